Context: an optimization exercise on an open-source flow, tuned for small area, a short achievable clock period and few clock cycles. The choices shown serve that exercise and are no tape-out recipe.
RTL that was checked went through simulation tests only; none was proved equivalent to the original.
Order is by start time. A run may have started before the one above it ended, and the first run may already hold edits.
The series may have gaps, and a smaller design here may also do less where the tests do not look.
The RTL of runs 1, 2, 6, 7, 9 to 12, 24 and 25 was laid out without a check of its function.
The clock cells of runs 19 to 25 come from the design's own scripts or RTL, not from TritonCTS.
The flow treats the clock pin as an ideal source. Dropping or thinning the clock tree relies on that and would not hold on a real chip.
Power and IR drop assume default switching activity.

**design/flow/config.mk**
```make
export PLATFORM = sky130hd
export DESIGN_NAME = MyDesign
export DESIGN_NICKNAME = MyDesign
export VERILOG_FILES = /design/flow/design.v
export SDC_FILE = /design/flow/constraint.sdc
export NUM_CORES = 4
export LEC_CHECK = 0
export CAP_MARGIN = 20
export CORE_MARGIN = 2
export CORE_UTILIZATION = 40
export SLEW_MARGIN = 20
```
**design/flow/constraint.sdc**
```tcl
create_clock -name core_clock -period 16.0 [get_ports {clk}]
set_input_delay 3.2000 -clock core_clock [delete_from_list [all_inputs] [get_ports {clk}]]
set_output_delay 3.2000 -clock core_clock [all_outputs]
set_load 0.01 [all_outputs]
```
**design/flow/design.v**
```verilog
module MyDesign(
  input wire reset_n                      ,  
  input wire clk                          ,
  input wire dut_valid                    , 
  output wire dut_ready                   ,
  output wire                           dut__tb__sram_input_write_enable  ,
  output wire [16-1 : 0     ]   dut__tb__sram_input_write_address ,
  output wire [32-1 : 0     ]   dut__tb__sram_input_write_data    ,
  output wire [16-1 : 0     ]   dut__tb__sram_input_read_address  , 
  input  wire signed [32-1 : 0     ]   tb__dut__sram_input_read_data     ,     
  output wire                           dut__tb__sram_weight_write_enable  ,
  output wire [16-1 : 0     ]   dut__tb__sram_weight_write_address ,
  output wire [32-1 : 0     ]   dut__tb__sram_weight_write_data    ,
  output wire [16-1 : 0     ]   dut__tb__sram_weight_read_address  , 
  input  wire signed [32-1 : 0     ]   tb__dut__sram_weight_read_data     ,     
  output wire                           dut__tb__sram_result_write_enable  ,
  output wire [16-1 : 0     ]   dut__tb__sram_result_write_address ,
  output wire signed [32-1 : 0     ]   dut__tb__sram_result_write_data    ,
  output wire [16-1 : 0     ]   dut__tb__sram_result_read_address  , 
  input  wire signed [32-1 : 0     ]   tb__dut__sram_result_read_data     ,     
  output wire                           dut__tb__sram_scratchpad_write_enable  ,
  output wire [16-1 : 0     ]   dut__tb__sram_scratchpad_write_address ,
  output wire signed [32-1 : 0     ]   dut__tb__sram_scratchpad_write_data    ,
  output wire [16-1 : 0     ]   dut__tb__sram_scratchpad_read_address  , 
  input  wire signed [32-1 : 0     ]   tb__dut__sram_scratchpad_read_data  
);
typedef enum bit[2:0] {
  IDLE              = 3'd0, 
  INITIAL           = 3'd1,   
  READ_ADDRESS      = 3'd2,
  MATRIX_COMPLETED  = 3'd3} states;
states current_state, next_state; 
logic signed [32-1 : 0     ]   A_matrix_read_data;
logic signed [32-1 : 0     ]   B_matrix_read_data;
logic [16-1 : 0     ]   A_matrix_read_addr;
logic [16-1 : 0     ]   B_matrix_read_addr;
logic [16-1 : 0     ]   C_matrix_write_addr;
logic [16-1 : 0] dut__tb__sram_scratchpad_write_address_r ;
logic dut_ready_r;
logic write_flag;
logic reset_transpose;
logic matrix_change_flag;
logic [1:0] initial_flag;
logic [15:0] rows_A; 
logic [15:0] columns_A; 
logic [15:0] rows_B; 
logic [15:0] columns_B; 
logic [15:0] A_row_counter; 
logic [15:0] A_column_counter; 
logic [3:0] matrix_mult_count;
logic [3:0] delayed_matrix_change;
logic [15:0] result_counter; 
logic [15:0] write_counter;  
logic [15:0] QKV_matrix_size;
logic signed [32-1 : 0     ] accum_result_r;
logic signed [32-1 : 0     ] mult_res;
always_ff @(posedge clk) begin
  if (!reset_n)
    current_state <= IDLE;
  else
    current_state <= next_state;
end
always_comb begin
  case (current_state)
    IDLE: begin
      dut_ready_r <= 1; 
      if (dut_valid==1) begin
        next_state <= INITIAL;
      end
      else begin
        next_state <= IDLE;
      end
    end
    INITIAL: begin
      dut_ready_r <= 0; 
      next_state <= READ_ADDRESS;
    end
    READ_ADDRESS: begin
      dut_ready_r <= 0;
      if ((write_counter == ((rows_A*columns_B)-1)) && (A_column_counter == columns_A)) begin
        next_state <= MATRIX_COMPLETED;
      end
      else begin
        next_state <= READ_ADDRESS;
      end
    end
    MATRIX_COMPLETED: begin
      dut_ready_r <= 0; 
      if (matrix_mult_count == 4) begin  
        next_state <= IDLE;
      end
      else if (matrix_mult_count > 1) begin   
        next_state <= INITIAL;
      end
      else begin
        next_state <= READ_ADDRESS;
      end
    end
    default: begin
      dut_ready_r <= 0; 
      next_state <= IDLE;
    end
  endcase
end
assign dut_ready = dut_ready_r;
always_ff @(posedge clk) begin
  if(current_state == IDLE) begin
    rows_A <= 16'b0;
    columns_A <= 16'b0;
    rows_B <= 16'b0;
    columns_B <= 16'b0; 
  end 
  else if (current_state == INITIAL) begin
    if (matrix_mult_count == 3) begin
      rows_A <= rows_A;  
      columns_A <= columns_B;  
      rows_B <= columns_B;  
      columns_B <= rows_A;  
    end
    else if (matrix_mult_count == 4) begin
      rows_A <= rows_A;  
      columns_A <= columns_B;  
      rows_B <= rows_A;  
      columns_B <= columns_A;  
    end
    else begin
      rows_A <= A_matrix_read_data[31:16];  
      columns_A <= A_matrix_read_data[15:0];  
      rows_B <= B_matrix_read_data[31:16];  
      columns_B <= B_matrix_read_data[15:0];  
    end
  end
end
always_ff @(posedge clk) begin
  if(current_state == IDLE) begin
    A_matrix_read_addr <= 16'b0;
    B_matrix_read_addr <= 16'b0;
    matrix_mult_count <= 0;
    A_row_counter <= 0;
    A_column_counter <= 0;
    result_counter <= 0;
    matrix_change_flag <= 0;
  end
  else if(current_state == READ_ADDRESS && next_state != MATRIX_COMPLETED) begin
  matrix_change_flag <= 0;
    if (matrix_change_flag == 1) begin
      case (matrix_mult_count)
        1:  
        begin 
          A_matrix_read_addr <= 16'b1;
          B_matrix_read_addr <= (rows_B*columns_B) + 16'b1;
          QKV_matrix_size <= (rows_A*columns_B);   
        end     
        2:  
        begin
          A_matrix_read_addr <= 16'b1;
          B_matrix_read_addr <= (rows_B*columns_B) + (rows_B*columns_B) + 16'b1; 
        end
        3:  
        begin
          A_matrix_read_addr <= 16'b0;
          B_matrix_read_addr <= 16'b0;
        end
        4:  
        begin
          A_matrix_read_addr <= QKV_matrix_size + QKV_matrix_size + QKV_matrix_size;
          B_matrix_read_addr <= QKV_matrix_size; 
        end
        default:  
        begin
          A_matrix_read_addr <= 16'b0;
          B_matrix_read_addr <= 16'b0;
        end
      endcase
      A_column_counter <= A_column_counter + 1;
    end
    else begin
      if((A_column_counter == columns_A) && (result_counter == (columns_B-1))) begin 
        A_matrix_read_addr <= A_matrix_read_addr + 16'b1;
        B_matrix_read_addr <= (B_matrix_read_addr - (rows_B*columns_B)) + 16'b1;
        result_counter <= 0;
        A_column_counter <= 1;
        A_row_counter <= A_row_counter + 1;
      end
      else if ((A_column_counter == columns_A)) begin
        A_matrix_read_addr <= A_matrix_read_addr - columns_A + 16'b1;
        B_matrix_read_addr <= B_matrix_read_addr + 16'b1;
        A_column_counter <= 1;
        result_counter <= result_counter + 1;   
      end
      else begin
        A_matrix_read_addr <= A_matrix_read_addr + 16'b1;
        B_matrix_read_addr <= B_matrix_read_addr + 16'b1;
        A_column_counter <= A_column_counter + 1;
      end
    end
  end
  else if(current_state == MATRIX_COMPLETED) begin
      A_column_counter <= 0;
      result_counter <= 0;
      A_row_counter <= 0;    
      matrix_change_flag <= 1;
      matrix_mult_count <= matrix_mult_count+1;
  end
end
always_ff @(posedge clk) begin
  if(current_state == IDLE) begin
    C_matrix_write_addr <= 16'b0;
    dut__tb__sram_scratchpad_write_address_r <= 16'b0;
    write_flag <= 0;
    reset_transpose <= 0;
    write_counter <= 0;
  end
  if(current_state == INITIAL) begin
    write_flag <= 0;
    write_counter <= 0;
  end
  else if(current_state == READ_ADDRESS) begin
    if (matrix_change_flag == 1) begin
      write_flag <= 1'b0;
      reset_transpose <= 1;
    end
    else begin
      if((A_column_counter == columns_A) && (result_counter == (columns_B-1))) begin 
        write_flag <= 1'b1;
        write_counter <= write_counter + 1'b1;
        C_matrix_write_addr <= C_matrix_write_addr + 1;
        reset_transpose <= 1;
        if(matrix_mult_count == 1) 
        begin
          dut__tb__sram_scratchpad_write_address_r <= dut__tb__sram_scratchpad_write_address_r + 16'b1;
        end
        else if (matrix_mult_count == 2)
        begin
          dut__tb__sram_scratchpad_write_address_r <= dut__tb__sram_scratchpad_write_address_r + rows_A;
        end
      end
      else if ((A_column_counter == columns_A)) begin      
        write_flag <= 1'b1;
        write_counter <= write_counter + 1'b1;
        C_matrix_write_addr <= C_matrix_write_addr + 1;
        if(matrix_mult_count == 1) 
        begin
          dut__tb__sram_scratchpad_write_address_r <= dut__tb__sram_scratchpad_write_address_r + 16'b1;
        end
        else if (matrix_mult_count == 2)
        begin
          if(reset_transpose == 1) 
          begin 
            dut__tb__sram_scratchpad_write_address_r <= (rows_A*columns_B) + A_row_counter + 1;
            reset_transpose <= 0;
          end
          else
          begin
            dut__tb__sram_scratchpad_write_address_r <= dut__tb__sram_scratchpad_write_address_r + rows_A;
          end
        end
      end
      else begin
        write_flag <= 1'b0;
      end
    end
  end
  else if(current_state == MATRIX_COMPLETED) begin
    write_flag <= 1'b0;
    write_counter <= 0;
  end
end
always_ff @(posedge clk) begin
  if(current_state == IDLE || current_state == INITIAL) begin
    accum_result_r <= 32'b0;  
    initial_flag <= 2;
  end
  else if(initial_flag > 0) begin
    initial_flag <= initial_flag - 1;
    accum_result_r <= 32'b0; 
  end
  else if(write_flag == 1'b1) begin
    accum_result_r <= 32'b0; 
  end
  else if(matrix_change_flag == 1'b1) begin
    accum_result_r <= 32'b0; 
    initial_flag <= 1;
  end  
  else begin
    accum_result_r <= accum_result_r + mult_res;    
  end
end
always_ff @(posedge clk) begin
  if(current_state == IDLE) begin
    delayed_matrix_change <= 0;
  end
  else if(matrix_mult_count > 0) begin
    delayed_matrix_change <= matrix_mult_count;  
  end
  else begin
    delayed_matrix_change <= 0;  
  end
end
assign mult_res = A_matrix_read_data*B_matrix_read_data;
assign dut__tb__sram_input_write_enable = 1'b0;
assign dut__tb__sram_input_write_address = 16'b0;
assign dut__tb__sram_input_write_data = 32'b0;
assign dut__tb__sram_input_read_address = (delayed_matrix_change < 3) ? A_matrix_read_addr : 32'b0;
assign dut__tb__sram_weight_write_enable = 1'b0;
assign dut__tb__sram_weight_write_address = 16'b0;
assign dut__tb__sram_weight_write_data = 32'b0;
assign dut__tb__sram_weight_read_address = (delayed_matrix_change < 3) ? B_matrix_read_addr : 32'b0;
assign dut__tb__sram_result_read_address = (delayed_matrix_change < 3) ? 32'b0 : A_matrix_read_addr;
assign dut__tb__sram_result_write_enable = write_flag;
assign dut__tb__sram_result_write_address = C_matrix_write_addr - 1;
assign dut__tb__sram_result_write_data = accum_result_r + mult_res;
assign dut__tb__sram_scratchpad_read_address = (delayed_matrix_change < 3) ? 32'b0 : B_matrix_read_addr;
assign dut__tb__sram_scratchpad_write_enable = ((delayed_matrix_change < 1) || (delayed_matrix_change > 2)) ? 32'b0 : write_flag;
assign dut__tb__sram_scratchpad_write_address = dut__tb__sram_scratchpad_write_address_r - 1;
assign dut__tb__sram_scratchpad_write_data = ((delayed_matrix_change < 1) || (delayed_matrix_change > 2)) ? 32'b0 : accum_result_r + mult_res;
assign A_matrix_read_data = (delayed_matrix_change < 3) ? tb__dut__sram_input_read_data : tb__dut__sram_result_read_data;
assign B_matrix_read_data = (delayed_matrix_change < 3) ? tb__dut__sram_weight_read_data : tb__dut__sram_scratchpad_read_data;
endmodule
```
**design/flow/run.sh**
```bash
#!/bin/bash
# synth_recipe.tcl (not shown) runs the flow's synth.tcl, then flattens the netlist and writes it again
# the make line also repeats each setting of config.mk as NAME=value (left out here)
make -C /OpenROAD-flow-scripts/flow DESIGN_CONFIG=/design/flow/config.mk WORK_HOME=/design/flow/orfs CLKGATE_MAP_FILE= SYNTH_SCRIPT=/design/flow/synth_recipe.tcl finish
```
==> results of run 1 <==
## layer usage
metal,share of wire,wire [um]
met3,0.078,12500
met4,0.036,5820
met5,0.00017,27
met2,0.46,74100
met1,0.42,68000
## worst min-delay path by stage
stage / startpoint / slack [ns] / to / depth (start not counted)
final: initial_flag[0] / 0.44 / initial_flag[1] / 2
after global routing: initial_flag[0] / 0.47 / initial_flag[1] / 2
after CTS: initial_flag[0] / 0.45 / initial_flag[1] / 2
after detailed placement: initial_flag[0] / 0.44 / initial_flag[1] / 2
after global placement: initial_flag[0] / 0.42 / initial_flag[1] / 2
after floorplan: initial_flag[0] / 0.41 / initial_flag[1] / 2
## worst register-to-register path, delay by kind of cell (launching register included)
kind            cells  cell delay, ns
fa+ha+maj          10            3.98
mux                 1            0.63
buf+inv             5            0.74
xor+xnor            2            0.45
compound gates     12            2.99
flops               1            0.36
simple gates        4            0.55
## cells by family after synthesis
group,after synthesis,share of synthesized area
and+or+nand+nor,2040,0.187
buffers and inverters,1424,0.114
adders and majority gates,1142,0.386
AOI/OAI and AO/OA,869,0.111
xor gates and xnor gates,393,0.0692
DFF,255,0.105
muxes,128,0.0268
other,1,0.0000745
## layout by cell type, fill, tap and decap left out, drive strengths merged, types with 17 or more instances in the layout
master         instances
o211ai                22
nor3                  73
conb                  98
a21oi                225
dfxtp                239
and3                  68
a31oi                 26
nand2b                31
o21ai                220
nor2                 474
nor4                  42
nand4                 27
buf                  132
o22ai                 36
ha                   454
mux2i                 73
clkbuf                45
inv                 1014
a21o                  55
or2                   17
nor2b                 61
mux2                  55
fa                   688
xor2                 154
o21bai                17
and2                 236
nand2                839
xnor2                236
a211oi                82
o21a                  31
clkdlybuf4s50        293
nand3                110
## through the flow
stage                     hold slack (ns)  setup slack (ns)  std cells  instance area, um^2   util
after CTS                           0.445             0.350       8072                56000  0.447
after global placement              0.424             0.509       8006                54800  0.437
after detailed placement            0.436             0.395       8007                54800  0.437
final                               0.441             0.442       8077                56100  0.448
after global routing                0.467          0.000594       8077                56100  0.448
after floorplan                     0.415              1.69       6349                50700      -
## what timing repair did
item	in CTS	in global routing
setup buffers	0	4
endpoints found under the setup margin	0	8
resized for setup	0	18
## final cells by class
class                      instances  area [um^2]  area share
sequential                       255         5270      0.0938
clock buffer                      45          995      0.0177
clock inverter                    20          255     0.00455
tap                             1650         2060      0.0368
multi-input combinational       4670        39800       0.709
timing repair buffer             425         3940      0.0702
inverter                        1012         3800      0.0677
==> impl_metrics.tcl, run 1 <==
set metrics [dict create \
    start_util 0.402 \
    busiest_layer "met2" \
    min_period_ns 15.56 \
    core.rowCount 130 \
    fin_crit_sh 0.972 \
    rrSetupSlack_ns 6.16 \
    maxSlewHeadroom 0.191 \
    status "finished clean" \
    clockBufferDepth 3 \
    grt_start_max_net_pins 67 \
    fillerInstances 12500 \
    via_count 43100 \
    grt.overflow.total 0 \
    route.detailed.drc 0 \
    r2r_start "delayed_matrix_change[0]" \
    drv_cap 0 \
    vias_per_cell 5.33 \
    ys_ff_latch 255 \
    async_reset_ff_frac 0 \
    clk_pin_slew_worst_paths_ns 0.06 \
    synth_most_common_cell "inv_1" \
    grt_usage 0.250 \
    fp.dieW_um 359 \
    cts_buffers 36 \
    tightestPinTransition_ns 1.20 \
    diodes 0 \
    setup_tns_ns 0 \
    ios 392 \
    grtUsageMet2 0.416 \
    crit_required_ns 12.80 \
    synth-edff-count 16 \
    fmax_ghz 0.0643 \
    largest_register_ffs 32 \
    drtIter0Drc 3536 \
    finalHoldViolations 0 \
    crit_fanout 15 \
    syn_inst 6252 \
    use_met1 0.330 \
    ys_seq_area_frac 0.105 \
    grt_pass1_wl_um 251000 \
    numPortBuffers 293 \
    yosysWarnings 1 \
    rr_endpoint "accum_result_r[29]" \
    ant_nets 0 \
    htreeDepth 2 \
    syn_area_per_cell_um2 8.05 \
    cts_sinks 255 \
    crit_top_cell "fa_1" \
    reg2reg_depth 34 \
    synth_ff_type "dfxtp_1" \
    core-area_mm2 0.125 \
    die_h_um 359 \
    regMostFlops "accum_result_r" \
    hpwl_um 128000 \
    crit_buf_inv 5 \
    synth_top_area_frac 0.274 \
    dieArea_mm2 0.129 \
    cts_tree "done" \
    dr.pass1.iters 5 \
    rsz0062_at_grt "false" \
    critPathLaunchType "input pin" \
    cpLargestDelayFamily "adder cells" \
    insertion_delay_ns 0.59 \
    wl_per_cell_um 19.9 \
    slowest_stage "fa_1" \
    setup_viol 0 \
    cts_hold_buf 0 \
    syn_area_mm2 0.0503 \
    finalWeightedCongestion 0.967 \
    globalRouteMet3Util 0.0430 \
    yosysTopAreaCell "fa_1" \
    synthTopCellsByArea "fa_1 (27%), ha_1 (11%), dfxtp_1 (9.5%)" \
    fin_worst_skew_ns 0.0366 \
    drive_above_1_share 0.0482 \
    synthDistinctLibCells 95 \
    crit_start "tb__dut__sram_result_read_data[4]" \
    path_class "input pin to output pin" \
    drv_slew 0 \
    fin_nets 7673 \
    cp.depth 33 \
    synthToLayoutAreaGrowth_pct 11.5 \
    ys_top_cells_by_count "inv_1 (1009), nand2_1 (839), fa_1 (688), nor2_1 (473), ha_1 (454)" \
    worstPathArrival_ns 12.36 \
    first_global_vias 43300 \
    end_kind "output pin" \
    postRouteWirelength_um 160000 \
    min_path_type "flop to flop" \
    clock-root-buffer "clkbuf_16" \
    endpoint "dut__tb__sram_scratchpad_write_data[29]" \
    antenna_found_initial 3 \
    cp_slowest_stage_delay_ns 0.53 \
]
Power of run 1 is left out: the tool's default activity adds up to more than one toggle a clock period on the data nets, which glitch-free logic cannot reach.
==> run 2: changes to the inputs <==
==> design/flow/design.v (replaced) <==
module MyDesign(
  input wire reset_n                      ,  
  input wire clk                          ,
  input wire dut_valid                    , 
  output wire dut_ready                   ,
  output wire                           dut__tb__sram_input_write_enable  ,
  output wire [16-1 : 0     ]   dut__tb__sram_input_write_address ,
  output wire [32-1 : 0     ]   dut__tb__sram_input_write_data    ,
  output wire [16-1 : 0     ]   dut__tb__sram_input_read_address  , 
  input  wire signed [32-1 : 0     ]   tb__dut__sram_input_read_data     ,     
  output wire                           dut__tb__sram_weight_write_enable  ,
  output wire [16-1 : 0     ]   dut__tb__sram_weight_write_address ,
  output wire [32-1 : 0     ]   dut__tb__sram_weight_write_data    ,
  output wire [16-1 : 0     ]   dut__tb__sram_weight_read_address  , 
  input  wire signed [32-1 : 0     ]   tb__dut__sram_weight_read_data     ,     
  output wire                           dut__tb__sram_result_write_enable  ,
  output wire [16-1 : 0     ]   dut__tb__sram_result_write_address ,
  output wire signed [32-1 : 0     ]   dut__tb__sram_result_write_data    ,
  output wire [16-1 : 0     ]   dut__tb__sram_result_read_address  , 
  input  wire signed [32-1 : 0     ]   tb__dut__sram_result_read_data     ,     
  output wire                           dut__tb__sram_scratchpad_write_enable  ,
  output wire [16-1 : 0     ]   dut__tb__sram_scratchpad_write_address ,
  output wire signed [32-1 : 0     ]   dut__tb__sram_scratchpad_write_data    ,
  output wire [16-1 : 0     ]   dut__tb__sram_scratchpad_read_address  , 
  input  wire signed [32-1 : 0     ]   tb__dut__sram_scratchpad_read_data  
);
localparam AW = 12;    
localparam [2:0] ST_IDLE = 3'd0, ST_HDR = 3'd1, ST_RUN = 3'd2, ST_WAIT = 3'd3, ST_FIN = 3'd4;
localparam [2:0] PH_Q = 3'd0, PH_K = 3'd1, PH_V = 3'd2, PH_S = 3'd3, PH_Z = 3'd4;
logic [2:0]    st;
logic          ready_r;
logic [2:0]    ph;
logic [1:0]    wcnt;
logic [3:0]    n1;         
logic [4:0]    d1;         
logic [4:0]    p1;         
logic [4:0]    k_cnt;      
logic [4:0]    j_cnt;      
logic [3:0]    i_cnt;      
logic          kfirst;
logic [9:0]    np;         
logic [AW-1:0] a_addr, a_row, b_addr, b_base, b_col;
logic f0, l0, sel0, f1, l1, f2, l2;
logic [31:0] opa, opb, s_r, c_r, acc;
logic        we_r;
logic [AW-1:0] waddr;
wire kl = (k_cnt == 5'd0);
wire jl = (j_cnt == 5'd0);
wire il = (i_cnt == 4'd0);
function automatic [4:0] klen(input [2:0] p, input [3:0] n1_, input [4:0] d1_, input [4:0] p1_);
  klen = (p == PH_S) ? p1_ : (p == PH_Z) ? {1'b0, n1_} : d1_;
endfunction
function automatic [4:0] jlen(input [2:0] p, input [3:0] n1_, input [4:0] p1_);
  jlen = (p == PH_S) ? {1'b0, n1_} : p1_;
endfunction
wire [AW-1:0] np2 = {1'b0, np, 1'b0};
wire [AW-1:0] np3 = {2'b0, np} + np2;
wire [AW-1:0] a_inc = a_addr + 1'b1;
wire [AW-1:0] b_inc = b_addr + 1'b1;
wire [AW-1:0] b_step = b_addr + ((ph == PH_Z) ? {{(AW-5){1'b0}}, p1} + 1'b1 : {{(AW-1){1'b0}}, 1'b1});
wire          n_is1 = (n1 == 4'd0);
always_ff @(posedge clk) begin
  if (!reset_n) begin
    st      <= ST_IDLE;
    ready_r <= 1'b1;
    a_addr  <= '0;
    b_addr  <= '0;
    f0 <= 1'b0; l0 <= 1'b0; sel0 <= 1'b0;
    kfirst  <= 1'b1;
  end else begin
    f0 <= 1'b0; l0 <= 1'b0;
    case (st)
      ST_IDLE: begin
        a_addr <= '0;
        b_addr <= '0;
        if (dut_valid) begin
          st      <= ST_HDR;
          ready_r <= 1'b0;
        end
      end
      ST_HDR: begin
        n1     <= tb__dut__sram_input_read_data[19:16] - 4'd1;
        d1     <= tb__dut__sram_input_read_data[4:0] - 5'd1;
        p1     <= tb__dut__sram_weight_read_data[4:0] - 5'd1;
        k_cnt  <= tb__dut__sram_input_read_data[4:0] - 5'd1;
        j_cnt  <= tb__dut__sram_weight_read_data[4:0] - 5'd1;
        i_cnt  <= tb__dut__sram_input_read_data[19:16] - 4'd1;
        ph     <= PH_Q;
        np     <= '0;
        a_addr <= 1; a_row <= 1;
        b_addr <= 1; b_base <= 1;
        kfirst <= 1'b1;
        st     <= ST_RUN;
      end
      ST_WAIT: begin
        wcnt <= wcnt + 2'd1;
        if (wcnt == 2'd3) st <= ST_RUN;
      end
      ST_FIN: begin
        wcnt <= wcnt + 2'd1;
        if (wcnt == 2'd3) begin
          st      <= ST_IDLE;
          ready_r <= 1'b1;
        end
      end
      ST_RUN: begin
        f0     <= kfirst;
        l0     <= kl;
        sel0   <= (ph == PH_S) || (ph == PH_Z);
        kfirst <= kl;
        if (ph == PH_Q && kl) np <= np + 1'b1;
        if (!kl) begin
          k_cnt  <= k_cnt - 1'b1;
          a_addr <= a_inc;
          b_addr <= b_step;
        end else begin
          k_cnt <= klen(ph, n1, d1, p1);
          if (!jl) begin
            j_cnt  <= j_cnt - 1'b1;
            a_addr <= a_row;
            if (ph == PH_Z) begin
              b_addr <= b_col + 1'b1;
              b_col  <= b_col + 1'b1;
            end else begin
              b_addr <= b_inc;
            end
          end else begin
            j_cnt <= jlen(ph, n1, p1);
            if (!il) begin
              i_cnt  <= i_cnt - 1'b1;
              a_addr <= a_inc;
              a_row  <= a_inc;
              b_addr <= b_base;
              b_col  <= b_base;
            end else begin
              i_cnt <= n1;
              ph    <= ph + 3'd1;
              k_cnt <= klen(ph + 3'd1, n1, d1, p1);
              j_cnt <= jlen(ph + 3'd1, n1, p1);
              wcnt  <= 2'd0;
              case (ph)
                PH_Q, PH_K: begin
                  a_addr <= 1; a_row <= 1;
                  b_addr <= b_inc; b_base <= b_inc;
                end
                PH_V: begin
                  a_addr <= '0; a_row <= '0;
                  b_addr <= {2'b0, np}; b_base <= {2'b0, np};
                  if (n_is1) st <= ST_WAIT;
                end
                PH_S: begin
                  a_addr <= np3; a_row <= np3;
                  b_addr <= np2; b_base <= np2; b_col <= np2;
                  if (n_is1) st <= ST_WAIT;
                end
                default: begin
                  a_addr <= '0;
                  b_addr <= '0;
                  st <= ST_FIN;
                end
              endcase
            end
          end
        end
      end
      default: st <= ST_IDLE;
    endcase
  end
end
wire [31:0] mt_s, mt_c;
mul_tree u_mul (.a(opa), .b(opb), .s(mt_s), .c(mt_c));
always_ff @(posedge clk) begin
  if (!reset_n) begin
    f1 <= 1'b0; l1 <= 1'b0; f2 <= 1'b0; l2 <= 1'b0;
    we_r <= 1'b0;
  end else begin
    f1 <= f0; l1 <= l0;
    f2 <= f1; l2 <= l1;
    we_r <= l2;
  end
end
always_ff @(posedge clk) begin
  opa <= sel0 ? tb__dut__sram_result_read_data : tb__dut__sram_input_read_data;
  opb <= sel0 ? tb__dut__sram_scratchpad_read_data : tb__dut__sram_weight_read_data;
  s_r <= mt_s;
  c_r <= mt_c;
  acc <= (f2 ? 32'd0 : acc) + s_r + c_r;
end
always_ff @(posedge clk) begin
  if (st == ST_HDR) waddr <= '0;
  else if (we_r)    waddr <= waddr + 1'b1;
end
assign dut_ready = ready_r;
assign dut__tb__sram_input_write_enable  = 1'b0;
assign dut__tb__sram_input_write_address = 16'b0;
assign dut__tb__sram_input_write_data    = 32'b0;
assign dut__tb__sram_input_read_address  = {{(16-AW){1'b0}}, a_addr};
assign dut__tb__sram_weight_write_enable  = 1'b0;
assign dut__tb__sram_weight_write_address = 16'b0;
assign dut__tb__sram_weight_write_data    = 32'b0;
assign dut__tb__sram_weight_read_address  = {{(16-AW){1'b0}}, b_addr};
assign dut__tb__sram_result_write_enable  = we_r;
assign dut__tb__sram_result_write_address = {{(16-AW){1'b0}}, waddr};
assign dut__tb__sram_result_write_data    = acc;
assign dut__tb__sram_result_read_address  = {{(16-AW){1'b0}}, a_addr};
assign dut__tb__sram_scratchpad_write_enable  = we_r;
assign dut__tb__sram_scratchpad_write_address = {{(16-AW){1'b0}}, waddr};
assign dut__tb__sram_scratchpad_write_data    = acc;
assign dut__tb__sram_scratchpad_read_address  = {{(16-AW){1'b0}}, b_addr};
endmodule
module mul_tree(input wire [31:0] a, input wire [31:0] b, output wire [31:0] s, output wire [31:0] c);
  wire neg0 = a[1];
  wire one0 = a[0] ^ 1'b0;
  wire two0 = (a[1] & ~a[0] & ~1'b0) | (~a[1] & a[0] & 1'b0);
  wire pp0_0 = (one0 & b[0]) ^ neg0;
  wire pp0_1 = ((one0 & b[1]) | (two0 & b[0])) ^ neg0;
  wire pp0_2 = ((one0 & b[2]) | (two0 & b[1])) ^ neg0;
  wire pp0_3 = ((one0 & b[3]) | (two0 & b[2])) ^ neg0;
  wire pp0_4 = ((one0 & b[4]) | (two0 & b[3])) ^ neg0;
  wire pp0_5 = ((one0 & b[5]) | (two0 & b[4])) ^ neg0;
  wire pp0_6 = ((one0 & b[6]) | (two0 & b[5])) ^ neg0;
  wire pp0_7 = ((one0 & b[7]) | (two0 & b[6])) ^ neg0;
  wire pp0_8 = ((one0 & b[8]) | (two0 & b[7])) ^ neg0;
  wire pp0_9 = ((one0 & b[9]) | (two0 & b[8])) ^ neg0;
  wire pp0_10 = ((one0 & b[10]) | (two0 & b[9])) ^ neg0;
  wire pp0_11 = ((one0 & b[11]) | (two0 & b[10])) ^ neg0;
  wire pp0_12 = ((one0 & b[12]) | (two0 & b[11])) ^ neg0;
  wire pp0_13 = ((one0 & b[13]) | (two0 & b[12])) ^ neg0;
  wire pp0_14 = ((one0 & b[14]) | (two0 & b[13])) ^ neg0;
  wire pp0_15 = ((one0 & b[15]) | (two0 & b[14])) ^ neg0;
  wire pp0_16 = ((one0 & b[16]) | (two0 & b[15])) ^ neg0;
  wire pp0_17 = ((one0 & b[17]) | (two0 & b[16])) ^ neg0;
  wire pp0_18 = ((one0 & b[18]) | (two0 & b[17])) ^ neg0;
  wire pp0_19 = ((one0 & b[19]) | (two0 & b[18])) ^ neg0;
  wire pp0_20 = ((one0 & b[20]) | (two0 & b[19])) ^ neg0;
  wire pp0_21 = ((one0 & b[21]) | (two0 & b[20])) ^ neg0;
  wire pp0_22 = ((one0 & b[22]) | (two0 & b[21])) ^ neg0;
  wire pp0_23 = ((one0 & b[23]) | (two0 & b[22])) ^ neg0;
  wire pp0_24 = ((one0 & b[24]) | (two0 & b[23])) ^ neg0;
  wire pp0_25 = ((one0 & b[25]) | (two0 & b[24])) ^ neg0;
  wire pp0_26 = ((one0 & b[26]) | (two0 & b[25])) ^ neg0;
  wire pp0_27 = ((one0 & b[27]) | (two0 & b[26])) ^ neg0;
  wire pp0_28 = ((one0 & b[28]) | (two0 & b[27])) ^ neg0;
  wire pp0_29 = ((one0 & b[29]) | (two0 & b[28])) ^ neg0;
  wire pp0_30 = ((one0 & b[30]) | (two0 & b[29])) ^ neg0;
  wire pp0_31 = ((one0 & b[31]) | (two0 & b[30])) ^ neg0;
  wire neg1 = a[3];
  wire one1 = a[2] ^ a[1];
  wire two1 = (a[3] & ~a[2] & ~a[1]) | (~a[3] & a[2] & a[1]);
  wire pp1_0 = (one1 & b[0]) ^ neg1;
  wire pp1_1 = ((one1 & b[1]) | (two1 & b[0])) ^ neg1;
  wire pp1_2 = ((one1 & b[2]) | (two1 & b[1])) ^ neg1;
  wire pp1_3 = ((one1 & b[3]) | (two1 & b[2])) ^ neg1;
  wire pp1_4 = ((one1 & b[4]) | (two1 & b[3])) ^ neg1;
  wire pp1_5 = ((one1 & b[5]) | (two1 & b[4])) ^ neg1;
  wire pp1_6 = ((one1 & b[6]) | (two1 & b[5])) ^ neg1;
  wire pp1_7 = ((one1 & b[7]) | (two1 & b[6])) ^ neg1;
  wire pp1_8 = ((one1 & b[8]) | (two1 & b[7])) ^ neg1;
  wire pp1_9 = ((one1 & b[9]) | (two1 & b[8])) ^ neg1;
  wire pp1_10 = ((one1 & b[10]) | (two1 & b[9])) ^ neg1;
  wire pp1_11 = ((one1 & b[11]) | (two1 & b[10])) ^ neg1;
  wire pp1_12 = ((one1 & b[12]) | (two1 & b[11])) ^ neg1;
  wire pp1_13 = ((one1 & b[13]) | (two1 & b[12])) ^ neg1;
  wire pp1_14 = ((one1 & b[14]) | (two1 & b[13])) ^ neg1;
  wire pp1_15 = ((one1 & b[15]) | (two1 & b[14])) ^ neg1;
  wire pp1_16 = ((one1 & b[16]) | (two1 & b[15])) ^ neg1;
  wire pp1_17 = ((one1 & b[17]) | (two1 & b[16])) ^ neg1;
  wire pp1_18 = ((one1 & b[18]) | (two1 & b[17])) ^ neg1;
  wire pp1_19 = ((one1 & b[19]) | (two1 & b[18])) ^ neg1;
  wire pp1_20 = ((one1 & b[20]) | (two1 & b[19])) ^ neg1;
  wire pp1_21 = ((one1 & b[21]) | (two1 & b[20])) ^ neg1;
  wire pp1_22 = ((one1 & b[22]) | (two1 & b[21])) ^ neg1;
  wire pp1_23 = ((one1 & b[23]) | (two1 & b[22])) ^ neg1;
  wire pp1_24 = ((one1 & b[24]) | (two1 & b[23])) ^ neg1;
  wire pp1_25 = ((one1 & b[25]) | (two1 & b[24])) ^ neg1;
  wire pp1_26 = ((one1 & b[26]) | (two1 & b[25])) ^ neg1;
  wire pp1_27 = ((one1 & b[27]) | (two1 & b[26])) ^ neg1;
  wire pp1_28 = ((one1 & b[28]) | (two1 & b[27])) ^ neg1;
  wire pp1_29 = ((one1 & b[29]) | (two1 & b[28])) ^ neg1;
  wire neg2 = a[5];
  wire one2 = a[4] ^ a[3];
  wire two2 = (a[5] & ~a[4] & ~a[3]) | (~a[5] & a[4] & a[3]);
  wire pp2_0 = (one2 & b[0]) ^ neg2;
  wire pp2_1 = ((one2 & b[1]) | (two2 & b[0])) ^ neg2;
  wire pp2_2 = ((one2 & b[2]) | (two2 & b[1])) ^ neg2;
  wire pp2_3 = ((one2 & b[3]) | (two2 & b[2])) ^ neg2;
  wire pp2_4 = ((one2 & b[4]) | (two2 & b[3])) ^ neg2;
  wire pp2_5 = ((one2 & b[5]) | (two2 & b[4])) ^ neg2;
  wire pp2_6 = ((one2 & b[6]) | (two2 & b[5])) ^ neg2;
  wire pp2_7 = ((one2 & b[7]) | (two2 & b[6])) ^ neg2;
  wire pp2_8 = ((one2 & b[8]) | (two2 & b[7])) ^ neg2;
  wire pp2_9 = ((one2 & b[9]) | (two2 & b[8])) ^ neg2;
  wire pp2_10 = ((one2 & b[10]) | (two2 & b[9])) ^ neg2;
  wire pp2_11 = ((one2 & b[11]) | (two2 & b[10])) ^ neg2;
  wire pp2_12 = ((one2 & b[12]) | (two2 & b[11])) ^ neg2;
  wire pp2_13 = ((one2 & b[13]) | (two2 & b[12])) ^ neg2;
  wire pp2_14 = ((one2 & b[14]) | (two2 & b[13])) ^ neg2;
  wire pp2_15 = ((one2 & b[15]) | (two2 & b[14])) ^ neg2;
  wire pp2_16 = ((one2 & b[16]) | (two2 & b[15])) ^ neg2;
  wire pp2_17 = ((one2 & b[17]) | (two2 & b[16])) ^ neg2;
  wire pp2_18 = ((one2 & b[18]) | (two2 & b[17])) ^ neg2;
  wire pp2_19 = ((one2 & b[19]) | (two2 & b[18])) ^ neg2;
  wire pp2_20 = ((one2 & b[20]) | (two2 & b[19])) ^ neg2;
  wire pp2_21 = ((one2 & b[21]) | (two2 & b[20])) ^ neg2;
  wire pp2_22 = ((one2 & b[22]) | (two2 & b[21])) ^ neg2;
  wire pp2_23 = ((one2 & b[23]) | (two2 & b[22])) ^ neg2;
  wire pp2_24 = ((one2 & b[24]) | (two2 & b[23])) ^ neg2;
  wire pp2_25 = ((one2 & b[25]) | (two2 & b[24])) ^ neg2;
  wire pp2_26 = ((one2 & b[26]) | (two2 & b[25])) ^ neg2;
  wire pp2_27 = ((one2 & b[27]) | (two2 & b[26])) ^ neg2;
  wire neg3 = a[7];
  wire one3 = a[6] ^ a[5];
  wire two3 = (a[7] & ~a[6] & ~a[5]) | (~a[7] & a[6] & a[5]);
  wire pp3_0 = (one3 & b[0]) ^ neg3;
  wire pp3_1 = ((one3 & b[1]) | (two3 & b[0])) ^ neg3;
  wire pp3_2 = ((one3 & b[2]) | (two3 & b[1])) ^ neg3;
  wire pp3_3 = ((one3 & b[3]) | (two3 & b[2])) ^ neg3;
  wire pp3_4 = ((one3 & b[4]) | (two3 & b[3])) ^ neg3;
  wire pp3_5 = ((one3 & b[5]) | (two3 & b[4])) ^ neg3;
  wire pp3_6 = ((one3 & b[6]) | (two3 & b[5])) ^ neg3;
  wire pp3_7 = ((one3 & b[7]) | (two3 & b[6])) ^ neg3;
  wire pp3_8 = ((one3 & b[8]) | (two3 & b[7])) ^ neg3;
  wire pp3_9 = ((one3 & b[9]) | (two3 & b[8])) ^ neg3;
  wire pp3_10 = ((one3 & b[10]) | (two3 & b[9])) ^ neg3;
  wire pp3_11 = ((one3 & b[11]) | (two3 & b[10])) ^ neg3;
  wire pp3_12 = ((one3 & b[12]) | (two3 & b[11])) ^ neg3;
  wire pp3_13 = ((one3 & b[13]) | (two3 & b[12])) ^ neg3;
  wire pp3_14 = ((one3 & b[14]) | (two3 & b[13])) ^ neg3;
  wire pp3_15 = ((one3 & b[15]) | (two3 & b[14])) ^ neg3;
  wire pp3_16 = ((one3 & b[16]) | (two3 & b[15])) ^ neg3;
  wire pp3_17 = ((one3 & b[17]) | (two3 & b[16])) ^ neg3;
  wire pp3_18 = ((one3 & b[18]) | (two3 & b[17])) ^ neg3;
  wire pp3_19 = ((one3 & b[19]) | (two3 & b[18])) ^ neg3;
  wire pp3_20 = ((one3 & b[20]) | (two3 & b[19])) ^ neg3;
  wire pp3_21 = ((one3 & b[21]) | (two3 & b[20])) ^ neg3;
  wire pp3_22 = ((one3 & b[22]) | (two3 & b[21])) ^ neg3;
  wire pp3_23 = ((one3 & b[23]) | (two3 & b[22])) ^ neg3;
  wire pp3_24 = ((one3 & b[24]) | (two3 & b[23])) ^ neg3;
  wire pp3_25 = ((one3 & b[25]) | (two3 & b[24])) ^ neg3;
  wire neg4 = a[9];
  wire one4 = a[8] ^ a[7];
  wire two4 = (a[9] & ~a[8] & ~a[7]) | (~a[9] & a[8] & a[7]);
  wire pp4_0 = (one4 & b[0]) ^ neg4;
  wire pp4_1 = ((one4 & b[1]) | (two4 & b[0])) ^ neg4;
  wire pp4_2 = ((one4 & b[2]) | (two4 & b[1])) ^ neg4;
  wire pp4_3 = ((one4 & b[3]) | (two4 & b[2])) ^ neg4;
  wire pp4_4 = ((one4 & b[4]) | (two4 & b[3])) ^ neg4;
  wire pp4_5 = ((one4 & b[5]) | (two4 & b[4])) ^ neg4;
  wire pp4_6 = ((one4 & b[6]) | (two4 & b[5])) ^ neg4;
  wire pp4_7 = ((one4 & b[7]) | (two4 & b[6])) ^ neg4;
  wire pp4_8 = ((one4 & b[8]) | (two4 & b[7])) ^ neg4;
  wire pp4_9 = ((one4 & b[9]) | (two4 & b[8])) ^ neg4;
  wire pp4_10 = ((one4 & b[10]) | (two4 & b[9])) ^ neg4;
  wire pp4_11 = ((one4 & b[11]) | (two4 & b[10])) ^ neg4;
  wire pp4_12 = ((one4 & b[12]) | (two4 & b[11])) ^ neg4;
  wire pp4_13 = ((one4 & b[13]) | (two4 & b[12])) ^ neg4;
  wire pp4_14 = ((one4 & b[14]) | (two4 & b[13])) ^ neg4;
  wire pp4_15 = ((one4 & b[15]) | (two4 & b[14])) ^ neg4;
  wire pp4_16 = ((one4 & b[16]) | (two4 & b[15])) ^ neg4;
  wire pp4_17 = ((one4 & b[17]) | (two4 & b[16])) ^ neg4;
  wire pp4_18 = ((one4 & b[18]) | (two4 & b[17])) ^ neg4;
  wire pp4_19 = ((one4 & b[19]) | (two4 & b[18])) ^ neg4;
  wire pp4_20 = ((one4 & b[20]) | (two4 & b[19])) ^ neg4;
  wire pp4_21 = ((one4 & b[21]) | (two4 & b[20])) ^ neg4;
  wire pp4_22 = ((one4 & b[22]) | (two4 & b[21])) ^ neg4;
  wire pp4_23 = ((one4 & b[23]) | (two4 & b[22])) ^ neg4;
  wire neg5 = a[11];
  wire one5 = a[10] ^ a[9];
  wire two5 = (a[11] & ~a[10] & ~a[9]) | (~a[11] & a[10] & a[9]);
  wire pp5_0 = (one5 & b[0]) ^ neg5;
  wire pp5_1 = ((one5 & b[1]) | (two5 & b[0])) ^ neg5;
  wire pp5_2 = ((one5 & b[2]) | (two5 & b[1])) ^ neg5;
  wire pp5_3 = ((one5 & b[3]) | (two5 & b[2])) ^ neg5;
  wire pp5_4 = ((one5 & b[4]) | (two5 & b[3])) ^ neg5;
  wire pp5_5 = ((one5 & b[5]) | (two5 & b[4])) ^ neg5;
  wire pp5_6 = ((one5 & b[6]) | (two5 & b[5])) ^ neg5;
  wire pp5_7 = ((one5 & b[7]) | (two5 & b[6])) ^ neg5;
  wire pp5_8 = ((one5 & b[8]) | (two5 & b[7])) ^ neg5;
  wire pp5_9 = ((one5 & b[9]) | (two5 & b[8])) ^ neg5;
  wire pp5_10 = ((one5 & b[10]) | (two5 & b[9])) ^ neg5;
  wire pp5_11 = ((one5 & b[11]) | (two5 & b[10])) ^ neg5;
  wire pp5_12 = ((one5 & b[12]) | (two5 & b[11])) ^ neg5;
  wire pp5_13 = ((one5 & b[13]) | (two5 & b[12])) ^ neg5;
  wire pp5_14 = ((one5 & b[14]) | (two5 & b[13])) ^ neg5;
  wire pp5_15 = ((one5 & b[15]) | (two5 & b[14])) ^ neg5;
  wire pp5_16 = ((one5 & b[16]) | (two5 & b[15])) ^ neg5;
  wire pp5_17 = ((one5 & b[17]) | (two5 & b[16])) ^ neg5;
  wire pp5_18 = ((one5 & b[18]) | (two5 & b[17])) ^ neg5;
  wire pp5_19 = ((one5 & b[19]) | (two5 & b[18])) ^ neg5;
  wire pp5_20 = ((one5 & b[20]) | (two5 & b[19])) ^ neg5;
  wire pp5_21 = ((one5 & b[21]) | (two5 & b[20])) ^ neg5;
  wire neg6 = a[13];
  wire one6 = a[12] ^ a[11];
  wire two6 = (a[13] & ~a[12] & ~a[11]) | (~a[13] & a[12] & a[11]);
  wire pp6_0 = (one6 & b[0]) ^ neg6;
  wire pp6_1 = ((one6 & b[1]) | (two6 & b[0])) ^ neg6;
  wire pp6_2 = ((one6 & b[2]) | (two6 & b[1])) ^ neg6;
  wire pp6_3 = ((one6 & b[3]) | (two6 & b[2])) ^ neg6;
  wire pp6_4 = ((one6 & b[4]) | (two6 & b[3])) ^ neg6;
  wire pp6_5 = ((one6 & b[5]) | (two6 & b[4])) ^ neg6;
  wire pp6_6 = ((one6 & b[6]) | (two6 & b[5])) ^ neg6;
  wire pp6_7 = ((one6 & b[7]) | (two6 & b[6])) ^ neg6;
  wire pp6_8 = ((one6 & b[8]) | (two6 & b[7])) ^ neg6;
  wire pp6_9 = ((one6 & b[9]) | (two6 & b[8])) ^ neg6;
  wire pp6_10 = ((one6 & b[10]) | (two6 & b[9])) ^ neg6;
  wire pp6_11 = ((one6 & b[11]) | (two6 & b[10])) ^ neg6;
  wire pp6_12 = ((one6 & b[12]) | (two6 & b[11])) ^ neg6;
  wire pp6_13 = ((one6 & b[13]) | (two6 & b[12])) ^ neg6;
  wire pp6_14 = ((one6 & b[14]) | (two6 & b[13])) ^ neg6;
  wire pp6_15 = ((one6 & b[15]) | (two6 & b[14])) ^ neg6;
  wire pp6_16 = ((one6 & b[16]) | (two6 & b[15])) ^ neg6;
  wire pp6_17 = ((one6 & b[17]) | (two6 & b[16])) ^ neg6;
  wire pp6_18 = ((one6 & b[18]) | (two6 & b[17])) ^ neg6;
  wire pp6_19 = ((one6 & b[19]) | (two6 & b[18])) ^ neg6;
  wire neg7 = a[15];
  wire one7 = a[14] ^ a[13];
  wire two7 = (a[15] & ~a[14] & ~a[13]) | (~a[15] & a[14] & a[13]);
  wire pp7_0 = (one7 & b[0]) ^ neg7;
  wire pp7_1 = ((one7 & b[1]) | (two7 & b[0])) ^ neg7;
  wire pp7_2 = ((one7 & b[2]) | (two7 & b[1])) ^ neg7;
  wire pp7_3 = ((one7 & b[3]) | (two7 & b[2])) ^ neg7;
  wire pp7_4 = ((one7 & b[4]) | (two7 & b[3])) ^ neg7;
  wire pp7_5 = ((one7 & b[5]) | (two7 & b[4])) ^ neg7;
  wire pp7_6 = ((one7 & b[6]) | (two7 & b[5])) ^ neg7;
  wire pp7_7 = ((one7 & b[7]) | (two7 & b[6])) ^ neg7;
  wire pp7_8 = ((one7 & b[8]) | (two7 & b[7])) ^ neg7;
  wire pp7_9 = ((one7 & b[9]) | (two7 & b[8])) ^ neg7;
  wire pp7_10 = ((one7 & b[10]) | (two7 & b[9])) ^ neg7;
  wire pp7_11 = ((one7 & b[11]) | (two7 & b[10])) ^ neg7;
  wire pp7_12 = ((one7 & b[12]) | (two7 & b[11])) ^ neg7;
  wire pp7_13 = ((one7 & b[13]) | (two7 & b[12])) ^ neg7;
  wire pp7_14 = ((one7 & b[14]) | (two7 & b[13])) ^ neg7;
  wire pp7_15 = ((one7 & b[15]) | (two7 & b[14])) ^ neg7;
  wire pp7_16 = ((one7 & b[16]) | (two7 & b[15])) ^ neg7;
  wire pp7_17 = ((one7 & b[17]) | (two7 & b[16])) ^ neg7;
  wire neg8 = a[17];
  wire one8 = a[16] ^ a[15];
  wire two8 = (a[17] & ~a[16] & ~a[15]) | (~a[17] & a[16] & a[15]);
  wire pp8_0 = (one8 & b[0]) ^ neg8;
  wire pp8_1 = ((one8 & b[1]) | (two8 & b[0])) ^ neg8;
  wire pp8_2 = ((one8 & b[2]) | (two8 & b[1])) ^ neg8;
  wire pp8_3 = ((one8 & b[3]) | (two8 & b[2])) ^ neg8;
  wire pp8_4 = ((one8 & b[4]) | (two8 & b[3])) ^ neg8;
  wire pp8_5 = ((one8 & b[5]) | (two8 & b[4])) ^ neg8;
  wire pp8_6 = ((one8 & b[6]) | (two8 & b[5])) ^ neg8;
  wire pp8_7 = ((one8 & b[7]) | (two8 & b[6])) ^ neg8;
  wire pp8_8 = ((one8 & b[8]) | (two8 & b[7])) ^ neg8;
  wire pp8_9 = ((one8 & b[9]) | (two8 & b[8])) ^ neg8;
  wire pp8_10 = ((one8 & b[10]) | (two8 & b[9])) ^ neg8;
  wire pp8_11 = ((one8 & b[11]) | (two8 & b[10])) ^ neg8;
  wire pp8_12 = ((one8 & b[12]) | (two8 & b[11])) ^ neg8;
  wire pp8_13 = ((one8 & b[13]) | (two8 & b[12])) ^ neg8;
  wire pp8_14 = ((one8 & b[14]) | (two8 & b[13])) ^ neg8;
  wire pp8_15 = ((one8 & b[15]) | (two8 & b[14])) ^ neg8;
  wire neg9 = a[19];
  wire one9 = a[18] ^ a[17];
  wire two9 = (a[19] & ~a[18] & ~a[17]) | (~a[19] & a[18] & a[17]);
  wire pp9_0 = (one9 & b[0]) ^ neg9;
  wire pp9_1 = ((one9 & b[1]) | (two9 & b[0])) ^ neg9;
  wire pp9_2 = ((one9 & b[2]) | (two9 & b[1])) ^ neg9;
  wire pp9_3 = ((one9 & b[3]) | (two9 & b[2])) ^ neg9;
  wire pp9_4 = ((one9 & b[4]) | (two9 & b[3])) ^ neg9;
  wire pp9_5 = ((one9 & b[5]) | (two9 & b[4])) ^ neg9;
  wire pp9_6 = ((one9 & b[6]) | (two9 & b[5])) ^ neg9;
  wire pp9_7 = ((one9 & b[7]) | (two9 & b[6])) ^ neg9;
  wire pp9_8 = ((one9 & b[8]) | (two9 & b[7])) ^ neg9;
  wire pp9_9 = ((one9 & b[9]) | (two9 & b[8])) ^ neg9;
  wire pp9_10 = ((one9 & b[10]) | (two9 & b[9])) ^ neg9;
  wire pp9_11 = ((one9 & b[11]) | (two9 & b[10])) ^ neg9;
  wire pp9_12 = ((one9 & b[12]) | (two9 & b[11])) ^ neg9;
  wire pp9_13 = ((one9 & b[13]) | (two9 & b[12])) ^ neg9;
  wire neg10 = a[21];
  wire one10 = a[20] ^ a[19];
  wire two10 = (a[21] & ~a[20] & ~a[19]) | (~a[21] & a[20] & a[19]);
  wire pp10_0 = (one10 & b[0]) ^ neg10;
  wire pp10_1 = ((one10 & b[1]) | (two10 & b[0])) ^ neg10;
  wire pp10_2 = ((one10 & b[2]) | (two10 & b[1])) ^ neg10;
  wire pp10_3 = ((one10 & b[3]) | (two10 & b[2])) ^ neg10;
  wire pp10_4 = ((one10 & b[4]) | (two10 & b[3])) ^ neg10;
  wire pp10_5 = ((one10 & b[5]) | (two10 & b[4])) ^ neg10;
  wire pp10_6 = ((one10 & b[6]) | (two10 & b[5])) ^ neg10;
  wire pp10_7 = ((one10 & b[7]) | (two10 & b[6])) ^ neg10;
  wire pp10_8 = ((one10 & b[8]) | (two10 & b[7])) ^ neg10;
  wire pp10_9 = ((one10 & b[9]) | (two10 & b[8])) ^ neg10;
  wire pp10_10 = ((one10 & b[10]) | (two10 & b[9])) ^ neg10;
  wire pp10_11 = ((one10 & b[11]) | (two10 & b[10])) ^ neg10;
  wire neg11 = a[23];
  wire one11 = a[22] ^ a[21];
  wire two11 = (a[23] & ~a[22] & ~a[21]) | (~a[23] & a[22] & a[21]);
  wire pp11_0 = (one11 & b[0]) ^ neg11;
  wire pp11_1 = ((one11 & b[1]) | (two11 & b[0])) ^ neg11;
  wire pp11_2 = ((one11 & b[2]) | (two11 & b[1])) ^ neg11;
  wire pp11_3 = ((one11 & b[3]) | (two11 & b[2])) ^ neg11;
  wire pp11_4 = ((one11 & b[4]) | (two11 & b[3])) ^ neg11;
  wire pp11_5 = ((one11 & b[5]) | (two11 & b[4])) ^ neg11;
  wire pp11_6 = ((one11 & b[6]) | (two11 & b[5])) ^ neg11;
  wire pp11_7 = ((one11 & b[7]) | (two11 & b[6])) ^ neg11;
  wire pp11_8 = ((one11 & b[8]) | (two11 & b[7])) ^ neg11;
  wire pp11_9 = ((one11 & b[9]) | (two11 & b[8])) ^ neg11;
  wire neg12 = a[25];
  wire one12 = a[24] ^ a[23];
  wire two12 = (a[25] & ~a[24] & ~a[23]) | (~a[25] & a[24] & a[23]);
  wire pp12_0 = (one12 & b[0]) ^ neg12;
  wire pp12_1 = ((one12 & b[1]) | (two12 & b[0])) ^ neg12;
  wire pp12_2 = ((one12 & b[2]) | (two12 & b[1])) ^ neg12;
  wire pp12_3 = ((one12 & b[3]) | (two12 & b[2])) ^ neg12;
  wire pp12_4 = ((one12 & b[4]) | (two12 & b[3])) ^ neg12;
  wire pp12_5 = ((one12 & b[5]) | (two12 & b[4])) ^ neg12;
  wire pp12_6 = ((one12 & b[6]) | (two12 & b[5])) ^ neg12;
  wire pp12_7 = ((one12 & b[7]) | (two12 & b[6])) ^ neg12;
  wire neg13 = a[27];
  wire one13 = a[26] ^ a[25];
  wire two13 = (a[27] & ~a[26] & ~a[25]) | (~a[27] & a[26] & a[25]);
  wire pp13_0 = (one13 & b[0]) ^ neg13;
  wire pp13_1 = ((one13 & b[1]) | (two13 & b[0])) ^ neg13;
  wire pp13_2 = ((one13 & b[2]) | (two13 & b[1])) ^ neg13;
  wire pp13_3 = ((one13 & b[3]) | (two13 & b[2])) ^ neg13;
  wire pp13_4 = ((one13 & b[4]) | (two13 & b[3])) ^ neg13;
  wire pp13_5 = ((one13 & b[5]) | (two13 & b[4])) ^ neg13;
  wire neg14 = a[29];
  wire one14 = a[28] ^ a[27];
  wire two14 = (a[29] & ~a[28] & ~a[27]) | (~a[29] & a[28] & a[27]);
  wire pp14_0 = (one14 & b[0]) ^ neg14;
  wire pp14_1 = ((one14 & b[1]) | (two14 & b[0])) ^ neg14;
  wire pp14_2 = ((one14 & b[2]) | (two14 & b[1])) ^ neg14;
  wire pp14_3 = ((one14 & b[3]) | (two14 & b[2])) ^ neg14;
  wire neg15 = a[31];
  wire one15 = a[30] ^ a[29];
  wire two15 = (a[31] & ~a[30] & ~a[29]) | (~a[31] & a[30] & a[29]);
  wire pp15_0 = (one15 & b[0]) ^ neg15;
  wire pp15_1 = ((one15 & b[1]) | (two15 & b[0])) ^ neg15;
  wire hs1 = neg12 ^ pp0_24;
  wire hc2 = neg12 & pp0_24;
  wire hs3 = pp0_25 ^ pp1_23;
  wire hc4 = pp0_25 & pp1_23;
  wire fs5 = neg13 ^ pp0_26 ^ pp1_24;
  wire fc6 = (neg13 & pp0_26) | (neg13 & pp1_24) | (pp0_26 & pp1_24);
  wire hs7 = pp2_22 ^ pp3_20;
  wire hc8 = pp2_22 & pp3_20;
  wire fs9 = pp0_27 ^ pp1_25 ^ pp2_23;
  wire fc10 = (pp0_27 & pp1_25) | (pp0_27 & pp2_23) | (pp1_25 & pp2_23);
  wire hs11 = pp3_21 ^ pp4_19;
  wire hc12 = pp3_21 & pp4_19;
  wire fs13 = neg14 ^ pp0_28 ^ pp1_26;
  wire fc14 = (neg14 & pp0_28) | (neg14 & pp1_26) | (pp0_28 & pp1_26);
  wire fs15 = pp2_24 ^ pp3_22 ^ pp4_20;
  wire fc16 = (pp2_24 & pp3_22) | (pp2_24 & pp4_20) | (pp3_22 & pp4_20);
  wire hs17 = pp5_18 ^ pp6_16;
  wire hc18 = pp5_18 & pp6_16;
  wire fs19 = pp0_29 ^ pp1_27 ^ pp2_25;
  wire fc20 = (pp0_29 & pp1_27) | (pp0_29 & pp2_25) | (pp1_27 & pp2_25);
  wire fs21 = pp3_23 ^ pp4_21 ^ pp5_19;
  wire fc22 = (pp3_23 & pp4_21) | (pp3_23 & pp5_19) | (pp4_21 & pp5_19);
  wire hs23 = pp6_17 ^ pp7_15;
  wire hc24 = pp6_17 & pp7_15;
  wire fs25 = neg15 ^ pp0_30 ^ pp1_28;
  wire fc26 = (neg15 & pp0_30) | (neg15 & pp1_28) | (pp0_30 & pp1_28);
  wire fs27 = pp2_26 ^ pp3_24 ^ pp4_22;
  wire fc28 = (pp2_26 & pp3_24) | (pp2_26 & pp4_22) | (pp3_24 & pp4_22);
  wire fs29 = pp5_20 ^ pp6_18 ^ pp7_16;
  wire fc30 = (pp5_20 & pp6_18) | (pp5_20 & pp7_16) | (pp6_18 & pp7_16);
  wire hs31 = pp8_14 ^ pp9_12;
  wire hc32 = pp8_14 & pp9_12;
  wire fs33 = pp0_31 ^ pp1_29 ^ pp2_27;
  wire fc34 = (pp0_31 & pp1_29) | (pp0_31 & pp2_27) | (pp1_29 & pp2_27);
  wire fs35 = pp3_25 ^ pp4_23 ^ pp5_21;
  wire fc36 = (pp3_25 & pp4_23) | (pp3_25 & pp5_21) | (pp4_23 & pp5_21);
  wire fs37 = pp6_19 ^ pp7_17 ^ pp8_15;
  wire fc38 = (pp6_19 & pp7_17) | (pp6_19 & pp8_15) | (pp7_17 & pp8_15);
  wire hs39 = pp9_13 ^ pp10_11;
  wire hc40 = pp9_13 & pp10_11;
  wire hs41 = neg8 ^ pp0_16;
  wire hc42 = neg8 & pp0_16;
  wire hs43 = pp0_17 ^ pp1_15;
  wire hc44 = pp0_17 & pp1_15;
  wire fs45 = neg9 ^ pp0_18 ^ pp1_16;
  wire fc46 = (neg9 & pp0_18) | (neg9 & pp1_16) | (pp0_18 & pp1_16);
  wire hs47 = pp2_14 ^ pp3_12;
  wire hc48 = pp2_14 & pp3_12;
  wire fs49 = pp0_19 ^ pp1_17 ^ pp2_15;
  wire fc50 = (pp0_19 & pp1_17) | (pp0_19 & pp2_15) | (pp1_17 & pp2_15);
  wire hs51 = pp3_13 ^ pp4_11;
  wire hc52 = pp3_13 & pp4_11;
  wire fs53 = neg10 ^ pp0_20 ^ pp1_18;
  wire fc54 = (neg10 & pp0_20) | (neg10 & pp1_18) | (pp0_20 & pp1_18);
  wire fs55 = pp2_16 ^ pp3_14 ^ pp4_12;
  wire fc56 = (pp2_16 & pp3_14) | (pp2_16 & pp4_12) | (pp3_14 & pp4_12);
  wire hs57 = pp5_10 ^ pp6_8;
  wire hc58 = pp5_10 & pp6_8;
  wire fs59 = pp0_21 ^ pp1_19 ^ pp2_17;
  wire fc60 = (pp0_21 & pp1_19) | (pp0_21 & pp2_17) | (pp1_19 & pp2_17);
  wire fs61 = pp3_15 ^ pp4_13 ^ pp5_11;
  wire fc62 = (pp3_15 & pp4_13) | (pp3_15 & pp5_11) | (pp4_13 & pp5_11);
  wire hs63 = pp6_9 ^ pp7_7;
  wire hc64 = pp6_9 & pp7_7;
  wire fs65 = neg11 ^ pp0_22 ^ pp1_20;
  wire fc66 = (neg11 & pp0_22) | (neg11 & pp1_20) | (pp0_22 & pp1_20);
  wire fs67 = pp2_18 ^ pp3_16 ^ pp4_14;
  wire fc68 = (pp2_18 & pp3_16) | (pp2_18 & pp4_14) | (pp3_16 & pp4_14);
  wire fs69 = pp5_12 ^ pp6_10 ^ pp7_8;
  wire fc70 = (pp5_12 & pp6_10) | (pp5_12 & pp7_8) | (pp6_10 & pp7_8);
  wire hs71 = pp8_6 ^ pp9_4;
  wire hc72 = pp8_6 & pp9_4;
  wire fs73 = pp0_23 ^ pp1_21 ^ pp2_19;
  wire fc74 = (pp0_23 & pp1_21) | (pp0_23 & pp2_19) | (pp1_21 & pp2_19);
  wire fs75 = pp3_17 ^ pp4_15 ^ pp5_13;
  wire fc76 = (pp3_17 & pp4_15) | (pp3_17 & pp5_13) | (pp4_15 & pp5_13);
  wire fs77 = pp6_11 ^ pp7_9 ^ pp8_7;
  wire fc78 = (pp6_11 & pp7_9) | (pp6_11 & pp8_7) | (pp7_9 & pp8_7);
  wire hs79 = pp9_5 ^ pp10_3;
  wire hc80 = pp9_5 & pp10_3;
  wire fs81 = pp1_22 ^ pp2_20 ^ pp3_18;
  wire fc82 = (pp1_22 & pp2_20) | (pp1_22 & pp3_18) | (pp2_20 & pp3_18);
  wire fs83 = pp4_16 ^ pp5_14 ^ pp6_12;
  wire fc84 = (pp4_16 & pp5_14) | (pp4_16 & pp6_12) | (pp5_14 & pp6_12);
  wire fs85 = pp7_10 ^ pp8_8 ^ pp9_6;
  wire fc86 = (pp7_10 & pp8_8) | (pp7_10 & pp9_6) | (pp8_8 & pp9_6);
  wire fs87 = pp10_4 ^ pp11_2 ^ pp12_0;
  wire fc88 = (pp10_4 & pp11_2) | (pp10_4 & pp12_0) | (pp11_2 & pp12_0);
  wire fs89 = pp2_21 ^ pp3_19 ^ pp4_17;
  wire fc90 = (pp2_21 & pp3_19) | (pp2_21 & pp4_17) | (pp3_19 & pp4_17);
  wire fs91 = pp5_15 ^ pp6_13 ^ pp7_11;
  wire fc92 = (pp5_15 & pp6_13) | (pp5_15 & pp7_11) | (pp6_13 & pp7_11);
  wire fs93 = pp8_9 ^ pp9_7 ^ pp10_5;
  wire fc94 = (pp8_9 & pp9_7) | (pp8_9 & pp10_5) | (pp9_7 & pp10_5);
  wire fs95 = pp11_3 ^ pp12_1 ^ hc2;
  wire fc96 = (pp11_3 & pp12_1) | (pp11_3 & hc2) | (pp12_1 & hc2);
  wire fs97 = pp4_18 ^ pp5_16 ^ pp6_14;
  wire fc98 = (pp4_18 & pp5_16) | (pp4_18 & pp6_14) | (pp5_16 & pp6_14);
  wire fs99 = pp7_12 ^ pp8_10 ^ pp9_8;
  wire fc100 = (pp7_12 & pp8_10) | (pp7_12 & pp9_8) | (pp8_10 & pp9_8);
  wire fs101 = pp10_6 ^ pp11_4 ^ pp12_2;
  wire fc102 = (pp10_6 & pp11_4) | (pp10_6 & pp12_2) | (pp11_4 & pp12_2);
  wire fs103 = pp13_0 ^ hc4 ^ hs7;
  wire fc104 = (pp13_0 & hc4) | (pp13_0 & hs7) | (hc4 & hs7);
  wire fs105 = pp5_17 ^ pp6_15 ^ pp7_13;
  wire fc106 = (pp5_17 & pp6_15) | (pp5_17 & pp7_13) | (pp6_15 & pp7_13);
  wire fs107 = pp8_11 ^ pp9_9 ^ pp10_7;
  wire fc108 = (pp8_11 & pp9_9) | (pp8_11 & pp10_7) | (pp9_9 & pp10_7);
  wire fs109 = pp11_5 ^ pp12_3 ^ pp13_1;
  wire fc110 = (pp11_5 & pp12_3) | (pp11_5 & pp13_1) | (pp12_3 & pp13_1);
  wire fs111 = hc8 ^ hs11 ^ fc6;
  wire fc112 = (hc8 & hs11) | (hc8 & fc6) | (hs11 & fc6);
  wire fs113 = pp7_14 ^ pp8_12 ^ pp9_10;
  wire fc114 = (pp7_14 & pp8_12) | (pp7_14 & pp9_10) | (pp8_12 & pp9_10);
  wire fs115 = pp10_8 ^ pp11_6 ^ pp12_4;
  wire fc116 = (pp10_8 & pp11_6) | (pp10_8 & pp12_4) | (pp11_6 & pp12_4);
  wire fs117 = pp13_2 ^ pp14_0 ^ hc12;
  wire fc118 = (pp13_2 & pp14_0) | (pp13_2 & hc12) | (pp14_0 & hc12);
  wire fs119 = hs17 ^ fc10 ^ fs13;
  wire fc120 = (hs17 & fc10) | (hs17 & fs13) | (fc10 & fs13);
  wire fs121 = pp8_13 ^ pp9_11 ^ pp10_9;
  wire fc122 = (pp8_13 & pp9_11) | (pp8_13 & pp10_9) | (pp9_11 & pp10_9);
  wire fs123 = pp11_7 ^ pp12_5 ^ pp13_3;
  wire fc124 = (pp11_7 & pp12_5) | (pp11_7 & pp13_3) | (pp12_5 & pp13_3);
  wire fs125 = pp14_1 ^ hc18 ^ hs23;
  wire fc126 = (pp14_1 & hc18) | (pp14_1 & hs23) | (hc18 & hs23);
  wire fs127 = fc14 ^ fc16 ^ fs19;
  wire fc128 = (fc14 & fc16) | (fc14 & fs19) | (fc16 & fs19);
  wire fs129 = pp10_10 ^ pp11_8 ^ pp12_6;
  wire fc130 = (pp10_10 & pp11_8) | (pp10_10 & pp12_6) | (pp11_8 & pp12_6);
  wire fs131 = pp13_4 ^ pp14_2 ^ pp15_0;
  wire fc132 = (pp13_4 & pp14_2) | (pp13_4 & pp15_0) | (pp14_2 & pp15_0);
  wire fs133 = hc24 ^ hs31 ^ fc20;
  wire fc134 = (hc24 & hs31) | (hc24 & fc20) | (hs31 & fc20);
  wire fs135 = fc22 ^ fs25 ^ fs27;
  wire fc136 = (fc22 & fs25) | (fc22 & fs27) | (fs25 & fs27);
  wire fs137 = pp11_9 ^ pp12_7 ^ pp13_5;
  wire fc138 = (pp11_9 & pp12_7) | (pp11_9 & pp13_5) | (pp12_7 & pp13_5);
  wire fs139 = pp14_3 ^ pp15_1 ^ hc32;
  wire fc140 = (pp14_3 & pp15_1) | (pp14_3 & hc32) | (pp15_1 & hc32);
  wire fs141 = hs39 ^ fc26 ^ fc28;
  wire fc142 = (hs39 & fc26) | (hs39 & fc28) | (fc26 & fc28);
  wire fs143 = fc30 ^ fs33 ^ fs35;
  wire fc144 = (fc30 & fs33) | (fc30 & fs35) | (fs33 & fs35);
  wire hs145 = neg5 ^ pp0_10;
  wire hc146 = neg5 & pp0_10;
  wire hs147 = pp0_11 ^ pp1_9;
  wire hc148 = pp0_11 & pp1_9;
  wire fs149 = neg6 ^ pp0_12 ^ pp1_10;
  wire fc150 = (neg6 & pp0_12) | (neg6 & pp1_10) | (pp0_12 & pp1_10);
  wire hs151 = pp2_8 ^ pp3_6;
  wire hc152 = pp2_8 & pp3_6;
  wire fs153 = pp0_13 ^ pp1_11 ^ pp2_9;
  wire fc154 = (pp0_13 & pp1_11) | (pp0_13 & pp2_9) | (pp1_11 & pp2_9);
  wire hs155 = pp3_7 ^ pp4_5;
  wire hc156 = pp3_7 & pp4_5;
  wire fs157 = neg7 ^ pp0_14 ^ pp1_12;
  wire fc158 = (neg7 & pp0_14) | (neg7 & pp1_12) | (pp0_14 & pp1_12);
  wire fs159 = pp2_10 ^ pp3_8 ^ pp4_6;
  wire fc160 = (pp2_10 & pp3_8) | (pp2_10 & pp4_6) | (pp3_8 & pp4_6);
  wire hs161 = pp5_4 ^ pp6_2;
  wire hc162 = pp5_4 & pp6_2;
  wire fs163 = pp0_15 ^ pp1_13 ^ pp2_11;
  wire fc164 = (pp0_15 & pp1_13) | (pp0_15 & pp2_11) | (pp1_13 & pp2_11);
  wire fs165 = pp3_9 ^ pp4_7 ^ pp5_5;
  wire fc166 = (pp3_9 & pp4_7) | (pp3_9 & pp5_5) | (pp4_7 & pp5_5);
  wire hs167 = pp6_3 ^ pp7_1;
  wire hc168 = pp6_3 & pp7_1;
  wire fs169 = pp1_14 ^ pp2_12 ^ pp3_10;
  wire fc170 = (pp1_14 & pp2_12) | (pp1_14 & pp3_10) | (pp2_12 & pp3_10);
  wire fs171 = pp4_8 ^ pp5_6 ^ pp6_4;
  wire fc172 = (pp4_8 & pp5_6) | (pp4_8 & pp6_4) | (pp5_6 & pp6_4);
  wire fs173 = pp7_2 ^ pp8_0 ^ hs41;
  wire fc174 = (pp7_2 & pp8_0) | (pp7_2 & hs41) | (pp8_0 & hs41);
  wire fs175 = pp2_13 ^ pp3_11 ^ pp4_9;
  wire fc176 = (pp2_13 & pp3_11) | (pp2_13 & pp4_9) | (pp3_11 & pp4_9);
  wire fs177 = pp5_7 ^ pp6_5 ^ pp7_3;
  wire fc178 = (pp5_7 & pp6_5) | (pp5_7 & pp7_3) | (pp6_5 & pp7_3);
  wire fs179 = pp8_1 ^ hc42 ^ hs43;
  wire fc180 = (pp8_1 & hc42) | (pp8_1 & hs43) | (hc42 & hs43);
  wire fs181 = pp4_10 ^ pp5_8 ^ pp6_6;
  wire fc182 = (pp4_10 & pp5_8) | (pp4_10 & pp6_6) | (pp5_8 & pp6_6);
  wire fs183 = pp7_4 ^ pp8_2 ^ pp9_0;
  wire fc184 = (pp7_4 & pp8_2) | (pp7_4 & pp9_0) | (pp8_2 & pp9_0);
  wire fs185 = hc44 ^ hs47 ^ fs45;
  wire fc186 = (hc44 & hs47) | (hc44 & fs45) | (hs47 & fs45);
  wire fs187 = pp5_9 ^ pp6_7 ^ pp7_5;
  wire fc188 = (pp5_9 & pp6_7) | (pp5_9 & pp7_5) | (pp6_7 & pp7_5);
  wire fs189 = pp8_3 ^ pp9_1 ^ hc48;
  wire fc190 = (pp8_3 & pp9_1) | (pp8_3 & hc48) | (pp9_1 & hc48);
  wire fs191 = hs51 ^ fc46 ^ fs49;
  wire fc192 = (hs51 & fc46) | (hs51 & fs49) | (fc46 & fs49);
  wire fs193 = pp7_6 ^ pp8_4 ^ pp9_2;
  wire fc194 = (pp7_6 & pp8_4) | (pp7_6 & pp9_2) | (pp8_4 & pp9_2);
  wire fs195 = pp10_0 ^ hc52 ^ hs57;
  wire fc196 = (pp10_0 & hc52) | (pp10_0 & hs57) | (hc52 & hs57);
  wire fs197 = fc50 ^ fs53 ^ fs55;
  wire fc198 = (fc50 & fs53) | (fc50 & fs55) | (fs53 & fs55);
  wire fs199 = pp8_5 ^ pp9_3 ^ pp10_1;
  wire fc200 = (pp8_5 & pp9_3) | (pp8_5 & pp10_1) | (pp9_3 & pp10_1);
  wire fs201 = hc58 ^ hs63 ^ fc54;
  wire fc202 = (hc58 & hs63) | (hc58 & fc54) | (hs63 & fc54);
  wire fs203 = fc56 ^ fs59 ^ fs61;
  wire fc204 = (fc56 & fs59) | (fc56 & fs61) | (fs59 & fs61);
  wire fs205 = pp10_2 ^ pp11_0 ^ hc64;
  wire fc206 = (pp10_2 & pp11_0) | (pp10_2 & hc64) | (pp11_0 & hc64);
  wire fs207 = hs71 ^ fc60 ^ fc62;
  wire fc208 = (hs71 & fc60) | (hs71 & fc62) | (fc60 & fc62);
  wire fs209 = fs65 ^ fs67 ^ fs69;
  wire fc210 = (fs65 & fs67) | (fs65 & fs69) | (fs67 & fs69);
  wire fs211 = pp11_1 ^ hc72 ^ hs79;
  wire fc212 = (pp11_1 & hc72) | (pp11_1 & hs79) | (hc72 & hs79);
  wire fs213 = fc66 ^ fc68 ^ fc70;
  wire fc214 = (fc66 & fc68) | (fc66 & fc70) | (fc68 & fc70);
  wire fs215 = fs73 ^ fs75 ^ fs77;
  wire fc216 = (fs73 & fs75) | (fs73 & fs77) | (fs75 & fs77);
  wire fs217 = hc80 ^ hs1 ^ fc74;
  wire fc218 = (hc80 & hs1) | (hc80 & fc74) | (hs1 & fc74);
  wire fs219 = fc76 ^ fc78 ^ fs81;
  wire fc220 = (fc76 & fc78) | (fc76 & fs81) | (fc78 & fs81);
  wire fs221 = fs83 ^ fs85 ^ fs87;
  wire fc222 = (fs83 & fs85) | (fs83 & fs87) | (fs85 & fs87);
  wire fs223 = hs3 ^ fc82 ^ fc84;
  wire fc224 = (hs3 & fc82) | (hs3 & fc84) | (fc82 & fc84);
  wire fs225 = fc86 ^ fc88 ^ fs89;
  wire fc226 = (fc86 & fc88) | (fc86 & fs89) | (fc88 & fs89);
  wire fs227 = fs91 ^ fs93 ^ fs95;
  wire fc228 = (fs91 & fs93) | (fs91 & fs95) | (fs93 & fs95);
  wire fs229 = fc90 ^ fc92 ^ fc94;
  wire fc230 = (fc90 & fc92) | (fc90 & fc94) | (fc92 & fc94);
  wire fs231 = fs97 ^ fs99 ^ fs101;
  wire fc232 = (fs97 & fs99) | (fs97 & fs101) | (fs99 & fs101);
  wire fs233 = fs5 ^ fc96 ^ fs103;
  wire fc234 = (fs5 & fc96) | (fs5 & fs103) | (fc96 & fs103);
  wire fs235 = fc98 ^ fc100 ^ fc102;
  wire fc236 = (fc98 & fc100) | (fc98 & fc102) | (fc100 & fc102);
  wire fs237 = fs105 ^ fs107 ^ fs109;
  wire fc238 = (fs105 & fs107) | (fs105 & fs109) | (fs107 & fs109);
  wire fs239 = fs9 ^ fc104 ^ fs111;
  wire fc240 = (fs9 & fc104) | (fs9 & fs111) | (fc104 & fs111);
  wire fs241 = fc106 ^ fc108 ^ fc110;
  wire fc242 = (fc106 & fc108) | (fc106 & fc110) | (fc108 & fc110);
  wire fs243 = fs113 ^ fs115 ^ fs15;
  wire fc244 = (fs113 & fs115) | (fs113 & fs15) | (fs115 & fs15);
  wire fs245 = fs117 ^ fc112 ^ fs119;
  wire fc246 = (fs117 & fc112) | (fs117 & fs119) | (fc112 & fs119);
  wire fs247 = fc114 ^ fc116 ^ fs121;
  wire fc248 = (fc114 & fc116) | (fc114 & fs121) | (fc116 & fs121);
  wire fs249 = fs123 ^ fs21 ^ fc118;
  wire fc250 = (fs123 & fs21) | (fs123 & fc118) | (fs21 & fc118);
  wire fs251 = fs125 ^ fc120 ^ fs127;
  wire fc252 = (fs125 & fc120) | (fs125 & fs127) | (fc120 & fs127);
  wire fs253 = fc122 ^ fc124 ^ fs129;
  wire fc254 = (fc122 & fc124) | (fc122 & fs129) | (fc124 & fs129);
  wire fs255 = fs131 ^ fs29 ^ fc126;
  wire fc256 = (fs131 & fs29) | (fs131 & fc126) | (fs29 & fc126);
  wire fs257 = fc128 ^ fs133 ^ fs135;
  wire fc258 = (fc128 & fs133) | (fc128 & fs135) | (fs133 & fs135);
  wire fs259 = fc130 ^ fc132 ^ fs137;
  wire fc260 = (fc130 & fc132) | (fc130 & fs137) | (fc132 & fs137);
  wire fs261 = fs37 ^ fs139 ^ fc134;
  wire fc262 = (fs37 & fs139) | (fs37 & fc134) | (fs139 & fc134);
  wire fs263 = fc136 ^ fs141 ^ fs143;
  wire fc264 = (fc136 & fs141) | (fc136 & fs143) | (fs141 & fs143);
  wire hs265 = neg3 ^ pp0_6;
  wire hc266 = neg3 & pp0_6;
  wire hs267 = pp0_7 ^ pp1_5;
  wire hc268 = pp0_7 & pp1_5;
  wire fs269 = neg4 ^ pp0_8 ^ pp1_6;
  wire fc270 = (neg4 & pp0_8) | (neg4 & pp1_6) | (pp0_8 & pp1_6);
  wire hs271 = pp2_4 ^ pp3_2;
  wire hc272 = pp2_4 & pp3_2;
  wire fs273 = pp0_9 ^ pp1_7 ^ pp2_5;
  wire fc274 = (pp0_9 & pp1_7) | (pp0_9 & pp2_5) | (pp1_7 & pp2_5);
  wire hs275 = pp3_3 ^ pp4_1;
  wire hc276 = pp3_3 & pp4_1;
  wire fs277 = pp1_8 ^ pp2_6 ^ pp3_4;
  wire fc278 = (pp1_8 & pp2_6) | (pp1_8 & pp3_4) | (pp2_6 & pp3_4);
  wire fs279 = pp4_2 ^ pp5_0 ^ hs145;
  wire fc280 = (pp4_2 & pp5_0) | (pp4_2 & hs145) | (pp5_0 & hs145);
  wire fs281 = pp2_7 ^ pp3_5 ^ pp4_3;
  wire fc282 = (pp2_7 & pp3_5) | (pp2_7 & pp4_3) | (pp3_5 & pp4_3);
  wire fs283 = pp5_1 ^ hc146 ^ hs147;
  wire fc284 = (pp5_1 & hc146) | (pp5_1 & hs147) | (hc146 & hs147);
  wire fs285 = pp4_4 ^ pp5_2 ^ pp6_0;
  wire fc286 = (pp4_4 & pp5_2) | (pp4_4 & pp6_0) | (pp5_2 & pp6_0);
  wire fs287 = hc148 ^ hs151 ^ fs149;
  wire fc288 = (hc148 & hs151) | (hc148 & fs149) | (hs151 & fs149);
  wire fs289 = pp5_3 ^ pp6_1 ^ hc152;
  wire fc290 = (pp5_3 & pp6_1) | (pp5_3 & hc152) | (pp6_1 & hc152);
  wire fs291 = hs155 ^ fc150 ^ fs153;
  wire fc292 = (hs155 & fc150) | (hs155 & fs153) | (fc150 & fs153);
  wire fs293 = pp7_0 ^ hc156 ^ hs161;
  wire fc294 = (pp7_0 & hc156) | (pp7_0 & hs161) | (hc156 & hs161);
  wire fs295 = fc154 ^ fs157 ^ fs159;
  wire fc296 = (fc154 & fs157) | (fc154 & fs159) | (fs157 & fs159);
  wire fs297 = hc162 ^ hs167 ^ fc158;
  wire fc298 = (hc162 & hs167) | (hc162 & fc158) | (hs167 & fc158);
  wire fs299 = fc160 ^ fs163 ^ fs165;
  wire fc300 = (fc160 & fs163) | (fc160 & fs165) | (fs163 & fs165);
  wire fs301 = hc168 ^ fc164 ^ fc166;
  wire fc302 = (hc168 & fc164) | (hc168 & fc166) | (fc164 & fc166);
  wire fs303 = fs169 ^ fs171 ^ fs173;
  wire fc304 = (fs169 & fs171) | (fs169 & fs173) | (fs171 & fs173);
  wire fs305 = fc170 ^ fc172 ^ fs175;
  wire fc306 = (fc170 & fc172) | (fc170 & fs175) | (fc172 & fs175);
  wire fs307 = fs177 ^ fc174 ^ fs179;
  wire fc308 = (fs177 & fc174) | (fs177 & fs179) | (fc174 & fs179);
  wire fs309 = fc176 ^ fc178 ^ fs181;
  wire fc310 = (fc176 & fc178) | (fc176 & fs181) | (fc178 & fs181);
  wire fs311 = fs183 ^ fc180 ^ fs185;
  wire fc312 = (fs183 & fc180) | (fs183 & fs185) | (fc180 & fs185);
  wire fs313 = fc182 ^ fc184 ^ fs187;
  wire fc314 = (fc182 & fc184) | (fc182 & fs187) | (fc184 & fs187);
  wire fs315 = fs189 ^ fc186 ^ fs191;
  wire fc316 = (fs189 & fc186) | (fs189 & fs191) | (fc186 & fs191);
  wire fs317 = fc188 ^ fs193 ^ fc190;
  wire fc318 = (fc188 & fs193) | (fc188 & fc190) | (fs193 & fc190);
  wire fs319 = fs195 ^ fc192 ^ fs197;
  wire fc320 = (fs195 & fc192) | (fs195 & fs197) | (fc192 & fs197);
  wire fs321 = fc194 ^ fs199 ^ fc196;
  wire fc322 = (fc194 & fs199) | (fc194 & fc196) | (fs199 & fc196);
  wire fs323 = fc198 ^ fs201 ^ fs203;
  wire fc324 = (fc198 & fs201) | (fc198 & fs203) | (fs201 & fs203);
  wire fs325 = fc200 ^ fs205 ^ fc202;
  wire fc326 = (fc200 & fs205) | (fc200 & fc202) | (fs205 & fc202);
  wire fs327 = fc204 ^ fs207 ^ fs209;
  wire fc328 = (fc204 & fs207) | (fc204 & fs209) | (fs207 & fs209);
  wire fs329 = fc206 ^ fs211 ^ fc208;
  wire fc330 = (fc206 & fs211) | (fc206 & fc208) | (fs211 & fc208);
  wire fs331 = fc210 ^ fs213 ^ fs215;
  wire fc332 = (fc210 & fs213) | (fc210 & fs215) | (fs213 & fs215);
  wire fs333 = fc212 ^ fc214 ^ fc216;
  wire fc334 = (fc212 & fc214) | (fc212 & fc216) | (fc214 & fc216);
  wire fs335 = fs217 ^ fs219 ^ fs221;
  wire fc336 = (fs217 & fs219) | (fs217 & fs221) | (fs219 & fs221);
  wire fs337 = fc218 ^ fc220 ^ fc222;
  wire fc338 = (fc218 & fc220) | (fc218 & fc222) | (fc220 & fc222);
  wire fs339 = fs223 ^ fs225 ^ fs227;
  wire fc340 = (fs223 & fs225) | (fs223 & fs227) | (fs225 & fs227);
  wire fs341 = fc224 ^ fc226 ^ fs229;
  wire fc342 = (fc224 & fc226) | (fc224 & fs229) | (fc226 & fs229);
  wire fs343 = fs231 ^ fc228 ^ fs233;
  wire fc344 = (fs231 & fc228) | (fs231 & fs233) | (fc228 & fs233);
  wire fs345 = fc230 ^ fc232 ^ fs235;
  wire fc346 = (fc230 & fc232) | (fc230 & fs235) | (fc232 & fs235);
  wire fs347 = fs237 ^ fc234 ^ fs239;
  wire fc348 = (fs237 & fc234) | (fs237 & fs239) | (fc234 & fs239);
  wire fs349 = fc236 ^ fc238 ^ fs241;
  wire fc350 = (fc236 & fc238) | (fc236 & fs241) | (fc238 & fs241);
  wire fs351 = fs243 ^ fc240 ^ fs245;
  wire fc352 = (fs243 & fc240) | (fs243 & fs245) | (fc240 & fs245);
  wire fs353 = fc242 ^ fc244 ^ fs247;
  wire fc354 = (fc242 & fc244) | (fc242 & fs247) | (fc244 & fs247);
  wire fs355 = fs249 ^ fc246 ^ fs251;
  wire fc356 = (fs249 & fc246) | (fs249 & fs251) | (fc246 & fs251);
  wire fs357 = fc248 ^ fs253 ^ fc250;
  wire fc358 = (fc248 & fs253) | (fc248 & fc250) | (fs253 & fc250);
  wire fs359 = fs255 ^ fc252 ^ fs257;
  wire fc360 = (fs255 & fc252) | (fs255 & fs257) | (fc252 & fs257);
  wire fs361 = fc254 ^ fs259 ^ fc256;
  wire fc362 = (fc254 & fs259) | (fc254 & fc256) | (fs259 & fc256);
  wire fs363 = fc258 ^ fs261 ^ fs263;
  wire fc364 = (fc258 & fs261) | (fc258 & fs263) | (fs261 & fs263);
  wire hs365 = neg2 ^ pp0_4;
  wire hc366 = neg2 & pp0_4;
  wire hs367 = pp0_5 ^ pp1_3;
  wire hc368 = pp0_5 & pp1_3;
  wire fs369 = pp1_4 ^ pp2_2 ^ pp3_0;
  wire fc370 = (pp1_4 & pp2_2) | (pp1_4 & pp3_0) | (pp2_2 & pp3_0);
  wire fs371 = pp2_3 ^ pp3_1 ^ hc266;
  wire fc372 = (pp2_3 & pp3_1) | (pp2_3 & hc266) | (pp3_1 & hc266);
  wire fs373 = pp4_0 ^ hc268 ^ hs271;
  wire fc374 = (pp4_0 & hc268) | (pp4_0 & hs271) | (hc268 & hs271);
  wire fs375 = hc272 ^ hs275 ^ fc270;
  wire fc376 = (hc272 & hs275) | (hc272 & fc270) | (hs275 & fc270);
  wire fs377 = hc276 ^ fc274 ^ fs277;
  wire fc378 = (hc276 & fc274) | (hc276 & fs277) | (fc274 & fs277);
  wire fs379 = fc278 ^ fs281 ^ fc280;
  wire fc380 = (fc278 & fs281) | (fc278 & fc280) | (fs281 & fc280);
  wire fs381 = fc282 ^ fs285 ^ fc284;
  wire fc382 = (fc282 & fs285) | (fc282 & fc284) | (fs285 & fc284);
  wire fs383 = fc286 ^ fs289 ^ fc288;
  wire fc384 = (fc286 & fs289) | (fc286 & fc288) | (fs289 & fc288);
  wire fs385 = fc290 ^ fs293 ^ fc292;
  wire fc386 = (fc290 & fs293) | (fc290 & fc292) | (fs293 & fc292);
  wire fs387 = fc294 ^ fc296 ^ fs297;
  wire fc388 = (fc294 & fc296) | (fc294 & fs297) | (fc296 & fs297);
  wire fs389 = fc298 ^ fc300 ^ fs301;
  wire fc390 = (fc298 & fc300) | (fc298 & fs301) | (fc300 & fs301);
  wire fs391 = fc302 ^ fs305 ^ fc304;
  wire fc392 = (fc302 & fs305) | (fc302 & fc304) | (fs305 & fc304);
  wire fs393 = fc306 ^ fs309 ^ fc308;
  wire fc394 = (fc306 & fs309) | (fc306 & fc308) | (fs309 & fc308);
  wire fs395 = fc310 ^ fs313 ^ fc312;
  wire fc396 = (fc310 & fs313) | (fc310 & fc312) | (fs313 & fc312);
  wire fs397 = fc314 ^ fs317 ^ fc316;
  wire fc398 = (fc314 & fs317) | (fc314 & fc316) | (fs317 & fc316);
  wire fs399 = fc318 ^ fs321 ^ fc320;
  wire fc400 = (fc318 & fs321) | (fc318 & fc320) | (fs321 & fc320);
  wire fs401 = fc322 ^ fc324 ^ fs325;
  wire fc402 = (fc322 & fc324) | (fc322 & fs325) | (fc324 & fs325);
  wire fs403 = fc326 ^ fc328 ^ fs329;
  wire fc404 = (fc326 & fc328) | (fc326 & fs329) | (fc328 & fs329);
  wire fs405 = fc330 ^ fc332 ^ fs333;
  wire fc406 = (fc330 & fc332) | (fc330 & fs333) | (fc332 & fs333);
  wire fs407 = fc334 ^ fc336 ^ fs337;
  wire fc408 = (fc334 & fc336) | (fc334 & fs337) | (fc336 & fs337);
  wire fs409 = fc338 ^ fs341 ^ fc340;
  wire fc410 = (fc338 & fs341) | (fc338 & fc340) | (fs341 & fc340);
  wire fs411 = fc342 ^ fs345 ^ fc344;
  wire fc412 = (fc342 & fs345) | (fc342 & fc344) | (fs345 & fc344);
  wire fs413 = fc346 ^ fs349 ^ fc348;
  wire fc414 = (fc346 & fs349) | (fc346 & fc348) | (fs349 & fc348);
  wire fs415 = fc350 ^ fs353 ^ fc352;
  wire fc416 = (fc350 & fs353) | (fc350 & fc352) | (fs353 & fc352);
  wire fs417 = fc354 ^ fs357 ^ fc356;
  wire fc418 = (fc354 & fs357) | (fc354 & fc356) | (fs357 & fc356);
  wire fs419 = fc358 ^ fs361 ^ fc360;
  wire fc420 = (fc358 & fs361) | (fc358 & fc360) | (fs361 & fc360);
  wire hs421 = neg1 ^ pp0_2;
  wire hc422 = neg1 & pp0_2;
  wire hs423 = pp0_3 ^ pp1_1;
  wire hc424 = pp0_3 & pp1_1;
  wire fs425 = pp1_2 ^ pp2_0 ^ hs365;
  wire fc426 = (pp1_2 & pp2_0) | (pp1_2 & hs365) | (pp2_0 & hs365);
  wire fs427 = pp2_1 ^ hc366 ^ hs367;
  wire fc428 = (pp2_1 & hc366) | (pp2_1 & hs367) | (hc366 & hs367);
  wire fs429 = hc368 ^ hs265 ^ fs369;
  wire fc430 = (hc368 & hs265) | (hc368 & fs369) | (hs265 & fs369);
  wire fs431 = hs267 ^ fc370 ^ fs371;
  wire fc432 = (hs267 & fc370) | (hs267 & fs371) | (fc370 & fs371);
  wire fs433 = fs269 ^ fc372 ^ fs373;
  wire fc434 = (fs269 & fc372) | (fs269 & fs373) | (fc372 & fs373);
  wire fs435 = fs273 ^ fc374 ^ fs375;
  wire fc436 = (fs273 & fc374) | (fs273 & fs375) | (fc374 & fs375);
  wire fs437 = fs279 ^ fc376 ^ fs377;
  wire fc438 = (fs279 & fc376) | (fs279 & fs377) | (fc376 & fs377);
  wire fs439 = fs283 ^ fc378 ^ fs379;
  wire fc440 = (fs283 & fc378) | (fs283 & fs379) | (fc378 & fs379);
  wire fs441 = fs287 ^ fc380 ^ fs381;
  wire fc442 = (fs287 & fc380) | (fs287 & fs381) | (fc380 & fs381);
  wire fs443 = fs291 ^ fc382 ^ fs383;
  wire fc444 = (fs291 & fc382) | (fs291 & fs383) | (fc382 & fs383);
  wire fs445 = fs295 ^ fc384 ^ fs385;
  wire fc446 = (fs295 & fc384) | (fs295 & fs385) | (fc384 & fs385);
  wire fs447 = fs299 ^ fc386 ^ fs387;
  wire fc448 = (fs299 & fc386) | (fs299 & fs387) | (fc386 & fs387);
  wire fs449 = fs303 ^ fc388 ^ fs389;
  wire fc450 = (fs303 & fc388) | (fs303 & fs389) | (fc388 & fs389);
  wire fs451 = fs307 ^ fc390 ^ fs391;
  wire fc452 = (fs307 & fc390) | (fs307 & fs391) | (fc390 & fs391);
  wire fs453 = fs311 ^ fc392 ^ fs393;
  wire fc454 = (fs311 & fc392) | (fs311 & fs393) | (fc392 & fs393);
  wire fs455 = fs315 ^ fc394 ^ fs395;
  wire fc456 = (fs315 & fc394) | (fs315 & fs395) | (fc394 & fs395);
  wire fs457 = fs319 ^ fc396 ^ fs397;
  wire fc458 = (fs319 & fc396) | (fs319 & fs397) | (fc396 & fs397);
  wire fs459 = fs323 ^ fc398 ^ fs399;
  wire fc460 = (fs323 & fc398) | (fs323 & fs399) | (fc398 & fs399);
  wire fs461 = fs327 ^ fc400 ^ fs401;
  wire fc462 = (fs327 & fc400) | (fs327 & fs401) | (fc400 & fs401);
  wire fs463 = fs331 ^ fc402 ^ fs403;
  wire fc464 = (fs331 & fc402) | (fs331 & fs403) | (fc402 & fs403);
  wire fs465 = fs335 ^ fc404 ^ fs405;
  wire fc466 = (fs335 & fc404) | (fs335 & fs405) | (fc404 & fs405);
  wire fs467 = fs339 ^ fc406 ^ fs407;
  wire fc468 = (fs339 & fc406) | (fs339 & fs407) | (fc406 & fs407);
  wire fs469 = fs343 ^ fc408 ^ fs409;
  wire fc470 = (fs343 & fc408) | (fs343 & fs409) | (fc408 & fs409);
  wire fs471 = fs347 ^ fc410 ^ fs411;
  wire fc472 = (fs347 & fc410) | (fs347 & fs411) | (fc410 & fs411);
  wire fs473 = fs351 ^ fc412 ^ fs413;
  wire fc474 = (fs351 & fc412) | (fs351 & fs413) | (fc412 & fs413);
  wire fs475 = fs355 ^ fc414 ^ fs415;
  wire fc476 = (fs355 & fc414) | (fs355 & fs415) | (fc414 & fs415);
  wire fs477 = fs359 ^ fc416 ^ fs417;
  wire fc478 = (fs359 & fc416) | (fs359 & fs417) | (fc416 & fs417);
  wire fs479 = fs363 ^ fc418 ^ fs419;
  wire fc480 = (fs363 & fc418) | (fs363 & fs419) | (fc418 & fs419);
  assign s[0] = neg0;
  assign c[0] = pp0_0;
  assign s[1] = pp0_1;
  assign c[1] = 1'b0;
  assign s[2] = hs421;
  assign c[2] = pp1_0;
  assign s[3] = hc422;
  assign c[3] = hs423;
  assign s[4] = hc424;
  assign c[4] = fs425;
  assign s[5] = fc426;
  assign c[5] = fs427;
  assign s[6] = fc428;
  assign c[6] = fs429;
  assign s[7] = fc430;
  assign c[7] = fs431;
  assign s[8] = fc432;
  assign c[8] = fs433;
  assign s[9] = fc434;
  assign c[9] = fs435;
  assign s[10] = fc436;
  assign c[10] = fs437;
  assign s[11] = fc438;
  assign c[11] = fs439;
  assign s[12] = fc440;
  assign c[12] = fs441;
  assign s[13] = fc442;
  assign c[13] = fs443;
  assign s[14] = fc444;
  assign c[14] = fs445;
  assign s[15] = fc446;
  assign c[15] = fs447;
  assign s[16] = fc448;
  assign c[16] = fs449;
  assign s[17] = fc450;
  assign c[17] = fs451;
  assign s[18] = fc452;
  assign c[18] = fs453;
  assign s[19] = fc454;
  assign c[19] = fs455;
  assign s[20] = fc456;
  assign c[20] = fs457;
  assign s[21] = fc458;
  assign c[21] = fs459;
  assign s[22] = fc460;
  assign c[22] = fs461;
  assign s[23] = fc462;
  assign c[23] = fs463;
  assign s[24] = fc464;
  assign c[24] = fs465;
  assign s[25] = fc466;
  assign c[25] = fs467;
  assign s[26] = fc468;
  assign c[26] = fs469;
  assign s[27] = fc470;
  assign c[27] = fs471;
  assign s[28] = fc472;
  assign c[28] = fs473;
  assign s[29] = fc474;
  assign c[29] = fs475;
  assign s[30] = fc476;
  assign c[30] = fs477;
  assign s[31] = fc478;
  assign c[31] = fs479;
endmodule
==> run 2 against run 1 <==
  * Still clean on timing, DRC and antenna
  * Register-to-register slack better by 4.0 ns
  * Global-route usage shrank 1.1 points
  * Wire length fell by 37%
  * Largest cell class unchanged
==> impl_metrics.tcl, run 2 <==
set metrics [dict create \
    wl_per_cell_um 19.6 \
    dr.pass1.iters 9 \
    drv_cap 0 \
    yosysWarnings 1 \
    core-area_mm2 0.0787 \
    cts_tree "done" \
    synth_top_area_frac 0.144 \
    fin_util 0.446 \
    crit_start "opa[9]" \
    core.rowCount 103 \
    ctsResizeCount 0 \
    mostFrequentLayoutCells "nand2_1 (435), a21oi_1 (346), nor2_1 (335), o21ai_0 (332), inv_1 (271)" \
    diodes 0 \
    fin_worst_skew_ns 0.0271 \
    end_kind "flop" \
    async_reset_ff_frac 0 \
    synthDistinctLibCells 80 \
    dpl_cell_area_mm2 0.0338 \
    tightestPinTransition_ns 1.13 \
    start_util 0.403 \
    crit_buf_inv 4 \
    syn_area_per_cell_um2 7.71 \
    final_common_cell "nand2_1" \
    fp.dieW_um 286 \
    drive_above_1_share 0.0527 \
    status "finished clean" \
    cp_slowest_stage_delay_ns 0.94 \
    finalHoldViolations 0 \
    ant_nets 0 \
    clk_pin_slew_worst_paths_ns 0.06 \
    critPathLaunchType "flop" \
    crit_required_ns 16.49 \
    cts_buffers 37 \
    grt_pass1_wl_um 153000 \
    slowest_stage "dfxtp_2" \
    ys_top_cells_by_count "nand2_1 (435), a21oi_1 (347), nor2_1 (337), o21ai_0 (332), clkbuf_1 (303)" \
    synthTopCellsByArea "fa_1 (14%), dfxtp_1 (13%), edfxtp_1 (7.5%)" \
    maxSlewHeadroom 0.245 \
    antenna_found_initial 0 \
    path_class "flop to flop" \
    insertion_delay_ns 0.58 \
    grt.overflow.total 0 \
    ys_seq_area_frac 0.206 \
    drtIter0Drc 3520 \
    fmax_ghz 0.170 \
    cts_setup_buffers 0 \
    die_h_um 286 \
    fin_crit_sh 0.368 \
    yosysTopAreaCell "fa_1" \
    worstPathArrival_ns 6.38 \
    ys_ff_latch 287 \
    clockBufferDepth 3 \
    via_count 28400 \
    cpLargestDelayFamily "adder cells" \
    syn_area_mm2 0.0318 \
    numPortBuffers 269 \
    syn_inst 4120 \
    dpl.cell_count 5048 \
    route.detailed.drc 0 \
    min_path_type "flop to flop" \
    rsz0062_at_grt "false" \
    crit_chain "buf_4, nand2_1, a211oi_1, nor2_1, a221oi_1, ha_1, inv_1, fa_1, fa_1, inv_1, fa_1, inv_1, fa_1, xor2_1, xnor2_1, xnor2_1, xnor2_1, xnor2_1, xnor2_1, xnor2_1" \
    finalNonFillerCells 5114 \
    synth-edff-count 79 \
    crit_top_cell "xnor2_1" \
    grt_usage 0.239 \
    synthToLayoutAreaGrowth_pct 10.4 \
    setup_viol 0 \
    setup_tns_ns 0 \
    cts_hold_buf 0 \
    vias_per_cell 5.55 \
    hold_start "l1" \
    postRouteWirelength_um 100000 \
    crit_fanout 52 \
    drv_slew 0 \
    ios 392 \
    grt_start_max_net_pins 104 \
    final_area_mm2 0.0351 \
    hpwl_um 72300 \
    dieArea_mm2 0.0817 \
    r2r_start "opa[9]" \
    synth_ff_type "dfxtp_1" \
    finalWeightedCongestion 0.901 \
    min_period_ns 5.88 \
    clock-root-buffer "clkbuf_16" \
    fin_nets 4490 \
    htreeDepth 2 \
    first_global_vias 25200 \
    cts_sinks 287 \
    synth_most_common_cell "nand2_1" \
]
run 2: changes by cell type in the layout (fill, tap and decap cells not counted), sizes merged, moves of 135 or more:
cell and delta:
inv -737, o21ai +135, nor2 -136, and2 -194, nand2 -403, ha -361, fa -459
run 2: cell type report:
cell class,instances,area [um^2]
multi-input combinational,3100,21700
clock buffer,46,1020
clock inverter,20,234
inverter,282,1060
tap,1050,1310
sequential,287,6570
timing repair buffer,329,3140
fill,7843,43700
run 2: cell families (layout without fill, tap and decap cells):
logic type	Yosys count	in the layout	synth area share
flip-flops	287	287	0.206
AND/OR/NAND/NOR	1101	1101	0.151
other	1	122	0.000118
multiplexers	83	83	0.0285
adder cells (fa/ha/maj)	413	413	0.210
XOR/XNOR	204	204	0.0567
AO/OA/AOI/OAI	1177	1177	0.223
buffers and inverters	854	677	0.125
run 2: per-stage QoR:
stage | hold WS [ns] | setup WS, ns
CTS | 0.437 | 10.21
finish | 0.435 | 10.12
global route | 0.453 | 9.81
floorplan | 0.329 | 11.04
global placement | 0.414 | 10.02
detailed placement | 0.427 | 9.96
run 2: path summary, 6_finish.rpt:
path	to	slack, ns	cells after the start
setup / recovery	c_r[31]	10.12	20
hold / removal	l2	0.43	1
setup reg to reg	c_r[31]	10.12	20
hold reg to reg	l2	0.43	1
run 2: per-layer routing:
metal / up-vias / routed length (um) / share of wire / track usage
met4: 0 / 3530 / 0.035 / 0.0809
met5: - / 0 / 0 / 0
met1: 13300 / 45500 / 0.45 / 0.354
met3: 160 / 8840 / 0.088 / 0.0382
met2: 1309 / 42600 / 0.42 / 0.351
li1: 13600 / - / - / -
Power of run 2 is not shown: the default activity estimate is doubtful for this run.
==> run 3: changes to the inputs <==
==> design/flow/design.v (replaced) <==
module MyDesign(
  input wire reset_n                      ,  
  input wire clk                          ,
  input wire dut_valid                    , 
  output wire dut_ready                   ,
  output wire                           dut__tb__sram_input_write_enable  ,
  output wire [16-1 : 0     ]   dut__tb__sram_input_write_address ,
  output wire [32-1 : 0     ]   dut__tb__sram_input_write_data    ,
  output wire [16-1 : 0     ]   dut__tb__sram_input_read_address  , 
  input  wire signed [32-1 : 0     ]   tb__dut__sram_input_read_data     ,     
  output wire                           dut__tb__sram_weight_write_enable  ,
  output wire [16-1 : 0     ]   dut__tb__sram_weight_write_address ,
  output wire [32-1 : 0     ]   dut__tb__sram_weight_write_data    ,
  output wire [16-1 : 0     ]   dut__tb__sram_weight_read_address  , 
  input  wire signed [32-1 : 0     ]   tb__dut__sram_weight_read_data     ,     
  output wire                           dut__tb__sram_result_write_enable  ,
  output wire [16-1 : 0     ]   dut__tb__sram_result_write_address ,
  output wire signed [32-1 : 0     ]   dut__tb__sram_result_write_data    ,
  output wire [16-1 : 0     ]   dut__tb__sram_result_read_address  , 
  input  wire signed [32-1 : 0     ]   tb__dut__sram_result_read_data     ,     
  output wire                           dut__tb__sram_scratchpad_write_enable  ,
  output wire [16-1 : 0     ]   dut__tb__sram_scratchpad_write_address ,
  output wire signed [32-1 : 0     ]   dut__tb__sram_scratchpad_write_data    ,
  output wire [16-1 : 0     ]   dut__tb__sram_scratchpad_read_address  , 
  input  wire signed [32-1 : 0     ]   tb__dut__sram_scratchpad_read_data  
);
localparam AW = 12;    
localparam [2:0] ST_IDLE = 3'd0, ST_HDR = 3'd1, ST_RUN = 3'd2, ST_WAIT = 3'd3, ST_FIN = 3'd4;
localparam [2:0] PH_Q = 3'd0, PH_K = 3'd1, PH_V = 3'd2, PH_S = 3'd3, PH_Z = 3'd4;
logic [2:0]    st;
logic          ready_r;
logic [2:0]    ph;
logic [1:0]    wcnt;
logic [4:0]    n1;         
logic [5:0]    d1;         
logic [5:0]    p1;         
logic [5:0]    k_cnt;      
logic [5:0]    j_cnt;      
logic [4:0]    i_cnt;      
logic          kfirst;
logic [9:0]    np;         
logic [AW-1:0] a_addr, a_row, b_addr, b_base, b_col;
logic f0, l0, sel0, f1, l1, f2, l2;
logic [31:0] opa, opb, s_r, c_r, acc;
logic        we_r;
logic [AW-1:0] waddr;
wire kl = (k_cnt == 6'd1);
wire jl = (j_cnt == 6'd1);
wire il = (i_cnt == 5'd1);
function automatic [5:0] klen(input [2:0] p, input [4:0] n1_, input [5:0] d1_, input [5:0] p1_);
  klen = (p == PH_S) ? p1_ : (p == PH_Z) ? {1'b0, n1_} : d1_;
endfunction
function automatic [5:0] jlen(input [2:0] p, input [4:0] n1_, input [5:0] p1_);
  jlen = (p == PH_S) ? {1'b0, n1_} : p1_;
endfunction
wire [AW-1:0] np2 = {1'b0, np, 1'b0};
wire [AW-1:0] np3 = {2'b0, np} + np2;
wire [AW-1:0] a_inc = a_addr + 1'b1;
wire [AW-1:0] b_inc = b_addr + 1'b1;
wire [AW-1:0] b_step = b_addr + ((ph == PH_Z) ? {{(AW-6){1'b0}}, p1} : {{(AW-1){1'b0}}, 1'b1});
wire          n_is1 = (n1 == 5'd1);
wire issue     = (st == ST_RUN);
wire phase_end = issue && kl && jl && il;
always_ff @(posedge clk) begin
  if (!reset_n) begin
    st      <= ST_IDLE;
    ready_r <= 1'b1;
    f0      <= 1'b0;
    l0      <= 1'b0;
  end else begin
    f0 <= issue && kfirst;
    l0 <= issue && kl;
    case (st)
      ST_IDLE: if (dut_valid) begin
        st      <= ST_HDR;
        ready_r <= 1'b0;
      end
      ST_HDR: st <= ST_RUN;
      ST_RUN: if (phase_end) begin
        if (ph == PH_Z)                            st <= ST_FIN;
        else if ((ph == PH_V || ph == PH_S) && n_is1) st <= ST_WAIT;
      end
      ST_WAIT: if (wcnt == 2'd3) st <= ST_RUN;
      ST_FIN: if (wcnt == 2'd3) begin
        st      <= ST_IDLE;
        ready_r <= 1'b1;
      end
      default: st <= ST_IDLE;
    endcase
  end
end
always_ff @(posedge clk) begin
  wcnt <= issue ? 2'd0 : wcnt + 2'd1;
  case (st)
    ST_IDLE: begin
      a_addr <= '0;
      b_addr <= '0;
    end
    ST_HDR: begin
      n1     <= tb__dut__sram_input_read_data[20:16];
      d1     <= tb__dut__sram_input_read_data[5:0];
      p1     <= tb__dut__sram_weight_read_data[5:0];
      k_cnt  <= tb__dut__sram_input_read_data[5:0];
      j_cnt  <= tb__dut__sram_weight_read_data[5:0];
      i_cnt  <= tb__dut__sram_input_read_data[20:16];
      ph     <= PH_Q;
      np     <= '0;
      a_addr <= 1; a_row <= 1;
      b_addr <= 1; b_base <= 1;
      kfirst <= 1'b1;
    end
    ST_RUN: begin
      sel0   <= (ph == PH_S) || (ph == PH_Z);
      kfirst <= kl;
      if (ph == PH_Q && kl) np <= np + 1'b1;
      if (!kl) begin
        k_cnt  <= k_cnt - 1'b1;
        a_addr <= a_inc;
        b_addr <= b_step;
      end else begin
        k_cnt <= klen(ph, n1, d1, p1);
        if (!jl) begin
          j_cnt  <= j_cnt - 1'b1;
          a_addr <= a_row;
          if (ph == PH_Z) begin
            b_addr <= b_col + 1'b1;
            b_col  <= b_col + 1'b1;
          end else begin
            b_addr <= b_inc;
          end
        end else begin
          j_cnt <= jlen(ph, n1, p1);
          if (!il) begin
            i_cnt  <= i_cnt - 1'b1;
            a_addr <= a_inc;
            a_row  <= a_inc;
            b_addr <= b_base;
            b_col  <= b_base;
          end else begin
            i_cnt <= n1;
            ph    <= ph + 3'd1;
            k_cnt <= klen(ph + 3'd1, n1, d1, p1);
            j_cnt <= jlen(ph + 3'd1, n1, p1);
            case (ph)
              PH_Q, PH_K: begin
                a_addr <= 1; a_row <= 1;
                b_addr <= b_inc; b_base <= b_inc;
              end
              PH_V: begin
                a_addr <= '0; a_row <= '0;
                b_addr <= {2'b0, np}; b_base <= {2'b0, np};
              end
              PH_S: begin
                a_addr <= np3; a_row <= np3;
                b_addr <= np2; b_base <= np2; b_col <= np2;
              end
              default: begin
                a_addr <= '0;
                b_addr <= '0;
              end
            endcase
          end
        end
      end
    end
    default: ;
  endcase
end
wire [31:0] mt_s, mt_c;
mul_tree u_mul (.a(opa), .b(opb), .s(mt_s), .c(mt_c));
always_ff @(posedge clk) begin
  if (!reset_n) begin
    f1 <= 1'b0; l1 <= 1'b0; f2 <= 1'b0; l2 <= 1'b0;
    we_r <= 1'b0;
  end else begin
    f1 <= f0; l1 <= l0;
    f2 <= f1; l2 <= l1;
    we_r <= l2;
  end
end
always_ff @(posedge clk) begin
  opa <= sel0 ? tb__dut__sram_result_read_data : tb__dut__sram_input_read_data;
  opb <= sel0 ? tb__dut__sram_scratchpad_read_data : tb__dut__sram_weight_read_data;
  s_r <= mt_s;
  c_r <= mt_c;
  acc <= (f2 ? 32'd0 : acc) + s_r + c_r;
end
always_ff @(posedge clk) begin
  if (st == ST_HDR) waddr <= '0;
  else if (we_r)    waddr <= waddr + 1'b1;
end
assign dut_ready = ready_r;
assign dut__tb__sram_input_write_enable  = 1'b0;
assign dut__tb__sram_input_write_address = 16'b0;
assign dut__tb__sram_input_write_data    = 32'b0;
assign dut__tb__sram_input_read_address  = {{(16-AW){1'b0}}, a_addr};
assign dut__tb__sram_weight_write_enable  = 1'b0;
assign dut__tb__sram_weight_write_address = 16'b0;
assign dut__tb__sram_weight_write_data    = 32'b0;
assign dut__tb__sram_weight_read_address  = {{(16-AW){1'b0}}, b_addr};
assign dut__tb__sram_result_write_enable  = we_r;
assign dut__tb__sram_result_write_address = {{(16-AW){1'b0}}, waddr};
assign dut__tb__sram_result_write_data    = acc;
assign dut__tb__sram_result_read_address  = {{(16-AW){1'b0}}, a_addr};
assign dut__tb__sram_scratchpad_write_enable  = we_r;
assign dut__tb__sram_scratchpad_write_address = {{(16-AW){1'b0}}, waddr};
assign dut__tb__sram_scratchpad_write_data    = acc;
assign dut__tb__sram_scratchpad_read_address  = {{(16-AW){1'b0}}, b_addr};
endmodule
module mul_tree(input wire [31:0] a, input wire [31:0] b, output wire [31:0] s, output wire [31:0] c);
  wire neg0 = a[1] & ~(a[0] & 1'b0);
  wire one0 = a[0] ^ 1'b0;
  wire two0 = (a[1] & ~a[0] & ~1'b0) | (~a[1] & a[0] & 1'b0);
  wire [31:0] xb0 = b[31:0] ^ {32{neg0}};
  wire pp0_0 = (one0 & xb0[0]) | (two0 & neg0);
  wire pp0_1 = (one0 & xb0[1]) | (two0 & xb0[0]);
  wire pp0_2 = (one0 & xb0[2]) | (two0 & xb0[1]);
  wire pp0_3 = (one0 & xb0[3]) | (two0 & xb0[2]);
  wire pp0_4 = (one0 & xb0[4]) | (two0 & xb0[3]);
  wire pp0_5 = (one0 & xb0[5]) | (two0 & xb0[4]);
  wire pp0_6 = (one0 & xb0[6]) | (two0 & xb0[5]);
  wire pp0_7 = (one0 & xb0[7]) | (two0 & xb0[6]);
  wire pp0_8 = (one0 & xb0[8]) | (two0 & xb0[7]);
  wire pp0_9 = (one0 & xb0[9]) | (two0 & xb0[8]);
  wire pp0_10 = (one0 & xb0[10]) | (two0 & xb0[9]);
  wire pp0_11 = (one0 & xb0[11]) | (two0 & xb0[10]);
  wire pp0_12 = (one0 & xb0[12]) | (two0 & xb0[11]);
  wire pp0_13 = (one0 & xb0[13]) | (two0 & xb0[12]);
  wire pp0_14 = (one0 & xb0[14]) | (two0 & xb0[13]);
  wire pp0_15 = (one0 & xb0[15]) | (two0 & xb0[14]);
  wire pp0_16 = (one0 & xb0[16]) | (two0 & xb0[15]);
  wire pp0_17 = (one0 & xb0[17]) | (two0 & xb0[16]);
  wire pp0_18 = (one0 & xb0[18]) | (two0 & xb0[17]);
  wire pp0_19 = (one0 & xb0[19]) | (two0 & xb0[18]);
  wire pp0_20 = (one0 & xb0[20]) | (two0 & xb0[19]);
  wire pp0_21 = (one0 & xb0[21]) | (two0 & xb0[20]);
  wire pp0_22 = (one0 & xb0[22]) | (two0 & xb0[21]);
  wire pp0_23 = (one0 & xb0[23]) | (two0 & xb0[22]);
  wire pp0_24 = (one0 & xb0[24]) | (two0 & xb0[23]);
  wire pp0_25 = (one0 & xb0[25]) | (two0 & xb0[24]);
  wire pp0_26 = (one0 & xb0[26]) | (two0 & xb0[25]);
  wire pp0_27 = (one0 & xb0[27]) | (two0 & xb0[26]);
  wire pp0_28 = (one0 & xb0[28]) | (two0 & xb0[27]);
  wire pp0_29 = (one0 & xb0[29]) | (two0 & xb0[28]);
  wire pp0_30 = (one0 & xb0[30]) | (two0 & xb0[29]);
  wire pp0_31 = (one0 & xb0[31]) | (two0 & xb0[30]);
  wire neg1 = a[3] & ~(a[2] & a[1]);
  wire one1 = a[2] ^ a[1];
  wire two1 = (a[3] & ~a[2] & ~a[1]) | (~a[3] & a[2] & a[1]);
  wire [29:0] xb1 = b[29:0] ^ {30{neg1}};
  wire pp1_0 = (one1 & xb1[0]) | (two1 & neg1);
  wire pp1_1 = (one1 & xb1[1]) | (two1 & xb1[0]);
  wire pp1_2 = (one1 & xb1[2]) | (two1 & xb1[1]);
  wire pp1_3 = (one1 & xb1[3]) | (two1 & xb1[2]);
  wire pp1_4 = (one1 & xb1[4]) | (two1 & xb1[3]);
  wire pp1_5 = (one1 & xb1[5]) | (two1 & xb1[4]);
  wire pp1_6 = (one1 & xb1[6]) | (two1 & xb1[5]);
  wire pp1_7 = (one1 & xb1[7]) | (two1 & xb1[6]);
  wire pp1_8 = (one1 & xb1[8]) | (two1 & xb1[7]);
  wire pp1_9 = (one1 & xb1[9]) | (two1 & xb1[8]);
  wire pp1_10 = (one1 & xb1[10]) | (two1 & xb1[9]);
  wire pp1_11 = (one1 & xb1[11]) | (two1 & xb1[10]);
  wire pp1_12 = (one1 & xb1[12]) | (two1 & xb1[11]);
  wire pp1_13 = (one1 & xb1[13]) | (two1 & xb1[12]);
  wire pp1_14 = (one1 & xb1[14]) | (two1 & xb1[13]);
  wire pp1_15 = (one1 & xb1[15]) | (two1 & xb1[14]);
  wire pp1_16 = (one1 & xb1[16]) | (two1 & xb1[15]);
  wire pp1_17 = (one1 & xb1[17]) | (two1 & xb1[16]);
  wire pp1_18 = (one1 & xb1[18]) | (two1 & xb1[17]);
  wire pp1_19 = (one1 & xb1[19]) | (two1 & xb1[18]);
  wire pp1_20 = (one1 & xb1[20]) | (two1 & xb1[19]);
  wire pp1_21 = (one1 & xb1[21]) | (two1 & xb1[20]);
  wire pp1_22 = (one1 & xb1[22]) | (two1 & xb1[21]);
  wire pp1_23 = (one1 & xb1[23]) | (two1 & xb1[22]);
  wire pp1_24 = (one1 & xb1[24]) | (two1 & xb1[23]);
  wire pp1_25 = (one1 & xb1[25]) | (two1 & xb1[24]);
  wire pp1_26 = (one1 & xb1[26]) | (two1 & xb1[25]);
  wire pp1_27 = (one1 & xb1[27]) | (two1 & xb1[26]);
  wire pp1_28 = (one1 & xb1[28]) | (two1 & xb1[27]);
  wire pp1_29 = (one1 & xb1[29]) | (two1 & xb1[28]);
  wire neg2 = a[5] & ~(a[4] & a[3]);
  wire one2 = a[4] ^ a[3];
  wire two2 = (a[5] & ~a[4] & ~a[3]) | (~a[5] & a[4] & a[3]);
  wire [27:0] xb2 = b[27:0] ^ {28{neg2}};
  wire pp2_0 = (one2 & xb2[0]) | (two2 & neg2);
  wire pp2_1 = (one2 & xb2[1]) | (two2 & xb2[0]);
  wire pp2_2 = (one2 & xb2[2]) | (two2 & xb2[1]);
  wire pp2_3 = (one2 & xb2[3]) | (two2 & xb2[2]);
  wire pp2_4 = (one2 & xb2[4]) | (two2 & xb2[3]);
  wire pp2_5 = (one2 & xb2[5]) | (two2 & xb2[4]);
  wire pp2_6 = (one2 & xb2[6]) | (two2 & xb2[5]);
  wire pp2_7 = (one2 & xb2[7]) | (two2 & xb2[6]);
  wire pp2_8 = (one2 & xb2[8]) | (two2 & xb2[7]);
  wire pp2_9 = (one2 & xb2[9]) | (two2 & xb2[8]);
  wire pp2_10 = (one2 & xb2[10]) | (two2 & xb2[9]);
  wire pp2_11 = (one2 & xb2[11]) | (two2 & xb2[10]);
  wire pp2_12 = (one2 & xb2[12]) | (two2 & xb2[11]);
  wire pp2_13 = (one2 & xb2[13]) | (two2 & xb2[12]);
  wire pp2_14 = (one2 & xb2[14]) | (two2 & xb2[13]);
  wire pp2_15 = (one2 & xb2[15]) | (two2 & xb2[14]);
  wire pp2_16 = (one2 & xb2[16]) | (two2 & xb2[15]);
  wire pp2_17 = (one2 & xb2[17]) | (two2 & xb2[16]);
  wire pp2_18 = (one2 & xb2[18]) | (two2 & xb2[17]);
  wire pp2_19 = (one2 & xb2[19]) | (two2 & xb2[18]);
  wire pp2_20 = (one2 & xb2[20]) | (two2 & xb2[19]);
  wire pp2_21 = (one2 & xb2[21]) | (two2 & xb2[20]);
  wire pp2_22 = (one2 & xb2[22]) | (two2 & xb2[21]);
  wire pp2_23 = (one2 & xb2[23]) | (two2 & xb2[22]);
  wire pp2_24 = (one2 & xb2[24]) | (two2 & xb2[23]);
  wire pp2_25 = (one2 & xb2[25]) | (two2 & xb2[24]);
  wire pp2_26 = (one2 & xb2[26]) | (two2 & xb2[25]);
  wire pp2_27 = (one2 & xb2[27]) | (two2 & xb2[26]);
  wire neg3 = a[7] & ~(a[6] & a[5]);
  wire one3 = a[6] ^ a[5];
  wire two3 = (a[7] & ~a[6] & ~a[5]) | (~a[7] & a[6] & a[5]);
  wire [25:0] xb3 = b[25:0] ^ {26{neg3}};
  wire pp3_0 = (one3 & xb3[0]) | (two3 & neg3);
  wire pp3_1 = (one3 & xb3[1]) | (two3 & xb3[0]);
  wire pp3_2 = (one3 & xb3[2]) | (two3 & xb3[1]);
  wire pp3_3 = (one3 & xb3[3]) | (two3 & xb3[2]);
  wire pp3_4 = (one3 & xb3[4]) | (two3 & xb3[3]);
  wire pp3_5 = (one3 & xb3[5]) | (two3 & xb3[4]);
  wire pp3_6 = (one3 & xb3[6]) | (two3 & xb3[5]);
  wire pp3_7 = (one3 & xb3[7]) | (two3 & xb3[6]);
  wire pp3_8 = (one3 & xb3[8]) | (two3 & xb3[7]);
  wire pp3_9 = (one3 & xb3[9]) | (two3 & xb3[8]);
  wire pp3_10 = (one3 & xb3[10]) | (two3 & xb3[9]);
  wire pp3_11 = (one3 & xb3[11]) | (two3 & xb3[10]);
  wire pp3_12 = (one3 & xb3[12]) | (two3 & xb3[11]);
  wire pp3_13 = (one3 & xb3[13]) | (two3 & xb3[12]);
  wire pp3_14 = (one3 & xb3[14]) | (two3 & xb3[13]);
  wire pp3_15 = (one3 & xb3[15]) | (two3 & xb3[14]);
  wire pp3_16 = (one3 & xb3[16]) | (two3 & xb3[15]);
  wire pp3_17 = (one3 & xb3[17]) | (two3 & xb3[16]);
  wire pp3_18 = (one3 & xb3[18]) | (two3 & xb3[17]);
  wire pp3_19 = (one3 & xb3[19]) | (two3 & xb3[18]);
  wire pp3_20 = (one3 & xb3[20]) | (two3 & xb3[19]);
  wire pp3_21 = (one3 & xb3[21]) | (two3 & xb3[20]);
  wire pp3_22 = (one3 & xb3[22]) | (two3 & xb3[21]);
  wire pp3_23 = (one3 & xb3[23]) | (two3 & xb3[22]);
  wire pp3_24 = (one3 & xb3[24]) | (two3 & xb3[23]);
  wire pp3_25 = (one3 & xb3[25]) | (two3 & xb3[24]);
  wire neg4 = a[9] & ~(a[8] & a[7]);
  wire one4 = a[8] ^ a[7];
  wire two4 = (a[9] & ~a[8] & ~a[7]) | (~a[9] & a[8] & a[7]);
  wire [23:0] xb4 = b[23:0] ^ {24{neg4}};
  wire pp4_0 = (one4 & xb4[0]) | (two4 & neg4);
  wire pp4_1 = (one4 & xb4[1]) | (two4 & xb4[0]);
  wire pp4_2 = (one4 & xb4[2]) | (two4 & xb4[1]);
  wire pp4_3 = (one4 & xb4[3]) | (two4 & xb4[2]);
  wire pp4_4 = (one4 & xb4[4]) | (two4 & xb4[3]);
  wire pp4_5 = (one4 & xb4[5]) | (two4 & xb4[4]);
  wire pp4_6 = (one4 & xb4[6]) | (two4 & xb4[5]);
  wire pp4_7 = (one4 & xb4[7]) | (two4 & xb4[6]);
  wire pp4_8 = (one4 & xb4[8]) | (two4 & xb4[7]);
  wire pp4_9 = (one4 & xb4[9]) | (two4 & xb4[8]);
  wire pp4_10 = (one4 & xb4[10]) | (two4 & xb4[9]);
  wire pp4_11 = (one4 & xb4[11]) | (two4 & xb4[10]);
  wire pp4_12 = (one4 & xb4[12]) | (two4 & xb4[11]);
  wire pp4_13 = (one4 & xb4[13]) | (two4 & xb4[12]);
  wire pp4_14 = (one4 & xb4[14]) | (two4 & xb4[13]);
  wire pp4_15 = (one4 & xb4[15]) | (two4 & xb4[14]);
  wire pp4_16 = (one4 & xb4[16]) | (two4 & xb4[15]);
  wire pp4_17 = (one4 & xb4[17]) | (two4 & xb4[16]);
  wire pp4_18 = (one4 & xb4[18]) | (two4 & xb4[17]);
  wire pp4_19 = (one4 & xb4[19]) | (two4 & xb4[18]);
  wire pp4_20 = (one4 & xb4[20]) | (two4 & xb4[19]);
  wire pp4_21 = (one4 & xb4[21]) | (two4 & xb4[20]);
  wire pp4_22 = (one4 & xb4[22]) | (two4 & xb4[21]);
  wire pp4_23 = (one4 & xb4[23]) | (two4 & xb4[22]);
  wire neg5 = a[11] & ~(a[10] & a[9]);
  wire one5 = a[10] ^ a[9];
  wire two5 = (a[11] & ~a[10] & ~a[9]) | (~a[11] & a[10] & a[9]);
  wire [21:0] xb5 = b[21:0] ^ {22{neg5}};
  wire pp5_0 = (one5 & xb5[0]) | (two5 & neg5);
  wire pp5_1 = (one5 & xb5[1]) | (two5 & xb5[0]);
  wire pp5_2 = (one5 & xb5[2]) | (two5 & xb5[1]);
  wire pp5_3 = (one5 & xb5[3]) | (two5 & xb5[2]);
  wire pp5_4 = (one5 & xb5[4]) | (two5 & xb5[3]);
  wire pp5_5 = (one5 & xb5[5]) | (two5 & xb5[4]);
  wire pp5_6 = (one5 & xb5[6]) | (two5 & xb5[5]);
  wire pp5_7 = (one5 & xb5[7]) | (two5 & xb5[6]);
  wire pp5_8 = (one5 & xb5[8]) | (two5 & xb5[7]);
  wire pp5_9 = (one5 & xb5[9]) | (two5 & xb5[8]);
  wire pp5_10 = (one5 & xb5[10]) | (two5 & xb5[9]);
  wire pp5_11 = (one5 & xb5[11]) | (two5 & xb5[10]);
  wire pp5_12 = (one5 & xb5[12]) | (two5 & xb5[11]);
  wire pp5_13 = (one5 & xb5[13]) | (two5 & xb5[12]);
  wire pp5_14 = (one5 & xb5[14]) | (two5 & xb5[13]);
  wire pp5_15 = (one5 & xb5[15]) | (two5 & xb5[14]);
  wire pp5_16 = (one5 & xb5[16]) | (two5 & xb5[15]);
  wire pp5_17 = (one5 & xb5[17]) | (two5 & xb5[16]);
  wire pp5_18 = (one5 & xb5[18]) | (two5 & xb5[17]);
  wire pp5_19 = (one5 & xb5[19]) | (two5 & xb5[18]);
  wire pp5_20 = (one5 & xb5[20]) | (two5 & xb5[19]);
  wire pp5_21 = (one5 & xb5[21]) | (two5 & xb5[20]);
  wire neg6 = a[13] & ~(a[12] & a[11]);
  wire one6 = a[12] ^ a[11];
  wire two6 = (a[13] & ~a[12] & ~a[11]) | (~a[13] & a[12] & a[11]);
  wire [19:0] xb6 = b[19:0] ^ {20{neg6}};
  wire pp6_0 = (one6 & xb6[0]) | (two6 & neg6);
  wire pp6_1 = (one6 & xb6[1]) | (two6 & xb6[0]);
  wire pp6_2 = (one6 & xb6[2]) | (two6 & xb6[1]);
  wire pp6_3 = (one6 & xb6[3]) | (two6 & xb6[2]);
  wire pp6_4 = (one6 & xb6[4]) | (two6 & xb6[3]);
  wire pp6_5 = (one6 & xb6[5]) | (two6 & xb6[4]);
  wire pp6_6 = (one6 & xb6[6]) | (two6 & xb6[5]);
  wire pp6_7 = (one6 & xb6[7]) | (two6 & xb6[6]);
  wire pp6_8 = (one6 & xb6[8]) | (two6 & xb6[7]);
  wire pp6_9 = (one6 & xb6[9]) | (two6 & xb6[8]);
  wire pp6_10 = (one6 & xb6[10]) | (two6 & xb6[9]);
  wire pp6_11 = (one6 & xb6[11]) | (two6 & xb6[10]);
  wire pp6_12 = (one6 & xb6[12]) | (two6 & xb6[11]);
  wire pp6_13 = (one6 & xb6[13]) | (two6 & xb6[12]);
  wire pp6_14 = (one6 & xb6[14]) | (two6 & xb6[13]);
  wire pp6_15 = (one6 & xb6[15]) | (two6 & xb6[14]);
  wire pp6_16 = (one6 & xb6[16]) | (two6 & xb6[15]);
  wire pp6_17 = (one6 & xb6[17]) | (two6 & xb6[16]);
  wire pp6_18 = (one6 & xb6[18]) | (two6 & xb6[17]);
  wire pp6_19 = (one6 & xb6[19]) | (two6 & xb6[18]);
  wire neg7 = a[15] & ~(a[14] & a[13]);
  wire one7 = a[14] ^ a[13];
  wire two7 = (a[15] & ~a[14] & ~a[13]) | (~a[15] & a[14] & a[13]);
  wire [17:0] xb7 = b[17:0] ^ {18{neg7}};
  wire pp7_0 = (one7 & xb7[0]) | (two7 & neg7);
  wire pp7_1 = (one7 & xb7[1]) | (two7 & xb7[0]);
  wire pp7_2 = (one7 & xb7[2]) | (two7 & xb7[1]);
  wire pp7_3 = (one7 & xb7[3]) | (two7 & xb7[2]);
  wire pp7_4 = (one7 & xb7[4]) | (two7 & xb7[3]);
  wire pp7_5 = (one7 & xb7[5]) | (two7 & xb7[4]);
  wire pp7_6 = (one7 & xb7[6]) | (two7 & xb7[5]);
  wire pp7_7 = (one7 & xb7[7]) | (two7 & xb7[6]);
  wire pp7_8 = (one7 & xb7[8]) | (two7 & xb7[7]);
  wire pp7_9 = (one7 & xb7[9]) | (two7 & xb7[8]);
  wire pp7_10 = (one7 & xb7[10]) | (two7 & xb7[9]);
  wire pp7_11 = (one7 & xb7[11]) | (two7 & xb7[10]);
  wire pp7_12 = (one7 & xb7[12]) | (two7 & xb7[11]);
  wire pp7_13 = (one7 & xb7[13]) | (two7 & xb7[12]);
  wire pp7_14 = (one7 & xb7[14]) | (two7 & xb7[13]);
  wire pp7_15 = (one7 & xb7[15]) | (two7 & xb7[14]);
  wire pp7_16 = (one7 & xb7[16]) | (two7 & xb7[15]);
  wire pp7_17 = (one7 & xb7[17]) | (two7 & xb7[16]);
  wire neg8 = a[17] & ~(a[16] & a[15]);
  wire one8 = a[16] ^ a[15];
  wire two8 = (a[17] & ~a[16] & ~a[15]) | (~a[17] & a[16] & a[15]);
  wire [15:0] xb8 = b[15:0] ^ {16{neg8}};
  wire pp8_0 = (one8 & xb8[0]) | (two8 & neg8);
  wire pp8_1 = (one8 & xb8[1]) | (two8 & xb8[0]);
  wire pp8_2 = (one8 & xb8[2]) | (two8 & xb8[1]);
  wire pp8_3 = (one8 & xb8[3]) | (two8 & xb8[2]);
  wire pp8_4 = (one8 & xb8[4]) | (two8 & xb8[3]);
  wire pp8_5 = (one8 & xb8[5]) | (two8 & xb8[4]);
  wire pp8_6 = (one8 & xb8[6]) | (two8 & xb8[5]);
  wire pp8_7 = (one8 & xb8[7]) | (two8 & xb8[6]);
  wire pp8_8 = (one8 & xb8[8]) | (two8 & xb8[7]);
  wire pp8_9 = (one8 & xb8[9]) | (two8 & xb8[8]);
  wire pp8_10 = (one8 & xb8[10]) | (two8 & xb8[9]);
  wire pp8_11 = (one8 & xb8[11]) | (two8 & xb8[10]);
  wire pp8_12 = (one8 & xb8[12]) | (two8 & xb8[11]);
  wire pp8_13 = (one8 & xb8[13]) | (two8 & xb8[12]);
  wire pp8_14 = (one8 & xb8[14]) | (two8 & xb8[13]);
  wire pp8_15 = (one8 & xb8[15]) | (two8 & xb8[14]);
  wire neg9 = a[19] & ~(a[18] & a[17]);
  wire one9 = a[18] ^ a[17];
  wire two9 = (a[19] & ~a[18] & ~a[17]) | (~a[19] & a[18] & a[17]);
  wire [13:0] xb9 = b[13:0] ^ {14{neg9}};
  wire pp9_0 = (one9 & xb9[0]) | (two9 & neg9);
  wire pp9_1 = (one9 & xb9[1]) | (two9 & xb9[0]);
  wire pp9_2 = (one9 & xb9[2]) | (two9 & xb9[1]);
  wire pp9_3 = (one9 & xb9[3]) | (two9 & xb9[2]);
  wire pp9_4 = (one9 & xb9[4]) | (two9 & xb9[3]);
  wire pp9_5 = (one9 & xb9[5]) | (two9 & xb9[4]);
  wire pp9_6 = (one9 & xb9[6]) | (two9 & xb9[5]);
  wire pp9_7 = (one9 & xb9[7]) | (two9 & xb9[6]);
  wire pp9_8 = (one9 & xb9[8]) | (two9 & xb9[7]);
  wire pp9_9 = (one9 & xb9[9]) | (two9 & xb9[8]);
  wire pp9_10 = (one9 & xb9[10]) | (two9 & xb9[9]);
  wire pp9_11 = (one9 & xb9[11]) | (two9 & xb9[10]);
  wire pp9_12 = (one9 & xb9[12]) | (two9 & xb9[11]);
  wire pp9_13 = (one9 & xb9[13]) | (two9 & xb9[12]);
  wire neg10 = a[21] & ~(a[20] & a[19]);
  wire one10 = a[20] ^ a[19];
  wire two10 = (a[21] & ~a[20] & ~a[19]) | (~a[21] & a[20] & a[19]);
  wire [11:0] xb10 = b[11:0] ^ {12{neg10}};
  wire pp10_0 = (one10 & xb10[0]) | (two10 & neg10);
  wire pp10_1 = (one10 & xb10[1]) | (two10 & xb10[0]);
  wire pp10_2 = (one10 & xb10[2]) | (two10 & xb10[1]);
  wire pp10_3 = (one10 & xb10[3]) | (two10 & xb10[2]);
  wire pp10_4 = (one10 & xb10[4]) | (two10 & xb10[3]);
  wire pp10_5 = (one10 & xb10[5]) | (two10 & xb10[4]);
  wire pp10_6 = (one10 & xb10[6]) | (two10 & xb10[5]);
  wire pp10_7 = (one10 & xb10[7]) | (two10 & xb10[6]);
  wire pp10_8 = (one10 & xb10[8]) | (two10 & xb10[7]);
  wire pp10_9 = (one10 & xb10[9]) | (two10 & xb10[8]);
  wire pp10_10 = (one10 & xb10[10]) | (two10 & xb10[9]);
  wire pp10_11 = (one10 & xb10[11]) | (two10 & xb10[10]);
  wire neg11 = a[23] & ~(a[22] & a[21]);
  wire one11 = a[22] ^ a[21];
  wire two11 = (a[23] & ~a[22] & ~a[21]) | (~a[23] & a[22] & a[21]);
  wire [9:0] xb11 = b[9:0] ^ {10{neg11}};
  wire pp11_0 = (one11 & xb11[0]) | (two11 & neg11);
  wire pp11_1 = (one11 & xb11[1]) | (two11 & xb11[0]);
  wire pp11_2 = (one11 & xb11[2]) | (two11 & xb11[1]);
  wire pp11_3 = (one11 & xb11[3]) | (two11 & xb11[2]);
  wire pp11_4 = (one11 & xb11[4]) | (two11 & xb11[3]);
  wire pp11_5 = (one11 & xb11[5]) | (two11 & xb11[4]);
  wire pp11_6 = (one11 & xb11[6]) | (two11 & xb11[5]);
  wire pp11_7 = (one11 & xb11[7]) | (two11 & xb11[6]);
  wire pp11_8 = (one11 & xb11[8]) | (two11 & xb11[7]);
  wire pp11_9 = (one11 & xb11[9]) | (two11 & xb11[8]);
  wire neg12 = a[25] & ~(a[24] & a[23]);
  wire one12 = a[24] ^ a[23];
  wire two12 = (a[25] & ~a[24] & ~a[23]) | (~a[25] & a[24] & a[23]);
  wire [7:0] xb12 = b[7:0] ^ {8{neg12}};
  wire pp12_0 = (one12 & xb12[0]) | (two12 & neg12);
  wire pp12_1 = (one12 & xb12[1]) | (two12 & xb12[0]);
  wire pp12_2 = (one12 & xb12[2]) | (two12 & xb12[1]);
  wire pp12_3 = (one12 & xb12[3]) | (two12 & xb12[2]);
  wire pp12_4 = (one12 & xb12[4]) | (two12 & xb12[3]);
  wire pp12_5 = (one12 & xb12[5]) | (two12 & xb12[4]);
  wire pp12_6 = (one12 & xb12[6]) | (two12 & xb12[5]);
  wire pp12_7 = (one12 & xb12[7]) | (two12 & xb12[6]);
  wire neg13 = a[27] & ~(a[26] & a[25]);
  wire one13 = a[26] ^ a[25];
  wire two13 = (a[27] & ~a[26] & ~a[25]) | (~a[27] & a[26] & a[25]);
  wire [5:0] xb13 = b[5:0] ^ {6{neg13}};
  wire pp13_0 = (one13 & xb13[0]) | (two13 & neg13);
  wire pp13_1 = (one13 & xb13[1]) | (two13 & xb13[0]);
  wire pp13_2 = (one13 & xb13[2]) | (two13 & xb13[1]);
  wire pp13_3 = (one13 & xb13[3]) | (two13 & xb13[2]);
  wire pp13_4 = (one13 & xb13[4]) | (two13 & xb13[3]);
  wire pp13_5 = (one13 & xb13[5]) | (two13 & xb13[4]);
  wire neg14 = a[29] & ~(a[28] & a[27]);
  wire one14 = a[28] ^ a[27];
  wire two14 = (a[29] & ~a[28] & ~a[27]) | (~a[29] & a[28] & a[27]);
  wire [3:0] xb14 = b[3:0] ^ {4{neg14}};
  wire pp14_0 = (one14 & xb14[0]) | (two14 & neg14);
  wire pp14_1 = (one14 & xb14[1]) | (two14 & xb14[0]);
  wire pp14_2 = (one14 & xb14[2]) | (two14 & xb14[1]);
  wire pp14_3 = (one14 & xb14[3]) | (two14 & xb14[2]);
  wire neg15 = a[31] & ~(a[30] & a[29]);
  wire one15 = a[30] ^ a[29];
  wire two15 = (a[31] & ~a[30] & ~a[29]) | (~a[31] & a[30] & a[29]);
  wire [1:0] xb15 = b[1:0] ^ {2{neg15}};
  wire pp15_0 = (one15 & xb15[0]) | (two15 & neg15);
  wire pp15_1 = (one15 & xb15[1]) | (two15 & xb15[0]);
  wire hs1, hc2;
  ha_cell u_hs1 (.a(neg12), .b(pp0_24), .s(hs1), .co(hc2));
  wire hs3, hc4;
  ha_cell u_hs3 (.a(pp0_25), .b(pp1_23), .s(hs3), .co(hc4));
  wire fs5, fc6;
  fa_cell u_fs5 (.a(neg13), .b(pp0_26), .c(pp1_24), .s(fs5), .co(fc6));
  wire hs7, hc8;
  ha_cell u_hs7 (.a(pp2_22), .b(pp3_20), .s(hs7), .co(hc8));
  wire fs9, fc10;
  fa_cell u_fs9 (.a(pp0_27), .b(pp1_25), .c(pp2_23), .s(fs9), .co(fc10));
  wire hs11, hc12;
  ha_cell u_hs11 (.a(pp3_21), .b(pp4_19), .s(hs11), .co(hc12));
  wire fs13, fc14;
  fa_cell u_fs13 (.a(neg14), .b(pp0_28), .c(pp1_26), .s(fs13), .co(fc14));
  wire fs15, fc16;
  fa_cell u_fs15 (.a(pp2_24), .b(pp3_22), .c(pp4_20), .s(fs15), .co(fc16));
  wire hs17, hc18;
  ha_cell u_hs17 (.a(pp5_18), .b(pp6_16), .s(hs17), .co(hc18));
  wire fs19, fc20;
  fa_cell u_fs19 (.a(pp0_29), .b(pp1_27), .c(pp2_25), .s(fs19), .co(fc20));
  wire fs21, fc22;
  fa_cell u_fs21 (.a(pp3_23), .b(pp4_21), .c(pp5_19), .s(fs21), .co(fc22));
  wire hs23, hc24;
  ha_cell u_hs23 (.a(pp6_17), .b(pp7_15), .s(hs23), .co(hc24));
  wire fs25, fc26;
  fa_cell u_fs25 (.a(neg15), .b(pp0_30), .c(pp1_28), .s(fs25), .co(fc26));
  wire fs27, fc28;
  fa_cell u_fs27 (.a(pp2_26), .b(pp3_24), .c(pp4_22), .s(fs27), .co(fc28));
  wire fs29, fc30;
  fa_cell u_fs29 (.a(pp5_20), .b(pp6_18), .c(pp7_16), .s(fs29), .co(fc30));
  wire hs31, hc32;
  ha_cell u_hs31 (.a(pp8_14), .b(pp9_12), .s(hs31), .co(hc32));
  wire fs33, fc34;
  fa_cell u_fs33 (.a(pp0_31), .b(pp1_29), .c(pp2_27), .s(fs33), .co(fc34));
  wire fs35, fc36;
  fa_cell u_fs35 (.a(pp3_25), .b(pp4_23), .c(pp5_21), .s(fs35), .co(fc36));
  wire fs37, fc38;
  fa_cell u_fs37 (.a(pp6_19), .b(pp7_17), .c(pp8_15), .s(fs37), .co(fc38));
  wire hs39, hc40;
  ha_cell u_hs39 (.a(pp9_13), .b(pp10_11), .s(hs39), .co(hc40));
  wire hs41, hc42;
  ha_cell u_hs41 (.a(neg8), .b(pp0_16), .s(hs41), .co(hc42));
  wire hs43, hc44;
  ha_cell u_hs43 (.a(pp0_17), .b(pp1_15), .s(hs43), .co(hc44));
  wire fs45, fc46;
  fa_cell u_fs45 (.a(neg9), .b(pp0_18), .c(pp1_16), .s(fs45), .co(fc46));
  wire hs47, hc48;
  ha_cell u_hs47 (.a(pp2_14), .b(pp3_12), .s(hs47), .co(hc48));
  wire fs49, fc50;
  fa_cell u_fs49 (.a(pp0_19), .b(pp1_17), .c(pp2_15), .s(fs49), .co(fc50));
  wire hs51, hc52;
  ha_cell u_hs51 (.a(pp3_13), .b(pp4_11), .s(hs51), .co(hc52));
  wire fs53, fc54;
  fa_cell u_fs53 (.a(neg10), .b(pp0_20), .c(pp1_18), .s(fs53), .co(fc54));
  wire fs55, fc56;
  fa_cell u_fs55 (.a(pp2_16), .b(pp3_14), .c(pp4_12), .s(fs55), .co(fc56));
  wire hs57, hc58;
  ha_cell u_hs57 (.a(pp5_10), .b(pp6_8), .s(hs57), .co(hc58));
  wire fs59, fc60;
  fa_cell u_fs59 (.a(pp0_21), .b(pp1_19), .c(pp2_17), .s(fs59), .co(fc60));
  wire fs61, fc62;
  fa_cell u_fs61 (.a(pp3_15), .b(pp4_13), .c(pp5_11), .s(fs61), .co(fc62));
  wire hs63, hc64;
  ha_cell u_hs63 (.a(pp6_9), .b(pp7_7), .s(hs63), .co(hc64));
  wire fs65, fc66;
  fa_cell u_fs65 (.a(neg11), .b(pp0_22), .c(pp1_20), .s(fs65), .co(fc66));
  wire fs67, fc68;
  fa_cell u_fs67 (.a(pp2_18), .b(pp3_16), .c(pp4_14), .s(fs67), .co(fc68));
  wire fs69, fc70;
  fa_cell u_fs69 (.a(pp5_12), .b(pp6_10), .c(pp7_8), .s(fs69), .co(fc70));
  wire hs71, hc72;
  ha_cell u_hs71 (.a(pp8_6), .b(pp9_4), .s(hs71), .co(hc72));
  wire fs73, fc74;
  fa_cell u_fs73 (.a(pp0_23), .b(pp1_21), .c(pp2_19), .s(fs73), .co(fc74));
  wire fs75, fc76;
  fa_cell u_fs75 (.a(pp3_17), .b(pp4_15), .c(pp5_13), .s(fs75), .co(fc76));
  wire fs77, fc78;
  fa_cell u_fs77 (.a(pp6_11), .b(pp7_9), .c(pp8_7), .s(fs77), .co(fc78));
  wire hs79, hc80;
  ha_cell u_hs79 (.a(pp9_5), .b(pp10_3), .s(hs79), .co(hc80));
  wire fs81, fc82;
  fa_cell u_fs81 (.a(pp1_22), .b(pp2_20), .c(pp3_18), .s(fs81), .co(fc82));
  wire fs83, fc84;
  fa_cell u_fs83 (.a(pp4_16), .b(pp5_14), .c(pp6_12), .s(fs83), .co(fc84));
  wire fs85, fc86;
  fa_cell u_fs85 (.a(pp7_10), .b(pp8_8), .c(pp9_6), .s(fs85), .co(fc86));
  wire fs87, fc88;
  fa_cell u_fs87 (.a(pp10_4), .b(pp11_2), .c(pp12_0), .s(fs87), .co(fc88));
  wire fs89, fc90;
  fa_cell u_fs89 (.a(pp2_21), .b(pp3_19), .c(pp4_17), .s(fs89), .co(fc90));
  wire fs91, fc92;
  fa_cell u_fs91 (.a(pp5_15), .b(pp6_13), .c(pp7_11), .s(fs91), .co(fc92));
  wire fs93, fc94;
  fa_cell u_fs93 (.a(pp8_9), .b(pp9_7), .c(pp10_5), .s(fs93), .co(fc94));
  wire fs95, fc96;
  fa_cell u_fs95 (.a(pp11_3), .b(pp12_1), .c(hc2), .s(fs95), .co(fc96));
  wire fs97, fc98;
  fa_cell u_fs97 (.a(pp4_18), .b(pp5_16), .c(pp6_14), .s(fs97), .co(fc98));
  wire fs99, fc100;
  fa_cell u_fs99 (.a(pp7_12), .b(pp8_10), .c(pp9_8), .s(fs99), .co(fc100));
  wire fs101, fc102;
  fa_cell u_fs101 (.a(pp10_6), .b(pp11_4), .c(pp12_2), .s(fs101), .co(fc102));
  wire fs103, fc104;
  fa_cell u_fs103 (.a(pp13_0), .b(hc4), .c(hs7), .s(fs103), .co(fc104));
  wire fs105, fc106;
  fa_cell u_fs105 (.a(pp5_17), .b(pp6_15), .c(pp7_13), .s(fs105), .co(fc106));
  wire fs107, fc108;
  fa_cell u_fs107 (.a(pp8_11), .b(pp9_9), .c(pp10_7), .s(fs107), .co(fc108));
  wire fs109, fc110;
  fa_cell u_fs109 (.a(pp11_5), .b(pp12_3), .c(pp13_1), .s(fs109), .co(fc110));
  wire fs111, fc112;
  fa_cell u_fs111 (.a(hc8), .b(hs11), .c(fc6), .s(fs111), .co(fc112));
  wire fs113, fc114;
  fa_cell u_fs113 (.a(pp7_14), .b(pp8_12), .c(pp9_10), .s(fs113), .co(fc114));
  wire fs115, fc116;
  fa_cell u_fs115 (.a(pp10_8), .b(pp11_6), .c(pp12_4), .s(fs115), .co(fc116));
  wire fs117, fc118;
  fa_cell u_fs117 (.a(pp13_2), .b(pp14_0), .c(hc12), .s(fs117), .co(fc118));
  wire fs119, fc120;
  fa_cell u_fs119 (.a(hs17), .b(fc10), .c(fs13), .s(fs119), .co(fc120));
  wire fs121, fc122;
  fa_cell u_fs121 (.a(pp8_13), .b(pp9_11), .c(pp10_9), .s(fs121), .co(fc122));
  wire fs123, fc124;
  fa_cell u_fs123 (.a(pp11_7), .b(pp12_5), .c(pp13_3), .s(fs123), .co(fc124));
  wire fs125, fc126;
  fa_cell u_fs125 (.a(pp14_1), .b(hc18), .c(hs23), .s(fs125), .co(fc126));
  wire fs127, fc128;
  fa_cell u_fs127 (.a(fc14), .b(fc16), .c(fs19), .s(fs127), .co(fc128));
  wire fs129, fc130;
  fa_cell u_fs129 (.a(pp10_10), .b(pp11_8), .c(pp12_6), .s(fs129), .co(fc130));
  wire fs131, fc132;
  fa_cell u_fs131 (.a(pp13_4), .b(pp14_2), .c(pp15_0), .s(fs131), .co(fc132));
  wire fs133, fc134;
  fa_cell u_fs133 (.a(hc24), .b(hs31), .c(fc20), .s(fs133), .co(fc134));
  wire fs135, fc136;
  fa_cell u_fs135 (.a(fc22), .b(fs25), .c(fs27), .s(fs135), .co(fc136));
  wire fs137, fc138;
  fa_cell u_fs137 (.a(pp11_9), .b(pp12_7), .c(pp13_5), .s(fs137), .co(fc138));
  wire fs139, fc140;
  fa_cell u_fs139 (.a(pp14_3), .b(pp15_1), .c(hc32), .s(fs139), .co(fc140));
  wire fs141, fc142;
  fa_cell u_fs141 (.a(hs39), .b(fc26), .c(fc28), .s(fs141), .co(fc142));
  wire fs143, fc144;
  fa_cell u_fs143 (.a(fc30), .b(fs33), .c(fs35), .s(fs143), .co(fc144));
  wire hs145, hc146;
  ha_cell u_hs145 (.a(neg5), .b(pp0_10), .s(hs145), .co(hc146));
  wire hs147, hc148;
  ha_cell u_hs147 (.a(pp0_11), .b(pp1_9), .s(hs147), .co(hc148));
  wire fs149, fc150;
  fa_cell u_fs149 (.a(neg6), .b(pp0_12), .c(pp1_10), .s(fs149), .co(fc150));
  wire hs151, hc152;
  ha_cell u_hs151 (.a(pp2_8), .b(pp3_6), .s(hs151), .co(hc152));
  wire fs153, fc154;
  fa_cell u_fs153 (.a(pp0_13), .b(pp1_11), .c(pp2_9), .s(fs153), .co(fc154));
  wire hs155, hc156;
  ha_cell u_hs155 (.a(pp3_7), .b(pp4_5), .s(hs155), .co(hc156));
  wire fs157, fc158;
  fa_cell u_fs157 (.a(neg7), .b(pp0_14), .c(pp1_12), .s(fs157), .co(fc158));
  wire fs159, fc160;
  fa_cell u_fs159 (.a(pp2_10), .b(pp3_8), .c(pp4_6), .s(fs159), .co(fc160));
  wire hs161, hc162;
  ha_cell u_hs161 (.a(pp5_4), .b(pp6_2), .s(hs161), .co(hc162));
  wire fs163, fc164;
  fa_cell u_fs163 (.a(pp0_15), .b(pp1_13), .c(pp2_11), .s(fs163), .co(fc164));
  wire fs165, fc166;
  fa_cell u_fs165 (.a(pp3_9), .b(pp4_7), .c(pp5_5), .s(fs165), .co(fc166));
  wire hs167, hc168;
  ha_cell u_hs167 (.a(pp6_3), .b(pp7_1), .s(hs167), .co(hc168));
  wire fs169, fc170;
  fa_cell u_fs169 (.a(pp1_14), .b(pp2_12), .c(pp3_10), .s(fs169), .co(fc170));
  wire fs171, fc172;
  fa_cell u_fs171 (.a(pp4_8), .b(pp5_6), .c(pp6_4), .s(fs171), .co(fc172));
  wire fs173, fc174;
  fa_cell u_fs173 (.a(pp7_2), .b(pp8_0), .c(hs41), .s(fs173), .co(fc174));
  wire fs175, fc176;
  fa_cell u_fs175 (.a(pp2_13), .b(pp3_11), .c(pp4_9), .s(fs175), .co(fc176));
  wire fs177, fc178;
  fa_cell u_fs177 (.a(pp5_7), .b(pp6_5), .c(pp7_3), .s(fs177), .co(fc178));
  wire fs179, fc180;
  fa_cell u_fs179 (.a(pp8_1), .b(hc42), .c(hs43), .s(fs179), .co(fc180));
  wire fs181, fc182;
  fa_cell u_fs181 (.a(pp4_10), .b(pp5_8), .c(pp6_6), .s(fs181), .co(fc182));
  wire fs183, fc184;
  fa_cell u_fs183 (.a(pp7_4), .b(pp8_2), .c(pp9_0), .s(fs183), .co(fc184));
  wire fs185, fc186;
  fa_cell u_fs185 (.a(hc44), .b(hs47), .c(fs45), .s(fs185), .co(fc186));
  wire fs187, fc188;
  fa_cell u_fs187 (.a(pp5_9), .b(pp6_7), .c(pp7_5), .s(fs187), .co(fc188));
  wire fs189, fc190;
  fa_cell u_fs189 (.a(pp8_3), .b(pp9_1), .c(hc48), .s(fs189), .co(fc190));
  wire fs191, fc192;
  fa_cell u_fs191 (.a(hs51), .b(fc46), .c(fs49), .s(fs191), .co(fc192));
  wire fs193, fc194;
  fa_cell u_fs193 (.a(pp7_6), .b(pp8_4), .c(pp9_2), .s(fs193), .co(fc194));
  wire fs195, fc196;
  fa_cell u_fs195 (.a(pp10_0), .b(hc52), .c(hs57), .s(fs195), .co(fc196));
  wire fs197, fc198;
  fa_cell u_fs197 (.a(fc50), .b(fs53), .c(fs55), .s(fs197), .co(fc198));
  wire fs199, fc200;
  fa_cell u_fs199 (.a(pp8_5), .b(pp9_3), .c(pp10_1), .s(fs199), .co(fc200));
  wire fs201, fc202;
  fa_cell u_fs201 (.a(hc58), .b(hs63), .c(fc54), .s(fs201), .co(fc202));
  wire fs203, fc204;
  fa_cell u_fs203 (.a(fc56), .b(fs59), .c(fs61), .s(fs203), .co(fc204));
  wire fs205, fc206;
  fa_cell u_fs205 (.a(pp10_2), .b(pp11_0), .c(hc64), .s(fs205), .co(fc206));
  wire fs207, fc208;
  fa_cell u_fs207 (.a(hs71), .b(fc60), .c(fc62), .s(fs207), .co(fc208));
  wire fs209, fc210;
  fa_cell u_fs209 (.a(fs65), .b(fs67), .c(fs69), .s(fs209), .co(fc210));
  wire fs211, fc212;
  fa_cell u_fs211 (.a(pp11_1), .b(hc72), .c(hs79), .s(fs211), .co(fc212));
  wire fs213, fc214;
  fa_cell u_fs213 (.a(fc66), .b(fc68), .c(fc70), .s(fs213), .co(fc214));
  wire fs215, fc216;
  fa_cell u_fs215 (.a(fs73), .b(fs75), .c(fs77), .s(fs215), .co(fc216));
  wire fs217, fc218;
  fa_cell u_fs217 (.a(hc80), .b(hs1), .c(fc74), .s(fs217), .co(fc218));
  wire fs219, fc220;
  fa_cell u_fs219 (.a(fc76), .b(fc78), .c(fs81), .s(fs219), .co(fc220));
  wire fs221, fc222;
  fa_cell u_fs221 (.a(fs83), .b(fs85), .c(fs87), .s(fs221), .co(fc222));
  wire fs223, fc224;
  fa_cell u_fs223 (.a(hs3), .b(fc82), .c(fc84), .s(fs223), .co(fc224));
  wire fs225, fc226;
  fa_cell u_fs225 (.a(fc86), .b(fc88), .c(fs89), .s(fs225), .co(fc226));
  wire fs227, fc228;
  fa_cell u_fs227 (.a(fs91), .b(fs93), .c(fs95), .s(fs227), .co(fc228));
  wire fs229, fc230;
  fa_cell u_fs229 (.a(fc90), .b(fc92), .c(fc94), .s(fs229), .co(fc230));
  wire fs231, fc232;
  fa_cell u_fs231 (.a(fs97), .b(fs99), .c(fs101), .s(fs231), .co(fc232));
  wire fs233, fc234;
  fa_cell u_fs233 (.a(fs5), .b(fc96), .c(fs103), .s(fs233), .co(fc234));
  wire fs235, fc236;
  fa_cell u_fs235 (.a(fc98), .b(fc100), .c(fc102), .s(fs235), .co(fc236));
  wire fs237, fc238;
  fa_cell u_fs237 (.a(fs105), .b(fs107), .c(fs109), .s(fs237), .co(fc238));
  wire fs239, fc240;
  fa_cell u_fs239 (.a(fs9), .b(fc104), .c(fs111), .s(fs239), .co(fc240));
  wire fs241, fc242;
  fa_cell u_fs241 (.a(fc106), .b(fc108), .c(fc110), .s(fs241), .co(fc242));
  wire fs243, fc244;
  fa_cell u_fs243 (.a(fs113), .b(fs115), .c(fs15), .s(fs243), .co(fc244));
  wire fs245, fc246;
  fa_cell u_fs245 (.a(fs117), .b(fc112), .c(fs119), .s(fs245), .co(fc246));
  wire fs247, fc248;
  fa_cell u_fs247 (.a(fc114), .b(fc116), .c(fs121), .s(fs247), .co(fc248));
  wire fs249, fc250;
  fa_cell u_fs249 (.a(fs123), .b(fs21), .c(fc118), .s(fs249), .co(fc250));
  wire fs251, fc252;
  fa_cell u_fs251 (.a(fs125), .b(fc120), .c(fs127), .s(fs251), .co(fc252));
  wire fs253, fc254;
  fa_cell u_fs253 (.a(fc122), .b(fc124), .c(fs129), .s(fs253), .co(fc254));
  wire fs255, fc256;
  fa_cell u_fs255 (.a(fs131), .b(fs29), .c(fc126), .s(fs255), .co(fc256));
  wire fs257, fc258;
  fa_cell u_fs257 (.a(fc128), .b(fs133), .c(fs135), .s(fs257), .co(fc258));
  wire fs259, fc260;
  fa_cell u_fs259 (.a(fc130), .b(fc132), .c(fs137), .s(fs259), .co(fc260));
  wire fs261, fc262;
  fa_cell u_fs261 (.a(fs37), .b(fs139), .c(fc134), .s(fs261), .co(fc262));
  wire fs263, fc264;
  fa_cell u_fs263 (.a(fc136), .b(fs141), .c(fs143), .s(fs263), .co(fc264));
  wire hs265, hc266;
  ha_cell u_hs265 (.a(neg3), .b(pp0_6), .s(hs265), .co(hc266));
  wire hs267, hc268;
  ha_cell u_hs267 (.a(pp0_7), .b(pp1_5), .s(hs267), .co(hc268));
  wire fs269, fc270;
  fa_cell u_fs269 (.a(neg4), .b(pp0_8), .c(pp1_6), .s(fs269), .co(fc270));
  wire hs271, hc272;
  ha_cell u_hs271 (.a(pp2_4), .b(pp3_2), .s(hs271), .co(hc272));
  wire fs273, fc274;
  fa_cell u_fs273 (.a(pp0_9), .b(pp1_7), .c(pp2_5), .s(fs273), .co(fc274));
  wire hs275, hc276;
  ha_cell u_hs275 (.a(pp3_3), .b(pp4_1), .s(hs275), .co(hc276));
  wire fs277, fc278;
  fa_cell u_fs277 (.a(pp1_8), .b(pp2_6), .c(pp3_4), .s(fs277), .co(fc278));
  wire fs279, fc280;
  fa_cell u_fs279 (.a(pp4_2), .b(pp5_0), .c(hs145), .s(fs279), .co(fc280));
  wire fs281, fc282;
  fa_cell u_fs281 (.a(pp2_7), .b(pp3_5), .c(pp4_3), .s(fs281), .co(fc282));
  wire fs283, fc284;
  fa_cell u_fs283 (.a(pp5_1), .b(hc146), .c(hs147), .s(fs283), .co(fc284));
  wire fs285, fc286;
  fa_cell u_fs285 (.a(pp4_4), .b(pp5_2), .c(pp6_0), .s(fs285), .co(fc286));
  wire fs287, fc288;
  fa_cell u_fs287 (.a(hc148), .b(hs151), .c(fs149), .s(fs287), .co(fc288));
  wire fs289, fc290;
  fa_cell u_fs289 (.a(pp5_3), .b(pp6_1), .c(hc152), .s(fs289), .co(fc290));
  wire fs291, fc292;
  fa_cell u_fs291 (.a(hs155), .b(fc150), .c(fs153), .s(fs291), .co(fc292));
  wire fs293, fc294;
  fa_cell u_fs293 (.a(pp7_0), .b(hc156), .c(hs161), .s(fs293), .co(fc294));
  wire fs295, fc296;
  fa_cell u_fs295 (.a(fc154), .b(fs157), .c(fs159), .s(fs295), .co(fc296));
  wire fs297, fc298;
  fa_cell u_fs297 (.a(hc162), .b(hs167), .c(fc158), .s(fs297), .co(fc298));
  wire fs299, fc300;
  fa_cell u_fs299 (.a(fc160), .b(fs163), .c(fs165), .s(fs299), .co(fc300));
  wire fs301, fc302;
  fa_cell u_fs301 (.a(hc168), .b(fc164), .c(fc166), .s(fs301), .co(fc302));
  wire fs303, fc304;
  fa_cell u_fs303 (.a(fs169), .b(fs171), .c(fs173), .s(fs303), .co(fc304));
  wire fs305, fc306;
  fa_cell u_fs305 (.a(fc170), .b(fc172), .c(fs175), .s(fs305), .co(fc306));
  wire fs307, fc308;
  fa_cell u_fs307 (.a(fs177), .b(fc174), .c(fs179), .s(fs307), .co(fc308));
  wire fs309, fc310;
  fa_cell u_fs309 (.a(fc176), .b(fc178), .c(fs181), .s(fs309), .co(fc310));
  wire fs311, fc312;
  fa_cell u_fs311 (.a(fs183), .b(fc180), .c(fs185), .s(fs311), .co(fc312));
  wire fs313, fc314;
  fa_cell u_fs313 (.a(fc182), .b(fc184), .c(fs187), .s(fs313), .co(fc314));
  wire fs315, fc316;
  fa_cell u_fs315 (.a(fs189), .b(fc186), .c(fs191), .s(fs315), .co(fc316));
  wire fs317, fc318;
  fa_cell u_fs317 (.a(fc188), .b(fs193), .c(fc190), .s(fs317), .co(fc318));
  wire fs319, fc320;
  fa_cell u_fs319 (.a(fs195), .b(fc192), .c(fs197), .s(fs319), .co(fc320));
  wire fs321, fc322;
  fa_cell u_fs321 (.a(fc194), .b(fs199), .c(fc196), .s(fs321), .co(fc322));
  wire fs323, fc324;
  fa_cell u_fs323 (.a(fc198), .b(fs201), .c(fs203), .s(fs323), .co(fc324));
  wire fs325, fc326;
  fa_cell u_fs325 (.a(fc200), .b(fs205), .c(fc202), .s(fs325), .co(fc326));
  wire fs327, fc328;
  fa_cell u_fs327 (.a(fc204), .b(fs207), .c(fs209), .s(fs327), .co(fc328));
  wire fs329, fc330;
  fa_cell u_fs329 (.a(fc206), .b(fs211), .c(fc208), .s(fs329), .co(fc330));
  wire fs331, fc332;
  fa_cell u_fs331 (.a(fc210), .b(fs213), .c(fs215), .s(fs331), .co(fc332));
  wire fs333, fc334;
  fa_cell u_fs333 (.a(fc212), .b(fc214), .c(fc216), .s(fs333), .co(fc334));
  wire fs335, fc336;
  fa_cell u_fs335 (.a(fs217), .b(fs219), .c(fs221), .s(fs335), .co(fc336));
  wire fs337, fc338;
  fa_cell u_fs337 (.a(fc218), .b(fc220), .c(fc222), .s(fs337), .co(fc338));
  wire fs339, fc340;
  fa_cell u_fs339 (.a(fs223), .b(fs225), .c(fs227), .s(fs339), .co(fc340));
  wire fs341, fc342;
  fa_cell u_fs341 (.a(fc224), .b(fc226), .c(fs229), .s(fs341), .co(fc342));
  wire fs343, fc344;
  fa_cell u_fs343 (.a(fs231), .b(fc228), .c(fs233), .s(fs343), .co(fc344));
  wire fs345, fc346;
  fa_cell u_fs345 (.a(fc230), .b(fc232), .c(fs235), .s(fs345), .co(fc346));
  wire fs347, fc348;
  fa_cell u_fs347 (.a(fs237), .b(fc234), .c(fs239), .s(fs347), .co(fc348));
  wire fs349, fc350;
  fa_cell u_fs349 (.a(fc236), .b(fc238), .c(fs241), .s(fs349), .co(fc350));
  wire fs351, fc352;
  fa_cell u_fs351 (.a(fs243), .b(fc240), .c(fs245), .s(fs351), .co(fc352));
  wire fs353, fc354;
  fa_cell u_fs353 (.a(fc242), .b(fc244), .c(fs247), .s(fs353), .co(fc354));
  wire fs355, fc356;
  fa_cell u_fs355 (.a(fs249), .b(fc246), .c(fs251), .s(fs355), .co(fc356));
  wire fs357, fc358;
  fa_cell u_fs357 (.a(fc248), .b(fs253), .c(fc250), .s(fs357), .co(fc358));
  wire fs359, fc360;
  fa_cell u_fs359 (.a(fs255), .b(fc252), .c(fs257), .s(fs359), .co(fc360));
  wire fs361, fc362;
  fa_cell u_fs361 (.a(fc254), .b(fs259), .c(fc256), .s(fs361), .co(fc362));
  wire fs363, fc364;
  fa_cell u_fs363 (.a(fc258), .b(fs261), .c(fs263), .s(fs363), .co(fc364));
  wire hs365, hc366;
  ha_cell u_hs365 (.a(neg2), .b(pp0_4), .s(hs365), .co(hc366));
  wire hs367, hc368;
  ha_cell u_hs367 (.a(pp0_5), .b(pp1_3), .s(hs367), .co(hc368));
  wire fs369, fc370;
  fa_cell u_fs369 (.a(pp1_4), .b(pp2_2), .c(pp3_0), .s(fs369), .co(fc370));
  wire fs371, fc372;
  fa_cell u_fs371 (.a(pp2_3), .b(pp3_1), .c(hc266), .s(fs371), .co(fc372));
  wire fs373, fc374;
  fa_cell u_fs373 (.a(pp4_0), .b(hc268), .c(hs271), .s(fs373), .co(fc374));
  wire fs375, fc376;
  fa_cell u_fs375 (.a(hc272), .b(hs275), .c(fc270), .s(fs375), .co(fc376));
  wire fs377, fc378;
  fa_cell u_fs377 (.a(hc276), .b(fc274), .c(fs277), .s(fs377), .co(fc378));
  wire fs379, fc380;
  fa_cell u_fs379 (.a(fc278), .b(fs281), .c(fc280), .s(fs379), .co(fc380));
  wire fs381, fc382;
  fa_cell u_fs381 (.a(fc282), .b(fs285), .c(fc284), .s(fs381), .co(fc382));
  wire fs383, fc384;
  fa_cell u_fs383 (.a(fc286), .b(fs289), .c(fc288), .s(fs383), .co(fc384));
  wire fs385, fc386;
  fa_cell u_fs385 (.a(fc290), .b(fs293), .c(fc292), .s(fs385), .co(fc386));
  wire fs387, fc388;
  fa_cell u_fs387 (.a(fc294), .b(fc296), .c(fs297), .s(fs387), .co(fc388));
  wire fs389, fc390;
  fa_cell u_fs389 (.a(fc298), .b(fc300), .c(fs301), .s(fs389), .co(fc390));
  wire fs391, fc392;
  fa_cell u_fs391 (.a(fc302), .b(fs305), .c(fc304), .s(fs391), .co(fc392));
  wire fs393, fc394;
  fa_cell u_fs393 (.a(fc306), .b(fs309), .c(fc308), .s(fs393), .co(fc394));
  wire fs395, fc396;
  fa_cell u_fs395 (.a(fc310), .b(fs313), .c(fc312), .s(fs395), .co(fc396));
  wire fs397, fc398;
  fa_cell u_fs397 (.a(fc314), .b(fs317), .c(fc316), .s(fs397), .co(fc398));
  wire fs399, fc400;
  fa_cell u_fs399 (.a(fc318), .b(fs321), .c(fc320), .s(fs399), .co(fc400));
  wire fs401, fc402;
  fa_cell u_fs401 (.a(fc322), .b(fc324), .c(fs325), .s(fs401), .co(fc402));
  wire fs403, fc404;
  fa_cell u_fs403 (.a(fc326), .b(fc328), .c(fs329), .s(fs403), .co(fc404));
  wire fs405, fc406;
  fa_cell u_fs405 (.a(fc330), .b(fc332), .c(fs333), .s(fs405), .co(fc406));
  wire fs407, fc408;
  fa_cell u_fs407 (.a(fc334), .b(fc336), .c(fs337), .s(fs407), .co(fc408));
  wire fs409, fc410;
  fa_cell u_fs409 (.a(fc338), .b(fs341), .c(fc340), .s(fs409), .co(fc410));
  wire fs411, fc412;
  fa_cell u_fs411 (.a(fc342), .b(fs345), .c(fc344), .s(fs411), .co(fc412));
  wire fs413, fc414;
  fa_cell u_fs413 (.a(fc346), .b(fs349), .c(fc348), .s(fs413), .co(fc414));
  wire fs415, fc416;
  fa_cell u_fs415 (.a(fc350), .b(fs353), .c(fc352), .s(fs415), .co(fc416));
  wire fs417, fc418;
  fa_cell u_fs417 (.a(fc354), .b(fs357), .c(fc356), .s(fs417), .co(fc418));
  wire fs419, fc420;
  fa_cell u_fs419 (.a(fc358), .b(fs361), .c(fc360), .s(fs419), .co(fc420));
  wire hs421, hc422;
  ha_cell u_hs421 (.a(neg1), .b(pp0_2), .s(hs421), .co(hc422));
  wire hs423, hc424;
  ha_cell u_hs423 (.a(pp0_3), .b(pp1_1), .s(hs423), .co(hc424));
  wire fs425, fc426;
  fa_cell u_fs425 (.a(pp1_2), .b(pp2_0), .c(hs365), .s(fs425), .co(fc426));
  wire fs427, fc428;
  fa_cell u_fs427 (.a(pp2_1), .b(hc366), .c(hs367), .s(fs427), .co(fc428));
  wire fs429, fc430;
  fa_cell u_fs429 (.a(hc368), .b(hs265), .c(fs369), .s(fs429), .co(fc430));
  wire fs431, fc432;
  fa_cell u_fs431 (.a(hs267), .b(fc370), .c(fs371), .s(fs431), .co(fc432));
  wire fs433, fc434;
  fa_cell u_fs433 (.a(fs269), .b(fc372), .c(fs373), .s(fs433), .co(fc434));
  wire fs435, fc436;
  fa_cell u_fs435 (.a(fs273), .b(fc374), .c(fs375), .s(fs435), .co(fc436));
  wire fs437, fc438;
  fa_cell u_fs437 (.a(fs279), .b(fc376), .c(fs377), .s(fs437), .co(fc438));
  wire fs439, fc440;
  fa_cell u_fs439 (.a(fs283), .b(fc378), .c(fs379), .s(fs439), .co(fc440));
  wire fs441, fc442;
  fa_cell u_fs441 (.a(fs287), .b(fc380), .c(fs381), .s(fs441), .co(fc442));
  wire fs443, fc444;
  fa_cell u_fs443 (.a(fs291), .b(fc382), .c(fs383), .s(fs443), .co(fc444));
  wire fs445, fc446;
  fa_cell u_fs445 (.a(fs295), .b(fc384), .c(fs385), .s(fs445), .co(fc446));
  wire fs447, fc448;
  fa_cell u_fs447 (.a(fs299), .b(fc386), .c(fs387), .s(fs447), .co(fc448));
  wire fs449, fc450;
  fa_cell u_fs449 (.a(fs303), .b(fc388), .c(fs389), .s(fs449), .co(fc450));
  wire fs451, fc452;
  fa_cell u_fs451 (.a(fs307), .b(fc390), .c(fs391), .s(fs451), .co(fc452));
  wire fs453, fc454;
  fa_cell u_fs453 (.a(fs311), .b(fc392), .c(fs393), .s(fs453), .co(fc454));
  wire fs455, fc456;
  fa_cell u_fs455 (.a(fs315), .b(fc394), .c(fs395), .s(fs455), .co(fc456));
  wire fs457, fc458;
  fa_cell u_fs457 (.a(fs319), .b(fc396), .c(fs397), .s(fs457), .co(fc458));
  wire fs459, fc460;
  fa_cell u_fs459 (.a(fs323), .b(fc398), .c(fs399), .s(fs459), .co(fc460));
  wire fs461, fc462;
  fa_cell u_fs461 (.a(fs327), .b(fc400), .c(fs401), .s(fs461), .co(fc462));
  wire fs463, fc464;
  fa_cell u_fs463 (.a(fs331), .b(fc402), .c(fs403), .s(fs463), .co(fc464));
  wire fs465, fc466;
  fa_cell u_fs465 (.a(fs335), .b(fc404), .c(fs405), .s(fs465), .co(fc466));
  wire fs467, fc468;
  fa_cell u_fs467 (.a(fs339), .b(fc406), .c(fs407), .s(fs467), .co(fc468));
  wire fs469, fc470;
  fa_cell u_fs469 (.a(fs343), .b(fc408), .c(fs409), .s(fs469), .co(fc470));
  wire fs471, fc472;
  fa_cell u_fs471 (.a(fs347), .b(fc410), .c(fs411), .s(fs471), .co(fc472));
  wire fs473, fc474;
  fa_cell u_fs473 (.a(fs351), .b(fc412), .c(fs413), .s(fs473), .co(fc474));
  wire fs475, fc476;
  fa_cell u_fs475 (.a(fs355), .b(fc414), .c(fs415), .s(fs475), .co(fc476));
  wire fs477, fc478;
  fa_cell u_fs477 (.a(fs359), .b(fc416), .c(fs417), .s(fs477), .co(fc478));
  wire fs479, fc480;
  fa_cell u_fs479 (.a(fs363), .b(fc418), .c(fs419), .s(fs479), .co(fc480));
  assign s[0] = neg0;
  assign c[0] = pp0_0;
  assign s[1] = pp0_1;
  assign c[1] = 1'b0;
  assign s[2] = hs421;
  assign c[2] = pp1_0;
  assign s[3] = hc422;
  assign c[3] = hs423;
  assign s[4] = hc424;
  assign c[4] = fs425;
  assign s[5] = fc426;
  assign c[5] = fs427;
  assign s[6] = fc428;
  assign c[6] = fs429;
  assign s[7] = fc430;
  assign c[7] = fs431;
  assign s[8] = fc432;
  assign c[8] = fs433;
  assign s[9] = fc434;
  assign c[9] = fs435;
  assign s[10] = fc436;
  assign c[10] = fs437;
  assign s[11] = fc438;
  assign c[11] = fs439;
  assign s[12] = fc440;
  assign c[12] = fs441;
  assign s[13] = fc442;
  assign c[13] = fs443;
  assign s[14] = fc444;
  assign c[14] = fs445;
  assign s[15] = fc446;
  assign c[15] = fs447;
  assign s[16] = fc448;
  assign c[16] = fs449;
  assign s[17] = fc450;
  assign c[17] = fs451;
  assign s[18] = fc452;
  assign c[18] = fs453;
  assign s[19] = fc454;
  assign c[19] = fs455;
  assign s[20] = fc456;
  assign c[20] = fs457;
  assign s[21] = fc458;
  assign c[21] = fs459;
  assign s[22] = fc460;
  assign c[22] = fs461;
  assign s[23] = fc462;
  assign c[23] = fs463;
  assign s[24] = fc464;
  assign c[24] = fs465;
  assign s[25] = fc466;
  assign c[25] = fs467;
  assign s[26] = fc468;
  assign c[26] = fs469;
  assign s[27] = fc470;
  assign c[27] = fs471;
  assign s[28] = fc472;
  assign c[28] = fs473;
  assign s[29] = fc474;
  assign c[29] = fs475;
  assign s[30] = fc476;
  assign c[30] = fs477;
  assign s[31] = fc478;
  assign c[31] = fs479;
endmodule
module fa_cell(input wire a, input wire b, input wire c, output wire s, output wire co);
  assign s = a ^ b ^ c;
  assign co = (a & b) | (a & c) | (b & c);
endmodule
module bsel_cell(input wire one, input wire two, input wire neg, input wire b0, input wire b1, output wire p);
  assign p = ((one & b0) | (two & b1)) ^ neg;
endmodule
module ha_cell(input wire a, input wire b, output wire s, output wire co);
  assign s = a ^ b;
  assign co = a & b;
endmodule
--- a/design/flow/config.mk
+++ b/design/flow/config.mk
@@ -11 +11,3 @@
 export SLEW_MARGIN = 20
+export SYNTH_HIERARCHICAL = 1
+export SYNTH_MINIMUM_KEEP_SIZE = 0
==> run 3 against run 2 <==
  * Worst hold slack got worse by 0.0099 ns
  * Register-to-register slack improved by 0.65 ns
  * Cell count fell by 28%
  * Fmax rose by 12%
  * Area after synthesis fell by 15%
  * Global-route usage fell by 2.6 points
  * Via count fell by 29%
  * Wire length fell by 25%
  * First-iteration DRC count fell by 54%
  * Non-clock buffer count fell by 24
  * Clock skew rose by 0.0051 ns
  * Die area fell by 15%
==> impl_metrics.tcl, run 3 <==
set metrics [dict create \
    grtUsageMet2 0.344 \
    use_met1 0.288 \
    antenna_found_initial 0 \
    ys_ff_latch 294 \
    drive_above_1_share 0.0684 \
    maxSlewHeadroom 0.284 \
    synth_ff_type "dfxtp_1" \
    via_count 20200 \
    cp_slowest_stage_delay_ns 0.84 \
    reg2reg_depth 10 \
    synthDistinctLibCells 81 \
    vias_per_cell 5.47 \
    die_h_um 263 \
    cts_tree "done" \
    synth-edff-count 109 \
    end_kind "flop" \
    fin_worst_skew_ns 0.0322 \
    critPathLaunchType "flop" \
    ant_nets 0 \
    rsz0062_at_grt "false" \
    drv_cap 0 \
    finalHoldViolations 0 \
    start_util 0.402 \
    core.rowCount 95 \
    ctsResizeCount 0 \
    drv_slew 0 \
    cts_hold_buf 0 \
    min_path_type "flop to flop" \
    final_common_cell "xnor2_1" \
    globalRouteMet3Util 0.0386 \
    crit_required_ns 16.45 \
    hpwl_um 58300 \
    crit_top_cell "fa_1" \
    synthToLayoutAreaGrowth_pct 11.1 \
    path_class "flop to flop" \
    fin_nets 3277 \
    setup_tns_ns 0 \
    dr.pass1.iters 7 \
    cpLargestDelayFamily "adder cells" \
    crit_chain "ha_1, nor2b_4, xnor2_1, o22ai_1, fa_1, fa_1, fa_1, fa_1, fa_1, fa_1" \
    cts_sinks 294 \
    yosysWarnings 7 \
    async_reset_ff_frac 0 \
    synth_top_area_frac 0.182 \
    synthTopCellsByArea "fa_1 (18%), dfxtp_1 (14%), edfxtp_1 (12%)" \
    first_global_vias 20300 \
    syn_area_per_cell_um2 9.73 \
    route.detailed.drc 0 \
    rr_endpoint "c_r[31]" \
    crit_buf_inv 0 \
    grt.overflow.total 0 \
    clk_pin_slew_worst_paths_ns 0.06 \
    core-area_mm2 0.0669 \
    dieArea_mm2 0.0694 \
    busiest_layer "met2" \
    postRouteWirelength_um 75200 \
    clock-root-buffer "clkbuf_16" \
    clockBufferDepth 3 \
    min_period_ns 5.23 \
    slowest_stage "nor2b_4" \
    cts_setup_buffers 0 \
    yosysTopAreaCell "fa_1" \
    wl_per_cell_um 20.4 \
    crit_fanout 67 \
    worstPathArrival_ns 5.68 \
    finalWeightedCongestion 0.905 \
    fmax_ghz 0.191 \
    grt_start_max_net_pins 80 \
    ys_top_cells_by_count "xnor2_1 (292), buf_4 (268), o22ai_1 (245), fa_1 (244), dfxtp_1 (185)" \
    syn_inst 2764 \
    grt_usage 0.212 \
    cp.depth 10 \
    grt_pass1_wl_um 117000 \
    rrSetupSlack_ns 10.77 \
    fin_crit_sh 0.327 \
    ys_seq_area_frac 0.259 \
    fp.dieW_um 263 \
    htreeDepth 2 \
    r2r_start "opa[1]" \
    insertion_delay_ns 0.58 \
    cts_buffers 37 \
    numPortBuffers 269 \
    status "finished clean" \
    tightestPinTransition_ns 1.07 \
    diodes 0 \
    drtIter0Drc 1606 \
    synth_most_common_cell "xnor2_1" \
    ios 392 \
    endpoint "c_r[31]" \
    setup_viol 0 \
    crit_start "opa[1]" \
    mostFrequentLayoutCells "xnor2_1 (292), clkdlybuf4s50_1 (269), o22ai_1 (245), fa_1 (244), dfxtp_1 (184)" \
    syn_area_mm2 0.0269 \
]
-- run 3: changes by cell type in the layout (fill, tap and decap cells not counted), sizes merged, moves of 42 or more --
cell    change
nand2     -262
o21ai     -241
a21oi     -233
nor2      -216
inv       -205
xnor2     +176
o22ai     +148
maj3       -91
a22oi      -76
a211oi     -52
nand3      -42
-- run 3: per-layer routing --
| metal | share of wire | wire (um) |
|---|---|---|
| met5 | 0 | 0 |
| met4 | 0.027 | 2060 |
| met3 | 0.074 | 5540 |
| met2 | 0.46 | 34700 |
| met1 | 0.44 | 33000 |
-- run 3: cell families after synthesis --
group | synth area share
muxes | 0.0340
xor gates and xnor gates | 0.111
other | 0.000279
and+or+nand+nor | 0.104
DFF | 0.259
AOI/OAI and AO/OA | 0.144
adders and majority gates | 0.231
buffers and inverters | 0.116
-- run 3: worst min path at each step --
| stage | to | cells past startpoint | from |
|---|---|---|---|
| floorplan | wcnt[0] | 1 | wcnt[0] |
| global placement | wcnt[0] | 1 | wcnt[0] |
| finish | wcnt[0] | 1 | wcnt[0] |
| CTS | wcnt[0] | 1 | wcnt[0] |
| detailed placement | wcnt[0] | 1 | wcnt[0] |
| global route | f1 | 1 | f0 |
-- run 3: area by class of cell --
type                       instances  area, um^2
tap                              873        1090
clock inverter                    18         231
multi-input combinational       2085       17300
clock buffer                      49        1010
sequential                       294        6980
timing repair buffer             305        2960
fill                            6353       37000
inverter                          72         270
-- run 3: through the flow --
stage / setup WS [ns] / hold WS, ns / std cells / utilization / area (um^2)
CTS: 10.78 / 0.430 / 3696 / 0.446 / 29900
finish: 10.77 / 0.425 / 3696 / 0.447 / 29900
detailed placement: 10.79 / 0.421 / 3629 / 0.428 / 28600
global route: 10.41 / 0.453 / 3696 / 0.447 / 29900
global placement: 10.77 / 0.409 / 3629 / 0.428 / 28600
floorplan: 11.89 / 0.399 / 2885 / - / 27400
-- run 3: Yosys stat by module, one instance, submodules excluded --
module	cells	area (um^2)	flops+latches
MyDesign	1638	16200	294
ha_cell	1	12.5	0
fa_cell	1	20.0	0
mul_tree	886	6080	0
Testbench counts for the RTL of run 3, summed over its fixed seeds: cycles 88,723.
Power of run 3 is not shown: the default activity estimate is doubtful for this run.
==> run 4: changes to the inputs <==
==> design/flow/flow/run.sh (new file) <==
#!/bin/bash
# Layout flow: the standard flow (standard.sh) with two changes to how the
# layout is made: port buffers use the small sky130_fd_sc_hd__buf_1 cell, and
# timing repair aims for extra setup slack so that the achieved period shrinks.
# The clock period and constraints are the standard flow's own (constraint.sdc).
set -euo pipefail
bash standard.sh finish \
  "BUFFER_PORTS_ARGS=-buffer_cell sky130_fd_sc_hd__buf_1" \
  "SETUP_SLACK_MARGIN=12" \
  > standard.log 2>&1
==> design/flow/standard.sh (new file) <==
#!/bin/bash
# synth_recipe.tcl (not shown) runs the flow's synth.tcl, then flattens the netlist and writes it again
# the make line also repeats each setting of config.mk as NAME=value (left out here)
make -C /OpenROAD-flow-scripts/flow DESIGN_CONFIG=/design/flow/config.mk WORK_HOME=/design/flow/orfs CLKGATE_MAP_FILE= SYNTH_SCRIPT=/design/flow/synth_recipe.tcl "${@:-finish}"
--- a/design/flow/config.mk
+++ b/design/flow/config.mk
@@ -10,2 +10,3 @@
 export CORE_UTILIZATION = 40
+export CTS_BUF_LIST = sky130_fd_sc_hd__clkbuf_4 sky130_fd_sc_hd__clkbuf_8
 export SLEW_MARGIN = 20
removed: design/flow/run.sh
==> run 4 against run 3 <==
  * Clock skew is 0.031 ns higher
  * Largest cell class unchanged
  * Non-clock buffer count is 116 higher
  * Global-route usage is 0.92 points higher
  * Worst setup slack better by 0.63 ns
  * Synthesized cell count stayed put
  * Still clean on timing, DRC and antenna
  * Sequential cell count stayed put
  * Die area stayed put
==> impl_metrics.tcl, run 4 <==
set metrics [dict create \
    status "finished clean" \
    hold_start "wcnt[0]" \
    ys_ff_latch 294 \
    min_to "wcnt[0]" \
    synthToLayoutAreaGrowth_pct 15.1 \
    hpwl_um 58300 \
    fin_nets 3415 \
    drv_slew 0 \
    cp_slowest_stage_delay_ns 0.42 \
    final_common_cell "xnor2_1" \
    grt_start_max_net_pins 65 \
    cts_buffers 53 \
    antenna_found_initial 3 \
    syn_area_mm2 0.0269 \
    fin_worst_skew_ns 0.0635 \
    fp.dieW_um 263 \
    cts_hold_buf 0 \
    grt_pass1_wl_um 121000 \
    synth_top_area_frac 0.182 \
    clk_pin_slew_worst_paths_ns 0.06 \
    fin_crit_sh 0.288 \
    cpLargestDelayFamily "flip-flops" \
    drv_cap 0 \
    numPortBuffers 269 \
    critPathLaunchType "flop" \
    postRouteWirelength_um 79400 \
    route.detailed.drc 0 \
    crit_buf_inv 2 \
    synthTopCellsByArea "fa_1 (18%), dfxtp_1 (14%), edfxtp_1 (12%)" \
    grt.overflow.total 0 \
    clockBufferDepth 3 \
    min_period_ns 4.60 \
    yosysWarnings 7 \
    grt_usage 0.222 \
    crit_chain "buf_6, buf_6" \
    via_count 20900 \
    ys_seq_area_frac 0.259 \
    rrSetupSlack_ns 11.93 \
    tightestPinTransition_ns 0.926 \
    synth_most_common_cell "xnor2_1" \
    crit_required_ns 12.80 \
    fmax_ghz 0.217 \
    die_h_um 263 \
    reg2reg_depth 11 \
    drive_above_1_share 0.213 \
    synthDistinctLibCells 81 \
    ys_top_cells_by_count "xnor2_1 (292), buf_4 (268), o22ai_1 (245), fa_1 (244), dfxtp_1 (185)" \
    holdWs_ns 0.423 \
    hold_depth 1 \
    mostFrequentLayoutCells "xnor2_1 (264), o22ai_1 (227), fa_1 (222), nand2_1 (174), buf_1 (152)" \
    core-area_mm2 0.0669 \
    end_kind "output pin" \
    r2r_start "opa[7]" \
    crit_fanout 2 \
    crit_top_cell "buf_6" \
    finalWeightedCongestion 0.864 \
    async_reset_ff_frac 0 \
    worstPathArrival_ns 1.40 \
    clock-root-buffer "clkbuf_8" \
    cp.depth 2 \
    core.rowCount 95 \
    ios 392 \
    syn_area_per_cell_um2 9.73 \
    htreeDepth 2 \
    maxSlewHeadroom 0.383 \
    setup_tns_ns 0 \
    dieArea_mm2 0.0694 \
    min_path_type "flop to flop" \
    cts_sinks 294 \
    start_util 0.402 \
    ant_nets 0 \
    slowest_stage "edfxtp_1" \
    vias_per_cell 5.43 \
    insertion_delay_ns 0.70 \
    drtIter0Drc 1607 \
    synth_ff_type "dfxtp_1" \
    rsz0062_at_grt "true" \
    finalHoldViolations 0 \
    wl_per_cell_um 20.6 \
    setup_viol 0 \
    yosysTopAreaCell "fa_1" \
    dr.pass1.iters 5 \
    syn_inst 2764 \
    first_global_vias 21100 \
    path_class "flop to output pin" \
    cts_tree "done" \
    synth-edff-count 109 \
    rr_endpoint "c_r[31]" \
]
## run 4: changes by cell type in the layout (fill, tap and decap cells not counted), sizes merged, moves of 3 or more
cell	before	now
bufbuf	0	3
inv	72	67
clkdlybuf4s50	269	0
clkbuf	49	106
buf	36	392
clkinvlp	2	9
## run 4: what timing repair did
action,CTS,global route
endpoints found under the setup margin,181,165
gates resized for setup,318,143
pin swaps,8,24
setup buffers,78,31
cloned,9,2
## run 4: worst max path at each step
stage	slack, ns	from	to
after floorplan	11.98	opa[5]	c_r[31]
after global placement	10.86	opa[1]	c_r[31]
after detailed placement	10.79	opa[1]	c_r[30]
after CTS	11.37	b_addr[0]	dut__tb__sram_weight_read_address[0]
after global routing	11.36	b_addr[0]	dut__tb__sram_scratchpad_read_address[0]
final	11.40	b_addr[0]	dut__tb__sram_weight_read_address[0]
## run 4: cell type report
cell class	instances	area, um^2
antenna	2	5.00
clock buffer	80	1030
clock inverter	20	259
fill	6259	35900
inverter	72	298
multi-input combinational	2087	17900
sequential	294	7160
tap	873	1090
timing repair buffer	421	3240
timing repair inverter	4	22.5
## run 4: Yosys stat by module (local to each module, per instance)
module | times used | area, um^2 | flops+latches | cells inside
fa_cell | 210 | 20.0 | 0 | 1
ha_cell | 30 | 12.5 | 0 | 1
MyDesign | 1 | 16200 | 294 | 1638
mul_tree | 1 | 6080 | 0 | 886
## run 4: routing by layer
| layer | part of all wire | global-route usage | wire length [um] |
|---|---|---|---|
| met4 | 0.034 | 0.0755 | 2720 |
| met5 | 0.00016 | 0 | 13 |
| met3 | 0.071 | 0.0355 | 5660 |
| met1 | 0.44 | 0.303 | 34800 |
| met2 | 0.46 | 0.357 | 36200 |
## run 4: worst reg2reg max path: cells and delay by family, from the launching register on
| family | cells | cell delay, ns |
|---|---|---|
| AO/OA/AOI/OAI | 1 | 0.13 |
| XOR/XNOR | 1 | 0.15 |
| buffers and inverters | 1 | 0.15 |
| adder cells (fa/ha/maj) | 7 | 2.89 |
| flip-flops | 1 | 0.37 |
| AND/OR/NAND/NOR | 1 | 0.25 |
## run 4: cells by family (layout without fill, tap and decap cells)
| family | Yosys count | after routing | share of synthesized area |
|---|---|---|---|
| compound gates | 620 | 620 | 0.144 |
| flops | 294 | 294 | 0.259 |
| other cells | 2 | 125 | 0.000279 |
| xor+xnor | 340 | 340 | 0.111 |
| buf+inv | 506 | 597 | 0.116 |
| fa+ha+maj | 351 | 351 | 0.231 |
| simple gates | 568 | 570 | 0.104 |
| mux | 83 | 83 | 0.0340 |
## run 4: through the flow
stage	utilization	setup WS [ns]	instance area, um^2	instances
5_1_grt	0.463	11.36	31000	3853
2_1_floorplan	-	11.98	27400	2885
3_3_place_gp	0.403	10.86	27000	3630
4_1_cts	0.451	11.37	30200	3818
3_5_place_dp	0.403	10.79	27000	3631
6_report	0.463	11.40	31000	3853
Power of run 4 is not shown: the default activity estimate is doubtful for this run.
==> run 5: changes to the inputs <==
--- a/design/flow/config.mk
+++ b/design/flow/config.mk
@@ -10,3 +10,2 @@
 export CORE_UTILIZATION = 40
-export CTS_BUF_LIST = sky130_fd_sc_hd__clkbuf_4 sky130_fd_sc_hd__clkbuf_8
 export SLEW_MARGIN = 20
==> run 5 against run 4 <==
  * Still clean on timing, DRC and antenna
  * Via count is 0.25% lower
  * Critical path depth unchanged
  * First-iteration DRC count down 0.62%
  * Cell count decreased by 0.65%
  * Core utilization rose by 0.12 points
  * Sequential cell count is the same
  * Clock skew fell by 0.0060 ns
  * Fmax increased by 2.5%
  * Largest cell class unchanged
==> impl_metrics.tcl, run 5 <==
set metrics [dict create \
    finalHoldViolations 0 \
    crit_start "b_addr[0]" \
    drv_cap 0 \
    ant_nets 0 \
    yosysWarnings 7 \
    antenna_found_initial 2 \
    pre_cts_ws_ns 10.79 \
    cpLargestDelayFamily "flip-flops" \
    core-area_mm2 0.0669 \
    rr_endpoint "c_r[31]" \
    dpl.cell_count 3631 \
    finalWeightedCongestion 0.864 \
    clk_pin_slew_worst_paths_ns 0.06 \
    numPortBuffers 269 \
    clock-root-buffer "clkbuf_16" \
    fp.dieW_um 263 \
    fmax_ghz 0.223 \
    min_period_ns 4.49 \
    syn_area_mm2 0.0269 \
    clockBufferDepth 3 \
    rsz0062_at_grt "true" \
    drive_above_1_share 0.205 \
    cts_tree "done" \
    synth_top_area_frac 0.182 \
    crit_top_cell "buf_6" \
    fin_nets 3411 \
    grt_pass1_wl_um 121000 \
    endpoint "dut__tb__sram_weight_read_address[0]" \
    ys_ff_latch 294 \
    synthToLayoutAreaGrowth_pct 15.4 \
    cp.depth 2 \
    critPathLaunchType "flop" \
    ios 392 \
    dieArea_mm2 0.0694 \
    dr.pass1.iters 7 \
    mostFrequentLayoutCells "xnor2_1 (267), o22ai_1 (227), fa_1 (215), nand2_1 (174), buf_1 (151)" \
    synth_ff_type "dfxtp_1" \
    postRouteWirelength_um 79300 \
    synth_most_common_cell "xnor2_1" \
    diodes 0 \
    holdWs_ns 0.426 \
    r2r_start "opa[19]" \
    reg2reg_depth 9 \
    final_common_cell "xnor2_1" \
    insertion_delay_ns 0.60 \
    fin_worst_skew_ns 0.0575 \
    route.detailed.drc 0 \
    crit_buf_inv 2 \
    hpwl_um 58300 \
    ys_top_cells_by_count "xnor2_1 (292), buf_4 (268), o22ai_1 (245), fa_1 (244), dfxtp_1 (185)" \
    cp_slowest_stage_delay_ns 0.42 \
    crit_required_ns 12.80 \
    async_reset_ff_frac 0 \
    grt_start_max_net_pins 65 \
    synthDistinctLibCells 81 \
    crit_fanout 2 \
    status "finished clean" \
    drtIter0Drc 1597 \
    rrSetupSlack_ns 11.93 \
    syn_inst 2764 \
    end_kind "output pin" \
    yosysTopAreaCell "fa_1" \
    core.rowCount 95 \
    syn_area_per_cell_um2 9.73 \
    maxSlewHeadroom 0.378 \
    vias_per_cell 5.46 \
    tightestPinTransition_ns 0.930 \
    wl_per_cell_um 20.7 \
    crit_chain "buf_6, buf_6" \
    grt_usage 0.221 \
    fillerInstances 6240 \
    first_global_vias 21000 \
    cts_buffers 36 \
    setup_slack_ns 11.51 \
    start_util 0.402 \
    finalNonFillerCells 3828 \
    setup_tns_ns 0 \
    synthTopCellsByArea "fa_1 (18%), dfxtp_1 (14%), edfxtp_1 (12%)" \
    drv_slew 0 \
    ys_seq_area_frac 0.259 \
    worstPathArrival_ns 1.29 \
    synth-edff-count 109 \
    min_path_type "flop to flop" \
    via_count 20900 \
    htreeDepth 2 \
    cts_sinks 294 \
    fin_crit_sh 0.281 \
    setup_viol 0 \
    path_class "flop to output pin" \
    die_h_um 263 \
    grt.overflow.total 0 \
    slowest_stage "edfxtp_1" \
]
-- run 5: timing repair --
item / 4_1_cts / 5_1_grt
setup endpoints to repair: 182 / 162
setup buffers: 82 / 40
pin swaps: 14 / 25
cloned: 9 / 2
hold buffers: 0 / 0
resized for setup: 322 / 138
-- run 5: worst min-delay path by stage --
| stage | start | to | slack [ns] | depth (start not counted) |
|---|---|---|---|---|
| 2_1_floorplan | wcnt[0] | wcnt[0] | 0.40 | 1 |
| 3_3_place_gp | wcnt[0] | wcnt[0] | 0.41 | 1 |
| 3_5_place_dp | wcnt[0] | wcnt[0] | 0.41 | 1 |
| 4_1_cts | wcnt[0] | wcnt[0] | 0.42 | 1 |
| 5_1_grt | wcnt[0] | wcnt[0] | 0.45 | 1 |
| 6_report | wcnt[0] | wcnt[0] | 0.43 | 1 |
-- run 5: stage by stage --
step,utilization,cell area [um^2]
global route,0.464,31100
CTS,0.451,30200
detailed placement,0.403,27000
finish,0.464,31100
global placement,0.403,27000
floorplan,-,27400
-- run 5: layer usage --
layer  GRT usage  vias to the layer above  share of wire
met1       0.304                    10100           0.43
met5           0                        -        0.00028
met2       0.358                      975           0.46
met3      0.0315                      170          0.072
met4      0.0741                        4          0.034
li1            -                     9609              -
-- run 5: logic make-up (layout without fill, tap and decap cells) --
group,after synthesis,count (layout),synth area share
multiplexers,83,83,0.0340
buffers and inverters,506,574,0.116
other,2,123,0.000279
AND/OR/NAND/NOR,568,570,0.104
adder cells (fa/ha/maj),351,351,0.231
XOR/XNOR,340,340,0.111
flip-flops,294,294,0.259
AO/OA/AOI/OAI,620,620,0.144
-- run 5: area by class of cell --
cell class	count	area [um^2]	area share
Clock buffer	48	1040	0.0335
Clock inverter	16	235	0.00757
Inverter	72	298	0.00959
Multi-Input combinational cell	2087	17900	0.576
Sequential cell	294	7160	0.230
Tap cell	873	1090	0.0352
Timing Repair Buffer	434	3340	0.107
Timing Repair inverter	4	20.0	0.000645
-- run 5: Yosys stat by module, one instance, submodules excluded --
module    flops+latches  times used  cell area, um^2  cells
fa_cell               0         210             20.0      1
ha_cell               0          30             12.5      1
MyDesign            294           1            16200   1638
mul_tree              0           1             6080    886
Power of run 5 is not shown: the default activity estimate is doubtful for this run.
==> run 6: changes to the inputs <==
--- a/design/flow/design.v
+++ b/design/flow/design.v
@@ -43,3 +43,4 @@
 logic f0, l0, sel0, f1, l1, f2, l2;
-logic [31:0] opa, opb, s_r, c_r, acc;
+logic [15:0] bone, btwo, bneg;    
+logic [31:0] opb, s_r, c_r, acc;
 logic        we_r;
@@ -168,4 +169,7 @@
 end
+wire [31:0] a_in = sel0 ? tb__dut__sram_result_read_data : tb__dut__sram_input_read_data;
+wire [15:0] enc_one, enc_two, enc_neg;
+booth_enc u_enc (.a(a_in), .one(enc_one), .two(enc_two), .neg(enc_neg));
 wire [31:0] mt_s, mt_c;
-mul_tree u_mul (.a(opa), .b(opb), .s(mt_s), .c(mt_c));
+mul_tree u_mul (.one(bone), .two(btwo), .neg(bneg), .b(opb), .s(mt_s), .c(mt_c));
 always_ff @(posedge clk) begin
@@ -181,3 +185,5 @@
 always_ff @(posedge clk) begin
-  opa <= sel0 ? tb__dut__sram_result_read_data : tb__dut__sram_input_read_data;
+  bone <= enc_one;
+  btwo <= enc_two;
+  bneg <= enc_neg;
   opb <= sel0 ? tb__dut__sram_scratchpad_read_data : tb__dut__sram_weight_read_data;
@@ -209,341 +215,302 @@
 endmodule
-module mul_tree(input wire [31:0] a, input wire [31:0] b, output wire [31:0] s, output wire [31:0] c);
-  wire neg0 = a[1] & ~(a[0] & 1'b0);
-  wire one0 = a[0] ^ 1'b0;
-  wire two0 = (a[1] & ~a[0] & ~1'b0) | (~a[1] & a[0] & 1'b0);
-  wire [31:0] xb0 = b[31:0] ^ {32{neg0}};
-  wire pp0_0 = (one0 & xb0[0]) | (two0 & neg0);
-  wire pp0_1 = (one0 & xb0[1]) | (two0 & xb0[0]);
-  wire pp0_2 = (one0 & xb0[2]) | (two0 & xb0[1]);
-  wire pp0_3 = (one0 & xb0[3]) | (two0 & xb0[2]);
-  wire pp0_4 = (one0 & xb0[4]) | (two0 & xb0[3]);
-  wire pp0_5 = (one0 & xb0[5]) | (two0 & xb0[4]);
-  wire pp0_6 = (one0 & xb0[6]) | (two0 & xb0[5]);
-  wire pp0_7 = (one0 & xb0[7]) | (two0 & xb0[6]);
-  wire pp0_8 = (one0 & xb0[8]) | (two0 & xb0[7]);
-  wire pp0_9 = (one0 & xb0[9]) | (two0 & xb0[8]);
-  wire pp0_10 = (one0 & xb0[10]) | (two0 & xb0[9]);
-  wire pp0_11 = (one0 & xb0[11]) | (two0 & xb0[10]);
-  wire pp0_12 = (one0 & xb0[12]) | (two0 & xb0[11]);
-  wire pp0_13 = (one0 & xb0[13]) | (two0 & xb0[12]);
-  wire pp0_14 = (one0 & xb0[14]) | (two0 & xb0[13]);
-  wire pp0_15 = (one0 & xb0[15]) | (two0 & xb0[14]);
-  wire pp0_16 = (one0 & xb0[16]) | (two0 & xb0[15]);
-  wire pp0_17 = (one0 & xb0[17]) | (two0 & xb0[16]);
-  wire pp0_18 = (one0 & xb0[18]) | (two0 & xb0[17]);
-  wire pp0_19 = (one0 & xb0[19]) | (two0 & xb0[18]);
-  wire pp0_20 = (one0 & xb0[20]) | (two0 & xb0[19]);
-  wire pp0_21 = (one0 & xb0[21]) | (two0 & xb0[20]);
-  wire pp0_22 = (one0 & xb0[22]) | (two0 & xb0[21]);
-  wire pp0_23 = (one0 & xb0[23]) | (two0 & xb0[22]);
-  wire pp0_24 = (one0 & xb0[24]) | (two0 & xb0[23]);
-  wire pp0_25 = (one0 & xb0[25]) | (two0 & xb0[24]);
-  wire pp0_26 = (one0 & xb0[26]) | (two0 & xb0[25]);
-  wire pp0_27 = (one0 & xb0[27]) | (two0 & xb0[26]);
-  wire pp0_28 = (one0 & xb0[28]) | (two0 & xb0[27]);
-  wire pp0_29 = (one0 & xb0[29]) | (two0 & xb0[28]);
-  wire pp0_30 = (one0 & xb0[30]) | (two0 & xb0[29]);
-  wire pp0_31 = (one0 & xb0[31]) | (two0 & xb0[30]);
-  wire neg1 = a[3] & ~(a[2] & a[1]);
-  wire one1 = a[2] ^ a[1];
-  wire two1 = (a[3] & ~a[2] & ~a[1]) | (~a[3] & a[2] & a[1]);
-  wire [29:0] xb1 = b[29:0] ^ {30{neg1}};
-  wire pp1_0 = (one1 & xb1[0]) | (two1 & neg1);
-  wire pp1_1 = (one1 & xb1[1]) | (two1 & xb1[0]);
-  wire pp1_2 = (one1 & xb1[2]) | (two1 & xb1[1]);
-  wire pp1_3 = (one1 & xb1[3]) | (two1 & xb1[2]);
-  wire pp1_4 = (one1 & xb1[4]) | (two1 & xb1[3]);
-  wire pp1_5 = (one1 & xb1[5]) | (two1 & xb1[4]);
-  wire pp1_6 = (one1 & xb1[6]) | (two1 & xb1[5]);
-  wire pp1_7 = (one1 & xb1[7]) | (two1 & xb1[6]);
-  wire pp1_8 = (one1 & xb1[8]) | (two1 & xb1[7]);
-  wire pp1_9 = (one1 & xb1[9]) | (two1 & xb1[8]);
-  wire pp1_10 = (one1 & xb1[10]) | (two1 & xb1[9]);
-  wire pp1_11 = (one1 & xb1[11]) | (two1 & xb1[10]);
-  wire pp1_12 = (one1 & xb1[12]) | (two1 & xb1[11]);
-  wire pp1_13 = (one1 & xb1[13]) | (two1 & xb1[12]);
-  wire pp1_14 = (one1 & xb1[14]) | (two1 & xb1[13]);
-  wire pp1_15 = (one1 & xb1[15]) | (two1 & xb1[14]);
-  wire pp1_16 = (one1 & xb1[16]) | (two1 & xb1[15]);
-  wire pp1_17 = (one1 & xb1[17]) | (two1 & xb1[16]);
-  wire pp1_18 = (one1 & xb1[18]) | (two1 & xb1[17]);
-  wire pp1_19 = (one1 & xb1[19]) | (two1 & xb1[18]);
-  wire pp1_20 = (one1 & xb1[20]) | (two1 & xb1[19]);
-  wire pp1_21 = (one1 & xb1[21]) | (two1 & xb1[20]);
-  wire pp1_22 = (one1 & xb1[22]) | (two1 & xb1[21]);
-  wire pp1_23 = (one1 & xb1[23]) | (two1 & xb1[22]);
-  wire pp1_24 = (one1 & xb1[24]) | (two1 & xb1[23]);
-  wire pp1_25 = (one1 & xb1[25]) | (two1 & xb1[24]);
-  wire pp1_26 = (one1 & xb1[26]) | (two1 & xb1[25]);
-  wire pp1_27 = (one1 & xb1[27]) | (two1 & xb1[26]);
-  wire pp1_28 = (one1 & xb1[28]) | (two1 & xb1[27]);
-  wire pp1_29 = (one1 & xb1[29]) | (two1 & xb1[28]);
-  wire neg2 = a[5] & ~(a[4] & a[3]);
-  wire one2 = a[4] ^ a[3];
-  wire two2 = (a[5] & ~a[4] & ~a[3]) | (~a[5] & a[4] & a[3]);
-  wire [27:0] xb2 = b[27:0] ^ {28{neg2}};
-  wire pp2_0 = (one2 & xb2[0]) | (two2 & neg2);
-  wire pp2_1 = (one2 & xb2[1]) | (two2 & xb2[0]);
-  wire pp2_2 = (one2 & xb2[2]) | (two2 & xb2[1]);
-  wire pp2_3 = (one2 & xb2[3]) | (two2 & xb2[2]);
-  wire pp2_4 = (one2 & xb2[4]) | (two2 & xb2[3]);
-  wire pp2_5 = (one2 & xb2[5]) | (two2 & xb2[4]);
-  wire pp2_6 = (one2 & xb2[6]) | (two2 & xb2[5]);
-  wire pp2_7 = (one2 & xb2[7]) | (two2 & xb2[6]);
-  wire pp2_8 = (one2 & xb2[8]) | (two2 & xb2[7]);
-  wire pp2_9 = (one2 & xb2[9]) | (two2 & xb2[8]);
-  wire pp2_10 = (one2 & xb2[10]) | (two2 & xb2[9]);
-  wire pp2_11 = (one2 & xb2[11]) | (two2 & xb2[10]);
-  wire pp2_12 = (one2 & xb2[12]) | (two2 & xb2[11]);
-  wire pp2_13 = (one2 & xb2[13]) | (two2 & xb2[12]);
-  wire pp2_14 = (one2 & xb2[14]) | (two2 & xb2[13]);
-  wire pp2_15 = (one2 & xb2[15]) | (two2 & xb2[14]);
-  wire pp2_16 = (one2 & xb2[16]) | (two2 & xb2[15]);
-  wire pp2_17 = (one2 & xb2[17]) | (two2 & xb2[16]);
-  wire pp2_18 = (one2 & xb2[18]) | (two2 & xb2[17]);
-  wire pp2_19 = (one2 & xb2[19]) | (two2 & xb2[18]);
-  wire pp2_20 = (one2 & xb2[20]) | (two2 & xb2[19]);
-  wire pp2_21 = (one2 & xb2[21]) | (two2 & xb2[20]);
-  wire pp2_22 = (one2 & xb2[22]) | (two2 & xb2[21]);
-  wire pp2_23 = (one2 & xb2[23]) | (two2 & xb2[22]);
-  wire pp2_24 = (one2 & xb2[24]) | (two2 & xb2[23]);
-  wire pp2_25 = (one2 & xb2[25]) | (two2 & xb2[24]);
-  wire pp2_26 = (one2 & xb2[26]) | (two2 & xb2[25]);
-  wire pp2_27 = (one2 & xb2[27]) | (two2 & xb2[26]);
-  wire neg3 = a[7] & ~(a[6] & a[5]);
-  wire one3 = a[6] ^ a[5];
-  wire two3 = (a[7] & ~a[6] & ~a[5]) | (~a[7] & a[6] & a[5]);
-  wire [25:0] xb3 = b[25:0] ^ {26{neg3}};
-  wire pp3_0 = (one3 & xb3[0]) | (two3 & neg3);
-  wire pp3_1 = (one3 & xb3[1]) | (two3 & xb3[0]);
-  wire pp3_2 = (one3 & xb3[2]) | (two3 & xb3[1]);
-  wire pp3_3 = (one3 & xb3[3]) | (two3 & xb3[2]);
-  wire pp3_4 = (one3 & xb3[4]) | (two3 & xb3[3]);
-  wire pp3_5 = (one3 & xb3[5]) | (two3 & xb3[4]);
-  wire pp3_6 = (one3 & xb3[6]) | (two3 & xb3[5]);
-  wire pp3_7 = (one3 & xb3[7]) | (two3 & xb3[6]);
-  wire pp3_8 = (one3 & xb3[8]) | (two3 & xb3[7]);
-  wire pp3_9 = (one3 & xb3[9]) | (two3 & xb3[8]);
-  wire pp3_10 = (one3 & xb3[10]) | (two3 & xb3[9]);
-  wire pp3_11 = (one3 & xb3[11]) | (two3 & xb3[10]);
-  wire pp3_12 = (one3 & xb3[12]) | (two3 & xb3[11]);
-  wire pp3_13 = (one3 & xb3[13]) | (two3 & xb3[12]);
-  wire pp3_14 = (one3 & xb3[14]) | (two3 & xb3[13]);
-  wire pp3_15 = (one3 & xb3[15]) | (two3 & xb3[14]);
-  wire pp3_16 = (one3 & xb3[16]) | (two3 & xb3[15]);
-  wire pp3_17 = (one3 & xb3[17]) | (two3 & xb3[16]);
-  wire pp3_18 = (one3 & xb3[18]) | (two3 & xb3[17]);
-  wire pp3_19 = (one3 & xb3[19]) | (two3 & xb3[18]);
-  wire pp3_20 = (one3 & xb3[20]) | (two3 & xb3[19]);
-  wire pp3_21 = (one3 & xb3[21]) | (two3 & xb3[20]);
-  wire pp3_22 = (one3 & xb3[22]) | (two3 & xb3[21]);
-  wire pp3_23 = (one3 & xb3[23]) | (two3 & xb3[22]);
-  wire pp3_24 = (one3 & xb3[24]) | (two3 & xb3[23]);
-  wire pp3_25 = (one3 & xb3[25]) | (two3 & xb3[24]);
-  wire neg4 = a[9] & ~(a[8] & a[7]);
-  wire one4 = a[8] ^ a[7];
-  wire two4 = (a[9] & ~a[8] & ~a[7]) | (~a[9] & a[8] & a[7]);
-  wire [23:0] xb4 = b[23:0] ^ {24{neg4}};
-  wire pp4_0 = (one4 & xb4[0]) | (two4 & neg4);
-  wire pp4_1 = (one4 & xb4[1]) | (two4 & xb4[0]);
-  wire pp4_2 = (one4 & xb4[2]) | (two4 & xb4[1]);
-  wire pp4_3 = (one4 & xb4[3]) | (two4 & xb4[2]);
-  wire pp4_4 = (one4 & xb4[4]) | (two4 & xb4[3]);
-  wire pp4_5 = (one4 & xb4[5]) | (two4 & xb4[4]);
-  wire pp4_6 = (one4 & xb4[6]) | (two4 & xb4[5]);
-  wire pp4_7 = (one4 & xb4[7]) | (two4 & xb4[6]);
-  wire pp4_8 = (one4 & xb4[8]) | (two4 & xb4[7]);
-  wire pp4_9 = (one4 & xb4[9]) | (two4 & xb4[8]);
-  wire pp4_10 = (one4 & xb4[10]) | (two4 & xb4[9]);
-  wire pp4_11 = (one4 & xb4[11]) | (two4 & xb4[10]);
-  wire pp4_12 = (one4 & xb4[12]) | (two4 & xb4[11]);
-  wire pp4_13 = (one4 & xb4[13]) | (two4 & xb4[12]);
-  wire pp4_14 = (one4 & xb4[14]) | (two4 & xb4[13]);
-  wire pp4_15 = (one4 & xb4[15]) | (two4 & xb4[14]);
-  wire pp4_16 = (one4 & xb4[16]) | (two4 & xb4[15]);
-  wire pp4_17 = (one4 & xb4[17]) | (two4 & xb4[16]);
-  wire pp4_18 = (one4 & xb4[18]) | (two4 & xb4[17]);
-  wire pp4_19 = (one4 & xb4[19]) | (two4 & xb4[18]);
-  wire pp4_20 = (one4 & xb4[20]) | (two4 & xb4[19]);
-  wire pp4_21 = (one4 & xb4[21]) | (two4 & xb4[20]);
-  wire pp4_22 = (one4 & xb4[22]) | (two4 & xb4[21]);
-  wire pp4_23 = (one4 & xb4[23]) | (two4 & xb4[22]);
-  wire neg5 = a[11] & ~(a[10] & a[9]);
-  wire one5 = a[10] ^ a[9];
-  wire two5 = (a[11] & ~a[10] & ~a[9]) | (~a[11] & a[10] & a[9]);
-  wire [21:0] xb5 = b[21:0] ^ {22{neg5}};
-  wire pp5_0 = (one5 & xb5[0]) | (two5 & neg5);
-  wire pp5_1 = (one5 & xb5[1]) | (two5 & xb5[0]);
-  wire pp5_2 = (one5 & xb5[2]) | (two5 & xb5[1]);
-  wire pp5_3 = (one5 & xb5[3]) | (two5 & xb5[2]);
-  wire pp5_4 = (one5 & xb5[4]) | (two5 & xb5[3]);
-  wire pp5_5 = (one5 & xb5[5]) | (two5 & xb5[4]);
-  wire pp5_6 = (one5 & xb5[6]) | (two5 & xb5[5]);
-  wire pp5_7 = (one5 & xb5[7]) | (two5 & xb5[6]);
-  wire pp5_8 = (one5 & xb5[8]) | (two5 & xb5[7]);
-  wire pp5_9 = (one5 & xb5[9]) | (two5 & xb5[8]);
-  wire pp5_10 = (one5 & xb5[10]) | (two5 & xb5[9]);
-  wire pp5_11 = (one5 & xb5[11]) | (two5 & xb5[10]);
-  wire pp5_12 = (one5 & xb5[12]) | (two5 & xb5[11]);
-  wire pp5_13 = (one5 & xb5[13]) | (two5 & xb5[12]);
-  wire pp5_14 = (one5 & xb5[14]) | (two5 & xb5[13]);
-  wire pp5_15 = (one5 & xb5[15]) | (two5 & xb5[14]);
-  wire pp5_16 = (one5 & xb5[16]) | (two5 & xb5[15]);
-  wire pp5_17 = (one5 & xb5[17]) | (two5 & xb5[16]);
-  wire pp5_18 = (one5 & xb5[18]) | (two5 & xb5[17]);
-  wire pp5_19 = (one5 & xb5[19]) | (two5 & xb5[18]);
-  wire pp5_20 = (one5 & xb5[20]) | (two5 & xb5[19]);
-  wire pp5_21 = (one5 & xb5[21]) | (two5 & xb5[20]);
-  wire neg6 = a[13] & ~(a[12] & a[11]);
-  wire one6 = a[12] ^ a[11];
-  wire two6 = (a[13] & ~a[12] & ~a[11]) | (~a[13] & a[12] & a[11]);
-  wire [19:0] xb6 = b[19:0] ^ {20{neg6}};
-  wire pp6_0 = (one6 & xb6[0]) | (two6 & neg6);
-  wire pp6_1 = (one6 & xb6[1]) | (two6 & xb6[0]);
-  wire pp6_2 = (one6 & xb6[2]) | (two6 & xb6[1]);
-  wire pp6_3 = (one6 & xb6[3]) | (two6 & xb6[2]);
-  wire pp6_4 = (one6 & xb6[4]) | (two6 & xb6[3]);
-  wire pp6_5 = (one6 & xb6[5]) | (two6 & xb6[4]);
-  wire pp6_6 = (one6 & xb6[6]) | (two6 & xb6[5]);
-  wire pp6_7 = (one6 & xb6[7]) | (two6 & xb6[6]);
-  wire pp6_8 = (one6 & xb6[8]) | (two6 & xb6[7]);
-  wire pp6_9 = (one6 & xb6[9]) | (two6 & xb6[8]);
-  wire pp6_10 = (one6 & xb6[10]) | (two6 & xb6[9]);
-  wire pp6_11 = (one6 & xb6[11]) | (two6 & xb6[10]);
-  wire pp6_12 = (one6 & xb6[12]) | (two6 & xb6[11]);
-  wire pp6_13 = (one6 & xb6[13]) | (two6 & xb6[12]);
-  wire pp6_14 = (one6 & xb6[14]) | (two6 & xb6[13]);
-  wire pp6_15 = (one6 & xb6[15]) | (two6 & xb6[14]);
-  wire pp6_16 = (one6 & xb6[16]) | (two6 & xb6[15]);
-  wire pp6_17 = (one6 & xb6[17]) | (two6 & xb6[16]);
-  wire pp6_18 = (one6 & xb6[18]) | (two6 & xb6[17]);
-  wire pp6_19 = (one6 & xb6[19]) | (two6 & xb6[18]);
-  wire neg7 = a[15] & ~(a[14] & a[13]);
-  wire one7 = a[14] ^ a[13];
-  wire two7 = (a[15] & ~a[14] & ~a[13]) | (~a[15] & a[14] & a[13]);
-  wire [17:0] xb7 = b[17:0] ^ {18{neg7}};
-  wire pp7_0 = (one7 & xb7[0]) | (two7 & neg7);
-  wire pp7_1 = (one7 & xb7[1]) | (two7 & xb7[0]);
-  wire pp7_2 = (one7 & xb7[2]) | (two7 & xb7[1]);
-  wire pp7_3 = (one7 & xb7[3]) | (two7 & xb7[2]);
-  wire pp7_4 = (one7 & xb7[4]) | (two7 & xb7[3]);
-  wire pp7_5 = (one7 & xb7[5]) | (two7 & xb7[4]);
-  wire pp7_6 = (one7 & xb7[6]) | (two7 & xb7[5]);
-  wire pp7_7 = (one7 & xb7[7]) | (two7 & xb7[6]);
-  wire pp7_8 = (one7 & xb7[8]) | (two7 & xb7[7]);
-  wire pp7_9 = (one7 & xb7[9]) | (two7 & xb7[8]);
-  wire pp7_10 = (one7 & xb7[10]) | (two7 & xb7[9]);
-  wire pp7_11 = (one7 & xb7[11]) | (two7 & xb7[10]);
-  wire pp7_12 = (one7 & xb7[12]) | (two7 & xb7[11]);
-  wire pp7_13 = (one7 & xb7[13]) | (two7 & xb7[12]);
-  wire pp7_14 = (one7 & xb7[14]) | (two7 & xb7[13]);
-  wire pp7_15 = (one7 & xb7[15]) | (two7 & xb7[14]);
-  wire pp7_16 = (one7 & xb7[16]) | (two7 & xb7[15]);
-  wire pp7_17 = (one7 & xb7[17]) | (two7 & xb7[16]);
-  wire neg8 = a[17] & ~(a[16] & a[15]);
-  wire one8 = a[16] ^ a[15];
-  wire two8 = (a[17] & ~a[16] & ~a[15]) | (~a[17] & a[16] & a[15]);
-  wire [15:0] xb8 = b[15:0] ^ {16{neg8}};
-  wire pp8_0 = (one8 & xb8[0]) | (two8 & neg8);
-  wire pp8_1 = (one8 & xb8[1]) | (two8 & xb8[0]);
-  wire pp8_2 = (one8 & xb8[2]) | (two8 & xb8[1]);
-  wire pp8_3 = (one8 & xb8[3]) | (two8 & xb8[2]);
-  wire pp8_4 = (one8 & xb8[4]) | (two8 & xb8[3]);
-  wire pp8_5 = (one8 & xb8[5]) | (two8 & xb8[4]);
-  wire pp8_6 = (one8 & xb8[6]) | (two8 & xb8[5]);
-  wire pp8_7 = (one8 & xb8[7]) | (two8 & xb8[6]);
-  wire pp8_8 = (one8 & xb8[8]) | (two8 & xb8[7]);
-  wire pp8_9 = (one8 & xb8[9]) | (two8 & xb8[8]);
-  wire pp8_10 = (one8 & xb8[10]) | (two8 & xb8[9]);
-  wire pp8_11 = (one8 & xb8[11]) | (two8 & xb8[10]);
-  wire pp8_12 = (one8 & xb8[12]) | (two8 & xb8[11]);
-  wire pp8_13 = (one8 & xb8[13]) | (two8 & xb8[12]);
-  wire pp8_14 = (one8 & xb8[14]) | (two8 & xb8[13]);
-  wire pp8_15 = (one8 & xb8[15]) | (two8 & xb8[14]);
-  wire neg9 = a[19] & ~(a[18] & a[17]);
-  wire one9 = a[18] ^ a[17];
-  wire two9 = (a[19] & ~a[18] & ~a[17]) | (~a[19] & a[18] & a[17]);
-  wire [13:0] xb9 = b[13:0] ^ {14{neg9}};
-  wire pp9_0 = (one9 & xb9[0]) | (two9 & neg9);
-  wire pp9_1 = (one9 & xb9[1]) | (two9 & xb9[0]);
-  wire pp9_2 = (one9 & xb9[2]) | (two9 & xb9[1]);
-  wire pp9_3 = (one9 & xb9[3]) | (two9 & xb9[2]);
-  wire pp9_4 = (one9 & xb9[4]) | (two9 & xb9[3]);
-  wire pp9_5 = (one9 & xb9[5]) | (two9 & xb9[4]);
-  wire pp9_6 = (one9 & xb9[6]) | (two9 & xb9[5]);
-  wire pp9_7 = (one9 & xb9[7]) | (two9 & xb9[6]);
-  wire pp9_8 = (one9 & xb9[8]) | (two9 & xb9[7]);
-  wire pp9_9 = (one9 & xb9[9]) | (two9 & xb9[8]);
-  wire pp9_10 = (one9 & xb9[10]) | (two9 & xb9[9]);
-  wire pp9_11 = (one9 & xb9[11]) | (two9 & xb9[10]);
-  wire pp9_12 = (one9 & xb9[12]) | (two9 & xb9[11]);
-  wire pp9_13 = (one9 & xb9[13]) | (two9 & xb9[12]);
-  wire neg10 = a[21] & ~(a[20] & a[19]);
-  wire one10 = a[20] ^ a[19];
-  wire two10 = (a[21] & ~a[20] & ~a[19]) | (~a[21] & a[20] & a[19]);
-  wire [11:0] xb10 = b[11:0] ^ {12{neg10}};
-  wire pp10_0 = (one10 & xb10[0]) | (two10 & neg10);
-  wire pp10_1 = (one10 & xb10[1]) | (two10 & xb10[0]);
-  wire pp10_2 = (one10 & xb10[2]) | (two10 & xb10[1]);
-  wire pp10_3 = (one10 & xb10[3]) | (two10 & xb10[2]);
-  wire pp10_4 = (one10 & xb10[4]) | (two10 & xb10[3]);
-  wire pp10_5 = (one10 & xb10[5]) | (two10 & xb10[4]);
-  wire pp10_6 = (one10 & xb10[6]) | (two10 & xb10[5]);
-  wire pp10_7 = (one10 & xb10[7]) | (two10 & xb10[6]);
-  wire pp10_8 = (one10 & xb10[8]) | (two10 & xb10[7]);
-  wire pp10_9 = (one10 & xb10[9]) | (two10 & xb10[8]);
-  wire pp10_10 = (one10 & xb10[10]) | (two10 & xb10[9]);
-  wire pp10_11 = (one10 & xb10[11]) | (two10 & xb10[10]);
-  wire neg11 = a[23] & ~(a[22] & a[21]);
-  wire one11 = a[22] ^ a[21];
-  wire two11 = (a[23] & ~a[22] & ~a[21]) | (~a[23] & a[22] & a[21]);
-  wire [9:0] xb11 = b[9:0] ^ {10{neg11}};
-  wire pp11_0 = (one11 & xb11[0]) | (two11 & neg11);
-  wire pp11_1 = (one11 & xb11[1]) | (two11 & xb11[0]);
-  wire pp11_2 = (one11 & xb11[2]) | (two11 & xb11[1]);
-  wire pp11_3 = (one11 & xb11[3]) | (two11 & xb11[2]);
-  wire pp11_4 = (one11 & xb11[4]) | (two11 & xb11[3]);
-  wire pp11_5 = (one11 & xb11[5]) | (two11 & xb11[4]);
-  wire pp11_6 = (one11 & xb11[6]) | (two11 & xb11[5]);
-  wire pp11_7 = (one11 & xb11[7]) | (two11 & xb11[6]);
-  wire pp11_8 = (one11 & xb11[8]) | (two11 & xb11[7]);
-  wire pp11_9 = (one11 & xb11[9]) | (two11 & xb11[8]);
-  wire neg12 = a[25] & ~(a[24] & a[23]);
-  wire one12 = a[24] ^ a[23];
-  wire two12 = (a[25] & ~a[24] & ~a[23]) | (~a[25] & a[24] & a[23]);
-  wire [7:0] xb12 = b[7:0] ^ {8{neg12}};
-  wire pp12_0 = (one12 & xb12[0]) | (two12 & neg12);
-  wire pp12_1 = (one12 & xb12[1]) | (two12 & xb12[0]);
-  wire pp12_2 = (one12 & xb12[2]) | (two12 & xb12[1]);
-  wire pp12_3 = (one12 & xb12[3]) | (two12 & xb12[2]);
-  wire pp12_4 = (one12 & xb12[4]) | (two12 & xb12[3]);
-  wire pp12_5 = (one12 & xb12[5]) | (two12 & xb12[4]);
-  wire pp12_6 = (one12 & xb12[6]) | (two12 & xb12[5]);
-  wire pp12_7 = (one12 & xb12[7]) | (two12 & xb12[6]);
-  wire neg13 = a[27] & ~(a[26] & a[25]);
-  wire one13 = a[26] ^ a[25];
-  wire two13 = (a[27] & ~a[26] & ~a[25]) | (~a[27] & a[26] & a[25]);
-  wire [5:0] xb13 = b[5:0] ^ {6{neg13}};
-  wire pp13_0 = (one13 & xb13[0]) | (two13 & neg13);
-  wire pp13_1 = (one13 & xb13[1]) | (two13 & xb13[0]);
-  wire pp13_2 = (one13 & xb13[2]) | (two13 & xb13[1]);
-  wire pp13_3 = (one13 & xb13[3]) | (two13 & xb13[2]);
-  wire pp13_4 = (one13 & xb13[4]) | (two13 & xb13[3]);
-  wire pp13_5 = (one13 & xb13[5]) | (two13 & xb13[4]);
-  wire neg14 = a[29] & ~(a[28] & a[27]);
-  wire one14 = a[28] ^ a[27];
-  wire two14 = (a[29] & ~a[28] & ~a[27]) | (~a[29] & a[28] & a[27]);
-  wire [3:0] xb14 = b[3:0] ^ {4{neg14}};
-  wire pp14_0 = (one14 & xb14[0]) | (two14 & neg14);
-  wire pp14_1 = (one14 & xb14[1]) | (two14 & xb14[0]);
-  wire pp14_2 = (one14 & xb14[2]) | (two14 & xb14[1]);
-  wire pp14_3 = (one14 & xb14[3]) | (two14 & xb14[2]);
-  wire neg15 = a[31] & ~(a[30] & a[29]);
-  wire one15 = a[30] ^ a[29];
-  wire two15 = (a[31] & ~a[30] & ~a[29]) | (~a[31] & a[30] & a[29]);
-  wire [1:0] xb15 = b[1:0] ^ {2{neg15}};
-  wire pp15_0 = (one15 & xb15[0]) | (two15 & neg15);
-  wire pp15_1 = (one15 & xb15[1]) | (two15 & xb15[0]);
+module booth_enc(input wire [31:0] a, output wire [15:0] one, output wire [15:0] two, output wire [15:0] neg);
+  wire [32:0] ax = {a, 1'b0};
+  genvar i;
+  for (i = 0; i < 16; i = i + 1) begin : g_enc
+    assign neg[i] = ax[2*i+2] & ~(ax[2*i+1] & ax[2*i]);
+    assign one[i] = ax[2*i+1] ^ ax[2*i];
+    assign two[i] = (ax[2*i+2] & ~ax[2*i+1] & ~ax[2*i]) | (~ax[2*i+2] & ax[2*i+1] & ax[2*i]);
+  end
+endmodule
+module mul_tree(input wire [15:0] one, input wire [15:0] two, input wire [15:0] neg, input wire [31:0] b, output wire [31:0] s, output wire [31:0] c);
+  wire [31:0] xb0 = b[31:0] ^ {32{neg[0]}};
+  wire pp0_0 = (one[0] & xb0[0]) | (two[0] & neg[0]);
+  wire pp0_1 = (one[0] & xb0[1]) | (two[0] & xb0[0]);
+  wire pp0_2 = (one[0] & xb0[2]) | (two[0] & xb0[1]);
+  wire pp0_3 = (one[0] & xb0[3]) | (two[0] & xb0[2]);
+  wire pp0_4 = (one[0] & xb0[4]) | (two[0] & xb0[3]);
+  wire pp0_5 = (one[0] & xb0[5]) | (two[0] & xb0[4]);
+  wire pp0_6 = (one[0] & xb0[6]) | (two[0] & xb0[5]);
+  wire pp0_7 = (one[0] & xb0[7]) | (two[0] & xb0[6]);
+  wire pp0_8 = (one[0] & xb0[8]) | (two[0] & xb0[7]);
+  wire pp0_9 = (one[0] & xb0[9]) | (two[0] & xb0[8]);
+  wire pp0_10 = (one[0] & xb0[10]) | (two[0] & xb0[9]);
+  wire pp0_11 = (one[0] & xb0[11]) | (two[0] & xb0[10]);
+  wire pp0_12 = (one[0] & xb0[12]) | (two[0] & xb0[11]);
+  wire pp0_13 = (one[0] & xb0[13]) | (two[0] & xb0[12]);
+  wire pp0_14 = (one[0] & xb0[14]) | (two[0] & xb0[13]);
+  wire pp0_15 = (one[0] & xb0[15]) | (two[0] & xb0[14]);
+  wire pp0_16 = (one[0] & xb0[16]) | (two[0] & xb0[15]);
+  wire pp0_17 = (one[0] & xb0[17]) | (two[0] & xb0[16]);
+  wire pp0_18 = (one[0] & xb0[18]) | (two[0] & xb0[17]);
+  wire pp0_19 = (one[0] & xb0[19]) | (two[0] & xb0[18]);
+  wire pp0_20 = (one[0] & xb0[20]) | (two[0] & xb0[19]);
+  wire pp0_21 = (one[0] & xb0[21]) | (two[0] & xb0[20]);
+  wire pp0_22 = (one[0] & xb0[22]) | (two[0] & xb0[21]);
+  wire pp0_23 = (one[0] & xb0[23]) | (two[0] & xb0[22]);
+  wire pp0_24 = (one[0] & xb0[24]) | (two[0] & xb0[23]);
+  wire pp0_25 = (one[0] & xb0[25]) | (two[0] & xb0[24]);
+  wire pp0_26 = (one[0] & xb0[26]) | (two[0] & xb0[25]);
+  wire pp0_27 = (one[0] & xb0[27]) | (two[0] & xb0[26]);
+  wire pp0_28 = (one[0] & xb0[28]) | (two[0] & xb0[27]);
+  wire pp0_29 = (one[0] & xb0[29]) | (two[0] & xb0[28]);
+  wire pp0_30 = (one[0] & xb0[30]) | (two[0] & xb0[29]);
+  wire pp0_31 = (one[0] & xb0[31]) | (two[0] & xb0[30]);
+  wire [29:0] xb1 = b[29:0] ^ {30{neg[1]}};
+  wire pp1_0 = (one[1] & xb1[0]) | (two[1] & neg[1]);
+  wire pp1_1 = (one[1] & xb1[1]) | (two[1] & xb1[0]);
+  wire pp1_2 = (one[1] & xb1[2]) | (two[1] & xb1[1]);
+  wire pp1_3 = (one[1] & xb1[3]) | (two[1] & xb1[2]);
+  wire pp1_4 = (one[1] & xb1[4]) | (two[1] & xb1[3]);
+  wire pp1_5 = (one[1] & xb1[5]) | (two[1] & xb1[4]);
+  wire pp1_6 = (one[1] & xb1[6]) | (two[1] & xb1[5]);
+  wire pp1_7 = (one[1] & xb1[7]) | (two[1] & xb1[6]);
+  wire pp1_8 = (one[1] & xb1[8]) | (two[1] & xb1[7]);
+  wire pp1_9 = (one[1] & xb1[9]) | (two[1] & xb1[8]);
+  wire pp1_10 = (one[1] & xb1[10]) | (two[1] & xb1[9]);
+  wire pp1_11 = (one[1] & xb1[11]) | (two[1] & xb1[10]);
+  wire pp1_12 = (one[1] & xb1[12]) | (two[1] & xb1[11]);
+  wire pp1_13 = (one[1] & xb1[13]) | (two[1] & xb1[12]);
+  wire pp1_14 = (one[1] & xb1[14]) | (two[1] & xb1[13]);
+  wire pp1_15 = (one[1] & xb1[15]) | (two[1] & xb1[14]);
+  wire pp1_16 = (one[1] & xb1[16]) | (two[1] & xb1[15]);
+  wire pp1_17 = (one[1] & xb1[17]) | (two[1] & xb1[16]);
+  wire pp1_18 = (one[1] & xb1[18]) | (two[1] & xb1[17]);
+  wire pp1_19 = (one[1] & xb1[19]) | (two[1] & xb1[18]);
+  wire pp1_20 = (one[1] & xb1[20]) | (two[1] & xb1[19]);
+  wire pp1_21 = (one[1] & xb1[21]) | (two[1] & xb1[20]);
+  wire pp1_22 = (one[1] & xb1[22]) | (two[1] & xb1[21]);
+  wire pp1_23 = (one[1] & xb1[23]) | (two[1] & xb1[22]);
+  wire pp1_24 = (one[1] & xb1[24]) | (two[1] & xb1[23]);
+  wire pp1_25 = (one[1] & xb1[25]) | (two[1] & xb1[24]);
+  wire pp1_26 = (one[1] & xb1[26]) | (two[1] & xb1[25]);
+  wire pp1_27 = (one[1] & xb1[27]) | (two[1] & xb1[26]);
+  wire pp1_28 = (one[1] & xb1[28]) | (two[1] & xb1[27]);
+  wire pp1_29 = (one[1] & xb1[29]) | (two[1] & xb1[28]);
+  wire [27:0] xb2 = b[27:0] ^ {28{neg[2]}};
+  wire pp2_0 = (one[2] & xb2[0]) | (two[2] & neg[2]);
+  wire pp2_1 = (one[2] & xb2[1]) | (two[2] & xb2[0]);
+  wire pp2_2 = (one[2] & xb2[2]) | (two[2] & xb2[1]);
+  wire pp2_3 = (one[2] & xb2[3]) | (two[2] & xb2[2]);
+  wire pp2_4 = (one[2] & xb2[4]) | (two[2] & xb2[3]);
+  wire pp2_5 = (one[2] & xb2[5]) | (two[2] & xb2[4]);
+  wire pp2_6 = (one[2] & xb2[6]) | (two[2] & xb2[5]);
+  wire pp2_7 = (one[2] & xb2[7]) | (two[2] & xb2[6]);
+  wire pp2_8 = (one[2] & xb2[8]) | (two[2] & xb2[7]);
+  wire pp2_9 = (one[2] & xb2[9]) | (two[2] & xb2[8]);
+  wire pp2_10 = (one[2] & xb2[10]) | (two[2] & xb2[9]);
+  wire pp2_11 = (one[2] & xb2[11]) | (two[2] & xb2[10]);
+  wire pp2_12 = (one[2] & xb2[12]) | (two[2] & xb2[11]);
+  wire pp2_13 = (one[2] & xb2[13]) | (two[2] & xb2[12]);
+  wire pp2_14 = (one[2] & xb2[14]) | (two[2] & xb2[13]);
+  wire pp2_15 = (one[2] & xb2[15]) | (two[2] & xb2[14]);
+  wire pp2_16 = (one[2] & xb2[16]) | (two[2] & xb2[15]);
+  wire pp2_17 = (one[2] & xb2[17]) | (two[2] & xb2[16]);
+  wire pp2_18 = (one[2] & xb2[18]) | (two[2] & xb2[17]);
+  wire pp2_19 = (one[2] & xb2[19]) | (two[2] & xb2[18]);
+  wire pp2_20 = (one[2] & xb2[20]) | (two[2] & xb2[19]);
+  wire pp2_21 = (one[2] & xb2[21]) | (two[2] & xb2[20]);
+  wire pp2_22 = (one[2] & xb2[22]) | (two[2] & xb2[21]);
+  wire pp2_23 = (one[2] & xb2[23]) | (two[2] & xb2[22]);
+  wire pp2_24 = (one[2] & xb2[24]) | (two[2] & xb2[23]);
+  wire pp2_25 = (one[2] & xb2[25]) | (two[2] & xb2[24]);
+  wire pp2_26 = (one[2] & xb2[26]) | (two[2] & xb2[25]);
+  wire pp2_27 = (one[2] & xb2[27]) | (two[2] & xb2[26]);
+  wire [25:0] xb3 = b[25:0] ^ {26{neg[3]}};
+  wire pp3_0 = (one[3] & xb3[0]) | (two[3] & neg[3]);
+  wire pp3_1 = (one[3] & xb3[1]) | (two[3] & xb3[0]);
+  wire pp3_2 = (one[3] & xb3[2]) | (two[3] & xb3[1]);
+  wire pp3_3 = (one[3] & xb3[3]) | (two[3] & xb3[2]);
+  wire pp3_4 = (one[3] & xb3[4]) | (two[3] & xb3[3]);
+  wire pp3_5 = (one[3] & xb3[5]) | (two[3] & xb3[4]);
+  wire pp3_6 = (one[3] & xb3[6]) | (two[3] & xb3[5]);
+  wire pp3_7 = (one[3] & xb3[7]) | (two[3] & xb3[6]);
+  wire pp3_8 = (one[3] & xb3[8]) | (two[3] & xb3[7]);
+  wire pp3_9 = (one[3] & xb3[9]) | (two[3] & xb3[8]);
+  wire pp3_10 = (one[3] & xb3[10]) | (two[3] & xb3[9]);
+  wire pp3_11 = (one[3] & xb3[11]) | (two[3] & xb3[10]);
+  wire pp3_12 = (one[3] & xb3[12]) | (two[3] & xb3[11]);
+  wire pp3_13 = (one[3] & xb3[13]) | (two[3] & xb3[12]);
+  wire pp3_14 = (one[3] & xb3[14]) | (two[3] & xb3[13]);
+  wire pp3_15 = (one[3] & xb3[15]) | (two[3] & xb3[14]);
+  wire pp3_16 = (one[3] & xb3[16]) | (two[3] & xb3[15]);
+  wire pp3_17 = (one[3] & xb3[17]) | (two[3] & xb3[16]);
+  wire pp3_18 = (one[3] & xb3[18]) | (two[3] & xb3[17]);
+  wire pp3_19 = (one[3] & xb3[19]) | (two[3] & xb3[18]);
+  wire pp3_20 = (one[3] & xb3[20]) | (two[3] & xb3[19]);
+  wire pp3_21 = (one[3] & xb3[21]) | (two[3] & xb3[20]);
+  wire pp3_22 = (one[3] & xb3[22]) | (two[3] & xb3[21]);
+  wire pp3_23 = (one[3] & xb3[23]) | (two[3] & xb3[22]);
+  wire pp3_24 = (one[3] & xb3[24]) | (two[3] & xb3[23]);
+  wire pp3_25 = (one[3] & xb3[25]) | (two[3] & xb3[24]);
+  wire [23:0] xb4 = b[23:0] ^ {24{neg[4]}};
+  wire pp4_0 = (one[4] & xb4[0]) | (two[4] & neg[4]);
+  wire pp4_1 = (one[4] & xb4[1]) | (two[4] & xb4[0]);
+  wire pp4_2 = (one[4] & xb4[2]) | (two[4] & xb4[1]);
+  wire pp4_3 = (one[4] & xb4[3]) | (two[4] & xb4[2]);
+  wire pp4_4 = (one[4] & xb4[4]) | (two[4] & xb4[3]);
+  wire pp4_5 = (one[4] & xb4[5]) | (two[4] & xb4[4]);
+  wire pp4_6 = (one[4] & xb4[6]) | (two[4] & xb4[5]);
+  wire pp4_7 = (one[4] & xb4[7]) | (two[4] & xb4[6]);
+  wire pp4_8 = (one[4] & xb4[8]) | (two[4] & xb4[7]);
+  wire pp4_9 = (one[4] & xb4[9]) | (two[4] & xb4[8]);
+  wire pp4_10 = (one[4] & xb4[10]) | (two[4] & xb4[9]);
+  wire pp4_11 = (one[4] & xb4[11]) | (two[4] & xb4[10]);
+  wire pp4_12 = (one[4] & xb4[12]) | (two[4] & xb4[11]);
+  wire pp4_13 = (one[4] & xb4[13]) | (two[4] & xb4[12]);
+  wire pp4_14 = (one[4] & xb4[14]) | (two[4] & xb4[13]);
+  wire pp4_15 = (one[4] & xb4[15]) | (two[4] & xb4[14]);
+  wire pp4_16 = (one[4] & xb4[16]) | (two[4] & xb4[15]);
+  wire pp4_17 = (one[4] & xb4[17]) | (two[4] & xb4[16]);
+  wire pp4_18 = (one[4] & xb4[18]) | (two[4] & xb4[17]);
+  wire pp4_19 = (one[4] & xb4[19]) | (two[4] & xb4[18]);
+  wire pp4_20 = (one[4] & xb4[20]) | (two[4] & xb4[19]);
+  wire pp4_21 = (one[4] & xb4[21]) | (two[4] & xb4[20]);
+  wire pp4_22 = (one[4] & xb4[22]) | (two[4] & xb4[21]);
+  wire pp4_23 = (one[4] & xb4[23]) | (two[4] & xb4[22]);
+  wire [21:0] xb5 = b[21:0] ^ {22{neg[5]}};
+  wire pp5_0 = (one[5] & xb5[0]) | (two[5] & neg[5]);
+  wire pp5_1 = (one[5] & xb5[1]) | (two[5] & xb5[0]);
+  wire pp5_2 = (one[5] & xb5[2]) | (two[5] & xb5[1]);
+  wire pp5_3 = (one[5] & xb5[3]) | (two[5] & xb5[2]);
+  wire pp5_4 = (one[5] & xb5[4]) | (two[5] & xb5[3]);
+  wire pp5_5 = (one[5] & xb5[5]) | (two[5] & xb5[4]);
+  wire pp5_6 = (one[5] & xb5[6]) | (two[5] & xb5[5]);
+  wire pp5_7 = (one[5] & xb5[7]) | (two[5] & xb5[6]);
+  wire pp5_8 = (one[5] & xb5[8]) | (two[5] & xb5[7]);
+  wire pp5_9 = (one[5] & xb5[9]) | (two[5] & xb5[8]);
+  wire pp5_10 = (one[5] & xb5[10]) | (two[5] & xb5[9]);
+  wire pp5_11 = (one[5] & xb5[11]) | (two[5] & xb5[10]);
+  wire pp5_12 = (one[5] & xb5[12]) | (two[5] & xb5[11]);
+  wire pp5_13 = (one[5] & xb5[13]) | (two[5] & xb5[12]);
+  wire pp5_14 = (one[5] & xb5[14]) | (two[5] & xb5[13]);
+  wire pp5_15 = (one[5] & xb5[15]) | (two[5] & xb5[14]);
+  wire pp5_16 = (one[5] & xb5[16]) | (two[5] & xb5[15]);
+  wire pp5_17 = (one[5] & xb5[17]) | (two[5] & xb5[16]);
+  wire pp5_18 = (one[5] & xb5[18]) | (two[5] & xb5[17]);
+  wire pp5_19 = (one[5] & xb5[19]) | (two[5] & xb5[18]);
+  wire pp5_20 = (one[5] & xb5[20]) | (two[5] & xb5[19]);
+  wire pp5_21 = (one[5] & xb5[21]) | (two[5] & xb5[20]);
+  wire [19:0] xb6 = b[19:0] ^ {20{neg[6]}};
+  wire pp6_0 = (one[6] & xb6[0]) | (two[6] & neg[6]);
+  wire pp6_1 = (one[6] & xb6[1]) | (two[6] & xb6[0]);
+  wire pp6_2 = (one[6] & xb6[2]) | (two[6] & xb6[1]);
+  wire pp6_3 = (one[6] & xb6[3]) | (two[6] & xb6[2]);
+  wire pp6_4 = (one[6] & xb6[4]) | (two[6] & xb6[3]);
+  wire pp6_5 = (one[6] & xb6[5]) | (two[6] & xb6[4]);
+  wire pp6_6 = (one[6] & xb6[6]) | (two[6] & xb6[5]);
+  wire pp6_7 = (one[6] & xb6[7]) | (two[6] & xb6[6]);
+  wire pp6_8 = (one[6] & xb6[8]) | (two[6] & xb6[7]);
+  wire pp6_9 = (one[6] & xb6[9]) | (two[6] & xb6[8]);
+  wire pp6_10 = (one[6] & xb6[10]) | (two[6] & xb6[9]);
+  wire pp6_11 = (one[6] & xb6[11]) | (two[6] & xb6[10]);
+  wire pp6_12 = (one[6] & xb6[12]) | (two[6] & xb6[11]);
+  wire pp6_13 = (one[6] & xb6[13]) | (two[6] & xb6[12]);
+  wire pp6_14 = (one[6] & xb6[14]) | (two[6] & xb6[13]);
+  wire pp6_15 = (one[6] & xb6[15]) | (two[6] & xb6[14]);
+  wire pp6_16 = (one[6] & xb6[16]) | (two[6] & xb6[15]);
+  wire pp6_17 = (one[6] & xb6[17]) | (two[6] & xb6[16]);
+  wire pp6_18 = (one[6] & xb6[18]) | (two[6] & xb6[17]);
+  wire pp6_19 = (one[6] & xb6[19]) | (two[6] & xb6[18]);
+  wire [17:0] xb7 = b[17:0] ^ {18{neg[7]}};
+  wire pp7_0 = (one[7] & xb7[0]) | (two[7] & neg[7]);
+  wire pp7_1 = (one[7] & xb7[1]) | (two[7] & xb7[0]);
+  wire pp7_2 = (one[7] & xb7[2]) | (two[7] & xb7[1]);
+  wire pp7_3 = (one[7] & xb7[3]) | (two[7] & xb7[2]);
+  wire pp7_4 = (one[7] & xb7[4]) | (two[7] & xb7[3]);
+  wire pp7_5 = (one[7] & xb7[5]) | (two[7] & xb7[4]);
+  wire pp7_6 = (one[7] & xb7[6]) | (two[7] & xb7[5]);
+  wire pp7_7 = (one[7] & xb7[7]) | (two[7] & xb7[6]);
+  wire pp7_8 = (one[7] & xb7[8]) | (two[7] & xb7[7]);
+  wire pp7_9 = (one[7] & xb7[9]) | (two[7] & xb7[8]);
+  wire pp7_10 = (one[7] & xb7[10]) | (two[7] & xb7[9]);
+  wire pp7_11 = (one[7] & xb7[11]) | (two[7] & xb7[10]);
+  wire pp7_12 = (one[7] & xb7[12]) | (two[7] & xb7[11]);
+  wire pp7_13 = (one[7] & xb7[13]) | (two[7] & xb7[12]);
+  wire pp7_14 = (one[7] & xb7[14]) | (two[7] & xb7[13]);
+  wire pp7_15 = (one[7] & xb7[15]) | (two[7] & xb7[14]);
+  wire pp7_16 = (one[7] & xb7[16]) | (two[7] & xb7[15]);
+  wire pp7_17 = (one[7] & xb7[17]) | (two[7] & xb7[16]);
+  wire [15:0] xb8 = b[15:0] ^ {16{neg[8]}};
+  wire pp8_0 = (one[8] & xb8[0]) | (two[8] & neg[8]);
+  wire pp8_1 = (one[8] & xb8[1]) | (two[8] & xb8[0]);
+  wire pp8_2 = (one[8] & xb8[2]) | (two[8] & xb8[1]);
+  wire pp8_3 = (one[8] & xb8[3]) | (two[8] & xb8[2]);
+  wire pp8_4 = (one[8] & xb8[4]) | (two[8] & xb8[3]);
+  wire pp8_5 = (one[8] & xb8[5]) | (two[8] & xb8[4]);
+  wire pp8_6 = (one[8] & xb8[6]) | (two[8] & xb8[5]);
+  wire pp8_7 = (one[8] & xb8[7]) | (two[8] & xb8[6]);
+  wire pp8_8 = (one[8] & xb8[8]) | (two[8] & xb8[7]);
+  wire pp8_9 = (one[8] & xb8[9]) | (two[8] & xb8[8]);
+  wire pp8_10 = (one[8] & xb8[10]) | (two[8] & xb8[9]);
+  wire pp8_11 = (one[8] & xb8[11]) | (two[8] & xb8[10]);
+  wire pp8_12 = (one[8] & xb8[12]) | (two[8] & xb8[11]);
+  wire pp8_13 = (one[8] & xb8[13]) | (two[8] & xb8[12]);
+  wire pp8_14 = (one[8] & xb8[14]) | (two[8] & xb8[13]);
+  wire pp8_15 = (one[8] & xb8[15]) | (two[8] & xb8[14]);
+  wire [13:0] xb9 = b[13:0] ^ {14{neg[9]}};
+  wire pp9_0 = (one[9] & xb9[0]) | (two[9] & neg[9]);
+  wire pp9_1 = (one[9] & xb9[1]) | (two[9] & xb9[0]);
+  wire pp9_2 = (one[9] & xb9[2]) | (two[9] & xb9[1]);
+  wire pp9_3 = (one[9] & xb9[3]) | (two[9] & xb9[2]);
+  wire pp9_4 = (one[9] & xb9[4]) | (two[9] & xb9[3]);
+  wire pp9_5 = (one[9] & xb9[5]) | (two[9] & xb9[4]);
+  wire pp9_6 = (one[9] & xb9[6]) | (two[9] & xb9[5]);
+  wire pp9_7 = (one[9] & xb9[7]) | (two[9] & xb9[6]);
+  wire pp9_8 = (one[9] & xb9[8]) | (two[9] & xb9[7]);
+  wire pp9_9 = (one[9] & xb9[9]) | (two[9] & xb9[8]);
+  wire pp9_10 = (one[9] & xb9[10]) | (two[9] & xb9[9]);
+  wire pp9_11 = (one[9] & xb9[11]) | (two[9] & xb9[10]);
+  wire pp9_12 = (one[9] & xb9[12]) | (two[9] & xb9[11]);
+  wire pp9_13 = (one[9] & xb9[13]) | (two[9] & xb9[12]);
+  wire [11:0] xb10 = b[11:0] ^ {12{neg[10]}};
+  wire pp10_0 = (one[10] & xb10[0]) | (two[10] & neg[10]);
+  wire pp10_1 = (one[10] & xb10[1]) | (two[10] & xb10[0]);
+  wire pp10_2 = (one[10] & xb10[2]) | (two[10] & xb10[1]);
+  wire pp10_3 = (one[10] & xb10[3]) | (two[10] & xb10[2]);
+  wire pp10_4 = (one[10] & xb10[4]) | (two[10] & xb10[3]);
+  wire pp10_5 = (one[10] & xb10[5]) | (two[10] & xb10[4]);
+  wire pp10_6 = (one[10] & xb10[6]) | (two[10] & xb10[5]);
+  wire pp10_7 = (one[10] & xb10[7]) | (two[10] & xb10[6]);
+  wire pp10_8 = (one[10] & xb10[8]) | (two[10] & xb10[7]);
+  wire pp10_9 = (one[10] & xb10[9]) | (two[10] & xb10[8]);
+  wire pp10_10 = (one[10] & xb10[10]) | (two[10] & xb10[9]);
+  wire pp10_11 = (one[10] & xb10[11]) | (two[10] & xb10[10]);
+  wire [9:0] xb11 = b[9:0] ^ {10{neg[11]}};
+  wire pp11_0 = (one[11] & xb11[0]) | (two[11] & neg[11]);
+  wire pp11_1 = (one[11] & xb11[1]) | (two[11] & xb11[0]);
+  wire pp11_2 = (one[11] & xb11[2]) | (two[11] & xb11[1]);
+  wire pp11_3 = (one[11] & xb11[3]) | (two[11] & xb11[2]);
+  wire pp11_4 = (one[11] & xb11[4]) | (two[11] & xb11[3]);
+  wire pp11_5 = (one[11] & xb11[5]) | (two[11] & xb11[4]);
+  wire pp11_6 = (one[11] & xb11[6]) | (two[11] & xb11[5]);
+  wire pp11_7 = (one[11] & xb11[7]) | (two[11] & xb11[6]);
+  wire pp11_8 = (one[11] & xb11[8]) | (two[11] & xb11[7]);
+  wire pp11_9 = (one[11] & xb11[9]) | (two[11] & xb11[8]);
+  wire [7:0] xb12 = b[7:0] ^ {8{neg[12]}};
+  wire pp12_0 = (one[12] & xb12[0]) | (two[12] & neg[12]);
+  wire pp12_1 = (one[12] & xb12[1]) | (two[12] & xb12[0]);
+  wire pp12_2 = (one[12] & xb12[2]) | (two[12] & xb12[1]);
+  wire pp12_3 = (one[12] & xb12[3]) | (two[12] & xb12[2]);
+  wire pp12_4 = (one[12] & xb12[4]) | (two[12] & xb12[3]);
+  wire pp12_5 = (one[12] & xb12[5]) | (two[12] & xb12[4]);
+  wire pp12_6 = (one[12] & xb12[6]) | (two[12] & xb12[5]);
+  wire pp12_7 = (one[12] & xb12[7]) | (two[12] & xb12[6]);
+  wire [5:0] xb13 = b[5:0] ^ {6{neg[13]}};
+  wire pp13_0 = (one[13] & xb13[0]) | (two[13] & neg[13]);
+  wire pp13_1 = (one[13] & xb13[1]) | (two[13] & xb13[0]);
+  wire pp13_2 = (one[13] & xb13[2]) | (two[13] & xb13[1]);
+  wire pp13_3 = (one[13] & xb13[3]) | (two[13] & xb13[2]);
+  wire pp13_4 = (one[13] & xb13[4]) | (two[13] & xb13[3]);
+  wire pp13_5 = (one[13] & xb13[5]) | (two[13] & xb13[4]);
+  wire [3:0] xb14 = b[3:0] ^ {4{neg[14]}};
+  wire pp14_0 = (one[14] & xb14[0]) | (two[14] & neg[14]);
+  wire pp14_1 = (one[14] & xb14[1]) | (two[14] & xb14[0]);
+  wire pp14_2 = (one[14] & xb14[2]) | (two[14] & xb14[1]);
+  wire pp14_3 = (one[14] & xb14[3]) | (two[14] & xb14[2]);
+  wire [1:0] xb15 = b[1:0] ^ {2{neg[15]}};
+  wire pp15_0 = (one[15] & xb15[0]) | (two[15] & neg[15]);
+  wire pp15_1 = (one[15] & xb15[1]) | (two[15] & xb15[0]);
   wire hs1, hc2;
-  ha_cell u_hs1 (.a(neg12), .b(pp0_24), .s(hs1), .co(hc2));
+  ha_cell u_hs1 (.a(neg[12]), .b(pp0_24), .s(hs1), .co(hc2));
   wire hs3, hc4;
@@ -551,3 +518,3 @@
   wire fs5, fc6;
-  fa_cell u_fs5 (.a(neg13), .b(pp0_26), .c(pp1_24), .s(fs5), .co(fc6));
+  fa_cell u_fs5 (.a(neg[13]), .b(pp0_26), .c(pp1_24), .s(fs5), .co(fc6));
   wire hs7, hc8;
@@ -559,3 +526,3 @@
   wire fs13, fc14;
-  fa_cell u_fs13 (.a(neg14), .b(pp0_28), .c(pp1_26), .s(fs13), .co(fc14));
+  fa_cell u_fs13 (.a(neg[14]), .b(pp0_28), .c(pp1_26), .s(fs13), .co(fc14));
   wire fs15, fc16;
@@ -571,3 +538,3 @@
   wire fs25, fc26;
-  fa_cell u_fs25 (.a(neg15), .b(pp0_30), .c(pp1_28), .s(fs25), .co(fc26));
+  fa_cell u_fs25 (.a(neg[15]), .b(pp0_30), .c(pp1_28), .s(fs25), .co(fc26));
   wire fs27, fc28;
@@ -587,3 +554,3 @@
   wire hs41, hc42;
-  ha_cell u_hs41 (.a(neg8), .b(pp0_16), .s(hs41), .co(hc42));
+  ha_cell u_hs41 (.a(neg[8]), .b(pp0_16), .s(hs41), .co(hc42));
   wire hs43, hc44;
@@ -591,3 +558,3 @@
   wire fs45, fc46;
-  fa_cell u_fs45 (.a(neg9), .b(pp0_18), .c(pp1_16), .s(fs45), .co(fc46));
+  fa_cell u_fs45 (.a(neg[9]), .b(pp0_18), .c(pp1_16), .s(fs45), .co(fc46));
   wire hs47, hc48;
@@ -599,3 +566,3 @@
   wire fs53, fc54;
-  fa_cell u_fs53 (.a(neg10), .b(pp0_20), .c(pp1_18), .s(fs53), .co(fc54));
+  fa_cell u_fs53 (.a(neg[10]), .b(pp0_20), .c(pp1_18), .s(fs53), .co(fc54));
   wire fs55, fc56;
@@ -611,3 +578,3 @@
   wire fs65, fc66;
-  fa_cell u_fs65 (.a(neg11), .b(pp0_22), .c(pp1_20), .s(fs65), .co(fc66));
+  fa_cell u_fs65 (.a(neg[11]), .b(pp0_22), .c(pp1_20), .s(fs65), .co(fc66));
   wire fs67, fc68;
@@ -691,3 +658,3 @@
   wire hs145, hc146;
-  ha_cell u_hs145 (.a(neg5), .b(pp0_10), .s(hs145), .co(hc146));
+  ha_cell u_hs145 (.a(neg[5]), .b(pp0_10), .s(hs145), .co(hc146));
   wire hs147, hc148;
@@ -695,3 +662,3 @@
   wire fs149, fc150;
-  fa_cell u_fs149 (.a(neg6), .b(pp0_12), .c(pp1_10), .s(fs149), .co(fc150));
+  fa_cell u_fs149 (.a(neg[6]), .b(pp0_12), .c(pp1_10), .s(fs149), .co(fc150));
   wire hs151, hc152;
@@ -703,3 +670,3 @@
   wire fs157, fc158;
-  fa_cell u_fs157 (.a(neg7), .b(pp0_14), .c(pp1_12), .s(fs157), .co(fc158));
+  fa_cell u_fs157 (.a(neg[7]), .b(pp0_14), .c(pp1_12), .s(fs157), .co(fc158));
   wire fs159, fc160;
@@ -811,3 +778,3 @@
   wire hs265, hc266;
-  ha_cell u_hs265 (.a(neg3), .b(pp0_6), .s(hs265), .co(hc266));
+  ha_cell u_hs265 (.a(neg[3]), .b(pp0_6), .s(hs265), .co(hc266));
   wire hs267, hc268;
@@ -815,3 +782,3 @@
   wire fs269, fc270;
-  fa_cell u_fs269 (.a(neg4), .b(pp0_8), .c(pp1_6), .s(fs269), .co(fc270));
+  fa_cell u_fs269 (.a(neg[4]), .b(pp0_8), .c(pp1_6), .s(fs269), .co(fc270));
   wire hs271, hc272;
@@ -911,3 +878,3 @@
   wire hs365, hc366;
-  ha_cell u_hs365 (.a(neg2), .b(pp0_4), .s(hs365), .co(hc366));
+  ha_cell u_hs365 (.a(neg[2]), .b(pp0_4), .s(hs365), .co(hc366));
   wire hs367, hc368;
@@ -967,3 +934,3 @@
   wire hs421, hc422;
-  ha_cell u_hs421 (.a(neg1), .b(pp0_2), .s(hs421), .co(hc422));
+  ha_cell u_hs421 (.a(neg[1]), .b(pp0_2), .s(hs421), .co(hc422));
   wire hs423, hc424;
@@ -1026,3 +993,3 @@
   fa_cell u_fs479 (.a(fs363), .b(fc418), .c(fs419), .s(fs479), .co(fc480));
-  assign s[0] = neg0;
+  assign s[0] = neg[0];
   assign c[0] = pp0_0;
@@ -1095,5 +1062,2 @@
 endmodule
-module bsel_cell(input wire one, input wire two, input wire neg, input wire b0, input wire b1, output wire p);
-  assign p = ((one & b0) | (two & b1)) ^ neg;
-endmodule
 module ha_cell(input wire a, input wire b, output wire s, output wire co);
--- a/design/flow/flow/run.sh
+++ b/design/flow/flow/run.sh
@@ -8,3 +8,3 @@
   "BUFFER_PORTS_ARGS=-buffer_cell sky130_fd_sc_hd__buf_1" \
-  "SETUP_SLACK_MARGIN=12" \
+  "SETUP_SLACK_MARGIN=11.5" \
   > standard.log 2>&1
==> run 6 against run 5 <==
  * Worst hold slack worse by 0.0049 ns
  * First-iteration DRC count rose by 52%
  * Via count rose by 20%
  * Final area grew 3.6%
  * Core utilization decreased by 4.7 points
  * Largest cell class unchanged
  * Critical endpoint is now dut__tb__sram_weight_read_address[5]
  * Critical path depth shrank 1
  * Die area up 15%
  * Sequential cell count rose by 16
  * Area after synthesis increased by 16%
  * Worst setup slack improved by 0.018 ns
  * Still clean on timing, DRC and antenna
  * Clock skew down 0.016 ns
  * Cell count grew 15%
==> impl_metrics.tcl, run 6 <==
set metrics [dict create \
    grt_start_max_net_pins 78 \
    clock-root-buffer "clkbuf_16" \
    p_leak_nw 11.7 \
    rsz0062_at_grt "true" \
    synth_most_common_cell "nand2b_1" \
    yosysTopAreaCell "fa_1" \
    fin_util 0.417 \
    fin_crit_sh 0.280 \
    hpwl_um 61000 \
    mostFrequentLayoutCells "nand2b_1 (535), buf_1 (266), a221oi_1 (264), a31oi_1 (264), fa_1 (244)" \
    min_path_type "flop to flop" \
    fp.dieW_um 283 \
    ant_nets 0 \
    final_common_cell "nand2b_1" \
    dpl.cell_count 4315 \
    synth_xor_area_frac 0.0285 \
    fin_worst_skew_ns 0.0415 \
    core.rowCount 102 \
    final_area_mm2 0.0322 \
    cp_slowest_stage_delay_ns 0.51 \
    grt_usage 0.218 \
    drive_above_1_share 0.0718 \
    insertion_delay_ns 0.59 \
    synthTopCellsByArea "fa_1 (16%), dfxtp_1 (13%), nand2b_1 (11%)" \
    vias_per_cell 5.71 \
    start_util 0.403 \
    drtIter0Drc 2435 \
    cts_buffers 38 \
    grt.overflow.total 0 \
    cts_sinks 310 \
    finalWeightedCongestion 0.868 \
    clockBufferDepth 3 \
    synthToLayoutAreaGrowth_pct 3.58 \
    synth-edff-count 109 \
    fmax_ghz 0.224 \
    yosysWarnings 7 \
    dpl_cell_area_mm2 0.0308 \
    holdWs_ns 0.421 \
    crit_fanout 5 \
    path_class "flop to output pin" \
    pre_cts_ws_ns 11.78 \
    synth_compound_area_frac 0.200 \
    setup_tns_ns 0 \
    ios 392 \
    core-area_mm2 0.0772 \
    setup_slack_ns 11.53 \
    synth_ff_type "dfxtp_1" \
    clk_pin_slew_worst_paths_ns 0.06 \
    tightestPinTransition_ns 0.998 \
    numPortBuffers 269 \
    ir_drop_mv 0.212 \
    rrSetupSlack_ns 11.71 \
    min_period_ns 4.47 \
    dieArea_mm2 0.0799 \
    status "finished clean" \
    rr_endpoint "c_r[29]" \
    maxSlewHeadroom 0.334 \
    hold_depth 1 \
    slowest_stage "edfxtp_1" \
    synth-adder-area-share 0.200 \
    postRouteWirelength_um 88900 \
    setup_viol 0 \
    antenna_found_initial 0 \
    first_global_vias 22700 \
    syn_area_per_cell_um2 9.10 \
    r2r_start "btwo[0]" \
    worstPathArrival_ns 1.27 \
    finalNonFillerCells 4395 \
    diodes 0 \
    ys_ff_latch 310 \
    hold_start "wcnt[0]" \
    synth_top_area_frac 0.157 \
    syn_inst 3417 \
    synth_top_family_by_area "adder cells" \
    min_to "wcnt[0]" \
    via_count 25100 \
    syn_area_mm2 0.0311 \
    cts_tree "done" \
    p_per_area_mw_per_mm2 215 \
    ys_seq_area_frac 0.235 \
    drv_cap 0 \
    dr.pass1.iters 6 \
    synthDistinctLibCells 73 \
    cpLargestDelayFamily "flip-flops" \
    grt_pass1_wl_um 137000 \
    critPathLaunchType "flop" \
    crit_required_ns 12.80 \
    wl_per_cell_um 20.2 \
    fin_nets 3809 \
    die_h_um 283 \
    power_mw 6.91 \
    finalHoldViolations 0 \
    ys_top_cells_by_count "nand2b_1 (535), buf_4 (270), a31oi_1 (265), a221oi_1 (264), fa_1 (244)" \
    synthMuxAreaShare 0.0291 \
    fillerInstances 7656 \
    drv_slew 0 \
    synthSimpleGateAreaFrac 0.187 \
    route.detailed.drc 0 \
    crit_buf_inv 1 \
    crit_chain "buf_1" \
    async_reset_ff_frac 0 \
    end_kind "output pin" \
    htreeDepth 2 \
    reg2reg_depth 9 \
]
## run 6: cell count changes in the layout (fill, tap and decap cells not counted), moves of 40 or more
cell / change
a31oi_1: +254
buf_1: +115
buf_6: -104
dfxtp_4: -40
buf_4: -58
dfxtp_1: +66
a221oi_1: +256
xnor2_1: -214
nand2b_1: +494
o22ai_1: -220
## run 6: repair_timing
item                       in CTS  in global routing
pin swaps                       0                  0
buffers inserted               11                  1
setup endpoints to repair      18                  8
hold buffers                    0                  0
cloned                          0                  0
resized for setup               0                  5
## run 6: worst max path at each step
stage,startpoint,endpoint,slack [ns],cells after the start
CTS,b_addr[0],dut__tb__sram_scratchpad_read_address[0],11.50,1
global route,a_addr[4],dut__tb__sram_input_read_address[4],11.50,1
floorplan,dut_valid,st[0],12.09,4
global placement,btwo[0],c_r[31],11.81,9
detailed placement,btwo[0],c_r[31],11.78,9
finish,b_addr[5],dut__tb__sram_weight_read_address[5],11.53,1
## run 6: power breakdown
part           switching, mW  internal (mW)  leakage (nW)
clock network          0.363          0.517         0.637
registers              0.186           1.13          2.77
logic                   2.65           2.05          8.30
total                   3.20           3.70          11.7
## run 6: area by class of cell
type | instances | area (um^2) | area share
well taps | 1040 | 1300 | 0.0404
repair buffers | 343 | 1570 | 0.0487
clock inverters | 15 | 198 | 0.00614
inverters | 47 | 176 | 0.00548
multi-input cells | 2587 | 20500 | 0.638
flip-flops and latches | 310 | 7310 | 0.227
clock buffers | 53 | 1090 | 0.0339
## run 6: per-module statistics from Yosys, one instance, submodules excluded
module,cells,times used
MyDesign,1682,1
booth_enc,78,1
fa_cell,1,210
ha_cell,1,30
mul_tree,1417,1
## run 6: worst register-to-register path: cells and delay by family, from the launching register on
| kind | cells | cell delay [ns] |
|---|---|---|
| fa+ha+maj | 6 | 2.76 |
| compound gates | 2 | 0.49 |
| buf+inv | 1 | 0.55 |
| flops | 1 | 0.31 |
## run 6: logic make-up after synthesis
logic type | Yosys count
muxes | 82
DFF | 310
xor gates and xnor gates | 101
AOI/OAI and AO/OA | 904
buffers and inverters | 641
and+or+nand+nor | 1026
adders and majority gates | 351
other | 2
## run 6: layer usage
metal  track usage  vias to the layer above  share of wire
met5             0                        -              0
met4        0.0600                        0          0.024
met3        0.0268                      134          0.070
met2         0.351                     1043           0.47
met1         0.307                    12300           0.44
li1              -                    11600              -
==> run 7: changes to the inputs <==
--- a/design/flow/flow/run.sh
+++ b/design/flow/flow/run.sh
@@ -8,3 +8,3 @@
   "BUFFER_PORTS_ARGS=-buffer_cell sky130_fd_sc_hd__buf_1" \
-  "SETUP_SLACK_MARGIN=11.5" \
+  "SETUP_SLACK_MARGIN=11" \
   > standard.log 2>&1
==> run 7 against run 6 <==
  * Global-route usage is 0.089 points lower
  * Via count is 0.41% lower
  * Still clean
  * Worst setup slack worse by 0.19 ns
  * Clock skew hardly changed
  * Synthesized cell count stayed put
  * Clock power hardly changed
  * Critical endpoint is now dut__tb__sram_weight_read_address[0]
  * Wire length is 0.35% lower
  * Core utilization is 0.12 points lower
  * Final area is 0.30% lower
  * Sequential cell count stayed put
  * Non-clock buffer count is 12 lower
==> impl_metrics.tcl, run 7 <==
set metrics [dict create \
    final_common_cell "nand2b_1" \
    fillerInstances 7665 \
    ys_top_cells_by_count "nand2b_1 (535), buf_4 (270), a31oi_1 (265), a221oi_1 (264), fa_1 (244)" \
    ant_nets 0 \
    syn_area_mm2 0.0311 \
    core.rowCount 102 \
    use_met1 0.307 \
    p_per_area_mw_per_mm2 215 \
    synth_top_area_frac 0.157 \
    crit_start "b_addr[0]" \
    fin_nets 3797 \
    slowest_stage "edfxtp_1" \
    start_util 0.403 \
    hpwl_um 61000 \
    drv_slew 0 \
    finalWeightedCongestion 0.868 \
    cts_setup_buffers 0 \
    path_class "flop to output pin" \
    hold_start "wcnt[0]" \
    grt_pass1_wl_um 136000 \
    wl_per_cell_um 20.2 \
    crit_buf_inv 1 \
    postRouteWirelength_um 88600 \
    via_count 25000 \
    drive_above_1_share 0.0670 \
    setup_tns_ns 0 \
    first_global_vias 22700 \
    maxSlewHeadroom 0.329 \
    fmax_ghz 0.214 \
    vias_per_cell 5.71 \
    syn_inst 3417 \
    fin_worst_skew_ns 0.0418 \
    cp_slowest_stage_delay_ns 0.66 \
    grt.overflow.total 0 \
    clk_pin_slew_worst_paths_ns 0.06 \
    insertion_delay_ns 0.59 \
    route.detailed.drc 0 \
    crit_required_ns 12.80 \
    status "finished clean" \
    setup_viol 0 \
    fin_util 0.416 \
    yosysWarnings 7 \
    syn_area_per_cell_um2 9.10 \
    ff_latch_area_mm2 0.00731 \
    cts_buffers 38 \
    ys_seq_area_frac 0.235 \
    crit_chain "buf_1" \
    dieArea_mm2 0.0799 \
    async_reset_ff_frac 0 \
    synthDistinctLibCells 73 \
    power_mw 6.89 \
    die_h_um 283 \
    finalHoldViolations 0 \
    dpl.cell_count 4315 \
    rsz0062_at_grt "false" \
    end_kind "output pin" \
    cts_sinks 310 \
    diodes 0 \
    busiest_layer "met2" \
    synthToLayoutAreaGrowth_pct 3.27 \
    yosysTopAreaCell "fa_1" \
    ys_ff_latch 310 \
    cts_tree "done" \
    critPathLaunchType "flop" \
    fp.dieW_um 283 \
    drtIter0Drc 2267 \
    ctsResizeCount 0 \
    worstPathArrival_ns 1.46 \
    synth_most_common_cell "nand2b_1" \
    mostFrequentLayoutCells "nand2b_1 (535), buf_1 (269), a221oi_1 (264), a31oi_1 (264), fa_1 (244)" \
    clockBufferDepth 3 \
    dr.pass1.iters 6 \
    grtUsageMet2 0.349 \
    ir_drop_mv 0.213 \
    tightestPinTransition_ns 1.00 \
    fin_crit_sh 0.291 \
    crit_fanout 10 \
    drv_cap 0 \
    finalNonFillerCells 4383 \
    cpLargestDelayFamily "flip-flops" \
    globalRouteMet3Util 0.0268 \
    min_period_ns 4.66 \
    grt_usage 0.217 \
    ios 392 \
    min_path_type "flop to flop" \
    grt_start_max_net_pins 78 \
    clock-root-buffer "clkbuf_16" \
    synth_ff_type "dfxtp_1" \
    core-area_mm2 0.0772 \
    final_area_mm2 0.0321 \
    synth-edff-count 109 \
    htreeDepth 2 \
    dpl_cell_area_mm2 0.0308 \
    antenna_found_initial 0 \
    cts_hold_buf 0 \
    r2r_start "btwo[0]" \
    p_leak_nw 11.6 \
    synthTopCellsByArea "fa_1 (16%), dfxtp_1 (13%), nand2b_1 (11%)" \
    numPortBuffers 269 \
    multi_input_area_mm2 0.0205 \
]
[run 7: cell counts after synthesis]
No cell type changed its count.
[run 7: kinds of logic after synthesis]
family | synth area share
buffers and inverters | 0.120
XOR/XNOR | 0.0285
AO/OA/AOI/OAI | 0.200
multiplexers | 0.0291
other | 0.000242
adder cells (fa/ha/maj) | 0.200
AND/OR/NAND/NOR | 0.187
flip-flops | 0.235
[run 7: report_power, final]
part	total (mW)	switching (mW)	internal (mW)
registers	1.32	0.191	1.13
clock network	0.878	0.361	0.517
logic	4.69	2.64	2.05
[run 7: layout make-up]
| class | count | area share |
|---|---|---|
| clock inverter | 15 | 0.00616 |
| clock buffer | 53 | 0.0340 |
| multi-input combinational | 2587 | 0.640 |
| inverter | 47 | 0.00550 |
| sequential | 310 | 0.228 |
| timing repair buffer | 331 | 0.0460 |
| tap | 1040 | 0.0405 |
[run 7: routing by layer]
metal  vias up  wire (um)
li1      11600          -
met1     12200      39100
met2      1033      41100
met3       146       6220
met4         0       2190
met5         -          0
[run 7: worst paths after layout]
kind / end / cells after the start / slack, ns
worst max-delay path: dut__tb__sram_weight_read_address[0] / 1 / 11.34
worst min-delay path: wcnt[0] / 1 / 0.42
worst max register to register: c_r[29] / 9 / 11.68
worst min register to register: wcnt[0] / 1 / 0.42
[run 7: stage by stage]
step / hold WS, ns / worst slack (ns)
4_1_cts: 0.424 / 11.33
3_3_place_gp: 0.413 / 11.81
2_1_floorplan: 0.399 / 12.09
6_report: 0.421 / 11.34
3_5_place_dp: 0.412 / 11.78
5_1_grt: 0.433 / 11.30
[run 7: Yosys stat by module (local to each module, per instance)]
module     cells  copies in the design  flip-flops and latches
fa_cell        1                   210                       0
mul_tree    1417                     1                       0
ha_cell        1                    30                       0
MyDesign    1682                     1                     310
booth_enc     78                     1                       0
==> run 8: changes to the inputs <==
==> design/flow/design.v: back to that of run 3 <==
==> run 8 against run 7 <==
  * Core utilization increased by 0.72 points
  * Critical path depth increased by 9
  * Die area decreased by 13%
  * Synthesized cell count decreased by 19%
  * Worst hold slack got worse by 0.0023 ns
  * Critical endpoint is now c_r[31]
==> impl_metrics.tcl, run 8 <==
set metrics [dict create \
    crit_top_cell "fa_1" \
    crit_chain "ha_1, nor2b_4, xnor2_1, o22ai_1, fa_1, fa_1, fa_1, fa_1, fa_1, fa_1" \
    clk_pin_slew_worst_paths_ns 0.06 \
    synth_most_common_cell "xnor2_1" \
    async_reset_ff_frac 0 \
    grt_start_max_net_pins 80 \
    syn_inst 2764 \
    drtIter0Drc 1583 \
    cts_tree "done" \
    ys_seq_area_frac 0.259 \
    min_period_ns 4.73 \
    ys_ff_latch 294 \
    cp_slowest_stage_delay_ns 0.53 \
    fillerInstances 6572 \
    synthDistinctLibCells 81 \
    syn_area_per_cell_um2 9.73 \
    numPortBuffers 269 \
    fp.dieW_um 263 \
    cpLargestDelayFamily "adder cells" \
    route.detailed.drc 0 \
    cts_buffers 37 \
    grt_usage 0.203 \
    critPathLaunchType "flop" \
    cts_setup_buffers 0 \
    cts_hold_buf 0 \
    finalHoldViolations 0 \
    ys_top_cells_by_count "xnor2_1 (292), buf_4 (268), o22ai_1 (245), fa_1 (244), dfxtp_1 (185)" \
    fin_crit_sh 0.296 \
    clock-root-buffer "clkbuf_16" \
    crit_buf_inv 0 \
    maxSlewHeadroom 0.247 \
    worstPathArrival_ns 5.21 \
    synthTopCellsByArea "fa_1 (18%), dfxtp_1 (14%), edfxtp_1 (12%)" \
    syn_area_mm2 0.0269 \
    multi_input_area_mm2 0.0173 \
    fmax_ghz 0.211 \
    synthToLayoutAreaGrowth_pct 5.19 \
    mostFrequentLayoutCells "xnor2_1 (292), buf_1 (269), o22ai_1 (245), fa_1 (244), dfxtp_1 (183)" \
    crit_required_ns 16.47 \
    tightestPinTransition_ns 1.12 \
    wl_per_cell_um 19.3 \
    final_common_cell "xnor2_1" \
    hpwl_um 55600 \
    synth-edff-count 109 \
    via_count 19600 \
    drv_slew 0 \
    rsz0062_at_grt "false" \
    grt.overflow.total 0 \
    grt_pass1_wl_um 111000 \
    ff_latch_area_mm2 0.00698 \
    path_class "flop to flop" \
    status "finished clean" \
    drv_cap 0 \
    postRouteWirelength_um 71600 \
    slowest_stage "fa_1" \
    dieArea_mm2 0.0694 \
    core.rowCount 95 \
    core-area_mm2 0.0669 \
    synth_top_area_frac 0.182 \
    synth_ff_type "dfxtp_1" \
    htreeDepth 2 \
    finalWeightedCongestion 0.852 \
    setup_tns_ns 0 \
    yosysWarnings 7 \
    clockBufferDepth 3 \
    first_global_vias 18900 \
    yosysTopAreaCell "fa_1" \
    end_kind "flop" \
    fin_nets 3281 \
    setup_viol 0 \
    fin_worst_skew_ns 0.0617 \
    ant_nets 0 \
    antenna_found_initial 4 \
    dr.pass1.iters 5 \
    min_path_type "flop to flop" \
    drive_above_1_share 0.0729 \
    vias_per_cell 5.28 \
    insertion_delay_ns 0.61 \
    cts_sinks 294 \
    ios 392 \
    die_h_um 263 \
    crit_fanout 67 \
    start_util 0.402 \
]
[run 8: final cells by class]
cell class / instances / area share
multi-input cells: 2087 / 0.613
flip-flops and latches: 294 / 0.247
repair buffers: 307 / 0.0458
well taps: 873 / 0.0386
clock buffers: 49 / 0.0383
inverters: 72 / 0.00968
clock inverters: 18 / 0.00800
diodes: 2 / 0.000177
[run 8: through the flow]
stage	setup WS [ns]	std cells	hold WS (ns)	utilization	cell area (um^2)
floorplan	11.89	2885	0.399	-	27400
global placement	10.81	3631	0.412	0.403	26900
detailed placement	10.76	3631	0.415	0.403	26900
CTS	11.17	3699	0.415	0.422	28300
global route	11.06	3702	0.444	0.423	28300
finish	11.27	3702	0.419	0.423	28300
[run 8: final timing paths]
kind | endpoint | cells after the start | startpoint | slack [ns]
worst max-delay path | c_r[31] | 10 | opa[1] | 11.27
worst min-delay path | f1 | 1 | f0 | 0.42
worst min register to register | f1 | 1 | f0 | 0.42
worst max register to register | c_r[31] | 10 | opa[1] | 11.27
[run 8: logic make-up after synthesis]
family,Yosys count,synth area share
muxes,83,0.0340
adders and majority gates,351,0.231
other,2,0.000279
xor gates and xnor gates,340,0.111
AOI/OAI and AO/OA,620,0.144
buffers and inverters,506,0.116
DFF,294,0.259
and+or+nand+nor,568,0.104
[run 8: repair_timing]
item,CTS,global route
endpoints found under the setup margin,6,4
cloned,1,1
gates resized for setup,1,1
endpoints found under the hold margin,0,0
[run 8: worst register-to-register path, stage by stage (launching register included)]
cell	delay, ns
dfxtp_4	0.51
ha_1	0.36
nor2b_4	0.51
xnor2_1	0.19
o22ai_1	0.26
fa_1	0.49
fa_1	0.53
fa_1	0.42
fa_1	0.40
fa_1	0.51
fa_1	0.41
[run 8: metal layers]
layer	up-vias	GRT usage	wire length [um]
met4	0	0.0683	2240
met5	-	0	0
met3	111	0.0389	5210
met1	9352	0.287	32700
li1	9346	-	-
met2	751	0.312	31400
[run 8: Yosys stat by module (local to each module, per instance)]
module	cells	cell area (um^2)	flops+latches
mul_tree	886	6080	0
fa_cell	1	20.0	0
ha_cell	1	12.5	0
MyDesign	1638	16200	294
Testbench counts for the RTL of run 8, summed over its fixed seeds: cycles 88,723.
Power of run 8 is not shown: the default activity estimate is doubtful for this run.
--- run 9: outline of the changes from run 8 ---
design/flow/design.v: 1102 -> 1780 lines; modules unchanged: 2
  MyDesign: edited, 209 -> 226 lines
  booth_enc: new, 9 lines
  mul_tree: edited, 882 -> 1381 lines, shown in part
  xnor_cell: new, 3 lines
  bsel_cell: edited, 3 -> 3 lines
  bk_add: new, 150 lines
==> module MyDesign, changes in run 9 <==
@@ -41,5 +41,6 @@
 logic [9:0]    np;         
-logic [AW-1:0] a_addr, a_row, b_addr, b_base, b_col;
+logic [AW-1:0] a_addr, a_row, b_addr, b_base;    
 logic f0, l0, sel0, f1, l1, f2, l2;
-logic [31:0] opa, opb, s_r, c_r, acc;
+logic [15:0] bone, btwo, bneg;    
+logic [31:0] opb, s_r, c_r, acc;
 logic        we_r;
@@ -58,3 +59,3 @@
 wire [AW-1:0] a_inc = a_addr + 1'b1;
-wire [AW-1:0] b_inc = b_addr + 1'b1;
+wire [AW-1:0] b_nxtcol = b_base + 1'b1;
 wire [AW-1:0] b_step = b_addr + ((ph == PH_Z) ? {{(AW-6){1'b0}}, p1} : {{(AW-1){1'b0}}, 1'b1});
@@ -125,6 +126,6 @@
           if (ph == PH_Z) begin
-            b_addr <= b_col + 1'b1;
-            b_col  <= b_col + 1'b1;
+            b_addr <= b_nxtcol;
+            b_base <= b_nxtcol;
           end else begin
-            b_addr <= b_inc;
+            b_addr <= b_step;
           end
@@ -136,4 +137,8 @@
             a_row  <= a_inc;
-            b_addr <= b_base;
-            b_col  <= b_base;
+            if (ph == PH_Z) begin
+              b_addr <= np2;
+              b_base <= np2;
+            end else begin
+              b_addr <= b_base;
+            end
           end else begin
@@ -146,3 +151,3 @@
                 a_addr <= 1; a_row <= 1;
-                b_addr <= b_inc; b_base <= b_inc;
+                b_addr <= b_step; b_base <= b_step;
               end
@@ -154,3 +159,3 @@
                 a_addr <= np3; a_row <= np3;
-                b_addr <= np2; b_base <= np2; b_col <= np2;
+                b_addr <= np2; b_base <= np2;
               end
@@ -168,4 +173,14 @@
 end
+wire [31:0] a_in = sel0 ? tb__dut__sram_result_read_data : tb__dut__sram_input_read_data;
+wire [15:0] enc_one, enc_two, enc_neg;
+booth_enc u_enc (.a(a_in), .one(enc_one), .two(enc_two), .neg(enc_neg));
+wire [31:0] acc_in = f2 ? 32'd0 : acc;
+wire [31:0] cs_s, cs_c, acc_nxt;
+genvar gi;
+for (gi = 0; gi < 32; gi = gi + 1) begin : g_csa
+  fa_cell u_fa (.a(acc_in[gi]), .b(s_r[gi]), .c(c_r[gi]), .s(cs_s[gi]), .co(cs_c[gi]));
+end
+bk_add u_add (.x(cs_s), .y({cs_c[30:0], 1'b0}), .z(acc_nxt));
 wire [31:0] mt_s, mt_c;
-mul_tree u_mul (.a(opa), .b(opb), .s(mt_s), .c(mt_c));
+mul_tree u_mul (.one(bone), .two(btwo), .neg(bneg), .b(opb), .s(mt_s), .c(mt_c));
 always_ff @(posedge clk) begin
@@ -181,3 +196,5 @@
 always_ff @(posedge clk) begin
-  opa <= sel0 ? tb__dut__sram_result_read_data : tb__dut__sram_input_read_data;
+  bone <= enc_one;
+  btwo <= enc_two;
+  bneg <= enc_neg;
   opb <= sel0 ? tb__dut__sram_scratchpad_read_data : tb__dut__sram_weight_read_data;
@@ -185,3 +202,3 @@
   c_r <= mt_c;
-  acc <= (f2 ? 32'd0 : acc) + s_r + c_r;
+  acc <= acc_nxt;
 end
==> module booth_enc as of run 9 <==
module booth_enc(input wire [31:0] a, output wire [15:0] one, output wire [15:0] two, output wire [15:0] neg);
  wire [32:0] ax = {a, 1'b0};
  genvar i;
  for (i = 0; i < 16; i = i + 1) begin : g_enc
    assign neg[i] = ax[2*i+2] & ~(ax[2*i+1] & ax[2*i]);
    assign one[i] = ax[2*i+1] ^ ax[2*i];
    assign two[i] = (ax[2*i+2] & ~ax[2*i+1] & ~ax[2*i]) | (~ax[2*i+2] & ax[2*i+1] & ax[2*i]);
  end
endmodule
==> module mul_tree as of run 9, first 31 of 1381 lines <==
module mul_tree(input wire [15:0] one, input wire [15:0] two, input wire [15:0] neg, input wire [31:0] b, output wire [31:0] s, output wire [31:0] c);
  wire [15:0] none = ~one;
  wire [15:0] ntwo = ~two;
  wire [15:0] nneg = ~neg;
  wire [31:0] xn0;
  xnor_cell u_xn0_0 (.a(b[0]), .b(neg[0]), .y(xn0[0]));
  xnor_cell u_xn0_1 (.a(b[1]), .b(neg[0]), .y(xn0[1]));
  xnor_cell u_xn0_2 (.a(b[2]), .b(neg[0]), .y(xn0[2]));
  xnor_cell u_xn0_3 (.a(b[3]), .b(neg[0]), .y(xn0[3]));
  xnor_cell u_xn0_4 (.a(b[4]), .b(neg[0]), .y(xn0[4]));
  xnor_cell u_xn0_5 (.a(b[5]), .b(neg[0]), .y(xn0[5]));
  xnor_cell u_xn0_6 (.a(b[6]), .b(neg[0]), .y(xn0[6]));
  xnor_cell u_xn0_7 (.a(b[7]), .b(neg[0]), .y(xn0[7]));
  xnor_cell u_xn0_8 (.a(b[8]), .b(neg[0]), .y(xn0[8]));
  xnor_cell u_xn0_9 (.a(b[9]), .b(neg[0]), .y(xn0[9]));
  xnor_cell u_xn0_10 (.a(b[10]), .b(neg[0]), .y(xn0[10]));
  xnor_cell u_xn0_11 (.a(b[11]), .b(neg[0]), .y(xn0[11]));
  xnor_cell u_xn0_12 (.a(b[12]), .b(neg[0]), .y(xn0[12]));
  xnor_cell u_xn0_13 (.a(b[13]), .b(neg[0]), .y(xn0[13]));
  xnor_cell u_xn0_14 (.a(b[14]), .b(neg[0]), .y(xn0[14]));
  xnor_cell u_xn0_15 (.a(b[15]), .b(neg[0]), .y(xn0[15]));
  xnor_cell u_xn0_16 (.a(b[16]), .b(neg[0]), .y(xn0[16]));
  xnor_cell u_xn0_17 (.a(b[17]), .b(neg[0]), .y(xn0[17]));
  xnor_cell u_xn0_18 (.a(b[18]), .b(neg[0]), .y(xn0[18]));
  xnor_cell u_xn0_19 (.a(b[19]), .b(neg[0]), .y(xn0[19]));
  xnor_cell u_xn0_20 (.a(b[20]), .b(neg[0]), .y(xn0[20]));
  xnor_cell u_xn0_21 (.a(b[21]), .b(neg[0]), .y(xn0[21]));
  xnor_cell u_xn0_22 (.a(b[22]), .b(neg[0]), .y(xn0[22]));
  xnor_cell u_xn0_23 (.a(b[23]), .b(neg[0]), .y(xn0[23]));
  xnor_cell u_xn0_24 (.a(b[24]), .b(neg[0]), .y(xn0[24]));
  xnor_cell u_xn0_25 (.a(b[25]), .b(neg[0]), .y(xn0[25]));
==> module xnor_cell as of run 9 <==
module xnor_cell(input wire a, input wire b, output wire y);
  assign y = ~(a ^ b);
endmodule
==> module bsel_cell as of run 9 <==
module bsel_cell(input wire n_one, input wire x0, input wire n_two, input wire x1, output wire p);
  assign p = ~((n_one | x0) & (n_two | x1));
endmodule
==> module bk_add as of run 9 <==
module bk_add(input wire [31:0] x, input wire [31:0] y, output wire [31:0] z);
  wire [31:0] g0 = x & y;
  wire [31:0] p0 = x ^ y;
  wire gg1 = g0[1] | (p0[1] & g0[0]);
  wire pp1 = p0[1] & p0[0];
  wire gg2 = g0[3] | (p0[3] & g0[2]);
  wire pp2 = p0[3] & p0[2];
  wire gg3 = g0[5] | (p0[5] & g0[4]);
  wire pp3 = p0[5] & p0[4];
  wire gg4 = g0[7] | (p0[7] & g0[6]);
  wire pp4 = p0[7] & p0[6];
  wire gg5 = g0[9] | (p0[9] & g0[8]);
  wire pp5 = p0[9] & p0[8];
  wire gg6 = g0[11] | (p0[11] & g0[10]);
  wire pp6 = p0[11] & p0[10];
  wire gg7 = g0[13] | (p0[13] & g0[12]);
  wire pp7 = p0[13] & p0[12];
  wire gg8 = g0[15] | (p0[15] & g0[14]);
  wire pp8 = p0[15] & p0[14];
  wire gg9 = g0[17] | (p0[17] & g0[16]);
  wire pp9 = p0[17] & p0[16];
  wire gg10 = g0[19] | (p0[19] & g0[18]);
  wire pp10 = p0[19] & p0[18];
  wire gg11 = g0[21] | (p0[21] & g0[20]);
  wire pp11 = p0[21] & p0[20];
  wire gg12 = g0[23] | (p0[23] & g0[22]);
  wire pp12 = p0[23] & p0[22];
  wire gg13 = g0[25] | (p0[25] & g0[24]);
  wire pp13 = p0[25] & p0[24];
  wire gg14 = g0[27] | (p0[27] & g0[26]);
  wire pp14 = p0[27] & p0[26];
  wire gg15 = g0[29] | (p0[29] & g0[28]);
  wire pp15 = p0[29] & p0[28];
  wire gg16 = g0[31] | (p0[31] & g0[30]);
  wire pp16 = p0[31] & p0[30];
  wire gg17 = gg2 | (pp2 & gg1);
  wire pp17 = pp2 & pp1;
  wire gg18 = gg4 | (pp4 & gg3);
  wire pp18 = pp4 & pp3;
  wire gg19 = gg6 | (pp6 & gg5);
  wire pp19 = pp6 & pp5;
  wire gg20 = gg8 | (pp8 & gg7);
  wire pp20 = pp8 & pp7;
  wire gg21 = gg10 | (pp10 & gg9);
  wire pp21 = pp10 & pp9;
  wire gg22 = gg12 | (pp12 & gg11);
  wire pp22 = pp12 & pp11;
  wire gg23 = gg14 | (pp14 & gg13);
  wire pp23 = pp14 & pp13;
  wire gg24 = gg16 | (pp16 & gg15);
  wire pp24 = pp16 & pp15;
  wire gg25 = gg18 | (pp18 & gg17);
  wire pp25 = pp18 & pp17;
  wire gg26 = gg20 | (pp20 & gg19);
  wire pp26 = pp20 & pp19;
  wire gg27 = gg22 | (pp22 & gg21);
  wire pp27 = pp22 & pp21;
  wire gg28 = gg24 | (pp24 & gg23);
  wire pp28 = pp24 & pp23;
  wire gg29 = gg26 | (pp26 & gg25);
  wire pp29 = pp26 & pp25;
  wire gg30 = gg28 | (pp28 & gg27);
  wire pp30 = pp28 & pp27;
  wire gg31 = gg30 | (pp30 & gg29);
  wire pp31 = pp30 & pp29;
  wire gg32 = gg27 | (pp27 & gg29);
  wire pp32 = pp27 & pp29;
  wire gg33 = gg19 | (pp19 & gg25);
  wire pp33 = pp19 & pp25;
  wire gg34 = gg21 | (pp21 & gg29);
  wire pp34 = pp21 & pp29;
  wire gg35 = gg23 | (pp23 & gg32);
  wire pp35 = pp23 & pp32;
  wire gg36 = gg3 | (pp3 & gg17);
  wire pp36 = pp3 & pp17;
  wire gg37 = gg5 | (pp5 & gg25);
  wire pp37 = pp5 & pp25;
  wire gg38 = gg7 | (pp7 & gg33);
  wire pp38 = pp7 & pp33;
  wire gg39 = gg9 | (pp9 & gg29);
  wire pp39 = pp9 & pp29;
  wire gg40 = gg11 | (pp11 & gg34);
  wire pp40 = pp11 & pp34;
  wire gg41 = gg13 | (pp13 & gg32);
  wire pp41 = pp13 & pp32;
  wire gg42 = gg15 | (pp15 & gg35);
  wire pp42 = pp15 & pp35;
  wire gg43 = g0[2] | (p0[2] & gg1);
  wire pp43 = p0[2] & pp1;
  wire gg44 = g0[4] | (p0[4] & gg17);
  wire pp44 = p0[4] & pp17;
  wire gg45 = g0[6] | (p0[6] & gg36);
  wire pp45 = p0[6] & pp36;
  wire gg46 = g0[8] | (p0[8] & gg25);
  wire pp46 = p0[8] & pp25;
  wire gg47 = g0[10] | (p0[10] & gg37);
  wire pp47 = p0[10] & pp37;
  wire gg48 = g0[12] | (p0[12] & gg33);
  wire pp48 = p0[12] & pp33;
  wire gg49 = g0[14] | (p0[14] & gg38);
  wire pp49 = p0[14] & pp38;
  wire gg50 = g0[16] | (p0[16] & gg29);
  wire pp50 = p0[16] & pp29;
  wire gg51 = g0[18] | (p0[18] & gg39);
  wire pp51 = p0[18] & pp39;
  wire gg52 = g0[20] | (p0[20] & gg34);
  wire pp52 = p0[20] & pp34;
  wire gg53 = g0[22] | (p0[22] & gg40);
  wire pp53 = p0[22] & pp40;
  wire gg54 = g0[24] | (p0[24] & gg32);
  wire pp54 = p0[24] & pp32;
  wire gg55 = g0[26] | (p0[26] & gg41);
  wire pp55 = p0[26] & pp41;
  wire gg56 = g0[28] | (p0[28] & gg35);
  wire pp56 = p0[28] & pp35;
  wire gg57 = g0[30] | (p0[30] & gg42);
  wire pp57 = p0[30] & pp42;
  assign z[0] = p0[0];
  assign z[1] = p0[1] ^ g0[0];
  assign z[2] = p0[2] ^ gg1;
  assign z[3] = p0[3] ^ gg43;
  assign z[4] = p0[4] ^ gg17;
  assign z[5] = p0[5] ^ gg44;
  assign z[6] = p0[6] ^ gg36;
  assign z[7] = p0[7] ^ gg45;
  assign z[8] = p0[8] ^ gg25;
  assign z[9] = p0[9] ^ gg46;
  assign z[10] = p0[10] ^ gg37;
  assign z[11] = p0[11] ^ gg47;
  assign z[12] = p0[12] ^ gg33;
  assign z[13] = p0[13] ^ gg48;
  assign z[14] = p0[14] ^ gg38;
  assign z[15] = p0[15] ^ gg49;
  assign z[16] = p0[16] ^ gg29;
  assign z[17] = p0[17] ^ gg50;
  assign z[18] = p0[18] ^ gg39;
  assign z[19] = p0[19] ^ gg51;
  assign z[20] = p0[20] ^ gg34;
  assign z[21] = p0[21] ^ gg52;
  assign z[22] = p0[22] ^ gg40;
  assign z[23] = p0[23] ^ gg53;
  assign z[24] = p0[24] ^ gg32;
  assign z[25] = p0[25] ^ gg54;
  assign z[26] = p0[26] ^ gg41;
  assign z[27] = p0[27] ^ gg55;
  assign z[28] = p0[28] ^ gg35;
  assign z[29] = p0[29] ^ gg56;
  assign z[30] = p0[30] ^ gg42;
  assign z[31] = p0[31] ^ gg57;
endmodule
--- a/design/flow/config.mk
+++ b/design/flow/config.mk
@@ -10,2 +10,4 @@
 export CORE_UTILIZATION = 40
+export CTS_CLUSTER_DIAMETER = 100
+export CTS_CLUSTER_SIZE = 20
 export SLEW_MARGIN = 20
==> run 9 against run 8 <==
  * Die area decreased by 4.0%
  * Highest routed layer unchanged
  * Still clean on timing, DRC and antenna
  * Global-route usage increased by 0.63 points
  * Critical path type is now flop to output pin
  * Sequential share of layout area increased by 0.83 points
  * Cell count decreased by 5.2%
  * Fmax increased by 1.6%
  * Area after synthesis decreased by 4.0%
  * Clock-buffer cell count decreased by 19
  * First-iteration DRC count increased by 9.0%
==> impl_metrics.tcl, run 9 <==
set metrics [dict create \
    p_per_area_mw_per_mm2 208 \
    crit_fanout 7 \
    cts_setup_buffers 0 \
    vias_per_cell 5.48 \
    fin_worst_skew_ns 0.0403 \
    drv_cap 0 \
    rsz0062_at_grt "false" \
    clockBufferDepth 3 \
    setup_viol 0 \
    core-area_mm2 0.0641 \
    end_kind "output pin" \
    numPortBuffers 269 \
    tightestPinTransition_ns 1.11 \
    fp.dieW_um 258 \
    wl_per_cell_um 20.5 \
    ir_drop_mv 0.116 \
    synth_top_area_frac 0.202 \
    drv_slew 0 \
    drtIter0Drc 1726 \
    cts_tree "done" \
    switchingPower_mw 2.59 \
    synthTopCellsByArea "fa_1 (20%), dfxtp_1 (16%), edfxtp_1 (11%)" \
    internal-power_mw 3.07 \
    finalWeightedCongestion 0.880 \
    crit_chain "buf_1" \
    ys_ff_latch 298 \
    async_reset_ff_frac 0 \
    antenna_found_initial 4 \
    ios 392 \
    fmax_ghz 0.215 \
    dr.pass1.iters 6 \
    fin_crit_sh 0.291 \
    dieArea_mm2 0.0666 \
    start_util 0.403 \
    ant_nets 0 \
    die_h_um 258 \
    syn_area_mm2 0.0258 \
    core.rowCount 93 \
    status "finished clean" \
    yosysTopAreaCell "fa_1" \
    min_path_type "flop to flop" \
    fin_util 0.424 \
    maxSlewHeadroom 0.259 \
    fin_nets 3133 \
    grt_usage 0.210 \
    power_frac_seq 0.225 \
    synth-edff-count 97 \
    ys_top_cells_by_count "xnor2_1 (311), o22ai_1 (286), fa_1 (260), buf_4 (258), dfxtp_1 (201)" \
    crit_required_ns 12.80 \
    insertion_delay_ns 0.59 \
    yosysWarnings 7 \
    cts_sinks 298 \
    cp_slowest_stage_delay_ns 0.65 \
    swShare 0.457 \
    finalHoldViolations 0 \
    syn_inst 2508 \
    clock-root-buffer "clkbuf_16" \
    pwr-share-comb 0.670 \
    setup_tns_ns 0 \
    postRouteWirelength_um 72100 \
    first_global_vias 19200 \
    ys_seq_area_frac 0.269 \
    clkPwrFrac 0.105 \
    final_common_cell "xnor2_1" \
    cts_hold_buf 0 \
    min_period_ns 4.66 \
    grt_pass1_wl_um 110000 \
    fillerInstances 6273 \
    synthToLayoutAreaGrowth_pct 5.36 \
    p_leak_nw 10.2 \
    htreeDepth 1 \
    via_count 19200 \
    grt.overflow.total 0 \
    grt_start_max_net_pins 62 \
    pre_cts_ws_ns 11.64 \
    synthDistinctLibCells 82 \
    path_class "flop to output pin" \
    synth_most_common_cell "xnor2_1" \
    synth_ff_type "dfxtp_1" \
    crit_buf_inv 1 \
    cpLargestDelayFamily "flip-flops" \
    drive_above_1_share 0.0634 \
    route.detailed.drc 0 \
    critPathLaunchType "flop" \
    mostFrequentLayoutCells "xnor2_1 (311), o22ai_1 (286), buf_1 (269), fa_1 (260), dfxtp_1 (199)" \
    syn_area_per_cell_um2 10.3 \
    slowest_stage "dfxtp_1" \
    ctsResizeCount 0 \
    setup_slack_ns 11.34 \
    worstPathArrival_ns 1.46 \
    hpwl_um 55200 \
    clk_pin_slew_worst_paths_ns 0.10 \
    cts_buffers 22 \
]
==> run 9: worst register-to-register path, stage by stage (launching register included) <==
cell and delay [ns]:
dfxtp_2 0.99, xnor2_1 0.21, o22ai_1 0.26, fa_1 0.49, fa_1 0.57, fa_1 0.44, fa_1 0.41, fa_1 0.52
fa_1 0.41
==> run 9: modules after synthesis (local to each module, per instance) <==
module,flops+latches,cells inside,cell area (um^2),copies in the design
MyDesign,298,1356,13900,1
bk_add,0,145,1370,1
booth_enc,0,78,578,1
bsel_cell,0,1,6.26,272
fa_cell,0,1,20.0,242
ha_cell,0,1,12.5,30
mul_tree,0,113,664,1
xnor_cell,0,1,8.76,272
==> run 9: worst paths after layout <==
kind	startpoint	to	slack, ns	cells past startpoint
setup reg to reg	bneg[0]	c_r[31]	11.57	8
hold reg to reg	wcnt[0]	wcnt[0]	0.43	1
hold / removal	wcnt[0]	wcnt[0]	0.43	1
setup / recovery	we_r	dut__tb__sram_scratchpad_write_enable	11.34	1
==> run 9: cell families (layout without fill, tap and decap cells) <==
logic type | after synthesis | in the layout | share of synthesized area
buf+inv | 418 | 438 | 0.0985
other cells | 2 | 128 | 0.000291
xor+xnor | 350 | 350 | 0.119
fa+ha+maj | 366 | 366 | 0.253
mux | 85 | 85 | 0.0362
compound gates | 578 | 578 | 0.144
simple gates | 411 | 411 | 0.0804
flops | 298 | 298 | 0.269
==> run 9: layout make-up <==
class,count,area (um^2),area share
Multi-Input combinational cell,1914,16800,0.619
Sequential cell,298,6940,0.255
Timing Repair Buffer,304,1270,0.0468
Tap cell,855,1070,0.0393
Clock buffer,30,623,0.0229
Inverter,96,360,0.0132
Clock inverter,8,105,0.00386
Antenna cell,4,10.0,0.000368
==> run 9: metal layers <==
metal	GRT usage	routed length (um)	vias up
li1	-	-	8722
met4	0.0621	2020	0
met1	0.288	31000	9477
met3	0.0312	5550	120
met5	0	0	-
met2	0.343	33500	923
==> run 9: power by group through the flow <==
stage | clock network [mW] | registers, mW | logic, mW
floorplan | 0 | 1.27 | 3.98
global placement | 0 | 1.29 | 3.73
detailed placement | 0 | 1.29 | 3.85
CTS | 0.619 | 1.28 | 3.87
global route | 0.641 | 1.30 | 4.39
finish | 0.596 | 1.27 | 3.79
==> run 9: stage by stage <==
step	power [mW]	std cells	hold WS (ns)	area, um^2
3_5_place_dp	5.14	3467	0.424	26500
4_1_cts	5.77	3505	0.442	27200
6_report	5.65	3509	0.431	27200
3_3_place_gp	5.02	3467	0.409	26500
5_1_grt	6.32	3508	0.459	27200
2_1_floorplan	5.25	2630	0.399	26300
==> run 10: changes to the inputs <==
--- a/design/flow/design.v
+++ b/design/flow/design.v
@@ -64,29 +64,23 @@
 wire phase_end = issue && kl && jl && il;
+logic [2:0] st_nxt;
+always_comb begin
+  st_nxt = st;
+  case (st)
+    ST_IDLE: if (dut_valid) st_nxt = ST_HDR;
+    ST_HDR:  st_nxt = ST_RUN;
+    ST_RUN:  if (phase_end) begin
+      if (ph == PH_Z)                                st_nxt = ST_FIN;
+      else if ((ph == PH_V || ph == PH_S) && n_is1)  st_nxt = ST_WAIT;
+    end
+    ST_WAIT: if (wcnt == 2'd3) st_nxt = ST_RUN;
+    ST_FIN:  if (wcnt == 2'd3) st_nxt = ST_IDLE;
+    default: st_nxt = ST_IDLE;
+  endcase
+  if (!reset_n) st_nxt = ST_IDLE;
+end
 always_ff @(posedge clk) begin
-  if (!reset_n) begin
-    st      <= ST_IDLE;
-    ready_r <= 1'b1;
-    f0      <= 1'b0;
-    l0      <= 1'b0;
-  end else begin
-    f0 <= issue && kfirst;
-    l0 <= issue && kl;
-    case (st)
-      ST_IDLE: if (dut_valid) begin
-        st      <= ST_HDR;
-        ready_r <= 1'b0;
-      end
-      ST_HDR: st <= ST_RUN;
-      ST_RUN: if (phase_end) begin
-        if (ph == PH_Z)                            st <= ST_FIN;
-        else if ((ph == PH_V || ph == PH_S) && n_is1) st <= ST_WAIT;
-      end
-      ST_WAIT: if (wcnt == 2'd3) st <= ST_RUN;
-      ST_FIN: if (wcnt == 2'd3) begin
-        st      <= ST_IDLE;
-        ready_r <= 1'b1;
-      end
-      default: st <= ST_IDLE;
-    endcase
-  end
+  st      <= st_nxt;
+  ready_r <= (st_nxt == ST_IDLE);
+  f0      <= reset_n && issue && kfirst;
+  l0      <= reset_n && issue && kl;
 end
@@ -170,3 +164,10 @@
     end
-    default: ;
+    ST_WAIT: begin
+      a_addr <= (ph == PH_S) ? '0 : np3;
+      b_addr <= (ph == PH_S) ? {2'b0, np} : np2;
+    end
+    default: begin
+      a_addr <= '0;
+      b_addr <= '0;
+    end
   endcase
@@ -205,4 +206,3 @@
 always_ff @(posedge clk) begin
-  if (st == ST_HDR) waddr <= '0;
-  else if (we_r)    waddr <= waddr + 1'b1;
+  waddr <= (st == ST_HDR) ? '0 : waddr + {{(AW-1){1'b0}}, we_r};
 end
==> run 10 against run 9 <==
  * Via count is 0.78% higher
  * Non-clock buffer count stayed put
  * Clock power is 3% lower
  * Core utilization is 0.16 points lower
  * Largest cell class unchanged
  * Largest power group unchanged
==> impl_metrics.tcl, run 10 <==
set metrics [dict create \
    status "finished clean" \
    hold_start "wcnt[0]" \
    mostFrequentLayoutCells "xnor2_1 (308), o22ai_1 (283), buf_1 (269), fa_1 (260), dfxtp_1 (223)" \
    ios 392 \
    htreeDepth 1 \
    p_leak_nw 10.2 \
    grt_usage 0.216 \
    wl_per_cell_um 20.8 \
    insertion_delay_ns 0.58 \
    ys_ff_latch 298 \
    rr_endpoint "c_r[31]" \
    hold_depth 1 \
    syn_area_per_cell_um2 10.2 \
    fp.dieW_um 258 \
    holdWs_ns 0.430 \
    synthTopCellsByArea "fa_1 (20%), dfxtp_1 (17%), xnor2_1 (10%)" \
    setup_tns_ns 0 \
    crit_buf_inv 1 \
    clock-root-buffer "clkbuf_16" \
    fmax_ghz 0.217 \
    grt.overflow.total 0 \
    synth_top_area_frac 0.202 \
    syn_inst 2529 \
    postRouteWirelength_um 73300 \
    setup_viol 0 \
    power_mw 5.00 \
    via_count 19400 \
    critPathLaunchType "flop" \
    drv_slew 0 \
    cpLargestDelayFamily "flip-flops" \
    final_common_cell "xnor2_1" \
    start_util 0.402 \
    yosysWarnings 7 \
    drtIter0Drc 1843 \
    maxSlewHeadroom 0.287 \
    ctsResizeCount 0 \
    grt_pass1_wl_um 113000 \
    finalHoldViolations 0 \
    syn_area_mm2 0.0258 \
    hpwl_um 56000 \
    synthDistinctLibCells 84 \
    dieArea_mm2 0.0666 \
    route.detailed.drc 0 \
    die_h_um 258 \
    cts_hold_buf 0 \
    drive_above_1_share 0.0644 \
    synthToLayoutAreaGrowth_pct 5.04 \
    clockBufferDepth 3 \
    dpl.cell_count 3486 \
    synth_ff_type "dfxtp_1" \
    ys_top_cells_by_count "xnor2_1 (308), o22ai_1 (283), fa_1 (260), buf_4 (259), dfxtp_1 (225)" \
    cp_slowest_stage_delay_ns 0.62 \
    path_class "flop to output pin" \
    end_kind "output pin" \
    cts_sinks 298 \
    vias_per_cell 5.50 \
    async_reset_ff_frac 0 \
    slowest_stage "dfxtp_1" \
    fin_nets 3152 \
    crit_fanout 9 \
    core-area_mm2 0.0641 \
    worstPathArrival_ns 1.41 \
    finalWeightedCongestion 0.921 \
    rrSetupSlack_ns 11.59 \
    min_to "wcnt[0]" \
    reg2reg_depth 8 \
    cts_tree "done" \
    finalNonFillerCells 3527 \
    tightestPinTransition_ns 1.07 \
    crit_required_ns 12.80 \
    ant_nets 0 \
    dr.pass1.iters 6 \
    ys_seq_area_frac 0.259 \
    fin_crit_sh 0.288 \
    rsz0062_at_grt "false" \
    yosysTopAreaCell "fa_1" \
    synth_most_common_cell "xnor2_1" \
    antenna_found_initial 2 \
    ir_drop_mv 0.0961 \
    min_period_ns 4.61 \
    numPortBuffers 269 \
    core.rowCount 93 \
    cts_buffers 22 \
    r2r_start "bneg[0]" \
    fin_worst_skew_ns 0.0332 \
    grt_start_max_net_pins 69 \
    cts_setup_buffers 0 \
    first_global_vias 19500 \
    crit_chain "buf_1" \
    drv_cap 0 \
    min_path_type "flop to flop" \
    p_per_area_mw_per_mm2 184 \
    synth-edff-count 73 \
    clk_pin_slew_worst_paths_ns 0.09 \
]
## run 10: worst reg2reg max path, cell delays in order, from the launching register on
cell and delay (ns):
dfxtp_2 0.96, xnor2_1 0.22, o22ai_1 0.29, fa_1 0.48, fa_1 0.56, fa_1 0.46, fa_1 0.40, fa_1 0.51
fa_1 0.40
## run 10: stage by stage
| step | setup WS, ns | utilization | area (um^2) |
|---|---|---|---|
| 2_1_floorplan | 11.34 | - | 26300 |
| 3_3_place_gp | 11.71 | 0.412 | 26400 |
| 3_5_place_dp | 11.62 | 0.412 | 26400 |
| 4_1_cts | 11.38 | 0.423 | 27100 |
| 5_1_grt | 11.33 | 0.423 | 27100 |
| 6_report | 11.39 | 0.423 | 27100 |
## run 10: Yosys stat by module, one instance, submodules excluded
| module | cells | copies in the design | flops+latches | cell area [um^2] |
|---|---|---|---|---|
| bk_add | 145 | 1 | 0 | 1360 |
| ha_cell | 1 | 30 | 0 | 12.5 |
| fa_cell | 1 | 242 | 0 | 20.0 |
| mul_tree | 113 | 1 | 0 | 664 |
| MyDesign | 1377 | 1 | 298 | 13900 |
| xnor_cell | 1 | 272 | 0 | 8.76 |
| booth_enc | 78 | 1 | 0 | 578 |
| bsel_cell | 1 | 272 | 0 | 6.26 |
## run 10: worst max path at each step
stage | startpoint | slack, ns | endpoint | cells past startpoint
final | a_addr[0] | 11.39 | dut__tb__sram_input_read_address[0] | 1
after global routing | bneg[0] | 11.33 | c_r[31] | 8
after CTS | a_addr[0] | 11.38 | dut__tb__sram_input_read_address[0] | 1
after detailed placement | bneg[0] | 11.62 | c_r[31] | 8
after global placement | bneg[0] | 11.71 | c_r[31] | 8
after floorplan | bneg[0] | 11.34 | c_r[31] | 9
## run 10: routing by layer
metal / global-route usage / share of wire / up-vias
li1: - / - / 8822
met1: 0.287 / 0.41 / 9532
met2: 0.353 / 0.47 / 903
met3: 0.0423 / 0.084 / 135
met4: 0.0750 / 0.037 / 0
met5: 0 / 0 / -
## run 10: cell type report
class | instances | area (um^2)
tap | 855 | 1070
timing repair buffer | 304 | 1270
multi-input combinational | 1936 | 17000
clock buffer | 30 | 581
sequential | 298 | 6700
fill | 6211 | 37000
antenna | 2 | 5.00
inverter | 93 | 349
clock inverter | 9 | 115
## run 10: power breakdown
group / leakage (nW) / switching [mW] / internal, mW
logic: 7.26 / 1.78 / 1.46
clock network: 0.335 / 0.312 / 0.268
registers: 2.56 / 0.147 / 1.03
## run 10: kinds of logic (layout without fill, tap and decap cells)
kind of cell / after synthesis / count (layout) / share of synthesized area
muxes: 93 / 93 / 0.0394
buffers and inverters: 417 / 436 / 0.100
and+or+nand+nor: 425 / 425 / 0.0831
other: 2 / 126 / 0.000291
xor gates and xnor gates: 345 / 345 / 0.117
DFF: 298 / 298 / 0.259
adders and majority gates: 366 / 366 / 0.253
AOI/OAI and AO/OA: 583 / 583 / 0.148
==> run 11: changes to the inputs <==
--- a/design/flow/flow/run.sh
+++ b/design/flow/flow/run.sh
@@ -8,3 +8,3 @@
   "BUFFER_PORTS_ARGS=-buffer_cell sky130_fd_sc_hd__buf_1" \
-  "SETUP_SLACK_MARGIN=11" \
+  "SETUP_SLACK_MARGIN=11.6" \
   > standard.log 2>&1
==> run 11 against run 10 <==
  * Still clean on timing, DRC and antenna
  * Fmax grew 5.6%
  * Non-clock buffer count grew 2
  * Die area is the same
  * Wire length grew 1.1%
  * First-iteration DRC count shrank 3.7%
  * Sequential cell count is the same
  * Cell count is essentially flat
  * Synthesized cell count is the same
  * Power grew 0.56%
  * Combinational power grew 2%
  * Sequential power is essentially flat
  * Largest power group unchanged
==> impl_metrics.tcl, run 11 <==
set metrics [dict create \
    synthToLayoutAreaGrowth_pct 5.11 \
    syn_area_mm2 0.0258 \
    ys_seq_area_frac 0.259 \
    slowest_stage "dfxtp_2" \
    ios 392 \
    yosysTopAreaCell "fa_1" \
    power_mw 5.02 \
    synth_top_family_by_area "adder cells" \
    synth_xor_area_frac 0.117 \
    clock-root-buffer "clkbuf_16" \
    reg2reg_depth 8 \
    core-area_mm2 0.0641 \
    status "finished clean" \
    htreeDepth 1 \
    synthDistinctLibCells 84 \
    drv_slew 0 \
    final_common_cell "xnor2_1" \
    ant_nets 0 \
    r2r_start "bneg[3]" \
    min_path_type "flop to flop" \
    drtIter0Drc 1774 \
    clk_pin_slew_worst_paths_ns 0.09 \
    dpl.cell_count 3487 \
    syn_inst 2529 \
    cts_sinks 298 \
    ir_drop_mv 0.0951 \
    fillerInstances 6177 \
    dieArea_mm2 0.0666 \
    synth_ff_type "dfxtp_1" \
    crit_chain "buf_2" \
    critPathLaunchType "flop" \
    setup_tns_ns 0 \
    fp.dieW_um 258 \
    via_count 19500 \
    ys_top_cells_by_count "xnor2_1 (308), o22ai_1 (283), fa_1 (260), buf_4 (259), dfxtp_1 (225)" \
    async_reset_ff_frac 0 \
    vias_per_cell 5.52 \
    synth-adder-area-share 0.253 \
    synth_top_area_frac 0.202 \
    start_util 0.402 \
    mostFrequentLayoutCells "xnor2_1 (308), o22ai_1 (283), buf_1 (265), fa_1 (260), dfxtp_1 (202)" \
    die_h_um 258 \
    p_per_area_mw_per_mm2 185 \
    grt_pass1_wl_um 113000 \
    synth_most_common_cell "xnor2_1" \
    cpLargestDelayFamily "flip-flops" \
    drv_cap 0 \
    grt.overflow.total 0 \
    finalNonFillerCells 3525 \
    syn_area_per_cell_um2 10.2 \
    rr_endpoint "c_r[31]" \
    cts_tree "done" \
    cts_buffers 21 \
    core.rowCount 93 \
    grt_start_max_net_pins 69 \
    hpwl_um 56000 \
    setup_viol 0 \
    first_global_vias 19400 \
    maxSlewHeadroom 0.259 \
    min_period_ns 4.36 \
    worstPathArrival_ns 1.16 \
    tightestPinTransition_ns 1.11 \
    rrSetupSlack_ns 11.67 \
    synth_compound_area_frac 0.148 \
    synthMuxAreaShare 0.0394 \
    insertion_delay_ns 0.57 \
    antenna_found_initial 2 \
    finalWeightedCongestion 0.913 \
    crit_required_ns 12.80 \
    yosysWarnings 7 \
    cp.depth 1 \
    cp_slowest_stage_delay_ns 0.43 \
    fin_crit_sh 0.273 \
    p_leak_nw 10.2 \
    crit_buf_inv 1 \
    endpoint "dut__tb__sram_input_read_address[2]" \
    synth-edff-count 73 \
    cts_hold_buf 0 \
    holdWs_ns 0.438 \
    end_kind "output pin" \
    diodes 0 \
    route.detailed.drc 0 \
    wl_per_cell_um 21.0 \
    rsz0062_at_grt "true" \
    drive_above_1_share 0.0742 \
    crit_start "a_addr[2]" \
    fin_worst_skew_ns 0.0250 \
    dr.pass1.iters 5 \
    numPortBuffers 269 \
    crit_fanout 7 \
    postRouteWirelength_um 74100 \
    grt_usage 0.216 \
    fin_nets 3153 \
    synthSimpleGateAreaFrac 0.0831 \
    ys_ff_latch 298 \
    synthTopCellsByArea "fa_1 (20%), dfxtp_1 (17%), xnor2_1 (10%)" \
    clockBufferDepth 3 \
    fmax_ghz 0.229 \
    path_class "flop to output pin" \
    finalHoldViolations 0 \
]
-- run 11: what timing repair did --
action,CTS,global route
endpoints found under the setup margin,30,18
pin swaps,0,0
buffers inserted,1,0
gates resized for setup,22,10
-- run 11: power breakdown --
part           leakage (nW)  total (mW)  internal [mW]  switching (mW)
Clock                 0.322       0.563          0.262           0.300
Sequential             2.57        1.17           1.03           0.146
Combinational          7.29        3.29           1.48            1.81
Total                  10.2        5.02           2.77            2.26
-- run 11: worst reg2reg max path, stage by stage, from the launching register on --
cell     delay, ns
dfxtp_2       0.89
xnor2_1       0.25
o22ai_1       0.16
fa_1          0.50
fa_1          0.60
fa_1          0.46
fa_1          0.41
fa_1          0.52
fa_1          0.41
-- run 11: how the worst min path moves through the flow --
| stage | from | to | cells after the start |
|---|---|---|---|
| floorplan | wcnt[0] | wcnt[0] | 1 |
| global placement | wcnt[0] | wcnt[0] | 1 |
| detailed placement | wcnt[0] | wcnt[0] | 1 |
| CTS | wcnt[0] | wcnt[0] | 1 |
| global route | wcnt[0] | wcnt[0] | 1 |
| finish | wcnt[0] | wcnt[0] | 1 |
-- run 11: cell families (layout without fill, tap and decap cells) --
group | after synthesis | after routing
compound gates | 583 | 583
mux | 93 | 93
other cells | 2 | 124
simple gates | 425 | 425
flops | 298 | 298
buf+inv | 417 | 436
xor+xnor | 345 | 345
fa+ha+maj | 366 | 366
-- run 11: cell type report --
class	count	area [um^2]	share of cell area
multi-input cells	1936	17000	0.627
flip-flops and latches	298	6750	0.249
repair buffers	306	1290	0.0477
well taps	855	1070	0.0394
clock buffers	30	579	0.0214
inverters	93	349	0.0129
clock inverters	7	81.3	0.00300
-- run 11: routing by layer --
layer | up-vias | part of all wire | track usage
met5 | - | 0 | 0
met4 | 0 | 0.029 | 0.0687
met3 | 129 | 0.075 | 0.0336
met2 | 912 | 0.47 | 0.359
met1 | 9599 | 0.42 | 0.289
li1 | 8832 | - | -
-- run 11: per-module statistics from Yosys, one instance, submodules excluded --
| module | flip-flops and latches | cell area [um^2] | times used |
|---|---|---|---|
| MyDesign | 298 | 13900 | 1 |
| bk_add | 0 | 1360 | 1 |
| booth_enc | 0 | 578 | 1 |
| bsel_cell | 0 | 6.26 | 272 |
| fa_cell | 0 | 20.0 | 242 |
| ha_cell | 0 | 12.5 | 30 |
| mul_tree | 0 | 664 | 1 |
| xnor_cell | 0 | 8.76 | 272 |
-- run 11: through the flow --
stage / setup WS (ns) / area (um^2) / utilization
2_1_floorplan: 11.64 / 26300 / -
3_3_place_gp: 11.71 / 26400 / 0.412
3_5_place_dp: 11.61 / 26400 / 0.412
4_1_cts: 11.61 / 27100 / 0.423
5_1_grt: 11.54 / 27100 / 0.423
6_report: 11.64 / 27100 / 0.423
==> run 12: changes to the inputs <==
--- a/design/flow/flow/run.sh
+++ b/design/flow/flow/run.sh
@@ -8,3 +8,3 @@
   "BUFFER_PORTS_ARGS=-buffer_cell sky130_fd_sc_hd__buf_1" \
-  "SETUP_SLACK_MARGIN=11.6" \
+  "SETUP_SLACK_MARGIN=11.8" \
   > standard.log 2>&1
==> run 12 against run 11 <==
  * Still clean on timing, DRC and antenna
  * Area after synthesis is the same
  * Wire length grew 1.9%
  * Sequential power grew 3%
  * Power grew 3.5%
  * Synthesized cell count is the same
  * First-iteration DRC count grew 2.6%
  * Register-to-register slack gained 0.20 ns
  * Fmax grew 0.74%
  * Combinational power grew 4%
  * Clock-buffer cell count is the same
  * Final area grew 5.2%
  * Critical path depth is the same
  * Largest cell class unchanged
==> impl_metrics.tcl, run 12 <==
set metrics [dict create \
    syn_inst 2529 \
    async_reset_ff_frac 0 \
    crit_required_ns 12.80 \
    cts_hold_buf 0 \
    htreeDepth 1 \
    clk_pin_slew_worst_paths_ns 0.09 \
    finalWeightedCongestion 0.917 \
    drtIter0Drc 1821 \
    insertion_delay_ns 0.57 \
    antenna_found_initial 2 \
    cts_buffers 21 \
    drv_cap 0 \
    fillerInstances 6079 \
    status "finished clean" \
    synthToLayoutAreaGrowth_pct 10.6 \
    multi_input_area_mm2 0.0170 \
    critPathLaunchType "flop" \
    vias_per_cell 5.54 \
    fin_nets 3183 \
    fin_util 0.445 \
    grt_usage 0.221 \
    synth-edff-count 73 \
    cts_sinks 298 \
    slowest_stage "dfxtp_4" \
    yosysTopAreaCell "fa_1" \
    cts_tree "done" \
    syn_area_mm2 0.0258 \
    drv_slew 0 \
    synthTopCellsByArea "fa_1 (20%), dfxtp_1 (17%), xnor2_1 (10%)" \
    final_common_cell "xnor2_1" \
    worstPathArrival_ns 1.13 \
    dr.pass1.iters 5 \
    synth_ff_type "dfxtp_1" \
    ir_drop_mv 0.0932 \
    setup_tns_ns 0 \
    crit_buf_inv 1 \
    ios 392 \
    mostFrequentLayoutCells "xnor2_1 (308), o22ai_1 (283), fa_1 (260), dfxtp_1 (147), buf_6 (138)" \
    crit_fanout 6 \
    fp.dieW_um 258 \
    grt_start_max_net_pins 69 \
    maxSlewHeadroom 0.220 \
    dieArea_mm2 0.0666 \
    fin_crit_sh 0.271 \
    synthDistinctLibCells 84 \
    clockBufferDepth 3 \
    postRouteWirelength_um 75500 \
    min_path_type "flop to flop" \
    ant_nets 0 \
    synth_top_area_frac 0.202 \
    yosysWarnings 7 \
    p_per_area_mw_per_mm2 182 \
    p_leak_nw 11.0 \
    ys_top_cells_by_count "xnor2_1 (308), o22ai_1 (283), fa_1 (260), buf_4 (259), dfxtp_1 (225)" \
    core-area_mm2 0.0641 \
    start_util 0.402 \
    grt_pass1_wl_um 116000 \
    ys_seq_area_frac 0.259 \
    ys_ff_latch 298 \
    wl_per_cell_um 21.2 \
    crit_chain "buf_6" \
    fmax_ghz 0.231 \
    hpwl_um 55800 \
    first_global_vias 20000 \
    end_kind "output pin" \
    rsz0062_at_grt "true" \
    numPortBuffers 269 \
    syn_area_per_cell_um2 10.2 \
    via_count 19700 \
    min_period_ns 4.33 \
    core.rowCount 93 \
    synth_most_common_cell "xnor2_1" \
    cpLargestDelayFamily "flip-flops" \
    grt.overflow.total 0 \
    setup_viol 0 \
    cp_slowest_stage_delay_ns 0.43 \
    die_h_um 258 \
    drive_above_1_share 0.155 \
    clock-root-buffer "clkbuf_16" \
    ff_latch_area_mm2 0.00692 \
    tightestPinTransition_ns 1.17 \
    path_class "flop to output pin" \
    fin_worst_skew_ns 0.0229 \
    route.detailed.drc 0 \
    finalHoldViolations 0 \
]
run 12: metrics by stage:
step | hold WS, ns | instance area [um^2] | instances | worst slack, ns | power, mW
after floorplan | 0.399 | 26300 | 2651 | 11.84 | 4.60
after global placement | 0.409 | 26400 | 3483 | 11.72 | 4.40
final | 0.438 | 28500 | 3558 | 11.67 | 5.20
after global routing | 0.459 | 28500 | 3558 | 11.65 | 5.79
after CTS | 0.444 | 28400 | 3549 | 11.66 | 5.29
after detailed placement | 0.425 | 26400 | 3483 | 11.67 | 4.54
run 12: Yosys stat by module (local to each module, per instance):
module,cells inside,flip-flops and latches,area (um^2)
bk_add,145,0,1360
bsel_cell,1,0,6.26
MyDesign,1377,298,13900
xnor_cell,1,0,8.76
fa_cell,1,0,20.0
booth_enc,78,0,578
mul_tree,113,0,664
ha_cell,1,0,12.5
run 12: cell families (layout without fill, tap and decap cells):
kind of cell / Yosys count / in the layout / share of synthesized area
buffers and inverters: 417 / 467 / 0.100
muxes: 93 / 93 / 0.0394
xor gates and xnor gates: 345 / 345 / 0.117
other: 2 / 126 / 0.000291
adders and majority gates: 366 / 366 / 0.253
DFF: 298 / 298 / 0.259
and+or+nand+nor: 425 / 425 / 0.0831
AOI/OAI and AO/OA: 583 / 583 / 0.148
run 12: final timing paths:
| path | from | endpoint | slack (ns) | cells after the start |
|---|---|---|---|---|
| worst max-delay path | a_addr[1] | dut__tb__sram_result_read_address[1] | 11.67 | 1 |
| worst min-delay path | wcnt[0] | wcnt[0] | 0.44 | 1 |
| worst max register to register | opb[9] | c_r[30] | 11.87 | 7 |
| worst min register to register | wcnt[0] | wcnt[0] | 0.44 | 1 |
run 12: what timing repair did:
action                                  CTS  global route
resized for setup                       385            21
endpoints found under the setup margin  144           147
setup buffers                            28             5
cloned                                    0             2
run 12: layout make-up:
cell class,instances,share of cell area
multi-input cells,1936,0.596
flip-flops and latches,298,0.242
repair buffers,334,0.0888
well taps,855,0.0375
clock buffers,30,0.0196
inverters,93,0.0125
clock inverters,8,0.00289
repair inverters,2,0.000351
diodes,2,0.000175
run 12: per-layer routing:
layer / vias up / wire [um] / global-route usage
met4: 0 / 2260 / 0.0715
met5: - / 0 / 0
met1: 9724 / 31500 / 0.295
met3: 123 / 5670 / 0.0309
li1: 8891 / - / -
met2: 963 / 36100 / 0.370
run 12: power breakdown:
part | internal, mW | switching, mW | total (mW) | leakage [nW]
sequential | 1.04 | 0.169 | 1.21 | 2.59
clock | 0.255 | 0.307 | 0.563 | 0.313
combinational | 1.61 | 1.81 | 3.42 | 8.09
==> run 13: changes to the inputs <==
--- a/design/flow/design.v
+++ b/design/flow/design.v
@@ -43,3 +43,3 @@
 logic f0, l0, sel0, f1, l1, f2, l2;
-logic [15:0] bone, btwo, bneg;    
+logic [15:0] bnone, bntwo, bneg;  
 logic [31:0] opb, s_r, c_r, acc;
@@ -175,4 +175,4 @@
 wire [31:0] a_in = sel0 ? tb__dut__sram_result_read_data : tb__dut__sram_input_read_data;
-wire [15:0] enc_one, enc_two, enc_neg;
-booth_enc u_enc (.a(a_in), .one(enc_one), .two(enc_two), .neg(enc_neg));
+wire [15:0] enc_none, enc_ntwo, enc_neg;
+booth_enc u_enc (.a(a_in), .none(enc_none), .ntwo(enc_ntwo), .neg(enc_neg));
 wire [31:0] acc_in = f2 ? 32'd0 : acc;
@@ -185,3 +185,3 @@
 wire [31:0] mt_s, mt_c;
-mul_tree u_mul (.one(bone), .two(btwo), .neg(bneg), .b(opb), .s(mt_s), .c(mt_c));
+mul_tree u_mul (.none(bnone), .ntwo(bntwo), .neg(bneg), .b(opb), .s(mt_s), .c(mt_c));
 always_ff @(posedge clk) begin
@@ -197,4 +197,4 @@
 always_ff @(posedge clk) begin
-  bone <= enc_one;
-  btwo <= enc_two;
+  bnone <= enc_none;
+  bntwo <= enc_ntwo;
   bneg <= enc_neg;
@@ -226,3 +226,3 @@
 endmodule
-module booth_enc(input wire [31:0] a, output wire [15:0] one, output wire [15:0] two, output wire [15:0] neg);
+module booth_enc(input wire [31:0] a, output wire [15:0] none, output wire [15:0] ntwo, output wire [15:0] neg);
   wire [32:0] ax = {a, 1'b0};
@@ -231,9 +231,7 @@
     assign neg[i] = ax[2*i+2] & ~(ax[2*i+1] & ax[2*i]);
-    assign one[i] = ax[2*i+1] ^ ax[2*i];
-    assign two[i] = (ax[2*i+2] & ~ax[2*i+1] & ~ax[2*i]) | (~ax[2*i+2] & ax[2*i+1] & ax[2*i]);
+    assign none[i] = ~(ax[2*i+1] ^ ax[2*i]);
+    assign ntwo[i] = ~((ax[2*i+2] & ~ax[2*i+1] & ~ax[2*i]) | (~ax[2*i+2] & ax[2*i+1] & ax[2*i]));
   end
 endmodule
-module mul_tree(input wire [15:0] one, input wire [15:0] two, input wire [15:0] neg, input wire [31:0] b, output wire [31:0] s, output wire [31:0] c);
-  wire [15:0] none = ~one;
-  wire [15:0] ntwo = ~two;
+module mul_tree(input wire [15:0] none, input wire [15:0] ntwo, input wire [15:0] neg, input wire [31:0] b, output wire [31:0] s, output wire [31:0] c);
   wire [15:0] nneg = ~neg;
--- a/design/flow/flow/run.sh
+++ b/design/flow/flow/run.sh
@@ -8,3 +8,3 @@
   "BUFFER_PORTS_ARGS=-buffer_cell sky130_fd_sc_hd__buf_1" \
-  "SETUP_SLACK_MARGIN=11.8" \
+  "SETUP_SLACK_MARGIN=11.6" \
   > standard.log 2>&1
--- a/design/flow/config.mk
+++ b/design/flow/config.mk
@@ -9,3 +9,3 @@
 export CORE_MARGIN = 2
-export CORE_UTILIZATION = 40
+export CORE_UTILIZATION = 60
 export CTS_CLUSTER_DIAMETER = 100
==> run 13 against run 12 <==
  * Synthesized cell count fell by 0.43%
  * Critical path type unchanged
  * Critical path depth did not move
  * Power decreased by 5.1%
  * Sequential power hardly changed
  * First-iteration DRC count is 16% higher
  * Clock skew up 0.0069 ns
  * Clock-buffer cell count fell by 2
  * Largest cell class unchanged
  * Worst hold slack got worse by 0.0024 ns
  * Via count is essentially flat
  * Wire length shrank 5.6%
==> impl_metrics.tcl, run 13 <==
set metrics [dict create \
    status "finished clean" \
    fillerInstances 3563 \
    pre_cts_ws_ns 11.64 \
    finalHoldViolations 0 \
    synthToLayoutAreaGrowth_pct 3.44 \
    antenna_found_initial 2 \
    clk_pin_slew_worst_paths_ns 0.10 \
    hold_depth 1 \
    min_period_ns 4.37 \
    setup_slack_ns 11.63 \
    first_global_vias 19100 \
    rsz0062_at_grt "false" \
    ys_seq_area_frac 0.261 \
    drtIter0Drc 2107 \
    crit_fanout 3 \
    clock-root-buffer "clkbuf_16" \
    p_per_area_mw_per_mm2 186 \
    end_kind "output pin" \
    route.detailed.drc 0 \
    yosysWarnings 7 \
    grt_start_max_net_pins 69 \
    reg2reg_depth 8 \
    synth_top_area_frac 0.203 \
    crit_required_ns 12.80 \
    grt_usage 0.320 \
    min_path_type "flop to flop" \
    clockBufferDepth 3 \
    critPathLaunchType "flop" \
    dpl_cell_area_mm2 0.0259 \
    cts_sinks 298 \
    grt.overflow.total 0 \
    vias_per_cell 6.15 \
    htreeDepth 1 \
    numPortBuffers 269 \
    crit_buf_inv 1 \
    holdWs_ns 0.436 \
    mostFrequentLayoutCells "xnor2_1 (308), o22ai_1 (280), buf_1 (269), fa_1 (260), dfxtp_1 (202)" \
    cp_slowest_stage_delay_ns 0.45 \
    synth-edff-count 73 \
    p_leak_nw 10.1 \
    setup_viol 0 \
    start_util 0.611 \
    syn_inst 2518 \
    cts_buffers 19 \
    drv_slew 0 \
    grt_pass1_wl_um 110000 \
    core.rowCount 75 \
    cts_tree "done" \
    slowest_stage "dfxtp_1" \
    core-area_mm2 0.0420 \
    synthTopCellsByArea "fa_1 (20%), dfxtp_1 (18%), xnor2_1 (11%)" \
    ys_top_cells_by_count "xnor2_1 (308), o22ai_1 (280), fa_1 (260), buf_4 (257), dfxtp_1 (225)" \
    insertion_delay_ns 0.55 \
    syn_area_per_cell_um2 10.2 \
    fin_nets 3146 \
    tightestPinTransition_ns 1.12 \
    ios 392 \
    finalWeightedCongestion 0.955 \
    via_count 19700 \
    drive_above_1_share 0.0677 \
    rrSetupSlack_ns 11.80 \
    ys_ff_latch 298 \
    wl_per_cell_um 22.3 \
    synth_ff_type "dfxtp_1" \
    yosysTopAreaCell "fa_1" \
    final_area_mm2 0.0266 \
    power_mw 4.93 \
    final_common_cell "xnor2_1" \
    postRouteWirelength_um 71300 \
    crit_chain "buf_1" \
    ant_nets 0 \
    fp.dieW_um 211 \
    cp.depth 1 \
    cpLargestDelayFamily "flip-flops" \
    dieArea_mm2 0.0445 \
    setup_tns_ns 0 \
    synthDistinctLibCells 77 \
    synth_most_common_cell "xnor2_1" \
    path_class "flop to output pin" \
    fin_crit_sh 0.273 \
    hpwl_um 53900 \
    syn_area_mm2 0.0257 \
    dr.pass1.iters 5 \
    fmax_ghz 0.229 \
    fin_worst_skew_ns 0.0299 \
    ir_drop_mv 0.117 \
    drv_cap 0 \
    die_h_um 211 \
    worstPathArrival_ns 1.17 \
    async_reset_ff_frac 0 \
    maxSlewHeadroom 0.254 \
]
## run 13: kinds of logic (layout without fill, tap and decap cells)
kind of cell,after synthesis,in the layout,share of synthesized area
multiplexers,93,93,0.0396
AO/OA/AOI/OAI,588,588,0.146
AND/OR/NAND/NOR,424,424,0.0832
other,2,126,0.000293
buffers and inverters,402,421,0.0981
XOR/XNOR,345,345,0.118
adder cells (fa/ha/maj),366,366,0.254
flip-flops,298,298,0.261
## run 13: area by class of cell
class | count | area, um^2 | area share
diodes | 2 | 5.00 | 0.000188
clock buffers | 28 | 541 | 0.0204
flip-flops and latches | 298 | 6740 | 0.254
repair buffers | 310 | 1320 | 0.0496
multi-input cells | 1940 | 16900 | 0.638
clock inverters | 3 | 27.5 | 0.00104
inverters | 80 | 300 | 0.0113
well taps | 539 | 674 | 0.0254
## run 13: layer usage
layer  global-route usage  share of wire  vias to the layer above
met4               0.0857          0.026                        0
met5                    0              0                        -
met3               0.0565           0.11                      142
met2                0.490           0.44                     1134
li1                     -              -                     8814
met1                0.470           0.43                     9596
## run 13: where the power goes
group | total, mW | internal, mW | switching, mW
clock network | 0.513 | 0.238 | 0.275
logic | 3.23 | 1.46 | 1.77
registers | 1.19 | 1.03 | 0.162
## run 13: metrics by stage
step	std cells	utilization
after global placement	3165	0.617
after global routing	3200	0.632
final	3200	0.632
after floorplan	2640	-
after detailed placement	3167	0.617
after CTS	3198	0.631
## run 13: modules after synthesis (local to each module, per instance)
module     flip-flops and latches  times used  cells  cell area (um^2)
bsel_cell                       0         272      1              6.26
booth_enc                       0           1     93               632
ha_cell                         0          30      1              12.5
mul_tree                        0           1     81               544
bk_add                          0           1    151              1290
xnor_cell                       0         272      1              8.76
fa_cell                         0         242      1              20.0
MyDesign                      298           1   1377             13900
## run 13: path summary, 6_finish.rpt
check / from / end
setup / recovery: b_addr[5] / dut__tb__sram_weight_read_address[5]
hold / removal: wcnt[0] / wcnt[0]
setup reg to reg: bneg[8] / c_r[31]
hold reg to reg: wcnt[0] / wcnt[0]
## run 13: timing repair
item | 4_1_cts | 5_1_grt
setup endpoints to repair | 22 | 21
resized for setup | 12 | 13
hold buffers | 0 | 0
buffers inserted | 0 | 0
Testbench counts for the RTL of run 13, summed over its fixed seeds: cycles 88,723.
==> run 14: changes to the inputs <==
--- a/design/flow/config.mk
+++ b/design/flow/config.mk
@@ -9,3 +9,3 @@
 export CORE_MARGIN = 2
-export CORE_UTILIZATION = 60
+export CORE_UTILIZATION = 40
 export CTS_CLUSTER_DIAMETER = 100
==> run 14 against run 13 <==
  * Non-clock buffer count decreased by 6
  * Sequential power about the same
  * Wire length is 1.9% higher
  * Synthesized cell count did not move
  * Highest routed layer unchanged
==> impl_metrics.tcl, run 14 <==
set metrics [dict create \
    finalHoldViolations 0 \
    wl_per_cell_um 20.7 \
    synthToLayoutAreaGrowth_pct 5.10 \
    drv_slew 0 \
    fin_crit_sh 0.273 \
    cts_sinks 298 \
    status "finished clean" \
    dr.pass1.iters 7 \
    end_kind "output pin" \
    synthMuxAreaShare 0.0396 \
    crit_required_ns 12.80 \
    vias_per_cell 5.54 \
    fin_worst_skew_ns 0.0633 \
    cpLargestDelayFamily "flip-flops" \
    core-area_mm2 0.0633 \
    drtIter0Drc 1681 \
    synth_compound_area_frac 0.146 \
    syn_area_per_cell_um2 10.2 \
    critPathLaunchType "flop" \
    ir_drop_mv 0.0999 \
    insertion_delay_ns 0.58 \
    fillerInstances 6248 \
    fin_util 0.426 \
    fp.dieW_um 257 \
    async_reset_ff_frac 0 \
    yosysWarnings 7 \
    finalNonFillerCells 3504 \
    route.detailed.drc 0 \
    synthDistinctLibCells 77 \
    start_util 0.405 \
    ys_seq_area_frac 0.261 \
    synth_top_family_by_area "adder cells" \
    rsz0062_at_grt "false" \
    clock-root-buffer "clkbuf_16" \
    mostFrequentLayoutCells "xnor2_1 (308), o22ai_1 (280), buf_1 (266), fa_1 (260), dfxtp_1 (198)" \
    final_common_cell "xnor2_1" \
    min_period_ns 4.36 \
    numPortBuffers 269 \
    fin_nets 3142 \
    synth_ff_type "dfxtp_1" \
    yosysTopAreaCell "fa_1" \
    grt_usage 0.213 \
    postRouteWirelength_um 72600 \
    via_count 19400 \
    dpl.cell_count 3468 \
    first_global_vias 19300 \
    grt_pass1_wl_um 112000 \
    antenna_found_initial 0 \
    synth-adder-area-share 0.254 \
    synthSimpleGateAreaFrac 0.0832 \
    cts_tree "done" \
    synth_xor_area_frac 0.118 \
    finalWeightedCongestion 0.918 \
    cp_slowest_stage_delay_ns 0.42 \
    syn_area_mm2 0.0257 \
    grt_start_max_net_pins 69 \
    ys_ff_latch 298 \
    crit_buf_inv 1 \
    core.rowCount 92 \
    min_path_type "flop to flop" \
    tightestPinTransition_ns 1.10 \
    path_class "flop to output pin" \
    grt.overflow.total 0 \
    crit_chain "buf_1" \
    rrSetupSlack_ns 11.71 \
    ant_nets 0 \
    htreeDepth 1 \
    cts_setup_buffers 0 \
    setup_tns_ns 0 \
    clockBufferDepth 3 \
    p_per_area_mw_per_mm2 184 \
    synth_top_area_frac 0.203 \
    synth-edff-count 73 \
    ys_top_cells_by_count "xnor2_1 (308), o22ai_1 (280), fa_1 (260), buf_4 (257), dfxtp_1 (225)" \
    drv_cap 0 \
    setup_viol 0 \
    synthTopCellsByArea "fa_1 (20%), dfxtp_1 (18%), xnor2_1 (11%)" \
    hpwl_um 55200 \
    slowest_stage "dfxtp_4" \
    dieArea_mm2 0.0662 \
    die_h_um 257 \
    maxSlewHeadroom 0.266 \
    crit_fanout 9 \
    clk_pin_slew_worst_paths_ns 0.09 \
    syn_inst 2518 \
    ios 392 \
    fmax_ghz 0.229 \
    cts_buffers 21 \
    synth_most_common_cell "xnor2_1" \
    drive_above_1_share 0.0696 \
    cts_hold_buf 0 \
    worstPathArrival_ns 1.16 \
    p_leak_nw 10.1 \
]
==> run 14: logic make-up after synthesis <==
family | Yosys count
buffers and inverters | 402
other | 2
multiplexers | 93
flip-flops | 298
adder cells (fa/ha/maj) | 366
AND/OR/NAND/NOR | 424
XOR/XNOR | 345
AO/OA/AOI/OAI | 588
==> run 14: Yosys stat by module, one instance, submodules excluded <==
module / flip-flops and latches / cells
MyDesign: 298 / 1377
bk_add: 0 / 151
booth_enc: 0 / 93
bsel_cell: 0 / 1
fa_cell: 0 / 1
ha_cell: 0 / 1
mul_tree: 0 / 81
xnor_cell: 0 / 1
==> run 14: cell type report <==
class                      count  area [um^2]  area share
antenna                        1         2.50   0.0000928
clock buffer                  28          573      0.0212
clock inverter                 7         77.6     0.00288
inverter                      80          300      0.0111
multi-input combinational   1940        16900       0.628
sequential                   298         6750       0.250
tap                          846         1060      0.0392
timing repair buffer         304         1280      0.0473
==> run 14: path summary, 6_finish.rpt <==
check	cells past startpoint	end	startpoint
worst min register to register	1	wcnt[0]	wcnt[0]
worst max register to register	8	c_r[31]	bneg[3]
worst max-delay path	1	dut__tb__sram_result_read_address[0]	a_addr[0]
worst min-delay path	1	wcnt[0]	wcnt[0]
==> run 14: layer usage <==
| metal | wire [um] | vias up | track usage |
|---|---|---|---|
| met5 | 0 | - | 0 |
| met4 | 2510 | 0 | 0.0657 |
| met3 | 5450 | 163 | 0.0301 |
| met2 | 32900 | 965 | 0.340 |
| met1 | 31800 | 9498 | 0.300 |
| li1 | - | 8798 | - |
==> run 14: through the flow <==
step                      worst slack [ns]  cell area, um^2  hold WS, ns  total power, mW
final                                11.64            27000        0.431             4.96
after global routing                 11.60            27000        0.448             5.54
after CTS                            11.60            27000        0.435             5.04
after detailed placement             11.63            26300        0.422             4.45
after global placement               11.68            26300        0.408             4.34
after floorplan                      11.64            26100        0.399             4.53
==> run 14: timing repair <==
action | in CTS | in global routing
gates cloned | 0 | 0
hold endpoints to repair | 0 | 0
gates resized for setup | 20 | 14
setup endpoints to repair | 27 | 22
==> run 14: power by group <==
part / switching, mW / internal, mW / total, mW
Clock: 0.300 / 0.262 / 0.562
Combinational: 1.74 / 1.45 / 3.19
Sequential: 0.175 / 1.03 / 1.20
Total: 2.22 / 2.74 / 4.96
==> run 15: changes to the inputs <==
--- a/design/flow/flow/run.sh
+++ b/design/flow/flow/run.sh
@@ -9,2 +9,3 @@
   "SETUP_SLACK_MARGIN=11.6" \
+  "SKIP_REPAIR_TIE_FANOUT=1" \
   > standard.log 2>&1
==> run 15 against run 14 <==
  * Register-to-register slack improved by 0.10 ns
  * Largest cell class unchanged
  * Critical path type unchanged
  * Highest routed layer unchanged
  * Clock power increased by 1%
  * Largest power group unchanged
  * Cell count fell by 3.7%
==> impl_metrics.tcl, run 15 <==
set metrics [dict create \
    vias_per_cell 5.63 \
    crit_fanout 3 \
    grt_start_max_net_pins 124 \
    fillerInstances 6139 \
    ios 392 \
    synth_most_common_cell "xnor2_1" \
    final_common_cell "xnor2_1" \
    ant_nets 0 \
    crit_chain "buf_1" \
    mostFrequentLayoutCells "xnor2_1 (308), o22ai_1 (280), buf_1 (264), fa_1 (260), dfxtp_1 (189)" \
    min_path_type "flop to flop" \
    core.rowCount 92 \
    crit_buf_inv 1 \
    setup_tns_ns 0 \
    syn_area_mm2 0.0257 \
    cts_buffers 22 \
    cp_slowest_stage_delay_ns 0.42 \
    clockBufferDepth 3 \
    fin_nets 3010 \
    cpLargestDelayFamily "flip-flops" \
    critPathLaunchType "flop" \
    synth_ff_type "dfxtp_1" \
    numPortBuffers 269 \
    p_per_area_mw_per_mm2 187 \
    yosysWarnings 7 \
    fp.dieW_um 257 \
    drtIter0Drc 1717 \
    slowest_stage "dfxtp_1" \
    ff_latch_area_mm2 0.00676 \
    fin_crit_sh 0.273 \
    finalHoldViolations 0 \
    fin_worst_skew_ns 0.0358 \
    tightestPinTransition_ns 1.14 \
    grt_pass1_wl_um 112000 \
    status "finished clean" \
    crit_required_ns 12.80 \
    synthDistinctLibCells 77 \
    clock-root-buffer "clkbuf_16" \
    ys_top_cells_by_count "xnor2_1 (308), o22ai_1 (280), fa_1 (260), buf_4 (257), dfxtp_1 (225)" \
    ir_drop_mv 0.106 \
    hpwl_um 54500 \
    synthTopCellsByArea "fa_1 (20%), dfxtp_1 (18%), xnor2_1 (11%)" \
    dieArea_mm2 0.0662 \
    core-area_mm2 0.0633 \
    htreeDepth 1 \
    cts_sinks 298 \
    route.detailed.drc 0 \
    pre_cts_ws_ns 11.64 \
    drv_slew 0 \
    first_global_vias 19400 \
    clk_pin_slew_worst_paths_ns 0.08 \
    async_reset_ff_frac 0 \
    wl_per_cell_um 21.2 \
    synthToLayoutAreaGrowth_pct 3.22 \
    grt_usage 0.213 \
    start_util 0.405 \
    synth-edff-count 73 \
    setup_slack_ns 11.64 \
    postRouteWirelength_um 71700 \
    finalWeightedCongestion 0.917 \
    drv_cap 0 \
    antenna_found_initial 5 \
    end_kind "output pin" \
    multi_input_area_mm2 0.0165 \
    insertion_delay_ns 0.57 \
    syn_inst 2518 \
    ys_ff_latch 298 \
    maxSlewHeadroom 0.241 \
    via_count 19000 \
    drive_above_1_share 0.0740 \
    die_h_um 257 \
    cts_tree "done" \
    syn_area_per_cell_um2 10.2 \
    path_class "flop to output pin" \
    dr.pass1.iters 6 \
    worstPathArrival_ns 1.16 \
    setup_viol 0 \
    min_period_ns 4.36 \
    holdWs_ns 0.437 \
    p_leak_nw 9.69 \
    fmax_ghz 0.229 \
    grt.overflow.total 0 \
    ys_seq_area_frac 0.261 \
    synth_top_area_frac 0.203 \
    yosysTopAreaCell "fa_1" \
    rsz0062_at_grt "true" \
]
-- run 15: cell types whose count changed in the layout (fill, tap and decap cells not counted), sizes merged --
cell      change
diode         +2
conb        -122
clkinvlp      -1
buf          -15
inv           -1
clkbuf        +5
clkinv        +3
-- run 15: power breakdown --
| part | internal (mW) | leakage (nW) | switching, mW | total [mW] |
|---|---|---|---|---|
| Clock | 0.267 | 0.332 | 0.302 | 0.569 |
| Sequential | 1.03 | 2.57 | 0.200 | 1.23 |
| Combinational | 1.44 | 6.79 | 1.71 | 3.15 |
| Total | 2.74 | 9.69 | 2.21 | 4.95 |
-- run 15: cell type report --
class | instances | share of cell area
multi-input combinational | 1818 | 0.622
sequential | 298 | 0.255
timing repair buffer | 293 | 0.0451
tap | 846 | 0.0400
clock buffer | 29 | 0.0218
inverter | 80 | 0.0113
clock inverter | 8 | 0.00434
antenna | 3 | 0.000283
-- run 15: worst register-to-register path, delay by kind of cell, from the launching register on --
| family | cells | cell delay, ns |
|---|---|---|
| fa+ha+maj | 6 | 2.86 |
| flops | 1 | 0.97 |
| compound gates | 1 | 0.22 |
-- run 15: worst paths after layout --
kind	startpoint	end	slack, ns	depth (start not counted)
setup / recovery	acc[5]	dut__tb__sram_scratchpad_write_data[5]	11.64	1
hold / removal	f1	f2	0.44	1
setup reg to reg	bnone[3]	c_r[31]	11.81	7
hold reg to reg	f1	f2	0.44	1
-- run 15: kinds of logic (layout without fill, tap and decap cells) --
logic type / after synthesis / after routing / share of synthesized area
compound gates: 588 / 588 / 0.146
simple gates: 424 / 424 / 0.0832
buf+inv: 402 / 410 / 0.0981
fa+ha+maj: 366 / 366 / 0.254
xor+xnor: 345 / 345 / 0.118
flops: 298 / 298 / 0.261
mux: 93 / 93 / 0.0396
other cells: 2 / 5 / 0.000293
-- run 15: timing repair --
item	in CTS	in global routing
endpoints found under the setup margin	43	27
setup buffers	0	1
gates resized for setup	24	22
hold buffers	0	0
-- run 15: Yosys stat by module (local to each module, per instance) --
module / flip-flops and latches / cells inside / copies in the design
xnor_cell: 0 / 1 / 272
mul_tree: 0 / 81 / 1
bsel_cell: 0 / 1 / 272
fa_cell: 0 / 1 / 242
ha_cell: 0 / 1 / 30
MyDesign: 298 / 1377 / 1
booth_enc: 0 / 93 / 1
bk_add: 0 / 151 / 1
-- run 15: metal layers --
layer | track usage | up-vias | part of all wire
met1 | 0.299 | 9295 | 0.44
li1 | - | 8652 | -
met2 | 0.332 | 917 | 0.44
met5 | 0 | - | 0
met4 | 0.0662 | 0 | 0.032
met3 | 0.0414 | 141 | 0.085
-- run 15: through the flow --
| step | instances | utilization | power [mW] | instance area, um^2 |
|---|---|---|---|---|
| 2_1_floorplan | 2518 | - | 4.53 | 25700 |
| 3_5_place_dp | 3334 | 0.406 | 4.43 | 25700 |
| 6_report | 3375 | 0.418 | 4.95 | 26500 |
| 3_3_place_gp | 3334 | 0.406 | 4.32 | 25700 |
| 5_1_grt | 3375 | 0.418 | 5.53 | 26500 |
| 4_1_cts | 3371 | 0.418 | 5.02 | 26400 |
==> run 16: changes to the inputs <==
==> design/flow/flow/run.sh (replaced) <==
#!/bin/bash
# Layout flow: the standard flow (standard.sh) with three changes to how the
# layout is made: port buffers use the small sky130_fd_sc_hd__buf_1 cell, and
# timing repair aims for extra setup slack so that the achieved period shrinks,
# and the constant outputs share one tie cell (SKIP_REPAIR_TIE_FANOUT).
# The clock period and constraints are the standard flow's own (constraint.sdc).
set -euo pipefail
bash standard.sh finish \
  "BUFFER_PORTS_ARGS=-buffer_cell sky130_fd_sc_hd__buf_1" \
  "SETUP_SLACK_MARGIN=11.6" \
  "SKIP_REPAIR_TIE_FANOUT=1" \
  > standard.log 2>&1
==> run 16 against run 15 <==
  * Still clean on timing, DRC and antenna
  * Worst hold slack is the same
  * Sequential share of layout area is the same
  * First-iteration DRC count is the same
  * Combinational power is essentially flat
  * Sequential cell count is the same
  * Worst setup slack is the same
  * Core utilization is the same
  * Area after synthesis is the same
  * Clock-buffer cell count is the same
  * Die area is the same
  * Register-to-register slack is essentially flat
  * Final area is the same
  * Critical endpoint unchanged
  * Largest cell class unchanged
==> impl_metrics.tcl, run 16 <==
set metrics [dict create \
    crit_buf_inv 1 \
    async_reset_ff_frac 0 \
    start_util 0.405 \
    grt.overflow.total 0 \
    vias_per_cell 5.63 \
    htreeDepth 1 \
    wl_per_cell_um 21.2 \
    crit_chain "buf_1" \
    fin_worst_skew_ns 0.0358 \
    crit_required_ns 12.80 \
    power_mw 4.95 \
    drive_above_1_share 0.0740 \
    crit_fanout 3 \
    cp_slowest_stage_delay_ns 0.42 \
    setup_viol 0 \
    synth_compound_area_frac 0.146 \
    synth_top_family_by_area "adder cells" \
    syn_area_mm2 0.0257 \
    synth_xor_area_frac 0.118 \
    ir_drop_mv 0.106 \
    clock-root-buffer "clkbuf_16" \
    tightestPinTransition_ns 1.14 \
    rsz0062_at_grt "true" \
    route.detailed.drc 0 \
    grt_start_max_net_pins 124 \
    ys_top_cells_by_count "xnor2_1 (308), o22ai_1 (280), fa_1 (260), buf_4 (257), dfxtp_1 (225)" \
    p_leak_nw 9.69 \
    syn_area_per_cell_um2 10.2 \
    grt_usage 0.213 \
    via_count 19000 \
    status "finished clean" \
    synthDistinctLibCells 77 \
    clk_pin_slew_worst_paths_ns 0.08 \
    mostFrequentLayoutCells "xnor2_1 (308), o22ai_1 (280), buf_1 (264), fa_1 (260), dfxtp_1 (189)" \
    numPortBuffers 269 \
    holdWs_ns 0.437 \
    ys_seq_area_frac 0.261 \
    yosysTopAreaCell "fa_1" \
    antenna_found_initial 5 \
    synth-adder-area-share 0.254 \
    min_period_ns 4.36 \
    cts_hold_buf 0 \
    synth_ff_type "dfxtp_1" \
    setup_tns_ns 0 \
    fin_util 0.418 \
    cpLargestDelayFamily "flip-flops" \
    setup_slack_ns 11.64 \
    drv_cap 0 \
    cts_buffers 22 \
    cts_sinks 298 \
    dieArea_mm2 0.0662 \
    die_h_um 257 \
    ff_latch_area_mm2 0.00676 \
    fin_nets 3010 \
    multi_input_area_mm2 0.0165 \
    fillerInstances 6139 \
    fin_crit_sh 0.273 \
    synthMuxAreaShare 0.0396 \
    syn_inst 2518 \
    insertion_delay_ns 0.57 \
    yosysWarnings 7 \
    synthSimpleGateAreaFrac 0.0832 \
    synth_most_common_cell "xnor2_1" \
    final_common_cell "xnor2_1" \
    core-area_mm2 0.0633 \
    hpwl_um 54500 \
    path_class "flop to output pin" \
    critPathLaunchType "flop" \
    synthTopCellsByArea "fa_1 (20%), dfxtp_1 (18%), xnor2_1 (11%)" \
    finalWeightedCongestion 0.917 \
    drtIter0Drc 1717 \
    fp.dieW_um 257 \
    min_path_type "flop to flop" \
    synth_top_area_frac 0.203 \
    postRouteWirelength_um 71700 \
    slowest_stage "dfxtp_1" \
    maxSlewHeadroom 0.241 \
    clockBufferDepth 3 \
    dr.pass1.iters 6 \
    ant_nets 0 \
    worstPathArrival_ns 1.16 \
    finalHoldViolations 0 \
    p_per_area_mw_per_mm2 187 \
    grt_pass1_wl_um 112000 \
    synthToLayoutAreaGrowth_pct 3.22 \
    drv_slew 0 \
    synth-edff-count 73 \
    ios 392 \
    fmax_ghz 0.229 \
    pre_cts_ws_ns 11.64 \
    first_global_vias 19400 \
    ys_ff_latch 298 \
    cts_tree "done" \
    end_kind "output pin" \
    core.rowCount 92 \
]
==> run 16: area by class of cell <==
cell class                      instances  share of cell area
Timing Repair Buffer                  293              0.0451
Sequential cell                       298               0.255
Clock buffer                           29              0.0218
Inverter                               80              0.0113
Tap cell                              846              0.0400
Clock inverter                          8             0.00434
Multi-Input combinational cell       1818               0.622
Antenna cell                            3            0.000283
==> run 16: layer usage <==
layer / GRT usage / vias up / part of all wire
met5: 0 / - / 0
met2: 0.332 / 917 / 0.44
met4: 0.0662 / 0 / 0.032
li1: - / 8652 / -
met3: 0.0414 / 141 / 0.085
met1: 0.299 / 9295 / 0.44
==> run 16: what timing repair did <==
item,in CTS,in global routing
endpoints found under the setup margin,43,27
gates resized for setup,24,22
buffers inserted,0,1
endpoints found under the hold margin,0,0
==> run 16: path summary, 6_finish.rpt <==
| kind | start | end | slack, ns | cells past startpoint |
|---|---|---|---|---|
| hold reg to reg | f1 | f2 | 0.44 | 1 |
| hold / removal | f1 | f2 | 0.44 | 1 |
| setup / recovery | acc[5] | dut__tb__sram_scratchpad_write_data[5] | 11.64 | 1 |
| setup reg to reg | bnone[3] | c_r[31] | 11.81 | 7 |
==> run 16: logic make-up (layout without fill, tap and decap cells) <==
kind of cell             after synthesis  after routing
AND/OR/NAND/NOR                      424            424
buffers and inverters                402            410
AO/OA/AOI/OAI                        588            588
other                                  2              5
adder cells (fa/ha/maj)              366            366
multiplexers                          93             93
XOR/XNOR                             345            345
flip-flops                           298            298
==> run 16: through the flow <==
stage | area [um^2] | cells
global route | 26500 | 3375
detailed placement | 25700 | 3334
CTS | 26400 | 3371
finish | 26500 | 3375
global placement | 25700 | 3334
floorplan | 25700 | 2518
==> run 16: per-module statistics from Yosys (local to each module, per instance), excerpt <==
module	cell area, um^2	times used	cells inside	flops+latches
mul_tree	544	1	81	0
MyDesign	13900	1	1377	298
bsel_cell	6.26	272	1	0
fa_cell	20.0	242	1	0
booth_enc	632	1	93	0
xnor_cell	8.76	272	1	0
==> run 16: power breakdown <==
part	switching [mW]	leakage [nW]	internal, mW
combinational	1.71	6.79	1.44
sequential	0.200	2.57	1.03
clock	0.302	0.332	0.267
==> run 17: changes to the inputs <==
--- a/design/flow/flow/run.sh
+++ b/design/flow/flow/run.sh
@@ -9,3 +9,3 @@
   "BUFFER_PORTS_ARGS=-buffer_cell sky130_fd_sc_hd__buf_1" \
-  "SETUP_SLACK_MARGIN=11.6" \
+  "SETUP_SLACK_MARGIN=11.7" \
   "SKIP_REPAIR_TIE_FANOUT=1" \
==> run 17 against run 16 <==
  * Wire length is 1.4% higher
  * Clock skew is 0.0018 ns lower
  * Power is 1.9% higher
  * Fmax is 1.8% higher
  * First-iteration DRC count is 11% higher
  * Register-to-register slack better by 0.06 ns
  * Combinational power is 2% higher
  * Clock-buffer cell count is 2 higher
  * Global-route usage is 0.091 points higher
  * Sequential power hardly changed
  * Largest cell class unchanged
==> impl_metrics.tcl, run 17 <==
set metrics [dict create \
    start_util 0.405 \
    wl_met2_um 32300 \
    core-area_mm2 0.0633 \
    postRouteWirelength_um 72700 \
    antenna_found_initial 7 \
    final_common_cell "xnor2_1" \
    synth_top_area_frac 0.203 \
    fin_nets 3031 \
    grt.overflow.total 0 \
    fin_crit_sh 0.268 \
    ys_seq_area_frac 0.261 \
    fin_worst_skew_ns 0.0340 \
    drv_slew 0 \
    route.detailed.drc 0 \
    ys_top_cells_by_count "xnor2_1 (308), o22ai_1 (280), fa_1 (260), buf_4 (257), dfxtp_1 (225)" \
    vias_per_cell 5.66 \
    cp_slowest_stage_delay_ns 0.40 \
    highest_layer "met5" \
    async_reset_ff_frac 0 \
    clockBufferDepth 3 \
    fin_util 0.428 \
    synthDistinctLibCells 77 \
    finalNonFillerCells 3396 \
    numPortBuffers 269 \
    clock-root-buffer "clkbuf_16" \
    htreeDepth 1 \
    fp.dieW_um 257 \
    crit_required_ns 12.80 \
    yosysWarnings 7 \
    crit_buf_inv 1 \
    synth_ff_type "dfxtp_1" \
    ant_nets 0 \
    dieArea_mm2 0.0662 \
    crit_chain "buf_6" \
    clk_pin_slew_worst_paths_ns 0.10 \
    p_leak_nw 10.3 \
    critPathLaunchType "flop" \
    worstPathArrival_ns 1.09 \
    synth_most_common_cell "xnor2_1" \
    multi_input_area_mm2 0.0165 \
    ys_ff_latch 298 \
    synth-edff-count 73 \
    ios 392 \
    synthTopCellsByArea "fa_1 (20%), dfxtp_1 (18%), xnor2_1 (11%)" \
    path_class "flop to output pin" \
    drv_cap 0 \
    drive_above_1_share 0.151 \
    min_period_ns 4.29 \
    synthToLayoutAreaGrowth_pct 5.54 \
    via_count 19200 \
    hpwl_um 55000 \
    syn_area_per_cell_um2 10.2 \
    insertion_delay_ns 0.57 \
    cts_sinks 298 \
    ff_latch_area_mm2 0.00688 \
    fmax_ghz 0.233 \
    rsz0062_at_grt "true" \
    setup_viol 0 \
    crit_fanout 4 \
    setup_tns_ns 0 \
    grt_pass1_wl_um 112000 \
    ir_drop_mv 0.108 \
    finalHoldViolations 0 \
    core.rowCount 92 \
    maxSlewHeadroom 0.217 \
    min_path_type "flop to flop" \
    dr.pass1.iters 8 \
    mostFrequentLayoutCells "xnor2_1 (308), o22ai_1 (280), fa_1 (260), dfxtp_1 (146), buf_1 (132)" \
    yosysTopAreaCell "fa_1" \
    tightestPinTransition_ns 1.17 \
    end_kind "output pin" \
    met3_length_um 6530 \
    syn_area_mm2 0.0257 \
    cts_tree "done" \
    cts_buffers 22 \
    drtIter0Drc 1901 \
    p_per_area_mw_per_mm2 186 \
    fillerInstances 6111 \
    dpl.cell_count 3336 \
    finalWeightedCongestion 0.930 \
    cpLargestDelayFamily "flip-flops" \
    die_h_um 257 \
    status "finished clean" \
    syn_inst 2518 \
    grt_start_max_net_pins 124 \
    grt_usage 0.214 \
    first_global_vias 19100 \
    wl_per_cell_um 21.4 \
    wl_met1_um 32100 \
    slowest_stage "dfxtp_4" \
]
-- run 17: cell type report --
class / instances / share of cell area
repair buffers: 314 / 0.0609
clock buffers: 31 / 0.0227
multi-input cells: 1818 / 0.608
inverters: 80 / 0.0111
clock inverters: 6 / 0.00351
well taps: 846 / 0.0391
flip-flops and latches: 298 / 0.254
diodes: 3 / 0.000277
-- run 17: modules after synthesis (local to each module, per instance) --
module     times used  cells
ha_cell            30      1
bsel_cell         272      1
booth_enc           1     93
xnor_cell         272      1
fa_cell           242      1
mul_tree            1     81
MyDesign            1   1377
bk_add              1    151
-- run 17: kinds of logic after synthesis --
logic type / count (synthesis) / synth area share
compound gates: 588 / 0.146
simple gates: 424 / 0.0832
buf+inv: 402 / 0.0981
fa+ha+maj: 366 / 0.254
xor+xnor: 345 / 0.118
flops: 298 / 0.261
mux: 93 / 0.0396
other cells: 2 / 0.000293
-- run 17: path summary, 6_finish.rpt --
kind	slack (ns)	to	start	cells past startpoint
worst max-delay path	11.71	dut__tb__sram_input_read_address[0]	a_addr[0]	1
worst min-delay path	0.43	wcnt[0]	wcnt[0]	1
worst max register to register	11.87	c_r[31]	opb[4]	7
worst min register to register	0.43	wcnt[0]	wcnt[0]	1
-- run 17: layer usage --
metal / up-vias / track usage
met1: 9461 / 0.301
li1: 8691 / -
met3: 97 / 0.0410
met2: 986 / 0.335
met5: - / 0
met4: 2 / 0.0615
-- run 17: power by group --
group,leakage [nW],internal (mW),switching (mW)
registers,2.59,1.04,0.201
logic,7.41,1.49,1.73
clock network,0.345,0.282,0.307
total,10.3,2.81,2.23
-- run 17: per-stage QoR --
step                      instance area, um^2  worst slack, ns  power [mW]  hold slack, ns
after floorplan                         25700            11.79        4.53           0.399
final                                   27100            11.71        5.04           0.434
after CTS                               26900            11.67        5.11           0.440
after global routing                    27100            11.68        5.63           0.455
after detailed placement                25700            11.60        4.45           0.419
after global placement                  25700            11.71        4.33           0.408
-- run 17: what timing repair did --
item,in CTS,in global routing
pin swaps,0,0
gates resized for setup,200,68
setup endpoints to repair,132,105
hold buffers,0,0
hold endpoints to repair,0,0
setup buffers,12,8
==> run 18: changes to the inputs <==
==> design/flow/flow/run.sh (replaced) <==
#!/bin/bash
# Layout flow: the standard flow (standard.sh) with these changes to how the
# layout is made:
# - port buffers use the small sky130_fd_sc_hd__buf_1 cell;
# - timing repair aims for extra setup slack so that the achieved period shrinks;
# - the constant outputs share one tie cell (SKIP_REPAIR_TIE_FANOUT);
# - the clock tree is built by flow/manual_cts.tcl (root buffer plus one level
#   of leaf buffers, no intended skew) before ORFS's CTS step, which then adds
#   nothing (it is limited to the clock port's net, already buffered).
# The clock period and constraints are the standard flow's own (constraint.sdc).
set -euo pipefail
here="$(pwd)"
bash standard.sh finish \
  "BUFFER_PORTS_ARGS=-buffer_cell sky130_fd_sc_hd__buf_1" \
  "SETUP_SLACK_MARGIN=11.6" \
  "SKIP_REPAIR_TIE_FANOUT=1" \
  "PRE_CTS_TCL=${here}/flow/manual_cts.tcl" \
  "CTS_ARGS=-clk_nets clk -sink_clustering_enable -repair_clock_nets" \
  > standard.log 2>&1
==> design/flow/flow/manual_cts.tcl (new file) <==
# Clock tree built by hand before ORFS's CTS step (PRE_CTS_TCL): the clock port
# drives one root clkbuf_16, which drives NX*NY leaf clkbuf_16 cells, each
# feeding the flip-flops of one region of the placement (regions of equal
# flip-flop count, NX columns by NY rows). Every flip-flop sees the same two
# buffers, so the tree has no intended skew; it only has one level fewer than
# TritonCTS's H-tree. ORFS's CTS step then runs with -clk_nets clk, finds the
# clock port already buffered and adds nothing; its timing repair and
# placement legalisation run as usual.
set NX 3
set NY 4
set db [ord::get_db]
set block [[$db getChip] getBlock]
set clknet [$block findNet clk]
set pts {}
foreach it [$clknet getITerms] {
  set b [[$it getInst] getBBox]
  lappend pts [list $it [expr {([$b xMin] + [$b xMax]) / 2}] [expr {([$b yMin] + [$b yMax]) / 2}]]
}
puts "manual CTS: [llength $pts] clock sinks"
set pts [lsort -integer -index 1 $pts]
set per [expr {int(ceil([llength $pts] / double($NX)))}]
set clusters {}
for {set c 0} {$c < $NX} {incr c} {
  set col [lsort -integer -index 2 [lrange $pts [expr {$c * $per}] [expr {($c + 1) * $per - 1}]]]
  set per2 [expr {int(ceil([llength $col] / double($NY)))}]
  for {set r 0} {$r < $NY} {incr r} {
    set cl [lrange $col [expr {$r * $per2}] [expr {($r + 1) * $per2 - 1}]]
    if {[llength $cl]} { lappend clusters $cl }
  }
}
set buf [$db findMaster sky130_fd_sc_hd__clkbuf_16]
set root [odb::dbInst_create $block $buf "ctsm_root"]
set rootnet [odb::dbNet_create $block "ctsm_root_net"]
$rootnet setSigType CLOCK
set sx 0
set sy 0
foreach p $pts {
  set sx [expr {$sx + [lindex $p 1]}]
  set sy [expr {$sy + [lindex $p 2]}]
}
$root setLocation [expr {$sx / [llength $pts]}] [expr {$sy / [llength $pts]}]
$root setPlacementStatus PLACED
[$root findITerm A] connect $clknet
[$root findITerm X] connect $rootnet
set i 0
foreach cl $clusters {
  set lb [odb::dbInst_create $block $buf "ctsm_leaf_$i"]
  set ln [odb::dbNet_create $block "ctsm_leaf_net_$i"]
  $ln setSigType CLOCK
  set sx 0
  set sy 0
  foreach p $cl {
    set sx [expr {$sx + [lindex $p 1]}]
    set sy [expr {$sy + [lindex $p 2]}]
  }
  $lb setLocation [expr {$sx / [llength $cl]}] [expr {$sy / [llength $cl]}]
  $lb setPlacementStatus PLACED
  [$lb findITerm A] connect $rootnet
  [$lb findITerm X] connect $ln
  foreach p $cl {
    set it [lindex $p 0]
    $it disconnect
    $it connect $ln
  }
  incr i
}
puts "manual CTS: 1 root and $i leaf buffers"
detailed_placement
set_propagated_clock [all_clocks]
==> run 18 against run 17 <==
  * Worst hold slack better by 0.0050 ns
  * Wire length down 1.9%
  * Power down 5.5%
  * Sequential cell count unchanged
  * Cell count down 1.4%
  * Critical path depth unchanged
  * Largest power group unchanged
==> impl_metrics.tcl, run 18 <==
set metrics [dict create \
    finalNonFillerCells 3350 \
    finalHoldViolations 0 \
    syn_inst 2518 \
    p_per_area_mw_per_mm2 183 \
    synthToLayoutAreaGrowth_pct 1.60 \
    crit_chain "buf_1" \
    path_class "flop to output pin" \
    ir_drop_mv 0.106 \
    ys_top_cells_by_count "xnor2_1 (308), o22ai_1 (280), fa_1 (260), buf_4 (257), dfxtp_1 (225)" \
    maxSlewHeadroom 0.211 \
    slowest_stage "dfxtp_1" \
    ios 392 \
    worstPathArrival_ns 1.15 \
    crit_required_ns 12.80 \
    holdWs_ns 0.439 \
    postRouteWirelength_um 71300 \
    fin_worst_skew_ns 0.0160 \
    insertion_delay_ns 0.51 \
    first_global_vias 19200 \
    async_reset_ff_frac 0 \
    power_mw 4.77 \
    rsz0062_at_grt "true" \
    synthDistinctLibCells 77 \
    grt_pass1_wl_um 111000 \
    ant_nets 0 \
    ys_ff_latch 298 \
    synthMuxAreaShare 0.0396 \
    p_leak_nw 9.49 \
    synthTopCellsByArea "fa_1 (20%), dfxtp_1 (18%), xnor2_1 (11%)" \
    fp.dieW_um 257 \
    synth_xor_area_frac 0.118 \
    start_util 0.405 \
    via_count 18900 \
    hold_depth 1 \
    drv_slew 0 \
    final_area_mm2 0.0261 \
    rrSetupSlack_ns 11.75 \
    reg2reg_depth 8 \
    crit_buf_inv 1 \
    synth-edff-count 73 \
    synth-adder-area-share 0.254 \
    min_to "wcnt[0]" \
    vias_per_cell 5.65 \
    dieArea_mm2 0.0662 \
    synth_compound_area_frac 0.146 \
    wl_per_cell_um 21.3 \
    rr_endpoint "c_r[31]" \
    syn_area_mm2 0.0257 \
    fin_util 0.412 \
    synth_top_family_by_area "adder cells" \
    grt.overflow.total 0 \
    core.rowCount 92 \
    core-area_mm2 0.0633 \
    fmax_ghz 0.230 \
    mostFrequentLayoutCells "xnor2_1 (308), o22ai_1 (280), buf_1 (269), fa_1 (260), dfxtp_1 (207)" \
    syn_area_per_cell_um2 10.2 \
    yosysTopAreaCell "fa_1" \
    crit_fanout 3 \
    clk_pin_slew_worst_paths_ns 0.11 \
    cp_slowest_stage_delay_ns 0.45 \
    cts_setup_buffers 0 \
    min_path_type "flop to flop" \
    drtIter0Drc 1653 \
    critPathLaunchType "flop" \
    grt_usage 0.210 \
    ys_seq_area_frac 0.261 \
    grt_start_max_net_pins 124 \
    final_common_cell "xnor2_1" \
    dr.pass1.iters 6 \
    hold_start "wcnt[0]" \
    fin_crit_sh 0.272 \
    numPortBuffers 269 \
    end_kind "output pin" \
    synth_top_area_frac 0.203 \
    cpLargestDelayFamily "flip-flops" \
    status "finished clean" \
    dpl.cell_count 3334 \
    finalWeightedCongestion 0.917 \
    synthSimpleGateAreaFrac 0.0832 \
    synth_most_common_cell "xnor2_1" \
    fin_nets 3000 \
    hpwl_um 54500 \
    yosysWarnings 7 \
    pre_cts_ws_ns 11.64 \
    drv_cap 0 \
    synth_ff_type "dfxtp_1" \
    fillerInstances 6177 \
    setup_tns_ns 0 \
    setup_slack_ns 11.65 \
    r2r_start "bneg[3]" \
    dpl_cell_area_mm2 0.0257 \
    tightestPinTransition_ns 1.18 \
    min_period_ns 4.35 \
    antenna_found_initial 5 \
    route.detailed.drc 0 \
    drive_above_1_share 0.0584 \
    die_h_um 257 \
    setup_viol 0 \
]
==> run 18: cell types whose count changed in the layout (fill, tap and decap cells not counted), sizes merged <==
cell and delta:
clkbuf -40, clkinv -1, inv -5
==> run 18: cells by family (layout without fill, tap and decap cells) <==
| kind of cell | Yosys count | count (layout) |
|---|---|---|
| AO/OA/AOI/OAI | 588 | 588 |
| AND/OR/NAND/NOR | 424 | 424 |
| buffers and inverters | 402 | 385 |
| adder cells (fa/ha/maj) | 366 | 366 |
| XOR/XNOR | 345 | 345 |
| flip-flops | 298 | 298 |
| multiplexers | 93 | 93 |
| other | 2 | 5 |
==> run 18: repair_timing <==
action,in CTS,in global routing
setup endpoints to repair,15,14
hold buffers,0,0
endpoints found under the hold margin,0,0
cloned,0,0
resized for setup,8,10
==> run 18: how the worst max path moves through the flow <==
| stage | from | end | slack [ns] | depth (start not counted) |
|---|---|---|---|---|
| 3_5_place_dp | bneg[0] | c_r[31] | 11.64 | 8 |
| 6_report | b_addr[0] | dut__tb__sram_scratchpad_read_address[0] | 11.65 | 1 |
| 5_1_grt | bneg[3] | c_r[31] | 11.58 | 8 |
| 2_1_floorplan | bneg[4] | c_r[31] | 11.64 | 9 |
| 4_1_cts | a_addr[1] | dut__tb__sram_result_read_address[1] | 11.60 | 1 |
| 3_3_place_gp | bneg[0] | c_r[31] | 11.72 | 8 |
==> run 18: power breakdown <==
group	switching, mW	internal [mW]
combinational	1.71	1.44
clock	0.249	0.145
sequential	0.199	1.03
==> run 18: per-module statistics from Yosys (local to each module, per instance) <==
module,cells,cell area [um^2],times used
MyDesign,1377,13900,1
fa_cell,1,20.0,242
ha_cell,1,12.5,30
booth_enc,93,632,1
bk_add,151,1290,1
xnor_cell,1,8.76,272
mul_tree,81,544,1
bsel_cell,1,6.26,272
==> run 18: routing by layer <==
layer	global-route usage	vias up	share of wire
met5	0	-	0
met4	0.0509	0	0.028
met3	0.0361	117	0.086
met2	0.332	908	0.45
met1	0.299	9253	0.44
li1	-	8638	-
==> run 18: cell type report <==
class                           count  area [um^2]  share of cell area
Buffer                             13          325              0.0125
Tap cell                          846         1060              0.0406
Timing Repair Buffer              292         1180              0.0453
Inverter                           80          300              0.0115
Sequential cell                   298         6730               0.258
Antenna cell                        3         7.51            0.000288
Multi-Input combinational cell   1818        16500               0.632
==> run 19: changes to the inputs <==
==> design/flow/flow/run.sh (replaced) <==
#!/bin/bash
# Layout flow: the standard flow (standard.sh) with these changes to how the
# layout is made:
# - port buffers use the small sky130_fd_sc_hd__buf_1 cell;
# - timing repair aims for extra setup slack so that the achieved period shrinks;
# - the constant outputs share one tie cell (SKIP_REPAIR_TIE_FANOUT);
# - after ORFS's CTS step, flow/manual_cts.tcl replaces TritonCTS's clock tree
#   with a flatter one (root buffers plus one level of leaf buffers, no
#   intended skew), then legalises placement and repairs timing again.
# The clock period and constraints are the standard flow's own (constraint.sdc).
set -euo pipefail
here="$(pwd)"
bash standard.sh finish \
  "BUFFER_PORTS_ARGS=-buffer_cell sky130_fd_sc_hd__buf_1" \
  "SETUP_SLACK_MARGIN=11.8" \
  "SKIP_REPAIR_TIE_FANOUT=1" \
  "POST_CTS_TCL=${here}/flow/manual_cts.tcl" \
  > standard.log 2>&1
==> design/flow/flow/manual_cts.tcl (replaced) <==
# Clock tree rebuilt by hand after ORFS's CTS step (POST_CTS_TCL). The tree
# TritonCTS built (an H-tree: root, branch and leaf buffers, plus dummy loads)
# is taken out, and the clock port instead drives NROOT root clkbuf_16 cells;
# each root drives the leaf clkbuf_16 cells of NX/NROOT columns of regions, and
# each leaf feeds the flip-flops of one region of the placement (regions of
# equal flip-flop count, NX columns by NY rows). Every flip-flop sees the same
# two buffers, so the tree has no intended skew; it has one level fewer than
# the H-tree. Then placement is legalised and timing repaired again, as the
# CTS step does after its own tree.
set NX 4
set NY 4
set NROOT 4
set db [ord::get_db]
set block [[$db getChip] getBlock]
set clknet [$block findNet clk]
# take out the tree TritonCTS built: every buffer or inverter reached from the
# clock port, and the nets they drive; collect the flip-flop clock pins
set sinks {}
set todo [list $clknet]
set tree_insts {}
set tree_nets {}
while {[llength $todo]} {
  set net [lindex $todo 0]
  set todo [lrange $todo 1 end]
  foreach it [$net getITerms] {
    if {![$it isInputSignal]} { continue }
    set inst [$it getInst]
    set mname [[$inst getMaster] getName]
    set is_buf 0
    foreach pat {clkbuf_* clkinv* clkdlybuf* buf_* bufbuf_* bufinv_* inv_* dlygate* dlymetal*} {
      if {[string match "sky130_fd_sc_hd__$pat" $mname]} { set is_buf 1 }
    }
    if {$is_buf} {
      lappend tree_insts $inst
      foreach ot [$inst getITerms] {
        if {[$ot isOutputSignal] && [$ot getNet] ne "NULL"} {
          lappend todo [$ot getNet]
          lappend tree_nets [$ot getNet]
        }
      }
    } else {
      lappend sinks $it
    }
  }
}
puts "manual CTS: removing [llength $tree_insts] clock tree cells, [llength $sinks] clock sinks"
foreach it $sinks { $it disconnect }
foreach inst $tree_insts { odb::dbInst_destroy $inst }
foreach net $tree_nets { odb::dbNet_destroy $net }
set pts {}
foreach it $sinks {
  set b [[$it getInst] getBBox]
  lappend pts [list $it [expr {([$b xMin] + [$b xMax]) / 2}] [expr {([$b yMin] + [$b yMax]) / 2}]]
}
puts "manual CTS: [llength $pts] clock sinks"
set pts [lsort -integer -index 1 $pts]
set per [expr {int(ceil([llength $pts] / double($NX)))}]
set clusters {}
for {set c 0} {$c < $NX} {incr c} {
  set col [lsort -integer -index 2 [lrange $pts [expr {$c * $per}] [expr {($c + 1) * $per - 1}]]]
  set per2 [expr {int(ceil([llength $col] / double($NY)))}]
  for {set r 0} {$r < $NY} {incr r} {
    set cl [lrange $col [expr {$r * $per2}] [expr {($r + 1) * $per2 - 1}]]
    if {[llength $cl]} { lappend clusters $cl }
  }
}
set buf [$db findMaster sky130_fd_sc_hd__clkbuf_16]
# leaf locations: centroids of the regions
set leaves {}
foreach cl $clusters {
  set sx 0
  set sy 0
  foreach p $cl {
    set sx [expr {$sx + [lindex $p 1]}]
    set sy [expr {$sy + [lindex $p 2]}]
  }
  lappend leaves [list [expr {$sx / [llength $cl]}] [expr {$sy / [llength $cl]}] $cl]
}
# regions come column by column, NY per column; root r takes NX/NROOT columns
set per_root [expr {[llength $leaves] / $NROOT}]
set i 0
for {set r 0} {$r < $NROOT} {incr r} {
  set group [lrange $leaves [expr {$r * $per_root}] [expr {($r + 1) * $per_root - 1}]]
  set root [odb::dbInst_create $block $buf "ctsm_root_$r"]
  set rootnet [odb::dbNet_create $block "ctsm_root_net_$r"]
  $rootnet setSigType CLOCK
  set sx 0
  set sy 0
  foreach l $group {
    set sx [expr {$sx + [lindex $l 0]}]
    set sy [expr {$sy + [lindex $l 1]}]
  }
  $root setLocation [expr {$sx / [llength $group]}] [expr {$sy / [llength $group]}]
  $root setPlacementStatus PLACED
  [$root findITerm A] connect $clknet
  [$root findITerm X] connect $rootnet
  foreach l $group {
    set lb [odb::dbInst_create $block $buf "ctsm_leaf_$i"]
    set ln [odb::dbNet_create $block "ctsm_leaf_net_$i"]
    $ln setSigType CLOCK
    $lb setLocation [lindex $l 0] [lindex $l 1]
    $lb setPlacementStatus PLACED
    [$lb findITerm A] connect $rootnet
    [$lb findITerm X] connect $ln
    foreach p [lindex $l 2] {
      [lindex $p 0] connect $ln
    }
    incr i
  }
}
puts "manual CTS: $NROOT root and $i leaf buffers"
set_propagated_clock [all_clocks]
detailed_placement
estimate_parasitics -placement
repair_timing_helper
detailed_placement
check_placement -verbose
==> run 19 against run 18 <==
  * Critical path depth is 7 higher
  * Worst setup slack improved by 0.19 ns
  * Via count is 1.8% higher
  * Sequential power is essentially flat
  * Cell count grew 1.4%
  * Wire length rose by 3.4%
  * Register-to-register slack improved by 0.08 ns
  * Sequential share of layout area fell by 0.92 points
  * Critical endpoint is now c_r[31]
==> impl_metrics.tcl, run 19 <==
set metrics [dict create \
    status "finished clean" \
    drive_above_1_share 0.156 \
    antenna_found_initial 7 \
    reg2reg_depth 8 \
    rsz0062_at_grt "true" \
    route.detailed.drc 0 \
    setup_slack_ns 11.83 \
    yosysWarnings 7 \
    crit_required_ns 16.21 \
    grt_start_max_net_pins 124 \
    final_common_cell "xnor2_1" \
    tightestPinTransition_ns 1.13 \
    numPortBuffers 269 \
    min_path_type "flop to flop" \
    die_h_um 257 \
    hold_depth 1 \
    synth-adder-area-share 0.254 \
    worstPathArrival_ns 4.37 \
    setup_viol 0 \
    ff_latch_area_mm2 0.00689 \
    fp.dieW_um 257 \
    fin_crit_sh 0.260 \
    pre_cts_ws_ns 11.68 \
    via_count 19300 \
    mostFrequentLayoutCells "xnor2_1 (308), o22ai_1 (280), fa_1 (260), dfxtp_1 (140), buf_6 (131)" \
    postRouteWirelength_um 73800 \
    yosysTopAreaCell "fa_1" \
    crit_fanout 18 \
    synth_ff_type "dfxtp_1" \
    synth_top_family_by_area "adder cells" \
    synthToLayoutAreaGrowth_pct 7.92 \
    wl_per_cell_um 21.7 \
    dieArea_mm2 0.0662 \
    fin_worst_skew_ns 0.0373 \
    path_class "flop to flop" \
    dpl.cell_count 3334 \
    hpwl_um 54500 \
    holdWs_ns 0.429 \
    synthMuxAreaShare 0.0396 \
    synth-edff-count 73 \
    p_per_area_mw_per_mm2 181 \
    finalHoldViolations 0 \
    synthSimpleGateAreaFrac 0.0832 \
    multi_input_area_mm2 0.0165 \
    min_period_ns 4.17 \
    drv_cap 0 \
    vias_per_cell 5.67 \
    grt_pass1_wl_um 114000 \
    finalWeightedCongestion 0.920 \
    syn_inst 2518 \
    cts_sinks 298 \
    synthDistinctLibCells 77 \
    grt.overflow.total 0 \
    ys_seq_area_frac 0.261 \
    fin_nets 3045 \
    ios 392 \
    ant_nets 0 \
    syn_area_per_cell_um2 10.2 \
    ys_top_cells_by_count "xnor2_1 (308), o22ai_1 (280), fa_1 (260), buf_4 (257), dfxtp_1 (225)" \
    first_global_vias 19600 \
    start_util 0.405 \
    core.rowCount 92 \
    finalNonFillerCells 3396 \
    drv_slew 0 \
    p_leak_nw 10.5 \
    grt_usage 0.218 \
    clk_pin_slew_worst_paths_ns 0.09 \
    fillerInstances 5988 \
    critPathLaunchType "flop" \
    ys_ff_latch 298 \
    synth_xor_area_frac 0.118 \
    async_reset_ff_frac 0 \
    drtIter0Drc 1711 \
    core-area_mm2 0.0633 \
    synth_most_common_cell "xnor2_1" \
    setup_tns_ns 0 \
    synthTopCellsByArea "fa_1 (20%), dfxtp_1 (18%), xnor2_1 (11%)" \
    insertion_delay_ns 0.34 \
    syn_area_mm2 0.0257 \
    dr.pass1.iters 5 \
    synth_compound_area_frac 0.146 \
    fmax_ghz 0.240 \
    maxSlewHeadroom 0.243 \
    ir_drop_mv 0.0891 \
    synth_top_area_frac 0.203 \
    end_kind "flop" \
]
-- run 19: cell counts after synthesis --
Identical to the previous run, type by type.
-- run 19: where the power goes --
group	switching, mW	internal [mW]	leakage, nW
Sequential	0.221	1.04	2.59
Combinational	1.72	1.57	7.65
Clock	0.256	0.225	0.246
-- run 19: final cells by class --
| class | count | area share |
|---|---|---|
| Multi-Input combinational cell | 1818 | 0.595 |
| Sequential cell | 298 | 0.249 |
| Timing Repair Buffer | 330 | 0.0888 |
| Tap cell | 846 | 0.0382 |
| Buffer | 20 | 0.0181 |
| Inverter | 80 | 0.0108 |
| Antenna cell | 4 | 0.000361 |
-- run 19: through the flow --
stage | cell area, um^2 | total power [mW] | util
global placement | 25700 | 4.33 | 0.406
floorplan | 25700 | 4.53 | -
finish | 27700 | 5.03 | 0.438
detailed placement | 25700 | 4.43 | 0.406
global route | 27700 | 5.58 | 0.437
-- run 19: per-layer routing --
layer  share of wire  GRT usage  vias to the layer above
li1                -          -                     8723
met1            0.45      0.308                     9480
met5         0.00018          0                        -
met2            0.45      0.342                      926
met4           0.034     0.0723                        2
met3           0.074     0.0318                      127
-- run 19: path summary, 6_finish.rpt --
kind | startpoint | endpoint | slack [ns]
worst min-delay path | wcnt[0] | wcnt[0] | 0.43
worst max-delay path | bneg[8] | c_r[31] | 11.83
worst max register to register | bneg[8] | c_r[31] | 11.83
worst min register to register | wcnt[0] | wcnt[0] | 0.43
-- run 19: worst max-delay path, stage by stage, from the launching register on --
cell and delay [ns]:
dfxtp_1 0.99, xnor2_1 0.23, o22ai_1 0.12, ha_1 0.37, fa_1 0.49, fa_1 0.51, fa_1 0.41, fa_1 0.52
fa_1 0.40
-- run 19: cells by family after synthesis --
logic type                 after synthesis
AOI/OAI and AO/OA                      588
buffers and inverters                  402
xor gates and xnor gates               345
muxes                                   93
and+or+nand+nor                        424
DFF                                    298
adders and majority gates              366
other                                    2
-- run 19: modules after synthesis, one instance, submodules excluded --
module / copies in the design / cells inside / flip-flops and latches
xnor_cell: 272 / 1 / 0
bsel_cell: 272 / 1 / 0
mul_tree: 1 / 81 / 0
fa_cell: 242 / 1 / 0
ha_cell: 30 / 1 / 0
booth_enc: 1 / 93 / 0
MyDesign: 1 / 1377 / 298
bk_add: 1 / 151 / 0
==> run 20: changes to the inputs <==
--- a/design/flow/flow/run.sh
+++ b/design/flow/flow/run.sh
@@ -14,3 +14,3 @@
   "BUFFER_PORTS_ARGS=-buffer_cell sky130_fd_sc_hd__buf_1" \
-  "SETUP_SLACK_MARGIN=11.8" \
+  "SETUP_SLACK_MARGIN=11.6" \
   "SKIP_REPAIR_TIE_FANOUT=1" \
==> run 20 against run 19 <==
  * Still clean
  * Die area did not move
  * Sequential power barely moved
  * Critical path depth fell by 1
  * Global-route usage fell by 0.45 points
  * Final area fell by 5.1%
  * Synthesized cell count did not move
  * Via count fell by 1.5%
  * Area after synthesis did not move
  * Combinational power fell by 4%
  * Power fell by 3.5%
  * Critical endpoint unchanged
==> impl_metrics.tcl, run 20 <==
set metrics [dict create \
    finalHoldViolations 0 \
    start_util 0.405 \
    internal-power_mw 2.69 \
    final_area_mm2 0.0263 \
    path_class "flop to flop" \
    rrSetupSlack_ns 11.81 \
    crit_chain "o22ai_1, fa_1, fa_1, fa_1, fa_1, fa_1, fa_1" \
    fin_crit_sh 0.262 \
    cp.depth 7 \
    rsz0062_at_grt "false" \
    min_path_type "flop to flop" \
    synth_top_area_frac 0.203 \
    tightestPinTransition_ns 1.17 \
    antenna_found_initial 5 \
    drv_slew 0 \
    hpwl_um 54500 \
    syn_area_per_cell_um2 10.2 \
    synthDistinctLibCells 77 \
    p_leak_nw 9.59 \
    ios 392 \
    maxSlewHeadroom 0.218 \
    finalWeightedCongestion 0.917 \
    insertion_delay_ns 0.33 \
    wl_per_cell_um 21.3 \
    final_common_cell "xnor2_1" \
    grt_start_max_net_pins 124 \
    dr.pass1.iters 6 \
    r2r_start "bntwo[3]" \
    route.detailed.drc 0 \
    clkPwrFrac 0.098 \
    fin_worst_skew_ns 0.0264 \
    yosysWarnings 7 \
    core-area_mm2 0.0633 \
    swShare 0.445 \
    power_frac_seq 0.254 \
    switchingPower_mw 2.16 \
    slowest_stage "dfxtp_1" \
    ys_top_cells_by_count "xnor2_1 (308), o22ai_1 (280), fa_1 (260), buf_4 (257), dfxtp_1 (225)" \
    synthTopCellsByArea "fa_1 (20%), dfxtp_1 (18%), xnor2_1 (11%)" \
    first_global_vias 19300 \
    rr_endpoint "c_r[31]" \
    synth-edff-count 73 \
    grt_pass1_wl_um 112000 \
    end_kind "flop" \
    cpLargestDelayFamily "adder cells" \
    via_count 19000 \
    syn_inst 2518 \
    core.rowCount 92 \
    postRouteWirelength_um 71700 \
    mostFrequentLayoutCells "xnor2_1 (308), o22ai_1 (280), buf_1 (268), fa_1 (260), dfxtp_1 (196)" \
    crit_required_ns 16.20 \
    dpl_cell_area_mm2 0.0257 \
    synth_most_common_cell "xnor2_1" \
    fp.dieW_um 257 \
    setup_viol 0 \
    pwr-share-comb 0.648 \
    grt_usage 0.213 \
    fin_nets 3007 \
    cp_slowest_stage_delay_ns 0.97 \
    async_reset_ff_frac 0 \
    yosysTopAreaCell "fa_1" \
    fmax_ghz 0.239 \
    cts_sinks 298 \
    crit_buf_inv 0 \
    ys_seq_area_frac 0.261 \
    worstPathArrival_ns 4.39 \
    hold_start "l1" \
    reg2reg_depth 7 \
    grt.overflow.total 0 \
    numPortBuffers 269 \
    p_per_area_mw_per_mm2 185 \
    critPathLaunchType "flop" \
    die_h_um 257 \
    drive_above_1_share 0.0658 \
    endpoint "c_r[31]" \
    drv_cap 0 \
    syn_area_mm2 0.0257 \
    synth_ff_type "dfxtp_1" \
    crit_top_cell "fa_1" \
    synthToLayoutAreaGrowth_pct 2.36 \
    ir_drop_mv 0.107 \
    min_period_ns 4.19 \
    crit_fanout 26 \
    setup_tns_ns 0 \
    crit_start "bntwo[3]" \
    vias_per_cell 5.65 \
    status "finished clean" \
    clk_pin_slew_worst_paths_ns 0.09 \
    drtIter0Drc 1656 \
    ys_ff_latch 298 \
    ant_nets 0 \
    dieArea_mm2 0.0662 \
]
-- run 20: cell counts after synthesis --
Identical to the previous run, type by type.
-- run 20: how the worst min path moves through the flow --
stage,endpoint,slack (ns),depth (start not counted)
floorplan,wcnt[0],0.40,1
global placement,wcnt[0],0.41,1
detailed placement,f2,0.42,1
global route,f2,0.45,1
finish,l2,0.43,1
-- run 20: metal layers --
metal | part of all wire | routed length [um] | GRT usage | vias up
met1 | 0.44 | 31600 | 0.298 | 9310
met3 | 0.081 | 5780 | 0.0392 | 127
met5 | 0 | 0 | 0 | -
met2 | 0.44 | 31800 | 0.333 | 900
met4 | 0.035 | 2510 | 0.0711 | 0
li1 | - | - | - | 8637
-- run 20: layout make-up --
| type | instances | area (um^2) |
|---|---|---|
| inverter | 80 | 300 |
| multi-input combinational | 1818 | 16500 |
| fill | 6147 | 37000 |
| timing repair buffer | 292 | 1180 |
| buffer | 20 | 500 |
| sequential | 298 | 6750 |
| antenna | 4 | 10.0 |
| tap | 846 | 1060 |
-- run 20: power groups by stage --
stage	combinational, mW	clock, mW	sequential, mW
6_report	3.14	0.475	1.23
3_5_place_dp	3.19	0	1.25
2_1_floorplan	3.31	0	1.22
3_3_place_gp	3.08	0	1.24
5_1_grt	3.65	0.511	1.25
-- run 20: worst register-to-register path: cells and delay by family, from the launching register on --
| family | cells | cell delay (ns) |
|---|---|---|
| DFF | 1 | 0.97 |
| adders and majority gates | 6 | 2.87 |
| AOI/OAI and AO/OA | 1 | 0.21 |
-- run 20: through the flow --
stage	utilization	setup WS [ns]	power [mW]	cells	hold slack (ns)
global placement	0.406	11.72	4.32	3334	0.408
floorplan	-	11.64	4.53	2518	0.399
finish	0.415	11.81	4.85	3358	0.434
global route	0.415	11.62	5.42	3357	0.446
detailed placement	0.406	11.64	4.43	3334	0.419
-- run 20: kinds of logic (layout without fill, tap and decap cells) --
group                      Yosys count  count (layout)  share of synthesized area
adders and majority gates          366             366                      0.254
muxes                               93              93                     0.0396
xor gates and xnor gates           345             345                      0.118
and+or+nand+nor                    424             424                     0.0832
AOI/OAI and AO/OA                  588             588                      0.146
buffers and inverters              402             392                     0.0981
other                                2               6                   0.000293
DFF                                298             298                      0.261
-- run 20: per-module statistics from Yosys, one instance, submodules excluded --
module | cells inside | area, um^2 | copies in the design | flops+latches
bsel_cell | 1 | 6.26 | 272 | 0
ha_cell | 1 | 12.5 | 30 | 0
mul_tree | 81 | 544 | 1 | 0
fa_cell | 1 | 20.0 | 242 | 0
bk_add | 151 | 1290 | 1 | 0
MyDesign | 1377 | 13900 | 1 | 298
booth_enc | 93 | 632 | 1 | 0
xnor_cell | 1 | 8.76 | 272 | 0
==> run 21: changes to the inputs <==
--- a/design/flow/flow/run.sh
+++ b/design/flow/flow/run.sh
@@ -14,3 +14,3 @@
   "BUFFER_PORTS_ARGS=-buffer_cell sky130_fd_sc_hd__buf_1" \
-  "SETUP_SLACK_MARGIN=11.6" \
+  "SETUP_SLACK_MARGIN=11.7" \
   "SKIP_REPAIR_TIE_FANOUT=1" \
==> run 21 against run 20 <==
  * Final area grew 1.6%
  * Still clean on timing, DRC and antenna
  * Highest routed layer unchanged
  * Power grew 1.4%
  * Clock power grew 1%
  * Fmax increased by 1.7%
  * Sequential power about the same
  * Synthesized cell count unchanged
  * Combinational power grew 2%
  * Worst hold slack is essentially flat
  * Area after synthesis is the same
==> impl_metrics.tcl, run 21 <==
set metrics [dict create \
    yosysWarnings 7 \
    syn_area_mm2 0.0257 \
    p_leak_nw 10.1 \
    wl_per_cell_um 21.5 \
    p_per_area_mw_per_mm2 184 \
    ir_drop_mv 0.109 \
    rsz0062_at_grt "false" \
    synthSimpleGateAreaFrac 0.0832 \
    pre_cts_ws_ns 11.60 \
    ys_top_cells_by_count "xnor2_1 (308), o22ai_1 (280), fa_1 (260), buf_4 (257), dfxtp_1 (225)" \
    grt.overflow.total 0 \
    vias_per_cell 5.68 \
    route.detailed.drc 0 \
    core.rowCount 92 \
    synthDistinctLibCells 77 \
    die_h_um 257 \
    final_area_mm2 0.0267 \
    drv_cap 0 \
    yosysTopAreaCell "fa_1" \
    fin_crit_sh 0.258 \
    setup_tns_ns 0 \
    via_count 19200 \
    hpwl_um 55000 \
    synth_most_common_cell "xnor2_1" \
    ios 392 \
    ys_ff_latch 298 \
    grt_start_max_net_pins 124 \
    met3_length_um 5680 \
    synthMuxAreaShare 0.0396 \
    cts_sinks 298 \
    synth_top_area_frac 0.203 \
    end_kind "flop" \
    drive_above_1_share 0.129 \
    path_class "flop to flop" \
    wl_met1_um 32400 \
    setup_viol 0 \
    synth_compound_area_frac 0.146 \
    synth-edff-count 73 \
    ys_seq_area_frac 0.261 \
    worstPathArrival_ns 4.33 \
    start_util 0.405 \
    clk_pin_slew_worst_paths_ns 0.08 \
    synthTopCellsByArea "fa_1 (20%), dfxtp_1 (18%), xnor2_1 (11%)" \
    maxSlewHeadroom 0.212 \
    min_path_type "flop to flop" \
    numPortBuffers 269 \
    wl_met2_um 32300 \
    crit_chain "xnor2_1, o22ai_1, fa_1, fa_1, fa_1, fa_1, fa_1" \
    fin_worst_skew_ns 0.0373 \
    crit_required_ns 16.20 \
    drv_slew 0 \
    crit_fanout 14 \
    core-area_mm2 0.0633 \
    syn_inst 2518 \
    tightestPinTransition_ns 1.18 \
    cp_slowest_stage_delay_ns 1.10 \
    crit_buf_inv 0 \
    grt_usage 0.214 \
    cpLargestDelayFamily "adder cells" \
    highest_layer "met4" \
    fmax_ghz 0.242 \
    dr.pass1.iters 6 \
    synthToLayoutAreaGrowth_pct 4.00 \
    synth-adder-area-share 0.254 \
    antenna_found_initial 7 \
    min_period_ns 4.12 \
    critPathLaunchType "flop" \
    status "finished clean" \
    final_common_cell "xnor2_1" \
    synth_ff_type "dfxtp_1" \
    finalWeightedCongestion 0.930 \
    grt_pass1_wl_um 112000 \
    drtIter0Drc 1875 \
    finalHoldViolations 0 \
    synth_xor_area_frac 0.118 \
    syn_area_per_cell_um2 10.2 \
    mostFrequentLayoutCells "xnor2_1 (308), o22ai_1 (280), fa_1 (260), dfxtp_1 (164), buf_1 (154)" \
    crit_top_cell "fa_1" \
    fin_util 0.422 \
    insertion_delay_ns 0.34 \
    async_reset_ff_frac 0 \
    power_mw 4.92 \
    ant_nets 0 \
    first_global_vias 19100 \
    synth_top_family_by_area "adder cells" \
    slowest_stage "dfxtp_1" \
    setup_slack_ns 11.88 \
    fillerInstances 6129 \
    fin_nets 3021 \
    dpl_cell_area_mm2 0.0257 \
    postRouteWirelength_um 72600 \
    fp.dieW_um 257 \
    dieArea_mm2 0.0662 \
]
## run 21: power breakdown
| part | internal (mW) | leakage (nW) | switching [mW] | total [mW] |
|---|---|---|---|---|
| combinational | 1.47 | 7.28 | 1.73 | 3.20 |
| sequential | 1.03 | 2.59 | 0.199 | 1.23 |
| clock | 0.225 | 0.246 | 0.256 | 0.481 |
| total | 2.73 | 10.1 | 2.18 | 4.92 |
## run 21: per-layer routing
layer,vias up,track usage
met1,9462,0.302
li1,8660,-
met3,114,0.0336
met4,0,0.0697
met2,938,0.336
met5,-,0
## run 21: worst paths after layout
check | end | slack, ns | startpoint | depth (start not counted)
setup / recovery | c_r[31] | 11.88 | opb[4] | 7
hold / removal | wcnt[0] | 0.43 | wcnt[0] | 1
setup reg to reg | c_r[31] | 11.88 | opb[4] | 7
hold reg to reg | wcnt[0] | 0.43 | wcnt[0] | 1
## run 21: cell type report
| cell class | count | area (um^2) | area share |
|---|---|---|---|
| tap | 846 | 1060 | 0.0397 |
| buffer | 20 | 500 | 0.0187 |
| antenna | 5 | 12.5 | 0.000469 |
| multi-input combinational | 1818 | 16500 | 0.617 |
| inverter | 80 | 300 | 0.0112 |
| timing repair buffer | 306 | 1500 | 0.0562 |
| sequential | 298 | 6840 | 0.256 |
## run 21: cell families after synthesis
group                    count (synthesis)
XOR/XNOR                               345
multiplexers                            93
AO/OA/AOI/OAI                          588
AND/OR/NAND/NOR                        424
buffers and inverters                  402
other                                    2
adder cells (fa/ha/maj)                366
flip-flops                             298
## run 21: modules after synthesis, one instance, submodules excluded
module | cells | flip-flops and latches | area [um^2] | times used
MyDesign | 1377 | 298 | 13900 | 1
bk_add | 151 | 0 | 1290 | 1
booth_enc | 93 | 0 | 632 | 1
bsel_cell | 1 | 0 | 6.26 | 272
fa_cell | 1 | 0 | 20.0 | 242
ha_cell | 1 | 0 | 12.5 | 30
mul_tree | 81 | 0 | 544 | 1
xnor_cell | 1 | 0 | 8.76 | 272
## run 21: metrics by stage
stage	hold WS, ns	std cells
2_1_floorplan	0.399	2518
3_3_place_gp	0.408	3336
3_5_place_dp	0.419	3336
5_1_grt	0.450	3372
6_report	0.434	3373
## run 21: worst register-to-register path, stage by stage (launching register included)
cell     delay (ns)
dfxtp_1        1.10
xnor2_1        0.21
o22ai_1        0.32
fa_1           0.47
fa_1           0.47
fa_1           0.49
fa_1           0.55
fa_1           0.42
==> run 22: changes to the inputs <==
--- a/design/flow/flow/run.sh
+++ b/design/flow/flow/run.sh
@@ -14,3 +14,3 @@
   "BUFFER_PORTS_ARGS=-buffer_cell sky130_fd_sc_hd__buf_1" \
-  "SETUP_SLACK_MARGIN=11.7" \
+  "SETUP_SLACK_MARGIN=11.75" \
   "SKIP_REPAIR_TIE_FANOUT=1" \
==> run 22 against run 21 <==
  * Global-route usage grew 0.34 points
  * Critical endpoint unchanged
  * Fmax grew 0.43%
  * Critical path type unchanged
  * Die area is the same
  * Sequential cell count is the same
  * Cell count grew 0.83%
  * Combinational power grew 3%
==> impl_metrics.tcl, run 22 <==
set metrics [dict create \
    first_global_vias 19600 \
    grt_usage 0.218 \
    syn_inst 2518 \
    ys_seq_area_frac 0.261 \
    fmax_ghz 0.244 \
    worstPathArrival_ns 4.31 \
    maxSlewHeadroom 0.222 \
    yosysTopAreaCell "fa_1" \
    grt.overflow.total 0 \
    status "finished clean" \
    ir_drop_mv 0.109 \
    fin_nets 3049 \
    syn_area_mm2 0.0257 \
    vias_per_cell 5.70 \
    core-area_mm2 0.0633 \
    clk_pin_slew_worst_paths_ns 0.08 \
    core.rowCount 92 \
    synth_top_area_frac 0.203 \
    start_util 0.405 \
    swShare 0.438 \
    p_leak_nw 10.5 \
    drv_cap 0 \
    dpl.cell_count 3336 \
    synthDistinctLibCells 77 \
    die_h_um 257 \
    min_period_ns 4.11 \
    syn_area_per_cell_um2 10.2 \
    ys_ff_latch 298 \
    globalRouteMet3Util 0.0334 \
    finalNonFillerCells 3401 \
    clkPwrFrac 0.095 \
    synthToLayoutAreaGrowth_pct 7.64 \
    fin_crit_sh 0.257 \
    p_per_area_mw_per_mm2 182 \
    setup_viol 0 \
    tightestPinTransition_ns 1.17 \
    grtUsageMet2 0.344 \
    numPortBuffers 269 \
    ys_top_cells_by_count "xnor2_1 (308), o22ai_1 (280), fa_1 (260), buf_4 (257), dfxtp_1 (225)" \
    cts_sinks 298 \
    critPathLaunchType "flop" \
    insertion_delay_ns 0.34 \
    hpwl_um 55000 \
    power_frac_seq 0.250 \
    internal-power_mw 2.82 \
    switchingPower_mw 2.20 \
    yosysWarnings 7 \
    path_class "flop to flop" \
    crit_fanout 14 \
    fp.dieW_um 257 \
    finalWeightedCongestion 0.930 \
    grt_pass1_wl_um 114000 \
    synth_most_common_cell "xnor2_1" \
    fin_worst_skew_ns 0.0344 \
    final_common_cell "xnor2_1" \
    synthTopCellsByArea "fa_1 (20%), dfxtp_1 (18%), xnor2_1 (11%)" \
    busiest_layer "met2" \
    ios 392 \
    rsz0062_at_grt "true" \
    end_kind "flop" \
    ant_nets 0 \
    finalHoldViolations 0 \
    crit_required_ns 16.20 \
    synth-edff-count 73 \
    setup_tns_ns 0 \
    via_count 19400 \
    grt_start_max_net_pins 124 \
    fillerInstances 6014 \
    pwr-share-comb 0.655 \
    drive_above_1_share 0.156 \
    route.detailed.drc 0 \
    min_path_type "flop to flop" \
    async_reset_ff_frac 0 \
    synth_ff_type "dfxtp_1" \
    postRouteWirelength_um 73700 \
    use_met1 0.304 \
    dieArea_mm2 0.0662 \
    wl_per_cell_um 21.7 \
    drv_slew 0 \
    drtIter0Drc 1963 \
    mostFrequentLayoutCells "xnor2_1 (308), o22ai_1 (280), fa_1 (260), dfxtp_1 (143), buf_1 (130)" \
    dr.pass1.iters 6 \
    antenna_found_initial 7 \
]
[run 22: cell counts after synthesis]
No cell type changed its count.
[run 22: stage by stage]
stage	setup slack, ns	util	power, mW	hold WS (ns)	cell area [um^2]
final	11.89	0.436	5.02	0.435	27600
after global routing	11.73	0.436	5.60	0.450	27600
after detailed placement	11.60	0.406	4.45	0.419	25700
after global placement	11.71	0.406	4.33	0.408	25700
after floorplan	11.79	-	4.53	0.399	25700
[run 22: final timing paths]
kind	from	endpoint	slack, ns	cells past startpoint
worst max-delay path	opb[4]	c_r[31]	11.89	7
worst min-delay path	wcnt[0]	wcnt[0]	0.43	1
worst max register to register	opb[4]	c_r[31]	11.89	7
worst min register to register	wcnt[0]	wcnt[0]	0.43	1
[run 22: critical path, stage by stage (launching register included)]
cell	delay, ns
dfxtp_1	1.08
xnor2_1	0.21
o22ai_1	0.32
fa_1	0.47
fa_1	0.46
fa_1	0.49
fa_1	0.55
fa_1	0.42
[run 22: area by class of cell]
class / count / area [um^2] / area share
Tap cell: 846 / 1060 / 0.0383
Sequential cell: 298 / 6890 / 0.249
Multi-Input combinational cell: 1818 / 16500 / 0.597
Antenna cell: 5 / 12.5 / 0.000453
Timing Repair Buffer: 334 / 2380 / 0.0863
Inverter: 80 / 300 / 0.0109
Buffer: 20 / 500 / 0.0181
[run 22: cell families (layout without fill, tap and decap cells)]
| kind of cell | count (synthesis) | in the layout | share of synthesized area |
|---|---|---|---|
| and+or+nand+nor | 424 | 424 | 0.0832 |
| DFF | 298 | 298 | 0.261 |
| AOI/OAI and AO/OA | 588 | 588 | 0.146 |
| adders and majority gates | 366 | 366 | 0.254 |
| muxes | 93 | 93 | 0.0396 |
| other | 2 | 7 | 0.000293 |
| xor gates and xnor gates | 345 | 345 | 0.118 |
| buffers and inverters | 402 | 434 | 0.0981 |
[run 22: power by group through the flow]
stage / Combinational [mW] / Sequential (mW) / Clock, mW
detailed placement: 3.21 / 1.24 / 0
global placement: 3.09 / 1.24 / 0
floorplan: 3.31 / 1.22 / 0
global route: 3.81 / 1.28 / 0.513
finish: 3.29 / 1.25 / 0.479
[run 22: per-module statistics from Yosys, one instance, submodules excluded]
module     area [um^2]  flip-flops and latches
fa_cell           20.0                       0
booth_enc          632                       0
MyDesign         13900                     298
bsel_cell         6.26                       0
ha_cell           12.5                       0
bk_add            1290                       0
xnor_cell         8.76                       0
mul_tree           544                       0
[run 22: metal layers]
| metal | routed length (um) | vias up |
|---|---|---|
| li1 | - | 8722 |
| met1 | 32500 | 9586 |
| met2 | 33200 | 977 |
| met3 | 5710 | 113 |
| met4 | 2310 | 0 |
| met5 | 0 | - |
==> run 23: changes to the inputs <==
--- a/design/flow/flow/run.sh
+++ b/design/flow/flow/run.sh
@@ -14,3 +14,3 @@
   "BUFFER_PORTS_ARGS=-buffer_cell sky130_fd_sc_hd__buf_1" \
-  "SETUP_SLACK_MARGIN=11.75" \
+  "SETUP_SLACK_MARGIN=11.6" \
   "SKIP_REPAIR_TIE_FANOUT=1" \
--- a/design/flow/config.mk
+++ b/design/flow/config.mk
@@ -12,2 +12,3 @@
 export CTS_CLUSTER_SIZE = 20
+export PLACE_DENSITY = 0.8
 export SLEW_MARGIN = 20
==> run 23 against run 22 <==
  * Core utilization fell by 2.2 points
  * Largest cell class unchanged
  * Cell count fell by 1.3%
  * Largest power group unchanged
  * Via count fell by 1.2%
  * Register-to-register slack got worse by 0.13 ns
  * Synthesized cell count did not move
  * Clock skew fell by 0.00071 ns
  * Combinational power fell by 4%
  * First-iteration DRC count fell by 1.7%
  * Die area did not move
  * Fmax fell by 3.1%
  * Worst hold slack got worse by 0.012 ns
==> impl_metrics.tcl, run 23 <==
set metrics [dict create \
    holdWs_ns 0.423 \
    drv_cap 0 \
    ys_top_cells_by_count "xnor2_1 (308), o22ai_1 (280), fa_1 (260), buf_4 (257), dfxtp_1 (225)" \
    grt_start_max_net_pins 124 \
    maxSlewHeadroom 0.280 \
    dpl.cell_count 3334 \
    ys_seq_area_frac 0.261 \
    core-area_mm2 0.0633 \
    yosysTopAreaCell "fa_1" \
    cts_sinks 298 \
    rr_endpoint "c_r[31]" \
    synth_ff_type "dfxtp_1" \
    syn_inst 2518 \
    hold_depth 1 \
    async_reset_ff_frac 0 \
    grt.overflow.total 0 \
    fin_crit_sh 0.265 \
    grt_usage 0.201 \
    drv_slew 0 \
    first_global_vias 18800 \
    ant_nets 0 \
    end_kind "flop" \
    synth-edff-count 73 \
    min_path_type "flop to flop" \
    synthDistinctLibCells 77 \
    ios 392 \
    cp_slowest_stage_delay_ns 0.89 \
    path_class "flop to flop" \
    core.rowCount 92 \
    finalWeightedCongestion 0.930 \
    p_per_area_mw_per_mm2 186 \
    crit_required_ns 16.22 \
    slowest_stage "dfxtp_2" \
    internal-power_mw 2.71 \
    crit_top_cell "fa_1" \
    pwr-share-comb 0.649 \
    clkPwrFrac 0.098 \
    die_h_um 257 \
    fillerInstances 6060 \
    via_count 19200 \
    antenna_found_initial 7 \
    final_common_cell "xnor2_1" \
    setup_tns_ns 0 \
    critPathLaunchType "flop" \
    start_util 0.405 \
    crit_chain "xnor2_1, o22ai_1, fa_1, fa_1, fa_1, fa_1, fa_1, fa_1" \
    postRouteWirelength_um 68600 \
    drtIter0Drc 1930 \
    drive_above_1_share 0.0602 \
    rsz0062_at_grt "true" \
    dr.pass1.iters 6 \
    crit_buf_inv 0 \
    synthTopCellsByArea "fa_1 (20%), dfxtp_1 (18%), xnor2_1 (11%)" \
    setup_viol 0 \
    endpoint "c_r[31]" \
    finalNonFillerCells 3356 \
    numPortBuffers 269 \
    clk_pin_slew_worst_paths_ns 0.08 \
    ir_drop_mv 0.112 \
    hpwl_um 52400 \
    min_period_ns 4.24 \
    worstPathArrival_ns 4.46 \
    crit_start "bneg[2]" \
    synth_top_area_frac 0.203 \
    rrSetupSlack_ns 11.76 \
    yosysWarnings 7 \
    synth_most_common_cell "xnor2_1" \
    p_leak_nw 9.58 \
    grt_pass1_wl_um 106000 \
    power_frac_seq 0.253 \
    crit_fanout 30 \
    insertion_delay_ns 0.34 \
    fp.dieW_um 257 \
    wl_per_cell_um 20.5 \
    reg2reg_depth 8 \
    status "finished clean" \
    fin_worst_skew_ns 0.0337 \
    finalHoldViolations 0 \
    swShare 0.447 \
    fin_nets 3007 \
    dieArea_mm2 0.0662 \
    cpLargestDelayFamily "adder cells" \
    cp.depth 8 \
    fmax_ghz 0.236 \
    tightestPinTransition_ns 1.08 \
    mostFrequentLayoutCells "xnor2_1 (308), o22ai_1 (280), buf_1 (269), fa_1 (260), dfxtp_1 (207)" \
    switchingPower_mw 2.18 \
    route.detailed.drc 0 \
    synthToLayoutAreaGrowth_pct 2.26 \
    vias_per_cell 5.71 \
    syn_area_per_cell_um2 10.2 \
    ys_ff_latch 298 \
    syn_area_mm2 0.0257 \
    r2r_start "bneg[2]" \
]
[run 23: cell types whose count changed in the layout (fill, tap and decap cells not counted), sizes merged]
cell	delta
diode	-3
buf	-42
[run 23: power groups by stage]
stage,sequential [mW],combinational [mW],clock [mW]
after floorplan,1.22,3.31,0
after global placement,1.25,2.98,0
after detailed placement,1.26,3.18,0
after global routing,1.26,3.62,0.514
final,1.24,3.17,0.478
[run 23: per-module statistics from Yosys, one instance, submodules excluded]
module / cell area, um^2 / flip-flops and latches
bsel_cell: 6.26 / 0
bk_add: 1290 / 0
booth_enc: 632 / 0
fa_cell: 20.0 / 0
mul_tree: 544 / 0
xnor_cell: 8.76 / 0
ha_cell: 12.5 / 0
MyDesign: 13900 / 298
[run 23: routing by layer]
layer / wire length, um / part of all wire / global-route usage
met1: 29000 / 0.42 / 0.279
met2: 29400 / 0.43 / 0.303
met3: 7360 / 0.11 / 0.0461
met4: 2840 / 0.041 / 0.0798
met5: 48 / 0.00070 / 0
[run 23: metrics by stage]
stage / util / setup slack, ns / total power, mW / area, um^2
floorplan: - / 11.64 / 4.53 / 25700
global placement: 0.406 / 11.72 / 4.23 / 25700
detailed placement: 0.406 / 11.65 / 4.44 / 25700
global route: 0.415 / 11.55 / 5.39 / 26200
finish: 0.415 / 11.76 / 4.89 / 26200
[run 23: area by class of cell]
cell class                 instances  area [um^2]  share of cell area
antenna                            2         5.00            0.000191
buffer                            20          500              0.0191
inverter                          80          300              0.0114
multi-input combinational       1818        16500               0.628
sequential                       298         6730               0.256
tap                              846         1060              0.0403
timing repair buffer             292         1180              0.0450
[run 23: worst reg2reg max path, stage by stage, from the launching register on]
cell     delay, ns
dfxtp_2       0.89
xnor2_1       0.20
o22ai_1       0.32
fa_1          0.46
fa_1          0.51
fa_1          0.43
fa_1          0.39
fa_1          0.51
fa_1          0.40
[run 23: logic make-up (layout without fill, tap and decap cells)]
logic type,after synthesis,count (layout),share of synthesized area
XOR/XNOR,345,345,0.118
buffers and inverters,402,392,0.0981
adder cells (fa/ha/maj),366,366,0.254
AO/OA/AOI/OAI,588,588,0.146
AND/OR/NAND/NOR,424,424,0.0832
flip-flops,298,298,0.261
multiplexers,93,93,0.0396
other,2,4,0.000293
[run 23: how the worst min path moves through the flow]
stage                     startpoint  endpoint  slack, ns
after floorplan              wcnt[0]   wcnt[0]       0.40
after global placement       wcnt[0]   wcnt[0]       0.41
after detailed placement     wcnt[0]   wcnt[0]       0.41
after global routing         wcnt[0]   wcnt[0]       0.44
final                        wcnt[0]   wcnt[0]       0.42
==> run 24: changes to the inputs <==
--- a/design/flow/design.v
+++ b/design/flow/design.v
@@ -1070,111 +1070,111 @@
   wire hs1, hc2;
-  ha_cell u_hs1 (.a(neg[12]), .b(pp0_24), .s(hs1), .co(hc2));
+  ha_cell u_hs1 (.a(neg[12]), .b(pp12_0), .s(hs1), .co(hc2));
   wire hs3, hc4;
-  ha_cell u_hs3 (.a(pp0_25), .b(pp1_23), .s(hs3), .co(hc4));
+  ha_cell u_hs3 (.a(pp12_1), .b(pp11_3), .s(hs3), .co(hc4));
   wire fs5, fc6;
-  fa_cell u_fs5 (.a(neg[13]), .b(pp0_26), .c(pp1_24), .s(fs5), .co(fc6));
+  fa_cell u_fs5 (.a(neg[13]), .b(pp13_0), .c(pp12_2), .s(fs5), .co(fc6));
   wire hs7, hc8;
-  ha_cell u_hs7 (.a(pp2_22), .b(pp3_20), .s(hs7), .co(hc8));
+  ha_cell u_hs7 (.a(pp11_4), .b(pp10_6), .s(hs7), .co(hc8));
   wire fs9, fc10;
-  fa_cell u_fs9 (.a(pp0_27), .b(pp1_25), .c(pp2_23), .s(fs9), .co(fc10));
+  fa_cell u_fs9 (.a(pp13_1), .b(pp12_3), .c(pp11_5), .s(fs9), .co(fc10));
   wire hs11, hc12;
-  ha_cell u_hs11 (.a(pp3_21), .b(pp4_19), .s(hs11), .co(hc12));
+  ha_cell u_hs11 (.a(pp10_7), .b(pp9_9), .s(hs11), .co(hc12));
   wire fs13, fc14;
-  fa_cell u_fs13 (.a(neg[14]), .b(pp0_28), .c(pp1_26), .s(fs13), .co(fc14));
+  fa_cell u_fs13 (.a(neg[14]), .b(pp14_0), .c(pp13_2), .s(fs13), .co(fc14));
   wire fs15, fc16;
-  fa_cell u_fs15 (.a(pp2_24), .b(pp3_22), .c(pp4_20), .s(fs15), .co(fc16));
+  fa_cell u_fs15 (.a(pp12_4), .b(pp11_6), .c(pp10_8), .s(fs15), .co(fc16));
   wire hs17, hc18;
-  ha_cell u_hs17 (.a(pp5_18), .b(pp6_16), .s(hs17), .co(hc18));
+  ha_cell u_hs17 (.a(pp9_10), .b(pp8_12), .s(hs17), .co(hc18));
   wire fs19, fc20;
-  fa_cell u_fs19 (.a(pp0_29), .b(pp1_27), .c(pp2_25), .s(fs19), .co(fc20));
+  fa_cell u_fs19 (.a(pp14_1), .b(pp13_3), .c(pp12_5), .s(fs19), .co(fc20));
   wire fs21, fc22;
-  fa_cell u_fs21 (.a(pp3_23), .b(pp4_21), .c(pp5_19), .s(fs21), .co(fc22));
+  fa_cell u_fs21 (.a(pp11_7), .b(pp10_9), .c(pp9_11), .s(fs21), .co(fc22));
   wire hs23, hc24;
-  ha_cell u_hs23 (.a(pp6_17), .b(pp7_15), .s(hs23), .co(hc24));
+  ha_cell u_hs23 (.a(pp8_13), .b(pp7_15), .s(hs23), .co(hc24));
   wire fs25, fc26;
-  fa_cell u_fs25 (.a(neg[15]), .b(pp0_30), .c(pp1_28), .s(fs25), .co(fc26));
+  fa_cell u_fs25 (.a(neg[15]), .b(pp15_0), .c(pp14_2), .s(fs25), .co(fc26));
   wire fs27, fc28;
-  fa_cell u_fs27 (.a(pp2_26), .b(pp3_24), .c(pp4_22), .s(fs27), .co(fc28));
+  fa_cell u_fs27 (.a(pp13_4), .b(pp12_6), .c(pp11_8), .s(fs27), .co(fc28));
   wire fs29, fc30;
-  fa_cell u_fs29 (.a(pp5_20), .b(pp6_18), .c(pp7_16), .s(fs29), .co(fc30));
+  fa_cell u_fs29 (.a(pp10_10), .b(pp9_12), .c(pp8_14), .s(fs29), .co(fc30));
   wire hs31, hc32;
-  ha_cell u_hs31 (.a(pp8_14), .b(pp9_12), .s(hs31), .co(hc32));
+  ha_cell u_hs31 (.a(pp7_16), .b(pp6_18), .s(hs31), .co(hc32));
   wire fs33, fc34;
-  fa_cell u_fs33 (.a(pp0_31), .b(pp1_29), .c(pp2_27), .s(fs33), .co(fc34));
+  fa_cell u_fs33 (.a(pp15_1), .b(pp14_3), .c(pp13_5), .s(fs33), .co(fc34));
   wire fs35, fc36;
-  fa_cell u_fs35 (.a(pp3_25), .b(pp4_23), .c(pp5_21), .s(fs35), .co(fc36));
+  fa_cell u_fs35 (.a(pp12_7), .b(pp11_9), .c(pp10_11), .s(fs35), .co(fc36));
   wire fs37, fc38;
-  fa_cell u_fs37 (.a(pp6_19), .b(pp7_17), .c(pp8_15), .s(fs37), .co(fc38));
+  fa_cell u_fs37 (.a(pp9_13), .b(pp8_15), .c(pp7_17), .s(fs37), .co(fc38));
   wire hs39, hc40;
-  ha_cell u_hs39 (.a(pp9_13), .b(pp10_11), .s(hs39), .co(hc40));
+  ha_cell u_hs39 (.a(pp6_19), .b(pp5_21), .s(hs39), .co(hc40));
   wire hs41, hc42;
-  ha_cell u_hs41 (.a(neg[8]), .b(pp0_16), .s(hs41), .co(hc42));
+  ha_cell u_hs41 (.a(neg[8]), .b(pp8_0), .s(hs41), .co(hc42));
   wire hs43, hc44;
-  ha_cell u_hs43 (.a(pp0_17), .b(pp1_15), .s(hs43), .co(hc44));
+  ha_cell u_hs43 (.a(pp8_1), .b(pp7_3), .s(hs43), .co(hc44));
   wire fs45, fc46;
-  fa_cell u_fs45 (.a(neg[9]), .b(pp0_18), .c(pp1_16), .s(fs45), .co(fc46));
+  fa_cell u_fs45 (.a(neg[9]), .b(pp9_0), .c(pp8_2), .s(fs45), .co(fc46));
   wire hs47, hc48;
-  ha_cell u_hs47 (.a(pp2_14), .b(pp3_12), .s(hs47), .co(hc48));
+  ha_cell u_hs47 (.a(pp7_4), .b(pp6_6), .s(hs47), .co(hc48));
   wire fs49, fc50;
-  fa_cell u_fs49 (.a(pp0_19), .b(pp1_17), .c(pp2_15), .s(fs49), .co(fc50));
+  fa_cell u_fs49 (.a(pp9_1), .b(pp8_3), .c(pp7_5), .s(fs49), .co(fc50));
   wire hs51, hc52;
-  ha_cell u_hs51 (.a(pp3_13), .b(pp4_11), .s(hs51), .co(hc52));
+  ha_cell u_hs51 (.a(pp6_7), .b(pp5_9), .s(hs51), .co(hc52));
   wire fs53, fc54;
-  fa_cell u_fs53 (.a(neg[10]), .b(pp0_20), .c(pp1_18), .s(fs53), .co(fc54));
+  fa_cell u_fs53 (.a(neg[10]), .b(pp10_0), .c(pp9_2), .s(fs53), .co(fc54));
   wire fs55, fc56;
-  fa_cell u_fs55 (.a(pp2_16), .b(pp3_14), .c(pp4_12), .s(fs55), .co(fc56));
+  fa_cell u_fs55 (.a(pp8_4), .b(pp7_6), .c(pp6_8), .s(fs55), .co(fc56));
   wire hs57, hc58;
-  ha_cell u_hs57 (.a(pp5_10), .b(pp6_8), .s(hs57), .co(hc58));
+  ha_cell u_hs57 (.a(pp5_10), .b(pp4_12), .s(hs57), .co(hc58));
   wire fs59, fc60;
-  fa_cell u_fs59 (.a(pp0_21), .b(pp1_19), .c(pp2_17), .s(fs59), .co(fc60));
+  fa_cell u_fs59 (.a(pp10_1), .b(pp9_3), .c(pp8_5), .s(fs59), .co(fc60));
   wire fs61, fc62;
-  fa_cell u_fs61 (.a(pp3_15), .b(pp4_13), .c(pp5_11), .s(fs61), .co(fc62));
+  fa_cell u_fs61 (.a(pp7_7), .b(pp6_9), .c(pp5_11), .s(fs61), .co(fc62));
   wire hs63, hc64;
-  ha_cell u_hs63 (.a(pp6_9), .b(pp7_7), .s(hs63), .co(hc64));
+  ha_cell u_hs63 (.a(pp4_13), .b(pp3_15), .s(hs63), .co(hc64));
   wire fs65, fc66;
-  fa_cell u_fs65 (.a(neg[11]), .b(pp0_22), .c(pp1_20), .s(fs65), .co(fc66));
+  fa_cell u_fs65 (.a(neg[11]), .b(pp11_0), .c(pp10_2), .s(fs65), .co(fc66));
   wire fs67, fc68;
-  fa_cell u_fs67 (.a(pp2_18), .b(pp3_16), .c(pp4_14), .s(fs67), .co(fc68));
+  fa_cell u_fs67 (.a(pp9_4), .b(pp8_6), .c(pp7_8), .s(fs67), .co(fc68));
   wire fs69, fc70;
-  fa_cell u_fs69 (.a(pp5_12), .b(pp6_10), .c(pp7_8), .s(fs69), .co(fc70));
+  fa_cell u_fs69 (.a(pp6_10), .b(pp5_12), .c(pp4_14), .s(fs69), .co(fc70));
   wire hs71, hc72;
-  ha_cell u_hs71 (.a(pp8_6), .b(pp9_4), .s(hs71), .co(hc72));
+  ha_cell u_hs71 (.a(pp3_16), .b(pp2_18), .s(hs71), .co(hc72));
   wire fs73, fc74;
-  fa_cell u_fs73 (.a(pp0_23), .b(pp1_21), .c(pp2_19), .s(fs73), .co(fc74));
+  fa_cell u_fs73 (.a(pp11_1), .b(pp10_3), .c(pp9_5), .s(fs73), .co(fc74));
   wire fs75, fc76;
-  fa_cell u_fs75 (.a(pp3_17), .b(pp4_15), .c(pp5_13), .s(fs75), .co(fc76));
+  fa_cell u_fs75 (.a(pp8_7), .b(pp7_9), .c(pp6_11), .s(fs75), .co(fc76));
   wire fs77, fc78;
-  fa_cell u_fs77 (.a(pp6_11), .b(pp7_9), .c(pp8_7), .s(fs77), .co(fc78));
+  fa_cell u_fs77 (.a(pp5_13), .b(pp4_15), .c(pp3_17), .s(fs77), .co(fc78));
   wire hs79, hc80;
-  ha_cell u_hs79 (.a(pp9_5), .b(pp10_3), .s(hs79), .co(hc80));
+  ha_cell u_hs79 (.a(pp2_19), .b(pp1_21), .s(hs79), .co(hc80));
   wire fs81, fc82;
-  fa_cell u_fs81 (.a(pp1_22), .b(pp2_20), .c(pp3_18), .s(fs81), .co(fc82));
+  fa_cell u_fs81 (.a(pp11_2), .b(pp10_4), .c(pp9_6), .s(fs81), .co(fc82));
   wire fs83, fc84;
-  fa_cell u_fs83 (.a(pp4_16), .b(pp5_14), .c(pp6_12), .s(fs83), .co(fc84));
+  fa_cell u_fs83 (.a(pp8_8), .b(pp7_10), .c(pp6_12), .s(fs83), .co(fc84));
   wire fs85, fc86;
-  fa_cell u_fs85 (.a(pp7_10), .b(pp8_8), .c(pp9_6), .s(fs85), .co(fc86));
+  fa_cell u_fs85 (.a(pp5_14), .b(pp4_16), .c(pp3_18), .s(fs85), .co(fc86));
   wire fs87, fc88;
-  fa_cell u_fs87 (.a(pp10_4), .b(pp11_2), .c(pp12_0), .s(fs87), .co(fc88));
+  fa_cell u_fs87 (.a(pp2_20), .b(pp1_22), .c(pp0_24), .s(fs87), .co(fc88));
   wire fs89, fc90;
-  fa_cell u_fs89 (.a(pp2_21), .b(pp3_19), .c(pp4_17), .s(fs89), .co(fc90));
+  fa_cell u_fs89 (.a(pp10_5), .b(pp9_7), .c(pp8_9), .s(fs89), .co(fc90));
   wire fs91, fc92;
-  fa_cell u_fs91 (.a(pp5_15), .b(pp6_13), .c(pp7_11), .s(fs91), .co(fc92));
+  fa_cell u_fs91 (.a(pp7_11), .b(pp6_13), .c(pp5_15), .s(fs91), .co(fc92));
   wire fs93, fc94;
-  fa_cell u_fs93 (.a(pp8_9), .b(pp9_7), .c(pp10_5), .s(fs93), .co(fc94));
+  fa_cell u_fs93 (.a(pp4_17), .b(pp3_19), .c(pp2_21), .s(fs93), .co(fc94));
   wire fs95, fc96;
-  fa_cell u_fs95 (.a(pp11_3), .b(pp12_1), .c(hc2), .s(fs95), .co(fc96));
+  fa_cell u_fs95 (.a(pp1_23), .b(hc2), .c(pp0_25), .s(fs95), .co(fc96));
   wire fs97, fc98;
-  fa_cell u_fs97 (.a(pp4_18), .b(pp5_16), .c(pp6_14), .s(fs97), .co(fc98));
+  fa_cell u_fs97 (.a(pp9_8), .b(pp8_10), .c(pp7_12), .s(fs97), .co(fc98));
   wire fs99, fc100;
-  fa_cell u_fs99 (.a(pp7_12), .b(pp8_10), .c(pp9_8), .s(fs99), .co(fc100));
+  fa_cell u_fs99 (.a(pp6_14), .b(pp5_16), .c(pp4_18), .s(fs99), .co(fc100));
   wire fs101, fc102;
-  fa_cell u_fs101 (.a(pp10_6), .b(pp11_4), .c(pp12_2), .s(fs101), .co(fc102));
+  fa_cell u_fs101 (.a(pp3_20), .b(pp2_22), .c(pp1_24), .s(fs101), .co(fc102));
   wire fs103, fc104;
-  fa_cell u_fs103 (.a(pp13_0), .b(hc4), .c(hs7), .s(fs103), .co(fc104));
+  fa_cell u_fs103 (.a(pp0_26), .b(hc4), .c(hs7), .s(fs103), .co(fc104));
   wire fs105, fc106;
-  fa_cell u_fs105 (.a(pp5_17), .b(pp6_15), .c(pp7_13), .s(fs105), .co(fc106));
+  fa_cell u_fs105 (.a(pp8_11), .b(pp7_13), .c(pp6_15), .s(fs105), .co(fc106));
   wire fs107, fc108;
-  fa_cell u_fs107 (.a(pp8_11), .b(pp9_9), .c(pp10_7), .s(fs107), .co(fc108));
+  fa_cell u_fs107 (.a(pp5_17), .b(pp4_19), .c(pp3_21), .s(fs107), .co(fc108));
   wire fs109, fc110;
-  fa_cell u_fs109 (.a(pp11_5), .b(pp12_3), .c(pp13_1), .s(fs109), .co(fc110));
+  fa_cell u_fs109 (.a(pp2_23), .b(pp1_25), .c(pp0_27), .s(fs109), .co(fc110));
   wire fs111, fc112;
@@ -1182,7 +1182,7 @@
   wire fs113, fc114;
-  fa_cell u_fs113 (.a(pp7_14), .b(pp8_12), .c(pp9_10), .s(fs113), .co(fc114));
+  fa_cell u_fs113 (.a(pp7_14), .b(pp6_16), .c(pp5_18), .s(fs113), .co(fc114));
   wire fs115, fc116;
-  fa_cell u_fs115 (.a(pp10_8), .b(pp11_6), .c(pp12_4), .s(fs115), .co(fc116));
+  fa_cell u_fs115 (.a(pp4_20), .b(pp3_22), .c(pp2_24), .s(fs115), .co(fc116));
   wire fs117, fc118;
-  fa_cell u_fs117 (.a(pp13_2), .b(pp14_0), .c(hc12), .s(fs117), .co(fc118));
+  fa_cell u_fs117 (.a(pp1_26), .b(pp0_28), .c(hc12), .s(fs117), .co(fc118));
   wire fs119, fc120;
@@ -1190,65 +1190,65 @@
   wire fs121, fc122;
-  fa_cell u_fs121 (.a(pp8_13), .b(pp9_11), .c(pp10_9), .s(fs121), .co(fc122));
+  fa_cell u_fs121 (.a(pp6_17), .b(pp5_19), .c(pp4_21), .s(fs121), .co(fc122));
   wire fs123, fc124;
-  fa_cell u_fs123 (.a(pp11_7), .b(pp12_5), .c(pp13_3), .s(fs123), .co(fc124));
+  fa_cell u_fs123 (.a(pp3_23), .b(pp2_25), .c(pp1_27), .s(fs123), .co(fc124));
   wire fs125, fc126;
-  fa_cell u_fs125 (.a(pp14_1), .b(hc18), .c(hs23), .s(fs125), .co(fc126));
+  fa_cell u_fs125 (.a(pp0_29), .b(hc18), .c(fc14), .s(fs125), .co(fc126));
   wire fs127, fc128;
-  fa_cell u_fs127 (.a(fc14), .b(fc16), .c(fs19), .s(fs127), .co(fc128));
+  fa_cell u_fs127 (.a(hs23), .b(fc16), .c(fs19), .s(fs127), .co(fc128));
   wire fs129, fc130;
-  fa_cell u_fs129 (.a(pp10_10), .b(pp11_8), .c(pp12_6), .s(fs129), .co(fc130));
+  fa_cell u_fs129 (.a(pp5_20), .b(pp4_22), .c(pp3_24), .s(fs129), .co(fc130));
   wire fs131, fc132;
-  fa_cell u_fs131 (.a(pp13_4), .b(pp14_2), .c(pp15_0), .s(fs131), .co(fc132));
+  fa_cell u_fs131 (.a(pp2_26), .b(pp1_28), .c(pp0_30), .s(fs131), .co(fc132));
   wire fs133, fc134;
-  fa_cell u_fs133 (.a(hc24), .b(hs31), .c(fc20), .s(fs133), .co(fc134));
+  fa_cell u_fs133 (.a(hc24), .b(fc20), .c(hs31), .s(fs133), .co(fc134));
   wire fs135, fc136;
-  fa_cell u_fs135 (.a(fc22), .b(fs25), .c(fs27), .s(fs135), .co(fc136));
+  fa_cell u_fs135 (.a(fs25), .b(fc22), .c(fs27), .s(fs135), .co(fc136));
   wire fs137, fc138;
-  fa_cell u_fs137 (.a(pp11_9), .b(pp12_7), .c(pp13_5), .s(fs137), .co(fc138));
+  fa_cell u_fs137 (.a(pp4_23), .b(pp3_25), .c(pp2_27), .s(fs137), .co(fc138));
   wire fs139, fc140;
-  fa_cell u_fs139 (.a(pp14_3), .b(pp15_1), .c(hc32), .s(fs139), .co(fc140));
+  fa_cell u_fs139 (.a(pp1_29), .b(pp0_31), .c(fc26), .s(fs139), .co(fc140));
   wire fs141, fc142;
-  fa_cell u_fs141 (.a(hs39), .b(fc26), .c(fc28), .s(fs141), .co(fc142));
+  fa_cell u_fs141 (.a(hc32), .b(fc28), .c(hs39), .s(fs141), .co(fc142));
   wire fs143, fc144;
-  fa_cell u_fs143 (.a(fc30), .b(fs33), .c(fs35), .s(fs143), .co(fc144));
+  fa_cell u_fs143 (.a(fs33), .b(fc30), .c(fs35), .s(fs143), .co(fc144));
   wire hs145, hc146;
-  ha_cell u_hs145 (.a(neg[5]), .b(pp0_10), .s(hs145), .co(hc146));
+  ha_cell u_hs145 (.a(neg[5]), .b(pp5_0), .s(hs145), .co(hc146));
   wire hs147, hc148;
-  ha_cell u_hs147 (.a(pp0_11), .b(pp1_9), .s(hs147), .co(hc148));
+  ha_cell u_hs147 (.a(pp5_1), .b(pp4_3), .s(hs147), .co(hc148));
   wire fs149, fc150;
-  fa_cell u_fs149 (.a(neg[6]), .b(pp0_12), .c(pp1_10), .s(fs149), .co(fc150));
+  fa_cell u_fs149 (.a(neg[6]), .b(pp6_0), .c(pp5_2), .s(fs149), .co(fc150));
   wire hs151, hc152;
-  ha_cell u_hs151 (.a(pp2_8), .b(pp3_6), .s(hs151), .co(hc152));
+  ha_cell u_hs151 (.a(pp4_4), .b(pp3_6), .s(hs151), .co(hc152));
   wire fs153, fc154;
-  fa_cell u_fs153 (.a(pp0_13), .b(pp1_11), .c(pp2_9), .s(fs153), .co(fc154));
+  fa_cell u_fs153 (.a(pp6_1), .b(pp5_3), .c(pp4_5), .s(fs153), .co(fc154));
   wire hs155, hc156;
-  ha_cell u_hs155 (.a(pp3_7), .b(pp4_5), .s(hs155), .co(hc156));
+  ha_cell u_hs155 (.a(pp3_7), .b(pp2_9), .s(hs155), .co(hc156));
   wire fs157, fc158;
-  fa_cell u_fs157 (.a(neg[7]), .b(pp0_14), .c(pp1_12), .s(fs157), .co(fc158));
+  fa_cell u_fs157 (.a(neg[7]), .b(pp7_0), .c(pp6_2), .s(fs157), .co(fc158));
   wire fs159, fc160;
-  fa_cell u_fs159 (.a(pp2_10), .b(pp3_8), .c(pp4_6), .s(fs159), .co(fc160));
+  fa_cell u_fs159 (.a(pp5_4), .b(pp4_6), .c(pp3_8), .s(fs159), .co(fc160));
   wire hs161, hc162;
-  ha_cell u_hs161 (.a(pp5_4), .b(pp6_2), .s(hs161), .co(hc162));
+  ha_cell u_hs161 (.a(pp2_10), .b(pp1_12), .s(hs161), .co(hc162));
   wire fs163, fc164;
-  fa_cell u_fs163 (.a(pp0_15), .b(pp1_13), .c(pp2_11), .s(fs163), .co(fc164));
+  fa_cell u_fs163 (.a(pp7_1), .b(pp6_3), .c(pp5_5), .s(fs163), .co(fc164));
   wire fs165, fc166;
-  fa_cell u_fs165 (.a(pp3_9), .b(pp4_7), .c(pp5_5), .s(fs165), .co(fc166));
+  fa_cell u_fs165 (.a(pp4_7), .b(pp3_9), .c(pp2_11), .s(fs165), .co(fc166));
   wire hs167, hc168;
-  ha_cell u_hs167 (.a(pp6_3), .b(pp7_1), .s(hs167), .co(hc168));
+  ha_cell u_hs167 (.a(pp1_13), .b(pp0_15), .s(hs167), .co(hc168));
   wire fs169, fc170;
-  fa_cell u_fs169 (.a(pp1_14), .b(pp2_12), .c(pp3_10), .s(fs169), .co(fc170));
+  fa_cell u_fs169 (.a(pp7_2), .b(pp6_4), .c(pp5_6), .s(fs169), .co(fc170));
   wire fs171, fc172;
-  fa_cell u_fs171 (.a(pp4_8), .b(pp5_6), .c(pp6_4), .s(fs171), .co(fc172));
+  fa_cell u_fs171 (.a(pp4_8), .b(pp3_10), .c(pp2_12), .s(fs171), .co(fc172));
   wire fs173, fc174;
-  fa_cell u_fs173 (.a(pp7_2), .b(pp8_0), .c(hs41), .s(fs173), .co(fc174));
+  fa_cell u_fs173 (.a(pp1_14), .b(pp0_16), .c(hs41), .s(fs173), .co(fc174));
   wire fs175, fc176;
-  fa_cell u_fs175 (.a(pp2_13), .b(pp3_11), .c(pp4_9), .s(fs175), .co(fc176));
+  fa_cell u_fs175 (.a(pp6_5), .b(pp5_7), .c(pp4_9), .s(fs175), .co(fc176));
   wire fs177, fc178;
-  fa_cell u_fs177 (.a(pp5_7), .b(pp6_5), .c(pp7_3), .s(fs177), .co(fc178));
+  fa_cell u_fs177 (.a(pp3_11), .b(pp2_13), .c(pp1_15), .s(fs177), .co(fc178));
   wire fs179, fc180;
-  fa_cell u_fs179 (.a(pp8_1), .b(hc42), .c(hs43), .s(fs179), .co(fc180));
+  fa_cell u_fs179 (.a(pp0_17), .b(hc42), .c(hs43), .s(fs179), .co(fc180));
   wire fs181, fc182;
-  fa_cell u_fs181 (.a(pp4_10), .b(pp5_8), .c(pp6_6), .s(fs181), .co(fc182));
+  fa_cell u_fs181 (.a(pp5_8), .b(pp4_10), .c(pp3_12), .s(fs181), .co(fc182));
   wire fs183, fc184;
-  fa_cell u_fs183 (.a(pp7_4), .b(pp8_2), .c(pp9_0), .s(fs183), .co(fc184));
+  fa_cell u_fs183 (.a(pp2_14), .b(pp1_16), .c(pp0_18), .s(fs183), .co(fc184));
   wire fs185, fc186;
@@ -1256,5 +1256,5 @@
   wire fs187, fc188;
-  fa_cell u_fs187 (.a(pp5_9), .b(pp6_7), .c(pp7_5), .s(fs187), .co(fc188));
+  fa_cell u_fs187 (.a(pp4_11), .b(pp3_13), .c(pp2_15), .s(fs187), .co(fc188));
   wire fs189, fc190;
-  fa_cell u_fs189 (.a(pp8_3), .b(pp9_1), .c(hc48), .s(fs189), .co(fc190));
+  fa_cell u_fs189 (.a(pp1_17), .b(pp0_19), .c(hc48), .s(fs189), .co(fc190));
   wire fs191, fc192;
@@ -1262,5 +1262,5 @@
   wire fs193, fc194;
-  fa_cell u_fs193 (.a(pp7_6), .b(pp8_4), .c(pp9_2), .s(fs193), .co(fc194));
+  fa_cell u_fs193 (.a(pp3_14), .b(pp2_16), .c(pp1_18), .s(fs193), .co(fc194));
   wire fs195, fc196;
-  fa_cell u_fs195 (.a(pp10_0), .b(hc52), .c(hs57), .s(fs195), .co(fc196));
+  fa_cell u_fs195 (.a(pp0_20), .b(hc52), .c(hs57), .s(fs195), .co(fc196));
   wire fs197, fc198;
@@ -1268,5 +1268,5 @@
   wire fs199, fc200;
-  fa_cell u_fs199 (.a(pp8_5), .b(pp9_3), .c(pp10_1), .s(fs199), .co(fc200));
+  fa_cell u_fs199 (.a(pp2_17), .b(pp1_19), .c(pp0_21), .s(fs199), .co(fc200));
   wire fs201, fc202;
-  fa_cell u_fs201 (.a(hc58), .b(hs63), .c(fc54), .s(fs201), .co(fc202));
+  fa_cell u_fs201 (.a(hc58), .b(fc54), .c(hs63), .s(fs201), .co(fc202));
   wire fs203, fc204;
@@ -1274,17 +1274,17 @@
   wire fs205, fc206;
-  fa_cell u_fs205 (.a(pp10_2), .b(pp11_0), .c(hc64), .s(fs205), .co(fc206));
+  fa_cell u_fs205 (.a(pp1_20), .b(pp0_22), .c(hc64), .s(fs205), .co(fc206));
   wire fs207, fc208;
-  fa_cell u_fs207 (.a(hs71), .b(fc60), .c(fc62), .s(fs207), .co(fc208));
+  fa_cell u_fs207 (.a(fc60), .b(hs71), .c(fs65), .s(fs207), .co(fc208));
   wire fs209, fc210;
-  fa_cell u_fs209 (.a(fs65), .b(fs67), .c(fs69), .s(fs209), .co(fc210));
+  fa_cell u_fs209 (.a(fc62), .b(fs67), .c(fs69), .s(fs209), .co(fc210));
   wire fs211, fc212;
-  fa_cell u_fs211 (.a(pp11_1), .b(hc72), .c(hs79), .s(fs211), .co(fc212));
+  fa_cell u_fs211 (.a(pp0_23), .b(fc66), .c(hc72), .s(fs211), .co(fc212));
   wire fs213, fc214;
-  fa_cell u_fs213 (.a(fc66), .b(fc68), .c(fc70), .s(fs213), .co(fc214));
+  fa_cell u_fs213 (.a(fc68), .b(hs79), .c(fs73), .s(fs213), .co(fc214));
   wire fs215, fc216;
-  fa_cell u_fs215 (.a(fs73), .b(fs75), .c(fs77), .s(fs215), .co(fc216));
+  fa_cell u_fs215 (.a(fc70), .b(fs75), .c(fs77), .s(fs215), .co(fc216));
   wire fs217, fc218;
-  fa_cell u_fs217 (.a(hc80), .b(hs1), .c(fc74), .s(fs217), .co(fc218));
+  fa_cell u_fs217 (.a(hs1), .b(hc80), .c(fc74), .s(fs217), .co(fc218));
   wire fs219, fc220;
-  fa_cell u_fs219 (.a(fc76), .b(fc78), .c(fs81), .s(fs219), .co(fc220));
+  fa_cell u_fs219 (.a(fc76), .b(fs81), .c(fc78), .s(fs219), .co(fc220));
   wire fs221, fc222;
@@ -1294,21 +1294,21 @@
   wire fs225, fc226;
-  fa_cell u_fs225 (.a(fc86), .b(fc88), .c(fs89), .s(fs225), .co(fc226));
+  fa_cell u_fs225 (.a(fs89), .b(fc86), .c(fs91), .s(fs225), .co(fc226));
   wire fs227, fc228;
-  fa_cell u_fs227 (.a(fs91), .b(fs93), .c(fs95), .s(fs227), .co(fc228));
+  fa_cell u_fs227 (.a(fc88), .b(fs93), .c(fs95), .s(fs227), .co(fc228));
   wire fs229, fc230;
-  fa_cell u_fs229 (.a(fc90), .b(fc92), .c(fc94), .s(fs229), .co(fc230));
+  fa_cell u_fs229 (.a(fc90), .b(fs5), .c(fc92), .s(fs229), .co(fc230));
   wire fs231, fc232;
-  fa_cell u_fs231 (.a(fs97), .b(fs99), .c(fs101), .s(fs231), .co(fc232));
+  fa_cell u_fs231 (.a(fs97), .b(fc94), .c(fs99), .s(fs231), .co(fc232));
   wire fs233, fc234;
-  fa_cell u_fs233 (.a(fs5), .b(fc96), .c(fs103), .s(fs233), .co(fc234));
+  fa_cell u_fs233 (.a(fc96), .b(fs101), .c(fs103), .s(fs233), .co(fc234));
   wire fs235, fc236;
-  fa_cell u_fs235 (.a(fc98), .b(fc100), .c(fc102), .s(fs235), .co(fc236));
+  fa_cell u_fs235 (.a(fc98), .b(fs9), .c(fc100), .s(fs235), .co(fc236));
   wire fs237, fc238;
-  fa_cell u_fs237 (.a(fs105), .b(fs107), .c(fs109), .s(fs237), .co(fc238));
+  fa_cell u_fs237 (.a(fs105), .b(fc102), .c(fs107), .s(fs237), .co(fc238));
   wire fs239, fc240;
-  fa_cell u_fs239 (.a(fs9), .b(fc104), .c(fs111), .s(fs239), .co(fc240));
+  fa_cell u_fs239 (.a(fs109), .b(fc104), .c(fs111), .s(fs239), .co(fc240));
   wire fs241, fc242;
-  fa_cell u_fs241 (.a(fc106), .b(fc108), .c(fc110), .s(fs241), .co(fc242));
+  fa_cell u_fs241 (.a(fc106), .b(fs15), .c(fc108), .s(fs241), .co(fc242));
   wire fs243, fc244;
-  fa_cell u_fs243 (.a(fs113), .b(fs115), .c(fs15), .s(fs243), .co(fc244));
+  fa_cell u_fs243 (.a(fs113), .b(fc110), .c(fs115), .s(fs243), .co(fc244));
   wire fs245, fc246;
@@ -1316,5 +1316,5 @@
   wire fs247, fc248;
-  fa_cell u_fs247 (.a(fc114), .b(fc116), .c(fs121), .s(fs247), .co(fc248));
+  fa_cell u_fs247 (.a(fc114), .b(fs21), .c(fc116), .s(fs247), .co(fc248));
   wire fs249, fc250;
-  fa_cell u_fs249 (.a(fs123), .b(fs21), .c(fc118), .s(fs249), .co(fc250));
+  fa_cell u_fs249 (.a(fs121), .b(fc118), .c(fs123), .s(fs249), .co(fc250));
   wire fs251, fc252;
@@ -1322,5 +1322,5 @@
   wire fs253, fc254;
-  fa_cell u_fs253 (.a(fc122), .b(fc124), .c(fs129), .s(fs253), .co(fc254));
+  fa_cell u_fs253 (.a(fc122), .b(fs29), .c(fc124), .s(fs253), .co(fc254));
   wire fs255, fc256;
-  fa_cell u_fs255 (.a(fs131), .b(fs29), .c(fc126), .s(fs255), .co(fc256));
+  fa_cell u_fs255 (.a(fs129), .b(fs131), .c(fc126), .s(fs255), .co(fc256));
   wire fs257, fc258;
@@ -1328,5 +1328,5 @@
   wire fs259, fc260;
-  fa_cell u_fs259 (.a(fc130), .b(fc132), .c(fs137), .s(fs259), .co(fc260));
+  fa_cell u_fs259 (.a(fc130), .b(fs37), .c(fc132), .s(fs259), .co(fc260));
   wire fs261, fc262;
-  fa_cell u_fs261 (.a(fs37), .b(fs139), .c(fc134), .s(fs261), .co(fc262));
+  fa_cell u_fs261 (.a(fs137), .b(fs139), .c(fc134), .s(fs261), .co(fc262));
   wire fs263, fc264;
@@ -1334,23 +1334,23 @@
   wire hs265, hc266;
-  ha_cell u_hs265 (.a(neg[3]), .b(pp0_6), .s(hs265), .co(hc266));
+  ha_cell u_hs265 (.a(neg[3]), .b(pp3_0), .s(hs265), .co(hc266));
   wire hs267, hc268;
-  ha_cell u_hs267 (.a(pp0_7), .b(pp1_5), .s(hs267), .co(hc268));
+  ha_cell u_hs267 (.a(pp3_1), .b(pp2_3), .s(hs267), .co(hc268));
   wire fs269, fc270;
-  fa_cell u_fs269 (.a(neg[4]), .b(pp0_8), .c(pp1_6), .s(fs269), .co(fc270));
+  fa_cell u_fs269 (.a(neg[4]), .b(pp4_0), .c(pp3_2), .s(fs269), .co(fc270));
   wire hs271, hc272;
-  ha_cell u_hs271 (.a(pp2_4), .b(pp3_2), .s(hs271), .co(hc272));
+  ha_cell u_hs271 (.a(pp2_4), .b(pp1_6), .s(hs271), .co(hc272));
   wire fs273, fc274;
-  fa_cell u_fs273 (.a(pp0_9), .b(pp1_7), .c(pp2_5), .s(fs273), .co(fc274));
+  fa_cell u_fs273 (.a(pp4_1), .b(pp3_3), .c(pp2_5), .s(fs273), .co(fc274));
   wire hs275, hc276;
-  ha_cell u_hs275 (.a(pp3_3), .b(pp4_1), .s(hs275), .co(hc276));
+  ha_cell u_hs275 (.a(pp1_7), .b(pp0_9), .s(hs275), .co(hc276));
   wire fs277, fc278;
-  fa_cell u_fs277 (.a(pp1_8), .b(pp2_6), .c(pp3_4), .s(fs277), .co(fc278));
+  fa_cell u_fs277 (.a(pp4_2), .b(pp3_4), .c(pp2_6), .s(fs277), .co(fc278));
   wire fs279, fc280;
-  fa_cell u_fs279 (.a(pp4_2), .b(pp5_0), .c(hs145), .s(fs279), .co(fc280));
+  fa_cell u_fs279 (.a(pp1_8), .b(pp0_10), .c(hs145), .s(fs279), .co(fc280));
   wire fs281, fc282;
-  fa_cell u_fs281 (.a(pp2_7), .b(pp3_5), .c(pp4_3), .s(fs281), .co(fc282));
+  fa_cell u_fs281 (.a(pp3_5), .b(pp2_7), .c(pp1_9), .s(fs281), .co(fc282));
   wire fs283, fc284;
-  fa_cell u_fs283 (.a(pp5_1), .b(hc146), .c(hs147), .s(fs283), .co(fc284));
+  fa_cell u_fs283 (.a(pp0_11), .b(hc146), .c(hs147), .s(fs283), .co(fc284));
   wire fs285, fc286;
-  fa_cell u_fs285 (.a(pp4_4), .b(pp5_2), .c(pp6_0), .s(fs285), .co(fc286));
+  fa_cell u_fs285 (.a(pp2_8), .b(pp1_10), .c(pp0_12), .s(fs285), .co(fc286));
   wire fs287, fc288;
@@ -1358,3 +1358,3 @@
   wire fs289, fc290;
-  fa_cell u_fs289 (.a(pp5_3), .b(pp6_1), .c(hc152), .s(fs289), .co(fc290));
+  fa_cell u_fs289 (.a(pp1_11), .b(pp0_13), .c(hc152), .s(fs289), .co(fc290));
   wire fs291, fc292;
@@ -1362,3 +1362,3 @@
   wire fs293, fc294;
-  fa_cell u_fs293 (.a(pp7_0), .b(hc156), .c(hs161), .s(fs293), .co(fc294));
+  fa_cell u_fs293 (.a(pp0_14), .b(hc156), .c(hs161), .s(fs293), .co(fc294));
   wire fs295, fc296;
@@ -1366,3 +1366,3 @@
   wire fs297, fc298;
-  fa_cell u_fs297 (.a(hc162), .b(hs167), .c(fc158), .s(fs297), .co(fc298));
+  fa_cell u_fs297 (.a(hc162), .b(fc158), .c(hs167), .s(fs297), .co(fc298));
   wire fs299, fc300;
@@ -1392,3 +1392,3 @@
   wire fs323, fc324;
-  fa_cell u_fs323 (.a(fc198), .b(fs201), .c(fs203), .s(fs323), .co(fc324));
+  fa_cell u_fs323 (.a(fs201), .b(fc198), .c(fs203), .s(fs323), .co(fc324));
   wire fs325, fc326;
@@ -1396,17 +1396,17 @@
   wire fs327, fc328;
-  fa_cell u_fs327 (.a(fc204), .b(fs207), .c(fs209), .s(fs327), .co(fc328));
+  fa_cell u_fs327 (.a(fs207), .b(fc204), .c(fs209), .s(fs327), .co(fc328));
   wire fs329, fc330;
-  fa_cell u_fs329 (.a(fc206), .b(fs211), .c(fc208), .s(fs329), .co(fc330));
+  fa_cell u_fs329 (.a(fc206), .b(fc208), .c(fs211), .s(fs329), .co(fc330));
   wire fs331, fc332;
-  fa_cell u_fs331 (.a(fc210), .b(fs213), .c(fs215), .s(fs331), .co(fc332));
+  fa_cell u_fs331 (.a(fs213), .b(fc210), .c(fs215), .s(fs331), .co(fc332));
   wire fs333, fc334;
-  fa_cell u_fs333 (.a(fc212), .b(fc214), .c(fc216), .s(fs333), .co(fc334));
+  fa_cell u_fs333 (.a(fc212), .b(fc214), .c(fs217), .s(fs333), .co(fc334));
   wire fs335, fc336;
-  fa_cell u_fs335 (.a(fs217), .b(fs219), .c(fs221), .s(fs335), .co(fc336));
+  fa_cell u_fs335 (.a(fs219), .b(fc216), .c(fs221), .s(fs335), .co(fc336));
   wire fs337, fc338;
-  fa_cell u_fs337 (.a(fc218), .b(fc220), .c(fc222), .s(fs337), .co(fc338));
+  fa_cell u_fs337 (.a(fc218), .b(fc220), .c(fs223), .s(fs337), .co(fc338));
   wire fs339, fc340;
-  fa_cell u_fs339 (.a(fs223), .b(fs225), .c(fs227), .s(fs339), .co(fc340));
+  fa_cell u_fs339 (.a(fs225), .b(fc222), .c(fs227), .s(fs339), .co(fc340));
   wire fs341, fc342;
-  fa_cell u_fs341 (.a(fc224), .b(fc226), .c(fs229), .s(fs341), .co(fc342));
+  fa_cell u_fs341 (.a(fc224), .b(fs229), .c(fc226), .s(fs341), .co(fc342));
   wire fs343, fc344;
@@ -1414,3 +1414,3 @@
   wire fs345, fc346;
-  fa_cell u_fs345 (.a(fc230), .b(fc232), .c(fs235), .s(fs345), .co(fc346));
+  fa_cell u_fs345 (.a(fc230), .b(fs235), .c(fc232), .s(fs345), .co(fc346));
   wire fs347, fc348;
@@ -1418,3 +1418,3 @@
   wire fs349, fc350;
-  fa_cell u_fs349 (.a(fc236), .b(fc238), .c(fs241), .s(fs349), .co(fc350));
+  fa_cell u_fs349 (.a(fc236), .b(fs241), .c(fc238), .s(fs349), .co(fc350));
   wire fs351, fc352;
@@ -1422,3 +1422,3 @@
   wire fs353, fc354;
-  fa_cell u_fs353 (.a(fc242), .b(fc244), .c(fs247), .s(fs353), .co(fc354));
+  fa_cell u_fs353 (.a(fc242), .b(fs247), .c(fc244), .s(fs353), .co(fc354));
   wire fs355, fc356;
@@ -1432,13 +1432,13 @@
   wire fs363, fc364;
-  fa_cell u_fs363 (.a(fc258), .b(fs261), .c(fs263), .s(fs363), .co(fc364));
+  fa_cell u_fs363 (.a(fs261), .b(fc258), .c(fs263), .s(fs363), .co(fc364));
   wire hs365, hc366;
-  ha_cell u_hs365 (.a(neg[2]), .b(pp0_4), .s(hs365), .co(hc366));
+  ha_cell u_hs365 (.a(neg[2]), .b(pp2_0), .s(hs365), .co(hc366));
   wire hs367, hc368;
-  ha_cell u_hs367 (.a(pp0_5), .b(pp1_3), .s(hs367), .co(hc368));
+  ha_cell u_hs367 (.a(pp2_1), .b(pp1_3), .s(hs367), .co(hc368));
   wire fs369, fc370;
-  fa_cell u_fs369 (.a(pp1_4), .b(pp2_2), .c(pp3_0), .s(fs369), .co(fc370));
+  fa_cell u_fs369 (.a(pp2_2), .b(pp1_4), .c(pp0_6), .s(fs369), .co(fc370));
   wire fs371, fc372;
-  fa_cell u_fs371 (.a(pp2_3), .b(pp3_1), .c(hc266), .s(fs371), .co(fc372));
+  fa_cell u_fs371 (.a(pp1_5), .b(pp0_7), .c(hc266), .s(fs371), .co(fc372));
   wire fs373, fc374;
-  fa_cell u_fs373 (.a(pp4_0), .b(hc268), .c(hs271), .s(fs373), .co(fc374));
+  fa_cell u_fs373 (.a(pp0_8), .b(hc268), .c(hs271), .s(fs373), .co(fc374));
   wire fs375, fc376;
@@ -1456,5 +1456,5 @@
   wire fs387, fc388;
-  fa_cell u_fs387 (.a(fc294), .b(fc296), .c(fs297), .s(fs387), .co(fc388));
+  fa_cell u_fs387 (.a(fc294), .b(fs297), .c(fc296), .s(fs387), .co(fc388));
   wire fs389, fc390;
-  fa_cell u_fs389 (.a(fc298), .b(fc300), .c(fs301), .s(fs389), .co(fc390));
+  fa_cell u_fs389 (.a(fc298), .b(fs301), .c(fc300), .s(fs389), .co(fc390));
   wire fs391, fc392;
@@ -1470,9 +1470,9 @@
   wire fs401, fc402;
-  fa_cell u_fs401 (.a(fc322), .b(fc324), .c(fs325), .s(fs401), .co(fc402));
+  fa_cell u_fs401 (.a(fc322), .b(fs325), .c(fc324), .s(fs401), .co(fc402));
   wire fs403, fc404;
-  fa_cell u_fs403 (.a(fc326), .b(fc328), .c(fs329), .s(fs403), .co(fc404));
+  fa_cell u_fs403 (.a(fc326), .b(fs329), .c(fc328), .s(fs403), .co(fc404));
   wire fs405, fc406;
-  fa_cell u_fs405 (.a(fc330), .b(fc332), .c(fs333), .s(fs405), .co(fc406));
+  fa_cell u_fs405 (.a(fc330), .b(fs333), .c(fc332), .s(fs405), .co(fc406));
   wire fs407, fc408;
-  fa_cell u_fs407 (.a(fc334), .b(fc336), .c(fs337), .s(fs407), .co(fc408));
+  fa_cell u_fs407 (.a(fc334), .b(fs337), .c(fc336), .s(fs407), .co(fc408));
   wire fs409, fc410;
@@ -1490,9 +1490,9 @@
   wire hs421, hc422;
-  ha_cell u_hs421 (.a(neg[1]), .b(pp0_2), .s(hs421), .co(hc422));
+  ha_cell u_hs421 (.a(neg[1]), .b(pp1_0), .s(hs421), .co(hc422));
   wire hs423, hc424;
-  ha_cell u_hs423 (.a(pp0_3), .b(pp1_1), .s(hs423), .co(hc424));
+  ha_cell u_hs423 (.a(pp1_1), .b(pp0_3), .s(hs423), .co(hc424));
   wire fs425, fc426;
-  fa_cell u_fs425 (.a(pp1_2), .b(pp2_0), .c(hs365), .s(fs425), .co(fc426));
+  fa_cell u_fs425 (.a(pp1_2), .b(pp0_4), .c(hs365), .s(fs425), .co(fc426));
   wire fs427, fc428;
-  fa_cell u_fs427 (.a(pp2_1), .b(hc366), .c(hs367), .s(fs427), .co(fc428));
+  fa_cell u_fs427 (.a(pp0_5), .b(hc366), .c(hs367), .s(fs427), .co(fc428));
   wire fs429, fc430;
@@ -1554,3 +1554,3 @@
   assign s[2] = hs421;
-  assign c[2] = pp1_0;
+  assign c[2] = pp0_2;
   assign s[3] = hc422;
--- a/design/flow/config.mk
+++ b/design/flow/config.mk
@@ -12,3 +12,2 @@
 export CTS_CLUSTER_SIZE = 20
-export PLACE_DENSITY = 0.8
 export SLEW_MARGIN = 20
==> run 24 against run 23 <==
  * Clock skew decreased by 0.011 ns
  * Worst setup slack worse by 0.010 ns
  * Worst hold slack better by 0.0072 ns
  * Cell count up 0.30%
  * Critical path depth stayed put
  * Sequential power barely moved
  * Sequential share of layout area about the same
  * Largest cell class unchanged
  * Sequential cell count unchanged
  * Register-to-register slack barely moved
  * Combinational power up 2%
==> impl_metrics.tcl, run 24 <==
set metrics [dict create \
    async_reset_ff_frac 0 \
    dr.pass1.iters 7 \
    rrSetupSlack_ns 11.75 \
    final_common_cell "xnor2_1" \
    fin_nets 3016 \
    synth_top_area_frac 0.203 \
    grt.overflow.total 0 \
    fmax_ghz 0.235 \
    ff_latch_area_mm2 0.00676 \
    setup_slack_ns 11.75 \
    crit_fanout 13 \
    endpoint "c_r[31]" \
    rsz0062_at_grt "false" \
    via_count 19200 \
    end_kind "flop" \
    die_h_um 257 \
    core.rowCount 92 \
    drtIter0Drc 1761 \
    path_class "flop to flop" \
    holdWs_ns 0.430 \
    antenna_found_initial 3 \
    dieArea_mm2 0.0662 \
    fp.dieW_um 257 \
    pre_cts_ws_ns 11.53 \
    finalNonFillerCells 3366 \
    synth_ff_type "dfxtp_1" \
    grt_usage 0.220 \
    vias_per_cell 5.70 \
    tightestPinTransition_ns 1.04 \
    min_period_ns 4.25 \
    fin_crit_sh 0.265 \
    hpwl_um 56200 \
    wl_per_cell_um 22.1 \
    crit_start "opb[7]" \
    fin_worst_skew_ns 0.0227 \
    syn_area_mm2 0.0257 \
    grt_pass1_wl_um 115000 \
    cts_sinks 298 \
    postRouteWirelength_um 74500 \
    grt_start_max_net_pins 124 \
    mostFrequentLayoutCells "xnor2_1 (308), o22ai_1 (280), buf_1 (268), fa_1 (260), dfxtp_1 (185)" \
    multi_input_area_mm2 0.0165 \
    setup_tns_ns 0 \
    finalWeightedCongestion 0.961 \
    yosysWarnings 7 \
    synth_most_common_cell "xnor2_1" \
    ys_ff_latch 298 \
    first_global_vias 19200 \
    route.detailed.drc 0 \
    reg2reg_depth 8 \
    synth-edff-count 73 \
    ys_top_cells_by_count "xnor2_1 (308), o22ai_1 (280), fa_1 (260), buf_4 (257), dfxtp_1 (225)" \
    synthDistinctLibCells 77 \
    insertion_delay_ns 0.33 \
    start_util 0.405 \
    dpl_cell_area_mm2 0.0258 \
    final_area_mm2 0.0264 \
    rr_endpoint "c_r[31]" \
    p_per_area_mw_per_mm2 187 \
    synthToLayoutAreaGrowth_pct 2.66 \
    core-area_mm2 0.0633 \
    status "finished clean" \
    syn_area_per_cell_um2 10.2 \
    drv_cap 0 \
    maxSlewHeadroom 0.308 \
    yosysTopAreaCell "fa_1" \
    synthTopCellsByArea "fa_1 (20%), dfxtp_1 (18%), xnor2_1 (11%)" \
    drive_above_1_share 0.0731 \
    ant_nets 0 \
    crit_required_ns 16.20 \
    syn_inst 2518 \
    ir_drop_mv 0.131 \
    finalHoldViolations 0 \
    p_leak_nw 9.63 \
    drv_slew 0 \
    dpl.cell_count 3343 \
    r2r_start "opb[7]" \
    ios 392 \
    worstPathArrival_ns 4.45 \
    numPortBuffers 269 \
    ys_seq_area_frac 0.261 \
    min_path_type "flop to flop" \
    fillerInstances 6247 \
    clk_pin_slew_worst_paths_ns 0.09 \
    critPathLaunchType "flop" \
    setup_viol 0 \
]
run 24: changes by cell type in the layout (fill, tap and decap cells not counted), sizes merged:
cell	before	now
buf	292	301
diode	2	3
run 24: power breakdown:
group          internal [mW]  total, mW  switching [mW]  leakage [nW]
Clock                  0.225      0.480           0.255         0.246
Sequential              1.03       1.21           0.174          2.57
Combinational           1.47       3.24            1.78          6.81
run 24: how the worst min path moves through the flow:
stage                       start      end  slack (ns)  cells past startpoint
after global placement    wcnt[0]  wcnt[0]        0.41                      1
after floorplan           wcnt[0]  wcnt[0]        0.40                      1
final                     wcnt[0]  wcnt[0]        0.43                      1
after global routing      wcnt[0]  wcnt[0]        0.45                      1
after detailed placement  wcnt[0]  wcnt[0]        0.42                      1
run 24: kinds of logic after synthesis:
family          Yosys count  synth area share
fa+ha+maj               366             0.254
other cells               2          0.000293
flops                   298             0.261
compound gates          588             0.146
simple gates            424            0.0832
mux                      93            0.0396
xor+xnor                345             0.118
buf+inv                 402            0.0981
run 24: final cells by class:
type	instances	share of cell area
diodes	3	0.000285
plain buffers	20	0.0190
inverters	80	0.0114
multi-input cells	1818	0.625
flip-flops and latches	298	0.256
well taps	846	0.0402
repair buffers	301	0.0475
run 24: metrics by stage:
stage               utilization  total power [mW]
floorplan                     -              4.55
detailed placement        0.407              4.51
global placement          0.407              4.39
global route              0.416              5.50
finish                    0.416              4.93
run 24: critical path, stage by stage (launching register included):
cell and delay, ns:
dfxtp_1 0.93, xnor2_1 0.19, o22ai_1 0.26, fa_1 0.48, fa_1 0.52, fa_1 0.44
fa_1 0.40, fa_1 0.51, fa_1 0.42
run 24: routing by layer:
| metal | vias to the layer above | GRT usage | wire length [um] |
|---|---|---|---|
| li1 | 8653 | - | - |
| met3 | 113 | 0.0349 | 5790 |
| met5 | - | 0 | 0 |
| met2 | 968 | 0.338 | 32600 |
| met1 | 9436 | 0.318 | 33800 |
| met4 | 0 | 0.0674 | 2240 |
run 24: modules after synthesis, one instance, submodules excluded:
module / flops+latches / area, um^2 / times used / cells inside
MyDesign: 298 / 13900 / 1 / 1377
bk_add: 0 / 1290 / 1 / 151
booth_enc: 0 / 632 / 1 / 93
bsel_cell: 0 / 6.26 / 272 / 1
fa_cell: 0 / 20.0 / 242 / 1
ha_cell: 0 / 12.5 / 30 / 1
mul_tree: 0 / 544 / 1 / 81
xnor_cell: 0 / 8.76 / 272 / 1
==> run 25: changes to the inputs <==
--- a/design/flow/flow/run.sh
+++ b/design/flow/flow/run.sh
@@ -14,3 +14,3 @@
   "BUFFER_PORTS_ARGS=-buffer_cell sky130_fd_sc_hd__buf_1" \
-  "SETUP_SLACK_MARGIN=11.6" \
+  "SETUP_SLACK_MARGIN=11.75" \
   "SKIP_REPAIR_TIE_FANOUT=1" \
==> run 25 against run 24 <==
  * Largest power group unchanged
  * First-iteration DRC count grew 8.2%
  * Worst hold slack about the same
  * Clock skew up 0.0032 ns
  * Sequential power barely moved
  * Sequential cell count unchanged
  * Combinational power rose by 5%
  * Fmax is 3.7% higher
  * Sequential share of layout area is 0.77 points lower
  * Register-to-register slack gained 0.15 ns
==> impl_metrics.tcl, run 25 <==
set metrics [dict create \
    drive_above_1_share 0.157 \
    ant_nets 0 \
    final_common_cell "xnor2_1" \
    mostFrequentLayoutCells "xnor2_1 (308), o22ai_1 (280), fa_1 (260), dfxtp_1 (140), buf_6 (139)" \
    ir_drop_mv 0.132 \
    grtUsageMet2 0.347 \
    ios 392 \
    crit_fanout 12 \
    p_per_area_mw_per_mm2 184 \
    dpl_cell_area_mm2 0.0258 \
    grt.overflow.total 0 \
    crit_chain "xnor2_1, o22ai_1, fa_1, fa_1, fa_1, fa_1, fa_1, fa_1" \
    drv_slew 0 \
    antenna_found_initial 3 \
    ys_top_cells_by_count "xnor2_1 (308), o22ai_1 (280), fa_1 (260), buf_4 (257), dfxtp_1 (225)" \
    drtIter0Drc 1906 \
    finalNonFillerCells 3396 \
    ys_seq_area_frac 0.261 \
    endpoint "c_r[31]" \
    setup_tns_ns 0 \
    crit_start "bneg[11]" \
    synth_ff_type "dfxtp_1" \
    synth-edff-count 73 \
    fillerInstances 6086 \
    status "finished clean" \
    busiest_layer "met2" \
    reg2reg_depth 8 \
    core-area_mm2 0.0633 \
    min_path_type "flop to flop" \
    via_count 19400 \
    rrSetupSlack_ns 11.91 \
    drv_cap 0 \
    finalWeightedCongestion 0.961 \
    end_kind "flop" \
    cts_sinks 298 \
    grt_usage 0.224 \
    dieArea_mm2 0.0662 \
    crit_top_cell "fa_1" \
    final_area_mm2 0.0278 \
    fp.dieW_um 257 \
    first_global_vias 19800 \
    insertion_delay_ns 0.33 \
    syn_area_per_cell_um2 10.2 \
    finalHoldViolations 0 \
    fin_nets 3047 \
    die_h_um 257 \
    syn_inst 2518 \
    path_class "flop to flop" \
    dpl.cell_count 3343 \
    grt_pass1_wl_um 117000 \
    worstPathArrival_ns 4.29 \
    synth_most_common_cell "xnor2_1" \
    yosysWarnings 7 \
    async_reset_ff_frac 0 \
    rsz0062_at_grt "true" \
    synthTopCellsByArea "fa_1 (20%), dfxtp_1 (18%), xnor2_1 (11%)" \
    grt_start_max_net_pins 124 \
    maxSlewHeadroom 0.304 \
    route.detailed.drc 0 \
    postRouteWirelength_um 75700 \
    globalRouteMet3Util 0.0374 \
    use_met1 0.320 \
    fin_util 0.439 \
    crit_required_ns 16.20 \
    setup_slack_ns 11.91 \
    fin_crit_sh 0.256 \
    synthToLayoutAreaGrowth_pct 8.24 \
    r2r_start "bneg[11]" \
    critPathLaunchType "flop" \
    setup_viol 0 \
    hpwl_um 56200 \
    min_period_ns 4.09 \
    vias_per_cell 5.72 \
    cp_slowest_stage_delay_ns 0.75 \
    p_leak_nw 10.5 \
    fmax_ghz 0.244 \
    tightestPinTransition_ns 1.04 \
    syn_area_mm2 0.0257 \
    wl_per_cell_um 22.3 \
    holdWs_ns 0.430 \
    pre_cts_ws_ns 11.53 \
    dr.pass1.iters 5 \
    yosysTopAreaCell "fa_1" \
    synth_top_area_frac 0.203 \
    rr_endpoint "c_r[31]" \
    clk_pin_slew_worst_paths_ns 0.09 \
    slowest_stage "dfxtp_1" \
    start_util 0.405 \
    synthDistinctLibCells 77 \
    core.rowCount 92 \
    fin_worst_skew_ns 0.0258 \
    numPortBuffers 269 \
    power_mw 5.10 \
    ys_ff_latch 298 \
]
## run 25: area by class of cell
cell class / count / area (um^2) / area share
buffer: 20 / 500 / 0.0180
inverter: 80 / 300 / 0.0108
tap: 846 / 1060 / 0.0381
antenna: 2 / 5.00 / 0.000180
sequential: 298 / 6910 / 0.249
timing repair buffer: 332 / 2530 / 0.0909
multi-input combinational: 1818 / 16500 / 0.593
## run 25: metal layers
layer  wire length, um  vias to the layer above
li1                  -                     8720
met4              2280                        0
met2             33600                      979
met3              5920                      119
met1             33900                     9592
met5                 0                        -
## run 25: Yosys stat by module (local to each module, per instance)
module | cells inside | cell area [um^2] | copies in the design
mul_tree | 81 | 544 | 1
fa_cell | 1 | 20.0 | 242
bk_add | 151 | 1290 | 1
booth_enc | 93 | 632 | 1
xnor_cell | 1 | 8.76 | 272
ha_cell | 1 | 12.5 | 30
bsel_cell | 1 | 6.26 | 272
MyDesign | 1377 | 13900 | 1
## run 25: power breakdown
| part | internal [mW] | switching, mW | leakage (nW) |
|---|---|---|---|
| Combinational | 1.60 | 1.79 | 7.66 |
| Sequential | 1.04 | 0.191 | 2.59 |
| Clock | 0.225 | 0.254 | 0.246 |
| Total | 2.87 | 2.23 | 10.5 |
## run 25: worst min path at each step
stage	from	cells after the start	end
after detailed placement	wcnt[0]	1	wcnt[0]
after floorplan	wcnt[0]	1	wcnt[0]
final	wcnt[0]	1	wcnt[0]
after global placement	wcnt[0]	1	wcnt[0]
after global routing	wcnt[0]	1	wcnt[0]
## run 25: critical path, delay by kind of cell, from the launching register on
kind | cells | cell delay [ns]
DFF | 1 | 0.75
adders and majority gates | 6 | 2.77
xor gates and xnor gates | 1 | 0.19
AOI/OAI and AO/OA | 1 | 0.28
## run 25: logic make-up (layout without fill, tap and decap cells)
kind of cell,after synthesis,count (layout),synth area share
AO/OA/AOI/OAI,588,588,0.146
flip-flops,298,298,0.261
buffers and inverters,402,432,0.0981
AND/OR/NAND/NOR,424,424,0.0832
XOR/XNOR,345,345,0.118
multiplexers,93,93,0.0396
adder cells (fa/ha/maj),366,366,0.254
other,2,4,0.000293

-- what the ideal ports hide --
Ports are ideal in the flow. The routed layouts listed here were re-timed in OpenROAD.
Step 1: set_driving_cell puts a clkbuf_16 on clk and a buf_2 on each other input, an assumption about the parent block.
Step 2 also shifts input and output timing later by t, the mid clock arrival at the registers, as if the neighbouring blocks saw the same clock.
Three values: ideal, step 1, step 2; two values: the first two.
run | t, ns | setup slack, ns | worst hold slack (ns)
run 1 | 0.631 | 0.442 / 0.393 / 0.393 | 0.441 / 0.441 / 0.441
run 2 | 0.633 | 10.117 / 10.117 / 10.117 | 0.435 / 0.435 / 0.435
run 3 | 0.634 | 10.766 / 10.766 / 10.766 | 0.425 / 0.425 / 0.425
run 4 | 0.733 | 11.396 / 11.335 / 11.788 | 0.423 / 0.423 / 0.423
run 5 | 0.633 | 11.508 / 11.446 / 11.791 | 0.426 / 0.426 / 0.426
run 6 | 0.638 | 11.526 / 11.463 / 11.709 | 0.421 / 0.421 / 0.421
run 7 | 0.637 | 11.337 / 11.273 / 11.684 | 0.421 / 0.421 / 0.421
run 8 | 0.641 | 11.266 / 11.266 / 11.266 | 0.419 / 0.419 / 0.419
run 9 | 0.632 | 11.339 / 11.278 / 11.567 | 0.431 / 0.431 / 0.431
run 10 | 0.631 | 11.394 / 11.330 / 11.585 | 0.430 / 0.430 / 0.430
run 11 | 0.619 | 11.640 / 11.574 / 11.666 | 0.438 / 0.438 / 0.438
run 12 | 0.619 | 11.671 / 11.610 / 11.875 | 0.438 / 0.438 / 0.438
run 13 | 0.602 | 11.634 / 11.573 / 11.804 | 0.436 / 0.436 / 0.436
run 14 | 0.611 | 11.635 / 11.573 / 11.715 | 0.431 / 0.431 / 0.431
run 15 | 0.619 | 11.639 / 11.575 / 11.801 | 0.437 / 0.437 / 0.437
run 16 | 0.619 | 11.639 / 11.575 / 11.801 | 0.437 / 0.437 / 0.437
run 17 | 0.613 | 11.714 / 11.651 / 11.852 | 0.434 / 0.434 / 0.434
run 18 | 0.565 | 11.647 / 11.588 / 11.747 | 0.439 / 0.439 / 0.439
run 19 | 0.435 | 11.834 / 11.832 / 11.806 | 0.429 / 0.429 / 0.429
run 20 | 0.433 | 11.808 / 11.734 / 11.808 | 0.434 / 0.434 / 0.434
run 21 | 0.441 | 11.876 / 11.810 / 11.850 | 0.434 / 0.434 / 0.434
run 22 | 0.438 | 11.894 / 11.828 / 11.855 | 0.435 / 0.435 / 0.435
run 23 | 0.425 | 11.763 / 11.705 / 11.763 | 0.423 / 0.423 / 0.423
run 24 | 0.429 | 11.753 / 11.753 / 11.753 | 0.430 / 0.430 / 0.430
run 25 | 0.429 | 11.905 / 11.812 / 11.841 | 0.430 / 0.430 / 0.430
After both steps every run listed still meets setup and hold. The setup slack of run 25, which loses most, moves by -0.093 ns with the drivers and by -0.064 ns with both steps.
